This is an optimization exercise on Yosys and OpenROAD, whose aim is small area, a short achievable clock period and few clock cycles per item, not a production implementation. RTL that was checked went through simulation tests only; none was proved equivalent to the original. The runs stand in the order in which they began. Some may have run side by side, so a run need not build on the results above it, and the first need not be the original design. The series may have gaps, and a smaller design here may also do less where the tests do not look. The RTL of runs 2 to 7 was laid out without a check of its function. Power figures rest on the tool's default switching activity, not on a simulated workload.

===== flow/run.sh =====
#!/bin/bash
# synth_recipe.tcl (not shown) runs the flow's synth.tcl, then flattens the netlist and writes it again
# the make line also repeats each setting of config.mk as NAME=value (left out here)
make -C /OpenROAD-flow-scripts/flow DESIGN_CONFIG=/design/flow/config.mk WORK_HOME=/design/flow/orfs CLKGATE_MAP_FILE= SYNTH_SCRIPT=/design/flow/synth_recipe.tcl finish

===== flow/config.mk =====
export PLATFORM = sky130hd
export DESIGN_NAME = median_filter
export DESIGN_NICKNAME = median_filter
export VERILOG_FILES = /design/flow/design.v
export SDC_FILE = /design/flow/constraint.sdc
export NUM_CORES = 4
export LEC_CHECK = 0
export CAP_MARGIN = 20
export CORE_MARGIN = 2
export CORE_UTILIZATION = 40
export SLEW_MARGIN = 20

===== flow/constraint.sdc =====
create_clock -name core_clock -period 8.5 [get_ports {clk}]
set_input_delay 1.7000 -clock core_clock [delete_from_list [all_inputs] [get_ports {clk}]]
set_output_delay 1.7000 -clock core_clock [all_outputs]
set_load 0.01 [all_outputs]

===== flow/design.v =====
module median_filter #(
  parameter WIDTH = 8,
  parameter P_WIN = 5
) (
  input  logic [WIDTH*P_WIN*P_WIN-1:0]  filter_win_in,
  input  logic                          filter_in_vld,
  output logic                          filter_in_rdy,
  output logic [WIDTH-1:0]              filter_data_out,
  output logic                          filter_out_vld,
  input  logic                          filter_out_rdy,
  input  logic [5:0]                    r_mf_threshold,
  input  logic clk,
  input  logic rst_n
);
genvar i,j;
wire  filter_act = filter_in_vld && filter_in_rdy;
logic   [WIDTH*P_WIN*P_WIN-1:0] filter_win_reg;
always@(posedge clk or negedge rst_n)
begin
    if(~rst_n)begin
      filter_win_reg   <= 'd0;
    end else if(filter_act) begin
      filter_win_reg   <= filter_win_in;
    end
end
logic   [WIDTH-1:0]  P00 ;
logic   [WIDTH-1:0]  P01 ;
logic   [WIDTH-1:0]  P02 ;
logic   [WIDTH-1:0]  P03 ;
logic   [WIDTH-1:0]  P04 ;
logic   [WIDTH-1:0]  P10 ;
logic   [WIDTH-1:0]  P11 ;
logic   [WIDTH-1:0]  P12 ;
logic   [WIDTH-1:0]  P13 ;
logic   [WIDTH-1:0]  P14 ;
logic   [WIDTH-1:0]  P20 ;
logic   [WIDTH-1:0]  P21 ;
logic   [WIDTH-1:0]  P22 ;
logic   [WIDTH-1:0]  P23 ;
logic   [WIDTH-1:0]  P24 ;
logic   [WIDTH-1:0]  P30 ;
logic   [WIDTH-1:0]  P31 ;
logic   [WIDTH-1:0]  P32 ;
logic   [WIDTH-1:0]  P33 ;
logic   [WIDTH-1:0]  P34 ;
logic   [WIDTH-1:0]  P40 ;
logic   [WIDTH-1:0]  P41 ;
logic   [WIDTH-1:0]  P42 ;
logic   [WIDTH-1:0]  P43 ;
logic   [WIDTH-1:0]  P44 ;
assign  P00 = filter_win_reg[0*P_WIN*WIDTH+0*WIDTH+:WIDTH];
assign  P01 = filter_win_reg[0*P_WIN*WIDTH+1*WIDTH+:WIDTH];
assign  P02 = filter_win_reg[0*P_WIN*WIDTH+2*WIDTH+:WIDTH];
assign  P03 = filter_win_reg[0*P_WIN*WIDTH+3*WIDTH+:WIDTH];
assign  P04 = filter_win_reg[0*P_WIN*WIDTH+4*WIDTH+:WIDTH];
assign  P10 = filter_win_reg[1*P_WIN*WIDTH+0*WIDTH+:WIDTH];
assign  P11 = filter_win_reg[1*P_WIN*WIDTH+1*WIDTH+:WIDTH];
assign  P12 = filter_win_reg[1*P_WIN*WIDTH+2*WIDTH+:WIDTH];
assign  P13 = filter_win_reg[1*P_WIN*WIDTH+3*WIDTH+:WIDTH];
assign  P14 = filter_win_reg[1*P_WIN*WIDTH+4*WIDTH+:WIDTH];
assign  P20 = filter_win_reg[2*P_WIN*WIDTH+0*WIDTH+:WIDTH];
assign  P21 = filter_win_reg[2*P_WIN*WIDTH+1*WIDTH+:WIDTH];
assign  P22 = filter_win_reg[2*P_WIN*WIDTH+2*WIDTH+:WIDTH];
assign  P23 = filter_win_reg[2*P_WIN*WIDTH+3*WIDTH+:WIDTH];
assign  P24 = filter_win_reg[2*P_WIN*WIDTH+4*WIDTH+:WIDTH];
assign  P30 = filter_win_reg[3*P_WIN*WIDTH+0*WIDTH+:WIDTH];
assign  P31 = filter_win_reg[3*P_WIN*WIDTH+1*WIDTH+:WIDTH];
assign  P32 = filter_win_reg[3*P_WIN*WIDTH+2*WIDTH+:WIDTH];
assign  P33 = filter_win_reg[3*P_WIN*WIDTH+3*WIDTH+:WIDTH];
assign  P34 = filter_win_reg[3*P_WIN*WIDTH+4*WIDTH+:WIDTH];
assign  P40 = filter_win_reg[4*P_WIN*WIDTH+0*WIDTH+:WIDTH];
assign  P41 = filter_win_reg[4*P_WIN*WIDTH+1*WIDTH+:WIDTH];
assign  P42 = filter_win_reg[4*P_WIN*WIDTH+2*WIDTH+:WIDTH];
assign  P43 = filter_win_reg[4*P_WIN*WIDTH+3*WIDTH+:WIDTH];
assign  P44 = filter_win_reg[4*P_WIN*WIDTH+4*WIDTH+:WIDTH];
logic   [24:0]  bit7, bit6, bit5, bit4, bit3, bit2, bit1, bit0;
always@*
begin
    for(int k=0; k<25; k++) begin
        bit7[k] = filter_win_reg[(k*WIDTH+7)+:1];
        bit6[k] = filter_win_reg[(k*WIDTH+6)+:1];
        bit5[k] = filter_win_reg[(k*WIDTH+5)+:1];
        bit4[k] = filter_win_reg[(k*WIDTH+4)+:1];
        bit3[k] = filter_win_reg[(k*WIDTH+3)+:1];
        bit2[k] = filter_win_reg[(k*WIDTH+2)+:1];
        bit1[k] = filter_win_reg[(k*WIDTH+1)+:1];
        bit0[k] = filter_win_reg[(k*WIDTH+0)+:1];
    end
end
enum logic [1:0] {IDLE=2'd0,ACT=2'd1} mf_cs, mf_ns;
logic   pe_clr, latch_last, latch_last_d1, bv_enable;
logic   [2:0] bit_cnt, bit_cnt_nxt, bit_cnt_d1;
always@(posedge clk or negedge rst_n)
begin
    if(~rst_n)begin
        mf_cs   <= IDLE;
        bit_cnt <= 3'd0;
    end else begin
        mf_cs   <= mf_ns;
        bit_cnt <= bit_cnt_nxt;
    end
end
always_comb
begin
    mf_ns = mf_cs;
    pe_clr = 1'b0;
    bit_cnt_nxt = 3'd0;
    latch_last = 1'b0;
    filter_in_rdy = 1'b0;
    bv_enable = 1'b0;
    case(mf_cs)
    IDLE: begin
    filter_in_rdy = filter_out_rdy;
       if(filter_in_vld && filter_out_rdy) begin
           pe_clr = 1'b1;
           mf_ns = ACT;
           bit_cnt_nxt = 3'd7;
       end
    end
    ACT: begin
    bv_enable = 1'b1;
        if(bit_cnt!=3'd0) begin
            bit_cnt_nxt = bit_cnt - 1'b1;
        end else begin
            mf_ns = IDLE;
            filter_in_rdy = 1'b0;
            latch_last = 1'b1;
        end
    end
    default: mf_ns = IDLE;
    endcase
end
logic [24:0] bit_select_array, bit_pe_out;
assign bit_select_array[ 0] = P00[bit_cnt];
assign bit_select_array[ 1] = P01[bit_cnt];
assign bit_select_array[ 2] = P02[bit_cnt];
assign bit_select_array[ 3] = P03[bit_cnt];
assign bit_select_array[ 4] = P04[bit_cnt];
assign bit_select_array[ 5] = P10[bit_cnt];
assign bit_select_array[ 6] = P11[bit_cnt];
assign bit_select_array[ 7] = P12[bit_cnt];
assign bit_select_array[ 8] = P13[bit_cnt];
assign bit_select_array[ 9] = P14[bit_cnt];
assign bit_select_array[10] = P20[bit_cnt];
assign bit_select_array[11] = P21[bit_cnt];
assign bit_select_array[12] = P22[bit_cnt];
assign bit_select_array[13] = P23[bit_cnt];
assign bit_select_array[14] = P24[bit_cnt];
assign bit_select_array[15] = P30[bit_cnt];
assign bit_select_array[16] = P31[bit_cnt];
assign bit_select_array[17] = P32[bit_cnt];
assign bit_select_array[18] = P33[bit_cnt];
assign bit_select_array[19] = P34[bit_cnt];
assign bit_select_array[20] = P40[bit_cnt];
assign bit_select_array[21] = P41[bit_cnt];
assign bit_select_array[22] = P42[bit_cnt];
assign bit_select_array[23] = P43[bit_cnt];
assign bit_select_array[24] = P44[bit_cnt];
logic   bit_fbbk;
generate
    for(i=0; i<25; i++) begin : gen_median_bv_pe
        median_bv_pe u_median_bv_pe_px(
          .bit_in(bit_select_array[i]),
          .bit_fbbk(bit_fbbk),
          .bit_out(bit_pe_out[i]),
          .bit_clr(pe_clr),
          .clk,
          .rst_n
        );
    end
endgenerate
wire   [5:0]   bit_threshold = r_mf_threshold;  
median_bv_acc u_median_bv_acc(
  .bits_in(bit_pe_out),
  .bit_out(bit_fbbk),
  .bit_clr(pe_clr),
  .bit_threshold(bit_threshold),
  .clk,
  .rst_n
);
logic [WIDTH-1:0] median_binary, median_binary_nxt;
always_comb
begin
    median_binary_nxt = median_binary;
    if(bv_enable) begin
        case(bit_cnt[2:0])
        3'd7: median_binary_nxt = {median_binary[6:0],bit_fbbk};
        3'd6: median_binary_nxt = {median_binary[6:0],bit_fbbk};
        3'd5: median_binary_nxt = {median_binary[6:0],bit_fbbk};
        3'd4: median_binary_nxt = {median_binary[6:0],bit_fbbk};
        3'd3: median_binary_nxt = {median_binary[6:0],bit_fbbk};
        3'd2: median_binary_nxt = {median_binary[6:0],bit_fbbk};
        3'd1: median_binary_nxt = {median_binary[6:0],bit_fbbk};
        3'd0: median_binary_nxt = {median_binary[6:0],bit_fbbk};
        default: median_binary_nxt = median_binary;
        endcase
    end else begin
        median_binary_nxt = median_binary;
    end
end
always@(posedge clk or negedge rst_n)
begin
    if(~rst_n)begin
        bit_cnt_d1 <= 3'd0;
        latch_last_d1 <= 1'b0;
    end else begin
        bit_cnt_d1 <= bit_cnt;
        latch_last_d1 <= latch_last;
    end
end
always@(posedge clk or negedge rst_n)
begin
    if(~rst_n)begin
        median_binary <= 'd0;
    end else if(pe_clr) begin
        median_binary <= 'd0;        
    end else if( bv_enable ) begin
        median_binary <= median_binary_nxt;
    end
end
always@(posedge clk or negedge rst_n)
begin
    if(~rst_n)begin
        filter_data_out <= 'd0;
    end else if(latch_last) begin
        filter_data_out <= median_binary_nxt;
    end
end
always@(posedge clk or negedge rst_n)
begin
    if(~rst_n)begin
        filter_out_vld <= 'd0;
    end else if(filter_out_vld & filter_out_rdy) begin
        filter_out_vld <= 1'b0;
    end else if(latch_last) begin
        filter_out_vld <= 1'b1;
    end
end
endmodule
module median_bv_pe(
  input  logic bit_in,
  input  logic bit_fbbk,
  output logic bit_out,
  input  logic bit_clr,
  input  logic clk,
  input  logic rst_n
);
logic   bit_hold, bit_elim;  
logic   st_elim;
always@(posedge clk or negedge rst_n)
    if(~rst_n) begin
        st_elim <= 1'b0;
    end else if(bit_clr) begin
        st_elim <= 1'b0;
    end else if( bit_fbbk!=bit_out && st_elim==0 ) begin
        st_elim <= 1'b1;
    end
always@(posedge clk or negedge rst_n)
    if(~rst_n) begin
        bit_elim <= 1'b0;
    end else if(bit_clr) begin
        bit_elim <= 1'b0;
    end else if( bit_fbbk!=bit_out && st_elim==0 ) begin
        bit_elim <= bit_in;
    end
assign  bit_out = (st_elim & ~bit_clr) ? bit_elim : bit_in ;
endmodule
module median_bv_acc#(
  parameter WIDTH = 8,
  parameter P_WIN = 5
) (
  input  logic  [P_WIN*P_WIN-1:0]   bits_in,
  output logic                      bit_out,
  input logic                       bit_clr,
  input logic   [5:0]               bit_threshold,
  input logic clk,
  input logic rst_n
);
logic [5:0] bit_acc;
assign  bit_acc = $countones(bits_in);
always_comb
begin
    if(bit_acc > bit_threshold)
        bit_out = 1'b1;
    else
        bit_out = 1'b0;
end
endmodule

==> results.py, run 1 <==
metrics = {
    "run_status": {
        "status": "finished clean",
    },
    "setup_path": {
        "worstPathArrival_ps": 8470,
        "reg2reg_slack_ps": 920,
        "endpoint_kind": "flop",
        "cp.required_ps": 8890,
        "cpMostUsedCell": "fa_1",
        "cp_max_fo": 16,
        "reg2reg_depth": 23,
        "start_kind": "input pin",
        "crit_type": "in -> reg",
        "rr_startpoint": "bit_cnt[0]",
        "crit_slowest_cell": "fa_1",
        "slowest_delay_ps": 560,
        "setup.worst_path.start": "filter_in_vld",
        "r2r-end": "gen_median_bv_pe[0].u_median_bv_pe_px.st_elim",
        "worstPathCellList": "clkdlybuf4s50_1 -> nand2_1 -> or2_4 -> nand2_1 -> mux2_4 -> fa_1 -> fa_1 -> fa_1 -> fa_1 -> inv_1 -> fa_1 -> fa_1 -> fa_1 -> nor2b_1 -> o21ai_0 -> nand2b_1 -> ha_1 -> and3_1 -> and3_1 -> a311oi_4 -> buf_4 -> buf_4 -> xnor2_1 -> a21oi_1",
    },
    "yosys": {
        "yosysTopAreaCell": "dfrtp_1",
        "mappedNetlistNets": 1562,
        "synth.avg_cell_area_um2": 9.89,
        "syn_inst": 1321,
        "ys_types": 33,
        "yosysTopAreaCellShare_pct": 51.7,
        "synth.top_cells.by_area": "dfrtp_1 (52%), nand2_1 (18%), mux4_2 (8.6%)",
        "synth_warnings": 3,
        "yosys_register_bits": 270,
        "synth_seq_area_share_pct": 51.7,
        "syn_area_mm2": 0.0131,
    },
    "sta": {
        "setup_viol": 0,
        "tightest_slew_ps": 1000,
        "clock-skew-final_ps": 17.6,
        "period_share_pct": 95.1,
        "min_period_ps": 8080,
        "max-slew-margin-rel_pct": 33.3,
        "rsz0062_at_grt": "no",
        "finalMaxSlewViolations": 0,
        "hold_viol": 0,
        "fmaxAchievable_ghz": 0.124,
        "whs_ps": 468,
    },
    "flow_run": {
        "maxCapViolCount": 0,
    },
    "finish": {
        "fin_area_mm2": 0.0167,
        "syn_to_final_growth_pct": 27.9,
        "final_core_util_pct": 51.6,
        "n_antenna_cell": 0,
        "drive_above_1_share_pct": 11.7,
        "nNetsFinal": 1762,
        "largest_reg_flops": 200,
        "final_cell_count_no_fill": 1983,
    },
    "floorplanning": {
        "die_area_mm2": 0.0341,
        "core_mm2": 0.0324,
        "initial_core_util_pct": 40.4,
        "pin_count": 220,
        "die_h_um": 185,
        "die_w_um": 185,
        "std_cell_rows": 66,
    },
    "global_route": {
        "overflow": 0,
        "grt_pass1_wl_um": 51000,
        "grt_max_degree": 167,
        "first_global_vias": 9818,
        "grt_antenna_before_repair": 0,
        "track_usage_pct": 18.8,
    },
    "hold_path": {
        "hp-class": "reg -> reg",
        "worst_hold_startpoint": "filter_win_reg[116]",
        "min_to": "filter_win_reg[116]",
        "holdPathStages": 2,
    },
    "drt": {
        "wl_per_cell_um": 15.7,
        "drt_first_pass_iters": 4,
        "ant_nets": 0,
        "viasPerCell": 4.81,
        "finalWirelength_um": 31100,
        "drc": 0,
        "num_vias": 9547,
        "initialDrtViolationCount": 500,
    },
    "placement": {
        "dp.final_hpwl_um": 20800,
        "post_dp_cell_area_mm2": 0.0157,
        "numPortBuffers": 219,
        "dp_cells": 1932,
        "globalplace.congestion": 0.732,
    },
    "clocking": {
        "cts_max_level": 1,
        "cts_hold_buf": 0,
        "cts_setup_buffers": 0,
        "cts-root-buf": "clkbuf_16",
        "clockBufferDepth": 3,
        "cts_resized": 0,
        "cts_tree": "built",
        "cts.sinks": 270,
        "clkSlewWorstSetupHoldPaths_ps": 60,
        "numCtsBuffers": 29,
        "clock_latency_ps": 560,
    },
}
## logic make-up after synthesis
kind of cell | Yosys count | share of synthesized area (%)
simple gates | 640 | 18.6
flops | 270 | 51.7
buf+inv | 125 | 4.21
compound gates | 120 | 5.19
mux | 108 | 14.5
fa+ha+maj | 31 | 4.00
xor+xnor | 27 | 1.81
## through the flow
| step | setup TNS (ps) | setup slack [ps] |
|---|---|---|
| 2_1_floorplan | 0 | 538 |
| 3_3_place_gp | -238 | -49.4 |
| 3_5_place_dp | -2460 | -136 |
| 4_1_cts | 0 | 403 |
| 5_1_grt | 0 | 149 |
| 6_report | 0 | 420 |
## cells in the final DEF (no fill, tap or decap), types with 2 or more instances in the layout
cell               n
a21oi_1           55
a22o_1             7
a31oi_1            2
and3_1             2
buf_12             4
buf_4             22
bufinv_16          4
clkbuf_1           5
clkbuf_16         29
clkbuf_8           4
clkdlybuf4s50_1  218
clkinv_2           6
clkinvlp_4         2
dfrtp_1          267
dfrtp_2            2
fa_1              18
ha_1              13
inv_1             49
mux2_2            16
mux2_4            34
mux2i_1            8
mux4_2            50
nand2_1          628
nand2b_1           2
nor2b_1            3
o21ai_0           23
o21ai_1            5
o22ai_1           24
xnor2_1           27
## synth_stat cells
cell      instances
a211oi_1          1
a21o_1            1
a21oi_1          55
a22o_1            7
a311oi_2          1
a31o_1            1
a31oi_1           2
and3_1            2
buf_1             1
buf_2            11
buf_4             1
buf_6             7
buf_8             1
clkbuf_1         55
dfrtp_1         270
fa_1             18
ha_1             13
inv_1            49
mux2_2           16
mux2_4           34
mux2i_1           8
mux4_2           50
nand2_1         628
nand2b_1          2
nand3_1           1
nor2_1            2
nor2b_1           3
o21ai_0          23
o21ai_1           5
o22ai_1          24
or2_1             1
or2_2             1
xnor2_1          27
## worst max-delay path by stage
stage                                                                  to  slack (ps)  depth (start not counted)
final                       gen_median_bv_pe[0].u_median_bv_pe_px.st_elim         420                         24
after global placement      gen_median_bv_pe[2].u_median_bv_pe_px.st_elim         -50                         24
after CTS                   gen_median_bv_pe[0].u_median_bv_pe_px.st_elim         400                         24
after global routing        gen_median_bv_pe[0].u_median_bv_pe_px.st_elim         150                         24
after detailed placement    gen_median_bv_pe[2].u_median_bv_pe_px.st_elim        -140                         24
after floorplan           gen_median_bv_pe[17].u_median_bv_pe_px.bit_elim         540                         26
## critical path: cells and delay by family
| family | cells | cell delay, ps |
|---|---|---|
| xor+xnor | 1 | 120 |
| mux | 1 | 320 |
| buf+inv | 4 | 950 |
| compound gates | 3 | 550 |
| fa+ha+maj | 8 | 3700 |
| simple gates | 7 | 1140 |
## final cells by class
class / count / area, um^2
Multi-Input combinational cell: 926 / 5780
Timing Repair Buffer: 245 / 2440
Clock inverter: 13 / 185
Sequential cell: 270 / 6760
Clock buffer: 38 / 800
Tap cell: 442 / 553
Inverter: 49 / 184
Fill cell: 2958 / 15700
## routing by layer
layer	vias to the layer above	GRT usage, %	wire, um
met5	-	0	0
met4	0	3.37	408
met3	30	2.23	1150
met2	168	31.4	15100
met1	4685	26.7	14400
li1	4664	-	-
Testbench counts, summed over its fixed seeds: cycles 28,808, items 3,200.
Power of run 1 is left out: the tool's default activity adds up to more than one toggle a clock period on the data nets, which glitch-free logic cannot reach.
==> inputs of run 2 (changes only) <==
==> flow/design.v (replaced) <==
module median_filter #(
  parameter WIDTH = 8,
  parameter P_WIN = 5
) (
  input  logic [WIDTH*P_WIN*P_WIN-1:0]  filter_win_in,
  input  logic                          filter_in_vld,
  output logic                          filter_in_rdy,
  output logic [WIDTH-1:0]              filter_data_out,
  output logic                          filter_out_vld,
  input  logic                          filter_out_rdy,
  input  logic [5:0]                    r_mf_threshold,
  input  logic clk,
  input  logic rst_n
);
localparam int LAT = 3;    
localparam int CAP = 5;    
localparam int CW  = $clog2(CAP+1);
wire acc = filter_in_vld & filter_in_rdy;
wire [5:0] rc0 = ~r_mf_threshold;
wire v0 = acc;
wire [7:0] e0_0 = filter_win_in[7:0];
wire [7:0] e0_1 = filter_win_in[15:8];
wire [7:0] e0_2 = filter_win_in[23:16];
wire [7:0] e0_3 = filter_win_in[31:24];
wire [7:0] e0_4 = filter_win_in[39:32];
wire [7:0] e0_5 = filter_win_in[47:40];
wire [7:0] e0_6 = filter_win_in[55:48];
wire [7:0] e0_7 = filter_win_in[63:56];
wire [7:0] e0_8 = filter_win_in[71:64];
wire [7:0] e0_9 = filter_win_in[79:72];
wire [7:0] e0_10 = filter_win_in[87:80];
wire [7:0] e0_11 = filter_win_in[95:88];
wire [7:0] e0_12 = filter_win_in[103:96];
wire [7:0] e0_13 = filter_win_in[111:104];
wire [7:0] e0_14 = filter_win_in[119:112];
wire [7:0] e0_15 = filter_win_in[127:120];
wire [7:0] e0_16 = filter_win_in[135:128];
wire [7:0] e0_17 = filter_win_in[143:136];
wire [7:0] e0_18 = filter_win_in[151:144];
wire [7:0] e0_19 = filter_win_in[159:152];
wire [7:0] e0_20 = filter_win_in[167:160];
wire [7:0] e0_21 = filter_win_in[175:168];
wire [7:0] e0_22 = filter_win_in[183:176];
wire [7:0] e0_23 = filter_win_in[191:184];
wire [7:0] e0_24 = filter_win_in[199:192];
wire s0a_f1s = (e0_0[7] & e0_0[6]) ^ (e0_10[7] & e0_10[6]) ^ (e0_11[7] & e0_11[6]);
wire s0a_f1c = ((e0_0[7] & e0_0[6]) & (e0_10[7] & e0_10[6])) | ((e0_0[7] & e0_0[6]) & (e0_11[7] & e0_11[6])) | ((e0_10[7] & e0_10[6]) & (e0_11[7] & e0_11[6]));
wire s0a_f2s = (e0_12[7] & e0_12[6]) ^ (e0_13[7] & e0_13[6]) ^ (e0_14[7] & e0_14[6]);
wire s0a_f2c = ((e0_12[7] & e0_12[6]) & (e0_13[7] & e0_13[6])) | ((e0_12[7] & e0_12[6]) & (e0_14[7] & e0_14[6])) | ((e0_13[7] & e0_13[6]) & (e0_14[7] & e0_14[6]));
wire s0a_f3s = (e0_15[7] & e0_15[6]) ^ (e0_16[7] & e0_16[6]) ^ (e0_17[7] & e0_17[6]);
wire s0a_f3c = ((e0_15[7] & e0_15[6]) & (e0_16[7] & e0_16[6])) | ((e0_15[7] & e0_15[6]) & (e0_17[7] & e0_17[6])) | ((e0_16[7] & e0_16[6]) & (e0_17[7] & e0_17[6]));
wire s0a_f4s = (e0_18[7] & e0_18[6]) ^ (e0_19[7] & e0_19[6]) ^ (e0_1[7] & e0_1[6]);
wire s0a_f4c = ((e0_18[7] & e0_18[6]) & (e0_19[7] & e0_19[6])) | ((e0_18[7] & e0_18[6]) & (e0_1[7] & e0_1[6])) | ((e0_19[7] & e0_19[6]) & (e0_1[7] & e0_1[6]));
wire s0a_f5s = (e0_20[7] & e0_20[6]) ^ (e0_21[7] & e0_21[6]) ^ (e0_22[7] & e0_22[6]);
wire s0a_f5c = ((e0_20[7] & e0_20[6]) & (e0_21[7] & e0_21[6])) | ((e0_20[7] & e0_20[6]) & (e0_22[7] & e0_22[6])) | ((e0_21[7] & e0_21[6]) & (e0_22[7] & e0_22[6]));
wire s0a_f6s = (e0_23[7] & e0_23[6]) ^ (e0_24[7] & e0_24[6]) ^ (e0_2[7] & e0_2[6]);
wire s0a_f6c = ((e0_23[7] & e0_23[6]) & (e0_24[7] & e0_24[6])) | ((e0_23[7] & e0_23[6]) & (e0_2[7] & e0_2[6])) | ((e0_24[7] & e0_24[6]) & (e0_2[7] & e0_2[6]));
wire s0a_f7s = (e0_3[7] & e0_3[6]) ^ (e0_4[7] & e0_4[6]) ^ (e0_5[7] & e0_5[6]);
wire s0a_f7c = ((e0_3[7] & e0_3[6]) & (e0_4[7] & e0_4[6])) | ((e0_3[7] & e0_3[6]) & (e0_5[7] & e0_5[6])) | ((e0_4[7] & e0_4[6]) & (e0_5[7] & e0_5[6]));
wire s0a_f8s = (e0_6[7] & e0_6[6]) ^ (e0_7[7] & e0_7[6]) ^ (e0_8[7] & e0_8[6]);
wire s0a_f8c = ((e0_6[7] & e0_6[6]) & (e0_7[7] & e0_7[6])) | ((e0_6[7] & e0_6[6]) & (e0_8[7] & e0_8[6])) | ((e0_7[7] & e0_7[6]) & (e0_8[7] & e0_8[6]));
wire s0a_f9s = (e0_9[7] & e0_9[6]) ^ rc0[0] ^ s0a_f1s;
wire s0a_f9c = ((e0_9[7] & e0_9[6]) & rc0[0]) | ((e0_9[7] & e0_9[6]) & s0a_f1s) | (rc0[0] & s0a_f1s);
wire s0a_f10s = s0a_f2s ^ s0a_f3s ^ s0a_f4s;
wire s0a_f10c = (s0a_f2s & s0a_f3s) | (s0a_f2s & s0a_f4s) | (s0a_f3s & s0a_f4s);
wire s0a_f11s = s0a_f5s ^ s0a_f6s ^ s0a_f7s;
wire s0a_f11c = (s0a_f5s & s0a_f6s) | (s0a_f5s & s0a_f7s) | (s0a_f6s & s0a_f7s);
wire s0a_f12s = s0a_f8s ^ s0a_f10s ^ s0a_f11s;
wire s0a_f12c = (s0a_f8s & s0a_f10s) | (s0a_f8s & s0a_f11s) | (s0a_f10s & s0a_f11s);
wire s0a_f13s = rc0[1] ^ s0a_f1c ^ s0a_f2c;
wire s0a_f13c = (rc0[1] & s0a_f1c) | (rc0[1] & s0a_f2c) | (s0a_f1c & s0a_f2c);
wire s0a_f14s = s0a_f3c ^ s0a_f4c ^ s0a_f5c;
wire s0a_f14c = (s0a_f3c & s0a_f4c) | (s0a_f3c & s0a_f5c) | (s0a_f4c & s0a_f5c);
wire s0a_f15s = s0a_f6c ^ s0a_f7c ^ s0a_f8c;
wire s0a_f15c = (s0a_f6c & s0a_f7c) | (s0a_f6c & s0a_f8c) | (s0a_f7c & s0a_f8c);
wire s0a_f16s = s0a_f10c ^ s0a_f11c ^ s0a_f13s;
wire s0a_f16c = (s0a_f10c & s0a_f11c) | (s0a_f10c & s0a_f13s) | (s0a_f11c & s0a_f13s);
wire s0a_f17s = s0a_f14s ^ s0a_f15s ^ s0a_f9c;
wire s0a_f17c = (s0a_f14s & s0a_f15s) | (s0a_f14s & s0a_f9c) | (s0a_f15s & s0a_f9c);
wire s0a_f18s = s0a_f12c ^ s0a_f16s ^ s0a_f17s;
wire s0a_f18c = (s0a_f12c & s0a_f16s) | (s0a_f12c & s0a_f17s) | (s0a_f16s & s0a_f17s);
wire s0a_f19s = rc0[2] ^ s0a_f13c ^ s0a_f14c;
wire s0a_f19c = (rc0[2] & s0a_f13c) | (rc0[2] & s0a_f14c) | (s0a_f13c & s0a_f14c);
wire s0a_f20s = s0a_f15c ^ s0a_f16c ^ s0a_f17c;
wire s0a_f20c = (s0a_f15c & s0a_f16c) | (s0a_f15c & s0a_f17c) | (s0a_f16c & s0a_f17c);
wire s0a_f21s = s0a_f19s ^ s0a_f18c ^ s0a_f20s;
wire s0a_f21c = (s0a_f19s & s0a_f18c) | (s0a_f19s & s0a_f20s) | (s0a_f18c & s0a_f20s);
wire s0a_f22s = rc0[3] ^ s0a_f19c ^ s0a_f20c;
wire s0a_f22c = (rc0[3] & s0a_f19c) | (rc0[3] & s0a_f20c) | (s0a_f19c & s0a_f20c);
wire [6:0] s0a = {1'b0, rc0[5], rc0[4], s0a_f21c, s0a_f21s, s0a_f18s, s0a_f9s} + {1'b0, 1'b0, s0a_f22c, s0a_f22s, 1'b0, 1'b0, s0a_f12s};
wire s0b_f1s = e0_0[7] ^ e0_10[7] ^ e0_11[7];
wire s0b_f1c = (e0_0[7] & e0_10[7]) | (e0_0[7] & e0_11[7]) | (e0_10[7] & e0_11[7]);
wire s0b_f2s = e0_12[7] ^ e0_13[7] ^ e0_14[7];
wire s0b_f2c = (e0_12[7] & e0_13[7]) | (e0_12[7] & e0_14[7]) | (e0_13[7] & e0_14[7]);
wire s0b_f3s = e0_15[7] ^ e0_16[7] ^ e0_17[7];
wire s0b_f3c = (e0_15[7] & e0_16[7]) | (e0_15[7] & e0_17[7]) | (e0_16[7] & e0_17[7]);
wire s0b_f4s = e0_18[7] ^ e0_19[7] ^ e0_1[7];
wire s0b_f4c = (e0_18[7] & e0_19[7]) | (e0_18[7] & e0_1[7]) | (e0_19[7] & e0_1[7]);
wire s0b_f5s = e0_20[7] ^ e0_21[7] ^ e0_22[7];
wire s0b_f5c = (e0_20[7] & e0_21[7]) | (e0_20[7] & e0_22[7]) | (e0_21[7] & e0_22[7]);
wire s0b_f6s = e0_23[7] ^ e0_24[7] ^ e0_2[7];
wire s0b_f6c = (e0_23[7] & e0_24[7]) | (e0_23[7] & e0_2[7]) | (e0_24[7] & e0_2[7]);
wire s0b_f7s = e0_3[7] ^ e0_4[7] ^ e0_5[7];
wire s0b_f7c = (e0_3[7] & e0_4[7]) | (e0_3[7] & e0_5[7]) | (e0_4[7] & e0_5[7]);
wire s0b_f8s = e0_6[7] ^ e0_7[7] ^ e0_8[7];
wire s0b_f8c = (e0_6[7] & e0_7[7]) | (e0_6[7] & e0_8[7]) | (e0_7[7] & e0_8[7]);
wire s0b_f9s = e0_9[7] ^ rc0[0] ^ s0b_f1s;
wire s0b_f9c = (e0_9[7] & rc0[0]) | (e0_9[7] & s0b_f1s) | (rc0[0] & s0b_f1s);
wire s0b_f10s = s0b_f2s ^ s0b_f3s ^ s0b_f4s;
wire s0b_f10c = (s0b_f2s & s0b_f3s) | (s0b_f2s & s0b_f4s) | (s0b_f3s & s0b_f4s);
wire s0b_f11s = s0b_f5s ^ s0b_f6s ^ s0b_f7s;
wire s0b_f11c = (s0b_f5s & s0b_f6s) | (s0b_f5s & s0b_f7s) | (s0b_f6s & s0b_f7s);
wire s0b_f12s = s0b_f8s ^ s0b_f10s ^ s0b_f11s;
wire s0b_f12c = (s0b_f8s & s0b_f10s) | (s0b_f8s & s0b_f11s) | (s0b_f10s & s0b_f11s);
wire s0b_f13s = rc0[1] ^ s0b_f1c ^ s0b_f2c;
wire s0b_f13c = (rc0[1] & s0b_f1c) | (rc0[1] & s0b_f2c) | (s0b_f1c & s0b_f2c);
wire s0b_f14s = s0b_f3c ^ s0b_f4c ^ s0b_f5c;
wire s0b_f14c = (s0b_f3c & s0b_f4c) | (s0b_f3c & s0b_f5c) | (s0b_f4c & s0b_f5c);
wire s0b_f15s = s0b_f6c ^ s0b_f7c ^ s0b_f8c;
wire s0b_f15c = (s0b_f6c & s0b_f7c) | (s0b_f6c & s0b_f8c) | (s0b_f7c & s0b_f8c);
wire s0b_f16s = s0b_f10c ^ s0b_f11c ^ s0b_f13s;
wire s0b_f16c = (s0b_f10c & s0b_f11c) | (s0b_f10c & s0b_f13s) | (s0b_f11c & s0b_f13s);
wire s0b_f17s = s0b_f14s ^ s0b_f15s ^ s0b_f9c;
wire s0b_f17c = (s0b_f14s & s0b_f15s) | (s0b_f14s & s0b_f9c) | (s0b_f15s & s0b_f9c);
wire s0b_f18s = s0b_f12c ^ s0b_f16s ^ s0b_f17s;
wire s0b_f18c = (s0b_f12c & s0b_f16s) | (s0b_f12c & s0b_f17s) | (s0b_f16s & s0b_f17s);
wire s0b_f19s = rc0[2] ^ s0b_f13c ^ s0b_f14c;
wire s0b_f19c = (rc0[2] & s0b_f13c) | (rc0[2] & s0b_f14c) | (s0b_f13c & s0b_f14c);
wire s0b_f20s = s0b_f15c ^ s0b_f16c ^ s0b_f17c;
wire s0b_f20c = (s0b_f15c & s0b_f16c) | (s0b_f15c & s0b_f17c) | (s0b_f16c & s0b_f17c);
wire s0b_f21s = s0b_f19s ^ s0b_f18c ^ s0b_f20s;
wire s0b_f21c = (s0b_f19s & s0b_f18c) | (s0b_f19s & s0b_f20s) | (s0b_f18c & s0b_f20s);
wire s0b_f22s = rc0[3] ^ s0b_f19c ^ s0b_f20c;
wire s0b_f22c = (rc0[3] & s0b_f19c) | (rc0[3] & s0b_f20c) | (s0b_f19c & s0b_f20c);
wire [6:0] s0b = {1'b0, rc0[5], rc0[4], s0b_f21c, s0b_f21s, s0b_f18s, s0b_f9s} + {1'b0, 1'b0, s0b_f22c, s0b_f22s, 1'b0, 1'b0, s0b_f12s};
wire s0c_f1s = ((e0_0[7] | e0_0[6])) ^ ((e0_10[7] | e0_10[6])) ^ ((e0_11[7] | e0_11[6]));
wire s0c_f1c = (((e0_0[7] | e0_0[6])) & ((e0_10[7] | e0_10[6]))) | (((e0_0[7] | e0_0[6])) & ((e0_11[7] | e0_11[6]))) | (((e0_10[7] | e0_10[6])) & ((e0_11[7] | e0_11[6])));
wire s0c_f2s = ((e0_12[7] | e0_12[6])) ^ ((e0_13[7] | e0_13[6])) ^ ((e0_14[7] | e0_14[6]));
wire s0c_f2c = (((e0_12[7] | e0_12[6])) & ((e0_13[7] | e0_13[6]))) | (((e0_12[7] | e0_12[6])) & ((e0_14[7] | e0_14[6]))) | (((e0_13[7] | e0_13[6])) & ((e0_14[7] | e0_14[6])));
wire s0c_f3s = ((e0_15[7] | e0_15[6])) ^ ((e0_16[7] | e0_16[6])) ^ ((e0_17[7] | e0_17[6]));
wire s0c_f3c = (((e0_15[7] | e0_15[6])) & ((e0_16[7] | e0_16[6]))) | (((e0_15[7] | e0_15[6])) & ((e0_17[7] | e0_17[6]))) | (((e0_16[7] | e0_16[6])) & ((e0_17[7] | e0_17[6])));
wire s0c_f4s = ((e0_18[7] | e0_18[6])) ^ ((e0_19[7] | e0_19[6])) ^ ((e0_1[7] | e0_1[6]));
wire s0c_f4c = (((e0_18[7] | e0_18[6])) & ((e0_19[7] | e0_19[6]))) | (((e0_18[7] | e0_18[6])) & ((e0_1[7] | e0_1[6]))) | (((e0_19[7] | e0_19[6])) & ((e0_1[7] | e0_1[6])));
wire s0c_f5s = ((e0_20[7] | e0_20[6])) ^ ((e0_21[7] | e0_21[6])) ^ ((e0_22[7] | e0_22[6]));
wire s0c_f5c = (((e0_20[7] | e0_20[6])) & ((e0_21[7] | e0_21[6]))) | (((e0_20[7] | e0_20[6])) & ((e0_22[7] | e0_22[6]))) | (((e0_21[7] | e0_21[6])) & ((e0_22[7] | e0_22[6])));
wire s0c_f6s = ((e0_23[7] | e0_23[6])) ^ ((e0_24[7] | e0_24[6])) ^ ((e0_2[7] | e0_2[6]));
wire s0c_f6c = (((e0_23[7] | e0_23[6])) & ((e0_24[7] | e0_24[6]))) | (((e0_23[7] | e0_23[6])) & ((e0_2[7] | e0_2[6]))) | (((e0_24[7] | e0_24[6])) & ((e0_2[7] | e0_2[6])));
wire s0c_f7s = ((e0_3[7] | e0_3[6])) ^ ((e0_4[7] | e0_4[6])) ^ ((e0_5[7] | e0_5[6]));
wire s0c_f7c = (((e0_3[7] | e0_3[6])) & ((e0_4[7] | e0_4[6]))) | (((e0_3[7] | e0_3[6])) & ((e0_5[7] | e0_5[6]))) | (((e0_4[7] | e0_4[6])) & ((e0_5[7] | e0_5[6])));
wire s0c_f8s = ((e0_6[7] | e0_6[6])) ^ ((e0_7[7] | e0_7[6])) ^ ((e0_8[7] | e0_8[6]));
wire s0c_f8c = (((e0_6[7] | e0_6[6])) & ((e0_7[7] | e0_7[6]))) | (((e0_6[7] | e0_6[6])) & ((e0_8[7] | e0_8[6]))) | (((e0_7[7] | e0_7[6])) & ((e0_8[7] | e0_8[6])));
wire s0c_f9s = ((e0_9[7] | e0_9[6])) ^ rc0[0] ^ s0c_f1s;
wire s0c_f9c = (((e0_9[7] | e0_9[6])) & rc0[0]) | (((e0_9[7] | e0_9[6])) & s0c_f1s) | (rc0[0] & s0c_f1s);
wire s0c_f10s = s0c_f2s ^ s0c_f3s ^ s0c_f4s;
wire s0c_f10c = (s0c_f2s & s0c_f3s) | (s0c_f2s & s0c_f4s) | (s0c_f3s & s0c_f4s);
wire s0c_f11s = s0c_f5s ^ s0c_f6s ^ s0c_f7s;
wire s0c_f11c = (s0c_f5s & s0c_f6s) | (s0c_f5s & s0c_f7s) | (s0c_f6s & s0c_f7s);
wire s0c_f12s = s0c_f8s ^ s0c_f10s ^ s0c_f11s;
wire s0c_f12c = (s0c_f8s & s0c_f10s) | (s0c_f8s & s0c_f11s) | (s0c_f10s & s0c_f11s);
wire s0c_f13s = rc0[1] ^ s0c_f1c ^ s0c_f2c;
wire s0c_f13c = (rc0[1] & s0c_f1c) | (rc0[1] & s0c_f2c) | (s0c_f1c & s0c_f2c);
wire s0c_f14s = s0c_f3c ^ s0c_f4c ^ s0c_f5c;
wire s0c_f14c = (s0c_f3c & s0c_f4c) | (s0c_f3c & s0c_f5c) | (s0c_f4c & s0c_f5c);
wire s0c_f15s = s0c_f6c ^ s0c_f7c ^ s0c_f8c;
wire s0c_f15c = (s0c_f6c & s0c_f7c) | (s0c_f6c & s0c_f8c) | (s0c_f7c & s0c_f8c);
wire s0c_f16s = s0c_f10c ^ s0c_f11c ^ s0c_f13s;
wire s0c_f16c = (s0c_f10c & s0c_f11c) | (s0c_f10c & s0c_f13s) | (s0c_f11c & s0c_f13s);
wire s0c_f17s = s0c_f14s ^ s0c_f15s ^ s0c_f9c;
wire s0c_f17c = (s0c_f14s & s0c_f15s) | (s0c_f14s & s0c_f9c) | (s0c_f15s & s0c_f9c);
wire s0c_f18s = s0c_f12c ^ s0c_f16s ^ s0c_f17s;
wire s0c_f18c = (s0c_f12c & s0c_f16s) | (s0c_f12c & s0c_f17s) | (s0c_f16s & s0c_f17s);
wire s0c_f19s = rc0[2] ^ s0c_f13c ^ s0c_f14c;
wire s0c_f19c = (rc0[2] & s0c_f13c) | (rc0[2] & s0c_f14c) | (s0c_f13c & s0c_f14c);
wire s0c_f20s = s0c_f15c ^ s0c_f16c ^ s0c_f17c;
wire s0c_f20c = (s0c_f15c & s0c_f16c) | (s0c_f15c & s0c_f17c) | (s0c_f16c & s0c_f17c);
wire s0c_f21s = s0c_f19s ^ s0c_f18c ^ s0c_f20s;
wire s0c_f21c = (s0c_f19s & s0c_f18c) | (s0c_f19s & s0c_f20s) | (s0c_f18c & s0c_f20s);
wire s0c_f22s = rc0[3] ^ s0c_f19c ^ s0c_f20c;
wire s0c_f22c = (rc0[3] & s0c_f19c) | (rc0[3] & s0c_f20c) | (s0c_f19c & s0c_f20c);
wire [6:0] s0c = {1'b0, rc0[5], rc0[4], s0c_f21c, s0c_f21s, s0c_f18s, s0c_f9s} + {1'b0, 1'b0, s0c_f22c, s0c_f22s, 1'b0, 1'b0, s0c_f12s};
wire [7:6] d0 = {s0b[6], s0a[6] | (s0c[6] & ~s0b[6])};
wire [5:0] rc1n = s0a[6] ? rc0 : s0b[6] ? s0a[5:0] : s0c[6] ? s0b[5:0] : s0c[5:0];
wire [7:6] r1n = d0;
wire q1n_0 = (e0_0[7:6] == d0);
wire q1n_1 = (e0_1[7:6] == d0);
wire q1n_2 = (e0_2[7:6] == d0);
wire q1n_3 = (e0_3[7:6] == d0);
wire q1n_4 = (e0_4[7:6] == d0);
wire q1n_5 = (e0_5[7:6] == d0);
wire q1n_6 = (e0_6[7:6] == d0);
wire q1n_7 = (e0_7[7:6] == d0);
wire q1n_8 = (e0_8[7:6] == d0);
wire q1n_9 = (e0_9[7:6] == d0);
wire q1n_10 = (e0_10[7:6] == d0);
wire q1n_11 = (e0_11[7:6] == d0);
wire q1n_12 = (e0_12[7:6] == d0);
wire q1n_13 = (e0_13[7:6] == d0);
wire q1n_14 = (e0_14[7:6] == d0);
wire q1n_15 = (e0_15[7:6] == d0);
wire q1n_16 = (e0_16[7:6] == d0);
wire q1n_17 = (e0_17[7:6] == d0);
wire q1n_18 = (e0_18[7:6] == d0);
wire q1n_19 = (e0_19[7:6] == d0);
wire q1n_20 = (e0_20[7:6] == d0);
wire q1n_21 = (e0_21[7:6] == d0);
wire q1n_22 = (e0_22[7:6] == d0);
wire q1n_23 = (e0_23[7:6] == d0);
wire q1n_24 = (e0_24[7:6] == d0);
logic [5:0] rc1;
logic [7:6] r1;
logic v1;
logic [5:0] e1_0;
logic q1_0;
logic [5:0] e1_1;
logic q1_1;
logic [5:0] e1_2;
logic q1_2;
logic [5:0] e1_3;
logic q1_3;
logic [5:0] e1_4;
logic q1_4;
logic [5:0] e1_5;
logic q1_5;
logic [5:0] e1_6;
logic q1_6;
logic [5:0] e1_7;
logic q1_7;
logic [5:0] e1_8;
logic q1_8;
logic [5:0] e1_9;
logic q1_9;
logic [5:0] e1_10;
logic q1_10;
logic [5:0] e1_11;
logic q1_11;
logic [5:0] e1_12;
logic q1_12;
logic [5:0] e1_13;
logic q1_13;
logic [5:0] e1_14;
logic q1_14;
logic [5:0] e1_15;
logic q1_15;
logic [5:0] e1_16;
logic q1_16;
logic [5:0] e1_17;
logic q1_17;
logic [5:0] e1_18;
logic q1_18;
logic [5:0] e1_19;
logic q1_19;
logic [5:0] e1_20;
logic q1_20;
logic [5:0] e1_21;
logic q1_21;
logic [5:0] e1_22;
logic q1_22;
logic [5:0] e1_23;
logic q1_23;
logic [5:0] e1_24;
logic q1_24;
always_ff @(posedge clk) begin
  e1_0 <= e0_0[5:0];
  q1_0 <= q1n_0;
  e1_1 <= e0_1[5:0];
  q1_1 <= q1n_1;
  e1_2 <= e0_2[5:0];
  q1_2 <= q1n_2;
  e1_3 <= e0_3[5:0];
  q1_3 <= q1n_3;
  e1_4 <= e0_4[5:0];
  q1_4 <= q1n_4;
  e1_5 <= e0_5[5:0];
  q1_5 <= q1n_5;
  e1_6 <= e0_6[5:0];
  q1_6 <= q1n_6;
  e1_7 <= e0_7[5:0];
  q1_7 <= q1n_7;
  e1_8 <= e0_8[5:0];
  q1_8 <= q1n_8;
  e1_9 <= e0_9[5:0];
  q1_9 <= q1n_9;
  e1_10 <= e0_10[5:0];
  q1_10 <= q1n_10;
  e1_11 <= e0_11[5:0];
  q1_11 <= q1n_11;
  e1_12 <= e0_12[5:0];
  q1_12 <= q1n_12;
  e1_13 <= e0_13[5:0];
  q1_13 <= q1n_13;
  e1_14 <= e0_14[5:0];
  q1_14 <= q1n_14;
  e1_15 <= e0_15[5:0];
  q1_15 <= q1n_15;
  e1_16 <= e0_16[5:0];
  q1_16 <= q1n_16;
  e1_17 <= e0_17[5:0];
  q1_17 <= q1n_17;
  e1_18 <= e0_18[5:0];
  q1_18 <= q1n_18;
  e1_19 <= e0_19[5:0];
  q1_19 <= q1n_19;
  e1_20 <= e0_20[5:0];
  q1_20 <= q1n_20;
  e1_21 <= e0_21[5:0];
  q1_21 <= q1n_21;
  e1_22 <= e0_22[5:0];
  q1_22 <= q1n_22;
  e1_23 <= e0_23[5:0];
  q1_23 <= q1n_23;
  e1_24 <= e0_24[5:0];
  q1_24 <= q1n_24;
  rc1 <= rc1n;
  r1 <= r1n;
end
always_ff @(posedge clk or negedge rst_n)
  if (~rst_n) v1 <= 1'b0; else v1 <= v0;
wire s1a_f1s = (q1_0 & e1_0[5] & e1_0[4]) ^ (q1_1 & e1_1[5] & e1_1[4]) ^ (q1_10 & e1_10[5] & e1_10[4]);
wire s1a_f1c = ((q1_0 & e1_0[5] & e1_0[4]) & (q1_1 & e1_1[5] & e1_1[4])) | ((q1_0 & e1_0[5] & e1_0[4]) & (q1_10 & e1_10[5] & e1_10[4])) | ((q1_1 & e1_1[5] & e1_1[4]) & (q1_10 & e1_10[5] & e1_10[4]));
wire s1a_f2s = (q1_11 & e1_11[5] & e1_11[4]) ^ (q1_12 & e1_12[5] & e1_12[4]) ^ (q1_13 & e1_13[5] & e1_13[4]);
wire s1a_f2c = ((q1_11 & e1_11[5] & e1_11[4]) & (q1_12 & e1_12[5] & e1_12[4])) | ((q1_11 & e1_11[5] & e1_11[4]) & (q1_13 & e1_13[5] & e1_13[4])) | ((q1_12 & e1_12[5] & e1_12[4]) & (q1_13 & e1_13[5] & e1_13[4]));
wire s1a_f3s = (q1_14 & e1_14[5] & e1_14[4]) ^ (q1_15 & e1_15[5] & e1_15[4]) ^ (q1_16 & e1_16[5] & e1_16[4]);
wire s1a_f3c = ((q1_14 & e1_14[5] & e1_14[4]) & (q1_15 & e1_15[5] & e1_15[4])) | ((q1_14 & e1_14[5] & e1_14[4]) & (q1_16 & e1_16[5] & e1_16[4])) | ((q1_15 & e1_15[5] & e1_15[4]) & (q1_16 & e1_16[5] & e1_16[4]));
wire s1a_f4s = (q1_17 & e1_17[5] & e1_17[4]) ^ (q1_18 & e1_18[5] & e1_18[4]) ^ (q1_19 & e1_19[5] & e1_19[4]);
wire s1a_f4c = ((q1_17 & e1_17[5] & e1_17[4]) & (q1_18 & e1_18[5] & e1_18[4])) | ((q1_17 & e1_17[5] & e1_17[4]) & (q1_19 & e1_19[5] & e1_19[4])) | ((q1_18 & e1_18[5] & e1_18[4]) & (q1_19 & e1_19[5] & e1_19[4]));
wire s1a_f5s = (q1_2 & e1_2[5] & e1_2[4]) ^ (q1_20 & e1_20[5] & e1_20[4]) ^ (q1_21 & e1_21[5] & e1_21[4]);
wire s1a_f5c = ((q1_2 & e1_2[5] & e1_2[4]) & (q1_20 & e1_20[5] & e1_20[4])) | ((q1_2 & e1_2[5] & e1_2[4]) & (q1_21 & e1_21[5] & e1_21[4])) | ((q1_20 & e1_20[5] & e1_20[4]) & (q1_21 & e1_21[5] & e1_21[4]));
wire s1a_f6s = (q1_22 & e1_22[5] & e1_22[4]) ^ (q1_23 & e1_23[5] & e1_23[4]) ^ (q1_24 & e1_24[5] & e1_24[4]);
wire s1a_f6c = ((q1_22 & e1_22[5] & e1_22[4]) & (q1_23 & e1_23[5] & e1_23[4])) | ((q1_22 & e1_22[5] & e1_22[4]) & (q1_24 & e1_24[5] & e1_24[4])) | ((q1_23 & e1_23[5] & e1_23[4]) & (q1_24 & e1_24[5] & e1_24[4]));
wire s1a_f7s = (q1_3 & e1_3[5] & e1_3[4]) ^ (q1_4 & e1_4[5] & e1_4[4]) ^ (q1_5 & e1_5[5] & e1_5[4]);
wire s1a_f7c = ((q1_3 & e1_3[5] & e1_3[4]) & (q1_4 & e1_4[5] & e1_4[4])) | ((q1_3 & e1_3[5] & e1_3[4]) & (q1_5 & e1_5[5] & e1_5[4])) | ((q1_4 & e1_4[5] & e1_4[4]) & (q1_5 & e1_5[5] & e1_5[4]));
wire s1a_f8s = (q1_6 & e1_6[5] & e1_6[4]) ^ (q1_7 & e1_7[5] & e1_7[4]) ^ (q1_8 & e1_8[5] & e1_8[4]);
wire s1a_f8c = ((q1_6 & e1_6[5] & e1_6[4]) & (q1_7 & e1_7[5] & e1_7[4])) | ((q1_6 & e1_6[5] & e1_6[4]) & (q1_8 & e1_8[5] & e1_8[4])) | ((q1_7 & e1_7[5] & e1_7[4]) & (q1_8 & e1_8[5] & e1_8[4]));
wire s1a_f9s = (q1_9 & e1_9[5] & e1_9[4]) ^ rc1[0] ^ s1a_f1s;
wire s1a_f9c = ((q1_9 & e1_9[5] & e1_9[4]) & rc1[0]) | ((q1_9 & e1_9[5] & e1_9[4]) & s1a_f1s) | (rc1[0] & s1a_f1s);
wire s1a_f10s = s1a_f2s ^ s1a_f3s ^ s1a_f4s;
wire s1a_f10c = (s1a_f2s & s1a_f3s) | (s1a_f2s & s1a_f4s) | (s1a_f3s & s1a_f4s);
wire s1a_f11s = s1a_f5s ^ s1a_f6s ^ s1a_f7s;
wire s1a_f11c = (s1a_f5s & s1a_f6s) | (s1a_f5s & s1a_f7s) | (s1a_f6s & s1a_f7s);
wire s1a_f12s = s1a_f8s ^ s1a_f10s ^ s1a_f11s;
wire s1a_f12c = (s1a_f8s & s1a_f10s) | (s1a_f8s & s1a_f11s) | (s1a_f10s & s1a_f11s);
wire s1a_f13s = rc1[1] ^ s1a_f1c ^ s1a_f2c;
wire s1a_f13c = (rc1[1] & s1a_f1c) | (rc1[1] & s1a_f2c) | (s1a_f1c & s1a_f2c);
wire s1a_f14s = s1a_f3c ^ s1a_f4c ^ s1a_f5c;
wire s1a_f14c = (s1a_f3c & s1a_f4c) | (s1a_f3c & s1a_f5c) | (s1a_f4c & s1a_f5c);
wire s1a_f15s = s1a_f6c ^ s1a_f7c ^ s1a_f8c;
wire s1a_f15c = (s1a_f6c & s1a_f7c) | (s1a_f6c & s1a_f8c) | (s1a_f7c & s1a_f8c);
wire s1a_f16s = s1a_f10c ^ s1a_f11c ^ s1a_f13s;
wire s1a_f16c = (s1a_f10c & s1a_f11c) | (s1a_f10c & s1a_f13s) | (s1a_f11c & s1a_f13s);
wire s1a_f17s = s1a_f14s ^ s1a_f15s ^ s1a_f9c;
wire s1a_f17c = (s1a_f14s & s1a_f15s) | (s1a_f14s & s1a_f9c) | (s1a_f15s & s1a_f9c);
wire s1a_f18s = s1a_f12c ^ s1a_f16s ^ s1a_f17s;
wire s1a_f18c = (s1a_f12c & s1a_f16s) | (s1a_f12c & s1a_f17s) | (s1a_f16s & s1a_f17s);
wire s1a_f19s = rc1[2] ^ s1a_f13c ^ s1a_f14c;
wire s1a_f19c = (rc1[2] & s1a_f13c) | (rc1[2] & s1a_f14c) | (s1a_f13c & s1a_f14c);
wire s1a_f20s = s1a_f15c ^ s1a_f16c ^ s1a_f17c;
wire s1a_f20c = (s1a_f15c & s1a_f16c) | (s1a_f15c & s1a_f17c) | (s1a_f16c & s1a_f17c);
wire s1a_f21s = s1a_f19s ^ s1a_f18c ^ s1a_f20s;
wire s1a_f21c = (s1a_f19s & s1a_f18c) | (s1a_f19s & s1a_f20s) | (s1a_f18c & s1a_f20s);
wire s1a_f22s = rc1[3] ^ s1a_f19c ^ s1a_f20c;
wire s1a_f22c = (rc1[3] & s1a_f19c) | (rc1[3] & s1a_f20c) | (s1a_f19c & s1a_f20c);
wire [6:0] s1a = {1'b0, rc1[5], rc1[4], s1a_f21c, s1a_f21s, s1a_f18s, s1a_f9s} + {1'b0, 1'b0, s1a_f22c, s1a_f22s, 1'b0, 1'b0, s1a_f12s};
wire s1b_f1s = (q1_0 & e1_0[5]) ^ (q1_1 & e1_1[5]) ^ (q1_10 & e1_10[5]);
wire s1b_f1c = ((q1_0 & e1_0[5]) & (q1_1 & e1_1[5])) | ((q1_0 & e1_0[5]) & (q1_10 & e1_10[5])) | ((q1_1 & e1_1[5]) & (q1_10 & e1_10[5]));
wire s1b_f2s = (q1_11 & e1_11[5]) ^ (q1_12 & e1_12[5]) ^ (q1_13 & e1_13[5]);
wire s1b_f2c = ((q1_11 & e1_11[5]) & (q1_12 & e1_12[5])) | ((q1_11 & e1_11[5]) & (q1_13 & e1_13[5])) | ((q1_12 & e1_12[5]) & (q1_13 & e1_13[5]));
wire s1b_f3s = (q1_14 & e1_14[5]) ^ (q1_15 & e1_15[5]) ^ (q1_16 & e1_16[5]);
wire s1b_f3c = ((q1_14 & e1_14[5]) & (q1_15 & e1_15[5])) | ((q1_14 & e1_14[5]) & (q1_16 & e1_16[5])) | ((q1_15 & e1_15[5]) & (q1_16 & e1_16[5]));
wire s1b_f4s = (q1_17 & e1_17[5]) ^ (q1_18 & e1_18[5]) ^ (q1_19 & e1_19[5]);
wire s1b_f4c = ((q1_17 & e1_17[5]) & (q1_18 & e1_18[5])) | ((q1_17 & e1_17[5]) & (q1_19 & e1_19[5])) | ((q1_18 & e1_18[5]) & (q1_19 & e1_19[5]));
wire s1b_f5s = (q1_2 & e1_2[5]) ^ (q1_20 & e1_20[5]) ^ (q1_21 & e1_21[5]);
wire s1b_f5c = ((q1_2 & e1_2[5]) & (q1_20 & e1_20[5])) | ((q1_2 & e1_2[5]) & (q1_21 & e1_21[5])) | ((q1_20 & e1_20[5]) & (q1_21 & e1_21[5]));
wire s1b_f6s = (q1_22 & e1_22[5]) ^ (q1_23 & e1_23[5]) ^ (q1_24 & e1_24[5]);
wire s1b_f6c = ((q1_22 & e1_22[5]) & (q1_23 & e1_23[5])) | ((q1_22 & e1_22[5]) & (q1_24 & e1_24[5])) | ((q1_23 & e1_23[5]) & (q1_24 & e1_24[5]));
wire s1b_f7s = (q1_3 & e1_3[5]) ^ (q1_4 & e1_4[5]) ^ (q1_5 & e1_5[5]);
wire s1b_f7c = ((q1_3 & e1_3[5]) & (q1_4 & e1_4[5])) | ((q1_3 & e1_3[5]) & (q1_5 & e1_5[5])) | ((q1_4 & e1_4[5]) & (q1_5 & e1_5[5]));
wire s1b_f8s = (q1_6 & e1_6[5]) ^ (q1_7 & e1_7[5]) ^ (q1_8 & e1_8[5]);
wire s1b_f8c = ((q1_6 & e1_6[5]) & (q1_7 & e1_7[5])) | ((q1_6 & e1_6[5]) & (q1_8 & e1_8[5])) | ((q1_7 & e1_7[5]) & (q1_8 & e1_8[5]));
wire s1b_f9s = (q1_9 & e1_9[5]) ^ rc1[0] ^ s1b_f1s;
wire s1b_f9c = ((q1_9 & e1_9[5]) & rc1[0]) | ((q1_9 & e1_9[5]) & s1b_f1s) | (rc1[0] & s1b_f1s);
wire s1b_f10s = s1b_f2s ^ s1b_f3s ^ s1b_f4s;
wire s1b_f10c = (s1b_f2s & s1b_f3s) | (s1b_f2s & s1b_f4s) | (s1b_f3s & s1b_f4s);
wire s1b_f11s = s1b_f5s ^ s1b_f6s ^ s1b_f7s;
wire s1b_f11c = (s1b_f5s & s1b_f6s) | (s1b_f5s & s1b_f7s) | (s1b_f6s & s1b_f7s);
wire s1b_f12s = s1b_f8s ^ s1b_f10s ^ s1b_f11s;
wire s1b_f12c = (s1b_f8s & s1b_f10s) | (s1b_f8s & s1b_f11s) | (s1b_f10s & s1b_f11s);
wire s1b_f13s = rc1[1] ^ s1b_f1c ^ s1b_f2c;
wire s1b_f13c = (rc1[1] & s1b_f1c) | (rc1[1] & s1b_f2c) | (s1b_f1c & s1b_f2c);
wire s1b_f14s = s1b_f3c ^ s1b_f4c ^ s1b_f5c;
wire s1b_f14c = (s1b_f3c & s1b_f4c) | (s1b_f3c & s1b_f5c) | (s1b_f4c & s1b_f5c);
wire s1b_f15s = s1b_f6c ^ s1b_f7c ^ s1b_f8c;
wire s1b_f15c = (s1b_f6c & s1b_f7c) | (s1b_f6c & s1b_f8c) | (s1b_f7c & s1b_f8c);
wire s1b_f16s = s1b_f10c ^ s1b_f11c ^ s1b_f13s;
wire s1b_f16c = (s1b_f10c & s1b_f11c) | (s1b_f10c & s1b_f13s) | (s1b_f11c & s1b_f13s);
wire s1b_f17s = s1b_f14s ^ s1b_f15s ^ s1b_f9c;
wire s1b_f17c = (s1b_f14s & s1b_f15s) | (s1b_f14s & s1b_f9c) | (s1b_f15s & s1b_f9c);
wire s1b_f18s = s1b_f12c ^ s1b_f16s ^ s1b_f17s;
wire s1b_f18c = (s1b_f12c & s1b_f16s) | (s1b_f12c & s1b_f17s) | (s1b_f16s & s1b_f17s);
wire s1b_f19s = rc1[2] ^ s1b_f13c ^ s1b_f14c;
wire s1b_f19c = (rc1[2] & s1b_f13c) | (rc1[2] & s1b_f14c) | (s1b_f13c & s1b_f14c);
wire s1b_f20s = s1b_f15c ^ s1b_f16c ^ s1b_f17c;
wire s1b_f20c = (s1b_f15c & s1b_f16c) | (s1b_f15c & s1b_f17c) | (s1b_f16c & s1b_f17c);
wire s1b_f21s = s1b_f19s ^ s1b_f18c ^ s1b_f20s;
wire s1b_f21c = (s1b_f19s & s1b_f18c) | (s1b_f19s & s1b_f20s) | (s1b_f18c & s1b_f20s);
wire s1b_f22s = rc1[3] ^ s1b_f19c ^ s1b_f20c;
wire s1b_f22c = (rc1[3] & s1b_f19c) | (rc1[3] & s1b_f20c) | (s1b_f19c & s1b_f20c);
wire [6:0] s1b = {1'b0, rc1[5], rc1[4], s1b_f21c, s1b_f21s, s1b_f18s, s1b_f9s} + {1'b0, 1'b0, s1b_f22c, s1b_f22s, 1'b0, 1'b0, s1b_f12s};
wire s1c_f1s = (q1_0 & (e1_0[5] | e1_0[4])) ^ (q1_1 & (e1_1[5] | e1_1[4])) ^ (q1_10 & (e1_10[5] | e1_10[4]));
wire s1c_f1c = ((q1_0 & (e1_0[5] | e1_0[4])) & (q1_1 & (e1_1[5] | e1_1[4]))) | ((q1_0 & (e1_0[5] | e1_0[4])) & (q1_10 & (e1_10[5] | e1_10[4]))) | ((q1_1 & (e1_1[5] | e1_1[4])) & (q1_10 & (e1_10[5] | e1_10[4])));
wire s1c_f2s = (q1_11 & (e1_11[5] | e1_11[4])) ^ (q1_12 & (e1_12[5] | e1_12[4])) ^ (q1_13 & (e1_13[5] | e1_13[4]));
wire s1c_f2c = ((q1_11 & (e1_11[5] | e1_11[4])) & (q1_12 & (e1_12[5] | e1_12[4]))) | ((q1_11 & (e1_11[5] | e1_11[4])) & (q1_13 & (e1_13[5] | e1_13[4]))) | ((q1_12 & (e1_12[5] | e1_12[4])) & (q1_13 & (e1_13[5] | e1_13[4])));
wire s1c_f3s = (q1_14 & (e1_14[5] | e1_14[4])) ^ (q1_15 & (e1_15[5] | e1_15[4])) ^ (q1_16 & (e1_16[5] | e1_16[4]));
wire s1c_f3c = ((q1_14 & (e1_14[5] | e1_14[4])) & (q1_15 & (e1_15[5] | e1_15[4]))) | ((q1_14 & (e1_14[5] | e1_14[4])) & (q1_16 & (e1_16[5] | e1_16[4]))) | ((q1_15 & (e1_15[5] | e1_15[4])) & (q1_16 & (e1_16[5] | e1_16[4])));
wire s1c_f4s = (q1_17 & (e1_17[5] | e1_17[4])) ^ (q1_18 & (e1_18[5] | e1_18[4])) ^ (q1_19 & (e1_19[5] | e1_19[4]));
wire s1c_f4c = ((q1_17 & (e1_17[5] | e1_17[4])) & (q1_18 & (e1_18[5] | e1_18[4]))) | ((q1_17 & (e1_17[5] | e1_17[4])) & (q1_19 & (e1_19[5] | e1_19[4]))) | ((q1_18 & (e1_18[5] | e1_18[4])) & (q1_19 & (e1_19[5] | e1_19[4])));
wire s1c_f5s = (q1_2 & (e1_2[5] | e1_2[4])) ^ (q1_20 & (e1_20[5] | e1_20[4])) ^ (q1_21 & (e1_21[5] | e1_21[4]));
wire s1c_f5c = ((q1_2 & (e1_2[5] | e1_2[4])) & (q1_20 & (e1_20[5] | e1_20[4]))) | ((q1_2 & (e1_2[5] | e1_2[4])) & (q1_21 & (e1_21[5] | e1_21[4]))) | ((q1_20 & (e1_20[5] | e1_20[4])) & (q1_21 & (e1_21[5] | e1_21[4])));
wire s1c_f6s = (q1_22 & (e1_22[5] | e1_22[4])) ^ (q1_23 & (e1_23[5] | e1_23[4])) ^ (q1_24 & (e1_24[5] | e1_24[4]));
wire s1c_f6c = ((q1_22 & (e1_22[5] | e1_22[4])) & (q1_23 & (e1_23[5] | e1_23[4]))) | ((q1_22 & (e1_22[5] | e1_22[4])) & (q1_24 & (e1_24[5] | e1_24[4]))) | ((q1_23 & (e1_23[5] | e1_23[4])) & (q1_24 & (e1_24[5] | e1_24[4])));
wire s1c_f7s = (q1_3 & (e1_3[5] | e1_3[4])) ^ (q1_4 & (e1_4[5] | e1_4[4])) ^ (q1_5 & (e1_5[5] | e1_5[4]));
wire s1c_f7c = ((q1_3 & (e1_3[5] | e1_3[4])) & (q1_4 & (e1_4[5] | e1_4[4]))) | ((q1_3 & (e1_3[5] | e1_3[4])) & (q1_5 & (e1_5[5] | e1_5[4]))) | ((q1_4 & (e1_4[5] | e1_4[4])) & (q1_5 & (e1_5[5] | e1_5[4])));
wire s1c_f8s = (q1_6 & (e1_6[5] | e1_6[4])) ^ (q1_7 & (e1_7[5] | e1_7[4])) ^ (q1_8 & (e1_8[5] | e1_8[4]));
wire s1c_f8c = ((q1_6 & (e1_6[5] | e1_6[4])) & (q1_7 & (e1_7[5] | e1_7[4]))) | ((q1_6 & (e1_6[5] | e1_6[4])) & (q1_8 & (e1_8[5] | e1_8[4]))) | ((q1_7 & (e1_7[5] | e1_7[4])) & (q1_8 & (e1_8[5] | e1_8[4])));
wire s1c_f9s = (q1_9 & (e1_9[5] | e1_9[4])) ^ rc1[0] ^ s1c_f1s;
wire s1c_f9c = ((q1_9 & (e1_9[5] | e1_9[4])) & rc1[0]) | ((q1_9 & (e1_9[5] | e1_9[4])) & s1c_f1s) | (rc1[0] & s1c_f1s);
wire s1c_f10s = s1c_f2s ^ s1c_f3s ^ s1c_f4s;
wire s1c_f10c = (s1c_f2s & s1c_f3s) | (s1c_f2s & s1c_f4s) | (s1c_f3s & s1c_f4s);
wire s1c_f11s = s1c_f5s ^ s1c_f6s ^ s1c_f7s;
wire s1c_f11c = (s1c_f5s & s1c_f6s) | (s1c_f5s & s1c_f7s) | (s1c_f6s & s1c_f7s);
wire s1c_f12s = s1c_f8s ^ s1c_f10s ^ s1c_f11s;
wire s1c_f12c = (s1c_f8s & s1c_f10s) | (s1c_f8s & s1c_f11s) | (s1c_f10s & s1c_f11s);
wire s1c_f13s = rc1[1] ^ s1c_f1c ^ s1c_f2c;
wire s1c_f13c = (rc1[1] & s1c_f1c) | (rc1[1] & s1c_f2c) | (s1c_f1c & s1c_f2c);
wire s1c_f14s = s1c_f3c ^ s1c_f4c ^ s1c_f5c;
wire s1c_f14c = (s1c_f3c & s1c_f4c) | (s1c_f3c & s1c_f5c) | (s1c_f4c & s1c_f5c);
wire s1c_f15s = s1c_f6c ^ s1c_f7c ^ s1c_f8c;
wire s1c_f15c = (s1c_f6c & s1c_f7c) | (s1c_f6c & s1c_f8c) | (s1c_f7c & s1c_f8c);
wire s1c_f16s = s1c_f10c ^ s1c_f11c ^ s1c_f13s;
wire s1c_f16c = (s1c_f10c & s1c_f11c) | (s1c_f10c & s1c_f13s) | (s1c_f11c & s1c_f13s);
wire s1c_f17s = s1c_f14s ^ s1c_f15s ^ s1c_f9c;
wire s1c_f17c = (s1c_f14s & s1c_f15s) | (s1c_f14s & s1c_f9c) | (s1c_f15s & s1c_f9c);
wire s1c_f18s = s1c_f12c ^ s1c_f16s ^ s1c_f17s;
wire s1c_f18c = (s1c_f12c & s1c_f16s) | (s1c_f12c & s1c_f17s) | (s1c_f16s & s1c_f17s);
wire s1c_f19s = rc1[2] ^ s1c_f13c ^ s1c_f14c;
wire s1c_f19c = (rc1[2] & s1c_f13c) | (rc1[2] & s1c_f14c) | (s1c_f13c & s1c_f14c);
wire s1c_f20s = s1c_f15c ^ s1c_f16c ^ s1c_f17c;
wire s1c_f20c = (s1c_f15c & s1c_f16c) | (s1c_f15c & s1c_f17c) | (s1c_f16c & s1c_f17c);
wire s1c_f21s = s1c_f19s ^ s1c_f18c ^ s1c_f20s;
wire s1c_f21c = (s1c_f19s & s1c_f18c) | (s1c_f19s & s1c_f20s) | (s1c_f18c & s1c_f20s);
wire s1c_f22s = rc1[3] ^ s1c_f19c ^ s1c_f20c;
wire s1c_f22c = (rc1[3] & s1c_f19c) | (rc1[3] & s1c_f20c) | (s1c_f19c & s1c_f20c);
wire [6:0] s1c = {1'b0, rc1[5], rc1[4], s1c_f21c, s1c_f21s, s1c_f18s, s1c_f9s} + {1'b0, 1'b0, s1c_f22c, s1c_f22s, 1'b0, 1'b0, s1c_f12s};
wire [5:4] d1 = {s1b[6], s1a[6] | (s1c[6] & ~s1b[6])};
wire [5:0] rc2n = s1a[6] ? rc1 : s1b[6] ? s1a[5:0] : s1c[6] ? s1b[5:0] : s1c[5:0];
wire [7:4] r2n = {r1, d1};
wire q2n_0 = q1_0 & (e1_0[5:4] == d1);
wire q2n_1 = q1_1 & (e1_1[5:4] == d1);
wire q2n_2 = q1_2 & (e1_2[5:4] == d1);
wire q2n_3 = q1_3 & (e1_3[5:4] == d1);
wire q2n_4 = q1_4 & (e1_4[5:4] == d1);
wire q2n_5 = q1_5 & (e1_5[5:4] == d1);
wire q2n_6 = q1_6 & (e1_6[5:4] == d1);
wire q2n_7 = q1_7 & (e1_7[5:4] == d1);
wire q2n_8 = q1_8 & (e1_8[5:4] == d1);
wire q2n_9 = q1_9 & (e1_9[5:4] == d1);
wire q2n_10 = q1_10 & (e1_10[5:4] == d1);
wire q2n_11 = q1_11 & (e1_11[5:4] == d1);
wire q2n_12 = q1_12 & (e1_12[5:4] == d1);
wire q2n_13 = q1_13 & (e1_13[5:4] == d1);
wire q2n_14 = q1_14 & (e1_14[5:4] == d1);
wire q2n_15 = q1_15 & (e1_15[5:4] == d1);
wire q2n_16 = q1_16 & (e1_16[5:4] == d1);
wire q2n_17 = q1_17 & (e1_17[5:4] == d1);
wire q2n_18 = q1_18 & (e1_18[5:4] == d1);
wire q2n_19 = q1_19 & (e1_19[5:4] == d1);
wire q2n_20 = q1_20 & (e1_20[5:4] == d1);
wire q2n_21 = q1_21 & (e1_21[5:4] == d1);
wire q2n_22 = q1_22 & (e1_22[5:4] == d1);
wire q2n_23 = q1_23 & (e1_23[5:4] == d1);
wire q2n_24 = q1_24 & (e1_24[5:4] == d1);
logic [5:0] rc2;
logic [7:4] r2;
logic v2;
logic [3:0] e2_0;
logic q2_0;
logic [3:0] e2_1;
logic q2_1;
logic [3:0] e2_2;
logic q2_2;
logic [3:0] e2_3;
logic q2_3;
logic [3:0] e2_4;
logic q2_4;
logic [3:0] e2_5;
logic q2_5;
logic [3:0] e2_6;
logic q2_6;
logic [3:0] e2_7;
logic q2_7;
logic [3:0] e2_8;
logic q2_8;
logic [3:0] e2_9;
logic q2_9;
logic [3:0] e2_10;
logic q2_10;
logic [3:0] e2_11;
logic q2_11;
logic [3:0] e2_12;
logic q2_12;
logic [3:0] e2_13;
logic q2_13;
logic [3:0] e2_14;
logic q2_14;
logic [3:0] e2_15;
logic q2_15;
logic [3:0] e2_16;
logic q2_16;
logic [3:0] e2_17;
logic q2_17;
logic [3:0] e2_18;
logic q2_18;
logic [3:0] e2_19;
logic q2_19;
logic [3:0] e2_20;
logic q2_20;
logic [3:0] e2_21;
logic q2_21;
logic [3:0] e2_22;
logic q2_22;
logic [3:0] e2_23;
logic q2_23;
logic [3:0] e2_24;
logic q2_24;
always_ff @(posedge clk) begin
  e2_0 <= e1_0[3:0];
  q2_0 <= q2n_0;
  e2_1 <= e1_1[3:0];
  q2_1 <= q2n_1;
  e2_2 <= e1_2[3:0];
  q2_2 <= q2n_2;
  e2_3 <= e1_3[3:0];
  q2_3 <= q2n_3;
  e2_4 <= e1_4[3:0];
  q2_4 <= q2n_4;
  e2_5 <= e1_5[3:0];
  q2_5 <= q2n_5;
  e2_6 <= e1_6[3:0];
  q2_6 <= q2n_6;
  e2_7 <= e1_7[3:0];
  q2_7 <= q2n_7;
  e2_8 <= e1_8[3:0];
  q2_8 <= q2n_8;
  e2_9 <= e1_9[3:0];
  q2_9 <= q2n_9;
  e2_10 <= e1_10[3:0];
  q2_10 <= q2n_10;
  e2_11 <= e1_11[3:0];
  q2_11 <= q2n_11;
  e2_12 <= e1_12[3:0];
  q2_12 <= q2n_12;
  e2_13 <= e1_13[3:0];
  q2_13 <= q2n_13;
  e2_14 <= e1_14[3:0];
  q2_14 <= q2n_14;
  e2_15 <= e1_15[3:0];
  q2_15 <= q2n_15;
  e2_16 <= e1_16[3:0];
  q2_16 <= q2n_16;
  e2_17 <= e1_17[3:0];
  q2_17 <= q2n_17;
  e2_18 <= e1_18[3:0];
  q2_18 <= q2n_18;
  e2_19 <= e1_19[3:0];
  q2_19 <= q2n_19;
  e2_20 <= e1_20[3:0];
  q2_20 <= q2n_20;
  e2_21 <= e1_21[3:0];
  q2_21 <= q2n_21;
  e2_22 <= e1_22[3:0];
  q2_22 <= q2n_22;
  e2_23 <= e1_23[3:0];
  q2_23 <= q2n_23;
  e2_24 <= e1_24[3:0];
  q2_24 <= q2n_24;
  rc2 <= rc2n;
  r2 <= r2n;
end
always_ff @(posedge clk or negedge rst_n)
  if (~rst_n) v2 <= 1'b0; else v2 <= v1;
wire s2a_f1s = (q2_0 & e2_0[3] & e2_0[2]) ^ (q2_1 & e2_1[3] & e2_1[2]) ^ (q2_10 & e2_10[3] & e2_10[2]);
wire s2a_f1c = ((q2_0 & e2_0[3] & e2_0[2]) & (q2_1 & e2_1[3] & e2_1[2])) | ((q2_0 & e2_0[3] & e2_0[2]) & (q2_10 & e2_10[3] & e2_10[2])) | ((q2_1 & e2_1[3] & e2_1[2]) & (q2_10 & e2_10[3] & e2_10[2]));
wire s2a_f2s = (q2_11 & e2_11[3] & e2_11[2]) ^ (q2_12 & e2_12[3] & e2_12[2]) ^ (q2_13 & e2_13[3] & e2_13[2]);
wire s2a_f2c = ((q2_11 & e2_11[3] & e2_11[2]) & (q2_12 & e2_12[3] & e2_12[2])) | ((q2_11 & e2_11[3] & e2_11[2]) & (q2_13 & e2_13[3] & e2_13[2])) | ((q2_12 & e2_12[3] & e2_12[2]) & (q2_13 & e2_13[3] & e2_13[2]));
wire s2a_f3s = (q2_14 & e2_14[3] & e2_14[2]) ^ (q2_15 & e2_15[3] & e2_15[2]) ^ (q2_16 & e2_16[3] & e2_16[2]);
wire s2a_f3c = ((q2_14 & e2_14[3] & e2_14[2]) & (q2_15 & e2_15[3] & e2_15[2])) | ((q2_14 & e2_14[3] & e2_14[2]) & (q2_16 & e2_16[3] & e2_16[2])) | ((q2_15 & e2_15[3] & e2_15[2]) & (q2_16 & e2_16[3] & e2_16[2]));
wire s2a_f4s = (q2_17 & e2_17[3] & e2_17[2]) ^ (q2_18 & e2_18[3] & e2_18[2]) ^ (q2_19 & e2_19[3] & e2_19[2]);
wire s2a_f4c = ((q2_17 & e2_17[3] & e2_17[2]) & (q2_18 & e2_18[3] & e2_18[2])) | ((q2_17 & e2_17[3] & e2_17[2]) & (q2_19 & e2_19[3] & e2_19[2])) | ((q2_18 & e2_18[3] & e2_18[2]) & (q2_19 & e2_19[3] & e2_19[2]));
wire s2a_f5s = (q2_2 & e2_2[3] & e2_2[2]) ^ (q2_20 & e2_20[3] & e2_20[2]) ^ (q2_21 & e2_21[3] & e2_21[2]);
wire s2a_f5c = ((q2_2 & e2_2[3] & e2_2[2]) & (q2_20 & e2_20[3] & e2_20[2])) | ((q2_2 & e2_2[3] & e2_2[2]) & (q2_21 & e2_21[3] & e2_21[2])) | ((q2_20 & e2_20[3] & e2_20[2]) & (q2_21 & e2_21[3] & e2_21[2]));
wire s2a_f6s = (q2_22 & e2_22[3] & e2_22[2]) ^ (q2_23 & e2_23[3] & e2_23[2]) ^ (q2_24 & e2_24[3] & e2_24[2]);
wire s2a_f6c = ((q2_22 & e2_22[3] & e2_22[2]) & (q2_23 & e2_23[3] & e2_23[2])) | ((q2_22 & e2_22[3] & e2_22[2]) & (q2_24 & e2_24[3] & e2_24[2])) | ((q2_23 & e2_23[3] & e2_23[2]) & (q2_24 & e2_24[3] & e2_24[2]));
wire s2a_f7s = (q2_3 & e2_3[3] & e2_3[2]) ^ (q2_4 & e2_4[3] & e2_4[2]) ^ (q2_5 & e2_5[3] & e2_5[2]);
wire s2a_f7c = ((q2_3 & e2_3[3] & e2_3[2]) & (q2_4 & e2_4[3] & e2_4[2])) | ((q2_3 & e2_3[3] & e2_3[2]) & (q2_5 & e2_5[3] & e2_5[2])) | ((q2_4 & e2_4[3] & e2_4[2]) & (q2_5 & e2_5[3] & e2_5[2]));
wire s2a_f8s = (q2_6 & e2_6[3] & e2_6[2]) ^ (q2_7 & e2_7[3] & e2_7[2]) ^ (q2_8 & e2_8[3] & e2_8[2]);
wire s2a_f8c = ((q2_6 & e2_6[3] & e2_6[2]) & (q2_7 & e2_7[3] & e2_7[2])) | ((q2_6 & e2_6[3] & e2_6[2]) & (q2_8 & e2_8[3] & e2_8[2])) | ((q2_7 & e2_7[3] & e2_7[2]) & (q2_8 & e2_8[3] & e2_8[2]));
wire s2a_f9s = (q2_9 & e2_9[3] & e2_9[2]) ^ rc2[0] ^ s2a_f1s;
wire s2a_f9c = ((q2_9 & e2_9[3] & e2_9[2]) & rc2[0]) | ((q2_9 & e2_9[3] & e2_9[2]) & s2a_f1s) | (rc2[0] & s2a_f1s);
wire s2a_f10s = s2a_f2s ^ s2a_f3s ^ s2a_f4s;
wire s2a_f10c = (s2a_f2s & s2a_f3s) | (s2a_f2s & s2a_f4s) | (s2a_f3s & s2a_f4s);
wire s2a_f11s = s2a_f5s ^ s2a_f6s ^ s2a_f7s;
wire s2a_f11c = (s2a_f5s & s2a_f6s) | (s2a_f5s & s2a_f7s) | (s2a_f6s & s2a_f7s);
wire s2a_f12s = s2a_f8s ^ s2a_f10s ^ s2a_f11s;
wire s2a_f12c = (s2a_f8s & s2a_f10s) | (s2a_f8s & s2a_f11s) | (s2a_f10s & s2a_f11s);
wire s2a_f13s = rc2[1] ^ s2a_f1c ^ s2a_f2c;
wire s2a_f13c = (rc2[1] & s2a_f1c) | (rc2[1] & s2a_f2c) | (s2a_f1c & s2a_f2c);
wire s2a_f14s = s2a_f3c ^ s2a_f4c ^ s2a_f5c;
wire s2a_f14c = (s2a_f3c & s2a_f4c) | (s2a_f3c & s2a_f5c) | (s2a_f4c & s2a_f5c);
wire s2a_f15s = s2a_f6c ^ s2a_f7c ^ s2a_f8c;
wire s2a_f15c = (s2a_f6c & s2a_f7c) | (s2a_f6c & s2a_f8c) | (s2a_f7c & s2a_f8c);
wire s2a_f16s = s2a_f10c ^ s2a_f11c ^ s2a_f13s;
wire s2a_f16c = (s2a_f10c & s2a_f11c) | (s2a_f10c & s2a_f13s) | (s2a_f11c & s2a_f13s);
wire s2a_f17s = s2a_f14s ^ s2a_f15s ^ s2a_f9c;
wire s2a_f17c = (s2a_f14s & s2a_f15s) | (s2a_f14s & s2a_f9c) | (s2a_f15s & s2a_f9c);
wire s2a_f18s = s2a_f12c ^ s2a_f16s ^ s2a_f17s;
wire s2a_f18c = (s2a_f12c & s2a_f16s) | (s2a_f12c & s2a_f17s) | (s2a_f16s & s2a_f17s);
wire s2a_f19s = rc2[2] ^ s2a_f13c ^ s2a_f14c;
wire s2a_f19c = (rc2[2] & s2a_f13c) | (rc2[2] & s2a_f14c) | (s2a_f13c & s2a_f14c);
wire s2a_f20s = s2a_f15c ^ s2a_f16c ^ s2a_f17c;
wire s2a_f20c = (s2a_f15c & s2a_f16c) | (s2a_f15c & s2a_f17c) | (s2a_f16c & s2a_f17c);
wire s2a_f21s = s2a_f19s ^ s2a_f18c ^ s2a_f20s;
wire s2a_f21c = (s2a_f19s & s2a_f18c) | (s2a_f19s & s2a_f20s) | (s2a_f18c & s2a_f20s);
wire s2a_f22s = rc2[3] ^ s2a_f19c ^ s2a_f20c;
wire s2a_f22c = (rc2[3] & s2a_f19c) | (rc2[3] & s2a_f20c) | (s2a_f19c & s2a_f20c);
wire [6:0] s2a = {1'b0, rc2[5], rc2[4], s2a_f21c, s2a_f21s, s2a_f18s, s2a_f9s} + {1'b0, 1'b0, s2a_f22c, s2a_f22s, 1'b0, 1'b0, s2a_f12s};
wire s2b_f1s = (q2_0 & e2_0[3]) ^ (q2_1 & e2_1[3]) ^ (q2_10 & e2_10[3]);
wire s2b_f1c = ((q2_0 & e2_0[3]) & (q2_1 & e2_1[3])) | ((q2_0 & e2_0[3]) & (q2_10 & e2_10[3])) | ((q2_1 & e2_1[3]) & (q2_10 & e2_10[3]));
wire s2b_f2s = (q2_11 & e2_11[3]) ^ (q2_12 & e2_12[3]) ^ (q2_13 & e2_13[3]);
wire s2b_f2c = ((q2_11 & e2_11[3]) & (q2_12 & e2_12[3])) | ((q2_11 & e2_11[3]) & (q2_13 & e2_13[3])) | ((q2_12 & e2_12[3]) & (q2_13 & e2_13[3]));
wire s2b_f3s = (q2_14 & e2_14[3]) ^ (q2_15 & e2_15[3]) ^ (q2_16 & e2_16[3]);
wire s2b_f3c = ((q2_14 & e2_14[3]) & (q2_15 & e2_15[3])) | ((q2_14 & e2_14[3]) & (q2_16 & e2_16[3])) | ((q2_15 & e2_15[3]) & (q2_16 & e2_16[3]));
wire s2b_f4s = (q2_17 & e2_17[3]) ^ (q2_18 & e2_18[3]) ^ (q2_19 & e2_19[3]);
wire s2b_f4c = ((q2_17 & e2_17[3]) & (q2_18 & e2_18[3])) | ((q2_17 & e2_17[3]) & (q2_19 & e2_19[3])) | ((q2_18 & e2_18[3]) & (q2_19 & e2_19[3]));
wire s2b_f5s = (q2_2 & e2_2[3]) ^ (q2_20 & e2_20[3]) ^ (q2_21 & e2_21[3]);
wire s2b_f5c = ((q2_2 & e2_2[3]) & (q2_20 & e2_20[3])) | ((q2_2 & e2_2[3]) & (q2_21 & e2_21[3])) | ((q2_20 & e2_20[3]) & (q2_21 & e2_21[3]));
wire s2b_f6s = (q2_22 & e2_22[3]) ^ (q2_23 & e2_23[3]) ^ (q2_24 & e2_24[3]);
wire s2b_f6c = ((q2_22 & e2_22[3]) & (q2_23 & e2_23[3])) | ((q2_22 & e2_22[3]) & (q2_24 & e2_24[3])) | ((q2_23 & e2_23[3]) & (q2_24 & e2_24[3]));
wire s2b_f7s = (q2_3 & e2_3[3]) ^ (q2_4 & e2_4[3]) ^ (q2_5 & e2_5[3]);
wire s2b_f7c = ((q2_3 & e2_3[3]) & (q2_4 & e2_4[3])) | ((q2_3 & e2_3[3]) & (q2_5 & e2_5[3])) | ((q2_4 & e2_4[3]) & (q2_5 & e2_5[3]));
wire s2b_f8s = (q2_6 & e2_6[3]) ^ (q2_7 & e2_7[3]) ^ (q2_8 & e2_8[3]);
wire s2b_f8c = ((q2_6 & e2_6[3]) & (q2_7 & e2_7[3])) | ((q2_6 & e2_6[3]) & (q2_8 & e2_8[3])) | ((q2_7 & e2_7[3]) & (q2_8 & e2_8[3]));
wire s2b_f9s = (q2_9 & e2_9[3]) ^ rc2[0] ^ s2b_f1s;
wire s2b_f9c = ((q2_9 & e2_9[3]) & rc2[0]) | ((q2_9 & e2_9[3]) & s2b_f1s) | (rc2[0] & s2b_f1s);
wire s2b_f10s = s2b_f2s ^ s2b_f3s ^ s2b_f4s;
wire s2b_f10c = (s2b_f2s & s2b_f3s) | (s2b_f2s & s2b_f4s) | (s2b_f3s & s2b_f4s);
wire s2b_f11s = s2b_f5s ^ s2b_f6s ^ s2b_f7s;
wire s2b_f11c = (s2b_f5s & s2b_f6s) | (s2b_f5s & s2b_f7s) | (s2b_f6s & s2b_f7s);
wire s2b_f12s = s2b_f8s ^ s2b_f10s ^ s2b_f11s;
wire s2b_f12c = (s2b_f8s & s2b_f10s) | (s2b_f8s & s2b_f11s) | (s2b_f10s & s2b_f11s);
wire s2b_f13s = rc2[1] ^ s2b_f1c ^ s2b_f2c;
wire s2b_f13c = (rc2[1] & s2b_f1c) | (rc2[1] & s2b_f2c) | (s2b_f1c & s2b_f2c);
wire s2b_f14s = s2b_f3c ^ s2b_f4c ^ s2b_f5c;
wire s2b_f14c = (s2b_f3c & s2b_f4c) | (s2b_f3c & s2b_f5c) | (s2b_f4c & s2b_f5c);
wire s2b_f15s = s2b_f6c ^ s2b_f7c ^ s2b_f8c;
wire s2b_f15c = (s2b_f6c & s2b_f7c) | (s2b_f6c & s2b_f8c) | (s2b_f7c & s2b_f8c);
wire s2b_f16s = s2b_f10c ^ s2b_f11c ^ s2b_f13s;
wire s2b_f16c = (s2b_f10c & s2b_f11c) | (s2b_f10c & s2b_f13s) | (s2b_f11c & s2b_f13s);
wire s2b_f17s = s2b_f14s ^ s2b_f15s ^ s2b_f9c;
wire s2b_f17c = (s2b_f14s & s2b_f15s) | (s2b_f14s & s2b_f9c) | (s2b_f15s & s2b_f9c);
wire s2b_f18s = s2b_f12c ^ s2b_f16s ^ s2b_f17s;
wire s2b_f18c = (s2b_f12c & s2b_f16s) | (s2b_f12c & s2b_f17s) | (s2b_f16s & s2b_f17s);
wire s2b_f19s = rc2[2] ^ s2b_f13c ^ s2b_f14c;
wire s2b_f19c = (rc2[2] & s2b_f13c) | (rc2[2] & s2b_f14c) | (s2b_f13c & s2b_f14c);
wire s2b_f20s = s2b_f15c ^ s2b_f16c ^ s2b_f17c;
wire s2b_f20c = (s2b_f15c & s2b_f16c) | (s2b_f15c & s2b_f17c) | (s2b_f16c & s2b_f17c);
wire s2b_f21s = s2b_f19s ^ s2b_f18c ^ s2b_f20s;
wire s2b_f21c = (s2b_f19s & s2b_f18c) | (s2b_f19s & s2b_f20s) | (s2b_f18c & s2b_f20s);
wire s2b_f22s = rc2[3] ^ s2b_f19c ^ s2b_f20c;
wire s2b_f22c = (rc2[3] & s2b_f19c) | (rc2[3] & s2b_f20c) | (s2b_f19c & s2b_f20c);
wire [6:0] s2b = {1'b0, rc2[5], rc2[4], s2b_f21c, s2b_f21s, s2b_f18s, s2b_f9s} + {1'b0, 1'b0, s2b_f22c, s2b_f22s, 1'b0, 1'b0, s2b_f12s};
wire s2c_f1s = (q2_0 & (e2_0[3] | e2_0[2])) ^ (q2_1 & (e2_1[3] | e2_1[2])) ^ (q2_10 & (e2_10[3] | e2_10[2]));
wire s2c_f1c = ((q2_0 & (e2_0[3] | e2_0[2])) & (q2_1 & (e2_1[3] | e2_1[2]))) | ((q2_0 & (e2_0[3] | e2_0[2])) & (q2_10 & (e2_10[3] | e2_10[2]))) | ((q2_1 & (e2_1[3] | e2_1[2])) & (q2_10 & (e2_10[3] | e2_10[2])));
wire s2c_f2s = (q2_11 & (e2_11[3] | e2_11[2])) ^ (q2_12 & (e2_12[3] | e2_12[2])) ^ (q2_13 & (e2_13[3] | e2_13[2]));
wire s2c_f2c = ((q2_11 & (e2_11[3] | e2_11[2])) & (q2_12 & (e2_12[3] | e2_12[2]))) | ((q2_11 & (e2_11[3] | e2_11[2])) & (q2_13 & (e2_13[3] | e2_13[2]))) | ((q2_12 & (e2_12[3] | e2_12[2])) & (q2_13 & (e2_13[3] | e2_13[2])));
wire s2c_f3s = (q2_14 & (e2_14[3] | e2_14[2])) ^ (q2_15 & (e2_15[3] | e2_15[2])) ^ (q2_16 & (e2_16[3] | e2_16[2]));
wire s2c_f3c = ((q2_14 & (e2_14[3] | e2_14[2])) & (q2_15 & (e2_15[3] | e2_15[2]))) | ((q2_14 & (e2_14[3] | e2_14[2])) & (q2_16 & (e2_16[3] | e2_16[2]))) | ((q2_15 & (e2_15[3] | e2_15[2])) & (q2_16 & (e2_16[3] | e2_16[2])));
wire s2c_f4s = (q2_17 & (e2_17[3] | e2_17[2])) ^ (q2_18 & (e2_18[3] | e2_18[2])) ^ (q2_19 & (e2_19[3] | e2_19[2]));
wire s2c_f4c = ((q2_17 & (e2_17[3] | e2_17[2])) & (q2_18 & (e2_18[3] | e2_18[2]))) | ((q2_17 & (e2_17[3] | e2_17[2])) & (q2_19 & (e2_19[3] | e2_19[2]))) | ((q2_18 & (e2_18[3] | e2_18[2])) & (q2_19 & (e2_19[3] | e2_19[2])));
wire s2c_f5s = (q2_2 & (e2_2[3] | e2_2[2])) ^ (q2_20 & (e2_20[3] | e2_20[2])) ^ (q2_21 & (e2_21[3] | e2_21[2]));
wire s2c_f5c = ((q2_2 & (e2_2[3] | e2_2[2])) & (q2_20 & (e2_20[3] | e2_20[2]))) | ((q2_2 & (e2_2[3] | e2_2[2])) & (q2_21 & (e2_21[3] | e2_21[2]))) | ((q2_20 & (e2_20[3] | e2_20[2])) & (q2_21 & (e2_21[3] | e2_21[2])));
wire s2c_f6s = (q2_22 & (e2_22[3] | e2_22[2])) ^ (q2_23 & (e2_23[3] | e2_23[2])) ^ (q2_24 & (e2_24[3] | e2_24[2]));
wire s2c_f6c = ((q2_22 & (e2_22[3] | e2_22[2])) & (q2_23 & (e2_23[3] | e2_23[2]))) | ((q2_22 & (e2_22[3] | e2_22[2])) & (q2_24 & (e2_24[3] | e2_24[2]))) | ((q2_23 & (e2_23[3] | e2_23[2])) & (q2_24 & (e2_24[3] | e2_24[2])));
wire s2c_f7s = (q2_3 & (e2_3[3] | e2_3[2])) ^ (q2_4 & (e2_4[3] | e2_4[2])) ^ (q2_5 & (e2_5[3] | e2_5[2]));
wire s2c_f7c = ((q2_3 & (e2_3[3] | e2_3[2])) & (q2_4 & (e2_4[3] | e2_4[2]))) | ((q2_3 & (e2_3[3] | e2_3[2])) & (q2_5 & (e2_5[3] | e2_5[2]))) | ((q2_4 & (e2_4[3] | e2_4[2])) & (q2_5 & (e2_5[3] | e2_5[2])));
wire s2c_f8s = (q2_6 & (e2_6[3] | e2_6[2])) ^ (q2_7 & (e2_7[3] | e2_7[2])) ^ (q2_8 & (e2_8[3] | e2_8[2]));
wire s2c_f8c = ((q2_6 & (e2_6[3] | e2_6[2])) & (q2_7 & (e2_7[3] | e2_7[2]))) | ((q2_6 & (e2_6[3] | e2_6[2])) & (q2_8 & (e2_8[3] | e2_8[2]))) | ((q2_7 & (e2_7[3] | e2_7[2])) & (q2_8 & (e2_8[3] | e2_8[2])));
wire s2c_f9s = (q2_9 & (e2_9[3] | e2_9[2])) ^ rc2[0] ^ s2c_f1s;
wire s2c_f9c = ((q2_9 & (e2_9[3] | e2_9[2])) & rc2[0]) | ((q2_9 & (e2_9[3] | e2_9[2])) & s2c_f1s) | (rc2[0] & s2c_f1s);
wire s2c_f10s = s2c_f2s ^ s2c_f3s ^ s2c_f4s;
wire s2c_f10c = (s2c_f2s & s2c_f3s) | (s2c_f2s & s2c_f4s) | (s2c_f3s & s2c_f4s);
wire s2c_f11s = s2c_f5s ^ s2c_f6s ^ s2c_f7s;
wire s2c_f11c = (s2c_f5s & s2c_f6s) | (s2c_f5s & s2c_f7s) | (s2c_f6s & s2c_f7s);
wire s2c_f12s = s2c_f8s ^ s2c_f10s ^ s2c_f11s;
wire s2c_f12c = (s2c_f8s & s2c_f10s) | (s2c_f8s & s2c_f11s) | (s2c_f10s & s2c_f11s);
wire s2c_f13s = rc2[1] ^ s2c_f1c ^ s2c_f2c;
wire s2c_f13c = (rc2[1] & s2c_f1c) | (rc2[1] & s2c_f2c) | (s2c_f1c & s2c_f2c);
wire s2c_f14s = s2c_f3c ^ s2c_f4c ^ s2c_f5c;
wire s2c_f14c = (s2c_f3c & s2c_f4c) | (s2c_f3c & s2c_f5c) | (s2c_f4c & s2c_f5c);
wire s2c_f15s = s2c_f6c ^ s2c_f7c ^ s2c_f8c;
wire s2c_f15c = (s2c_f6c & s2c_f7c) | (s2c_f6c & s2c_f8c) | (s2c_f7c & s2c_f8c);
wire s2c_f16s = s2c_f10c ^ s2c_f11c ^ s2c_f13s;
wire s2c_f16c = (s2c_f10c & s2c_f11c) | (s2c_f10c & s2c_f13s) | (s2c_f11c & s2c_f13s);
wire s2c_f17s = s2c_f14s ^ s2c_f15s ^ s2c_f9c;
wire s2c_f17c = (s2c_f14s & s2c_f15s) | (s2c_f14s & s2c_f9c) | (s2c_f15s & s2c_f9c);
wire s2c_f18s = s2c_f12c ^ s2c_f16s ^ s2c_f17s;
wire s2c_f18c = (s2c_f12c & s2c_f16s) | (s2c_f12c & s2c_f17s) | (s2c_f16s & s2c_f17s);
wire s2c_f19s = rc2[2] ^ s2c_f13c ^ s2c_f14c;
wire s2c_f19c = (rc2[2] & s2c_f13c) | (rc2[2] & s2c_f14c) | (s2c_f13c & s2c_f14c);
wire s2c_f20s = s2c_f15c ^ s2c_f16c ^ s2c_f17c;
wire s2c_f20c = (s2c_f15c & s2c_f16c) | (s2c_f15c & s2c_f17c) | (s2c_f16c & s2c_f17c);
wire s2c_f21s = s2c_f19s ^ s2c_f18c ^ s2c_f20s;
wire s2c_f21c = (s2c_f19s & s2c_f18c) | (s2c_f19s & s2c_f20s) | (s2c_f18c & s2c_f20s);
wire s2c_f22s = rc2[3] ^ s2c_f19c ^ s2c_f20c;
wire s2c_f22c = (rc2[3] & s2c_f19c) | (rc2[3] & s2c_f20c) | (s2c_f19c & s2c_f20c);
wire [6:0] s2c = {1'b0, rc2[5], rc2[4], s2c_f21c, s2c_f21s, s2c_f18s, s2c_f9s} + {1'b0, 1'b0, s2c_f22c, s2c_f22s, 1'b0, 1'b0, s2c_f12s};
wire [3:2] d2 = {s2b[6], s2a[6] | (s2c[6] & ~s2b[6])};
wire [5:0] rc3n = s2a[6] ? rc2 : s2b[6] ? s2a[5:0] : s2c[6] ? s2b[5:0] : s2c[5:0];
wire [7:2] r3n = {r2, d2};
wire q3n_0 = q2_0 & (e2_0[3:2] == d2);
wire q3n_1 = q2_1 & (e2_1[3:2] == d2);
wire q3n_2 = q2_2 & (e2_2[3:2] == d2);
wire q3n_3 = q2_3 & (e2_3[3:2] == d2);
wire q3n_4 = q2_4 & (e2_4[3:2] == d2);
wire q3n_5 = q2_5 & (e2_5[3:2] == d2);
wire q3n_6 = q2_6 & (e2_6[3:2] == d2);
wire q3n_7 = q2_7 & (e2_7[3:2] == d2);
wire q3n_8 = q2_8 & (e2_8[3:2] == d2);
wire q3n_9 = q2_9 & (e2_9[3:2] == d2);
wire q3n_10 = q2_10 & (e2_10[3:2] == d2);
wire q3n_11 = q2_11 & (e2_11[3:2] == d2);
wire q3n_12 = q2_12 & (e2_12[3:2] == d2);
wire q3n_13 = q2_13 & (e2_13[3:2] == d2);
wire q3n_14 = q2_14 & (e2_14[3:2] == d2);
wire q3n_15 = q2_15 & (e2_15[3:2] == d2);
wire q3n_16 = q2_16 & (e2_16[3:2] == d2);
wire q3n_17 = q2_17 & (e2_17[3:2] == d2);
wire q3n_18 = q2_18 & (e2_18[3:2] == d2);
wire q3n_19 = q2_19 & (e2_19[3:2] == d2);
wire q3n_20 = q2_20 & (e2_20[3:2] == d2);
wire q3n_21 = q2_21 & (e2_21[3:2] == d2);
wire q3n_22 = q2_22 & (e2_22[3:2] == d2);
wire q3n_23 = q2_23 & (e2_23[3:2] == d2);
wire q3n_24 = q2_24 & (e2_24[3:2] == d2);
logic [5:0] rc3;
logic [7:2] r3;
logic v3;
logic [1:0] e3_0;
logic q3_0;
logic [1:0] e3_1;
logic q3_1;
logic [1:0] e3_2;
logic q3_2;
logic [1:0] e3_3;
logic q3_3;
logic [1:0] e3_4;
logic q3_4;
logic [1:0] e3_5;
logic q3_5;
logic [1:0] e3_6;
logic q3_6;
logic [1:0] e3_7;
logic q3_7;
logic [1:0] e3_8;
logic q3_8;
logic [1:0] e3_9;
logic q3_9;
logic [1:0] e3_10;
logic q3_10;
logic [1:0] e3_11;
logic q3_11;
logic [1:0] e3_12;
logic q3_12;
logic [1:0] e3_13;
logic q3_13;
logic [1:0] e3_14;
logic q3_14;
logic [1:0] e3_15;
logic q3_15;
logic [1:0] e3_16;
logic q3_16;
logic [1:0] e3_17;
logic q3_17;
logic [1:0] e3_18;
logic q3_18;
logic [1:0] e3_19;
logic q3_19;
logic [1:0] e3_20;
logic q3_20;
logic [1:0] e3_21;
logic q3_21;
logic [1:0] e3_22;
logic q3_22;
logic [1:0] e3_23;
logic q3_23;
logic [1:0] e3_24;
logic q3_24;
always_ff @(posedge clk) begin
  e3_0 <= e2_0[1:0];
  q3_0 <= q3n_0;
  e3_1 <= e2_1[1:0];
  q3_1 <= q3n_1;
  e3_2 <= e2_2[1:0];
  q3_2 <= q3n_2;
  e3_3 <= e2_3[1:0];
  q3_3 <= q3n_3;
  e3_4 <= e2_4[1:0];
  q3_4 <= q3n_4;
  e3_5 <= e2_5[1:0];
  q3_5 <= q3n_5;
  e3_6 <= e2_6[1:0];
  q3_6 <= q3n_6;
  e3_7 <= e2_7[1:0];
  q3_7 <= q3n_7;
  e3_8 <= e2_8[1:0];
  q3_8 <= q3n_8;
  e3_9 <= e2_9[1:0];
  q3_9 <= q3n_9;
  e3_10 <= e2_10[1:0];
  q3_10 <= q3n_10;
  e3_11 <= e2_11[1:0];
  q3_11 <= q3n_11;
  e3_12 <= e2_12[1:0];
  q3_12 <= q3n_12;
  e3_13 <= e2_13[1:0];
  q3_13 <= q3n_13;
  e3_14 <= e2_14[1:0];
  q3_14 <= q3n_14;
  e3_15 <= e2_15[1:0];
  q3_15 <= q3n_15;
  e3_16 <= e2_16[1:0];
  q3_16 <= q3n_16;
  e3_17 <= e2_17[1:0];
  q3_17 <= q3n_17;
  e3_18 <= e2_18[1:0];
  q3_18 <= q3n_18;
  e3_19 <= e2_19[1:0];
  q3_19 <= q3n_19;
  e3_20 <= e2_20[1:0];
  q3_20 <= q3n_20;
  e3_21 <= e2_21[1:0];
  q3_21 <= q3n_21;
  e3_22 <= e2_22[1:0];
  q3_22 <= q3n_22;
  e3_23 <= e2_23[1:0];
  q3_23 <= q3n_23;
  e3_24 <= e2_24[1:0];
  q3_24 <= q3n_24;
  rc3 <= rc3n;
  r3 <= r3n;
end
always_ff @(posedge clk or negedge rst_n)
  if (~rst_n) v3 <= 1'b0; else v3 <= v2;
wire s3a_f1s = (q3_0 & e3_0[1] & e3_0[0]) ^ (q3_1 & e3_1[1] & e3_1[0]) ^ (q3_10 & e3_10[1] & e3_10[0]);
wire s3a_f1c = ((q3_0 & e3_0[1] & e3_0[0]) & (q3_1 & e3_1[1] & e3_1[0])) | ((q3_0 & e3_0[1] & e3_0[0]) & (q3_10 & e3_10[1] & e3_10[0])) | ((q3_1 & e3_1[1] & e3_1[0]) & (q3_10 & e3_10[1] & e3_10[0]));
wire s3a_f2s = (q3_11 & e3_11[1] & e3_11[0]) ^ (q3_12 & e3_12[1] & e3_12[0]) ^ (q3_13 & e3_13[1] & e3_13[0]);
wire s3a_f2c = ((q3_11 & e3_11[1] & e3_11[0]) & (q3_12 & e3_12[1] & e3_12[0])) | ((q3_11 & e3_11[1] & e3_11[0]) & (q3_13 & e3_13[1] & e3_13[0])) | ((q3_12 & e3_12[1] & e3_12[0]) & (q3_13 & e3_13[1] & e3_13[0]));
wire s3a_f3s = (q3_14 & e3_14[1] & e3_14[0]) ^ (q3_15 & e3_15[1] & e3_15[0]) ^ (q3_16 & e3_16[1] & e3_16[0]);
wire s3a_f3c = ((q3_14 & e3_14[1] & e3_14[0]) & (q3_15 & e3_15[1] & e3_15[0])) | ((q3_14 & e3_14[1] & e3_14[0]) & (q3_16 & e3_16[1] & e3_16[0])) | ((q3_15 & e3_15[1] & e3_15[0]) & (q3_16 & e3_16[1] & e3_16[0]));
wire s3a_f4s = (q3_17 & e3_17[1] & e3_17[0]) ^ (q3_18 & e3_18[1] & e3_18[0]) ^ (q3_19 & e3_19[1] & e3_19[0]);
wire s3a_f4c = ((q3_17 & e3_17[1] & e3_17[0]) & (q3_18 & e3_18[1] & e3_18[0])) | ((q3_17 & e3_17[1] & e3_17[0]) & (q3_19 & e3_19[1] & e3_19[0])) | ((q3_18 & e3_18[1] & e3_18[0]) & (q3_19 & e3_19[1] & e3_19[0]));
wire s3a_f5s = (q3_2 & e3_2[1] & e3_2[0]) ^ (q3_20 & e3_20[1] & e3_20[0]) ^ (q3_21 & e3_21[1] & e3_21[0]);
wire s3a_f5c = ((q3_2 & e3_2[1] & e3_2[0]) & (q3_20 & e3_20[1] & e3_20[0])) | ((q3_2 & e3_2[1] & e3_2[0]) & (q3_21 & e3_21[1] & e3_21[0])) | ((q3_20 & e3_20[1] & e3_20[0]) & (q3_21 & e3_21[1] & e3_21[0]));
wire s3a_f6s = (q3_22 & e3_22[1] & e3_22[0]) ^ (q3_23 & e3_23[1] & e3_23[0]) ^ (q3_24 & e3_24[1] & e3_24[0]);
wire s3a_f6c = ((q3_22 & e3_22[1] & e3_22[0]) & (q3_23 & e3_23[1] & e3_23[0])) | ((q3_22 & e3_22[1] & e3_22[0]) & (q3_24 & e3_24[1] & e3_24[0])) | ((q3_23 & e3_23[1] & e3_23[0]) & (q3_24 & e3_24[1] & e3_24[0]));
wire s3a_f7s = (q3_3 & e3_3[1] & e3_3[0]) ^ (q3_4 & e3_4[1] & e3_4[0]) ^ (q3_5 & e3_5[1] & e3_5[0]);
wire s3a_f7c = ((q3_3 & e3_3[1] & e3_3[0]) & (q3_4 & e3_4[1] & e3_4[0])) | ((q3_3 & e3_3[1] & e3_3[0]) & (q3_5 & e3_5[1] & e3_5[0])) | ((q3_4 & e3_4[1] & e3_4[0]) & (q3_5 & e3_5[1] & e3_5[0]));
wire s3a_f8s = (q3_6 & e3_6[1] & e3_6[0]) ^ (q3_7 & e3_7[1] & e3_7[0]) ^ (q3_8 & e3_8[1] & e3_8[0]);
wire s3a_f8c = ((q3_6 & e3_6[1] & e3_6[0]) & (q3_7 & e3_7[1] & e3_7[0])) | ((q3_6 & e3_6[1] & e3_6[0]) & (q3_8 & e3_8[1] & e3_8[0])) | ((q3_7 & e3_7[1] & e3_7[0]) & (q3_8 & e3_8[1] & e3_8[0]));
wire s3a_f9s = (q3_9 & e3_9[1] & e3_9[0]) ^ rc3[0] ^ s3a_f1s;
wire s3a_f9c = ((q3_9 & e3_9[1] & e3_9[0]) & rc3[0]) | ((q3_9 & e3_9[1] & e3_9[0]) & s3a_f1s) | (rc3[0] & s3a_f1s);
wire s3a_f10s = s3a_f2s ^ s3a_f3s ^ s3a_f4s;
wire s3a_f10c = (s3a_f2s & s3a_f3s) | (s3a_f2s & s3a_f4s) | (s3a_f3s & s3a_f4s);
wire s3a_f11s = s3a_f5s ^ s3a_f6s ^ s3a_f7s;
wire s3a_f11c = (s3a_f5s & s3a_f6s) | (s3a_f5s & s3a_f7s) | (s3a_f6s & s3a_f7s);
wire s3a_f12s = s3a_f8s ^ s3a_f10s ^ s3a_f11s;
wire s3a_f12c = (s3a_f8s & s3a_f10s) | (s3a_f8s & s3a_f11s) | (s3a_f10s & s3a_f11s);
wire s3a_f13s = rc3[1] ^ s3a_f1c ^ s3a_f2c;
wire s3a_f13c = (rc3[1] & s3a_f1c) | (rc3[1] & s3a_f2c) | (s3a_f1c & s3a_f2c);
wire s3a_f14s = s3a_f3c ^ s3a_f4c ^ s3a_f5c;
wire s3a_f14c = (s3a_f3c & s3a_f4c) | (s3a_f3c & s3a_f5c) | (s3a_f4c & s3a_f5c);
wire s3a_f15s = s3a_f6c ^ s3a_f7c ^ s3a_f8c;
wire s3a_f15c = (s3a_f6c & s3a_f7c) | (s3a_f6c & s3a_f8c) | (s3a_f7c & s3a_f8c);
wire s3a_f16s = s3a_f10c ^ s3a_f11c ^ s3a_f13s;
wire s3a_f16c = (s3a_f10c & s3a_f11c) | (s3a_f10c & s3a_f13s) | (s3a_f11c & s3a_f13s);
wire s3a_f17s = s3a_f14s ^ s3a_f15s ^ s3a_f9c;
wire s3a_f17c = (s3a_f14s & s3a_f15s) | (s3a_f14s & s3a_f9c) | (s3a_f15s & s3a_f9c);
wire s3a_f18s = s3a_f12c ^ s3a_f16s ^ s3a_f17s;
wire s3a_f18c = (s3a_f12c & s3a_f16s) | (s3a_f12c & s3a_f17s) | (s3a_f16s & s3a_f17s);
wire s3a_f19s = rc3[2] ^ s3a_f13c ^ s3a_f14c;
wire s3a_f19c = (rc3[2] & s3a_f13c) | (rc3[2] & s3a_f14c) | (s3a_f13c & s3a_f14c);
wire s3a_f20s = s3a_f15c ^ s3a_f16c ^ s3a_f17c;
wire s3a_f20c = (s3a_f15c & s3a_f16c) | (s3a_f15c & s3a_f17c) | (s3a_f16c & s3a_f17c);
wire s3a_f21s = s3a_f19s ^ s3a_f18c ^ s3a_f20s;
wire s3a_f21c = (s3a_f19s & s3a_f18c) | (s3a_f19s & s3a_f20s) | (s3a_f18c & s3a_f20s);
wire s3a_f22s = rc3[3] ^ s3a_f19c ^ s3a_f20c;
wire s3a_f22c = (rc3[3] & s3a_f19c) | (rc3[3] & s3a_f20c) | (s3a_f19c & s3a_f20c);
wire [6:0] s3a = {1'b0, rc3[5], rc3[4], s3a_f21c, s3a_f21s, s3a_f18s, s3a_f9s} + {1'b0, 1'b0, s3a_f22c, s3a_f22s, 1'b0, 1'b0, s3a_f12s};
wire s3b_f1s = (q3_0 & e3_0[1]) ^ (q3_1 & e3_1[1]) ^ (q3_10 & e3_10[1]);
wire s3b_f1c = ((q3_0 & e3_0[1]) & (q3_1 & e3_1[1])) | ((q3_0 & e3_0[1]) & (q3_10 & e3_10[1])) | ((q3_1 & e3_1[1]) & (q3_10 & e3_10[1]));
wire s3b_f2s = (q3_11 & e3_11[1]) ^ (q3_12 & e3_12[1]) ^ (q3_13 & e3_13[1]);
wire s3b_f2c = ((q3_11 & e3_11[1]) & (q3_12 & e3_12[1])) | ((q3_11 & e3_11[1]) & (q3_13 & e3_13[1])) | ((q3_12 & e3_12[1]) & (q3_13 & e3_13[1]));
wire s3b_f3s = (q3_14 & e3_14[1]) ^ (q3_15 & e3_15[1]) ^ (q3_16 & e3_16[1]);
wire s3b_f3c = ((q3_14 & e3_14[1]) & (q3_15 & e3_15[1])) | ((q3_14 & e3_14[1]) & (q3_16 & e3_16[1])) | ((q3_15 & e3_15[1]) & (q3_16 & e3_16[1]));
wire s3b_f4s = (q3_17 & e3_17[1]) ^ (q3_18 & e3_18[1]) ^ (q3_19 & e3_19[1]);
wire s3b_f4c = ((q3_17 & e3_17[1]) & (q3_18 & e3_18[1])) | ((q3_17 & e3_17[1]) & (q3_19 & e3_19[1])) | ((q3_18 & e3_18[1]) & (q3_19 & e3_19[1]));
wire s3b_f5s = (q3_2 & e3_2[1]) ^ (q3_20 & e3_20[1]) ^ (q3_21 & e3_21[1]);
wire s3b_f5c = ((q3_2 & e3_2[1]) & (q3_20 & e3_20[1])) | ((q3_2 & e3_2[1]) & (q3_21 & e3_21[1])) | ((q3_20 & e3_20[1]) & (q3_21 & e3_21[1]));
wire s3b_f6s = (q3_22 & e3_22[1]) ^ (q3_23 & e3_23[1]) ^ (q3_24 & e3_24[1]);
wire s3b_f6c = ((q3_22 & e3_22[1]) & (q3_23 & e3_23[1])) | ((q3_22 & e3_22[1]) & (q3_24 & e3_24[1])) | ((q3_23 & e3_23[1]) & (q3_24 & e3_24[1]));
wire s3b_f7s = (q3_3 & e3_3[1]) ^ (q3_4 & e3_4[1]) ^ (q3_5 & e3_5[1]);
wire s3b_f7c = ((q3_3 & e3_3[1]) & (q3_4 & e3_4[1])) | ((q3_3 & e3_3[1]) & (q3_5 & e3_5[1])) | ((q3_4 & e3_4[1]) & (q3_5 & e3_5[1]));
wire s3b_f8s = (q3_6 & e3_6[1]) ^ (q3_7 & e3_7[1]) ^ (q3_8 & e3_8[1]);
wire s3b_f8c = ((q3_6 & e3_6[1]) & (q3_7 & e3_7[1])) | ((q3_6 & e3_6[1]) & (q3_8 & e3_8[1])) | ((q3_7 & e3_7[1]) & (q3_8 & e3_8[1]));
wire s3b_f9s = (q3_9 & e3_9[1]) ^ rc3[0] ^ s3b_f1s;
wire s3b_f9c = ((q3_9 & e3_9[1]) & rc3[0]) | ((q3_9 & e3_9[1]) & s3b_f1s) | (rc3[0] & s3b_f1s);
wire s3b_f10s = s3b_f2s ^ s3b_f3s ^ s3b_f4s;
wire s3b_f10c = (s3b_f2s & s3b_f3s) | (s3b_f2s & s3b_f4s) | (s3b_f3s & s3b_f4s);
wire s3b_f11s = s3b_f5s ^ s3b_f6s ^ s3b_f7s;
wire s3b_f11c = (s3b_f5s & s3b_f6s) | (s3b_f5s & s3b_f7s) | (s3b_f6s & s3b_f7s);
wire s3b_f12s = s3b_f8s ^ s3b_f10s ^ s3b_f11s;
wire s3b_f12c = (s3b_f8s & s3b_f10s) | (s3b_f8s & s3b_f11s) | (s3b_f10s & s3b_f11s);
wire s3b_f13s = rc3[1] ^ s3b_f1c ^ s3b_f2c;
wire s3b_f13c = (rc3[1] & s3b_f1c) | (rc3[1] & s3b_f2c) | (s3b_f1c & s3b_f2c);
wire s3b_f14s = s3b_f3c ^ s3b_f4c ^ s3b_f5c;
wire s3b_f14c = (s3b_f3c & s3b_f4c) | (s3b_f3c & s3b_f5c) | (s3b_f4c & s3b_f5c);
wire s3b_f15s = s3b_f6c ^ s3b_f7c ^ s3b_f8c;
wire s3b_f15c = (s3b_f6c & s3b_f7c) | (s3b_f6c & s3b_f8c) | (s3b_f7c & s3b_f8c);
wire s3b_f16s = s3b_f10c ^ s3b_f11c ^ s3b_f13s;
wire s3b_f16c = (s3b_f10c & s3b_f11c) | (s3b_f10c & s3b_f13s) | (s3b_f11c & s3b_f13s);
wire s3b_f17s = s3b_f14s ^ s3b_f15s ^ s3b_f9c;
wire s3b_f17c = (s3b_f14s & s3b_f15s) | (s3b_f14s & s3b_f9c) | (s3b_f15s & s3b_f9c);
wire s3b_f18s = s3b_f12c ^ s3b_f16s ^ s3b_f17s;
wire s3b_f18c = (s3b_f12c & s3b_f16s) | (s3b_f12c & s3b_f17s) | (s3b_f16s & s3b_f17s);
wire s3b_f19s = rc3[2] ^ s3b_f13c ^ s3b_f14c;
wire s3b_f19c = (rc3[2] & s3b_f13c) | (rc3[2] & s3b_f14c) | (s3b_f13c & s3b_f14c);
wire s3b_f20s = s3b_f15c ^ s3b_f16c ^ s3b_f17c;
wire s3b_f20c = (s3b_f15c & s3b_f16c) | (s3b_f15c & s3b_f17c) | (s3b_f16c & s3b_f17c);
wire s3b_f21s = s3b_f19s ^ s3b_f18c ^ s3b_f20s;
wire s3b_f21c = (s3b_f19s & s3b_f18c) | (s3b_f19s & s3b_f20s) | (s3b_f18c & s3b_f20s);
wire s3b_f22s = rc3[3] ^ s3b_f19c ^ s3b_f20c;
wire s3b_f22c = (rc3[3] & s3b_f19c) | (rc3[3] & s3b_f20c) | (s3b_f19c & s3b_f20c);
wire [6:0] s3b = {1'b0, rc3[5], rc3[4], s3b_f21c, s3b_f21s, s3b_f18s, s3b_f9s} + {1'b0, 1'b0, s3b_f22c, s3b_f22s, 1'b0, 1'b0, s3b_f12s};
wire s3c_f1s = (q3_0 & (e3_0[1] | e3_0[0])) ^ (q3_1 & (e3_1[1] | e3_1[0])) ^ (q3_10 & (e3_10[1] | e3_10[0]));
wire s3c_f1c = ((q3_0 & (e3_0[1] | e3_0[0])) & (q3_1 & (e3_1[1] | e3_1[0]))) | ((q3_0 & (e3_0[1] | e3_0[0])) & (q3_10 & (e3_10[1] | e3_10[0]))) | ((q3_1 & (e3_1[1] | e3_1[0])) & (q3_10 & (e3_10[1] | e3_10[0])));
wire s3c_f2s = (q3_11 & (e3_11[1] | e3_11[0])) ^ (q3_12 & (e3_12[1] | e3_12[0])) ^ (q3_13 & (e3_13[1] | e3_13[0]));
wire s3c_f2c = ((q3_11 & (e3_11[1] | e3_11[0])) & (q3_12 & (e3_12[1] | e3_12[0]))) | ((q3_11 & (e3_11[1] | e3_11[0])) & (q3_13 & (e3_13[1] | e3_13[0]))) | ((q3_12 & (e3_12[1] | e3_12[0])) & (q3_13 & (e3_13[1] | e3_13[0])));
wire s3c_f3s = (q3_14 & (e3_14[1] | e3_14[0])) ^ (q3_15 & (e3_15[1] | e3_15[0])) ^ (q3_16 & (e3_16[1] | e3_16[0]));
wire s3c_f3c = ((q3_14 & (e3_14[1] | e3_14[0])) & (q3_15 & (e3_15[1] | e3_15[0]))) | ((q3_14 & (e3_14[1] | e3_14[0])) & (q3_16 & (e3_16[1] | e3_16[0]))) | ((q3_15 & (e3_15[1] | e3_15[0])) & (q3_16 & (e3_16[1] | e3_16[0])));
wire s3c_f4s = (q3_17 & (e3_17[1] | e3_17[0])) ^ (q3_18 & (e3_18[1] | e3_18[0])) ^ (q3_19 & (e3_19[1] | e3_19[0]));
wire s3c_f4c = ((q3_17 & (e3_17[1] | e3_17[0])) & (q3_18 & (e3_18[1] | e3_18[0]))) | ((q3_17 & (e3_17[1] | e3_17[0])) & (q3_19 & (e3_19[1] | e3_19[0]))) | ((q3_18 & (e3_18[1] | e3_18[0])) & (q3_19 & (e3_19[1] | e3_19[0])));
wire s3c_f5s = (q3_2 & (e3_2[1] | e3_2[0])) ^ (q3_20 & (e3_20[1] | e3_20[0])) ^ (q3_21 & (e3_21[1] | e3_21[0]));
wire s3c_f5c = ((q3_2 & (e3_2[1] | e3_2[0])) & (q3_20 & (e3_20[1] | e3_20[0]))) | ((q3_2 & (e3_2[1] | e3_2[0])) & (q3_21 & (e3_21[1] | e3_21[0]))) | ((q3_20 & (e3_20[1] | e3_20[0])) & (q3_21 & (e3_21[1] | e3_21[0])));
wire s3c_f6s = (q3_22 & (e3_22[1] | e3_22[0])) ^ (q3_23 & (e3_23[1] | e3_23[0])) ^ (q3_24 & (e3_24[1] | e3_24[0]));
wire s3c_f6c = ((q3_22 & (e3_22[1] | e3_22[0])) & (q3_23 & (e3_23[1] | e3_23[0]))) | ((q3_22 & (e3_22[1] | e3_22[0])) & (q3_24 & (e3_24[1] | e3_24[0]))) | ((q3_23 & (e3_23[1] | e3_23[0])) & (q3_24 & (e3_24[1] | e3_24[0])));
wire s3c_f7s = (q3_3 & (e3_3[1] | e3_3[0])) ^ (q3_4 & (e3_4[1] | e3_4[0])) ^ (q3_5 & (e3_5[1] | e3_5[0]));
wire s3c_f7c = ((q3_3 & (e3_3[1] | e3_3[0])) & (q3_4 & (e3_4[1] | e3_4[0]))) | ((q3_3 & (e3_3[1] | e3_3[0])) & (q3_5 & (e3_5[1] | e3_5[0]))) | ((q3_4 & (e3_4[1] | e3_4[0])) & (q3_5 & (e3_5[1] | e3_5[0])));
wire s3c_f8s = (q3_6 & (e3_6[1] | e3_6[0])) ^ (q3_7 & (e3_7[1] | e3_7[0])) ^ (q3_8 & (e3_8[1] | e3_8[0]));
wire s3c_f8c = ((q3_6 & (e3_6[1] | e3_6[0])) & (q3_7 & (e3_7[1] | e3_7[0]))) | ((q3_6 & (e3_6[1] | e3_6[0])) & (q3_8 & (e3_8[1] | e3_8[0]))) | ((q3_7 & (e3_7[1] | e3_7[0])) & (q3_8 & (e3_8[1] | e3_8[0])));
wire s3c_f9s = (q3_9 & (e3_9[1] | e3_9[0])) ^ rc3[0] ^ s3c_f1s;
wire s3c_f9c = ((q3_9 & (e3_9[1] | e3_9[0])) & rc3[0]) | ((q3_9 & (e3_9[1] | e3_9[0])) & s3c_f1s) | (rc3[0] & s3c_f1s);
wire s3c_f10s = s3c_f2s ^ s3c_f3s ^ s3c_f4s;
wire s3c_f10c = (s3c_f2s & s3c_f3s) | (s3c_f2s & s3c_f4s) | (s3c_f3s & s3c_f4s);
wire s3c_f11s = s3c_f5s ^ s3c_f6s ^ s3c_f7s;
wire s3c_f11c = (s3c_f5s & s3c_f6s) | (s3c_f5s & s3c_f7s) | (s3c_f6s & s3c_f7s);
wire s3c_f12s = s3c_f8s ^ s3c_f10s ^ s3c_f11s;
wire s3c_f12c = (s3c_f8s & s3c_f10s) | (s3c_f8s & s3c_f11s) | (s3c_f10s & s3c_f11s);
wire s3c_f13s = rc3[1] ^ s3c_f1c ^ s3c_f2c;
wire s3c_f13c = (rc3[1] & s3c_f1c) | (rc3[1] & s3c_f2c) | (s3c_f1c & s3c_f2c);
wire s3c_f14s = s3c_f3c ^ s3c_f4c ^ s3c_f5c;
wire s3c_f14c = (s3c_f3c & s3c_f4c) | (s3c_f3c & s3c_f5c) | (s3c_f4c & s3c_f5c);
wire s3c_f15s = s3c_f6c ^ s3c_f7c ^ s3c_f8c;
wire s3c_f15c = (s3c_f6c & s3c_f7c) | (s3c_f6c & s3c_f8c) | (s3c_f7c & s3c_f8c);
wire s3c_f16s = s3c_f10c ^ s3c_f11c ^ s3c_f13s;
wire s3c_f16c = (s3c_f10c & s3c_f11c) | (s3c_f10c & s3c_f13s) | (s3c_f11c & s3c_f13s);
wire s3c_f17s = s3c_f14s ^ s3c_f15s ^ s3c_f9c;
wire s3c_f17c = (s3c_f14s & s3c_f15s) | (s3c_f14s & s3c_f9c) | (s3c_f15s & s3c_f9c);
wire s3c_f18s = s3c_f12c ^ s3c_f16s ^ s3c_f17s;
wire s3c_f18c = (s3c_f12c & s3c_f16s) | (s3c_f12c & s3c_f17s) | (s3c_f16s & s3c_f17s);
wire s3c_f19s = rc3[2] ^ s3c_f13c ^ s3c_f14c;
wire s3c_f19c = (rc3[2] & s3c_f13c) | (rc3[2] & s3c_f14c) | (s3c_f13c & s3c_f14c);
wire s3c_f20s = s3c_f15c ^ s3c_f16c ^ s3c_f17c;
wire s3c_f20c = (s3c_f15c & s3c_f16c) | (s3c_f15c & s3c_f17c) | (s3c_f16c & s3c_f17c);
wire s3c_f21s = s3c_f19s ^ s3c_f18c ^ s3c_f20s;
wire s3c_f21c = (s3c_f19s & s3c_f18c) | (s3c_f19s & s3c_f20s) | (s3c_f18c & s3c_f20s);
wire s3c_f22s = rc3[3] ^ s3c_f19c ^ s3c_f20c;
wire s3c_f22c = (rc3[3] & s3c_f19c) | (rc3[3] & s3c_f20c) | (s3c_f19c & s3c_f20c);
wire [6:0] s3c = {1'b0, rc3[5], rc3[4], s3c_f21c, s3c_f21s, s3c_f18s, s3c_f9s} + {1'b0, 1'b0, s3c_f22c, s3c_f22s, 1'b0, 1'b0, s3c_f12s};
wire [1:0] d3 = {s3b[6], s3a[6] | (s3c[6] & ~s3b[6])};
wire [5:0] rc4n = s3a[6] ? rc3 : s3b[6] ? s3a[5:0] : s3c[6] ? s3b[5:0] : s3c[5:0];
wire [7:0] r4n = {r3, d3};
wire [5:0] rc4 = rc4n;
wire [7:0] r4 = r4n;
wire v4 = v3;
wire [7:0] res     = r4;
wire       res_vld = v4;
logic [7:0]     q  [CAP];
logic [CAP-1:0] qv;
logic [CW-1:0]  cnt;       
wire take = qv[0] & filter_out_rdy;
logic [CAP-1:0] ld;        
always_comb
  for (int k = 0; k < CAP; k++)
    ld[k] = res_vld & (take ? (((k+1 < CAP) ? ~qv[(k+1) % CAP] : 1'b1) & ((k == 0) ? 1'b1 : qv[k]))
                            : (~qv[k] & ((k == 0) ? 1'b1 : qv[(k+CAP-1) % CAP])));
always_ff @(posedge clk or negedge rst_n)
  if (~rst_n) qv <= '0;
  else
    for (int k = 0; k < CAP; k++) begin
      if (take) qv[k] <= (k+1 < CAP) ? qv[(k+1) % CAP] : 1'b0;
      if (ld[k]) qv[k] <= 1'b1;
    end
always_ff @(posedge clk)
  for (int k = 0; k < CAP; k++) begin
    if (take && k+1 < CAP) q[k] <= q[(k+1) % CAP];
    if (ld[k]) q[k] <= res;
  end
always_ff @(posedge clk or negedge rst_n)
  if (~rst_n) cnt <= '0;
  else cnt <= cnt + CW'(acc) - CW'(take);
assign filter_out_vld  = qv[0];
assign filter_data_out = q[0];
assign filter_in_rdy = (cnt < CW'(CAP));
endmodule
==> results.py, run 2 <==
metrics = {
    "finish": {
        "nNetsFinal": 2744,
        "largest_reg_flops": 40,
        "final_common_cell": "dfxtp_1",
        "drive_above_1_share_pct": 6.60,
        "nFillCells": 4938,
        "layout_common_cells": "dfxtp_1 (405), inv_1 (297), fa_1 (253)",
        "syn_to_final_growth_pct": 20.6,
    },
    "sta": {
        "clock-skew-final_ps": 22.0,
        "period_share_pct": 76.7,
        "hold_viol": 0,
        "fmaxAchievable_ghz": 0.153,
        "min_period_ps": 6520,
        "rsz0062_at_grt": "no",
        "setup_viol": 0,
        "finalMaxSlewViolations": 0,
        "max-slew-margin-rel_pct": 34.4,
        "tightest_slew_ps": 982,
        "finalSetupTns_ps": 0,
    },
    "yosys": {
        "yosys_register_bits": 456,
        "syn_area_mm2": 0.0225,
        "synth_flop_cell": "dfxtp_1",
        "synth_commonest_cells": "dfxtp_1 (405), inv_1 (297), fa_1 (253), nand2_1 (118), o21ai_0 (114)",
        "synth.most_common_cell": "dfxtp_1",
        "syn_inst": 2008,
        "ys_types": 68,
        "mappedNetlistNets": 2517,
        "synth-edff-count": 40,
        "synth.avg_cell_area_um2": 11.2,
        "synth_seq_area_share_pct": 42.5,
        "synth_warnings": 2,
        "yosysTopAreaCellShare_pct": 36.0,
        "synth.top_cells.by_area": "dfxtp_1 (36%), fa_1 (22%), edfxtp_1 (5.3%)",
        "yosysTopAreaCell": "dfxtp_1",
        "synthArstFlopShare_pct": 2.41,
    },
    "drt": {
        "wl_per_cell_um": 18.8,
        "drc": 0,
        "finalWirelength_um": 56700,
        "viasPerCell": 4.84,
        "drt_first_pass_iters": 5,
        "num_vias": 14600,
        "initialDrtViolationCount": 792,
        "ant_nets": 0,
    },
    "hold_path": {
        "hp-class": "reg -> reg",
        "holdPathStages": 0,
    },
    "setup_path": {
        "cpMostUsedCell": "fa_1",
        "crit_type": "in -> reg",
        "crit_end": "q1_3",
        "cp_max_fo": 34,
        "start_kind": "input pin",
        "rr_startpoint": "q2_11",
        "path_depth": 17,
        "worstPathCellList": "clkdlybuf4s50_1 -> inv_1 -> fa_1 -> fa_1 -> inv_1 -> fa_1 -> fa_1 -> inv_1 -> fa_1 -> inv_1 -> ha_1 -> nand4b_1 -> and2_1 -> a21oi_4 -> buf_4 -> nor3_1 -> nor3_1",
        "reg2reg_depth": 14,
        "worstPathArrival_ps": 7020,
        "cp.required_ps": 8990,
        "endpoint_kind": "flop",
        "reg2reg_slack_ps": 3190,
        "r2r-end": "q3_1",
        "crit_buf_inv": 6,
        "crit_slowest_cell": "a21oi_4",
        "slowest_delay_ps": 830,
        "cpLargestDelayFamily": "adder cells",
        "setup.worst_path.start": "filter_win_in[103]",
    },
    "clocking": {
        "cts-root-buf": "clkbuf_16",
        "clkSlewWorstSetupHoldPaths_ps": 70,
        "cts_max_level": 2,
        "clockBufferDepth": 3,
        "cts_resized": 0,
        "numCtsBuffers": 49,
        "cts_hold_buf": 0,
        "cts_tree": "built",
        "clock_latency_ps": 590,
        "cts_setup_buffers": 0,
        "cts.sinks": 456,
    },
    "floorplanning": {
        "pin_count": 220,
        "die_area_mm2": 0.0582,
        "initial_core_util_pct": 40.7,
        "die_w_um": 241,
        "core_mm2": 0.0554,
        "die_h_um": 241,
        "std_cell_rows": 86,
    },
    "flow_run": {
        "maxCapViolCount": 0,
    },
    "placement": {
        "numPortBuffers": 219,
        "dp.final_hpwl_um": 46400,
        "globalplace.congestion": 0.917,
    },
    "run_status": {
        "status": "finished clean",
    },
    "global_route": {
        "grt_pass1_wl_um": 87400,
        "first_global_vias": 15600,
        "grt_max_degree": 67,
        "track_usage_pct": 20.0,
        "overflow": 0,
        "grt_antenna_before_repair": 5,
    },
}
run 2: kinds of logic after synthesis:
logic type | synth area share, %
simple gates | 12.0
flops | 42.5
buf+inv | 6.36
fa+ha+maj | 25.4
compound gates | 7.70
xor+xnor | 4.70
mux | 1.30
run 2: cell type report:
cell class	count	area [um^2]	area share (%)
timing repair buffer	224	2260	8.33
clock buffer	69	1480	5.43
sequential	456	9580	35.3
tap	748	936	3.44
inverter	298	1120	4.12
antenna	2	5.00	0.0184
multi-input combinational	1206	11500	42.4
clock inverter	21	282	1.04
run 2: worst min-delay path by stage:
stage | from | to | slack, ps
6_report | e2_2[1] | e3_2[1] | 320
3_3_place_gp | e1_21[0] | e2_21[0] | 310
3_5_place_dp | e1_11[1] | e2_11[1] | 310
4_1_cts | r2[5] | r3[5] | 330
5_1_grt | e1_16[0] | e2_16[0] | 330
2_1_floorplan | e1_0[0] | e2_0[0] | 310
run 2: worst reg2reg max path: stages (launching register included):
cell and delay (ps):
dfxtp_1 430, o21ai_0 170, fa_1 570, inv_1 60, fa_1 470, fa_1 470
fa_1 430, fa_1 400, ha_1 350, a21oi_1 340, nand2_1 220, a21oi_4 560
buf_16 250, nor3_1 70, and4b_1 420
run 2: layer usage:
metal | vias to the layer above | global-route usage, % | wire (um)
met4 | 6 | 6.90 | 1770
met3 | 92 | 4.06 | 3210
met5 | - | 0 | 46
met2 | 415 | 33.6 | 27000
li1 | 7009 | - | -
met1 | 7120 | 25.8 | 24700
run 2: through the flow:
step,hold slack [ps],worst slack (ps),instances,area [um^2],utilization (%)
after CTS,326,2020,3022,27200,49.0
after global placement,312,1490,2930,25400,45.8
after detailed placement,312,1420,2932,25400,45.9
after global routing,330,1730,3022,27200,49.0
final,324,1980,3024,27200,49.1
after floorplan,310,2960,2008,22500,-
Power of run 2 is not shown: the default activity estimate is doubtful for this run.
==> inputs of run 3 (changes only) <==
--- a/flow/design.v
+++ b/flow/design.v
@@ -14,33 +14,63 @@
 );
-localparam int LAT = 3;    
-localparam int CAP = 5;    
+localparam int LAT = 4;    
+localparam int CAP = 6;    
 localparam int CW  = $clog2(CAP+1);
 wire acc = filter_in_vld & filter_in_rdy;
-wire [5:0] rc0 = ~r_mf_threshold;
-wire v0 = acc;
-wire [7:0] e0_0 = filter_win_in[7:0];
-wire [7:0] e0_1 = filter_win_in[15:8];
-wire [7:0] e0_2 = filter_win_in[23:16];
-wire [7:0] e0_3 = filter_win_in[31:24];
-wire [7:0] e0_4 = filter_win_in[39:32];
-wire [7:0] e0_5 = filter_win_in[47:40];
-wire [7:0] e0_6 = filter_win_in[55:48];
-wire [7:0] e0_7 = filter_win_in[63:56];
-wire [7:0] e0_8 = filter_win_in[71:64];
-wire [7:0] e0_9 = filter_win_in[79:72];
-wire [7:0] e0_10 = filter_win_in[87:80];
-wire [7:0] e0_11 = filter_win_in[95:88];
-wire [7:0] e0_12 = filter_win_in[103:96];
-wire [7:0] e0_13 = filter_win_in[111:104];
-wire [7:0] e0_14 = filter_win_in[119:112];
-wire [7:0] e0_15 = filter_win_in[127:120];
-wire [7:0] e0_16 = filter_win_in[135:128];
-wire [7:0] e0_17 = filter_win_in[143:136];
-wire [7:0] e0_18 = filter_win_in[151:144];
-wire [7:0] e0_19 = filter_win_in[159:152];
-wire [7:0] e0_20 = filter_win_in[167:160];
-wire [7:0] e0_21 = filter_win_in[175:168];
-wire [7:0] e0_22 = filter_win_in[183:176];
-wire [7:0] e0_23 = filter_win_in[191:184];
-wire [7:0] e0_24 = filter_win_in[199:192];
+logic [5:0] rc0;
+logic v0;
+logic [7:0] e0_0;
+logic [7:0] e0_1;
+logic [7:0] e0_2;
+logic [7:0] e0_3;
+logic [7:0] e0_4;
+logic [7:0] e0_5;
+logic [7:0] e0_6;
+logic [7:0] e0_7;
+logic [7:0] e0_8;
+logic [7:0] e0_9;
+logic [7:0] e0_10;
+logic [7:0] e0_11;
+logic [7:0] e0_12;
+logic [7:0] e0_13;
+logic [7:0] e0_14;
+logic [7:0] e0_15;
+logic [7:0] e0_16;
+logic [7:0] e0_17;
+logic [7:0] e0_18;
+logic [7:0] e0_19;
+logic [7:0] e0_20;
+logic [7:0] e0_21;
+logic [7:0] e0_22;
+logic [7:0] e0_23;
+logic [7:0] e0_24;
+always_ff @(posedge clk) begin
+  e0_0 <= filter_win_in[7:0];
+  e0_1 <= filter_win_in[15:8];
+  e0_2 <= filter_win_in[23:16];
+  e0_3 <= filter_win_in[31:24];
+  e0_4 <= filter_win_in[39:32];
+  e0_5 <= filter_win_in[47:40];
+  e0_6 <= filter_win_in[55:48];
+  e0_7 <= filter_win_in[63:56];
+  e0_8 <= filter_win_in[71:64];
+  e0_9 <= filter_win_in[79:72];
+  e0_10 <= filter_win_in[87:80];
+  e0_11 <= filter_win_in[95:88];
+  e0_12 <= filter_win_in[103:96];
+  e0_13 <= filter_win_in[111:104];
+  e0_14 <= filter_win_in[119:112];
+  e0_15 <= filter_win_in[127:120];
+  e0_16 <= filter_win_in[135:128];
+  e0_17 <= filter_win_in[143:136];
+  e0_18 <= filter_win_in[151:144];
+  e0_19 <= filter_win_in[159:152];
+  e0_20 <= filter_win_in[167:160];
+  e0_21 <= filter_win_in[175:168];
+  e0_22 <= filter_win_in[183:176];
+  e0_23 <= filter_win_in[191:184];
+  e0_24 <= filter_win_in[199:192];
+  rc0 <= ~r_mf_threshold;
+end
+always_ff @(posedge clk or negedge rst_n)
+  if (~rst_n) v0 <= 1'b0; else v0 <= acc;
 wire s0a_f1s = (e0_0[7] & e0_0[6]) ^ (e0_10[7] & e0_10[6]) ^ (e0_11[7] & e0_11[6]);
==> results.py, run 3 <==
metrics = {
    "run_status": {
        "status": "finished clean",
    },
    "floorplanning": {
        "std_cell_rows": 95,
        "die_area_mm2": 0.0697,
        "core_mm2": 0.0670,
        "die_h_um": 264,
        "pin_count": 220,
        "die_w_um": 264,
        "initial_core_util_pct": 40.3,
    },
    "finish": {
        "syn_to_final_growth_pct": 20.3,
        "final_common_cell": "dfxtp_1",
        "n_antenna_cell": 0,
        "drive_above_1_share_pct": 7.05,
        "nNetsFinal": 3037,
        "seq_area_mm2": 0.0140,
        "largest_reg_flops": 48,
        "final_cell_count_no_fill": 3456,
        "final_core_util_pct": 48.5,
        "nFillCells": 5919,
        "multiInputGateArea_mm2": 0.0116,
        "layout_common_cells": "dfxtp_1 (609), inv_1 (300), fa_1 (253)",
    },
    "global_route": {
        "track_usage_pct": 18.1,
        "grt_max_degree": 66,
        "grt_antenna_before_repair": 0,
        "overflow": 0,
        "first_global_vias": 17300,
        "grt_pass1_wl_um": 96500,
    },
    "clocking": {
        "clockBufferDepth": 3,
        "cts_max_level": 3,
        "cts_setup_buffers": 0,
        "cts_tree": "built",
        "cts-root-buf": "clkbuf_16",
        "clock_latency_ps": 620,
        "numCtsBuffers": 70,
        "cts.sinks": 672,
        "clkSlewWorstSetupHoldPaths_ps": 60,
        "cts_resized": 0,
        "cts_hold_buf": 0,
    },
    "flow_run": {
        "maxCapViolCount": 0,
    },
    "yosys": {
        "synth-edff-count": 48,
        "synth_flop_cell": "dfxtp_1",
        "synth.most_common_cell": "dfxtp_1",
        "yosysTopAreaCellShare_pct": 45.2,
        "mappedNetlistNets": 2791,
        "syn_area_mm2": 0.0270,
        "synth_commonest_cells": "dfxtp_1 (611), inv_1 (300), fa_1 (253), nand2_1 (161), o21ai_0 (94)",
        "synth.avg_cell_area_um2": 11.8,
        "synth_warnings": 2,
        "syn_inst": 2283,
        "synth.top_cells.by_area": "dfxtp_1 (45%), fa_1 (19%), edfxtp_1 (5.3%)",
        "yosysTopAreaCell": "dfxtp_1",
        "ys_types": 69,
        "synth_seq_area_share_pct": 51.8,
        "synthArstFlopShare_pct": 1.93,
        "yosys_register_bits": 672,
    },
    "setup_path": {
        "worstPathCellList": "o21ai_0 -> fa_1 -> inv_1 -> fa_1 -> inv_1 -> fa_1 -> fa_1 -> fa_1 -> inv_1 -> ha_1 -> and4b_4 -> a211o_4 -> a21oi_4 -> buf_16 -> o21ai_0 -> and4b_1",
        "start_kind": "flop",
        "endpoint_kind": "flop",
        "cp_max_fo": 28,
        "cpLargestDelayFamily": "adder cells",
        "crit_buf_inv": 4,
        "worstPathArrival_ps": 5860,
        "cp.required_ps": 9010,
        "crit_type": "reg -> reg",
        "slowest_delay_ps": 690,
        "crit_slowest_cell": "a21oi_4",
        "cpMostUsedCell": "fa_1",
    },
    "drt": {
        "drc": 0,
        "drt_first_pass_iters": 5,
        "ant_nets": 0,
        "initialDrtViolationCount": 830,
        "num_vias": 16300,
        "wl_per_cell_um": 17.9,
        "viasPerCell": 4.71,
        "finalWirelength_um": 62000,
    },
    "power_and_ir_drop": {
        "ir_worst_vdd_v": 0.000427,
        "p_leak_nw": 13.8,
        "p_per_area_mw_per_mm2": 399,
    },
    "placement": {
        "pre_cts_ws_ps": 3150,
        "dp_cells": 3330,
        "numPortBuffers": 219,
        "globalplace.congestion": 0.892,
        "dp.final_hpwl_um": 49200,
    },
    "sta": {
        "fmaxAchievable_ghz": 0.187,
        "hold_viol": 0,
        "rsz0062_at_grt": "no",
        "setup_viol": 0,
        "min_period_ps": 5350,
        "finalMaxSlewViolations": 0,
        "clock-skew-final_ps": 26.2,
        "fin_ws_ps": 3150,
        "tightest_slew_ps": 1070,
        "period_share_pct": 62.9,
        "whs_ps": 315,
        "max-slew-margin-rel_pct": 28.2,
        "finalSetupTns_ps": 0,
    },
    "hold_path": {
        "hp-class": "reg -> reg",
    },
}
-- run 3: changes by cell type after synthesis, sizes merged, moves of 16 or more --
cell / before / now
o21a: 62 / 37
nor3: 112 / 34
and4b: 50 / 26
nand3: 35 / 91
nand2: 120 / 162
o21ai: 116 / 95
dfxtp: 405 / 611
xnor2: 74 / 90
a21oi: 37 / 74
a21o: 4 / 56
-- run 3: cell families (layout without fill, tap and decap cells) --
logic type               after synthesis  after routing  share of synthesized area [%]
flip-flops                           672            672                           51.8
AND/OR/NAND/NOR                      469            469                           8.97
XOR/XNOR                             123            123                           3.98
AO/OA/AOI/OAI                        327            327                           7.71
multiplexers                          31             31                           1.29
buffers and inverters                355            655                           5.19
adder cells (fa/ha/maj)              306            306                           21.1
-- run 3: worst reg2reg max path: stages, from the launching register on --
cell and delay, ps:
dfxtp_1 380, o21ai_0 160, fa_1 560, inv_1 60, fa_1 540, inv_1 50
fa_1 420, fa_1 480, fa_1 420, inv_1 70, ha_1 270, and4b_4 240
a211o_4 350, a21oi_4 690, buf_16 230, o21ai_0 110, and4b_1 220
-- run 3: power by group --
group / internal [W] / total, W / switching, W / leakage [nW]
Sequential: 0.00370 / 0.00405 / 0.000357 / 5.75
Clock: 0.00184 / 0.00310 / 0.00126 / 1.16
Combinational: 0.00250 / 0.00581 / 0.00331 / 6.90
Total: 0.00804 / 0.0130 / 0.00492 / 13.8
-- run 3: cell type report --
cell class,instances,area share (%)
clock buffers,100,6.27
clock inverters,26,1.04
inverters,302,3.49
multi-input cells,1256,35.8
flip-flops and latches,672,43.0
well taps,873,3.36
repair buffers,227,6.99
-- run 3: worst paths after layout --
kind,startpoint,end,slack (ps),cells after the start
max,e2_11[3],q3_17,3150,16
min in group asynchronous,rst_n,qv[1],1460,1
min,e2_17[1],e3_17[1],320,0
min reg2reg,e2_17[1],e3_17[1],320,0
max reg2reg,e2_11[3],q3_17,3150,16
max in group asynchronous,rst_n,qv[2],6650,1
-- run 3: metrics by stage --
stage	total power [W]	cell area [um^2]
2_1_floorplan	0.00828	27000
3_5_place_dp	0.00991	30100
5_1_grt	0.0139	32500
6_report	0.0130	32500
3_3_place_gp	0.00982	30100
4_1_cts	0.0131	32500
-- run 3: routing by layer --
| metal | GRT usage [%] | vias to the layer above | routed length (um) |
|---|---|---|---|
| li1 | - | 7869 | - |
| met1 | 23.4 | 7913 | 27700 |
| met2 | 30.5 | 398 | 29900 |
| met3 | 2.89 | 102 | 2410 |
| met4 | 6.65 | 0 | 1960 |
| met5 | 0 | - | 0 |
==> inputs of run 4 (changes only) <==
==> flow/design.v: back to that of run 2 <==
--- a/flow/config.mk
+++ b/flow/config.mk
@@ -9,3 +9,4 @@
 export CORE_MARGIN = 2
-export CORE_UTILIZATION = 40
+export CORE_UTILIZATION = 60
+export SETUP_SLACK_MARGIN = 3.0
 export SLEW_MARGIN = 20
==> results.py, run 4 <==
metrics = {
    "sta": {
        "hold_viol": 0,
        "rsz0062_at_grt": "no",
        "finalMaxSlewViolations": 0,
        "tightest_slew_ps": 1120,
        "fmaxAchievable_ghz": 0.186,
        "clock-skew-final_ps": 25.9,
        "period_share_pct": 63.3,
        "min_period_ps": 5380,
        "finalSetupTns_ps": 0,
        "max-slew-margin-rel_pct": 25.5,
        "setup_viol": 0,
    },
    "floorplanning": {
        "std_cell_rows": 70,
        "initial_core_util_pct": 61.3,
        "die_area_mm2": 0.0391,
        "pin_count": 220,
        "die_w_um": 198,
        "die_h_um": 198,
        "core_mm2": 0.0368,
    },
    "setup_path": {
        "worstPathArrival_ps": 5870,
        "start_kind": "input pin",
        "crit_type": "in -> reg",
        "cp_max_fo": 12,
        "endpoint_kind": "flop",
        "cp.required_ps": 8990,
        "reg2reg_depth": 14,
    },
    "yosys": {
        "ys_types": 68,
        "yosys_register_bits": 456,
        "synth_flop_cell": "dfxtp_1",
        "syn_area_mm2": 0.0225,
        "synth_warnings": 2,
        "mappedNetlistNets": 2517,
        "yosysTopAreaCellShare_pct": 36.0,
        "synth.avg_cell_area_um2": 11.2,
        "synth-edff-count": 40,
        "synth.top_cells.by_area": "dfxtp_1 (36%), fa_1 (22%), edfxtp_1 (5.3%)",
        "yosysTopAreaCell": "dfxtp_1",
        "synth_seq_area_share_pct": 42.5,
        "synthArstFlopShare_pct": 2.41,
        "synth.most_common_cell": "dfxtp_1",
        "synth_commonest_cells": "dfxtp_1 (405), inv_1 (297), fa_1 (253), nand2_1 (118), o21ai_0 (114)",
        "syn_inst": 2008,
    },
    "drt": {
        "wl_per_cell_um": 20.0,
        "drc": 0,
        "viasPerCell": 5.44,
        "num_vias": 15100,
        "finalWirelength_um": 55400,
        "ant_nets": 0,
        "initialDrtViolationCount": 963,
        "drt_first_pass_iters": 6,
    },
    "global_route": {
        "grt_pass1_wl_um": 84400,
        "track_usage_pct": 28.9,
        "first_global_vias": 15500,
        "grt_max_degree": 68,
        "overflow": 0,
        "grt_antenna_before_repair": 3,
    },
    "finish": {
        "nNetsFinal": 2771,
        "final_common_cell": "dfxtp_1",
        "final_core_util_pct": 74.2,
        "multiInputGateArea_mm2": 0.0117,
        "drive_above_1_share_pct": 10.2,
        "syn_to_final_growth_pct": 21.1,
        "nFillCells": 2503,
        "largest_reg_flops": 40,
        "layout_common_cells": "dfxtp_1 (405), inv_1 (284), fa_1 (232)",
        "n_antenna_cell": 0,
        "seq_area_mm2": 0.00958,
    },
    "clocking": {
        "numCtsBuffers": 45,
        "cts-root-buf": "clkbuf_16",
        "clkSlewWorstSetupHoldPaths_ps": 70,
        "cts_max_level": 2,
        "cts.sinks": 456,
        "clock_latency_ps": 570,
        "clockBufferDepth": 3,
        "cts_tree": "built",
    },
    "hold_path": {
        "holdPathStages": 0,
        "hp-class": "reg -> reg",
    },
    "placement": {
        "globalplace.congestion": 0.918,
        "dp.final_hpwl_um": 42500,
        "numPortBuffers": 219,
    },
    "run_status": {
        "status": "finished clean",
    },
    "flow_run": {
        "maxCapViolCount": 0,
    },
}
[run 4: cell types whose count changed in the layout (fill, tap and decap cells not counted), sizes merged, moves of 26 or more]
| cell | change |
|---|---|
| nor3 | +78 |
| dfxtp | -206 |
| clkdlybuf4s50 | -49 |
| a21oi | -36 |
| clkbuf | -36 |
| nand3 | -56 |
| buf | +26 |
| nand2 | -42 |
| a21o | -52 |
[run 4: path summary, 6_finish.rpt]
check                                        start  endpoint  slack [ps]
worst max-delay path            filter_win_in[102]     q1_21        3120
worst max register to register            e2_14[3]     q3_20        3280
worst min register to register             e1_4[3]   e2_4[3]         310
worst min-delay path                       e1_4[3]   e2_4[3]         310
max in group asynchronous                    rst_n        v3        6690
min in group asynchronous                    rst_n        v2        1470
[run 4: through the flow]
step	worst slack (ps)	cell area, um^2	hold WS (ps)	instances
after CTS	3000	27000	305	2755
after floorplan	3010	22500	310	2008
after global routing	2960	27300	319	2767
after global placement	1630	25000	310	2650
after detailed placement	1520	25000	312	2650
final	3120	27300	311	2767
[run 4: cells by family (layout without fill, tap and decap cells)]
| logic type | Yosys count | count (layout) | synth area share, % |
|---|---|---|---|
| AOI/OAI and AO/OA | 275 | 276 | 7.70 |
| adders and majority gates | 307 | 307 | 25.4 |
| DFF | 456 | 456 | 42.5 |
| xor gates and xnor gates | 121 | 121 | 4.70 |
| and+or+nand+nor | 477 | 478 | 12.0 |
| buffers and inverters | 346 | 635 | 6.36 |
| muxes | 26 | 26 | 1.30 |
[run 4: what timing repair did]
| action | 4_1_cts | 5_1_grt |
|---|---|---|
| endpoints found under the setup margin | 33 | 33 |
| hold buffers | 0 | 0 |
| pin swaps | 18 | 19 |
| setup buffers | 19 | 9 |
| resized for setup | 66 | 57 |
| gates cloned | 2 | 1 |
[run 4: layout make-up]
cell class / count / share of cell area, %
clock buffer: 62 / 5.00
multi-input combinational: 1208 / 43.0
clock inverter: 22 / 1.06
tap: 468 / 2.15
sequential: 456 / 35.1
inverter: 298 / 4.10
timing repair buffer: 253 / 9.61
[run 4: worst max-delay path: stages]
cell           delay, ps
dlygate4sd2_1        280
or2_2                310
fa_2                 560
inv_1                 50
fa_2                 330
inv_2                 90
fa_2                 430
fa_2                 350
inv_2                 60
fa_2                 440
nand4b_1             290
nand2_2              200
a21oi_4               80
buf_12               150
clkbuf_16            170
o21a_1               180
nor3_2               190
[run 4: per-layer routing]
layer  up-vias  global-route usage (%)  part of all wire [%]
met5         -                       0                 0.029
met4         2                    9.77                   3.1
met3       113                    7.66                   9.0
met2       592                    45.5                    45
met1      7281                    39.2                    43
li1       7066                       -                     -
Power of run 4 is not shown: the default activity estimate is doubtful for this run.
==> inputs of run 5 (changes only) <==
--- a/flow/config.mk
+++ b/flow/config.mk
@@ -10,3 +10,3 @@
 export CORE_UTILIZATION = 60
-export SETUP_SLACK_MARGIN = 3.0
+export SETUP_SLACK_MARGIN = 4.0
 export SLEW_MARGIN = 20
==> results.py, run 5 <==
metrics = {
    "global_route": {
        "grt_pass1_wl_um": 88300,
        "grt_max_degree": 68,
        "first_global_vias": 16000,
        "track_usage_pct": 30.2,
        "grt_antenna_before_repair": 1,
        "overflow": 0,
    },
    "floorplanning": {
        "die_w_um": 198,
        "initial_core_util_pct": 61.3,
        "die_h_um": 198,
        "die_area_mm2": 0.0391,
        "pin_count": 220,
        "std_cell_rows": 70,
        "core_mm2": 0.0368,
    },
    "drt": {
        "initialDrtViolationCount": 928,
        "drc": 0,
        "ant_nets": 0,
        "drt_first_pass_iters": 7,
        "finalWirelength_um": 59000,
        "num_vias": 15600,
        "viasPerCell": 5.53,
        "wl_per_cell_um": 20.9,
    },
    "finish": {
        "layout_common_cells": "dfxtp_1 (288), inv_1 (251), clkdlybuf4s50_1 (169)",
        "n_antenna_cell": 0,
        "syn_to_final_growth_pct": 27.6,
        "largest_reg_flops": 40,
        "drive_above_1_share_pct": 28.5,
        "nNetsFinal": 2830,
        "final_common_cell": "dfxtp_1",
    },
    "sta": {
        "hold_viol": 0,
        "max-slew-margin-rel_pct": 39.6,
        "tightest_slew_ps": 900,
        "setup_viol": 0,
        "rsz0062_at_grt": "yes",
        "fmaxAchievable_ghz": 0.194,
        "period_share_pct": 60.8,
        "finalSetupTns_ps": 0,
        "whs_ps": 319,
        "clock-skew-final_ps": 14.6,
        "min_period_ps": 5170,
        "finalMaxSlewViolations": 0,
    },
    "clocking": {
        "clockBufferDepth": 3,
        "clkSlewWorstSetupHoldPaths_ps": 60,
        "cts_hold_buf": 0,
        "numCtsBuffers": 44,
        "cts_tree": "built",
        "cts.sinks": 456,
        "cts-root-buf": "clkbuf_16",
        "clock_latency_ps": 560,
        "cts_max_level": 2,
    },
    "yosys": {
        "synth.top_cells.by_area": "dfxtp_1 (36%), fa_1 (22%), edfxtp_1 (5.3%)",
        "synth_flop_cell": "dfxtp_1",
        "yosysTopAreaCellShare_pct": 36.0,
        "yosysTopAreaCell": "dfxtp_1",
        "synthArstFlopShare_pct": 2.41,
        "synth-edff-count": 40,
        "synth_warnings": 2,
        "syn_area_mm2": 0.0225,
        "ys_types": 68,
        "mappedNetlistNets": 2517,
        "synth.most_common_cell": "dfxtp_1",
        "synth_commonest_cells": "dfxtp_1 (405), inv_1 (297), fa_1 (253), nand2_1 (118), o21ai_0 (114)",
        "synth_seq_area_share_pct": 42.5,
        "syn_inst": 2008,
        "synth.avg_cell_area_um2": 11.2,
        "yosys_register_bits": 456,
    },
    "setup_path": {
        "cpMostUsedCell": "fa_2",
        "cp.required_ps": 8970,
        "cpLargestDelayFamily": "adder cells",
        "start_kind": "input pin",
        "rr_startpoint": "q1_19",
        "crit_slowest_cell": "fa_2",
        "cp_max_fo": 7,
        "r2r-end": "q2_2",
        "worstPathArrival_ps": 5640,
        "reg2reg_slack_ps": 4060,
        "crit_type": "in -> reg",
        "worstPathCellList": "buf_4 -> or2_4 -> fa_2 -> inv_2 -> fa_2 -> inv_2 -> fa_2 -> fa_2 -> inv_2 -> fa_2 -> nand4b_1 -> nand2_2 -> a21oi_4 -> buf_12 -> buf_12 -> clkbuf_16 -> o21a_1 -> nor3_2",
        "slowest_delay_ps": 580,
        "endpoint_kind": "flop",
        "crit_buf_inv": 7,
        "reg2reg_depth": 17,
    },
    "hold_path": {
        "min_to": "r3[6]",
        "hp-class": "reg -> reg",
        "holdPathStages": 0,
        "worst_hold_startpoint": "r2[6]",
    },
    "placement": {
        "globalplace.congestion": 0.923,
        "dp.final_hpwl_um": 42700,
        "numPortBuffers": 219,
    },
    "flow_run": {
        "maxCapViolCount": 0,
    },
    "run_status": {
        "status": "finished clean",
    },
}
-- run 5: per-stage QoR --
stage                     area [um^2]  worst slack, ps  instances  util, %
after CTS                       28000             3330       2791     76.0
after floorplan                 22800             3210       2008        -
after global placement          25300             1720       2650     68.7
after global routing            28700             3250       2819     78.1
after detailed placement        25300             1670       2651     68.8
final                           28700             3330       2819     78.1
-- run 5: final cells by class --
type	instances	area [um^2]
fillers	2319	8040
multi-input cells	1212	12600
well taps	468	586
clock inverters	19	198
flip-flops and latches	456	9780
repair buffers	309	3160
clock buffers	57	1290
inverters	298	1130
-- run 5: kinds of logic (layout without fill, tap and decap cells) --
| kind of cell | Yosys count | count (layout) | synth area share, % |
|---|---|---|---|
| buffers and inverters | 346 | 683 | 6.36 |
| AOI/OAI and AO/OA | 275 | 278 | 7.70 |
| muxes | 26 | 26 | 1.30 |
| and+or+nand+nor | 477 | 480 | 12.0 |
| DFF | 456 | 456 | 42.5 |
| xor gates and xnor gates | 121 | 121 | 4.70 |
| adders and majority gates | 307 | 307 | 25.4 |
-- run 5: worst register-to-register path, delay by kind of cell, from the launching register on --
kind,cells,cell delay [ps]
adder cells (fa/ha/maj),6,2430
AND/OR/NAND/NOR,4,670
buffers and inverters,5,520
AO/OA/AOI/OAI,2,390
flip-flops,1,370
-- run 5: worst max-delay path by stage --
stage	startpoint	to	depth (start not counted)
after global routing	filter_win_in[166]	q1_18	19
after detailed placement	filter_win_in[119]	q1_20	17
after floorplan	filter_win_in[191]	rc1[3]	14
after CTS	filter_win_in[118]	rc1[3]	16
final	filter_win_in[182]	q1_18	18
after global placement	filter_win_in[119]	q1_10	17
-- run 5: per-layer routing --
metal | track usage, % | wire length [um] | vias up
met2 | 47.4 | 26700 | 592
met3 | 5.52 | 4170 | 106
met5 | 0 | 9 | -
li1 | - | - | 7187
met4 | 9.75 | 1760 | 2
met1 | 42.8 | 26300 | 7704
-- run 5: timing repair --
| item | CTS | global route |
|---|---|---|
| pin swaps | 88 | 83 |
| buffers inserted | 54 | 22 |
| gates resized for setup | 398 | 257 |
| cloned | 10 | 6 |
| endpoints found under the setup margin | 101 | 101 |
Power of run 5 is not shown: the default activity estimate is doubtful for this run.
==> inputs of run 6 (changes only) <==
--- a/flow/design.v
+++ b/flow/design.v
@@ -15,3 +15,3 @@
 localparam int LAT = 3;    
-localparam int CAP = 5;    
+localparam int CAP = 4;    
 localparam int CW  = $clog2(CAP+1);
@@ -756,102 +756,52 @@
 logic [1:0] e3_0;
-logic q3_0;
 logic [1:0] e3_1;
-logic q3_1;
 logic [1:0] e3_2;
-logic q3_2;
 logic [1:0] e3_3;
-logic q3_3;
 logic [1:0] e3_4;
-logic q3_4;
 logic [1:0] e3_5;
-logic q3_5;
 logic [1:0] e3_6;
-logic q3_6;
 logic [1:0] e3_7;
-logic q3_7;
 logic [1:0] e3_8;
-logic q3_8;
 logic [1:0] e3_9;
-logic q3_9;
 logic [1:0] e3_10;
-logic q3_10;
 logic [1:0] e3_11;
-logic q3_11;
 logic [1:0] e3_12;
-logic q3_12;
 logic [1:0] e3_13;
-logic q3_13;
 logic [1:0] e3_14;
-logic q3_14;
 logic [1:0] e3_15;
-logic q3_15;
 logic [1:0] e3_16;
-logic q3_16;
 logic [1:0] e3_17;
-logic q3_17;
 logic [1:0] e3_18;
-logic q3_18;
 logic [1:0] e3_19;
-logic q3_19;
 logic [1:0] e3_20;
-logic q3_20;
 logic [1:0] e3_21;
-logic q3_21;
 logic [1:0] e3_22;
-logic q3_22;
 logic [1:0] e3_23;
-logic q3_23;
 logic [1:0] e3_24;
-logic q3_24;
 always_ff @(posedge clk) begin
-  e3_0 <= e2_0[1:0];
-  q3_0 <= q3n_0;
-  e3_1 <= e2_1[1:0];
-  q3_1 <= q3n_1;
-  e3_2 <= e2_2[1:0];
-  q3_2 <= q3n_2;
-  e3_3 <= e2_3[1:0];
-  q3_3 <= q3n_3;
-  e3_4 <= e2_4[1:0];
-  q3_4 <= q3n_4;
-  e3_5 <= e2_5[1:0];
-  q3_5 <= q3n_5;
-  e3_6 <= e2_6[1:0];
-  q3_6 <= q3n_6;
-  e3_7 <= e2_7[1:0];
-  q3_7 <= q3n_7;
-  e3_8 <= e2_8[1:0];
-  q3_8 <= q3n_8;
-  e3_9 <= e2_9[1:0];
-  q3_9 <= q3n_9;
-  e3_10 <= e2_10[1:0];
-  q3_10 <= q3n_10;
-  e3_11 <= e2_11[1:0];
-  q3_11 <= q3n_11;
-  e3_12 <= e2_12[1:0];
-  q3_12 <= q3n_12;
-  e3_13 <= e2_13[1:0];
-  q3_13 <= q3n_13;
-  e3_14 <= e2_14[1:0];
-  q3_14 <= q3n_14;
-  e3_15 <= e2_15[1:0];
-  q3_15 <= q3n_15;
-  e3_16 <= e2_16[1:0];
-  q3_16 <= q3n_16;
-  e3_17 <= e2_17[1:0];
-  q3_17 <= q3n_17;
-  e3_18 <= e2_18[1:0];
-  q3_18 <= q3n_18;
-  e3_19 <= e2_19[1:0];
-  q3_19 <= q3n_19;
-  e3_20 <= e2_20[1:0];
-  q3_20 <= q3n_20;
-  e3_21 <= e2_21[1:0];
-  q3_21 <= q3n_21;
-  e3_22 <= e2_22[1:0];
-  q3_22 <= q3n_22;
-  e3_23 <= e2_23[1:0];
-  q3_23 <= q3n_23;
-  e3_24 <= e2_24[1:0];
-  q3_24 <= q3n_24;
+  e3_0 <= e2_0[1:0] & {2{q3n_0}};
+  e3_1 <= e2_1[1:0] & {2{q3n_1}};
+  e3_2 <= e2_2[1:0] & {2{q3n_2}};
+  e3_3 <= e2_3[1:0] & {2{q3n_3}};
+  e3_4 <= e2_4[1:0] & {2{q3n_4}};
+  e3_5 <= e2_5[1:0] & {2{q3n_5}};
+  e3_6 <= e2_6[1:0] & {2{q3n_6}};
+  e3_7 <= e2_7[1:0] & {2{q3n_7}};
+  e3_8 <= e2_8[1:0] & {2{q3n_8}};
+  e3_9 <= e2_9[1:0] & {2{q3n_9}};
+  e3_10 <= e2_10[1:0] & {2{q3n_10}};
+  e3_11 <= e2_11[1:0] & {2{q3n_11}};
+  e3_12 <= e2_12[1:0] & {2{q3n_12}};
+  e3_13 <= e2_13[1:0] & {2{q3n_13}};
+  e3_14 <= e2_14[1:0] & {2{q3n_14}};
+  e3_15 <= e2_15[1:0] & {2{q3n_15}};
+  e3_16 <= e2_16[1:0] & {2{q3n_16}};
+  e3_17 <= e2_17[1:0] & {2{q3n_17}};
+  e3_18 <= e2_18[1:0] & {2{q3n_18}};
+  e3_19 <= e2_19[1:0] & {2{q3n_19}};
+  e3_20 <= e2_20[1:0] & {2{q3n_20}};
+  e3_21 <= e2_21[1:0] & {2{q3n_21}};
+  e3_22 <= e2_22[1:0] & {2{q3n_22}};
+  e3_23 <= e2_23[1:0] & {2{q3n_23}};
+  e3_24 <= e2_24[1:0] & {2{q3n_24}};
   rc3 <= rc3n;
@@ -861,20 +811,20 @@
   if (~rst_n) v3 <= 1'b0; else v3 <= v2;
-wire s3a_f1s = (q3_0 & e3_0[1] & e3_0[0]) ^ (q3_1 & e3_1[1] & e3_1[0]) ^ (q3_10 & e3_10[1] & e3_10[0]);
-wire s3a_f1c = ((q3_0 & e3_0[1] & e3_0[0]) & (q3_1 & e3_1[1] & e3_1[0])) | ((q3_0 & e3_0[1] & e3_0[0]) & (q3_10 & e3_10[1] & e3_10[0])) | ((q3_1 & e3_1[1] & e3_1[0]) & (q3_10 & e3_10[1] & e3_10[0]));
-wire s3a_f2s = (q3_11 & e3_11[1] & e3_11[0]) ^ (q3_12 & e3_12[1] & e3_12[0]) ^ (q3_13 & e3_13[1] & e3_13[0]);
-wire s3a_f2c = ((q3_11 & e3_11[1] & e3_11[0]) & (q3_12 & e3_12[1] & e3_12[0])) | ((q3_11 & e3_11[1] & e3_11[0]) & (q3_13 & e3_13[1] & e3_13[0])) | ((q3_12 & e3_12[1] & e3_12[0]) & (q3_13 & e3_13[1] & e3_13[0]));
-wire s3a_f3s = (q3_14 & e3_14[1] & e3_14[0]) ^ (q3_15 & e3_15[1] & e3_15[0]) ^ (q3_16 & e3_16[1] & e3_16[0]);
-wire s3a_f3c = ((q3_14 & e3_14[1] & e3_14[0]) & (q3_15 & e3_15[1] & e3_15[0])) | ((q3_14 & e3_14[1] & e3_14[0]) & (q3_16 & e3_16[1] & e3_16[0])) | ((q3_15 & e3_15[1] & e3_15[0]) & (q3_16 & e3_16[1] & e3_16[0]));
-wire s3a_f4s = (q3_17 & e3_17[1] & e3_17[0]) ^ (q3_18 & e3_18[1] & e3_18[0]) ^ (q3_19 & e3_19[1] & e3_19[0]);
-wire s3a_f4c = ((q3_17 & e3_17[1] & e3_17[0]) & (q3_18 & e3_18[1] & e3_18[0])) | ((q3_17 & e3_17[1] & e3_17[0]) & (q3_19 & e3_19[1] & e3_19[0])) | ((q3_18 & e3_18[1] & e3_18[0]) & (q3_19 & e3_19[1] & e3_19[0]));
-wire s3a_f5s = (q3_2 & e3_2[1] & e3_2[0]) ^ (q3_20 & e3_20[1] & e3_20[0]) ^ (q3_21 & e3_21[1] & e3_21[0]);
-wire s3a_f5c = ((q3_2 & e3_2[1] & e3_2[0]) & (q3_20 & e3_20[1] & e3_20[0])) | ((q3_2 & e3_2[1] & e3_2[0]) & (q3_21 & e3_21[1] & e3_21[0])) | ((q3_20 & e3_20[1] & e3_20[0]) & (q3_21 & e3_21[1] & e3_21[0]));
-wire s3a_f6s = (q3_22 & e3_22[1] & e3_22[0]) ^ (q3_23 & e3_23[1] & e3_23[0]) ^ (q3_24 & e3_24[1] & e3_24[0]);
-wire s3a_f6c = ((q3_22 & e3_22[1] & e3_22[0]) & (q3_23 & e3_23[1] & e3_23[0])) | ((q3_22 & e3_22[1] & e3_22[0]) & (q3_24 & e3_24[1] & e3_24[0])) | ((q3_23 & e3_23[1] & e3_23[0]) & (q3_24 & e3_24[1] & e3_24[0]));
-wire s3a_f7s = (q3_3 & e3_3[1] & e3_3[0]) ^ (q3_4 & e3_4[1] & e3_4[0]) ^ (q3_5 & e3_5[1] & e3_5[0]);
-wire s3a_f7c = ((q3_3 & e3_3[1] & e3_3[0]) & (q3_4 & e3_4[1] & e3_4[0])) | ((q3_3 & e3_3[1] & e3_3[0]) & (q3_5 & e3_5[1] & e3_5[0])) | ((q3_4 & e3_4[1] & e3_4[0]) & (q3_5 & e3_5[1] & e3_5[0]));
-wire s3a_f8s = (q3_6 & e3_6[1] & e3_6[0]) ^ (q3_7 & e3_7[1] & e3_7[0]) ^ (q3_8 & e3_8[1] & e3_8[0]);
-wire s3a_f8c = ((q3_6 & e3_6[1] & e3_6[0]) & (q3_7 & e3_7[1] & e3_7[0])) | ((q3_6 & e3_6[1] & e3_6[0]) & (q3_8 & e3_8[1] & e3_8[0])) | ((q3_7 & e3_7[1] & e3_7[0]) & (q3_8 & e3_8[1] & e3_8[0]));
-wire s3a_f9s = (q3_9 & e3_9[1] & e3_9[0]) ^ rc3[0] ^ s3a_f1s;
-wire s3a_f9c = ((q3_9 & e3_9[1] & e3_9[0]) & rc3[0]) | ((q3_9 & e3_9[1] & e3_9[0]) & s3a_f1s) | (rc3[0] & s3a_f1s);
+wire s3a_f1s = (e3_0[1] & e3_0[0]) ^ (e3_10[1] & e3_10[0]) ^ (e3_11[1] & e3_11[0]);
+wire s3a_f1c = ((e3_0[1] & e3_0[0]) & (e3_10[1] & e3_10[0])) | ((e3_0[1] & e3_0[0]) & (e3_11[1] & e3_11[0])) | ((e3_10[1] & e3_10[0]) & (e3_11[1] & e3_11[0]));
+wire s3a_f2s = (e3_12[1] & e3_12[0]) ^ (e3_13[1] & e3_13[0]) ^ (e3_14[1] & e3_14[0]);
+wire s3a_f2c = ((e3_12[1] & e3_12[0]) & (e3_13[1] & e3_13[0])) | ((e3_12[1] & e3_12[0]) & (e3_14[1] & e3_14[0])) | ((e3_13[1] & e3_13[0]) & (e3_14[1] & e3_14[0]));
+wire s3a_f3s = (e3_15[1] & e3_15[0]) ^ (e3_16[1] & e3_16[0]) ^ (e3_17[1] & e3_17[0]);
+wire s3a_f3c = ((e3_15[1] & e3_15[0]) & (e3_16[1] & e3_16[0])) | ((e3_15[1] & e3_15[0]) & (e3_17[1] & e3_17[0])) | ((e3_16[1] & e3_16[0]) & (e3_17[1] & e3_17[0]));
+wire s3a_f4s = (e3_18[1] & e3_18[0]) ^ (e3_19[1] & e3_19[0]) ^ (e3_1[1] & e3_1[0]);
+wire s3a_f4c = ((e3_18[1] & e3_18[0]) & (e3_19[1] & e3_19[0])) | ((e3_18[1] & e3_18[0]) & (e3_1[1] & e3_1[0])) | ((e3_19[1] & e3_19[0]) & (e3_1[1] & e3_1[0]));
+wire s3a_f5s = (e3_20[1] & e3_20[0]) ^ (e3_21[1] & e3_21[0]) ^ (e3_22[1] & e3_22[0]);
+wire s3a_f5c = ((e3_20[1] & e3_20[0]) & (e3_21[1] & e3_21[0])) | ((e3_20[1] & e3_20[0]) & (e3_22[1] & e3_22[0])) | ((e3_21[1] & e3_21[0]) & (e3_22[1] & e3_22[0]));
+wire s3a_f6s = (e3_23[1] & e3_23[0]) ^ (e3_24[1] & e3_24[0]) ^ (e3_2[1] & e3_2[0]);
+wire s3a_f6c = ((e3_23[1] & e3_23[0]) & (e3_24[1] & e3_24[0])) | ((e3_23[1] & e3_23[0]) & (e3_2[1] & e3_2[0])) | ((e3_24[1] & e3_24[0]) & (e3_2[1] & e3_2[0]));
+wire s3a_f7s = (e3_3[1] & e3_3[0]) ^ (e3_4[1] & e3_4[0]) ^ (e3_5[1] & e3_5[0]);
+wire s3a_f7c = ((e3_3[1] & e3_3[0]) & (e3_4[1] & e3_4[0])) | ((e3_3[1] & e3_3[0]) & (e3_5[1] & e3_5[0])) | ((e3_4[1] & e3_4[0]) & (e3_5[1] & e3_5[0]));
+wire s3a_f8s = (e3_6[1] & e3_6[0]) ^ (e3_7[1] & e3_7[0]) ^ (e3_8[1] & e3_8[0]);
+wire s3a_f8c = ((e3_6[1] & e3_6[0]) & (e3_7[1] & e3_7[0])) | ((e3_6[1] & e3_6[0]) & (e3_8[1] & e3_8[0])) | ((e3_7[1] & e3_7[0]) & (e3_8[1] & e3_8[0]));
+wire s3a_f9s = (e3_9[1] & e3_9[0]) ^ rc3[0] ^ s3a_f1s;
+wire s3a_f9c = ((e3_9[1] & e3_9[0]) & rc3[0]) | ((e3_9[1] & e3_9[0]) & s3a_f1s) | (rc3[0] & s3a_f1s);
 wire s3a_f10s = s3a_f2s ^ s3a_f3s ^ s3a_f4s;
@@ -906,20 +856,20 @@
 wire [6:0] s3a = {1'b0, rc3[5], rc3[4], s3a_f21c, s3a_f21s, s3a_f18s, s3a_f9s} + {1'b0, 1'b0, s3a_f22c, s3a_f22s, 1'b0, 1'b0, s3a_f12s};
-wire s3b_f1s = (q3_0 & e3_0[1]) ^ (q3_1 & e3_1[1]) ^ (q3_10 & e3_10[1]);
-wire s3b_f1c = ((q3_0 & e3_0[1]) & (q3_1 & e3_1[1])) | ((q3_0 & e3_0[1]) & (q3_10 & e3_10[1])) | ((q3_1 & e3_1[1]) & (q3_10 & e3_10[1]));
-wire s3b_f2s = (q3_11 & e3_11[1]) ^ (q3_12 & e3_12[1]) ^ (q3_13 & e3_13[1]);
-wire s3b_f2c = ((q3_11 & e3_11[1]) & (q3_12 & e3_12[1])) | ((q3_11 & e3_11[1]) & (q3_13 & e3_13[1])) | ((q3_12 & e3_12[1]) & (q3_13 & e3_13[1]));
-wire s3b_f3s = (q3_14 & e3_14[1]) ^ (q3_15 & e3_15[1]) ^ (q3_16 & e3_16[1]);
-wire s3b_f3c = ((q3_14 & e3_14[1]) & (q3_15 & e3_15[1])) | ((q3_14 & e3_14[1]) & (q3_16 & e3_16[1])) | ((q3_15 & e3_15[1]) & (q3_16 & e3_16[1]));
-wire s3b_f4s = (q3_17 & e3_17[1]) ^ (q3_18 & e3_18[1]) ^ (q3_19 & e3_19[1]);
-wire s3b_f4c = ((q3_17 & e3_17[1]) & (q3_18 & e3_18[1])) | ((q3_17 & e3_17[1]) & (q3_19 & e3_19[1])) | ((q3_18 & e3_18[1]) & (q3_19 & e3_19[1]));
-wire s3b_f5s = (q3_2 & e3_2[1]) ^ (q3_20 & e3_20[1]) ^ (q3_21 & e3_21[1]);
-wire s3b_f5c = ((q3_2 & e3_2[1]) & (q3_20 & e3_20[1])) | ((q3_2 & e3_2[1]) & (q3_21 & e3_21[1])) | ((q3_20 & e3_20[1]) & (q3_21 & e3_21[1]));
-wire s3b_f6s = (q3_22 & e3_22[1]) ^ (q3_23 & e3_23[1]) ^ (q3_24 & e3_24[1]);
-wire s3b_f6c = ((q3_22 & e3_22[1]) & (q3_23 & e3_23[1])) | ((q3_22 & e3_22[1]) & (q3_24 & e3_24[1])) | ((q3_23 & e3_23[1]) & (q3_24 & e3_24[1]));
-wire s3b_f7s = (q3_3 & e3_3[1]) ^ (q3_4 & e3_4[1]) ^ (q3_5 & e3_5[1]);
-wire s3b_f7c = ((q3_3 & e3_3[1]) & (q3_4 & e3_4[1])) | ((q3_3 & e3_3[1]) & (q3_5 & e3_5[1])) | ((q3_4 & e3_4[1]) & (q3_5 & e3_5[1]));
-wire s3b_f8s = (q3_6 & e3_6[1]) ^ (q3_7 & e3_7[1]) ^ (q3_8 & e3_8[1]);
-wire s3b_f8c = ((q3_6 & e3_6[1]) & (q3_7 & e3_7[1])) | ((q3_6 & e3_6[1]) & (q3_8 & e3_8[1])) | ((q3_7 & e3_7[1]) & (q3_8 & e3_8[1]));
-wire s3b_f9s = (q3_9 & e3_9[1]) ^ rc3[0] ^ s3b_f1s;
-wire s3b_f9c = ((q3_9 & e3_9[1]) & rc3[0]) | ((q3_9 & e3_9[1]) & s3b_f1s) | (rc3[0] & s3b_f1s);
+wire s3b_f1s = e3_0[1] ^ e3_10[1] ^ e3_11[1];
+wire s3b_f1c = (e3_0[1] & e3_10[1]) | (e3_0[1] & e3_11[1]) | (e3_10[1] & e3_11[1]);
+wire s3b_f2s = e3_12[1] ^ e3_13[1] ^ e3_14[1];
+wire s3b_f2c = (e3_12[1] & e3_13[1]) | (e3_12[1] & e3_14[1]) | (e3_13[1] & e3_14[1]);
+wire s3b_f3s = e3_15[1] ^ e3_16[1] ^ e3_17[1];
+wire s3b_f3c = (e3_15[1] & e3_16[1]) | (e3_15[1] & e3_17[1]) | (e3_16[1] & e3_17[1]);
+wire s3b_f4s = e3_18[1] ^ e3_19[1] ^ e3_1[1];
+wire s3b_f4c = (e3_18[1] & e3_19[1]) | (e3_18[1] & e3_1[1]) | (e3_19[1] & e3_1[1]);
+wire s3b_f5s = e3_20[1] ^ e3_21[1] ^ e3_22[1];
+wire s3b_f5c = (e3_20[1] & e3_21[1]) | (e3_20[1] & e3_22[1]) | (e3_21[1] & e3_22[1]);
+wire s3b_f6s = e3_23[1] ^ e3_24[1] ^ e3_2[1];
+wire s3b_f6c = (e3_23[1] & e3_24[1]) | (e3_23[1] & e3_2[1]) | (e3_24[1] & e3_2[1]);
+wire s3b_f7s = e3_3[1] ^ e3_4[1] ^ e3_5[1];
+wire s3b_f7c = (e3_3[1] & e3_4[1]) | (e3_3[1] & e3_5[1]) | (e3_4[1] & e3_5[1]);
+wire s3b_f8s = e3_6[1] ^ e3_7[1] ^ e3_8[1];
+wire s3b_f8c = (e3_6[1] & e3_7[1]) | (e3_6[1] & e3_8[1]) | (e3_7[1] & e3_8[1]);
+wire s3b_f9s = e3_9[1] ^ rc3[0] ^ s3b_f1s;
+wire s3b_f9c = (e3_9[1] & rc3[0]) | (e3_9[1] & s3b_f1s) | (rc3[0] & s3b_f1s);
 wire s3b_f10s = s3b_f2s ^ s3b_f3s ^ s3b_f4s;
@@ -951,20 +901,20 @@
 wire [6:0] s3b = {1'b0, rc3[5], rc3[4], s3b_f21c, s3b_f21s, s3b_f18s, s3b_f9s} + {1'b0, 1'b0, s3b_f22c, s3b_f22s, 1'b0, 1'b0, s3b_f12s};
-wire s3c_f1s = (q3_0 & (e3_0[1] | e3_0[0])) ^ (q3_1 & (e3_1[1] | e3_1[0])) ^ (q3_10 & (e3_10[1] | e3_10[0]));
-wire s3c_f1c = ((q3_0 & (e3_0[1] | e3_0[0])) & (q3_1 & (e3_1[1] | e3_1[0]))) | ((q3_0 & (e3_0[1] | e3_0[0])) & (q3_10 & (e3_10[1] | e3_10[0]))) | ((q3_1 & (e3_1[1] | e3_1[0])) & (q3_10 & (e3_10[1] | e3_10[0])));
-wire s3c_f2s = (q3_11 & (e3_11[1] | e3_11[0])) ^ (q3_12 & (e3_12[1] | e3_12[0])) ^ (q3_13 & (e3_13[1] | e3_13[0]));
-wire s3c_f2c = ((q3_11 & (e3_11[1] | e3_11[0])) & (q3_12 & (e3_12[1] | e3_12[0]))) | ((q3_11 & (e3_11[1] | e3_11[0])) & (q3_13 & (e3_13[1] | e3_13[0]))) | ((q3_12 & (e3_12[1] | e3_12[0])) & (q3_13 & (e3_13[1] | e3_13[0])));
-wire s3c_f3s = (q3_14 & (e3_14[1] | e3_14[0])) ^ (q3_15 & (e3_15[1] | e3_15[0])) ^ (q3_16 & (e3_16[1] | e3_16[0]));
-wire s3c_f3c = ((q3_14 & (e3_14[1] | e3_14[0])) & (q3_15 & (e3_15[1] | e3_15[0]))) | ((q3_14 & (e3_14[1] | e3_14[0])) & (q3_16 & (e3_16[1] | e3_16[0]))) | ((q3_15 & (e3_15[1] | e3_15[0])) & (q3_16 & (e3_16[1] | e3_16[0])));
-wire s3c_f4s = (q3_17 & (e3_17[1] | e3_17[0])) ^ (q3_18 & (e3_18[1] | e3_18[0])) ^ (q3_19 & (e3_19[1] | e3_19[0]));
-wire s3c_f4c = ((q3_17 & (e3_17[1] | e3_17[0])) & (q3_18 & (e3_18[1] | e3_18[0]))) | ((q3_17 & (e3_17[1] | e3_17[0])) & (q3_19 & (e3_19[1] | e3_19[0]))) | ((q3_18 & (e3_18[1] | e3_18[0])) & (q3_19 & (e3_19[1] | e3_19[0])));
-wire s3c_f5s = (q3_2 & (e3_2[1] | e3_2[0])) ^ (q3_20 & (e3_20[1] | e3_20[0])) ^ (q3_21 & (e3_21[1] | e3_21[0]));
-wire s3c_f5c = ((q3_2 & (e3_2[1] | e3_2[0])) & (q3_20 & (e3_20[1] | e3_20[0]))) | ((q3_2 & (e3_2[1] | e3_2[0])) & (q3_21 & (e3_21[1] | e3_21[0]))) | ((q3_20 & (e3_20[1] | e3_20[0])) & (q3_21 & (e3_21[1] | e3_21[0])));
-wire s3c_f6s = (q3_22 & (e3_22[1] | e3_22[0])) ^ (q3_23 & (e3_23[1] | e3_23[0])) ^ (q3_24 & (e3_24[1] | e3_24[0]));
-wire s3c_f6c = ((q3_22 & (e3_22[1] | e3_22[0])) & (q3_23 & (e3_23[1] | e3_23[0]))) | ((q3_22 & (e3_22[1] | e3_22[0])) & (q3_24 & (e3_24[1] | e3_24[0]))) | ((q3_23 & (e3_23[1] | e3_23[0])) & (q3_24 & (e3_24[1] | e3_24[0])));
-wire s3c_f7s = (q3_3 & (e3_3[1] | e3_3[0])) ^ (q3_4 & (e3_4[1] | e3_4[0])) ^ (q3_5 & (e3_5[1] | e3_5[0]));
-wire s3c_f7c = ((q3_3 & (e3_3[1] | e3_3[0])) & (q3_4 & (e3_4[1] | e3_4[0]))) | ((q3_3 & (e3_3[1] | e3_3[0])) & (q3_5 & (e3_5[1] | e3_5[0]))) | ((q3_4 & (e3_4[1] | e3_4[0])) & (q3_5 & (e3_5[1] | e3_5[0])));
-wire s3c_f8s = (q3_6 & (e3_6[1] | e3_6[0])) ^ (q3_7 & (e3_7[1] | e3_7[0])) ^ (q3_8 & (e3_8[1] | e3_8[0]));
-wire s3c_f8c = ((q3_6 & (e3_6[1] | e3_6[0])) & (q3_7 & (e3_7[1] | e3_7[0]))) | ((q3_6 & (e3_6[1] | e3_6[0])) & (q3_8 & (e3_8[1] | e3_8[0]))) | ((q3_7 & (e3_7[1] | e3_7[0])) & (q3_8 & (e3_8[1] | e3_8[0])));
-wire s3c_f9s = (q3_9 & (e3_9[1] | e3_9[0])) ^ rc3[0] ^ s3c_f1s;
-wire s3c_f9c = ((q3_9 & (e3_9[1] | e3_9[0])) & rc3[0]) | ((q3_9 & (e3_9[1] | e3_9[0])) & s3c_f1s) | (rc3[0] & s3c_f1s);
+wire s3c_f1s = ((e3_0[1] | e3_0[0])) ^ ((e3_10[1] | e3_10[0])) ^ ((e3_11[1] | e3_11[0]));
+wire s3c_f1c = (((e3_0[1] | e3_0[0])) & ((e3_10[1] | e3_10[0]))) | (((e3_0[1] | e3_0[0])) & ((e3_11[1] | e3_11[0]))) | (((e3_10[1] | e3_10[0])) & ((e3_11[1] | e3_11[0])));
+wire s3c_f2s = ((e3_12[1] | e3_12[0])) ^ ((e3_13[1] | e3_13[0])) ^ ((e3_14[1] | e3_14[0]));
+wire s3c_f2c = (((e3_12[1] | e3_12[0])) & ((e3_13[1] | e3_13[0]))) | (((e3_12[1] | e3_12[0])) & ((e3_14[1] | e3_14[0]))) | (((e3_13[1] | e3_13[0])) & ((e3_14[1] | e3_14[0])));
+wire s3c_f3s = ((e3_15[1] | e3_15[0])) ^ ((e3_16[1] | e3_16[0])) ^ ((e3_17[1] | e3_17[0]));
+wire s3c_f3c = (((e3_15[1] | e3_15[0])) & ((e3_16[1] | e3_16[0]))) | (((e3_15[1] | e3_15[0])) & ((e3_17[1] | e3_17[0]))) | (((e3_16[1] | e3_16[0])) & ((e3_17[1] | e3_17[0])));
+wire s3c_f4s = ((e3_18[1] | e3_18[0])) ^ ((e3_19[1] | e3_19[0])) ^ ((e3_1[1] | e3_1[0]));
+wire s3c_f4c = (((e3_18[1] | e3_18[0])) & ((e3_19[1] | e3_19[0]))) | (((e3_18[1] | e3_18[0])) & ((e3_1[1] | e3_1[0]))) | (((e3_19[1] | e3_19[0])) & ((e3_1[1] | e3_1[0])));
+wire s3c_f5s = ((e3_20[1] | e3_20[0])) ^ ((e3_21[1] | e3_21[0])) ^ ((e3_22[1] | e3_22[0]));
+wire s3c_f5c = (((e3_20[1] | e3_20[0])) & ((e3_21[1] | e3_21[0]))) | (((e3_20[1] | e3_20[0])) & ((e3_22[1] | e3_22[0]))) | (((e3_21[1] | e3_21[0])) & ((e3_22[1] | e3_22[0])));
+wire s3c_f6s = ((e3_23[1] | e3_23[0])) ^ ((e3_24[1] | e3_24[0])) ^ ((e3_2[1] | e3_2[0]));
+wire s3c_f6c = (((e3_23[1] | e3_23[0])) & ((e3_24[1] | e3_24[0]))) | (((e3_23[1] | e3_23[0])) & ((e3_2[1] | e3_2[0]))) | (((e3_24[1] | e3_24[0])) & ((e3_2[1] | e3_2[0])));
+wire s3c_f7s = ((e3_3[1] | e3_3[0])) ^ ((e3_4[1] | e3_4[0])) ^ ((e3_5[1] | e3_5[0]));
+wire s3c_f7c = (((e3_3[1] | e3_3[0])) & ((e3_4[1] | e3_4[0]))) | (((e3_3[1] | e3_3[0])) & ((e3_5[1] | e3_5[0]))) | (((e3_4[1] | e3_4[0])) & ((e3_5[1] | e3_5[0])));
+wire s3c_f8s = ((e3_6[1] | e3_6[0])) ^ ((e3_7[1] | e3_7[0])) ^ ((e3_8[1] | e3_8[0]));
+wire s3c_f8c = (((e3_6[1] | e3_6[0])) & ((e3_7[1] | e3_7[0]))) | (((e3_6[1] | e3_6[0])) & ((e3_8[1] | e3_8[0]))) | (((e3_7[1] | e3_7[0])) & ((e3_8[1] | e3_8[0])));
+wire s3c_f9s = ((e3_9[1] | e3_9[0])) ^ rc3[0] ^ s3c_f1s;
+wire s3c_f9c = (((e3_9[1] | e3_9[0])) & rc3[0]) | (((e3_9[1] | e3_9[0])) & s3c_f1s) | (rc3[0] & s3c_f1s);
 wire s3c_f10s = s3c_f2s ^ s3c_f3s ^ s3c_f4s;
@@ -1030,3 +980,3 @@
 assign filter_data_out = q[0];
-assign filter_in_rdy = (cnt < CW'(CAP));
+assign filter_in_rdy = (cnt < CW'(CAP)) | take;
 endmodule
--- a/flow/config.mk
+++ b/flow/config.mk
@@ -10,3 +10,3 @@
 export CORE_UTILIZATION = 60
-export SETUP_SLACK_MARGIN = 4.0
+export SETUP_SLACK_MARGIN = 3.0
 export SLEW_MARGIN = 20
==> results.py, run 6 <==
metrics = {
    "run_status": {
        "status": "finished clean",
    },
    "yosys": {
        "synth_flop_cell": "dfxtp_1",
        "synth.top_cells.by_area": "dfxtp_1 (34%), fa_1 (23%), inv_1 (5.3%)",
        "mappedNetlistNets": 2590,
        "synth.most_common_cell": "dfxtp_1",
        "syn_area_mm2": 0.0222,
        "ys_types": 71,
        "yosysTopAreaCellShare_pct": 34.3,
        "synth_commonest_cells": "dfxtp_1 (380), inv_1 (315), fa_1 (259), nand2_1 (102), xnor2_1 (101)",
        "synth_seq_area_share_pct": 39.8,
        "synth_warnings": 2,
        "yosysTopAreaCell": "dfxtp_1",
        "synthArstFlopShare_pct": 2.37,
        "synth-edff-count": 32,
        "synth.avg_cell_area_um2": 10.7,
        "yosys_register_bits": 422,
        "syn_inst": 2077,
    },
    "hold_path": {
        "min_to": "e2_18[2]",
        "holdPathStages": 0,
        "worst_hold_startpoint": "e1_18[2]",
        "hp-class": "reg -> reg",
    },
    "setup_path": {
        "r2r-end": "q2_8",
        "cp.required_ps": 8970,
        "cp_max_fo": 12,
        "rr_startpoint": "q1_2",
        "reg2reg_slack_ps": 3100,
        "worstPathArrival_ps": 5920,
        "reg2reg_depth": 14,
        "start_kind": "input pin",
        "endpoint_kind": "flop",
        "crit_type": "in -> reg",
    },
    "sta": {
        "clock-skew-final_ps": 21.6,
        "fmaxAchievable_ghz": 0.184,
        "hold_viol": 0,
        "tightest_slew_ps": 975,
        "max-slew-margin-rel_pct": 35.0,
        "finalMaxSlewViolations": 0,
        "finalSetupTns_ps": 0,
        "rsz0062_at_grt": "no",
        "period_share_pct": 64.1,
        "min_period_ps": 5450,
        "setup_viol": 0,
    },
    "floorplanning": {
        "pin_count": 220,
        "std_cell_rows": 70,
        "core_mm2": 0.0365,
        "die_area_mm2": 0.0385,
        "initial_core_util_pct": 60.7,
        "die_w_um": 196,
        "die_h_um": 196,
    },
    "finish": {
        "drive_above_1_share_pct": 11.6,
        "final_common_cell": "dfxtp_1",
        "nNetsFinal": 2842,
        "syn_to_final_growth_pct": 21.1,
        "layout_common_cells": "dfxtp_1 (378), inv_1 (301), fa_1 (240)",
        "final_core_util_pct": 73.5,
        "largest_reg_flops": 32,
        "fin_area_mm2": 0.0268,
    },
    "global_route": {
        "first_global_vias": 16500,
        "grt_antenna_before_repair": 5,
        "track_usage_pct": 30.9,
        "grt_max_degree": 63,
        "grt_pass1_wl_um": 89900,
        "overflow": 0,
    },
    "drt": {
        "viasPerCell": 5.63,
        "drc": 0,
        "ant_nets": 0,
        "drt_first_pass_iters": 5,
        "finalWirelength_um": 58600,
        "initialDrtViolationCount": 1112,
        "num_vias": 15900,
        "wl_per_cell_um": 20.7,
    },
    "placement": {
        "dp.final_hpwl_um": 44100,
        "globalplace.congestion": 0.916,
        "numPortBuffers": 219,
        "post_dp_cell_area_mm2": 0.0248,
    },
    "clocking": {
        "cts.sinks": 422,
        "cts_tree": "built",
        "numCtsBuffers": 43,
        "clock_latency_ps": 580,
        "clkSlewWorstSetupHoldPaths_ps": 70,
        "clockBufferDepth": 3,
        "cts_hold_buf": 0,
        "cts-root-buf": "clkbuf_16",
        "cts_max_level": 2,
    },
    "power_and_ir_drop": {
        "p_leak_nw": 11.3,
        "total_power_w": 0.0113,
        "p_per_area_mw_per_mm2": 419,
        "ir_worst_vdd_v": 0.000378,
    },
    "flow_run": {
        "maxCapViolCount": 0,
    },
}
[run 6: changes by cell type after synthesis, sizes merged, moves of 19 or more]
cell / delta
nand3: +65
o21a: -40
nor3: -58
and4b: -49
a32oi: +25
nor2: +43
dfxtp: -25
a21o: +29
xnor2: +27
o32ai: +25
clkbuf: +19
a21oi: +59
o21ai: -68
xor2: -38
[run 6: cell type report]
cell class	instances	area [um^2]
diodes	1	2.50
clock buffers	56	1250
clock inverters	22	275
fillers	2599	9690
inverters	315	1180
multi-input cells	1282	12200
flip-flops and latches	422	8820
well taps	468	586
repair buffers	265	2510
[run 6: timing repair]
action | CTS | global route
gates resized for setup | 103 | 103
buffers inserted | 23 | 10
cloned | 5 | 2
pin swaps | 19 | 12
endpoints found under the setup margin | 58 | 77
[run 6: how the worst max path moves through the flow]
stage,startpoint,to,slack (ps),cells after the start
final,filter_win_in[6],q1_11,3050,16
after global routing,filter_win_in[86],q1_11,2940,16
after CTS,filter_win_in[151],rc1[3],3000,18
after detailed placement,filter_win_in[126],q1_19,1580,17
after global placement,filter_win_in[126],q1_19,1720,17
after floorplan,filter_win_in[166],q1_0,3000,13
[run 6: kinds of logic after synthesis]
family	after synthesis	share of synthesized area [%]
compound gates	337	10.4
fa+ha+maj	308	26.1
mux	20	1.01
simple gates	503	11.6
flops	422	39.8
buf+inv	377	6.73
xor+xnor	110	4.35
[run 6: metrics by stage]
stage	std cells	worst slack (ps)	hold WS, ps
finish	2831	3050	307
global route	2830	2940	314
CTS	2818	3000	299
detailed placement	2712	1580	312
global placement	2712	1720	312
floorplan	2077	3000	310
[run 6: power by group]
group / leakage [nW] / internal (W) / total (W) / switching, W
combinational: 6.99 / 0.00280 / 0.00658 / 0.00377
sequential: 3.60 / 0.00238 / 0.00269 / 0.000315
clock: 0.737 / 0.00117 / 0.00198 / 0.000813
[run 6: metal layers]
metal | share of wire [%] | track usage [%]
met5 | 0 | 0
met4 | 5.4 | 16.3
met3 | 6.8 | 4.62
met2 | 47 | 50.3
met1 | 41 | 40.3
[run 6: critical path, stage by stage]
cell and delay, ps:
dlygate4sd2_1 280, and2_1 190, fa_1 450, inv_1 100, fa_1 410, inv_1 80, fa_2 440, fa_1 410
inv_1 100, fa_1 500, nand4b_1 250, and2_4 210, a21oi_4 290, clkbuf_16 240, a32oi_1 80, o32ai_2 180
==> inputs of run 7 (changes only) <==
==> flow/flow/run.sh (new file) <==
#!/bin/bash
# The standard layout (standard.sh: standard synthesis, ORFS place, CTS and route),
# with one change: the port buffers that global placement inserts on every input and output
# are sky130_fd_sc_hd__buf_1 instead of the cell buffer_ports picks by default. The resizer
# may still upsize them later. make's full output goes to flow.log here.
set -euo pipefail
export BUFFER_PORTS_ARGS="-buffer_cell sky130_fd_sc_hd__buf_1"
bash standard.sh BUFFER_PORTS_ARGS="$BUFFER_PORTS_ARGS" finish > flow.log 2>&1
==> flow/standard.sh (new file) <==
#!/bin/bash
# synth_recipe.tcl (not shown) runs the flow's synth.tcl, then flattens the netlist and writes it again
# the make line also repeats each setting of config.mk as NAME=value (left out here)
make -C /OpenROAD-flow-scripts/flow DESIGN_CONFIG=/design/flow/config.mk WORK_HOME=/design/flow/orfs CLKGATE_MAP_FILE= SYNTH_SCRIPT=/design/flow/synth_recipe.tcl "${@:-finish}"
removed: flow/run.sh
==> results.py, run 7 <==
metrics = {
    "run_status": {
        "status": "finished clean",
    },
    "yosys": {
        "yosysTopAreaCellShare_pct": 34.3,
        "synthMuxAreaShare_pct": 1.01,
        "synth_commonest_cells": "dfxtp_1 (380), inv_1 (315), fa_1 (259), nand2_1 (102), xnor2_1 (101)",
        "synth-edff-count": 32,
        "synth_top_family_by_area": "adder cells",
        "ys_types": 71,
        "synth_warnings": 2,
        "synth.most_common_cell": "dfxtp_1",
        "mappedNetlistNets": 2590,
        "yosys_register_bits": 422,
        "synthXorXnorAreaFrac_pct": 4.35,
        "synth_compound_area_share_pct": 10.4,
        "synth_flop_cell": "dfxtp_1",
        "synth-simple-area-share_pct": 11.6,
        "syn_area_mm2": 0.0222,
        "synth_seq_area_share_pct": 39.8,
        "synthAdderAreaFrac_pct": 26.1,
        "synthArstFlopShare_pct": 2.37,
        "yosysTopAreaCell": "dfxtp_1",
        "synth.top_cells.by_area": "dfxtp_1 (34%), fa_1 (23%), inv_1 (5.3%)",
        "syn_inst": 2077,
        "synth.avg_cell_area_um2": 10.7,
    },
    "setup_path": {
        "cpLargestDelayFamily": "adder cells",
        "crit_slowest_cell": "a31oi_4",
        "crit_buf_inv": 2,
        "endpoint_kind": "flop",
        "slowest_delay_ps": 570,
        "start_kind": "input pin",
        "worstPathCellList": "buf_1 -> and2_1 -> fa_1 -> fa_1 -> fa_1 -> fa_1 -> inv_1 -> fa_1 -> nand4b_1 -> and2_4 -> a31oi_4 -> o32ai_1",
        "crit_type": "in -> reg",
        "reg2reg_slack_ps": 3140,
        "cp_max_fo": 14,
        "worstPathArrival_ps": 5800,
        "cpMostUsedCell": "fa_1",
        "cp.required_ps": 8910,
    },
    "finish": {
        "drive_above_1_share_pct": 9.70,
        "nNetsFinal": 2819,
        "syn_to_final_growth_pct": 14.1,
        "largest_reg_flops": 32,
        "final_common_cell": "dfxtp_1",
        "layout_common_cells": "dfxtp_1 (379), inv_1 (309), fa_1 (243)",
    },
    "clocking": {
        "clkSlewWorstSetupHoldPaths_ps": 60,
        "cts_hold_buf": 0,
        "cts-root-buf": "clkbuf_16",
        "clockBufferDepth": 3,
        "cts_tree": "built",
        "numCtsBuffers": 44,
        "cts_max_level": 2,
        "clock_latency_ps": 590,
        "cts.sinks": 422,
    },
    "drt": {
        "viasPerCell": 5.57,
        "finalWirelength_um": 56800,
        "drc": 0,
        "initialDrtViolationCount": 1105,
        "ant_nets": 0,
        "drt_first_pass_iters": 5,
        "num_vias": 15700,
        "wl_per_cell_um": 20.2,
    },
    "hold_path": {
        "hp-class": "reg -> reg",
    },
    "placement": {
        "globalplace.congestion": 0.965,
        "dp.final_hpwl_um": 44500,
        "numPortBuffers": 219,
    },
    "sta": {
        "finalMaxSlewViolations": 0,
        "rsz0062_at_grt": "yes",
        "fmaxAchievable_ghz": 0.185,
        "hold_viol": 0,
        "min_period_ps": 5400,
        "setup_viol": 0,
        "clock-skew-final_ps": 20.8,
        "tightest_slew_ps": 1070,
        "period_share_pct": 63.5,
        "max-slew-margin-rel_pct": 28.9,
        "finalSetupTns_ps": 0,
    },
    "floorplanning": {
        "die_h_um": 196,
        "initial_core_util_pct": 60.7,
        "die_area_mm2": 0.0385,
        "die_w_um": 196,
        "core_mm2": 0.0365,
        "pin_count": 220,
        "std_cell_rows": 70,
    },
    "global_route": {
        "grt_antenna_before_repair": 9,
        "overflow": 0,
        "grt_max_degree": 63,
        "grt_pass1_wl_um": 87400,
        "track_usage_pct": 30.4,
        "first_global_vias": 16000,
    },
    "flow_run": {
        "maxCapViolCount": 0,
    },
}
## run 7: cell count changes in the layout (fill, tap and decap cells not counted), sizes merged
cell           change
inv                -2
clkinv             +7
dlygate4sd2        -8
clkdlybuf4s15      -3
buf              +160
o21ai              -1
clkdlybuf4s50    -171
clkinvlp           -3
bufinv             -1
## run 7: worst paths after layout
path                                          from       to  depth (start not counted)
worst min register to register             e1_2[2]  e2_2[2]                          0
max in group asynchronous                    rst_n    qv[2]                          1
worst max register to register               q1_15     q2_6                         13
worst max-delay path            filter_win_in[166]    q1_16                         12
min in group asynchronous                    rst_n    qv[0]                          1
worst min-delay path                       e1_2[2]  e2_2[2]                          0
## run 7: worst reg2reg max path, cell delays in order, from the launching register on
cell	delay, ps
dfxtp_1	510
o21ai_0	200
fa_1	470
fa_1	560
inv_1	60
fa_1	430
fa_1	440
fa_1	440
ha_1	400
a21o_1	250
a31oi_4	420
a31o_2	500
nand2_1	110
a31oi_1	400
## run 7: through the flow
| stage | instances | util, % | setup slack (ps) | area (um^2) | hold WS, ps |
|---|---|---|---|---|---|
| global route | 2808 | 69.2 | 2940 | 25300 | 316 |
| finish | 2809 | 69.2 | 3100 | 25300 | 314 |
| floorplan | 2077 | - | 3000 | 22300 | 310 |
| CTS | 2799 | 68.6 | 2960 | 25100 | 310 |
| global placement | 2712 | 64.1 | 1880 | 23400 | 310 |
| detailed placement | 2712 | 64.1 | 1720 | 23400 | 312 |
## run 7: repair_timing
| item | in CTS | in global routing |
|---|---|---|
| gates resized for setup | 18 | 68 |
| buffers inserted | 3 | 9 |
| cloned | 4 | 0 |
| setup endpoints to repair | 56 | 81 |
| pin swaps | 3 | 8 |
| hold endpoints to repair | 0 | 0 |
## run 7: routing by layer
layer	wire, um	track usage [%]
met1	23200	38.6
met2	26600	50.3
met3	3770	4.83
met4	3300	16.4
met5	14	0
## run 7: final cells by class
class | instances | area (um^2)
clock inverter | 23 | 272
inverter | 315 | 1180
sequential | 422 | 8820
antenna | 1 | 2.50
fill | 2800 | 11200
timing repair buffer | 242 | 1130
multi-input combinational | 1281 | 12100
tap | 468 | 586
clock buffer | 57 | 1210
## run 7: logic make-up (layout without fill, tap and decap cells)
group | Yosys count | after routing
fa+ha+maj | 308 | 308
simple gates | 503 | 503
xor+xnor | 110 | 110
compound gates | 337 | 340
other cells | 0 | 1
buf+inv | 377 | 637
mux | 20 | 20
flops | 422 | 422
Power of run 7 is not shown: the default activity estimate is doubtful for this run.
==> inputs of run 8 (changes only) <==
--- a/flow/design.v
+++ b/flow/design.v
@@ -16,3 +16,3 @@
 localparam int CAP = 4;    
-localparam int CW  = $clog2(CAP+1);
+localparam int CW  = 3;
 wire acc = filter_in_vld & filter_in_rdy;
==> results.py, run 8 <==
metrics = {
    "run_status": {
        "status": "finished clean",
    },
    "yosys": {
        "synth_commonest_cells": "dfxtp_1 (380), inv_1 (315), fa_1 (259), nand2_1 (102), xnor2_1 (101)",
        "mappedNetlistNets": 2590,
        "yosys_register_bits": 422,
        "synth_flop_cell": "dfxtp_1",
        "syn_area_mm2": 0.0222,
        "synth_seq_area_share_pct": 39.8,
        "syn_inst": 2077,
        "synthArstFlopShare_pct": 2.37,
        "synth.most_common_cell": "dfxtp_1",
        "yosysTopAreaCell": "dfxtp_1",
        "synth-edff-count": 32,
        "yosysTopAreaCellShare_pct": 34.3,
        "ys_types": 71,
        "synth.top_cells.by_area": "dfxtp_1 (34%), fa_1 (23%), inv_1 (5.3%)",
        "synth_warnings": 2,
        "synth.avg_cell_area_um2": 10.7,
    },
    "placement": {
        "globalplace.congestion": 0.965,
        "dp.final_hpwl_um": 44500,
        "numPortBuffers": 219,
    },
    "floorplanning": {
        "die_w_um": 196,
        "initial_core_util_pct": 60.7,
        "pin_count": 220,
        "std_cell_rows": 70,
        "die_h_um": 196,
        "die_area_mm2": 0.0385,
        "core_mm2": 0.0365,
    },
    "global_route": {
        "overflow": 0,
        "grt_pass1_wl_um": 87400,
        "grt_max_degree": 63,
        "grt_antenna_before_repair": 9,
        "globalRouteMet1Util_pct": 38.6,
        "track_usage_pct": 30.4,
        "grt_util_met2_pct": 50.3,
        "grt_busiest_layer": "met2",
        "grtUsageMet3_pct": 4.83,
        "first_global_vias": 16000,
    },
    "sta": {
        "finalSetupTns_ps": 0,
        "hold_viol": 0,
        "min_period_ps": 5400,
        "fmaxAchievable_ghz": 0.185,
        "tightest_slew_ps": 1070,
        "rsz0062_at_grt": "yes",
        "max-slew-margin-rel_pct": 28.9,
        "finalMaxSlewViolations": 0,
        "clock-skew-final_ps": 20.8,
        "period_share_pct": 63.5,
        "setup_viol": 0,
    },
    "finish": {
        "syn_to_final_growth_pct": 14.1,
        "drive_above_1_share_pct": 9.70,
        "nNetsFinal": 2819,
        "largest_reg_flops": 32,
        "seq_area_mm2": 0.00882,
        "multiInputGateArea_mm2": 0.0121,
        "nFillCells": 2800,
        "final_common_cell": "dfxtp_1",
        "layout_common_cells": "dfxtp_1 (379), inv_1 (309), fa_1 (243)",
    },
    "drt": {
        "ant_nets": 0,
        "drt_first_pass_iters": 5,
        "num_vias": 15700,
        "initialDrtViolationCount": 1105,
        "viasPerCell": 5.57,
        "wl_per_cell_um": 20.2,
        "drc": 0,
        "finalWirelength_um": 56800,
    },
    "clocking": {
        "clockBufferDepth": 3,
        "cts-root-buf": "clkbuf_16",
        "cts.sinks": 422,
        "clock_latency_ps": 590,
        "cts_hold_buf": 0,
        "cts_tree": "built",
        "cts_max_level": 2,
        "numCtsBuffers": 44,
        "clkSlewWorstSetupHoldPaths_ps": 60,
    },
    "flow_run": {
        "maxCapViolCount": 0,
    },
    "setup_path": {
        "endpoint_kind": "flop",
        "worstPathArrival_ps": 5800,
        "crit_type": "in -> reg",
        "cp.required_ps": 8910,
        "cp_max_fo": 14,
        "start_kind": "input pin",
    },
    "hold_path": {
        "hp-class": "reg -> reg",
    },
}
-- run 8: per-layer routing --
metal,part of all wire (%),routed length (um)
met5,0.025,14
met4,5.8,3300
met3,6.6,3770
met2,47,26600
met1,41,23200
-- run 8: metrics by stage --
| step | utilization (%) | setup WS, ps | std cells | instance area, um^2 | hold slack, ps |
|---|---|---|---|---|---|
| CTS | 68.6 | 2960 | 2799 | 25100 | 310 |
| detailed placement | 64.1 | 1720 | 2712 | 23400 | 312 |
| global placement | 64.1 | 1880 | 2712 | 23400 | 310 |
| global route | 69.2 | 2940 | 2808 | 25300 | 316 |
| floorplan | - | 3000 | 2077 | 22300 | 310 |
| finish | 69.2 | 3100 | 2809 | 25300 | 314 |
-- run 8: final timing paths --
kind                                         start       to  slack, ps  depth (start not counted)
worst max-delay path            filter_win_in[166]    q1_16       3100                         12
worst min-delay path                       e1_2[2]  e2_2[2]        310                          0
worst max register to register               q1_15     q2_6       3140                         13
worst min register to register             e1_2[2]  e2_2[2]        310                          0
max in group asynchronous                    rst_n    qv[2]       7080                          1
min in group asynchronous                    rst_n    qv[0]       1060                          1
-- run 8: critical path, stage by stage --
cell and delay, ps:
buf_1 120, and2_1 190, fa_1 530, fa_1 500, fa_1 440, fa_1 520
inv_1 50, fa_1 500, nand4b_1 250, and2_4 230, a31oi_4 570, o32ai_1 180
-- run 8: logic make-up after synthesis --
kind of cell | Yosys count | share of synthesized area, %
mux | 20 | 1.01
compound gates | 337 | 10.4
simple gates | 503 | 11.6
fa+ha+maj | 308 | 26.1
buf+inv | 377 | 6.73
flops | 422 | 39.8
xor+xnor | 110 | 4.35
-- run 8: cell type report --
type | count | area share, %
diodes | 1 | 0.00989
inverters | 315 | 4.67
clock buffers | 57 | 4.80
flip-flops and latches | 422 | 34.9
multi-input cells | 1281 | 47.8
well taps | 468 | 2.32
repair buffers | 242 | 4.45
clock inverters | 23 | 1.07
-- run 8: repair_timing --
item | 4_1_cts | 5_1_grt
gates cloned | 4 | 0
endpoints found under the setup margin | 56 | 81
resized for setup | 18 | 68
setup buffers | 3 | 9
pin swaps | 3 | 8
Testbench counts for the RTL of run 8, summed over its fixed seeds: cycles 3,232, items 3,200.
Power of run 8 is not shown: the default activity estimate is doubtful for this run.
==> inputs of run 9 (changes only) <==
--- a/flow/config.mk
+++ b/flow/config.mk
@@ -10,2 +10,4 @@
 export CORE_UTILIZATION = 60
+export CTS_BUF_LIST = sky130_fd_sc_hd__clkbuf_4 sky130_fd_sc_hd__clkbuf_8
+export CTS_CLUSTER_SIZE = 20
 export SETUP_SLACK_MARGIN = 3.0
==> results.py, run 9 <==
metrics = {
    "placement": {
        "globalplace.congestion": 0.965,
        "numPortBuffers": 219,
        "post_dp_cell_area_mm2": 0.0234,
        "pre_cts_ws_ps": 1720,
        "dp.final_hpwl_um": 44500,
    },
    "finish": {
        "final_common_cell": "dfxtp_1",
        "layout_common_cells": "dfxtp_1 (379), inv_1 (310), fa_1 (249)",
        "nNetsFinal": 2843,
        "nFillCells": 2809,
        "syn_to_final_growth_pct": 14.1,
        "drive_above_1_share_pct": 10.6,
        "final_core_util_pct": 69.3,
        "largest_reg_flops": 32,
        "fin_area_mm2": 0.0253,
    },
    "sta": {
        "whs_ps": 316,
        "min_period_ps": 5410,
        "finalMaxSlewViolations": 0,
        "fin_ws_ps": 3090,
        "rsz0062_at_grt": "yes",
        "period_share_pct": 63.6,
        "fmaxAchievable_ghz": 0.185,
        "tightest_slew_ps": 1070,
        "max-slew-margin-rel_pct": 28.6,
        "hold_viol": 0,
        "setup_viol": 0,
        "clock-skew-final_ps": 43.2,
        "finalSetupTns_ps": 0,
    },
    "drt": {
        "wl_per_cell_um": 20.1,
        "viasPerCell": 5.55,
        "initialDrtViolationCount": 1016,
        "num_vias": 15800,
        "drc": 0,
        "drt_first_pass_iters": 6,
        "finalWirelength_um": 57200,
        "ant_nets": 0,
    },
    "yosys": {
        "synth-edff-count": 32,
        "ys_types": 71,
        "synth_commonest_cells": "dfxtp_1 (380), inv_1 (315), fa_1 (259), nand2_1 (102), xnor2_1 (101)",
        "synth.avg_cell_area_um2": 10.7,
        "mappedNetlistNets": 2590,
        "synthArstFlopShare_pct": 2.37,
        "synth.most_common_cell": "dfxtp_1",
        "yosysTopAreaCell": "dfxtp_1",
        "syn_inst": 2077,
        "synth.top_cells.by_area": "dfxtp_1 (34%), fa_1 (23%), inv_1 (5.3%)",
        "syn_area_mm2": 0.0222,
        "synth_flop_cell": "dfxtp_1",
        "synth_seq_area_share_pct": 39.8,
        "yosysTopAreaCellShare_pct": 34.3,
        "yosys_register_bits": 422,
        "synth_warnings": 2,
    },
    "floorplanning": {
        "core_mm2": 0.0365,
        "initial_core_util_pct": 60.7,
        "die_area_mm2": 0.0385,
        "die_w_um": 196,
        "pin_count": 220,
        "die_h_um": 196,
        "std_cell_rows": 70,
    },
    "run_status": {
        "status": "finished clean",
    },
    "power_and_ir_drop": {
        "p_leak_nw": 10.7,
        "p_per_area_mw_per_mm2": 423,
        "ir_worst_vdd_v": 0.000401,
    },
    "hold_path": {
        "holdPathStages": 0,
        "hp-class": "reg -> reg",
        "worst_hold_startpoint": "e1_22[0]",
        "min_to": "e2_22[0]",
    },
    "global_route": {
        "grt_max_degree": 63,
        "first_global_vias": 16200,
        "grt_antenna_before_repair": 11,
        "track_usage_pct": 30.5,
        "grt_pass1_wl_um": 87600,
        "overflow": 0,
    },
    "setup_path": {
        "r2r-end": "q2_6",
        "endpoint_kind": "flop",
        "cp.required_ps": 8980,
        "reg2reg_depth": 15,
        "setup.worst_path.start": "filter_win_in[38]",
        "crit_type": "in -> reg",
        "reg2reg_slack_ps": 3100,
        "worstPathArrival_ps": 5880,
        "rr_startpoint": "q1_15",
        "start_kind": "input pin",
        "cp_max_fo": 7,
    },
    "flow_run": {
        "maxCapViolCount": 0,
    },
    "clocking": {
        "clkSlewWorstSetupHoldPaths_ps": 70,
        "cts_tree": "built",
        "cts_max_level": 3,
        "clockBufferDepth": 3,
        "clock_latency_ps": 650,
        "cts-root-buf": "clkbuf_8",
        "numCtsBuffers": 68,
        "cts.sinks": 422,
        "cts_hold_buf": 0,
    },
}
run 9: cell count changes in the layout (fill, tap and decap cells not counted), moves of 11 or more:
cell	delta
clkbuf_4	+19
clkbuf_2	-11
clkbuf_8	+69
buf_1	+13
clkbuf_16	-43
run 9: final cells by class:
class | instances | area (um^2) | share of cell area, %
timing repair buffer | 242 | 1090 | 4.32
inverter | 315 | 1180 | 4.67
multi-input combinational | 1281 | 12100 | 47.7
sequential | 422 | 8820 | 34.9
clock inverter | 25 | 352 | 1.39
clock buffer | 96 | 1190 | 4.70
antenna | 2 | 5.00 | 0.0198
tap | 468 | 586 | 2.32
run 9: logic make-up (layout without fill, tap and decap cells):
kind of cell,after synthesis,in the layout,share of synthesized area (%)
adder cells (fa/ha/maj),308,308,26.1
multiplexers,20,20,1.01
AO/OA/AOI/OAI,337,340,10.4
flip-flops,422,422,39.8
buffers and inverters,377,678,6.73
XOR/XNOR,110,110,4.35
AND/OR/NAND/NOR,503,503,11.6
other,0,2,0
run 9: how the worst max path moves through the flow:
stage / to / slack [ps] / depth (start not counted)
final: rc1[5] / 3090 / 17
after detailed placement: q1_16 / 1720 / 17
after global routing: rc1[5] / 2980 / 14
after floorplan: q1_0 / 3000 / 13
after CTS: q2_8 / 2950 / 13
after global placement: q1_13 / 1880 / 17
run 9: stage by stage:
step / std cells / power [W]
4_1_cts: 2837 / 0.0106
3_3_place_gp: 2712 / 0.00834
3_5_place_dp: 2712 / 0.00845
5_1_grt: 2849 / 0.0116
6_report: 2851 / 0.0107
2_1_floorplan: 2077 / 0.00700
run 9: metal layers:
| layer | track usage (%) | wire, um | up-vias |
|---|---|---|---|
| li1 | - | - | 7391 |
| met1 | 38.5 | 23200 | 7662 |
| met2 | 49.7 | 26800 | 609 |
| met3 | 6.14 | 3910 | 146 |
| met4 | 16.8 | 3260 | 6 |
| met5 | 0 | 38 | - |
run 9: critical path, stage by stage:
cell	delay, ps
buf_1	210
nor2_1	100
fa_1	440
fa_1	540
inv_1	60
fa_1	410
fa_1	490
inv_1	60
fa_2	350
inv_1	100
ha_4	150
nor2b_4	180
a31oi_4	170
buf_4	190
or4_1	400
o22ai_1	230
a211oi_1	90
run 9: what timing repair did:
action | in CTS | in global routing
pin swaps | 2 | 6
setup endpoints to repair | 55 | 76
gates resized for setup | 14 | 48
hold endpoints to repair | 0 | 0
setup buffers | 1 | 11
cloned | 3 | 1
run 9: power by group:
| group | internal, W | switching (W) |
|---|---|---|
| logic | 0.00248 | 0.00358 |
| clock network | 0.00111 | 0.000826 |
| registers | 0.00238 | 0.000327 |
| total | 0.00597 | 0.00473 |
==> inputs of run 10 (changes only) <==
--- a/flow/config.mk
+++ b/flow/config.mk
@@ -9,5 +9,3 @@
 export CORE_MARGIN = 2
-export CORE_UTILIZATION = 60
-export CTS_BUF_LIST = sky130_fd_sc_hd__clkbuf_4 sky130_fd_sc_hd__clkbuf_8
-export CTS_CLUSTER_SIZE = 20
+export CORE_UTILIZATION = 75
 export SETUP_SLACK_MARGIN = 3.0
==> results.py, run 10 <==
metrics = {
    "yosys": {
        "yosys_register_bits": 422,
        "synthArstFlopShare_pct": 2.37,
        "synth_commonest_cells": "dfxtp_1 (380), inv_1 (315), fa_1 (259), nand2_1 (102), xnor2_1 (101)",
        "synth_seq_area_share_pct": 39.8,
        "syn_inst": 2077,
        "ys_types": 71,
        "mappedNetlistNets": 2590,
        "synth.top_cells.by_area": "dfxtp_1 (34%), fa_1 (23%), inv_1 (5.3%)",
        "yosysTopAreaCell": "dfxtp_1",
        "synth-edff-count": 32,
        "synth_warnings": 2,
        "synth.most_common_cell": "dfxtp_1",
        "synth_flop_cell": "dfxtp_1",
        "synth.avg_cell_area_um2": 10.7,
        "yosysTopAreaCellShare_pct": 34.3,
        "syn_area_mm2": 0.0222,
    },
    "setup_path": {
        "crit_buf_inv": 7,
        "cp_max_fo": 7,
        "crit_type": "in -> reg",
        "worstPathArrival_ps": 5910,
        "slowest_delay_ps": 550,
        "cpLargestDelayFamily": "adder cells",
        "endpoint_kind": "flop",
        "cp.required_ps": 8950,
        "start_kind": "input pin",
        "cpMostUsedCell": "fa_2",
        "crit_slowest_cell": "fa_1",
        "worstPathCellList": "buf_2 -> nor2_1 -> fa_2 -> fa_1 -> inv_1 -> fa_2 -> fa_1 -> inv_1 -> fa_2 -> inv_2 -> ha_4 -> nor2b_4 -> a31oi_4 -> buf_4 -> buf_12 -> a31oi_4 -> buf_4 -> o32ai_1",
    },
    "clocking": {
        "clock_latency_ps": 570,
        "cts.sinks": 422,
        "clockBufferDepth": 3,
        "cts_tree": "built",
        "clkSlewWorstSetupHoldPaths_ps": 60,
        "cts_max_level": 2,
        "numCtsBuffers": 42,
        "cts-root-buf": "clkbuf_16",
    },
    "finish": {
        "layout_common_cells": "dfxtp_1 (379), inv_1 (305), fa_1 (239)",
        "final_common_cell": "dfxtp_1",
        "largest_reg_flops": 32,
        "drive_above_1_share_pct": 10.9,
        "syn_to_final_growth_pct": 14.5,
        "nNetsFinal": 2829,
    },
    "floorplanning": {
        "die_h_um": 176,
        "die_w_um": 176,
        "die_area_mm2": 0.0309,
        "core_mm2": 0.0289,
        "initial_core_util_pct": 76.6,
        "std_cell_rows": 62,
        "pin_count": 220,
    },
    "global_route": {
        "grt_antenna_before_repair": 5,
        "grt_max_degree": 63,
        "track_usage_pct": 41.1,
        "first_global_vias": 17900,
        "overflow": 0,
        "grt_pass1_wl_um": 96000,
    },
    "hold_path": {
        "hp-class": "reg -> reg",
    },
    "drt": {
        "drc": 0,
        "viasPerCell": 6.29,
        "highest_layer": "met5",
        "met3_length_um": 6060,
        "ant_nets": 0,
        "wl_met1_um": 21900,
        "drt_first_pass_iters": 6,
        "wl_per_cell_um": 23.0,
        "initialDrtViolationCount": 1844,
        "finalWirelength_um": 62900,
        "wl_met2_um": 30400,
        "num_vias": 17200,
    },
    "sta": {
        "tightest_slew_ps": 1070,
        "rsz0062_at_grt": "yes",
        "min_period_ps": 5460,
        "finalMaxSlewViolations": 0,
        "fmaxAchievable_ghz": 0.183,
        "finalSetupTns_ps": 0,
        "period_share_pct": 64.2,
        "hold_viol": 0,
        "setup_viol": 0,
        "max-slew-margin-rel_pct": 28.9,
        "clock-skew-final_ps": 22.6,
    },
    "run_status": {
        "status": "finished clean",
    },
    "placement": {
        "numPortBuffers": 219,
        "globalplace.congestion": 0.976,
        "dp.final_hpwl_um": 44300,
    },
    "flow_run": {
        "maxCapViolCount": 0,
    },
}
[run 10: cell counts after synthesis]
No cell type changed its count.
[run 10: per-stage QoR]
stage / area [um^2] / hold WS (ps) / util [%] / setup slack, ps / std cells
3_3_place_gp: 23300 / 311 / 80.5 / 1840 / 2625
5_1_grt: 25400 / 327 / 87.7 / 2920 / 2733
3_5_place_dp: 23300 / 312 / 80.5 / 1600 / 2625
2_1_floorplan: 22300 / 310 / - / 3000 / 2077
6_report: 25400 / 315 / 87.7 / 3040 / 2735
4_1_cts: 25100 / 319 / 86.8 / 2980 / 2721
[run 10: worst paths after layout]
kind                                    start       to  slack (ps)  depth (start not counted)
max in group asynchronous               rst_n   cnt[1]        7060                          1
hold / removal                        e1_5[1]  e2_5[1]         310                          0
setup reg to reg                        q1_14     q2_6        3090                         15
min in group asynchronous               rst_n    qv[3]        1080                          1
hold reg to reg                       e1_5[1]  e2_5[1]         310                          0
setup / recovery           filter_win_in[142]    q1_11        3040                         18
[run 10: timing repair]
| action | in CTS | in global routing |
|---|---|---|
| gates cloned | 5 | 0 |
| pin swaps | 5 | 11 |
| hold buffers | 0 | 0 |
| gates resized for setup | 39 | 66 |
| setup endpoints to repair | 62 | 80 |
| setup buffers | 14 | 12 |
[run 10: per-layer routing]
metal	global-route usage [%]	vias to the layer above
met5	0	-
met2	68.5	1115
met4	26.5	2
met1	48.1	8430
met3	9.37	287
li1	-	7360
[run 10: final cells by class]
cell class	instances	area, um^2
inverters	315	1180
well taps	384	480
multi-input cells	1282	12200
fillers	1376	3550
flip-flops and latches	422	8820
clock buffers	51	1130
repair buffers	253	1220
clock inverters	26	374
diodes	2	5.00
[run 10: cell families after synthesis]
group,count (synthesis),synth area share [%]
flip-flops,422,39.8
adder cells (fa/ha/maj),308,26.1
XOR/XNOR,110,4.35
AO/OA/AOI/OAI,337,10.4
buffers and inverters,377,6.73
multiplexers,20,1.01
AND/OR/NAND/NOR,503,11.6
Power of run 10 is not shown: the default activity estimate is doubtful for this run.
==> inputs of run 11 (changes only) <==
--- a/flow/config.mk
+++ b/flow/config.mk
@@ -9,4 +9,4 @@
 export CORE_MARGIN = 2
-export CORE_UTILIZATION = 75
-export SETUP_SLACK_MARGIN = 3.0
+export CORE_UTILIZATION = 60
+export SETUP_SLACK_MARGIN = 3.5
 export SLEW_MARGIN = 20
==> results.py, run 11 <==
metrics = {
    "run_status": {
        "status": "finished clean",
    },
    "finish": {
        "final_common_cell": "dfxtp_1",
        "nNetsFinal": 2887,
        "final_core_util_pct": 73.7,
        "largest_reg_flops": 32,
        "syn_to_final_growth_pct": 21.5,
        "layout_common_cells": "dfxtp_1 (346), inv_1 (283), fa_1 (217)",
        "drive_above_1_share_pct": 19.4,
    },
    "drt": {
        "num_vias": 16300,
        "ant_nets": 0,
        "wl_per_cell_um": 21.2,
        "finalWirelength_um": 61000,
        "drc": 0,
        "viasPerCell": 5.65,
        "drt_first_pass_iters": 5,
        "initialDrtViolationCount": 1122,
    },
    "sta": {
        "hold_viol": 0,
        "tightest_slew_ps": 1230,
        "fmaxAchievable_ghz": 0.194,
        "period_share_pct": 60.7,
        "finalMaxSlewViolations": 0,
        "max-slew-margin-rel_pct": 18.2,
        "clock-skew-final_ps": 30.3,
        "min_period_ps": 5160,
        "rsz0062_at_grt": "yes",
        "finalSetupTns_ps": 0,
        "setup_viol": 0,
    },
    "yosys": {
        "synth_seq_area_share_pct": 39.8,
        "synth_warnings": 2,
        "synthXorXnorAreaFrac_pct": 4.35,
        "synth_commonest_cells": "dfxtp_1 (380), inv_1 (315), fa_1 (259), nand2_1 (102), xnor2_1 (101)",
        "synth.top_cells.by_area": "dfxtp_1 (34%), fa_1 (23%), inv_1 (5.3%)",
        "ys_types": 71,
        "syn_inst": 2077,
        "yosysTopAreaCellShare_pct": 34.3,
        "synthMuxAreaShare_pct": 1.01,
        "syn_area_mm2": 0.0222,
        "synth_top_family_by_area": "adder cells",
        "mappedNetlistNets": 2590,
        "synth_flop_cell": "dfxtp_1",
        "synth.most_common_cell": "dfxtp_1",
        "synth.avg_cell_area_um2": 10.7,
        "synthAdderAreaFrac_pct": 26.1,
        "synth-simple-area-share_pct": 11.6,
        "synthArstFlopShare_pct": 2.37,
        "synth_compound_area_share_pct": 10.4,
        "synth-edff-count": 32,
        "yosys_register_bits": 422,
        "yosysTopAreaCell": "dfxtp_1",
    },
    "hold_path": {
        "hp-class": "reg -> reg",
        "min_to": "e2_24[2]",
        "holdPathStages": 0,
        "worst_hold_startpoint": "e1_24[2]",
    },
    "clocking": {
        "cts_hold_buf": 0,
        "cts_tree": "built",
        "clock_latency_ps": 590,
        "clockBufferDepth": 3,
        "numCtsBuffers": 43,
        "cts-root-buf": "clkbuf_16",
        "cts.sinks": 422,
        "cts_max_level": 2,
        "clkSlewWorstSetupHoldPaths_ps": 60,
    },
    "setup_path": {
        "cp.required_ps": 8910,
        "worstPathArrival_ps": 5570,
        "slowest_delay_ps": 590,
        "crit_type": "in -> reg",
        "start_kind": "input pin",
        "crit_buf_inv": 6,
        "worstPathCellList": "buf_4 -> nor2_2 -> fa_2 -> fa_2 -> inv_2 -> fa_2 -> fa_1 -> inv_2 -> fa_2 -> inv_2 -> ha_4 -> nor2b_4 -> a31oi_4 -> buf_12 -> a21oi_4 -> buf_12 -> a32oi_2 -> o32ai_2",
        "cp_max_fo": 8,
        "endpoint_kind": "flop",
        "rr_startpoint": "q1_17",
        "cpLargestDelayFamily": "adder cells",
        "cpMostUsedCell": "fa_2",
        "crit_slowest_cell": "fa_2",
        "reg2reg_depth": 16,
        "reg2reg_slack_ps": 3590,
        "r2r-end": "q2_17",
    },
    "placement": {
        "numPortBuffers": 219,
        "dp.final_hpwl_um": 43800,
        "globalplace.congestion": 0.917,
    },
    "floorplanning": {
        "die_h_um": 196,
        "std_cell_rows": 70,
        "initial_core_util_pct": 60.7,
        "die_area_mm2": 0.0385,
        "die_w_um": 196,
        "pin_count": 220,
        "core_mm2": 0.0365,
    },
    "global_route": {
        "track_usage_pct": 31.4,
        "first_global_vias": 16400,
        "globalRouteMet1Util_pct": 40.3,
        "grtUsageMet3_pct": 4.56,
        "grt_pass1_wl_um": 90800,
        "grt_util_met2_pct": 52.7,
        "grt_max_degree": 63,
        "grt_antenna_before_repair": 3,
        "overflow": 0,
        "grt_busiest_layer": "met2",
    },
    "flow_run": {
        "maxCapViolCount": 0,
    },
}
[run 11: cell counts after synthesis]
Identical to the previous run, type by type.
[run 11: logic make-up after synthesis]
logic type,after synthesis
AO/OA/AOI/OAI,337
XOR/XNOR,110
adder cells (fa/ha/maj),308
buffers and inverters,377
flip-flops,422
multiplexers,20
AND/OR/NAND/NOR,503
[run 11: area by class of cell]
type	instances	area, um^2
Antenna cell	2	5.00
Multi-Input combinational cell	1289	12800
Clock buffer	54	1200
Timing Repair Buffer	303	1980
Clock inverter	25	295
Fill cell	2591	9600
Inverter	315	1190
Sequential cell	422	8880
Tap cell	468	586
[run 11: what timing repair did]
item                                    CTS  global route
endpoints found under the setup margin   92            94
buffers inserted                         46            26
endpoints found under the hold margin     0             0
pin swaps                                33            36
cloned                                   10             4
gates resized for setup                 161           144
[run 11: how the worst max path moves through the flow]
stage               slack, ps      to               start  cells after the start
floorplan                3210  rc1[0]  filter_win_in[190]                     16
global placement         1860   q1_12  filter_win_in[183]                     15
detailed placement       1720   q1_22  filter_win_in[183]                     13
CTS                      3360  rc1[1]  filter_win_in[191]                     18
global route             3260  rc1[5]  filter_win_in[191]                     18
finish                   3340   q1_21  filter_win_in[167]                     18
[run 11: per-layer routing]
metal  up-vias  wire length, um
met2       619            29500
met4         2             3100
met3       154             3720
met5         -               12
met1      7986            24700
li1       7497                -
[run 11: through the flow]
step / setup slack (ps) / instances / cell area, um^2 / hold WS [ps]
finish: 3340 / 2878 / 26900 / 321
global route: 3260 / 2877 / 26900 / 329
CTS: 3360 / 2846 / 26100 / 324
detailed placement: 1720 / 2711 / 23600 / 312
global placement: 1860 / 2710 / 23600 / 309
floorplan: 3210 / 2077 / 22500 / 310
Power of run 11 is not shown: the default activity estimate is doubtful for this run.
==> inputs of run 12 (changes only) <==
--- a/flow/config.mk
+++ b/flow/config.mk
@@ -7,2 +7,3 @@
 export LEC_CHECK = 0
+export ABC_AREA = 1
 export CAP_MARGIN = 20
@@ -10,3 +11,3 @@
 export CORE_UTILIZATION = 60
-export SETUP_SLACK_MARGIN = 3.5
+export SETUP_SLACK_MARGIN = 3.0
 export SLEW_MARGIN = 20
==> results.py, run 12 <==
metrics = {
    "yosys": {
        "synthArstFlopShare_pct": 2.37,
        "synth_flop_cell": "dfxtp_1",
        "synth_warnings": 2,
        "syn_area_mm2": 0.0225,
        "synth-edff-count": 32,
        "mappedNetlistNets": 3043,
        "synth_commonest_cells": "inv_1 (517), nand2_1 (483), dfxtp_1 (380), nor2_1 (280), fa_1 (259)",
        "synth.avg_cell_area_um2": 8.87,
        "yosysTopAreaCellShare_pct": 33.9,
        "yosys_register_bits": 422,
        "ys_types": 39,
        "synth.top_cells.by_area": "dfxtp_1 (34%), fa_1 (23%), inv_1 (8.6%)",
        "syn_inst": 2530,
        "synth_seq_area_share_pct": 39.3,
        "synth.most_common_cell": "inv_1",
        "yosysTopAreaCell": "dfxtp_1",
    },
    "sta": {
        "tightest_slew_ps": 685,
        "hold_viol": 0,
        "period_share_pct": 63.3,
        "clock-skew-final_ps": 26.1,
        "setup_viol": 0,
        "rsz0062_at_grt": "yes",
        "min_period_ps": 5380,
        "max-slew-margin-rel_pct": 54.1,
        "finalMaxSlewViolations": 0,
        "whs_ps": 313,
        "finalSetupTns_ps": 0,
        "fmaxAchievable_ghz": 0.186,
    },
    "drt": {
        "num_vias": 16600,
        "wl_met2_um": 24200,
        "highest_layer": "met4",
        "wl_met1_um": 25300,
        "viasPerCell": 5.09,
        "finalWirelength_um": 55600,
        "wl_per_cell_um": 17.1,
        "met3_length_um": 4700,
        "ant_nets": 0,
        "drc": 0,
        "drt_first_pass_iters": 5,
        "initialDrtViolationCount": 1237,
    },
    "run_status": {
        "status": "finished clean",
    },
    "setup_path": {
        "worstPathArrival_ps": 5890,
        "cp.required_ps": 9000,
        "crit_type": "in -> reg",
        "endpoint_kind": "flop",
        "cp_max_fo": 15,
        "cpLargestDelayFamily": "adder cells",
        "crit_buf_inv": 5,
        "cpMostUsedCell": "fa_1",
        "start_kind": "input pin",
        "crit_slowest_cell": "fa_1",
        "worstPathCellList": "buf_1 -> inv_1 -> fa_1 -> fa_1 -> inv_1 -> fa_1 -> fa_1 -> inv_1 -> fa_1 -> inv_1 -> ha_1 -> nand2_1 -> nor2_2 -> nand2_4 -> nand2_8 -> xor2_1 -> nand2_1 -> nor2_1",
        "slowest_delay_ps": 560,
    },
    "floorplanning": {
        "die_w_um": 197,
        "die_h_um": 197,
        "initial_core_util_pct": 61.2,
        "die_area_mm2": 0.0390,
        "std_cell_rows": 70,
        "core_mm2": 0.0367,
        "pin_count": 220,
    },
    "hold_path": {
        "hp-class": "reg -> reg",
    },
    "finish": {
        "syn_to_final_growth_pct": 12.5,
        "drive_above_1_share_pct": 5.05,
        "largest_reg_flops": 32,
        "multiInputGateArea_mm2": 0.0115,
        "final_common_cell": "inv_1",
        "nNetsFinal": 3272,
        "final_core_util_pct": 68.8,
        "layout_common_cells": "inv_1 (516), nand2_1 (480), dfxtp_1 (380)",
        "seq_area_mm2": 0.00882,
        "nFillCells": 2991,
        "fin_area_mm2": 0.0252,
    },
    "clocking": {
        "cts_max_level": 2,
        "cts.sinks": 422,
        "cts_tree": "built",
        "cts-root-buf": "clkbuf_16",
        "clock_latency_ps": 570,
        "numCtsBuffers": 42,
        "clkSlewWorstSetupHoldPaths_ps": 70,
        "clockBufferDepth": 3,
    },
    "placement": {
        "post_dp_cell_area_mm2": 0.0236,
        "numPortBuffers": 219,
        "dp.final_hpwl_um": 43500,
        "globalplace.congestion": 0.937,
    },
    "flow_run": {
        "maxCapViolCount": 0,
    },
    "global_route": {
        "grt_max_degree": 52,
        "grt_pass1_wl_um": 84800,
        "first_global_vias": 16200,
        "grt_antenna_before_repair": 1,
        "track_usage_pct": 28.7,
        "overflow": 0,
    },
}
==> run 12: cell types whose count changed after synthesis, moves of 33 or more <==
cell,delta
nor3_1,-51
nand2_1,+381
a21o_1,-33
nand3_1,+98
inv_1,+202
nor2_1,+197
and2_1,-46
xnor2_1,-84
clkbuf_1,-34
==> run 12: worst paths after layout <==
kind / startpoint / to / slack, ps / cells after the start
max: filter_win_in[167] / q1_7 / 3120 / 18
max in group asynchronous: rst_n / cnt[1] / 7060 / 1
min reg2reg: e1_7[2] / e2_7[2] / 310 / 0
min in group asynchronous: rst_n / qv[1] / 1090 / 1
max reg2reg: q1_18 / q2_21 / 3220 / 19
min: e1_7[2] / e2_7[2] / 310 / 0
==> run 12: worst register-to-register path: stages (launching register included) <==
cell and delay, ps:
dfxtp_1 410, nand2_1 150, fa_1 430, fa_1 620, inv_1 90, fa_1 440, fa_1 500, inv_1 50
fa_1 380, inv_1 70, ha_1 230, inv_1 110, nor2_1 50, nand3_1 70, nand2_1 80, inv_2 410
nand2_4 300, nand2_8 290, nor2_1 90, nor2_1 350
==> run 12: logic make-up after synthesis <==
kind of cell	Yosys count	synth area share, %
and+or+nand+nor	1018	19.1
buffers and inverters	571	10.3
DFF	422	39.3
adders and majority gates	303	25.5
AOI/OAI and AO/OA	166	3.87
xor gates and xnor gates	50	1.95
==> run 12: layer usage <==
layer | up-vias | global-route usage, %
met2 | 598 | 43.9
met1 | 7880 | 42.2
met3 | 88 | 5.45
li1 | 8034 | -
met4 | 0 | 7.85
met5 | - | 0
==> run 12: repair_timing <==
action,CTS,global route
setup endpoints to repair,37,99
buffers inserted,0,4
resized for setup,2,24
cloned,1,5
pin swaps,1,5
hold buffers,0,0
==> run 12: stage by stage <==
| stage | std cells | setup WS (ps) |
|---|---|---|
| final | 3261 | 3120 |
| after global routing | 3260 | 2990 |
| after CTS | 3251 | 3000 |
| after detailed placement | 3173 | 2190 |
| after global placement | 3172 | 2370 |
| after floorplan | 2530 | 3080 |
==> run 12: layout make-up <==
type,count,area share (%)
timing repair buffer,227,3.56
clock buffer,54,4.66
multi-input combinational,1543,45.6
sequential,422,34.9
tap,468,2.32
clock inverter,23,1.12
antenna,1,0.00991
inverter,523,7.81
Power of run 12 is not shown: the default activity estimate is doubtful for this run.
==> inputs of run 13 (changes only) <==
==> flow/design.v (replaced) <==
module median_filter #(
  parameter WIDTH = 8,
  parameter P_WIN = 5
) (
  input  logic [WIDTH*P_WIN*P_WIN-1:0]  filter_win_in,
  input  logic                          filter_in_vld,
  output logic                          filter_in_rdy,
  output logic [WIDTH-1:0]              filter_data_out,
  output logic                          filter_out_vld,
  input  logic                          filter_out_rdy,
  input  logic [5:0]                    r_mf_threshold,
  input  logic clk,
  input  logic rst_n
);
localparam int LAT = 3;    
localparam int CAP = 4;    
localparam int CW  = 3;
wire acc = filter_in_vld & filter_in_rdy;
wire [5:0] rc0 = ~r_mf_threshold;
wire v0 = acc;
wire [7:0] e0_0 = filter_win_in[7:0];
wire [7:0] e0_1 = filter_win_in[15:8];
wire [7:0] e0_2 = filter_win_in[23:16];
wire [7:0] e0_3 = filter_win_in[31:24];
wire [7:0] e0_4 = filter_win_in[39:32];
wire [7:0] e0_5 = filter_win_in[47:40];
wire [7:0] e0_6 = filter_win_in[55:48];
wire [7:0] e0_7 = filter_win_in[63:56];
wire [7:0] e0_8 = filter_win_in[71:64];
wire [7:0] e0_9 = filter_win_in[79:72];
wire [7:0] e0_10 = filter_win_in[87:80];
wire [7:0] e0_11 = filter_win_in[95:88];
wire [7:0] e0_12 = filter_win_in[103:96];
wire [7:0] e0_13 = filter_win_in[111:104];
wire [7:0] e0_14 = filter_win_in[119:112];
wire [7:0] e0_15 = filter_win_in[127:120];
wire [7:0] e0_16 = filter_win_in[135:128];
wire [7:0] e0_17 = filter_win_in[143:136];
wire [7:0] e0_18 = filter_win_in[151:144];
wire [7:0] e0_19 = filter_win_in[159:152];
wire [7:0] e0_20 = filter_win_in[167:160];
wire [7:0] e0_21 = filter_win_in[175:168];
wire [7:0] e0_22 = filter_win_in[183:176];
wire [7:0] e0_23 = filter_win_in[191:184];
wire [7:0] e0_24 = filter_win_in[199:192];
wire [1:0] s0a_f1v = {1'b0, (e0_0[7] & e0_0[6])} + {1'b0, (e0_10[7] & e0_10[6])} + {1'b0, (e0_11[7] & e0_11[6])};
wire s0a_f1s = s0a_f1v[0];
wire s0a_f1c = s0a_f1v[1];
wire [1:0] s0a_f2v = {1'b0, (e0_12[7] & e0_12[6])} + {1'b0, (e0_13[7] & e0_13[6])} + {1'b0, (e0_14[7] & e0_14[6])};
wire s0a_f2s = s0a_f2v[0];
wire s0a_f2c = s0a_f2v[1];
wire [1:0] s0a_f3v = {1'b0, (e0_15[7] & e0_15[6])} + {1'b0, (e0_16[7] & e0_16[6])} + {1'b0, (e0_17[7] & e0_17[6])};
wire s0a_f3s = s0a_f3v[0];
wire s0a_f3c = s0a_f3v[1];
wire [1:0] s0a_f4v = {1'b0, (e0_18[7] & e0_18[6])} + {1'b0, (e0_19[7] & e0_19[6])} + {1'b0, (e0_1[7] & e0_1[6])};
wire s0a_f4s = s0a_f4v[0];
wire s0a_f4c = s0a_f4v[1];
wire [1:0] s0a_f5v = {1'b0, (e0_20[7] & e0_20[6])} + {1'b0, (e0_21[7] & e0_21[6])} + {1'b0, (e0_22[7] & e0_22[6])};
wire s0a_f5s = s0a_f5v[0];
wire s0a_f5c = s0a_f5v[1];
wire [1:0] s0a_f6v = {1'b0, (e0_23[7] & e0_23[6])} + {1'b0, (e0_24[7] & e0_24[6])} + {1'b0, (e0_2[7] & e0_2[6])};
wire s0a_f6s = s0a_f6v[0];
wire s0a_f6c = s0a_f6v[1];
wire [1:0] s0a_f7v = {1'b0, (e0_3[7] & e0_3[6])} + {1'b0, (e0_4[7] & e0_4[6])} + {1'b0, (e0_5[7] & e0_5[6])};
wire s0a_f7s = s0a_f7v[0];
wire s0a_f7c = s0a_f7v[1];
wire [1:0] s0a_f8v = {1'b0, (e0_6[7] & e0_6[6])} + {1'b0, (e0_7[7] & e0_7[6])} + {1'b0, (e0_8[7] & e0_8[6])};
wire s0a_f8s = s0a_f8v[0];
wire s0a_f8c = s0a_f8v[1];
wire [1:0] s0a_f9v = {1'b0, (e0_9[7] & e0_9[6])} + {1'b0, rc0[0]} + {1'b0, s0a_f1s};
wire s0a_f9s = s0a_f9v[0];
wire s0a_f9c = s0a_f9v[1];
wire [1:0] s0a_f10v = {1'b0, s0a_f2s} + {1'b0, s0a_f3s} + {1'b0, s0a_f4s};
wire s0a_f10s = s0a_f10v[0];
wire s0a_f10c = s0a_f10v[1];
wire [1:0] s0a_f11v = {1'b0, s0a_f5s} + {1'b0, s0a_f6s} + {1'b0, s0a_f7s};
wire s0a_f11s = s0a_f11v[0];
wire s0a_f11c = s0a_f11v[1];
wire [1:0] s0a_f12v = {1'b0, s0a_f8s} + {1'b0, s0a_f10s} + {1'b0, s0a_f11s};
wire s0a_f12s = s0a_f12v[0];
wire s0a_f12c = s0a_f12v[1];
wire [1:0] s0a_f13v = {1'b0, rc0[1]} + {1'b0, s0a_f1c} + {1'b0, s0a_f2c};
wire s0a_f13s = s0a_f13v[0];
wire s0a_f13c = s0a_f13v[1];
wire [1:0] s0a_f14v = {1'b0, s0a_f3c} + {1'b0, s0a_f4c} + {1'b0, s0a_f5c};
wire s0a_f14s = s0a_f14v[0];
wire s0a_f14c = s0a_f14v[1];
wire [1:0] s0a_f15v = {1'b0, s0a_f6c} + {1'b0, s0a_f7c} + {1'b0, s0a_f8c};
wire s0a_f15s = s0a_f15v[0];
wire s0a_f15c = s0a_f15v[1];
wire [1:0] s0a_f16v = {1'b0, s0a_f10c} + {1'b0, s0a_f11c} + {1'b0, s0a_f13s};
wire s0a_f16s = s0a_f16v[0];
wire s0a_f16c = s0a_f16v[1];
wire [1:0] s0a_f17v = {1'b0, s0a_f14s} + {1'b0, s0a_f15s} + {1'b0, s0a_f9c};
wire s0a_f17s = s0a_f17v[0];
wire s0a_f17c = s0a_f17v[1];
wire [1:0] s0a_f18v = {1'b0, s0a_f12c} + {1'b0, s0a_f16s} + {1'b0, s0a_f17s};
wire s0a_f18s = s0a_f18v[0];
wire s0a_f18c = s0a_f18v[1];
wire [1:0] s0a_f19v = {1'b0, rc0[2]} + {1'b0, s0a_f13c} + {1'b0, s0a_f14c};
wire s0a_f19s = s0a_f19v[0];
wire s0a_f19c = s0a_f19v[1];
wire [1:0] s0a_f20v = {1'b0, s0a_f15c} + {1'b0, s0a_f16c} + {1'b0, s0a_f17c};
wire s0a_f20s = s0a_f20v[0];
wire s0a_f20c = s0a_f20v[1];
wire [1:0] s0a_f21v = {1'b0, s0a_f19s} + {1'b0, s0a_f18c} + {1'b0, s0a_f20s};
wire s0a_f21s = s0a_f21v[0];
wire s0a_f21c = s0a_f21v[1];
wire [1:0] s0a_f22v = {1'b0, rc0[3]} + {1'b0, s0a_f19c} + {1'b0, s0a_f20c};
wire s0a_f22s = s0a_f22v[0];
wire s0a_f22c = s0a_f22v[1];
wire [6:0] s0a = {1'b0, rc0[5], rc0[4], s0a_f21c, s0a_f21s, s0a_f18s, s0a_f9s} + {1'b0, 1'b0, s0a_f22c, s0a_f22s, 1'b0, 1'b0, s0a_f12s};
wire [1:0] s0b_f1v = {1'b0, e0_0[7]} + {1'b0, e0_10[7]} + {1'b0, e0_11[7]};
wire s0b_f1s = s0b_f1v[0];
wire s0b_f1c = s0b_f1v[1];
wire [1:0] s0b_f2v = {1'b0, e0_12[7]} + {1'b0, e0_13[7]} + {1'b0, e0_14[7]};
wire s0b_f2s = s0b_f2v[0];
wire s0b_f2c = s0b_f2v[1];
wire [1:0] s0b_f3v = {1'b0, e0_15[7]} + {1'b0, e0_16[7]} + {1'b0, e0_17[7]};
wire s0b_f3s = s0b_f3v[0];
wire s0b_f3c = s0b_f3v[1];
wire [1:0] s0b_f4v = {1'b0, e0_18[7]} + {1'b0, e0_19[7]} + {1'b0, e0_1[7]};
wire s0b_f4s = s0b_f4v[0];
wire s0b_f4c = s0b_f4v[1];
wire [1:0] s0b_f5v = {1'b0, e0_20[7]} + {1'b0, e0_21[7]} + {1'b0, e0_22[7]};
wire s0b_f5s = s0b_f5v[0];
wire s0b_f5c = s0b_f5v[1];
wire [1:0] s0b_f6v = {1'b0, e0_23[7]} + {1'b0, e0_24[7]} + {1'b0, e0_2[7]};
wire s0b_f6s = s0b_f6v[0];
wire s0b_f6c = s0b_f6v[1];
wire [1:0] s0b_f7v = {1'b0, e0_3[7]} + {1'b0, e0_4[7]} + {1'b0, e0_5[7]};
wire s0b_f7s = s0b_f7v[0];
wire s0b_f7c = s0b_f7v[1];
wire [1:0] s0b_f8v = {1'b0, e0_6[7]} + {1'b0, e0_7[7]} + {1'b0, e0_8[7]};
wire s0b_f8s = s0b_f8v[0];
wire s0b_f8c = s0b_f8v[1];
wire [1:0] s0b_f9v = {1'b0, e0_9[7]} + {1'b0, rc0[0]} + {1'b0, s0b_f1s};
wire s0b_f9s = s0b_f9v[0];
wire s0b_f9c = s0b_f9v[1];
wire [1:0] s0b_f10v = {1'b0, s0b_f2s} + {1'b0, s0b_f3s} + {1'b0, s0b_f4s};
wire s0b_f10s = s0b_f10v[0];
wire s0b_f10c = s0b_f10v[1];
wire [1:0] s0b_f11v = {1'b0, s0b_f5s} + {1'b0, s0b_f6s} + {1'b0, s0b_f7s};
wire s0b_f11s = s0b_f11v[0];
wire s0b_f11c = s0b_f11v[1];
wire [1:0] s0b_f12v = {1'b0, s0b_f8s} + {1'b0, s0b_f10s} + {1'b0, s0b_f11s};
wire s0b_f12s = s0b_f12v[0];
wire s0b_f12c = s0b_f12v[1];
wire [1:0] s0b_f13v = {1'b0, rc0[1]} + {1'b0, s0b_f1c} + {1'b0, s0b_f2c};
wire s0b_f13s = s0b_f13v[0];
wire s0b_f13c = s0b_f13v[1];
wire [1:0] s0b_f14v = {1'b0, s0b_f3c} + {1'b0, s0b_f4c} + {1'b0, s0b_f5c};
wire s0b_f14s = s0b_f14v[0];
wire s0b_f14c = s0b_f14v[1];
wire [1:0] s0b_f15v = {1'b0, s0b_f6c} + {1'b0, s0b_f7c} + {1'b0, s0b_f8c};
wire s0b_f15s = s0b_f15v[0];
wire s0b_f15c = s0b_f15v[1];
wire [1:0] s0b_f16v = {1'b0, s0b_f10c} + {1'b0, s0b_f11c} + {1'b0, s0b_f13s};
wire s0b_f16s = s0b_f16v[0];
wire s0b_f16c = s0b_f16v[1];
wire [1:0] s0b_f17v = {1'b0, s0b_f14s} + {1'b0, s0b_f15s} + {1'b0, s0b_f9c};
wire s0b_f17s = s0b_f17v[0];
wire s0b_f17c = s0b_f17v[1];
wire [1:0] s0b_f18v = {1'b0, s0b_f12c} + {1'b0, s0b_f16s} + {1'b0, s0b_f17s};
wire s0b_f18s = s0b_f18v[0];
wire s0b_f18c = s0b_f18v[1];
wire [1:0] s0b_f19v = {1'b0, rc0[2]} + {1'b0, s0b_f13c} + {1'b0, s0b_f14c};
wire s0b_f19s = s0b_f19v[0];
wire s0b_f19c = s0b_f19v[1];
wire [1:0] s0b_f20v = {1'b0, s0b_f15c} + {1'b0, s0b_f16c} + {1'b0, s0b_f17c};
wire s0b_f20s = s0b_f20v[0];
wire s0b_f20c = s0b_f20v[1];
wire [1:0] s0b_f21v = {1'b0, s0b_f19s} + {1'b0, s0b_f18c} + {1'b0, s0b_f20s};
wire s0b_f21s = s0b_f21v[0];
wire s0b_f21c = s0b_f21v[1];
wire [1:0] s0b_f22v = {1'b0, rc0[3]} + {1'b0, s0b_f19c} + {1'b0, s0b_f20c};
wire s0b_f22s = s0b_f22v[0];
wire s0b_f22c = s0b_f22v[1];
wire [6:0] s0b = {1'b0, rc0[5], rc0[4], s0b_f21c, s0b_f21s, s0b_f18s, s0b_f9s} + {1'b0, 1'b0, s0b_f22c, s0b_f22s, 1'b0, 1'b0, s0b_f12s};
wire [1:0] s0c_f1v = {1'b0, ((e0_0[7] | e0_0[6]))} + {1'b0, ((e0_10[7] | e0_10[6]))} + {1'b0, ((e0_11[7] | e0_11[6]))};
wire s0c_f1s = s0c_f1v[0];
wire s0c_f1c = s0c_f1v[1];
wire [1:0] s0c_f2v = {1'b0, ((e0_12[7] | e0_12[6]))} + {1'b0, ((e0_13[7] | e0_13[6]))} + {1'b0, ((e0_14[7] | e0_14[6]))};
wire s0c_f2s = s0c_f2v[0];
wire s0c_f2c = s0c_f2v[1];
wire [1:0] s0c_f3v = {1'b0, ((e0_15[7] | e0_15[6]))} + {1'b0, ((e0_16[7] | e0_16[6]))} + {1'b0, ((e0_17[7] | e0_17[6]))};
wire s0c_f3s = s0c_f3v[0];
wire s0c_f3c = s0c_f3v[1];
wire [1:0] s0c_f4v = {1'b0, ((e0_18[7] | e0_18[6]))} + {1'b0, ((e0_19[7] | e0_19[6]))} + {1'b0, ((e0_1[7] | e0_1[6]))};
wire s0c_f4s = s0c_f4v[0];
wire s0c_f4c = s0c_f4v[1];
wire [1:0] s0c_f5v = {1'b0, ((e0_20[7] | e0_20[6]))} + {1'b0, ((e0_21[7] | e0_21[6]))} + {1'b0, ((e0_22[7] | e0_22[6]))};
wire s0c_f5s = s0c_f5v[0];
wire s0c_f5c = s0c_f5v[1];
wire [1:0] s0c_f6v = {1'b0, ((e0_23[7] | e0_23[6]))} + {1'b0, ((e0_24[7] | e0_24[6]))} + {1'b0, ((e0_2[7] | e0_2[6]))};
wire s0c_f6s = s0c_f6v[0];
wire s0c_f6c = s0c_f6v[1];
wire [1:0] s0c_f7v = {1'b0, ((e0_3[7] | e0_3[6]))} + {1'b0, ((e0_4[7] | e0_4[6]))} + {1'b0, ((e0_5[7] | e0_5[6]))};
wire s0c_f7s = s0c_f7v[0];
wire s0c_f7c = s0c_f7v[1];
wire [1:0] s0c_f8v = {1'b0, ((e0_6[7] | e0_6[6]))} + {1'b0, ((e0_7[7] | e0_7[6]))} + {1'b0, ((e0_8[7] | e0_8[6]))};
wire s0c_f8s = s0c_f8v[0];
wire s0c_f8c = s0c_f8v[1];
wire [1:0] s0c_f9v = {1'b0, ((e0_9[7] | e0_9[6]))} + {1'b0, rc0[0]} + {1'b0, s0c_f1s};
wire s0c_f9s = s0c_f9v[0];
wire s0c_f9c = s0c_f9v[1];
wire [1:0] s0c_f10v = {1'b0, s0c_f2s} + {1'b0, s0c_f3s} + {1'b0, s0c_f4s};
wire s0c_f10s = s0c_f10v[0];
wire s0c_f10c = s0c_f10v[1];
wire [1:0] s0c_f11v = {1'b0, s0c_f5s} + {1'b0, s0c_f6s} + {1'b0, s0c_f7s};
wire s0c_f11s = s0c_f11v[0];
wire s0c_f11c = s0c_f11v[1];
wire [1:0] s0c_f12v = {1'b0, s0c_f8s} + {1'b0, s0c_f10s} + {1'b0, s0c_f11s};
wire s0c_f12s = s0c_f12v[0];
wire s0c_f12c = s0c_f12v[1];
wire [1:0] s0c_f13v = {1'b0, rc0[1]} + {1'b0, s0c_f1c} + {1'b0, s0c_f2c};
wire s0c_f13s = s0c_f13v[0];
wire s0c_f13c = s0c_f13v[1];
wire [1:0] s0c_f14v = {1'b0, s0c_f3c} + {1'b0, s0c_f4c} + {1'b0, s0c_f5c};
wire s0c_f14s = s0c_f14v[0];
wire s0c_f14c = s0c_f14v[1];
wire [1:0] s0c_f15v = {1'b0, s0c_f6c} + {1'b0, s0c_f7c} + {1'b0, s0c_f8c};
wire s0c_f15s = s0c_f15v[0];
wire s0c_f15c = s0c_f15v[1];
wire [1:0] s0c_f16v = {1'b0, s0c_f10c} + {1'b0, s0c_f11c} + {1'b0, s0c_f13s};
wire s0c_f16s = s0c_f16v[0];
wire s0c_f16c = s0c_f16v[1];
wire [1:0] s0c_f17v = {1'b0, s0c_f14s} + {1'b0, s0c_f15s} + {1'b0, s0c_f9c};
wire s0c_f17s = s0c_f17v[0];
wire s0c_f17c = s0c_f17v[1];
wire [1:0] s0c_f18v = {1'b0, s0c_f12c} + {1'b0, s0c_f16s} + {1'b0, s0c_f17s};
wire s0c_f18s = s0c_f18v[0];
wire s0c_f18c = s0c_f18v[1];
wire [1:0] s0c_f19v = {1'b0, rc0[2]} + {1'b0, s0c_f13c} + {1'b0, s0c_f14c};
wire s0c_f19s = s0c_f19v[0];
wire s0c_f19c = s0c_f19v[1];
wire [1:0] s0c_f20v = {1'b0, s0c_f15c} + {1'b0, s0c_f16c} + {1'b0, s0c_f17c};
wire s0c_f20s = s0c_f20v[0];
wire s0c_f20c = s0c_f20v[1];
wire [1:0] s0c_f21v = {1'b0, s0c_f19s} + {1'b0, s0c_f18c} + {1'b0, s0c_f20s};
wire s0c_f21s = s0c_f21v[0];
wire s0c_f21c = s0c_f21v[1];
wire [1:0] s0c_f22v = {1'b0, rc0[3]} + {1'b0, s0c_f19c} + {1'b0, s0c_f20c};
wire s0c_f22s = s0c_f22v[0];
wire s0c_f22c = s0c_f22v[1];
wire [6:0] s0c = {1'b0, rc0[5], rc0[4], s0c_f21c, s0c_f21s, s0c_f18s, s0c_f9s} + {1'b0, 1'b0, s0c_f22c, s0c_f22s, 1'b0, 1'b0, s0c_f12s};
wire [7:6] d0 = {s0b[6], s0a[6] | (s0c[6] & ~s0b[6])};
wire [5:0] rc1n = s0a[6] ? rc0 : s0b[6] ? s0a[5:0] : s0c[6] ? s0b[5:0] : s0c[5:0];
wire [7:6] r1n = d0;
wire q1n_0 = (e0_0[7:6] == d0);
wire q1n_1 = (e0_1[7:6] == d0);
wire q1n_2 = (e0_2[7:6] == d0);
wire q1n_3 = (e0_3[7:6] == d0);
wire q1n_4 = (e0_4[7:6] == d0);
wire q1n_5 = (e0_5[7:6] == d0);
wire q1n_6 = (e0_6[7:6] == d0);
wire q1n_7 = (e0_7[7:6] == d0);
wire q1n_8 = (e0_8[7:6] == d0);
wire q1n_9 = (e0_9[7:6] == d0);
wire q1n_10 = (e0_10[7:6] == d0);
wire q1n_11 = (e0_11[7:6] == d0);
wire q1n_12 = (e0_12[7:6] == d0);
wire q1n_13 = (e0_13[7:6] == d0);
wire q1n_14 = (e0_14[7:6] == d0);
wire q1n_15 = (e0_15[7:6] == d0);
wire q1n_16 = (e0_16[7:6] == d0);
wire q1n_17 = (e0_17[7:6] == d0);
wire q1n_18 = (e0_18[7:6] == d0);
wire q1n_19 = (e0_19[7:6] == d0);
wire q1n_20 = (e0_20[7:6] == d0);
wire q1n_21 = (e0_21[7:6] == d0);
wire q1n_22 = (e0_22[7:6] == d0);
wire q1n_23 = (e0_23[7:6] == d0);
wire q1n_24 = (e0_24[7:6] == d0);
logic [5:0] rc1;
logic [7:6] r1;
logic v1;
logic [5:0] e1_0;
logic q1_0;
logic [5:0] e1_1;
logic q1_1;
logic [5:0] e1_2;
logic q1_2;
logic [5:0] e1_3;
logic q1_3;
logic [5:0] e1_4;
logic q1_4;
logic [5:0] e1_5;
logic q1_5;
logic [5:0] e1_6;
logic q1_6;
logic [5:0] e1_7;
logic q1_7;
logic [5:0] e1_8;
logic q1_8;
logic [5:0] e1_9;
logic q1_9;
logic [5:0] e1_10;
logic q1_10;
logic [5:0] e1_11;
logic q1_11;
logic [5:0] e1_12;
logic q1_12;
logic [5:0] e1_13;
logic q1_13;
logic [5:0] e1_14;
logic q1_14;
logic [5:0] e1_15;
logic q1_15;
logic [5:0] e1_16;
logic q1_16;
logic [5:0] e1_17;
logic q1_17;
logic [5:0] e1_18;
logic q1_18;
logic [5:0] e1_19;
logic q1_19;
logic [5:0] e1_20;
logic q1_20;
logic [5:0] e1_21;
logic q1_21;
logic [5:0] e1_22;
logic q1_22;
logic [5:0] e1_23;
logic q1_23;
logic [5:0] e1_24;
logic q1_24;
always_ff @(posedge clk) begin
  e1_0 <= e0_0[5:0];
  q1_0 <= q1n_0;
  e1_1 <= e0_1[5:0];
  q1_1 <= q1n_1;
  e1_2 <= e0_2[5:0];
  q1_2 <= q1n_2;
  e1_3 <= e0_3[5:0];
  q1_3 <= q1n_3;
  e1_4 <= e0_4[5:0];
  q1_4 <= q1n_4;
  e1_5 <= e0_5[5:0];
  q1_5 <= q1n_5;
  e1_6 <= e0_6[5:0];
  q1_6 <= q1n_6;
  e1_7 <= e0_7[5:0];
  q1_7 <= q1n_7;
  e1_8 <= e0_8[5:0];
  q1_8 <= q1n_8;
  e1_9 <= e0_9[5:0];
  q1_9 <= q1n_9;
  e1_10 <= e0_10[5:0];
  q1_10 <= q1n_10;
  e1_11 <= e0_11[5:0];
  q1_11 <= q1n_11;
  e1_12 <= e0_12[5:0];
  q1_12 <= q1n_12;
  e1_13 <= e0_13[5:0];
  q1_13 <= q1n_13;
  e1_14 <= e0_14[5:0];
  q1_14 <= q1n_14;
  e1_15 <= e0_15[5:0];
  q1_15 <= q1n_15;
  e1_16 <= e0_16[5:0];
  q1_16 <= q1n_16;
  e1_17 <= e0_17[5:0];
  q1_17 <= q1n_17;
  e1_18 <= e0_18[5:0];
  q1_18 <= q1n_18;
  e1_19 <= e0_19[5:0];
  q1_19 <= q1n_19;
  e1_20 <= e0_20[5:0];
  q1_20 <= q1n_20;
  e1_21 <= e0_21[5:0];
  q1_21 <= q1n_21;
  e1_22 <= e0_22[5:0];
  q1_22 <= q1n_22;
  e1_23 <= e0_23[5:0];
  q1_23 <= q1n_23;
  e1_24 <= e0_24[5:0];
  q1_24 <= q1n_24;
  rc1 <= rc1n;
  r1 <= r1n;
end
always_ff @(posedge clk or negedge rst_n)
  if (~rst_n) v1 <= 1'b0; else v1 <= v0;
wire [1:0] s1a_f1v = {1'b0, (q1_0 & e1_0[5] & e1_0[4])} + {1'b0, (q1_1 & e1_1[5] & e1_1[4])} + {1'b0, (q1_10 & e1_10[5] & e1_10[4])};
wire s1a_f1s = s1a_f1v[0];
wire s1a_f1c = s1a_f1v[1];
wire [1:0] s1a_f2v = {1'b0, (q1_11 & e1_11[5] & e1_11[4])} + {1'b0, (q1_12 & e1_12[5] & e1_12[4])} + {1'b0, (q1_13 & e1_13[5] & e1_13[4])};
wire s1a_f2s = s1a_f2v[0];
wire s1a_f2c = s1a_f2v[1];
wire [1:0] s1a_f3v = {1'b0, (q1_14 & e1_14[5] & e1_14[4])} + {1'b0, (q1_15 & e1_15[5] & e1_15[4])} + {1'b0, (q1_16 & e1_16[5] & e1_16[4])};
wire s1a_f3s = s1a_f3v[0];
wire s1a_f3c = s1a_f3v[1];
wire [1:0] s1a_f4v = {1'b0, (q1_17 & e1_17[5] & e1_17[4])} + {1'b0, (q1_18 & e1_18[5] & e1_18[4])} + {1'b0, (q1_19 & e1_19[5] & e1_19[4])};
wire s1a_f4s = s1a_f4v[0];
wire s1a_f4c = s1a_f4v[1];
wire [1:0] s1a_f5v = {1'b0, (q1_2 & e1_2[5] & e1_2[4])} + {1'b0, (q1_20 & e1_20[5] & e1_20[4])} + {1'b0, (q1_21 & e1_21[5] & e1_21[4])};
wire s1a_f5s = s1a_f5v[0];
wire s1a_f5c = s1a_f5v[1];
wire [1:0] s1a_f6v = {1'b0, (q1_22 & e1_22[5] & e1_22[4])} + {1'b0, (q1_23 & e1_23[5] & e1_23[4])} + {1'b0, (q1_24 & e1_24[5] & e1_24[4])};
wire s1a_f6s = s1a_f6v[0];
wire s1a_f6c = s1a_f6v[1];
wire [1:0] s1a_f7v = {1'b0, (q1_3 & e1_3[5] & e1_3[4])} + {1'b0, (q1_4 & e1_4[5] & e1_4[4])} + {1'b0, (q1_5 & e1_5[5] & e1_5[4])};
wire s1a_f7s = s1a_f7v[0];
wire s1a_f7c = s1a_f7v[1];
wire [1:0] s1a_f8v = {1'b0, (q1_6 & e1_6[5] & e1_6[4])} + {1'b0, (q1_7 & e1_7[5] & e1_7[4])} + {1'b0, (q1_8 & e1_8[5] & e1_8[4])};
wire s1a_f8s = s1a_f8v[0];
wire s1a_f8c = s1a_f8v[1];
wire [1:0] s1a_f9v = {1'b0, (q1_9 & e1_9[5] & e1_9[4])} + {1'b0, rc1[0]} + {1'b0, s1a_f1s};
wire s1a_f9s = s1a_f9v[0];
wire s1a_f9c = s1a_f9v[1];
wire [1:0] s1a_f10v = {1'b0, s1a_f2s} + {1'b0, s1a_f3s} + {1'b0, s1a_f4s};
wire s1a_f10s = s1a_f10v[0];
wire s1a_f10c = s1a_f10v[1];
wire [1:0] s1a_f11v = {1'b0, s1a_f5s} + {1'b0, s1a_f6s} + {1'b0, s1a_f7s};
wire s1a_f11s = s1a_f11v[0];
wire s1a_f11c = s1a_f11v[1];
wire [1:0] s1a_f12v = {1'b0, s1a_f8s} + {1'b0, s1a_f10s} + {1'b0, s1a_f11s};
wire s1a_f12s = s1a_f12v[0];
wire s1a_f12c = s1a_f12v[1];
wire [1:0] s1a_f13v = {1'b0, rc1[1]} + {1'b0, s1a_f1c} + {1'b0, s1a_f2c};
wire s1a_f13s = s1a_f13v[0];
wire s1a_f13c = s1a_f13v[1];
wire [1:0] s1a_f14v = {1'b0, s1a_f3c} + {1'b0, s1a_f4c} + {1'b0, s1a_f5c};
wire s1a_f14s = s1a_f14v[0];
wire s1a_f14c = s1a_f14v[1];
wire [1:0] s1a_f15v = {1'b0, s1a_f6c} + {1'b0, s1a_f7c} + {1'b0, s1a_f8c};
wire s1a_f15s = s1a_f15v[0];
wire s1a_f15c = s1a_f15v[1];
wire [1:0] s1a_f16v = {1'b0, s1a_f10c} + {1'b0, s1a_f11c} + {1'b0, s1a_f13s};
wire s1a_f16s = s1a_f16v[0];
wire s1a_f16c = s1a_f16v[1];
wire [1:0] s1a_f17v = {1'b0, s1a_f14s} + {1'b0, s1a_f15s} + {1'b0, s1a_f9c};
wire s1a_f17s = s1a_f17v[0];
wire s1a_f17c = s1a_f17v[1];
wire [1:0] s1a_f18v = {1'b0, s1a_f12c} + {1'b0, s1a_f16s} + {1'b0, s1a_f17s};
wire s1a_f18s = s1a_f18v[0];
wire s1a_f18c = s1a_f18v[1];
wire [1:0] s1a_f19v = {1'b0, rc1[2]} + {1'b0, s1a_f13c} + {1'b0, s1a_f14c};
wire s1a_f19s = s1a_f19v[0];
wire s1a_f19c = s1a_f19v[1];
wire [1:0] s1a_f20v = {1'b0, s1a_f15c} + {1'b0, s1a_f16c} + {1'b0, s1a_f17c};
wire s1a_f20s = s1a_f20v[0];
wire s1a_f20c = s1a_f20v[1];
wire [1:0] s1a_f21v = {1'b0, s1a_f19s} + {1'b0, s1a_f18c} + {1'b0, s1a_f20s};
wire s1a_f21s = s1a_f21v[0];
wire s1a_f21c = s1a_f21v[1];
wire [1:0] s1a_f22v = {1'b0, rc1[3]} + {1'b0, s1a_f19c} + {1'b0, s1a_f20c};
wire s1a_f22s = s1a_f22v[0];
wire s1a_f22c = s1a_f22v[1];
wire [6:0] s1a = {1'b0, rc1[5], rc1[4], s1a_f21c, s1a_f21s, s1a_f18s, s1a_f9s} + {1'b0, 1'b0, s1a_f22c, s1a_f22s, 1'b0, 1'b0, s1a_f12s};
wire [1:0] s1b_f1v = {1'b0, (q1_0 & e1_0[5])} + {1'b0, (q1_1 & e1_1[5])} + {1'b0, (q1_10 & e1_10[5])};
wire s1b_f1s = s1b_f1v[0];
wire s1b_f1c = s1b_f1v[1];
wire [1:0] s1b_f2v = {1'b0, (q1_11 & e1_11[5])} + {1'b0, (q1_12 & e1_12[5])} + {1'b0, (q1_13 & e1_13[5])};
wire s1b_f2s = s1b_f2v[0];
wire s1b_f2c = s1b_f2v[1];
wire [1:0] s1b_f3v = {1'b0, (q1_14 & e1_14[5])} + {1'b0, (q1_15 & e1_15[5])} + {1'b0, (q1_16 & e1_16[5])};
wire s1b_f3s = s1b_f3v[0];
wire s1b_f3c = s1b_f3v[1];
wire [1:0] s1b_f4v = {1'b0, (q1_17 & e1_17[5])} + {1'b0, (q1_18 & e1_18[5])} + {1'b0, (q1_19 & e1_19[5])};
wire s1b_f4s = s1b_f4v[0];
wire s1b_f4c = s1b_f4v[1];
wire [1:0] s1b_f5v = {1'b0, (q1_2 & e1_2[5])} + {1'b0, (q1_20 & e1_20[5])} + {1'b0, (q1_21 & e1_21[5])};
wire s1b_f5s = s1b_f5v[0];
wire s1b_f5c = s1b_f5v[1];
wire [1:0] s1b_f6v = {1'b0, (q1_22 & e1_22[5])} + {1'b0, (q1_23 & e1_23[5])} + {1'b0, (q1_24 & e1_24[5])};
wire s1b_f6s = s1b_f6v[0];
wire s1b_f6c = s1b_f6v[1];
wire [1:0] s1b_f7v = {1'b0, (q1_3 & e1_3[5])} + {1'b0, (q1_4 & e1_4[5])} + {1'b0, (q1_5 & e1_5[5])};
wire s1b_f7s = s1b_f7v[0];
wire s1b_f7c = s1b_f7v[1];
wire [1:0] s1b_f8v = {1'b0, (q1_6 & e1_6[5])} + {1'b0, (q1_7 & e1_7[5])} + {1'b0, (q1_8 & e1_8[5])};
wire s1b_f8s = s1b_f8v[0];
wire s1b_f8c = s1b_f8v[1];
wire [1:0] s1b_f9v = {1'b0, (q1_9 & e1_9[5])} + {1'b0, rc1[0]} + {1'b0, s1b_f1s};
wire s1b_f9s = s1b_f9v[0];
wire s1b_f9c = s1b_f9v[1];
wire [1:0] s1b_f10v = {1'b0, s1b_f2s} + {1'b0, s1b_f3s} + {1'b0, s1b_f4s};
wire s1b_f10s = s1b_f10v[0];
wire s1b_f10c = s1b_f10v[1];
wire [1:0] s1b_f11v = {1'b0, s1b_f5s} + {1'b0, s1b_f6s} + {1'b0, s1b_f7s};
wire s1b_f11s = s1b_f11v[0];
wire s1b_f11c = s1b_f11v[1];
wire [1:0] s1b_f12v = {1'b0, s1b_f8s} + {1'b0, s1b_f10s} + {1'b0, s1b_f11s};
wire s1b_f12s = s1b_f12v[0];
wire s1b_f12c = s1b_f12v[1];
wire [1:0] s1b_f13v = {1'b0, rc1[1]} + {1'b0, s1b_f1c} + {1'b0, s1b_f2c};
wire s1b_f13s = s1b_f13v[0];
wire s1b_f13c = s1b_f13v[1];
wire [1:0] s1b_f14v = {1'b0, s1b_f3c} + {1'b0, s1b_f4c} + {1'b0, s1b_f5c};
wire s1b_f14s = s1b_f14v[0];
wire s1b_f14c = s1b_f14v[1];
wire [1:0] s1b_f15v = {1'b0, s1b_f6c} + {1'b0, s1b_f7c} + {1'b0, s1b_f8c};
wire s1b_f15s = s1b_f15v[0];
wire s1b_f15c = s1b_f15v[1];
wire [1:0] s1b_f16v = {1'b0, s1b_f10c} + {1'b0, s1b_f11c} + {1'b0, s1b_f13s};
wire s1b_f16s = s1b_f16v[0];
wire s1b_f16c = s1b_f16v[1];
wire [1:0] s1b_f17v = {1'b0, s1b_f14s} + {1'b0, s1b_f15s} + {1'b0, s1b_f9c};
wire s1b_f17s = s1b_f17v[0];
wire s1b_f17c = s1b_f17v[1];
wire [1:0] s1b_f18v = {1'b0, s1b_f12c} + {1'b0, s1b_f16s} + {1'b0, s1b_f17s};
wire s1b_f18s = s1b_f18v[0];
wire s1b_f18c = s1b_f18v[1];
wire [1:0] s1b_f19v = {1'b0, rc1[2]} + {1'b0, s1b_f13c} + {1'b0, s1b_f14c};
wire s1b_f19s = s1b_f19v[0];
wire s1b_f19c = s1b_f19v[1];
wire [1:0] s1b_f20v = {1'b0, s1b_f15c} + {1'b0, s1b_f16c} + {1'b0, s1b_f17c};
wire s1b_f20s = s1b_f20v[0];
wire s1b_f20c = s1b_f20v[1];
wire [1:0] s1b_f21v = {1'b0, s1b_f19s} + {1'b0, s1b_f18c} + {1'b0, s1b_f20s};
wire s1b_f21s = s1b_f21v[0];
wire s1b_f21c = s1b_f21v[1];
wire [1:0] s1b_f22v = {1'b0, rc1[3]} + {1'b0, s1b_f19c} + {1'b0, s1b_f20c};
wire s1b_f22s = s1b_f22v[0];
wire s1b_f22c = s1b_f22v[1];
wire [6:0] s1b = {1'b0, rc1[5], rc1[4], s1b_f21c, s1b_f21s, s1b_f18s, s1b_f9s} + {1'b0, 1'b0, s1b_f22c, s1b_f22s, 1'b0, 1'b0, s1b_f12s};
wire [1:0] s1c_f1v = {1'b0, (q1_0 & (e1_0[5] | e1_0[4]))} + {1'b0, (q1_1 & (e1_1[5] | e1_1[4]))} + {1'b0, (q1_10 & (e1_10[5] | e1_10[4]))};
wire s1c_f1s = s1c_f1v[0];
wire s1c_f1c = s1c_f1v[1];
wire [1:0] s1c_f2v = {1'b0, (q1_11 & (e1_11[5] | e1_11[4]))} + {1'b0, (q1_12 & (e1_12[5] | e1_12[4]))} + {1'b0, (q1_13 & (e1_13[5] | e1_13[4]))};
wire s1c_f2s = s1c_f2v[0];
wire s1c_f2c = s1c_f2v[1];
wire [1:0] s1c_f3v = {1'b0, (q1_14 & (e1_14[5] | e1_14[4]))} + {1'b0, (q1_15 & (e1_15[5] | e1_15[4]))} + {1'b0, (q1_16 & (e1_16[5] | e1_16[4]))};
wire s1c_f3s = s1c_f3v[0];
wire s1c_f3c = s1c_f3v[1];
wire [1:0] s1c_f4v = {1'b0, (q1_17 & (e1_17[5] | e1_17[4]))} + {1'b0, (q1_18 & (e1_18[5] | e1_18[4]))} + {1'b0, (q1_19 & (e1_19[5] | e1_19[4]))};
wire s1c_f4s = s1c_f4v[0];
wire s1c_f4c = s1c_f4v[1];
wire [1:0] s1c_f5v = {1'b0, (q1_2 & (e1_2[5] | e1_2[4]))} + {1'b0, (q1_20 & (e1_20[5] | e1_20[4]))} + {1'b0, (q1_21 & (e1_21[5] | e1_21[4]))};
wire s1c_f5s = s1c_f5v[0];
wire s1c_f5c = s1c_f5v[1];
wire [1:0] s1c_f6v = {1'b0, (q1_22 & (e1_22[5] | e1_22[4]))} + {1'b0, (q1_23 & (e1_23[5] | e1_23[4]))} + {1'b0, (q1_24 & (e1_24[5] | e1_24[4]))};
wire s1c_f6s = s1c_f6v[0];
wire s1c_f6c = s1c_f6v[1];
wire [1:0] s1c_f7v = {1'b0, (q1_3 & (e1_3[5] | e1_3[4]))} + {1'b0, (q1_4 & (e1_4[5] | e1_4[4]))} + {1'b0, (q1_5 & (e1_5[5] | e1_5[4]))};
wire s1c_f7s = s1c_f7v[0];
wire s1c_f7c = s1c_f7v[1];
wire [1:0] s1c_f8v = {1'b0, (q1_6 & (e1_6[5] | e1_6[4]))} + {1'b0, (q1_7 & (e1_7[5] | e1_7[4]))} + {1'b0, (q1_8 & (e1_8[5] | e1_8[4]))};
wire s1c_f8s = s1c_f8v[0];
wire s1c_f8c = s1c_f8v[1];
wire [1:0] s1c_f9v = {1'b0, (q1_9 & (e1_9[5] | e1_9[4]))} + {1'b0, rc1[0]} + {1'b0, s1c_f1s};
wire s1c_f9s = s1c_f9v[0];
wire s1c_f9c = s1c_f9v[1];
wire [1:0] s1c_f10v = {1'b0, s1c_f2s} + {1'b0, s1c_f3s} + {1'b0, s1c_f4s};
wire s1c_f10s = s1c_f10v[0];
wire s1c_f10c = s1c_f10v[1];
wire [1:0] s1c_f11v = {1'b0, s1c_f5s} + {1'b0, s1c_f6s} + {1'b0, s1c_f7s};
wire s1c_f11s = s1c_f11v[0];
wire s1c_f11c = s1c_f11v[1];
wire [1:0] s1c_f12v = {1'b0, s1c_f8s} + {1'b0, s1c_f10s} + {1'b0, s1c_f11s};
wire s1c_f12s = s1c_f12v[0];
wire s1c_f12c = s1c_f12v[1];
wire [1:0] s1c_f13v = {1'b0, rc1[1]} + {1'b0, s1c_f1c} + {1'b0, s1c_f2c};
wire s1c_f13s = s1c_f13v[0];
wire s1c_f13c = s1c_f13v[1];
wire [1:0] s1c_f14v = {1'b0, s1c_f3c} + {1'b0, s1c_f4c} + {1'b0, s1c_f5c};
wire s1c_f14s = s1c_f14v[0];
wire s1c_f14c = s1c_f14v[1];
wire [1:0] s1c_f15v = {1'b0, s1c_f6c} + {1'b0, s1c_f7c} + {1'b0, s1c_f8c};
wire s1c_f15s = s1c_f15v[0];
wire s1c_f15c = s1c_f15v[1];
wire [1:0] s1c_f16v = {1'b0, s1c_f10c} + {1'b0, s1c_f11c} + {1'b0, s1c_f13s};
wire s1c_f16s = s1c_f16v[0];
wire s1c_f16c = s1c_f16v[1];
wire [1:0] s1c_f17v = {1'b0, s1c_f14s} + {1'b0, s1c_f15s} + {1'b0, s1c_f9c};
wire s1c_f17s = s1c_f17v[0];
wire s1c_f17c = s1c_f17v[1];
wire [1:0] s1c_f18v = {1'b0, s1c_f12c} + {1'b0, s1c_f16s} + {1'b0, s1c_f17s};
wire s1c_f18s = s1c_f18v[0];
wire s1c_f18c = s1c_f18v[1];
wire [1:0] s1c_f19v = {1'b0, rc1[2]} + {1'b0, s1c_f13c} + {1'b0, s1c_f14c};
wire s1c_f19s = s1c_f19v[0];
wire s1c_f19c = s1c_f19v[1];
wire [1:0] s1c_f20v = {1'b0, s1c_f15c} + {1'b0, s1c_f16c} + {1'b0, s1c_f17c};
wire s1c_f20s = s1c_f20v[0];
wire s1c_f20c = s1c_f20v[1];
wire [1:0] s1c_f21v = {1'b0, s1c_f19s} + {1'b0, s1c_f18c} + {1'b0, s1c_f20s};
wire s1c_f21s = s1c_f21v[0];
wire s1c_f21c = s1c_f21v[1];
wire [1:0] s1c_f22v = {1'b0, rc1[3]} + {1'b0, s1c_f19c} + {1'b0, s1c_f20c};
wire s1c_f22s = s1c_f22v[0];
wire s1c_f22c = s1c_f22v[1];
wire [6:0] s1c = {1'b0, rc1[5], rc1[4], s1c_f21c, s1c_f21s, s1c_f18s, s1c_f9s} + {1'b0, 1'b0, s1c_f22c, s1c_f22s, 1'b0, 1'b0, s1c_f12s};
wire [5:4] d1 = {s1b[6], s1a[6] | (s1c[6] & ~s1b[6])};
wire [5:0] rc2n = s1a[6] ? rc1 : s1b[6] ? s1a[5:0] : s1c[6] ? s1b[5:0] : s1c[5:0];
wire [7:4] r2n = {r1, d1};
wire q2n_0 = q1_0 & (e1_0[5:4] == d1);
wire q2n_1 = q1_1 & (e1_1[5:4] == d1);
wire q2n_2 = q1_2 & (e1_2[5:4] == d1);
wire q2n_3 = q1_3 & (e1_3[5:4] == d1);
wire q2n_4 = q1_4 & (e1_4[5:4] == d1);
wire q2n_5 = q1_5 & (e1_5[5:4] == d1);
wire q2n_6 = q1_6 & (e1_6[5:4] == d1);
wire q2n_7 = q1_7 & (e1_7[5:4] == d1);
wire q2n_8 = q1_8 & (e1_8[5:4] == d1);
wire q2n_9 = q1_9 & (e1_9[5:4] == d1);
wire q2n_10 = q1_10 & (e1_10[5:4] == d1);
wire q2n_11 = q1_11 & (e1_11[5:4] == d1);
wire q2n_12 = q1_12 & (e1_12[5:4] == d1);
wire q2n_13 = q1_13 & (e1_13[5:4] == d1);
wire q2n_14 = q1_14 & (e1_14[5:4] == d1);
wire q2n_15 = q1_15 & (e1_15[5:4] == d1);
wire q2n_16 = q1_16 & (e1_16[5:4] == d1);
wire q2n_17 = q1_17 & (e1_17[5:4] == d1);
wire q2n_18 = q1_18 & (e1_18[5:4] == d1);
wire q2n_19 = q1_19 & (e1_19[5:4] == d1);
wire q2n_20 = q1_20 & (e1_20[5:4] == d1);
wire q2n_21 = q1_21 & (e1_21[5:4] == d1);
wire q2n_22 = q1_22 & (e1_22[5:4] == d1);
wire q2n_23 = q1_23 & (e1_23[5:4] == d1);
wire q2n_24 = q1_24 & (e1_24[5:4] == d1);
logic [5:0] rc2;
logic [7:4] r2;
logic v2;
logic [3:0] e2_0;
logic q2_0;
logic [3:0] e2_1;
logic q2_1;
logic [3:0] e2_2;
logic q2_2;
logic [3:0] e2_3;
logic q2_3;
logic [3:0] e2_4;
logic q2_4;
logic [3:0] e2_5;
logic q2_5;
logic [3:0] e2_6;
logic q2_6;
logic [3:0] e2_7;
logic q2_7;
logic [3:0] e2_8;
logic q2_8;
logic [3:0] e2_9;
logic q2_9;
logic [3:0] e2_10;
logic q2_10;
logic [3:0] e2_11;
logic q2_11;
logic [3:0] e2_12;
logic q2_12;
logic [3:0] e2_13;
logic q2_13;
logic [3:0] e2_14;
logic q2_14;
logic [3:0] e2_15;
logic q2_15;
logic [3:0] e2_16;
logic q2_16;
logic [3:0] e2_17;
logic q2_17;
logic [3:0] e2_18;
logic q2_18;
logic [3:0] e2_19;
logic q2_19;
logic [3:0] e2_20;
logic q2_20;
logic [3:0] e2_21;
logic q2_21;
logic [3:0] e2_22;
logic q2_22;
logic [3:0] e2_23;
logic q2_23;
logic [3:0] e2_24;
logic q2_24;
always_ff @(posedge clk) begin
  e2_0 <= e1_0[3:0];
  q2_0 <= q2n_0;
  e2_1 <= e1_1[3:0];
  q2_1 <= q2n_1;
  e2_2 <= e1_2[3:0];
  q2_2 <= q2n_2;
  e2_3 <= e1_3[3:0];
  q2_3 <= q2n_3;
  e2_4 <= e1_4[3:0];
  q2_4 <= q2n_4;
  e2_5 <= e1_5[3:0];
  q2_5 <= q2n_5;
  e2_6 <= e1_6[3:0];
  q2_6 <= q2n_6;
  e2_7 <= e1_7[3:0];
  q2_7 <= q2n_7;
  e2_8 <= e1_8[3:0];
  q2_8 <= q2n_8;
  e2_9 <= e1_9[3:0];
  q2_9 <= q2n_9;
  e2_10 <= e1_10[3:0];
  q2_10 <= q2n_10;
  e2_11 <= e1_11[3:0];
  q2_11 <= q2n_11;
  e2_12 <= e1_12[3:0];
  q2_12 <= q2n_12;
  e2_13 <= e1_13[3:0];
  q2_13 <= q2n_13;
  e2_14 <= e1_14[3:0];
  q2_14 <= q2n_14;
  e2_15 <= e1_15[3:0];
  q2_15 <= q2n_15;
  e2_16 <= e1_16[3:0];
  q2_16 <= q2n_16;
  e2_17 <= e1_17[3:0];
  q2_17 <= q2n_17;
  e2_18 <= e1_18[3:0];
  q2_18 <= q2n_18;
  e2_19 <= e1_19[3:0];
  q2_19 <= q2n_19;
  e2_20 <= e1_20[3:0];
  q2_20 <= q2n_20;
  e2_21 <= e1_21[3:0];
  q2_21 <= q2n_21;
  e2_22 <= e1_22[3:0];
  q2_22 <= q2n_22;
  e2_23 <= e1_23[3:0];
  q2_23 <= q2n_23;
  e2_24 <= e1_24[3:0];
  q2_24 <= q2n_24;
  rc2 <= rc2n;
  r2 <= r2n;
end
always_ff @(posedge clk or negedge rst_n)
  if (~rst_n) v2 <= 1'b0; else v2 <= v1;
wire [1:0] s2a_f1v = {1'b0, (q2_0 & e2_0[3] & e2_0[2])} + {1'b0, (q2_1 & e2_1[3] & e2_1[2])} + {1'b0, (q2_10 & e2_10[3] & e2_10[2])};
wire s2a_f1s = s2a_f1v[0];
wire s2a_f1c = s2a_f1v[1];
wire [1:0] s2a_f2v = {1'b0, (q2_11 & e2_11[3] & e2_11[2])} + {1'b0, (q2_12 & e2_12[3] & e2_12[2])} + {1'b0, (q2_13 & e2_13[3] & e2_13[2])};
wire s2a_f2s = s2a_f2v[0];
wire s2a_f2c = s2a_f2v[1];
wire [1:0] s2a_f3v = {1'b0, (q2_14 & e2_14[3] & e2_14[2])} + {1'b0, (q2_15 & e2_15[3] & e2_15[2])} + {1'b0, (q2_16 & e2_16[3] & e2_16[2])};
wire s2a_f3s = s2a_f3v[0];
wire s2a_f3c = s2a_f3v[1];
wire [1:0] s2a_f4v = {1'b0, (q2_17 & e2_17[3] & e2_17[2])} + {1'b0, (q2_18 & e2_18[3] & e2_18[2])} + {1'b0, (q2_19 & e2_19[3] & e2_19[2])};
wire s2a_f4s = s2a_f4v[0];
wire s2a_f4c = s2a_f4v[1];
wire [1:0] s2a_f5v = {1'b0, (q2_2 & e2_2[3] & e2_2[2])} + {1'b0, (q2_20 & e2_20[3] & e2_20[2])} + {1'b0, (q2_21 & e2_21[3] & e2_21[2])};
wire s2a_f5s = s2a_f5v[0];
wire s2a_f5c = s2a_f5v[1];
wire [1:0] s2a_f6v = {1'b0, (q2_22 & e2_22[3] & e2_22[2])} + {1'b0, (q2_23 & e2_23[3] & e2_23[2])} + {1'b0, (q2_24 & e2_24[3] & e2_24[2])};
wire s2a_f6s = s2a_f6v[0];
wire s2a_f6c = s2a_f6v[1];
wire [1:0] s2a_f7v = {1'b0, (q2_3 & e2_3[3] & e2_3[2])} + {1'b0, (q2_4 & e2_4[3] & e2_4[2])} + {1'b0, (q2_5 & e2_5[3] & e2_5[2])};
wire s2a_f7s = s2a_f7v[0];
wire s2a_f7c = s2a_f7v[1];
wire [1:0] s2a_f8v = {1'b0, (q2_6 & e2_6[3] & e2_6[2])} + {1'b0, (q2_7 & e2_7[3] & e2_7[2])} + {1'b0, (q2_8 & e2_8[3] & e2_8[2])};
wire s2a_f8s = s2a_f8v[0];
wire s2a_f8c = s2a_f8v[1];
wire [1:0] s2a_f9v = {1'b0, (q2_9 & e2_9[3] & e2_9[2])} + {1'b0, rc2[0]} + {1'b0, s2a_f1s};
wire s2a_f9s = s2a_f9v[0];
wire s2a_f9c = s2a_f9v[1];
wire [1:0] s2a_f10v = {1'b0, s2a_f2s} + {1'b0, s2a_f3s} + {1'b0, s2a_f4s};
wire s2a_f10s = s2a_f10v[0];
wire s2a_f10c = s2a_f10v[1];
wire [1:0] s2a_f11v = {1'b0, s2a_f5s} + {1'b0, s2a_f6s} + {1'b0, s2a_f7s};
wire s2a_f11s = s2a_f11v[0];
wire s2a_f11c = s2a_f11v[1];
wire [1:0] s2a_f12v = {1'b0, s2a_f8s} + {1'b0, s2a_f10s} + {1'b0, s2a_f11s};
wire s2a_f12s = s2a_f12v[0];
wire s2a_f12c = s2a_f12v[1];
wire [1:0] s2a_f13v = {1'b0, rc2[1]} + {1'b0, s2a_f1c} + {1'b0, s2a_f2c};
wire s2a_f13s = s2a_f13v[0];
wire s2a_f13c = s2a_f13v[1];
wire [1:0] s2a_f14v = {1'b0, s2a_f3c} + {1'b0, s2a_f4c} + {1'b0, s2a_f5c};
wire s2a_f14s = s2a_f14v[0];
wire s2a_f14c = s2a_f14v[1];
wire [1:0] s2a_f15v = {1'b0, s2a_f6c} + {1'b0, s2a_f7c} + {1'b0, s2a_f8c};
wire s2a_f15s = s2a_f15v[0];
wire s2a_f15c = s2a_f15v[1];
wire [1:0] s2a_f16v = {1'b0, s2a_f10c} + {1'b0, s2a_f11c} + {1'b0, s2a_f13s};
wire s2a_f16s = s2a_f16v[0];
wire s2a_f16c = s2a_f16v[1];
wire [1:0] s2a_f17v = {1'b0, s2a_f14s} + {1'b0, s2a_f15s} + {1'b0, s2a_f9c};
wire s2a_f17s = s2a_f17v[0];
wire s2a_f17c = s2a_f17v[1];
wire [1:0] s2a_f18v = {1'b0, s2a_f12c} + {1'b0, s2a_f16s} + {1'b0, s2a_f17s};
wire s2a_f18s = s2a_f18v[0];
wire s2a_f18c = s2a_f18v[1];
wire [1:0] s2a_f19v = {1'b0, rc2[2]} + {1'b0, s2a_f13c} + {1'b0, s2a_f14c};
wire s2a_f19s = s2a_f19v[0];
wire s2a_f19c = s2a_f19v[1];
wire [1:0] s2a_f20v = {1'b0, s2a_f15c} + {1'b0, s2a_f16c} + {1'b0, s2a_f17c};
wire s2a_f20s = s2a_f20v[0];
wire s2a_f20c = s2a_f20v[1];
wire [1:0] s2a_f21v = {1'b0, s2a_f19s} + {1'b0, s2a_f18c} + {1'b0, s2a_f20s};
wire s2a_f21s = s2a_f21v[0];
wire s2a_f21c = s2a_f21v[1];
wire [1:0] s2a_f22v = {1'b0, rc2[3]} + {1'b0, s2a_f19c} + {1'b0, s2a_f20c};
wire s2a_f22s = s2a_f22v[0];
wire s2a_f22c = s2a_f22v[1];
wire [6:0] s2a = {1'b0, rc2[5], rc2[4], s2a_f21c, s2a_f21s, s2a_f18s, s2a_f9s} + {1'b0, 1'b0, s2a_f22c, s2a_f22s, 1'b0, 1'b0, s2a_f12s};
wire [1:0] s2b_f1v = {1'b0, (q2_0 & e2_0[3])} + {1'b0, (q2_1 & e2_1[3])} + {1'b0, (q2_10 & e2_10[3])};
wire s2b_f1s = s2b_f1v[0];
wire s2b_f1c = s2b_f1v[1];
wire [1:0] s2b_f2v = {1'b0, (q2_11 & e2_11[3])} + {1'b0, (q2_12 & e2_12[3])} + {1'b0, (q2_13 & e2_13[3])};
wire s2b_f2s = s2b_f2v[0];
wire s2b_f2c = s2b_f2v[1];
wire [1:0] s2b_f3v = {1'b0, (q2_14 & e2_14[3])} + {1'b0, (q2_15 & e2_15[3])} + {1'b0, (q2_16 & e2_16[3])};
wire s2b_f3s = s2b_f3v[0];
wire s2b_f3c = s2b_f3v[1];
wire [1:0] s2b_f4v = {1'b0, (q2_17 & e2_17[3])} + {1'b0, (q2_18 & e2_18[3])} + {1'b0, (q2_19 & e2_19[3])};
wire s2b_f4s = s2b_f4v[0];
wire s2b_f4c = s2b_f4v[1];
wire [1:0] s2b_f5v = {1'b0, (q2_2 & e2_2[3])} + {1'b0, (q2_20 & e2_20[3])} + {1'b0, (q2_21 & e2_21[3])};
wire s2b_f5s = s2b_f5v[0];
wire s2b_f5c = s2b_f5v[1];
wire [1:0] s2b_f6v = {1'b0, (q2_22 & e2_22[3])} + {1'b0, (q2_23 & e2_23[3])} + {1'b0, (q2_24 & e2_24[3])};
wire s2b_f6s = s2b_f6v[0];
wire s2b_f6c = s2b_f6v[1];
wire [1:0] s2b_f7v = {1'b0, (q2_3 & e2_3[3])} + {1'b0, (q2_4 & e2_4[3])} + {1'b0, (q2_5 & e2_5[3])};
wire s2b_f7s = s2b_f7v[0];
wire s2b_f7c = s2b_f7v[1];
wire [1:0] s2b_f8v = {1'b0, (q2_6 & e2_6[3])} + {1'b0, (q2_7 & e2_7[3])} + {1'b0, (q2_8 & e2_8[3])};
wire s2b_f8s = s2b_f8v[0];
wire s2b_f8c = s2b_f8v[1];
wire [1:0] s2b_f9v = {1'b0, (q2_9 & e2_9[3])} + {1'b0, rc2[0]} + {1'b0, s2b_f1s};
wire s2b_f9s = s2b_f9v[0];
wire s2b_f9c = s2b_f9v[1];
wire [1:0] s2b_f10v = {1'b0, s2b_f2s} + {1'b0, s2b_f3s} + {1'b0, s2b_f4s};
wire s2b_f10s = s2b_f10v[0];
wire s2b_f10c = s2b_f10v[1];
wire [1:0] s2b_f11v = {1'b0, s2b_f5s} + {1'b0, s2b_f6s} + {1'b0, s2b_f7s};
wire s2b_f11s = s2b_f11v[0];
wire s2b_f11c = s2b_f11v[1];
wire [1:0] s2b_f12v = {1'b0, s2b_f8s} + {1'b0, s2b_f10s} + {1'b0, s2b_f11s};
wire s2b_f12s = s2b_f12v[0];
wire s2b_f12c = s2b_f12v[1];
wire [1:0] s2b_f13v = {1'b0, rc2[1]} + {1'b0, s2b_f1c} + {1'b0, s2b_f2c};
wire s2b_f13s = s2b_f13v[0];
wire s2b_f13c = s2b_f13v[1];
wire [1:0] s2b_f14v = {1'b0, s2b_f3c} + {1'b0, s2b_f4c} + {1'b0, s2b_f5c};
wire s2b_f14s = s2b_f14v[0];
wire s2b_f14c = s2b_f14v[1];
wire [1:0] s2b_f15v = {1'b0, s2b_f6c} + {1'b0, s2b_f7c} + {1'b0, s2b_f8c};
wire s2b_f15s = s2b_f15v[0];
wire s2b_f15c = s2b_f15v[1];
wire [1:0] s2b_f16v = {1'b0, s2b_f10c} + {1'b0, s2b_f11c} + {1'b0, s2b_f13s};
wire s2b_f16s = s2b_f16v[0];
wire s2b_f16c = s2b_f16v[1];
wire [1:0] s2b_f17v = {1'b0, s2b_f14s} + {1'b0, s2b_f15s} + {1'b0, s2b_f9c};
wire s2b_f17s = s2b_f17v[0];
wire s2b_f17c = s2b_f17v[1];
wire [1:0] s2b_f18v = {1'b0, s2b_f12c} + {1'b0, s2b_f16s} + {1'b0, s2b_f17s};
wire s2b_f18s = s2b_f18v[0];
wire s2b_f18c = s2b_f18v[1];
wire [1:0] s2b_f19v = {1'b0, rc2[2]} + {1'b0, s2b_f13c} + {1'b0, s2b_f14c};
wire s2b_f19s = s2b_f19v[0];
wire s2b_f19c = s2b_f19v[1];
wire [1:0] s2b_f20v = {1'b0, s2b_f15c} + {1'b0, s2b_f16c} + {1'b0, s2b_f17c};
wire s2b_f20s = s2b_f20v[0];
wire s2b_f20c = s2b_f20v[1];
wire [1:0] s2b_f21v = {1'b0, s2b_f19s} + {1'b0, s2b_f18c} + {1'b0, s2b_f20s};
wire s2b_f21s = s2b_f21v[0];
wire s2b_f21c = s2b_f21v[1];
wire [1:0] s2b_f22v = {1'b0, rc2[3]} + {1'b0, s2b_f19c} + {1'b0, s2b_f20c};
wire s2b_f22s = s2b_f22v[0];
wire s2b_f22c = s2b_f22v[1];
wire [6:0] s2b = {1'b0, rc2[5], rc2[4], s2b_f21c, s2b_f21s, s2b_f18s, s2b_f9s} + {1'b0, 1'b0, s2b_f22c, s2b_f22s, 1'b0, 1'b0, s2b_f12s};
wire [1:0] s2c_f1v = {1'b0, (q2_0 & (e2_0[3] | e2_0[2]))} + {1'b0, (q2_1 & (e2_1[3] | e2_1[2]))} + {1'b0, (q2_10 & (e2_10[3] | e2_10[2]))};
wire s2c_f1s = s2c_f1v[0];
wire s2c_f1c = s2c_f1v[1];
wire [1:0] s2c_f2v = {1'b0, (q2_11 & (e2_11[3] | e2_11[2]))} + {1'b0, (q2_12 & (e2_12[3] | e2_12[2]))} + {1'b0, (q2_13 & (e2_13[3] | e2_13[2]))};
wire s2c_f2s = s2c_f2v[0];
wire s2c_f2c = s2c_f2v[1];
wire [1:0] s2c_f3v = {1'b0, (q2_14 & (e2_14[3] | e2_14[2]))} + {1'b0, (q2_15 & (e2_15[3] | e2_15[2]))} + {1'b0, (q2_16 & (e2_16[3] | e2_16[2]))};
wire s2c_f3s = s2c_f3v[0];
wire s2c_f3c = s2c_f3v[1];
wire [1:0] s2c_f4v = {1'b0, (q2_17 & (e2_17[3] | e2_17[2]))} + {1'b0, (q2_18 & (e2_18[3] | e2_18[2]))} + {1'b0, (q2_19 & (e2_19[3] | e2_19[2]))};
wire s2c_f4s = s2c_f4v[0];
wire s2c_f4c = s2c_f4v[1];
wire [1:0] s2c_f5v = {1'b0, (q2_2 & (e2_2[3] | e2_2[2]))} + {1'b0, (q2_20 & (e2_20[3] | e2_20[2]))} + {1'b0, (q2_21 & (e2_21[3] | e2_21[2]))};
wire s2c_f5s = s2c_f5v[0];
wire s2c_f5c = s2c_f5v[1];
wire [1:0] s2c_f6v = {1'b0, (q2_22 & (e2_22[3] | e2_22[2]))} + {1'b0, (q2_23 & (e2_23[3] | e2_23[2]))} + {1'b0, (q2_24 & (e2_24[3] | e2_24[2]))};
wire s2c_f6s = s2c_f6v[0];
wire s2c_f6c = s2c_f6v[1];
wire [1:0] s2c_f7v = {1'b0, (q2_3 & (e2_3[3] | e2_3[2]))} + {1'b0, (q2_4 & (e2_4[3] | e2_4[2]))} + {1'b0, (q2_5 & (e2_5[3] | e2_5[2]))};
wire s2c_f7s = s2c_f7v[0];
wire s2c_f7c = s2c_f7v[1];
wire [1:0] s2c_f8v = {1'b0, (q2_6 & (e2_6[3] | e2_6[2]))} + {1'b0, (q2_7 & (e2_7[3] | e2_7[2]))} + {1'b0, (q2_8 & (e2_8[3] | e2_8[2]))};
wire s2c_f8s = s2c_f8v[0];
wire s2c_f8c = s2c_f8v[1];
wire [1:0] s2c_f9v = {1'b0, (q2_9 & (e2_9[3] | e2_9[2]))} + {1'b0, rc2[0]} + {1'b0, s2c_f1s};
wire s2c_f9s = s2c_f9v[0];
wire s2c_f9c = s2c_f9v[1];
wire [1:0] s2c_f10v = {1'b0, s2c_f2s} + {1'b0, s2c_f3s} + {1'b0, s2c_f4s};
wire s2c_f10s = s2c_f10v[0];
wire s2c_f10c = s2c_f10v[1];
wire [1:0] s2c_f11v = {1'b0, s2c_f5s} + {1'b0, s2c_f6s} + {1'b0, s2c_f7s};
wire s2c_f11s = s2c_f11v[0];
wire s2c_f11c = s2c_f11v[1];
wire [1:0] s2c_f12v = {1'b0, s2c_f8s} + {1'b0, s2c_f10s} + {1'b0, s2c_f11s};
wire s2c_f12s = s2c_f12v[0];
wire s2c_f12c = s2c_f12v[1];
wire [1:0] s2c_f13v = {1'b0, rc2[1]} + {1'b0, s2c_f1c} + {1'b0, s2c_f2c};
wire s2c_f13s = s2c_f13v[0];
wire s2c_f13c = s2c_f13v[1];
wire [1:0] s2c_f14v = {1'b0, s2c_f3c} + {1'b0, s2c_f4c} + {1'b0, s2c_f5c};
wire s2c_f14s = s2c_f14v[0];
wire s2c_f14c = s2c_f14v[1];
wire [1:0] s2c_f15v = {1'b0, s2c_f6c} + {1'b0, s2c_f7c} + {1'b0, s2c_f8c};
wire s2c_f15s = s2c_f15v[0];
wire s2c_f15c = s2c_f15v[1];
wire [1:0] s2c_f16v = {1'b0, s2c_f10c} + {1'b0, s2c_f11c} + {1'b0, s2c_f13s};
wire s2c_f16s = s2c_f16v[0];
wire s2c_f16c = s2c_f16v[1];
wire [1:0] s2c_f17v = {1'b0, s2c_f14s} + {1'b0, s2c_f15s} + {1'b0, s2c_f9c};
wire s2c_f17s = s2c_f17v[0];
wire s2c_f17c = s2c_f17v[1];
wire [1:0] s2c_f18v = {1'b0, s2c_f12c} + {1'b0, s2c_f16s} + {1'b0, s2c_f17s};
wire s2c_f18s = s2c_f18v[0];
wire s2c_f18c = s2c_f18v[1];
wire [1:0] s2c_f19v = {1'b0, rc2[2]} + {1'b0, s2c_f13c} + {1'b0, s2c_f14c};
wire s2c_f19s = s2c_f19v[0];
wire s2c_f19c = s2c_f19v[1];
wire [1:0] s2c_f20v = {1'b0, s2c_f15c} + {1'b0, s2c_f16c} + {1'b0, s2c_f17c};
wire s2c_f20s = s2c_f20v[0];
wire s2c_f20c = s2c_f20v[1];
wire [1:0] s2c_f21v = {1'b0, s2c_f19s} + {1'b0, s2c_f18c} + {1'b0, s2c_f20s};
wire s2c_f21s = s2c_f21v[0];
wire s2c_f21c = s2c_f21v[1];
wire [1:0] s2c_f22v = {1'b0, rc2[3]} + {1'b0, s2c_f19c} + {1'b0, s2c_f20c};
wire s2c_f22s = s2c_f22v[0];
wire s2c_f22c = s2c_f22v[1];
wire [6:0] s2c = {1'b0, rc2[5], rc2[4], s2c_f21c, s2c_f21s, s2c_f18s, s2c_f9s} + {1'b0, 1'b0, s2c_f22c, s2c_f22s, 1'b0, 1'b0, s2c_f12s};
wire [3:2] d2 = {s2b[6], s2a[6] | (s2c[6] & ~s2b[6])};
wire [5:0] rc3n = s2a[6] ? rc2 : s2b[6] ? s2a[5:0] : s2c[6] ? s2b[5:0] : s2c[5:0];
wire [7:2] r3n = {r2, d2};
wire q3n_0 = q2_0 & (e2_0[3:2] == d2);
wire q3n_1 = q2_1 & (e2_1[3:2] == d2);
wire q3n_2 = q2_2 & (e2_2[3:2] == d2);
wire q3n_3 = q2_3 & (e2_3[3:2] == d2);
wire q3n_4 = q2_4 & (e2_4[3:2] == d2);
wire q3n_5 = q2_5 & (e2_5[3:2] == d2);
wire q3n_6 = q2_6 & (e2_6[3:2] == d2);
wire q3n_7 = q2_7 & (e2_7[3:2] == d2);
wire q3n_8 = q2_8 & (e2_8[3:2] == d2);
wire q3n_9 = q2_9 & (e2_9[3:2] == d2);
wire q3n_10 = q2_10 & (e2_10[3:2] == d2);
wire q3n_11 = q2_11 & (e2_11[3:2] == d2);
wire q3n_12 = q2_12 & (e2_12[3:2] == d2);
wire q3n_13 = q2_13 & (e2_13[3:2] == d2);
wire q3n_14 = q2_14 & (e2_14[3:2] == d2);
wire q3n_15 = q2_15 & (e2_15[3:2] == d2);
wire q3n_16 = q2_16 & (e2_16[3:2] == d2);
wire q3n_17 = q2_17 & (e2_17[3:2] == d2);
wire q3n_18 = q2_18 & (e2_18[3:2] == d2);
wire q3n_19 = q2_19 & (e2_19[3:2] == d2);
wire q3n_20 = q2_20 & (e2_20[3:2] == d2);
wire q3n_21 = q2_21 & (e2_21[3:2] == d2);
wire q3n_22 = q2_22 & (e2_22[3:2] == d2);
wire q3n_23 = q2_23 & (e2_23[3:2] == d2);
wire q3n_24 = q2_24 & (e2_24[3:2] == d2);
logic [5:0] rc3;
logic [7:2] r3;
logic v3;
logic [1:0] e3_0;
logic [1:0] e3_1;
logic [1:0] e3_2;
logic [1:0] e3_3;
logic [1:0] e3_4;
logic [1:0] e3_5;
logic [1:0] e3_6;
logic [1:0] e3_7;
logic [1:0] e3_8;
logic [1:0] e3_9;
logic [1:0] e3_10;
logic [1:0] e3_11;
logic [1:0] e3_12;
logic [1:0] e3_13;
logic [1:0] e3_14;
logic [1:0] e3_15;
logic [1:0] e3_16;
logic [1:0] e3_17;
logic [1:0] e3_18;
logic [1:0] e3_19;
logic [1:0] e3_20;
logic [1:0] e3_21;
logic [1:0] e3_22;
logic [1:0] e3_23;
logic [1:0] e3_24;
always_ff @(posedge clk) begin
  e3_0 <= e2_0[1:0] & {2{q3n_0}};
  e3_1 <= e2_1[1:0] & {2{q3n_1}};
  e3_2 <= e2_2[1:0] & {2{q3n_2}};
  e3_3 <= e2_3[1:0] & {2{q3n_3}};
  e3_4 <= e2_4[1:0] & {2{q3n_4}};
  e3_5 <= e2_5[1:0] & {2{q3n_5}};
  e3_6 <= e2_6[1:0] & {2{q3n_6}};
  e3_7 <= e2_7[1:0] & {2{q3n_7}};
  e3_8 <= e2_8[1:0] & {2{q3n_8}};
  e3_9 <= e2_9[1:0] & {2{q3n_9}};
  e3_10 <= e2_10[1:0] & {2{q3n_10}};
  e3_11 <= e2_11[1:0] & {2{q3n_11}};
  e3_12 <= e2_12[1:0] & {2{q3n_12}};
  e3_13 <= e2_13[1:0] & {2{q3n_13}};
  e3_14 <= e2_14[1:0] & {2{q3n_14}};
  e3_15 <= e2_15[1:0] & {2{q3n_15}};
  e3_16 <= e2_16[1:0] & {2{q3n_16}};
  e3_17 <= e2_17[1:0] & {2{q3n_17}};
  e3_18 <= e2_18[1:0] & {2{q3n_18}};
  e3_19 <= e2_19[1:0] & {2{q3n_19}};
  e3_20 <= e2_20[1:0] & {2{q3n_20}};
  e3_21 <= e2_21[1:0] & {2{q3n_21}};
  e3_22 <= e2_22[1:0] & {2{q3n_22}};
  e3_23 <= e2_23[1:0] & {2{q3n_23}};
  e3_24 <= e2_24[1:0] & {2{q3n_24}};
  rc3 <= rc3n;
  r3 <= r3n;
end
always_ff @(posedge clk or negedge rst_n)
  if (~rst_n) v3 <= 1'b0; else v3 <= v2;
wire [1:0] s3a_f1v = {1'b0, (e3_0[1] & e3_0[0])} + {1'b0, (e3_10[1] & e3_10[0])} + {1'b0, (e3_11[1] & e3_11[0])};
wire s3a_f1s = s3a_f1v[0];
wire s3a_f1c = s3a_f1v[1];
wire [1:0] s3a_f2v = {1'b0, (e3_12[1] & e3_12[0])} + {1'b0, (e3_13[1] & e3_13[0])} + {1'b0, (e3_14[1] & e3_14[0])};
wire s3a_f2s = s3a_f2v[0];
wire s3a_f2c = s3a_f2v[1];
wire [1:0] s3a_f3v = {1'b0, (e3_15[1] & e3_15[0])} + {1'b0, (e3_16[1] & e3_16[0])} + {1'b0, (e3_17[1] & e3_17[0])};
wire s3a_f3s = s3a_f3v[0];
wire s3a_f3c = s3a_f3v[1];
wire [1:0] s3a_f4v = {1'b0, (e3_18[1] & e3_18[0])} + {1'b0, (e3_19[1] & e3_19[0])} + {1'b0, (e3_1[1] & e3_1[0])};
wire s3a_f4s = s3a_f4v[0];
wire s3a_f4c = s3a_f4v[1];
wire [1:0] s3a_f5v = {1'b0, (e3_20[1] & e3_20[0])} + {1'b0, (e3_21[1] & e3_21[0])} + {1'b0, (e3_22[1] & e3_22[0])};
wire s3a_f5s = s3a_f5v[0];
wire s3a_f5c = s3a_f5v[1];
wire [1:0] s3a_f6v = {1'b0, (e3_23[1] & e3_23[0])} + {1'b0, (e3_24[1] & e3_24[0])} + {1'b0, (e3_2[1] & e3_2[0])};
wire s3a_f6s = s3a_f6v[0];
wire s3a_f6c = s3a_f6v[1];
wire [1:0] s3a_f7v = {1'b0, (e3_3[1] & e3_3[0])} + {1'b0, (e3_4[1] & e3_4[0])} + {1'b0, (e3_5[1] & e3_5[0])};
wire s3a_f7s = s3a_f7v[0];
wire s3a_f7c = s3a_f7v[1];
wire [1:0] s3a_f8v = {1'b0, (e3_6[1] & e3_6[0])} + {1'b0, (e3_7[1] & e3_7[0])} + {1'b0, (e3_8[1] & e3_8[0])};
wire s3a_f8s = s3a_f8v[0];
wire s3a_f8c = s3a_f8v[1];
wire [1:0] s3a_f9v = {1'b0, (e3_9[1] & e3_9[0])} + {1'b0, rc3[0]} + {1'b0, s3a_f1s};
wire s3a_f9s = s3a_f9v[0];
wire s3a_f9c = s3a_f9v[1];
wire [1:0] s3a_f10v = {1'b0, s3a_f2s} + {1'b0, s3a_f3s} + {1'b0, s3a_f4s};
wire s3a_f10s = s3a_f10v[0];
wire s3a_f10c = s3a_f10v[1];
wire [1:0] s3a_f11v = {1'b0, s3a_f5s} + {1'b0, s3a_f6s} + {1'b0, s3a_f7s};
wire s3a_f11s = s3a_f11v[0];
wire s3a_f11c = s3a_f11v[1];
wire [1:0] s3a_f12v = {1'b0, s3a_f8s} + {1'b0, s3a_f10s} + {1'b0, s3a_f11s};
wire s3a_f12s = s3a_f12v[0];
wire s3a_f12c = s3a_f12v[1];
wire [1:0] s3a_f13v = {1'b0, rc3[1]} + {1'b0, s3a_f1c} + {1'b0, s3a_f2c};
wire s3a_f13s = s3a_f13v[0];
wire s3a_f13c = s3a_f13v[1];
wire [1:0] s3a_f14v = {1'b0, s3a_f3c} + {1'b0, s3a_f4c} + {1'b0, s3a_f5c};
wire s3a_f14s = s3a_f14v[0];
wire s3a_f14c = s3a_f14v[1];
wire [1:0] s3a_f15v = {1'b0, s3a_f6c} + {1'b0, s3a_f7c} + {1'b0, s3a_f8c};
wire s3a_f15s = s3a_f15v[0];
wire s3a_f15c = s3a_f15v[1];
wire [1:0] s3a_f16v = {1'b0, s3a_f10c} + {1'b0, s3a_f11c} + {1'b0, s3a_f13s};
wire s3a_f16s = s3a_f16v[0];
wire s3a_f16c = s3a_f16v[1];
wire [1:0] s3a_f17v = {1'b0, s3a_f14s} + {1'b0, s3a_f15s} + {1'b0, s3a_f9c};
wire s3a_f17s = s3a_f17v[0];
wire s3a_f17c = s3a_f17v[1];
wire [1:0] s3a_f18v = {1'b0, s3a_f12c} + {1'b0, s3a_f16s} + {1'b0, s3a_f17s};
wire s3a_f18s = s3a_f18v[0];
wire s3a_f18c = s3a_f18v[1];
wire [1:0] s3a_f19v = {1'b0, rc3[2]} + {1'b0, s3a_f13c} + {1'b0, s3a_f14c};
wire s3a_f19s = s3a_f19v[0];
wire s3a_f19c = s3a_f19v[1];
wire [1:0] s3a_f20v = {1'b0, s3a_f15c} + {1'b0, s3a_f16c} + {1'b0, s3a_f17c};
wire s3a_f20s = s3a_f20v[0];
wire s3a_f20c = s3a_f20v[1];
wire [1:0] s3a_f21v = {1'b0, s3a_f19s} + {1'b0, s3a_f18c} + {1'b0, s3a_f20s};
wire s3a_f21s = s3a_f21v[0];
wire s3a_f21c = s3a_f21v[1];
wire [1:0] s3a_f22v = {1'b0, rc3[3]} + {1'b0, s3a_f19c} + {1'b0, s3a_f20c};
wire s3a_f22s = s3a_f22v[0];
wire s3a_f22c = s3a_f22v[1];
wire [6:0] s3a = {1'b0, rc3[5], rc3[4], s3a_f21c, s3a_f21s, s3a_f18s, s3a_f9s} + {1'b0, 1'b0, s3a_f22c, s3a_f22s, 1'b0, 1'b0, s3a_f12s};
wire [1:0] s3b_f1v = {1'b0, e3_0[1]} + {1'b0, e3_10[1]} + {1'b0, e3_11[1]};
wire s3b_f1s = s3b_f1v[0];
wire s3b_f1c = s3b_f1v[1];
wire [1:0] s3b_f2v = {1'b0, e3_12[1]} + {1'b0, e3_13[1]} + {1'b0, e3_14[1]};
wire s3b_f2s = s3b_f2v[0];
wire s3b_f2c = s3b_f2v[1];
wire [1:0] s3b_f3v = {1'b0, e3_15[1]} + {1'b0, e3_16[1]} + {1'b0, e3_17[1]};
wire s3b_f3s = s3b_f3v[0];
wire s3b_f3c = s3b_f3v[1];
wire [1:0] s3b_f4v = {1'b0, e3_18[1]} + {1'b0, e3_19[1]} + {1'b0, e3_1[1]};
wire s3b_f4s = s3b_f4v[0];
wire s3b_f4c = s3b_f4v[1];
wire [1:0] s3b_f5v = {1'b0, e3_20[1]} + {1'b0, e3_21[1]} + {1'b0, e3_22[1]};
wire s3b_f5s = s3b_f5v[0];
wire s3b_f5c = s3b_f5v[1];
wire [1:0] s3b_f6v = {1'b0, e3_23[1]} + {1'b0, e3_24[1]} + {1'b0, e3_2[1]};
wire s3b_f6s = s3b_f6v[0];
wire s3b_f6c = s3b_f6v[1];
wire [1:0] s3b_f7v = {1'b0, e3_3[1]} + {1'b0, e3_4[1]} + {1'b0, e3_5[1]};
wire s3b_f7s = s3b_f7v[0];
wire s3b_f7c = s3b_f7v[1];
wire [1:0] s3b_f8v = {1'b0, e3_6[1]} + {1'b0, e3_7[1]} + {1'b0, e3_8[1]};
wire s3b_f8s = s3b_f8v[0];
wire s3b_f8c = s3b_f8v[1];
wire [1:0] s3b_f9v = {1'b0, e3_9[1]} + {1'b0, rc3[0]} + {1'b0, s3b_f1s};
wire s3b_f9s = s3b_f9v[0];
wire s3b_f9c = s3b_f9v[1];
wire [1:0] s3b_f10v = {1'b0, s3b_f2s} + {1'b0, s3b_f3s} + {1'b0, s3b_f4s};
wire s3b_f10s = s3b_f10v[0];
wire s3b_f10c = s3b_f10v[1];
wire [1:0] s3b_f11v = {1'b0, s3b_f5s} + {1'b0, s3b_f6s} + {1'b0, s3b_f7s};
wire s3b_f11s = s3b_f11v[0];
wire s3b_f11c = s3b_f11v[1];
wire [1:0] s3b_f12v = {1'b0, s3b_f8s} + {1'b0, s3b_f10s} + {1'b0, s3b_f11s};
wire s3b_f12s = s3b_f12v[0];
wire s3b_f12c = s3b_f12v[1];
wire [1:0] s3b_f13v = {1'b0, rc3[1]} + {1'b0, s3b_f1c} + {1'b0, s3b_f2c};
wire s3b_f13s = s3b_f13v[0];
wire s3b_f13c = s3b_f13v[1];
wire [1:0] s3b_f14v = {1'b0, s3b_f3c} + {1'b0, s3b_f4c} + {1'b0, s3b_f5c};
wire s3b_f14s = s3b_f14v[0];
wire s3b_f14c = s3b_f14v[1];
wire [1:0] s3b_f15v = {1'b0, s3b_f6c} + {1'b0, s3b_f7c} + {1'b0, s3b_f8c};
wire s3b_f15s = s3b_f15v[0];
wire s3b_f15c = s3b_f15v[1];
wire [1:0] s3b_f16v = {1'b0, s3b_f10c} + {1'b0, s3b_f11c} + {1'b0, s3b_f13s};
wire s3b_f16s = s3b_f16v[0];
wire s3b_f16c = s3b_f16v[1];
wire [1:0] s3b_f17v = {1'b0, s3b_f14s} + {1'b0, s3b_f15s} + {1'b0, s3b_f9c};
wire s3b_f17s = s3b_f17v[0];
wire s3b_f17c = s3b_f17v[1];
wire [1:0] s3b_f18v = {1'b0, s3b_f12c} + {1'b0, s3b_f16s} + {1'b0, s3b_f17s};
wire s3b_f18s = s3b_f18v[0];
wire s3b_f18c = s3b_f18v[1];
wire [1:0] s3b_f19v = {1'b0, rc3[2]} + {1'b0, s3b_f13c} + {1'b0, s3b_f14c};
wire s3b_f19s = s3b_f19v[0];
wire s3b_f19c = s3b_f19v[1];
wire [1:0] s3b_f20v = {1'b0, s3b_f15c} + {1'b0, s3b_f16c} + {1'b0, s3b_f17c};
wire s3b_f20s = s3b_f20v[0];
wire s3b_f20c = s3b_f20v[1];
wire [1:0] s3b_f21v = {1'b0, s3b_f19s} + {1'b0, s3b_f18c} + {1'b0, s3b_f20s};
wire s3b_f21s = s3b_f21v[0];
wire s3b_f21c = s3b_f21v[1];
wire [1:0] s3b_f22v = {1'b0, rc3[3]} + {1'b0, s3b_f19c} + {1'b0, s3b_f20c};
wire s3b_f22s = s3b_f22v[0];
wire s3b_f22c = s3b_f22v[1];
wire [6:0] s3b = {1'b0, rc3[5], rc3[4], s3b_f21c, s3b_f21s, s3b_f18s, s3b_f9s} + {1'b0, 1'b0, s3b_f22c, s3b_f22s, 1'b0, 1'b0, s3b_f12s};
wire [1:0] s3c_f1v = {1'b0, ((e3_0[1] | e3_0[0]))} + {1'b0, ((e3_10[1] | e3_10[0]))} + {1'b0, ((e3_11[1] | e3_11[0]))};
wire s3c_f1s = s3c_f1v[0];
wire s3c_f1c = s3c_f1v[1];
wire [1:0] s3c_f2v = {1'b0, ((e3_12[1] | e3_12[0]))} + {1'b0, ((e3_13[1] | e3_13[0]))} + {1'b0, ((e3_14[1] | e3_14[0]))};
wire s3c_f2s = s3c_f2v[0];
wire s3c_f2c = s3c_f2v[1];
wire [1:0] s3c_f3v = {1'b0, ((e3_15[1] | e3_15[0]))} + {1'b0, ((e3_16[1] | e3_16[0]))} + {1'b0, ((e3_17[1] | e3_17[0]))};
wire s3c_f3s = s3c_f3v[0];
wire s3c_f3c = s3c_f3v[1];
wire [1:0] s3c_f4v = {1'b0, ((e3_18[1] | e3_18[0]))} + {1'b0, ((e3_19[1] | e3_19[0]))} + {1'b0, ((e3_1[1] | e3_1[0]))};
wire s3c_f4s = s3c_f4v[0];
wire s3c_f4c = s3c_f4v[1];
wire [1:0] s3c_f5v = {1'b0, ((e3_20[1] | e3_20[0]))} + {1'b0, ((e3_21[1] | e3_21[0]))} + {1'b0, ((e3_22[1] | e3_22[0]))};
wire s3c_f5s = s3c_f5v[0];
wire s3c_f5c = s3c_f5v[1];
wire [1:0] s3c_f6v = {1'b0, ((e3_23[1] | e3_23[0]))} + {1'b0, ((e3_24[1] | e3_24[0]))} + {1'b0, ((e3_2[1] | e3_2[0]))};
wire s3c_f6s = s3c_f6v[0];
wire s3c_f6c = s3c_f6v[1];
wire [1:0] s3c_f7v = {1'b0, ((e3_3[1] | e3_3[0]))} + {1'b0, ((e3_4[1] | e3_4[0]))} + {1'b0, ((e3_5[1] | e3_5[0]))};
wire s3c_f7s = s3c_f7v[0];
wire s3c_f7c = s3c_f7v[1];
wire [1:0] s3c_f8v = {1'b0, ((e3_6[1] | e3_6[0]))} + {1'b0, ((e3_7[1] | e3_7[0]))} + {1'b0, ((e3_8[1] | e3_8[0]))};
wire s3c_f8s = s3c_f8v[0];
wire s3c_f8c = s3c_f8v[1];
wire [1:0] s3c_f9v = {1'b0, ((e3_9[1] | e3_9[0]))} + {1'b0, rc3[0]} + {1'b0, s3c_f1s};
wire s3c_f9s = s3c_f9v[0];
wire s3c_f9c = s3c_f9v[1];
wire [1:0] s3c_f10v = {1'b0, s3c_f2s} + {1'b0, s3c_f3s} + {1'b0, s3c_f4s};
wire s3c_f10s = s3c_f10v[0];
wire s3c_f10c = s3c_f10v[1];
wire [1:0] s3c_f11v = {1'b0, s3c_f5s} + {1'b0, s3c_f6s} + {1'b0, s3c_f7s};
wire s3c_f11s = s3c_f11v[0];
wire s3c_f11c = s3c_f11v[1];
wire [1:0] s3c_f12v = {1'b0, s3c_f8s} + {1'b0, s3c_f10s} + {1'b0, s3c_f11s};
wire s3c_f12s = s3c_f12v[0];
wire s3c_f12c = s3c_f12v[1];
wire [1:0] s3c_f13v = {1'b0, rc3[1]} + {1'b0, s3c_f1c} + {1'b0, s3c_f2c};
wire s3c_f13s = s3c_f13v[0];
wire s3c_f13c = s3c_f13v[1];
wire [1:0] s3c_f14v = {1'b0, s3c_f3c} + {1'b0, s3c_f4c} + {1'b0, s3c_f5c};
wire s3c_f14s = s3c_f14v[0];
wire s3c_f14c = s3c_f14v[1];
wire [1:0] s3c_f15v = {1'b0, s3c_f6c} + {1'b0, s3c_f7c} + {1'b0, s3c_f8c};
wire s3c_f15s = s3c_f15v[0];
wire s3c_f15c = s3c_f15v[1];
wire [1:0] s3c_f16v = {1'b0, s3c_f10c} + {1'b0, s3c_f11c} + {1'b0, s3c_f13s};
wire s3c_f16s = s3c_f16v[0];
wire s3c_f16c = s3c_f16v[1];
wire [1:0] s3c_f17v = {1'b0, s3c_f14s} + {1'b0, s3c_f15s} + {1'b0, s3c_f9c};
wire s3c_f17s = s3c_f17v[0];
wire s3c_f17c = s3c_f17v[1];
wire [1:0] s3c_f18v = {1'b0, s3c_f12c} + {1'b0, s3c_f16s} + {1'b0, s3c_f17s};
wire s3c_f18s = s3c_f18v[0];
wire s3c_f18c = s3c_f18v[1];
wire [1:0] s3c_f19v = {1'b0, rc3[2]} + {1'b0, s3c_f13c} + {1'b0, s3c_f14c};
wire s3c_f19s = s3c_f19v[0];
wire s3c_f19c = s3c_f19v[1];
wire [1:0] s3c_f20v = {1'b0, s3c_f15c} + {1'b0, s3c_f16c} + {1'b0, s3c_f17c};
wire s3c_f20s = s3c_f20v[0];
wire s3c_f20c = s3c_f20v[1];
wire [1:0] s3c_f21v = {1'b0, s3c_f19s} + {1'b0, s3c_f18c} + {1'b0, s3c_f20s};
wire s3c_f21s = s3c_f21v[0];
wire s3c_f21c = s3c_f21v[1];
wire [1:0] s3c_f22v = {1'b0, rc3[3]} + {1'b0, s3c_f19c} + {1'b0, s3c_f20c};
wire s3c_f22s = s3c_f22v[0];
wire s3c_f22c = s3c_f22v[1];
wire [6:0] s3c = {1'b0, rc3[5], rc3[4], s3c_f21c, s3c_f21s, s3c_f18s, s3c_f9s} + {1'b0, 1'b0, s3c_f22c, s3c_f22s, 1'b0, 1'b0, s3c_f12s};
wire [1:0] d3 = {s3b[6], s3a[6] | (s3c[6] & ~s3b[6])};
wire [5:0] rc4n = s3a[6] ? rc3 : s3b[6] ? s3a[5:0] : s3c[6] ? s3b[5:0] : s3c[5:0];
wire [7:0] r4n = {r3, d3};
wire [5:0] rc4 = rc4n;
wire [7:0] r4 = r4n;
wire v4 = v3;
wire [7:0] res     = r4;
wire       res_vld = v4;
logic [7:0]     q  [CAP];
logic [CAP-1:0] qv;
logic [CW-1:0]  cnt;       
wire take = qv[0] & filter_out_rdy;
logic [CAP-1:0] ld;        
always_comb
  for (int k = 0; k < CAP; k++)
    ld[k] = res_vld & (take ? (((k+1 < CAP) ? ~qv[(k+1) % CAP] : 1'b1) & ((k == 0) ? 1'b1 : qv[k]))
                            : (~qv[k] & ((k == 0) ? 1'b1 : qv[(k+CAP-1) % CAP])));
always_ff @(posedge clk or negedge rst_n)
  if (~rst_n) qv <= '0;
  else
    for (int k = 0; k < CAP; k++) begin
      if (take) qv[k] <= (k+1 < CAP) ? qv[(k+1) % CAP] : 1'b0;
      if (ld[k]) qv[k] <= 1'b1;
    end
always_ff @(posedge clk)
  for (int k = 0; k < CAP; k++) begin
    if (take && k+1 < CAP) q[k] <= q[(k+1) % CAP];
    if (ld[k]) q[k] <= res;
  end
always_ff @(posedge clk or negedge rst_n)
  if (~rst_n) cnt <= '0;
  else cnt <= cnt + CW'(acc) - CW'(take);
assign filter_out_vld  = qv[0];
assign filter_data_out = q[0];
assign filter_in_rdy = (cnt < CW'(CAP)) | take;
endmodule
--- a/flow/config.mk
+++ b/flow/config.mk
@@ -7,3 +7,2 @@
 export LEC_CHECK = 0
-export ABC_AREA = 1
 export CAP_MARGIN = 20
==> results.py, run 13 <==
metrics = {
    "run_status": {
        "status": "finished clean",
    },
    "yosys": {
        "synth_flop_cell": "dfxtp_1",
        "synth.top_cells.by_area": "dfxtp_1 (34%), fa_1 (24%), edfxtp_1 (4.3%)",
        "syn_area_mm2": 0.0221,
        "yosysTopAreaCell": "dfxtp_1",
        "synth.most_common_cell": "dfxtp_1",
        "yosys_register_bits": 422,
        "syn_inst": 2005,
        "synth_commonest_cells": "dfxtp_1 (380), fa_1 (265), inv_1 (225), nand2_1 (129), and2_1 (102)",
        "synth-edff-count": 32,
        "ys_types": 71,
        "synth_warnings": 2,
        "mappedNetlistNets": 2524,
        "synthArstFlopShare_pct": 2.37,
        "yosysTopAreaCellShare_pct": 34.4,
        "synth.avg_cell_area_um2": 11.0,
        "synth_seq_area_share_pct": 39.9,
    },
    "placement": {
        "numPortBuffers": 219,
        "pre_cts_ws_ps": 1750,
        "globalplace.congestion": 0.952,
        "dp.final_hpwl_um": 43300,
    },
    "setup_path": {
        "start_kind": "input pin",
        "cp_max_fo": 7,
        "crit_type": "in -> reg",
        "worstPathArrival_ps": 5930,
        "cp.required_ps": 8930,
        "endpoint_kind": "flop",
    },
    "finish": {
        "largest_reg_flops": 32,
        "multiInputGateArea_mm2": 0.0125,
        "final_common_cell": "dfxtp_1",
        "nFillCells": 2734,
        "layout_common_cells": "dfxtp_1 (379), fa_1 (243), inv_1 (218)",
        "seq_area_mm2": 0.00882,
        "drive_above_1_share_pct": 11.1,
        "syn_to_final_growth_pct": 15.3,
        "nNetsFinal": 2767,
    },
    "sta": {
        "fmaxAchievable_ghz": 0.182,
        "min_period_ps": 5500,
        "fin_ws_ps": 3000,
        "finalSetupTns_ps": 0,
        "period_share_pct": 64.7,
        "max-slew-margin-rel_pct": 33.7,
        "tightest_slew_ps": 993,
        "setup_viol": 0,
        "finalMaxSlewViolations": 0,
        "rsz0062_at_grt": "yes",
        "clock-skew-final_ps": 15.7,
        "hold_viol": 0,
    },
    "drt": {
        "finalWirelength_um": 56500,
        "ant_nets": 0,
        "wl_met2_um": 27700,
        "viasPerCell": 5.61,
        "met3_length_um": 3270,
        "num_vias": 15500,
        "wl_met1_um": 23100,
        "wl_per_cell_um": 20.5,
        "drc": 0,
        "initialDrtViolationCount": 972,
        "drt_first_pass_iters": 6,
        "highest_layer": "met5",
    },
    "clocking": {
        "cts-root-buf": "clkbuf_16",
        "clock_latency_ps": 580,
        "clkSlewWorstSetupHoldPaths_ps": 70,
        "cts_hold_buf": 0,
        "cts.sinks": 422,
        "cts_max_level": 2,
        "clockBufferDepth": 3,
        "numCtsBuffers": 42,
        "cts_tree": "built",
    },
    "power_and_ir_drop": {
        "p_leak_nw": 10.2,
        "ir_worst_vdd_v": 0.000299,
        "p_per_area_mw_per_mm2": 410,
    },
    "global_route": {
        "grt_antenna_before_repair": 9,
        "grt_pass1_wl_um": 84800,
        "grt_max_degree": 92,
        "track_usage_pct": 29.3,
        "overflow": 0,
        "first_global_vias": 15600,
    },
    "hold_path": {
        "hp-class": "reg -> reg",
    },
    "floorplanning": {
        "die_area_mm2": 0.0384,
        "initial_core_util_pct": 60.7,
        "die_w_um": 196,
        "die_h_um": 196,
        "core_mm2": 0.0364,
        "pin_count": 220,
        "std_cell_rows": 70,
    },
    "flow_run": {
        "maxCapViolCount": 0,
    },
}
[run 13: changes by cell type in the layout (fill, tap and decap cells not counted), moves of 54 or more]
cell,previous run,this run
xnor2_1,17,71
nand3_1,198,92
and2_1,0,92
nand2_1,480,124
inv_1,516,218
nor2_1,279,86
[run 13: routing by layer]
layer  global-route usage [%]  up-vias
li1                         -     7248
met2                     49.8      512
met4                     13.3        2
met1                     36.8     7585
met3                     5.05      111
met5                        0        -
[run 13: path summary, 6_finish.rpt]
check | startpoint | to | slack [ps] | depth (start not counted)
worst max-delay path | filter_win_in[7] | q1_23 | 3000 | 15
worst min-delay path | e1_21[1] | e2_21[1] | 320 | 0
worst max register to register | q1_14 | q2_6 | 3170 | 13
worst min register to register | e1_21[1] | e2_21[1] | 320 | 0
max in group asynchronous | rst_n | cnt[0] | 7040 | 1
min in group asynchronous | rst_n | qv[3] | 1090 | 1
[run 13: area by class of cell]
| cell class | instances | share of cell area, % |
|---|---|---|
| Sequential cell | 422 | 34.6 |
| Timing Repair Buffer | 247 | 4.42 |
| Antenna cell | 6 | 0.0589 |
| Multi-Input combinational cell | 1309 | 49.2 |
| Clock buffer | 49 | 4.51 |
| Tap cell | 468 | 2.30 |
| Clock inverter | 29 | 1.56 |
| Inverter | 226 | 3.33 |
[run 13: cells by family (layout without fill, tap and decap cells)]
logic type	count (synthesis)	after routing	synth area share (%)
mux	23	23	1.14
buf+inv	282	551	5.16
flops	422	422	39.9
xor+xnor	75	75	2.97
simple gates	588	592	14.8
compound gates	306	310	9.59
other cells	0	6	0
fa+ha+maj	309	309	26.5
[run 13: per-stage QoR]
step | hold WS, ps | power, W | util, % | cells | area (um^2)
detailed placement | 312 | 0.00805 | 64.2 | 2646 | 23400
global placement | 313 | 0.00802 | 64.2 | 2646 | 23400
CTS | 323 | 0.0102 | 68.8 | 2732 | 25100
global route | 325 | 0.0111 | 69.9 | 2750 | 25500
finish | 321 | 0.0104 | 70.0 | 2756 | 25500
floorplan | 310 | 0.00658 | - | 2005 | 22200
[run 13: worst max-delay path, stage by stage]
cell and delay (ps):
buf_2 140, fa_1 550, inv_1 70, fa_1 420, fa_2 420, fa_2 370
fa_1 510, inv_1 70, ha_4 290, nand4b_1 220, and2_4 300, o21ai_4 130
buf_12 180, nor4b_1 60, a2111o_1 490
[run 13: power breakdown]
| group | switching (W) | internal, W |
|---|---|---|
| sequential | 0.000305 | 0.00237 |
| clock | 0.000814 | 0.00120 |
| combinational | 0.00334 | 0.00242 |
| total | 0.00446 | 0.00598 |
[run 13: repair_timing]
item | 4_1_cts | 5_1_grt
endpoints found under the setup margin | 28 | 84
setup buffers | 5 | 12
gates cloned | 3 | 6
gates resized for setup | 13 | 90
pin swaps | 5 | 31
Testbench counts for the RTL of run 13, summed over its fixed seeds: cycles 3,232, items 3,200.
==> inputs of run 14 (changes only) <==
==> flow/design.v: back to that of run 8 <==
==> flow/flow/run.sh (replaced) <==
#!/bin/bash
# The standard layout (standard.sh: standard synthesis, ORFS place, CTS and route),
# with two changes: the port buffers that global placement inserts on every input and output
# are sky130_fd_sc_hd__buf_1 instead of the cell buffer_ports picks by default (the resizer
# may still upsize them), and clock tree synthesis uses larger sink clusters and no dummy
# loads. make's full output goes to flow.log here.
set -euo pipefail
bash standard.sh \
  BUFFER_PORTS_ARGS="-buffer_cell sky130_fd_sc_hd__buf_1" \
  CTS_ARGS="-sink_clustering_enable -repair_clock_nets -sink_clustering_size 24 -sink_clustering_max_diameter 100 -dont_use_dummy_load" \
  finish > flow.log 2>&1
==> results.py, run 14 <==
metrics = {
    "floorplanning": {
        "core_mm2": 0.0365,
        "pin_count": 220,
        "die_w_um": 196,
        "std_cell_rows": 70,
        "die_area_mm2": 0.0385,
        "die_h_um": 196,
        "initial_core_util_pct": 60.7,
    },
    "setup_path": {
        "r2r-end": "q2_0",
        "reg2reg_slack_ps": 3160,
        "crit_type": "in -> reg",
        "cpMostUsedCell": "fa_1",
        "cp.required_ps": 8840,
        "slowest_delay_ps": 510,
        "endpoint_kind": "flop",
        "worstPathCellList": "buf_1 -> nor2_1 -> fa_1 -> fa_1 -> inv_1 -> fa_1 -> fa_1 -> inv_1 -> fa_2 -> inv_1 -> ha_4 -> nor2b_4 -> a31oi_4 -> a21oi_4 -> buf_6 -> a32oi_1 -> o32ai_1",
        "crit_slowest_cell": "fa_1",
        "cp_max_fo": 12,
        "start_kind": "input pin",
        "reg2reg_depth": 16,
        "setup.worst_path.start": "filter_win_in[118]",
        "rr_startpoint": "q1_15",
        "worstPathArrival_ps": 5810,
        "crit_end": "q1_16",
    },
    "global_route": {
        "grt_max_degree": 63,
        "grt_pass1_wl_um": 85400,
        "first_global_vias": 15600,
        "grt_antenna_before_repair": 10,
        "overflow": 0,
        "track_usage_pct": 29.5,
    },
    "finish": {
        "fin_area_mm2": 0.0244,
        "layout_common_cells": "dfxtp_1 (379), inv_1 (309), fa_1 (244)",
        "nNetsFinal": 2798,
        "drive_above_1_share_pct": 7.75,
        "largest_reg_flops": 32,
        "final_cell_count_no_fill": 2753,
        "syn_to_final_growth_pct": 10.1,
        "final_common_cell": "dfxtp_1",
    },
    "yosys": {
        "synthMuxAreaShare_pct": 1.01,
        "ys_types": 71,
        "mappedNetlistNets": 2590,
        "synth_seq_area_share_pct": 39.8,
        "synth-simple-area-share_pct": 11.6,
        "synth_compound_area_share_pct": 10.4,
        "yosysTopAreaCellShare_pct": 34.3,
        "synthArstFlopShare_pct": 2.37,
        "synthXorXnorAreaFrac_pct": 4.35,
        "syn_inst": 2077,
        "synth_flop_cell": "dfxtp_1",
        "synth_commonest_cells": "dfxtp_1 (380), inv_1 (315), fa_1 (259), nand2_1 (102), xnor2_1 (101)",
        "synth.most_common_cell": "dfxtp_1",
        "synth.avg_cell_area_um2": 10.7,
        "yosys_register_bits": 422,
        "yosysTopAreaCell": "dfxtp_1",
        "syn_area_mm2": 0.0222,
        "synth_warnings": 2,
        "synth_top_family_by_area": "adder cells",
        "synthAdderAreaFrac_pct": 26.1,
        "synth-edff-count": 32,
        "synth.top_cells.by_area": "dfxtp_1 (34%), fa_1 (23%), inv_1 (5.3%)",
    },
    "drt": {
        "drt_first_pass_iters": 5,
        "initialDrtViolationCount": 1080,
        "viasPerCell": 5.63,
        "drc": 0,
        "wl_per_cell_um": 20.4,
        "num_vias": 15500,
        "finalWirelength_um": 56100,
        "ant_nets": 0,
    },
    "placement": {
        "dp_cells": 2712,
        "post_dp_cell_area_mm2": 0.0234,
        "globalplace.congestion": 0.965,
        "dp.final_hpwl_um": 44500,
        "numPortBuffers": 219,
    },
    "clocking": {
        "clock_latency_ps": 560,
        "cts.sinks": 422,
        "clkSlewWorstSetupHoldPaths_ps": 80,
        "cts-root-buf": "clkbuf_16",
        "numCtsBuffers": 22,
        "cts_hold_buf": 0,
        "cts_max_level": 1,
        "clockBufferDepth": 3,
        "cts_tree": "built",
    },
    "sta": {
        "rsz0062_at_grt": "yes",
        "max-slew-margin-rel_pct": 27.7,
        "tightest_slew_ps": 1080,
        "clock-skew-final_ps": 51.6,
        "finalSetupTns_ps": 0,
        "hold_viol": 0,
        "whs_ps": 315,
        "setup_viol": 0,
        "fmaxAchievable_ghz": 0.183,
        "finalMaxSlewViolations": 0,
        "period_share_pct": 64.3,
        "min_period_ps": 5470,
    },
    "hold_path": {
        "holdPathStages": 0,
        "hp-class": "reg -> reg",
    },
    "run_status": {
        "status": "finished clean",
    },
    "flow_run": {
        "maxCapViolCount": 0,
    },
}
run 14: changes by cell type after synthesis, moves of 14 or more:
cell / previous run / this run
nor2b_1: 30 / 16
and4_1: 2 / 16
and2_1: 102 / 46
o32ai_1: 7 / 25
nor2_1: 100 / 83
nor3_1: 3 / 53
nand2_1: 129 / 102
inv_1: 225 / 315
and4b_1: 22 / 1
a2111o_1: 22 / 0
nor4b_1: 44 / 1
o22ai_1: 22 / 8
xnor2_1: 71 / 101
run 14: final cells by class:
cell class	count	area (um^2)
Antenna cell	2	5.00
Clock buffer	22	551
Fill cell	2917	12100
Inverter	315	1180
Multi-Input combinational cell	1281	12100
Sequential cell	422	8820
Tap cell	468	586
Timing Repair Buffer	243	1150
run 14: logic make-up after synthesis:
| logic type | count (synthesis) |
|---|---|
| simple gates | 503 |
| flops | 422 |
| buf+inv | 377 |
| compound gates | 337 |
| fa+ha+maj | 308 |
| xor+xnor | 110 |
| mux | 20 |
run 14: timing repair:
| item | in CTS | in global routing |
|---|---|---|
| gates cloned | 3 | 1 |
| gates resized for setup | 18 | 70 |
| pin swaps | 3 | 8 |
| setup buffers | 4 | 9 |
| setup endpoints to repair | 56 | 77 |
run 14: worst max-delay path: cells and delay by family:
family                     cells  cell delay, ps
adders and majority gates      6            2370
buffers and inverters          5             620
AOI/OAI and AO/OA              4             840
and+or+nand+nor                2             260
run 14: per-layer routing:
layer  wire (um)  vias to the layer above  track usage (%)  share of wire [%]
li1            -                     7254                -                  -
met1       23100                     7523             39.0                 41
met2       26500                      577             49.5                 47
met5          24                        -                0              0.043
met3        3450                      136             3.52                6.1
met4        3040                        4             12.7                5.4
run 14: worst min-delay path by stage:
stage,from,to
floorplan,e1_0[0],e2_0[0]
global placement,e1_13[2],e2_13[2]
detailed placement,e1_10[3],e2_10[3]
CTS,e1_2[2],e2_2[2]
global route,e1_23[1],e2_23[1]
finish,e1_2[2],e2_2[2]
run 14: stage by stage:
stage               utilization (%)  setup slack [ps]
floorplan                         -              3000
global placement               64.1              1880
detailed placement             64.1              1720
CTS                            66.1              2930
global route                   66.8              2890
finish                         66.8              3030
Testbench counts for the RTL of run 14, summed over its fixed seeds: cycles 3,232, items 3,200.
Power of run 14 is not shown: the default activity estimate is doubtful for this run.
==> inputs of run 15 (changes only) <==
--- a/flow/flow/run.sh
+++ b/flow/flow/run.sh
@@ -9,3 +9,3 @@
   BUFFER_PORTS_ARGS="-buffer_cell sky130_fd_sc_hd__buf_1" \
-  CTS_ARGS="-sink_clustering_enable -repair_clock_nets -sink_clustering_size 24 -sink_clustering_max_diameter 100 -dont_use_dummy_load" \
+  CTS_ARGS="-sink_clustering_enable -repair_clock_nets -sink_clustering_size 32 -sink_clustering_max_diameter 140 -dont_use_dummy_load" \
   finish > flow.log 2>&1
==> results.py, run 15 <==
metrics = {
    "yosys": {
        "synthMuxAreaShare_pct": 1.01,
        "synth.avg_cell_area_um2": 10.7,
        "synth.most_common_cell": "dfxtp_1",
        "synth-edff-count": 32,
        "yosysTopAreaCellShare_pct": 34.3,
        "synthArstFlopShare_pct": 2.37,
        "ys_types": 71,
        "mappedNetlistNets": 2590,
        "synth_flop_cell": "dfxtp_1",
        "synthXorXnorAreaFrac_pct": 4.35,
        "syn_inst": 2077,
        "synth_top_family_by_area": "adder cells",
        "synth_warnings": 2,
        "yosysTopAreaCell": "dfxtp_1",
        "synth_commonest_cells": "dfxtp_1 (380), inv_1 (315), fa_1 (259), nand2_1 (102), xnor2_1 (101)",
        "synthAdderAreaFrac_pct": 26.1,
        "synth-simple-area-share_pct": 11.6,
        "synth_compound_area_share_pct": 10.4,
        "syn_area_mm2": 0.0222,
        "yosys_register_bits": 422,
        "synth_seq_area_share_pct": 39.8,
        "synth.top_cells.by_area": "dfxtp_1 (34%), fa_1 (23%), inv_1 (5.3%)",
    },
    "sta": {
        "period_share_pct": 63.7,
        "rsz0062_at_grt": "yes",
        "max-slew-margin-rel_pct": 30.6,
        "clock-skew-final_ps": 60.9,
        "setup_viol": 0,
        "min_period_ps": 5420,
        "fmaxAchievable_ghz": 0.185,
        "hold_viol": 0,
        "tightest_slew_ps": 1040,
        "finalSetupTns_ps": 0,
        "finalMaxSlewViolations": 0,
    },
    "setup_path": {
        "slowest_delay_ps": 530,
        "start_kind": "input pin",
        "worstPathArrival_ps": 5810,
        "cp_max_fo": 14,
        "crit_slowest_cell": "fa_1",
        "cp.required_ps": 8890,
        "cpMostUsedCell": "fa_1",
        "worstPathCellList": "buf_1 -> nor2_1 -> fa_1 -> fa_1 -> inv_1 -> fa_1 -> fa_1 -> inv_1 -> fa_2 -> inv_1 -> ha_4 -> nor2b_4 -> a31oi_4 -> buf_4 -> a31oi_4 -> buf_12 -> o32ai_1",
        "crit_type": "in -> reg",
        "endpoint_kind": "flop",
    },
    "global_route": {
        "grt_pass1_wl_um": 85500,
        "grt_antenna_before_repair": 10,
        "first_global_vias": 15600,
        "track_usage_pct": 29.6,
        "overflow": 0,
        "grt_max_degree": 63,
    },
    "drt": {
        "wl_per_cell_um": 20.4,
        "finalWirelength_um": 56100,
        "num_vias": 15400,
        "ant_nets": 0,
        "drc": 0,
        "initialDrtViolationCount": 1149,
        "drt_first_pass_iters": 7,
        "viasPerCell": 5.59,
    },
    "finish": {
        "drive_above_1_share_pct": 8.10,
        "layout_common_cells": "dfxtp_1 (379), inv_1 (305), fa_1 (243)",
        "final_common_cell": "dfxtp_1",
        "nFillCells": 2931,
        "syn_to_final_growth_pct": 9.64,
        "nNetsFinal": 2798,
        "largest_reg_flops": 32,
    },
    "placement": {
        "globalplace.congestion": 0.965,
        "numPortBuffers": 219,
        "dp.final_hpwl_um": 44500,
    },
    "floorplanning": {
        "pin_count": 220,
        "core_mm2": 0.0365,
        "die_h_um": 196,
        "std_cell_rows": 70,
        "die_area_mm2": 0.0385,
        "initial_core_util_pct": 60.7,
        "die_w_um": 196,
    },
    "run_status": {
        "status": "finished clean",
    },
    "clocking": {
        "cts_tree": "built",
        "cts-root-buf": "clkbuf_16",
        "cts.sinks": 422,
        "clockBufferDepth": 3,
        "clock_latency_ps": 560,
        "cts_max_level": 1,
        "numCtsBuffers": 17,
        "clkSlewWorstSetupHoldPaths_ps": 110,
    },
    "hold_path": {
        "hp-class": "reg -> reg",
    },
    "flow_run": {
        "maxCapViolCount": 0,
    },
}
-- run 15: cell counts after synthesis --
No cell type changed its count.
-- run 15: critical path, delay by kind of cell --
kind	cells	cell delay, ps
compound gates	3	630
simple gates	2	230
fa+ha+maj	6	2410
buf+inv	6	820
-- run 15: what timing repair did --
item,4_1_cts,5_1_grt
hold buffers,0,0
cloned,3,1
setup endpoints to repair,56,77
endpoints found under the hold margin,0,0
buffers inserted,12,6
pin swaps,6,9
resized for setup,23,72
-- run 15: logic make-up (layout without fill, tap and decap cells) --
group | Yosys count | in the layout
compound gates | 337 | 340
buf+inv | 377 | 580
flops | 422 | 422
xor+xnor | 110 | 110
mux | 20 | 20
other cells | 0 | 2
simple gates | 503 | 503
fa+ha+maj | 308 | 308
-- run 15: area by class of cell --
cell class                 instances  area (um^2)  area share, %
inverter                         315         1180           4.87
timing repair buffer             248         1170           4.84
sequential                       422         8820           36.3
clock buffer                      17          425           1.75
multi-input combinational       1281        12100           49.8
antenna                            2         5.00         0.0206
tap                              468          586           2.41
-- run 15: metal layers --
layer,global-route usage [%],vias to the layer above,wire (um)
met2,50.0,511,26600
met3,4.11,115,3320
li1,-,7253,-
met4,12.3,0,2760
met5,0,-,0
met1,38.5,7497,23400
-- run 15: stage by stage --
step	utilization, %	instance area (um^2)	cells	setup WS (ps)	hold slack [ps]
floorplan	-	22300	2077	3000	310
global placement	64.1	23400	2712	1880	310
detailed placement	64.1	23400	2712	1720	312
CTS	65.9	24100	2744	2930	298
global route	66.5	24300	2751	2990	303
finish	66.5	24300	2753	3080	305
-- run 15: final timing paths --
kind	startpoint	end	slack, ps	cells past startpoint
setup / recovery	filter_win_in[70]	q1_16	3080	17
hold / removal	e1_23[2]	e2_23[2]	300	0
setup reg to reg	q1_14	q2_0	3160	16
min in group asynchronous	rst_n	qv[1]	1080	1
max in group asynchronous	rst_n	qv[3]	7060	1
hold reg to reg	e1_23[2]	e2_23[2]	300	0
Power of run 15 is not shown: the default activity estimate is doubtful for this run.
==> inputs of run 16 (changes only) <==
--- a/flow/flow/run.sh
+++ b/flow/flow/run.sh
@@ -9,3 +9,3 @@
   BUFFER_PORTS_ARGS="-buffer_cell sky130_fd_sc_hd__buf_1" \
-  CTS_ARGS="-sink_clustering_enable -repair_clock_nets -sink_clustering_size 32 -sink_clustering_max_diameter 140 -dont_use_dummy_load" \
+  CTS_ARGS="-sink_clustering_enable -repair_clock_nets -sink_clustering_size 24 -sink_clustering_max_diameter 100 -dont_use_dummy_load" \
   finish > flow.log 2>&1
--- a/flow/config.mk
+++ b/flow/config.mk
@@ -7,2 +7,3 @@
 export LEC_CHECK = 0
+export ABC_AREA = 1
 export CAP_MARGIN = 20
==> results.py, run 16 <==
metrics = {
    "setup_path": {
        "cp_max_fo": 15,
        "worstPathArrival_ps": 5760,
        "start_kind": "input pin",
        "endpoint_kind": "flop",
        "cp.required_ps": 8880,
        "crit_type": "in -> reg",
        "reg2reg_depth": 16,
    },
    "yosys": {
        "synth.avg_cell_area_um2": 8.87,
        "yosysTopAreaCell": "dfxtp_1",
        "synth.most_common_cell": "inv_1",
        "mappedNetlistNets": 3043,
        "yosys_register_bits": 422,
        "synth.top_cells.by_area": "dfxtp_1 (34%), fa_1 (23%), inv_1 (8.6%)",
        "synth_commonest_cells": "inv_1 (517), nand2_1 (483), dfxtp_1 (380), nor2_1 (280), fa_1 (259)",
        "synth-edff-count": 32,
        "synthArstFlopShare_pct": 2.37,
        "synth_warnings": 2,
        "yosysTopAreaCellShare_pct": 33.9,
        "ys_types": 39,
        "synth_seq_area_share_pct": 39.3,
        "syn_area_mm2": 0.0225,
        "syn_inst": 2530,
        "synth_flop_cell": "dfxtp_1",
    },
    "drt": {
        "drc": 0,
        "finalWirelength_um": 54300,
        "drt_first_pass_iters": 6,
        "num_vias": 16400,
        "ant_nets": 0,
        "initialDrtViolationCount": 1124,
        "viasPerCell": 5.11,
        "wl_per_cell_um": 16.9,
    },
    "finish": {
        "nFillCells": 3095,
        "layout_common_cells": "inv_1 (516), nand2_1 (481), dfxtp_1 (380)",
        "final_common_cell": "inv_1",
        "largest_reg_flops": 32,
        "syn_to_final_growth_pct": 8.43,
        "nNetsFinal": 3252,
        "multiInputGateArea_mm2": 0.0115,
        "n_antenna_cell": 0,
        "seq_area_mm2": 0.00882,
        "drive_above_1_share_pct": 3.29,
    },
    "clocking": {
        "clkSlewWorstSetupHoldPaths_ps": 90,
        "clockBufferDepth": 3,
        "clock_latency_ps": 560,
        "cts_hold_buf": 0,
        "cts.sinks": 422,
        "cts-root-buf": "clkbuf_16",
        "numCtsBuffers": 22,
        "cts_tree": "built",
        "cts_max_level": 1,
    },
    "placement": {
        "dp.final_hpwl_um": 43500,
        "numPortBuffers": 219,
        "globalplace.congestion": 0.937,
    },
    "floorplanning": {
        "die_w_um": 197,
        "std_cell_rows": 70,
        "die_area_mm2": 0.0390,
        "pin_count": 220,
        "core_mm2": 0.0367,
        "initial_core_util_pct": 61.2,
        "die_h_um": 197,
    },
    "sta": {
        "fmaxAchievable_ghz": 0.186,
        "clock-skew-final_ps": 71.9,
        "hold_viol": 0,
        "tightest_slew_ps": 645,
        "setup_viol": 0,
        "max-slew-margin-rel_pct": 56.8,
        "finalMaxSlewViolations": 0,
        "finalSetupTns_ps": 0,
        "period_share_pct": 63.3,
        "min_period_ps": 5380,
        "whs_ps": 303,
        "rsz0062_at_grt": "yes",
    },
    "global_route": {
        "overflow": 0,
        "grt_max_degree": 52,
        "track_usage_pct": 27.9,
        "grt_pass1_wl_um": 82800,
        "grt_antenna_before_repair": 0,
        "first_global_vias": 15800,
    },
    "hold_path": {
        "hp-class": "reg -> reg",
        "holdPathStages": 0,
    },
    "run_status": {
        "status": "finished clean",
    },
    "flow_run": {
        "maxCapViolCount": 0,
    },
}
## run 16: cells by family after synthesis
| family | after synthesis | synth area share (%) |
|---|---|---|
| DFF | 422 | 39.3 |
| AOI/OAI and AO/OA | 166 | 3.87 |
| adders and majority gates | 303 | 25.5 |
| buffers and inverters | 571 | 10.3 |
| and+or+nand+nor | 1018 | 19.1 |
| xor gates and xnor gates | 50 | 1.95 |
## run 16: layout make-up
type	instances	share of cell area (%)
timing repair buffer	228	3.78
inverter	523	8.10
tap	468	2.41
clock buffer	22	2.26
sequential	422	36.2
multi-input combinational	1542	47.2
## run 16: metal layers
metal	part of all wire (%)	up-vias	global-route usage, %	wire [um]
met5	0	-	0	0
met3	8.3	66	5.02	4520
met4	1.9	0	5.26	1050
li1	-	7956	-	-
met1	46	7778	41.7	25000
met2	44	564	43.0	23700
## run 16: final timing paths
kind	start	to	slack [ps]
worst max-delay path	filter_win_in[167]	rc1[5]	3120
worst min-delay path	r2[7]	r3[7]	300
worst max register to register	e2_8[3]	e3_22[1]	3300
worst min register to register	r2[7]	r3[7]	300
max in group asynchronous	rst_n	qv[3]	7020
min in group asynchronous	rst_n	cnt[2]	1120
## run 16: timing repair
| action | CTS | global route |
|---|---|---|
| pin swaps | 1 | 4 |
| gates resized for setup | 4 | 20 |
| setup buffers | 0 | 5 |
| endpoints found under the setup margin | 36 | 96 |
| gates cloned | 1 | 4 |
## run 16: worst max-delay path: stages
cell and delay [ps]:
buf_1 120, inv_1 100, fa_1 460, fa_1 550, inv_1 100, fa_1 420
fa_1 560, inv_1 60, fa_1 420, inv_1 80, ha_1 220, nand3_1 110
o21ai_1 200, inv_2 230, nand2_8 220, a21oi_1 60, o21ai_0 80, nand2_1 70
## run 16: through the flow
stage	cells	setup slack [ps]	cell area (um^2)	utilization, %
3_3_place_gp	3172	2370	23600	64.2
4_1_cts	3196	3020	24100	65.8
5_1_grt	3205	2990	24300	66.3
2_1_floorplan	2530	3080	22500	-
6_report	3205	3120	24300	66.3
3_5_place_dp	3173	2190	23600	64.2
Power of run 16 is not shown: the default activity estimate is doubtful for this run.
==> inputs of run 17 (changes only) <==
--- a/flow/config.mk
+++ b/flow/config.mk
@@ -10,3 +10,3 @@
 export CORE_MARGIN = 2
-export CORE_UTILIZATION = 60
+export CORE_UTILIZATION = 50
 export SETUP_SLACK_MARGIN = 3.0
==> results.py, run 17 <==
metrics = {
    "yosys": {
        "synth_flop_cell": "dfxtp_1",
        "synthArstFlopShare_pct": 2.37,
        "synth_seq_area_share_pct": 39.3,
        "mappedNetlistNets": 3043,
        "synth.top_cells.by_area": "dfxtp_1 (34%), fa_1 (23%), inv_1 (8.6%)",
        "synth_commonest_cells": "inv_1 (517), nand2_1 (483), dfxtp_1 (380), nor2_1 (280), fa_1 (259)",
        "synth-edff-count": 32,
        "yosysTopAreaCellShare_pct": 33.9,
        "yosysTopAreaCell": "dfxtp_1",
        "ys_types": 39,
        "syn_area_mm2": 0.0225,
        "synth.most_common_cell": "inv_1",
        "yosys_register_bits": 422,
        "synth_warnings": 2,
        "syn_inst": 2530,
        "synth.avg_cell_area_um2": 8.87,
    },
    "floorplanning": {
        "core_mm2": 0.0443,
        "initial_core_util_pct": 50.7,
        "die_w_um": 216,
        "die_h_um": 216,
        "die_area_mm2": 0.0466,
        "std_cell_rows": 77,
        "pin_count": 220,
    },
    "drt": {
        "wl_per_cell_um": 16.6,
        "drt_first_pass_iters": 7,
        "finalWirelength_um": 55400,
        "ant_nets": 0,
        "num_vias": 16100,
        "viasPerCell": 4.83,
        "drc": 0,
        "initialDrtViolationCount": 1066,
    },
    "finish": {
        "nNetsFinal": 3250,
        "final_cell_count_no_fill": 3329,
        "nFillCells": 4094,
        "syn_to_final_growth_pct": 9.33,
        "drive_above_1_share_pct": 3.29,
        "final_common_cell": "inv_1",
        "layout_common_cells": "inv_1 (516), nand2_1 (480), dfxtp_1 (380)",
        "largest_reg_flops": 32,
    },
    "sta": {
        "max-slew-margin-rel_pct": 52.3,
        "min_period_ps": 5420,
        "hold_viol": 0,
        "finalMaxSlewViolations": 0,
        "clock-skew-final_ps": 32.8,
        "rsz0062_at_grt": "yes",
        "tightest_slew_ps": 711,
        "fmaxAchievable_ghz": 0.185,
        "period_share_pct": 63.7,
        "finalSetupTns_ps": 0,
        "setup_viol": 0,
    },
    "clocking": {
        "clkSlewWorstSetupHoldPaths_ps": 90,
        "cts_tree": "built",
        "cts-root-buf": "clkbuf_16",
        "numCtsBuffers": 22,
        "clock_latency_ps": 550,
        "cts.sinks": 422,
        "clockBufferDepth": 3,
        "cts_max_level": 1,
    },
    "global_route": {
        "grt_antenna_before_repair": 1,
        "overflow": 0,
        "track_usage_pct": 23.5,
        "grt_pass1_wl_um": 84900,
        "grt_max_degree": 52,
        "first_global_vias": 16000,
    },
    "hold_path": {
        "hp-class": "reg -> reg",
    },
    "placement": {
        "dp.final_hpwl_um": 44400,
        "numPortBuffers": 219,
        "globalplace.congestion": 0.918,
        "dp_cells": 3296,
    },
    "setup_path": {
        "cp.required_ps": 8920,
        "worstPathArrival_ps": 5840,
        "start_kind": "input pin",
        "cp_max_fo": 13,
        "crit_type": "in -> reg",
        "endpoint_kind": "flop",
    },
    "run_status": {
        "status": "finished clean",
    },
    "flow_run": {
        "maxCapViolCount": 0,
    },
}
[run 17: cell type report]
type / count / area, um^2 / area share [%]
antenna: 2 / 5.00 / 0.0204
clock buffer: 22 / 551 / 2.24
inverter: 523 / 1970 / 8.04
multi-input combinational: 1543 / 11500 / 47.0
sequential: 422 / 8820 / 35.9
tap: 592 / 741 / 3.02
timing repair buffer: 225 / 910 / 3.71
[run 17: path summary, 6_finish.rpt]
path / start / to / slack, ps / cells after the start
worst max-delay path: filter_win_in[103] / q1_18 / 3080 / 19
worst min-delay path: r2[7] / r3[7] / 300 / 0
worst max register to register: e2_8[3] / e3_15[0] / 3320 / 19
worst min register to register: r2[7] / r3[7] / 300 / 0
max in group asynchronous: rst_n / qv[3] / 7030 / 1
min in group asynchronous: rst_n / qv[0] / 1090 / 1
[run 17: routing by layer]
| metal | global-route usage [%] | wire [um] |
|---|---|---|
| met2 | 37.4 | 24500 |
| met5 | 0 | 0 |
| met4 | 4.63 | 1050 |
| met3 | 3.37 | 3850 |
| met1 | 34.6 | 26000 |
[run 17: cells by family (layout without fill, tap and decap cells)]
logic type / count (synthesis) / in the layout / share of synthesized area (%)
flip-flops: 422 / 422 / 39.3
AO/OA/AOI/OAI: 166 / 167 / 3.87
AND/OR/NAND/NOR: 1018 / 1023 / 19.1
XOR/XNOR: 50 / 50 / 1.95
buffers and inverters: 571 / 770 / 10.3
other: 0 / 2 / 0
adder cells (fa/ha/maj): 303 / 303 / 25.5
[run 17: worst max-delay path, stage by stage]
cell	delay, ps
buf_1	120
inv_1	100
fa_1	480
fa_1	510
inv_1	50
fa_1	450
fa_1	600
inv_1	80
fa_1	420
inv_1	70
ha_1	200
nand2_1	120
nor2_4	230
a21oi_4	90
buf_12	170
nand2_4	190
nand3_1	110
nand2_1	80
nor2_1	40
[run 17: metrics by stage]
stage / instance area [um^2] / setup slack, ps / hold WS [ps] / utilization [%]
after detailed placement: 23700 / 2180 / 312 / 53.5
after floorplan: 22500 / 3080 / 310 / -
final: 24500 / 3080 / 298 / 55.4
after global placement: 23700 / 2280 / 310 / 53.5
after CTS: 24300 / 3010 / 302 / 54.8
after global routing: 24500 / 2930 / 313 / 55.4
[run 17: repair_timing]
action / in CTS / in global routing
endpoints found under the setup margin: 45 / 102
gates resized for setup: 4 / 26
pin swaps: 0 / 6
setup buffers: 0 / 3
cloned: 0 / 6
hold buffers: 0 / 0
Power of run 17 is not shown: the default activity estimate is doubtful for this run.
==> inputs of run 18 (changes only) <==
--- a/flow/config.mk
+++ b/flow/config.mk
@@ -10,4 +10,4 @@
 export CORE_MARGIN = 2
-export CORE_UTILIZATION = 50
-export SETUP_SLACK_MARGIN = 3.0
+export CORE_UTILIZATION = 60
+export SETUP_SLACK_MARGIN = 2.5
 export SLEW_MARGIN = 20
==> results.py, run 18 <==
metrics = {
    "yosys": {
        "synth_commonest_cells": "inv_1 (517), nand2_1 (483), dfxtp_1 (380), nor2_1 (280), fa_1 (259)",
        "synth.most_common_cell": "inv_1",
        "yosysTopAreaCell": "dfxtp_1",
        "mappedNetlistNets": 3043,
        "synth-edff-count": 32,
        "yosys_register_bits": 422,
        "syn_area_mm2": 0.0225,
        "synth.top_cells.by_area": "dfxtp_1 (34%), fa_1 (23%), inv_1 (8.6%)",
        "synthArstFlopShare_pct": 2.37,
        "yosysTopAreaCellShare_pct": 33.9,
        "synth_warnings": 2,
        "synth.avg_cell_area_um2": 8.87,
        "syn_inst": 2530,
        "synth_seq_area_share_pct": 39.3,
        "synth_flop_cell": "dfxtp_1",
        "ys_types": 39,
    },
    "flow_run": {
        "maxCapViolCount": 0,
    },
    "finish": {
        "layout_common_cells": "inv_1 (517), nand2_1 (483), dfxtp_1 (380)",
        "drive_above_1_share_pct": 2.75,
        "nNetsFinal": 3242,
        "largest_reg_flops": 32,
        "n_antenna_cell": 0,
        "final_common_cell": "inv_1",
        "syn_to_final_growth_pct": 7.40,
    },
    "drt": {
        "initialDrtViolationCount": 1016,
        "drt_first_pass_iters": 5,
        "ant_nets": 0,
        "drc": 0,
        "num_vias": 16200,
        "wl_per_cell_um": 16.5,
        "viasPerCell": 5.06,
        "finalWirelength_um": 52700,
    },
    "clocking": {
        "cts_tree": "built",
        "clock_latency_ps": 570,
        "clkSlewWorstSetupHoldPaths_ps": 90,
        "cts_max_level": 1,
        "cts-root-buf": "clkbuf_16",
        "cts_setup_buffers": 0,
        "numCtsBuffers": 22,
        "cts.sinks": 422,
        "clockBufferDepth": 3,
    },
    "setup_path": {
        "cp_max_fo": 33,
        "worstPathArrival_ps": 6120,
        "cp.required_ps": 8940,
        "crit_type": "in -> reg",
        "reg2reg_slack_ps": 2870,
        "start_kind": "input pin",
        "endpoint_kind": "flop",
    },
    "floorplanning": {
        "die_w_um": 197,
        "pin_count": 220,
        "initial_core_util_pct": 61.2,
        "die_h_um": 197,
        "core_mm2": 0.0367,
        "std_cell_rows": 70,
        "die_area_mm2": 0.0390,
    },
    "sta": {
        "clock-skew-final_ps": 74.5,
        "hold_viol": 0,
        "setup_viol": 0,
        "fin_ws_ps": 2810,
        "finalMaxSlewViolations": 0,
        "max-slew-margin-rel_pct": 38.9,
        "fmaxAchievable_ghz": 0.176,
        "rsz0062_at_grt": "no",
        "min_period_ps": 5690,
        "period_share_pct": 66.9,
        "tightest_slew_ps": 916,
        "finalSetupTns_ps": 0,
    },
    "placement": {
        "globalplace.congestion": 0.937,
        "pre_cts_ws_ps": 2190,
        "numPortBuffers": 219,
        "dp.final_hpwl_um": 43500,
    },
    "run_status": {
        "status": "finished clean",
    },
    "global_route": {
        "overflow": 0,
        "grt_antenna_before_repair": 0,
        "grt_pass1_wl_um": 82500,
        "first_global_vias": 15700,
        "grt_max_degree": 52,
        "track_usage_pct": 27.8,
    },
    "hold_path": {
        "hp-class": "reg -> reg",
    },
}
[run 18: final timing paths]
path,startpoint,depth (start not counted),to
worst min-delay path,r2[7],0,r3[7]
max in group asynchronous,rst_n,1,qv[3]
worst max register to register,q1_17,19,q2_2
worst min register to register,r2[7],0,r3[7]
worst max-delay path,filter_win_in[126],18,q1_13
min in group asynchronous,rst_n,1,cnt[2]
[run 18: logic make-up (layout without fill, tap and decap cells)]
logic type	count (synthesis)	count (layout)	synth area share, %
AOI/OAI and AO/OA	166	166	3.87
buffers and inverters	571	768	10.3
adders and majority gates	303	303	25.5
DFF	422	422	39.3
and+or+nand+nor	1018	1018	19.1
xor gates and xnor gates	50	50	1.95
[run 18: layout make-up]
class	instances	area, um^2
fill	3125	12600
clock buffer	22	551
inverter	523	1970
tap	468	586
multi-input combinational	1537	11300
sequential	422	8820
timing repair buffer	223	850
[run 18: per-stage QoR]
stage                     cells  instance area, um^2  hold slack (ps)  util (%)
final                      3195                24100              298      65.7
after global routing       3195                24100              315      65.7
after CTS                  3195                24100              302      65.7
after detailed placement   3173                23600              312      64.2
after global placement     3172                23600              310      64.2
after floorplan            2530                22500              310         -
[run 18: worst max-delay path: stages]
cell and delay [ps]:
buf_1 150, nand2_1 110, fa_1 480, fa_1 550
inv_1 100, fa_1 450, fa_1 490, inv_1 50
fa_1 360, inv_1 70, ha_1 240, inv_1 120
nor3_2 80, a21oi_4 460, buf_4 420, nand3_1 120
nand2_1 100, nor2_1 40
[run 18: what timing repair did]
action	4_1_cts	5_1_grt
endpoints found under the hold margin	0	0
resized for setup	0	1
setup endpoints to repair	0	1
hold buffers	0	0
[run 18: layer usage]
metal | part of all wire, % | vias up | global-route usage [%]
met5 | 0 | - | 0
met2 | 44 | 507 | 42.9
met1 | 47 | 7682 | 41.4
li1 | - | 7929 | -
met4 | 2.0 | 0 | 5.26
met3 | 6.8 | 63 | 5.02
Power of run 18 is not shown: the default activity estimate is doubtful for this run.
==> inputs of run 19 (changes only) <==
==> flow/design.v: back to that of run 13 <==
--- a/flow/config.mk
+++ b/flow/config.mk
@@ -11,3 +11,3 @@
 export CORE_UTILIZATION = 60
-export SETUP_SLACK_MARGIN = 2.5
+export SETUP_SLACK_MARGIN = 3.0
 export SLEW_MARGIN = 20
==> results.py, run 19 <==
metrics = {
    "drt": {
        "drt_first_pass_iters": 7,
        "finalWirelength_um": 52200,
        "num_vias": 15800,
        "initialDrtViolationCount": 1027,
        "wl_per_cell_um": 16.5,
        "ant_nets": 0,
        "viasPerCell": 5.02,
        "drc": 0,
    },
    "floorplanning": {
        "initial_core_util_pct": 60.7,
        "die_area_mm2": 0.0384,
        "die_w_um": 196,
        "core_mm2": 0.0364,
        "pin_count": 220,
        "die_h_um": 196,
        "std_cell_rows": 70,
    },
    "yosys": {
        "synth.avg_cell_area_um2": 8.95,
        "synth-edff-count": 32,
        "yosysTopAreaCell": "dfxtp_1",
        "syn_inst": 2473,
        "synth_seq_area_share_pct": 39.9,
        "yosys_register_bits": 422,
        "yosysTopAreaCellShare_pct": 34.4,
        "synth_flop_cell": "dfxtp_1",
        "ys_types": 33,
        "syn_area_mm2": 0.0221,
        "synth.top_cells.by_area": "dfxtp_1 (34%), fa_1 (24%), nand2_1 (8.6%)",
        "mappedNetlistNets": 2992,
        "synth.most_common_cell": "nand2_1",
        "synthArstFlopShare_pct": 2.37,
        "synth_commonest_cells": "nand2_1 (504), inv_1 (484), dfxtp_1 (380), nor2_1 (283), fa_1 (265)",
        "synth_warnings": 2,
    },
    "setup_path": {
        "endpoint_kind": "flop",
        "reg2reg_depth": 19,
        "cp_max_fo": 12,
        "start_kind": "input pin",
        "worstPathArrival_ps": 5740,
        "cp.required_ps": 8920,
        "reg2reg_slack_ps": 3440,
        "crit_type": "in -> reg",
    },
    "sta": {
        "clock-skew-final_ps": 50.7,
        "finalMaxSlewViolations": 0,
        "max-slew-margin-rel_pct": 41.6,
        "rsz0062_at_grt": "no",
        "setup_viol": 0,
        "hold_viol": 0,
        "tightest_slew_ps": 876,
        "min_period_ps": 5320,
        "fmaxAchievable_ghz": 0.188,
        "period_share_pct": 62.6,
        "finalSetupTns_ps": 0,
    },
    "global_route": {
        "grt_pass1_wl_um": 81200,
        "globalRouteMet1Util_pct": 40.3,
        "first_global_vias": 15700,
        "overflow": 0,
        "grt_max_degree": 52,
        "track_usage_pct": 27.6,
        "grt_util_met2_pct": 41.9,
        "grt_antenna_before_repair": 2,
        "grt_busiest_layer": "met2",
        "grtUsageMet3_pct": 6.89,
    },
    "clocking": {
        "cts_tree": "built",
        "cts_max_level": 1,
        "cts-root-buf": "clkbuf_16",
        "cts_hold_buf": 0,
        "clock_latency_ps": 570,
        "clkSlewWorstSetupHoldPaths_ps": 100,
        "numCtsBuffers": 21,
        "cts.sinks": 422,
        "clockBufferDepth": 3,
    },
    "placement": {
        "dp.final_hpwl_um": 42200,
        "globalplace.congestion": 0.950,
        "numPortBuffers": 219,
    },
    "finish": {
        "syn_to_final_growth_pct": 8.92,
        "drive_above_1_share_pct": 3.02,
        "nNetsFinal": 3205,
        "final_common_cell": "nand2_1",
        "layout_common_cells": "nand2_1 (502), inv_1 (484), dfxtp_1 (380)",
        "largest_reg_flops": 32,
    },
    "flow_run": {
        "maxCapViolCount": 0,
    },
    "hold_path": {
        "holdPathStages": 0,
        "hp-class": "reg -> reg",
    },
    "run_status": {
        "status": "finished clean",
    },
}
[run 19: cell types whose count changed in the layout (fill, tap and decap cells not counted), sizes merged, moves of 12 or more]
cell / before / now
nand3: 198 / 178
xnor2: 17 / 29
xor2: 33 / 15
nand2: 493 / 514
or2: 25 / 13
inv: 523 / 489
[run 19: per-layer routing]
metal,vias up,part of all wire (%)
met3,68,8.4
met1,7486,46
met2,487,43
li1,7789,-
met5,-,0
met4,0,2.3
[run 19: cell families after synthesis]
kind of cell | after synthesis | synth area share (%)
xor+xnor | 44 | 1.74
flops | 422 | 39.9
simple gates | 1010 | 18.7
fa+ha+maj | 309 | 26.5
buf+inv | 536 | 9.60
compound gates | 152 | 3.61
[run 19: layout make-up]
class                   count  area (um^2)
flip-flops and latches    422         8820
multi-input cells        1518        11300
fillers                  3058        12300
repair buffers            234         1000
clock buffers              21          526
diodes                      2         5.00
well taps                 468          586
inverters                 489         1840
[run 19: critical path, stage by stage]
cell and delay (ps):
buf_1 140, nand2_1 80, inv_1 60, fa_1 420
inv_1 90, fa_1 480, fa_1 450, fa_1 440
fa_1 510, inv_1 40, ha_1 310, inv_1 100
nor3_4 280, a21oi_4 170, buf_6 190, a21oi_1 180
nor2_2 80
[run 19: metrics by stage]
stage | worst slack (ps) | instance area, um^2 | util (%) | hold slack [ps] | instances
after floorplan | 3030 | 22100 | - | 310 | 2473
after global routing | 3000 | 24100 | 66.1 | 314 | 3153
final | 3180 | 24100 | 66.1 | 298 | 3154
after global placement | 2140 | 23300 | 63.9 | 310 | 3119
after CTS | 3000 | 23900 | 65.6 | 313 | 3145
after detailed placement | 1980 | 23300 | 63.9 | 312 | 3120
[run 19: final timing paths]
| path | startpoint | to |
|---|---|---|
| worst max-delay path | filter_win_in[127] | q1_18 |
| worst min-delay path | e1_3[2] | e2_3[2] |
| worst min register to register | e1_3[2] | e2_3[2] |
| worst max register to register | e2_0[2] | e3_12[0] |
| min in group asynchronous | rst_n | v1 |
| max in group asynchronous | rst_n | qv[3] |
[run 19: repair_timing]
| action | 4_1_cts | 5_1_grt |
|---|---|---|
| gates resized for setup | 7 | 21 |
| gates cloned | 2 | 2 |
| setup buffers | 2 | 5 |
| endpoints found under the setup margin | 28 | 41 |
| pin swaps | 2 | 7 |
Testbench counts for the RTL of run 19, summed over its fixed seeds: cycles 3,232, items 3,200.
Power of run 19 is not shown: the default activity estimate is doubtful for this run.
==> inputs of run 20 (changes only) <==
--- a/flow/config.mk
+++ b/flow/config.mk
@@ -11,3 +11,3 @@
 export CORE_UTILIZATION = 60
-export SETUP_SLACK_MARGIN = 3.0
+export SETUP_SLACK_MARGIN = 3.5
 export SLEW_MARGIN = 20
==> results.py, run 20 <==
metrics = {
    "setup_path": {
        "reg2reg_depth": 19,
        "endpoint_kind": "flop",
        "cp_max_fo": 8,
        "crit_end": "q1_8",
        "cp.required_ps": 8990,
        "worstPathCellList": "buf_8 -> or2_4 -> fa_1 -> inv_1 -> fa_1 -> fa_2 -> fa_2 -> inv_2 -> fa_1 -> ha_4 -> nand4_1 -> nand2_4 -> buf_12 -> nand2_8 -> nand3_2 -> nand2_1 -> nor2_1",
        "r2r-end": "e3_11[0]",
        "rr_startpoint": "q2_11",
        "cpMostUsedCell": "fa_1",
        "setup.worst_path.start": "filter_win_in[86]",
        "crit_type": "in -> reg",
        "worstPathArrival_ps": 5520,
        "slowest_delay_ps": 450,
        "reg2reg_slack_ps": 3630,
        "crit_slowest_cell": "fa_1",
        "start_kind": "input pin",
    },
    "clocking": {
        "cts_hold_buf": 0,
        "cts_tree": "built",
        "cts-root-buf": "clkbuf_16",
        "clock_latency_ps": 560,
        "cts.sinks": 422,
        "numCtsBuffers": 21,
        "cts_max_level": 1,
        "clockBufferDepth": 3,
        "clkSlewWorstSetupHoldPaths_ps": 100,
    },
    "floorplanning": {
        "initial_core_util_pct": 60.7,
        "die_area_mm2": 0.0384,
        "die_h_um": 196,
        "std_cell_rows": 70,
        "die_w_um": 196,
        "pin_count": 220,
        "core_mm2": 0.0364,
    },
    "yosys": {
        "synth-simple-area-share_pct": 18.7,
        "synth_compound_area_share_pct": 3.61,
        "synth_flop_cell": "dfxtp_1",
        "synth.most_common_cell": "nand2_1",
        "synth-edff-count": 32,
        "synthMuxAreaShare_pct": 0,
        "yosys_register_bits": 422,
        "mappedNetlistNets": 2992,
        "synth_commonest_cells": "nand2_1 (504), inv_1 (484), dfxtp_1 (380), nor2_1 (283), fa_1 (265)",
        "yosysTopAreaCellShare_pct": 34.4,
        "syn_area_mm2": 0.0221,
        "syn_inst": 2473,
        "synth.avg_cell_area_um2": 8.95,
        "synth_seq_area_share_pct": 39.9,
        "synth.top_cells.by_area": "dfxtp_1 (34%), fa_1 (24%), nand2_1 (8.6%)",
        "synth_warnings": 2,
        "synthXorXnorAreaFrac_pct": 1.74,
        "synth_top_family_by_area": "adder cells",
        "synthArstFlopShare_pct": 2.37,
        "yosysTopAreaCell": "dfxtp_1",
        "ys_types": 33,
        "synthAdderAreaFrac_pct": 26.5,
    },
    "global_route": {
        "grt_antenna_before_repair": 2,
        "grtUsageMet3_pct": 7.00,
        "grt_util_met2_pct": 43.1,
        "grt_busiest_layer": "met2",
        "first_global_vias": 15800,
        "overflow": 0,
        "track_usage_pct": 28.6,
        "grt_pass1_wl_um": 83300,
        "grt_max_degree": 52,
        "globalRouteMet1Util_pct": 42.1,
    },
    "finish": {
        "n_antenna_cell": 0,
        "syn_to_final_growth_pct": 15.2,
        "layout_common_cells": "nand2_1 (481), inv_1 (455), dfxtp_1 (380)",
        "nNetsFinal": 3245,
        "largest_reg_flops": 32,
        "final_common_cell": "nand2_1",
        "nFillCells": 2902,
        "drive_above_1_share_pct": 11.9,
        "final_core_util_pct": 70.0,
    },
    "flow_run": {
        "maxCapViolCount": 0,
    },
    "sta": {
        "tightest_slew_ps": 694,
        "fmaxAchievable_ghz": 0.199,
        "period_share_pct": 59.2,
        "setup_viol": 0,
        "finalSetupTns_ps": 0,
        "max-slew-margin-rel_pct": 53.4,
        "min_period_ps": 5030,
        "clock-skew-final_ps": 37.5,
        "hold_viol": 0,
        "finalMaxSlewViolations": 0,
        "rsz0062_at_grt": "yes",
    },
    "drt": {
        "num_vias": 16400,
        "finalWirelength_um": 56400,
        "drc": 0,
        "drt_first_pass_iters": 6,
        "ant_nets": 0,
        "wl_per_cell_um": 17.7,
        "initialDrtViolationCount": 1158,
        "viasPerCell": 5.15,
    },
    "run_status": {
        "status": "finished clean",
    },
    "placement": {
        "numPortBuffers": 219,
        "dp.final_hpwl_um": 42600,
        "globalplace.congestion": 0.978,
    },
    "hold_path": {
        "hp-class": "reg -> reg",
    },
}
==> run 20: cell counts after synthesis <==
Identical to the previous run, type by type.
==> run 20: repair_timing <==
item	4_1_cts	5_1_grt
cloned	6	12
pin swaps	11	81
endpoints found under the setup margin	108	109
resized for setup	39	247
setup buffers	14	21
==> run 20: worst min path at each step <==
stage	from	endpoint	cells past startpoint
after floorplan	e1_0[0]	e2_0[0]	0
after global placement	r2[7]	r3[7]	0
after detailed placement	e1_11[0]	e2_11[0]	0
after CTS	e1_12[3]	e2_12[3]	0
after global routing	e1_12[3]	e2_12[3]	0
final	e1_12[3]	e2_12[3]	0
==> run 20: logic make-up after synthesis <==
| family | Yosys count |
|---|---|
| compound gates | 152 |
| buf+inv | 536 |
| flops | 422 |
| simple gates | 1010 |
| fa+ha+maj | 309 |
| xor+xnor | 44 |
==> run 20: routing by layer <==
layer  wire length (um)  vias to the layer above
met3               4860                       94
met1              25800                     7816
met4               1560                        2
li1                   -                     7896
met2              24100                      617
met5                 64                        -
==> run 20: final cells by class <==
cell class              instances  area, um^2  area share, %
clock buffers                  21         526           2.06
inverters                     489        1850           7.27
multi-input cells            1528       12200           47.7
flip-flops and latches        422        8820           34.6
well taps                     468         586           2.30
repair buffers                264        1550           6.07
==> run 20: critical path, delay by kind of cell <==
kind | cells | cell delay, ps
and+or+nand+nor | 7 | 960
buffers and inverters | 4 | 450
adders and majority gates | 6 | 2370
==> run 20: stage by stage <==
stage	area, um^2	worst slack (ps)	instances	hold slack, ps
floorplan	22400	3360	2473	310
global placement	23500	2210	3118	311
detailed placement	23500	2060	3118	312
CTS	24400	3500	3159	319
global route	25500	3410	3192	329
finish	25500	3470	3192	321
Power of run 20 is not shown: the default activity estimate is doubtful for this run.
==> inputs of run 21 (changes only) <==
--- a/flow/config.mk
+++ b/flow/config.mk
@@ -7,3 +7,3 @@
 export LEC_CHECK = 0
-export ABC_AREA = 1
+export ABC_CLOCK_PERIOD_IN_PS = 5000
 export CAP_MARGIN = 20
@@ -11,3 +11,3 @@
 export CORE_UTILIZATION = 60
-export SETUP_SLACK_MARGIN = 3.5
+export SETUP_SLACK_MARGIN = 3.0
 export SLEW_MARGIN = 20
==> results.py, run 21 <==
metrics = {
    "finish": {
        "syn_to_final_growth_pct": 12.2,
        "multiInputGateArea_mm2": 0.0127,
        "largest_reg_flops": 32,
        "nNetsFinal": 2761,
        "drive_above_1_share_pct": 10.8,
        "nFillCells": 2832,
        "layout_common_cells": "dfxtp_1 (379), fa_1 (236), inv_1 (213)",
        "fin_area_mm2": 0.0248,
        "final_core_util_pct": 68.1,
        "final_common_cell": "dfxtp_1",
        "seq_area_mm2": 0.00882,
    },
    "setup_path": {
        "reg2reg_slack_ps": 3190,
        "crit_slowest_cell": "fa_1",
        "cpMostUsedCell": "fa_2",
        "setup.worst_path.start": "filter_win_in[47]",
        "cp_max_fo": 7,
        "rr_startpoint": "q1_11",
        "crit_type": "in -> reg",
        "cp.required_ps": 8890,
        "reg2reg_depth": 15,
        "slowest_delay_ps": 520,
        "worstPathCellList": "clkbuf_2 -> and2_4 -> fa_1 -> inv_1 -> fa_2 -> fa_2 -> fa_2 -> fa_1 -> inv_2 -> ha_4 -> nand4b_1 -> buf_4 -> nand2_8 -> o21ai_4 -> buf_12 -> nor4b_4 -> a2111o_1",
        "worstPathArrival_ps": 5950,
        "start_kind": "input pin",
        "endpoint_kind": "flop",
    },
    "power_and_ir_drop": {
        "p_leak_nw": 9.80,
        "switchingPower_w": 0.00427,
        "total_power_w": 0.00959,
        "comb_power_share_pct": 61.2,
        "internal_power_w": 0.00532,
        "seq_power_share_pct": 27.8,
        "ir_worst_vdd_v": 0.000326,
        "p_sw_share_pct": 44.5,
        "p_per_area_mw_per_mm2": 387,
        "p_clk_share_pct": 11.0,
    },
    "clocking": {
        "cts-root-buf": "clkbuf_16",
        "cts_max_level": 1,
        "cts.sinks": 422,
        "clockBufferDepth": 3,
        "cts_tree": "built",
        "clock_latency_ps": 560,
        "numCtsBuffers": 22,
        "clkSlewWorstSetupHoldPaths_ps": 90,
    },
    "global_route": {
        "grt_antenna_before_repair": 6,
        "globalRouteMet1Util_pct": 37.4,
        "overflow": 0,
        "grt_pass1_wl_um": 83600,
        "grt_max_degree": 93,
        "first_global_vias": 15200,
        "grtUsageMet3_pct": 4.11,
        "grt_busiest_layer": "met2",
        "grt_util_met2_pct": 49.3,
        "track_usage_pct": 28.8,
    },
    "floorplanning": {
        "core_mm2": 0.0364,
        "initial_core_util_pct": 60.7,
        "die_w_um": 196,
        "std_cell_rows": 70,
        "die_h_um": 196,
        "die_area_mm2": 0.0384,
        "pin_count": 220,
    },
    "yosys": {
        "yosysTopAreaCell": "dfxtp_1",
        "synth_commonest_cells": "dfxtp_1 (380), fa_1 (265), inv_1 (225), nand2_1 (129), and2_1 (102)",
        "syn_inst": 2005,
        "synth-edff-count": 32,
        "synth_warnings": 2,
        "synthArstFlopShare_pct": 2.37,
        "synth.most_common_cell": "dfxtp_1",
        "ys_types": 71,
        "synth_flop_cell": "dfxtp_1",
        "synth_seq_area_share_pct": 39.9,
        "syn_area_mm2": 0.0221,
        "mappedNetlistNets": 2524,
        "yosysTopAreaCellShare_pct": 34.4,
        "synth.top_cells.by_area": "dfxtp_1 (34%), fa_1 (24%), edfxtp_1 (4.3%)",
        "yosys_register_bits": 422,
        "synth.avg_cell_area_um2": 11.0,
    },
    "sta": {
        "period_share_pct": 65.4,
        "tightest_slew_ps": 969,
        "hold_viol": 0,
        "setup_viol": 0,
        "finalSetupTns_ps": 0,
        "fmaxAchievable_ghz": 0.180,
        "max-slew-margin-rel_pct": 35.3,
        "finalMaxSlewViolations": 0,
        "clock-skew-final_ps": 57.7,
        "whs_ps": 306,
        "rsz0062_at_grt": "yes",
        "min_period_ps": 5560,
    },
    "drt": {
        "drt_first_pass_iters": 5,
        "drc": 0,
        "viasPerCell": 5.65,
        "num_vias": 15300,
        "ant_nets": 0,
        "initialDrtViolationCount": 970,
        "finalWirelength_um": 55800,
        "wl_per_cell_um": 20.6,
    },
    "hold_path": {
        "hp-class": "reg -> reg",
        "worst_hold_startpoint": "e1_22[2]",
        "holdPathStages": 0,
    },
    "placement": {
        "globalplace.congestion": 0.952,
        "post_dp_cell_area_mm2": 0.0234,
        "numPortBuffers": 219,
        "dp.final_hpwl_um": 43300,
    },
    "flow_run": {
        "maxCapViolCount": 0,
    },
    "run_status": {
        "status": "finished clean",
    },
}
-- run 21: changes by cell type after synthesis, sizes merged, moves of 44 or more --
cell / before / now
nand2: 512 / 129
inv: 489 / 225
nand3: 178 / 92
nor4b: 0 / 44
and2: 0 / 103
nor2: 284 / 102
-- run 21: final cells by class --
class | instances | area share [%]
clock buffer | 22 | 2.22
sequential | 422 | 35.6
antenna | 1 | 0.0101
tap | 468 | 2.36
multi-input combinational | 1311 | 51.3
inverter | 226 | 3.42
timing repair buffer | 259 | 5.17
-- run 21: per-layer routing --
layer | vias up | part of all wire (%)
li1 | 7190 | -
met1 | 7481 | 41
met2 | 532 | 49
met3 | 113 | 6.3
met4 | 2 | 4.3
met5 | - | 0.027
-- run 21: stage by stage --
| step | worst slack [ps] | cells |
|---|---|---|
| after global placement | 1840 | 2646 |
| after global routing | 2890 | 2708 |
| after CTS | 2970 | 2691 |
| after floorplan | 2880 | 2005 |
| after detailed placement | 1750 | 2646 |
| final | 2940 | 2709 |
-- run 21: power by group through the flow --
stage	registers [W]	logic [W]	clock network [W]
2_1_floorplan	0.00258	0.00400	0
3_3_place_gp	0.00270	0.00532	0
3_5_place_dp	0.00271	0.00534	0
4_1_cts	0.00266	0.00555	0.00108
5_1_grt	0.00270	0.00641	0.00114
6_report	0.00267	0.00587	0.00105
-- run 21: worst paths after layout --
path,endpoint
setup / recovery,q1_1
hold / removal,e2_22[2]
setup reg to reg,q2_13
hold reg to reg,e2_22[2]
max in group asynchronous,qv[2]
min in group asynchronous,qv[1]
-- run 21: timing repair --
action                     CTS  global route
setup buffers               16            13
setup endpoints to repair   28            86
resized for setup           21           140
cloned                       7             4
pin swaps                   16            52
hold buffers                 0             0
-- run 21: kinds of logic (layout without fill, tap and decap cells) --
kind of cell             after synthesis  after routing  share of synthesized area [%]
AO/OA/AOI/OAI                        306            310                           9.59
buffers and inverters                282            507                           5.16
multiplexers                          23             23                           1.14
adder cells (fa/ha/maj)              309            309                           26.5
XOR/XNOR                              75             75                           2.97
flip-flops                           422            422                           39.9
AND/OR/NAND/NOR                      588            594                           14.8
other                                  0              1                              0
-- run 21: critical path, delay by kind of cell --
kind,cells,cell delay (ps)
AO/OA/AOI/OAI,2,750
AND/OR/NAND/NOR,4,450
adder cells (fa/ha/maj),6,2400
buffers and inverters,5,640
==> inputs of run 22 (changes only) <==
--- a/flow/config.mk
+++ b/flow/config.mk
@@ -7,3 +7,3 @@
 export LEC_CHECK = 0
-export ABC_CLOCK_PERIOD_IN_PS = 5000
+export ABC_AREA = 1
 export CAP_MARGIN = 20
@@ -11,3 +11,3 @@
 export CORE_UTILIZATION = 60
-export SETUP_SLACK_MARGIN = 3.0
+export SETUP_SLACK_MARGIN = 3.25
 export SLEW_MARGIN = 20
==> results.py, run 22 <==
metrics = {
    "clocking": {
        "clock_latency_ps": 560,
        "cts_hold_buf": 0,
        "cts_tree": "built",
        "clockBufferDepth": 3,
        "cts_max_level": 1,
        "cts-root-buf": "clkbuf_16",
        "clkSlewWorstSetupHoldPaths_ps": 90,
        "cts.sinks": 422,
        "numCtsBuffers": 21,
    },
    "floorplanning": {
        "pin_count": 220,
        "die_area_mm2": 0.0384,
        "die_w_um": 196,
        "die_h_um": 196,
        "core_mm2": 0.0364,
        "std_cell_rows": 70,
        "initial_core_util_pct": 60.7,
    },
    "placement": {
        "dp.final_hpwl_um": 41800,
        "globalplace.congestion": 0.960,
        "numPortBuffers": 219,
    },
    "yosys": {
        "synth_commonest_cells": "nand2_1 (504), inv_1 (484), dfxtp_1 (380), nor2_1 (283), fa_1 (265)",
        "synth.most_common_cell": "nand2_1",
        "synth_warnings": 2,
        "synth-edff-count": 32,
        "syn_area_mm2": 0.0221,
        "synth_seq_area_share_pct": 39.9,
        "yosysTopAreaCellShare_pct": 34.4,
        "syn_inst": 2473,
        "yosys_register_bits": 422,
        "ys_types": 33,
        "yosysTopAreaCell": "dfxtp_1",
        "synth.top_cells.by_area": "dfxtp_1 (34%), fa_1 (24%), nand2_1 (8.6%)",
        "synth_flop_cell": "dfxtp_1",
        "synthArstFlopShare_pct": 2.37,
        "mappedNetlistNets": 2992,
        "synth.avg_cell_area_um2": 8.95,
    },
    "setup_path": {
        "start_kind": "input pin",
        "crit_slowest_cell": "fa_1",
        "cp.required_ps": 8950,
        "cp_max_fo": 10,
        "cpMostUsedCell": "fa_1",
        "reg2reg_slack_ps": 3500,
        "crit_buf_inv": 6,
        "worstPathCellList": "clkbuf_2 -> nand2_1 -> inv_1 -> fa_1 -> inv_1 -> fa_2 -> fa_1 -> fa_1 -> fa_1 -> inv_1 -> ha_4 -> inv_2 -> nor3_4 -> buf_4 -> a21oi_2 -> nand3_1 -> nand2_1 -> nor2_1",
        "crit_type": "in -> reg",
        "endpoint_kind": "flop",
        "worstPathArrival_ps": 5620,
        "slowest_delay_ps": 530,
        "cpLargestDelayFamily": "adder cells",
    },
    "global_route": {
        "grt_pass1_wl_um": 81200,
        "track_usage_pct": 27.7,
        "globalRouteMet1Util_pct": 41.6,
        "first_global_vias": 15400,
        "grtUsageMet3_pct": 6.22,
        "grt_util_met2_pct": 41.8,
        "overflow": 0,
        "grt_max_degree": 52,
        "grt_busiest_layer": "met2",
        "grt_antenna_before_repair": 0,
    },
    "drt": {
        "num_vias": 16000,
        "finalWirelength_um": 52500,
        "drt_first_pass_iters": 6,
        "wl_per_cell_um": 16.6,
        "initialDrtViolationCount": 1294,
        "viasPerCell": 5.04,
        "ant_nets": 0,
        "drc": 0,
    },
    "flow_run": {
        "maxCapViolCount": 0,
    },
    "finish": {
        "largest_reg_flops": 32,
        "syn_to_final_growth_pct": 10.0,
        "layout_common_cells": "nand2_1 (501), inv_1 (482), dfxtp_1 (380)",
        "final_common_cell": "nand2_1",
        "drive_above_1_share_pct": 4.56,
        "nNetsFinal": 3216,
        "n_antenna_cell": 0,
    },
    "sta": {
        "setup_viol": 0,
        "finalMaxSlewViolations": 0,
        "tightest_slew_ps": 1110,
        "clock-skew-final_ps": 49.2,
        "period_share_pct": 60.8,
        "hold_viol": 0,
        "rsz0062_at_grt": "yes",
        "min_period_ps": 5170,
        "max-slew-margin-rel_pct": 25.4,
        "finalSetupTns_ps": 0,
        "fmaxAchievable_ghz": 0.193,
    },
    "run_status": {
        "status": "finished clean",
    },
    "hold_path": {
        "hp-class": "reg -> reg",
    },
}
-- run 22: cell count changes after synthesis, moves of 30 or more --
cell | previous run | this run
a21o_1 | 32 | 0
and2_1 | 102 | 0
inv_1 | 225 | 484
nand2_1 | 129 | 504
nand3_1 | 92 | 178
nor2_1 | 100 | 283
nor2b_1 | 30 | 0
nor4b_1 | 44 | 0
xnor2_1 | 71 | 29
-- run 22: what timing repair did --
item,4_1_cts,5_1_grt
gates resized for setup,12,40
endpoints found under the setup margin,27,103
pin swaps,1,11
setup buffers,3,9
cloned,3,7
-- run 22: layout make-up --
class | count | area [um^2]
flip-flops and latches | 422 | 8820
well taps | 468 | 586
multi-input cells | 1521 | 11400
repair buffers | 242 | 1140
fillers | 3062 | 12100
inverters | 489 | 1840
clock buffers | 21 | 526
-- run 22: routing by layer --
layer	wire (um)	share of wire (%)
met3	4230	8.1
met4	919	1.7
met1	24800	47
met5	0	0
met2	22600	43
-- run 22: stage by stage --
stage | worst slack (ps) | util (%) | hold WS, ps | cells | cell area [um^2]
global route | 3190 | 66.8 | 301 | 3163 | 24300
finish | 3330 | 66.8 | 303 | 3163 | 24300
global placement | 2410 | 64.1 | 310 | 3120 | 23300
CTS | 3270 | 65.9 | 291 | 3147 | 24000
floorplan | 3270 | - | 310 | 2473 | 22200
detailed placement | 2250 | 64.1 | 312 | 3120 | 23300
-- run 22: cells by family after synthesis --
logic type      Yosys count  share of synthesized area [%]
compound gates          152                           3.61
simple gates           1010                           18.7
buf+inv                 536                           9.60
flops                   422                           39.9
fa+ha+maj               309                           26.5
xor+xnor                 44                           1.74
-- run 22: final timing paths --
path | start | end | cells after the start
worst min register to register | e1_8[2] | e2_8[2] | 0
min in group asynchronous | rst_n | v1 | 1
max in group asynchronous | rst_n | qv[3] | 1
worst max register to register | q1_19 | q2_24 | 15
worst max-delay path | filter_win_in[167] | q1_9 | 18
worst min-delay path | e1_8[2] | e2_8[2] | 0
Power of run 22 is not shown: the default activity estimate is doubtful for this run.
==> inputs of run 23 (changes only) <==
--- a/flow/design.v
+++ b/flow/design.v
@@ -18,3 +18,3 @@
 wire acc = filter_in_vld & filter_in_rdy;
-wire [5:0] rc0 = ~r_mf_threshold;
+wire [4:0] rc0 = r_mf_threshold[5] ? 5'd0 : ~r_mf_threshold[4:0];
 wire v0 = acc;
@@ -111,3 +111,3 @@
 wire s0a_f22c = s0a_f22v[1];
-wire [6:0] s0a = {1'b0, rc0[5], rc0[4], s0a_f21c, s0a_f21s, s0a_f18s, s0a_f9s} + {1'b0, 1'b0, s0a_f22c, s0a_f22s, 1'b0, 1'b0, s0a_f12s};
+wire [5:0] s0a = {1'b0, rc0[4], s0a_f21c, s0a_f21s, s0a_f18s, s0a_f9s} + {1'b0, s0a_f22c, s0a_f22s, 1'b0, 1'b0, s0a_f12s};
 wire [1:0] s0b_f1v = {1'b0, e0_0[7]} + {1'b0, e0_10[7]} + {1'b0, e0_11[7]};
@@ -178,3 +178,3 @@
 wire s0b_f22c = s0b_f22v[1];
-wire [6:0] s0b = {1'b0, rc0[5], rc0[4], s0b_f21c, s0b_f21s, s0b_f18s, s0b_f9s} + {1'b0, 1'b0, s0b_f22c, s0b_f22s, 1'b0, 1'b0, s0b_f12s};
+wire [5:0] s0b = {1'b0, rc0[4], s0b_f21c, s0b_f21s, s0b_f18s, s0b_f9s} + {1'b0, s0b_f22c, s0b_f22s, 1'b0, 1'b0, s0b_f12s};
 wire [1:0] s0c_f1v = {1'b0, ((e0_0[7] | e0_0[6]))} + {1'b0, ((e0_10[7] | e0_10[6]))} + {1'b0, ((e0_11[7] | e0_11[6]))};
@@ -245,5 +245,5 @@
 wire s0c_f22c = s0c_f22v[1];
-wire [6:0] s0c = {1'b0, rc0[5], rc0[4], s0c_f21c, s0c_f21s, s0c_f18s, s0c_f9s} + {1'b0, 1'b0, s0c_f22c, s0c_f22s, 1'b0, 1'b0, s0c_f12s};
-wire [7:6] d0 = {s0b[6], s0a[6] | (s0c[6] & ~s0b[6])};
-wire [5:0] rc1n = s0a[6] ? rc0 : s0b[6] ? s0a[5:0] : s0c[6] ? s0b[5:0] : s0c[5:0];
+wire [5:0] s0c = {1'b0, rc0[4], s0c_f21c, s0c_f21s, s0c_f18s, s0c_f9s} + {1'b0, s0c_f22c, s0c_f22s, 1'b0, 1'b0, s0c_f12s};
+wire [7:6] d0 = {s0b[5], s0a[5] | (s0c[5] & ~s0b[5])};
+wire [4:0] rc1n = s0a[5] ? rc0 : s0b[5] ? s0a[4:0] : s0c[5] ? s0b[4:0] : s0c[4:0];
 wire [7:6] r1n = d0;
@@ -274,3 +274,3 @@
 wire q1n_24 = (e0_24[7:6] == d0);
-logic [5:0] rc1;
+logic [4:0] rc1;
 logic [7:6] r1;
@@ -449,3 +449,3 @@
 wire s1a_f22c = s1a_f22v[1];
-wire [6:0] s1a = {1'b0, rc1[5], rc1[4], s1a_f21c, s1a_f21s, s1a_f18s, s1a_f9s} + {1'b0, 1'b0, s1a_f22c, s1a_f22s, 1'b0, 1'b0, s1a_f12s};
+wire [5:0] s1a = {1'b0, rc1[4], s1a_f21c, s1a_f21s, s1a_f18s, s1a_f9s} + {1'b0, s1a_f22c, s1a_f22s, 1'b0, 1'b0, s1a_f12s};
 wire [1:0] s1b_f1v = {1'b0, (q1_0 & e1_0[5])} + {1'b0, (q1_1 & e1_1[5])} + {1'b0, (q1_10 & e1_10[5])};
@@ -516,3 +516,3 @@
 wire s1b_f22c = s1b_f22v[1];
-wire [6:0] s1b = {1'b0, rc1[5], rc1[4], s1b_f21c, s1b_f21s, s1b_f18s, s1b_f9s} + {1'b0, 1'b0, s1b_f22c, s1b_f22s, 1'b0, 1'b0, s1b_f12s};
+wire [5:0] s1b = {1'b0, rc1[4], s1b_f21c, s1b_f21s, s1b_f18s, s1b_f9s} + {1'b0, s1b_f22c, s1b_f22s, 1'b0, 1'b0, s1b_f12s};
 wire [1:0] s1c_f1v = {1'b0, (q1_0 & (e1_0[5] | e1_0[4]))} + {1'b0, (q1_1 & (e1_1[5] | e1_1[4]))} + {1'b0, (q1_10 & (e1_10[5] | e1_10[4]))};
@@ -583,5 +583,5 @@
 wire s1c_f22c = s1c_f22v[1];
-wire [6:0] s1c = {1'b0, rc1[5], rc1[4], s1c_f21c, s1c_f21s, s1c_f18s, s1c_f9s} + {1'b0, 1'b0, s1c_f22c, s1c_f22s, 1'b0, 1'b0, s1c_f12s};
-wire [5:4] d1 = {s1b[6], s1a[6] | (s1c[6] & ~s1b[6])};
-wire [5:0] rc2n = s1a[6] ? rc1 : s1b[6] ? s1a[5:0] : s1c[6] ? s1b[5:0] : s1c[5:0];
+wire [5:0] s1c = {1'b0, rc1[4], s1c_f21c, s1c_f21s, s1c_f18s, s1c_f9s} + {1'b0, s1c_f22c, s1c_f22s, 1'b0, 1'b0, s1c_f12s};
+wire [5:4] d1 = {s1b[5], s1a[5] | (s1c[5] & ~s1b[5])};
+wire [4:0] rc2n = s1a[5] ? rc1 : s1b[5] ? s1a[4:0] : s1c[5] ? s1b[4:0] : s1c[4:0];
 wire [7:4] r2n = {r1, d1};
@@ -612,3 +612,3 @@
 wire q2n_24 = q1_24 & (e1_24[5:4] == d1);
-logic [5:0] rc2;
+logic [4:0] rc2;
 logic [7:4] r2;
@@ -787,3 +787,3 @@
 wire s2a_f22c = s2a_f22v[1];
-wire [6:0] s2a = {1'b0, rc2[5], rc2[4], s2a_f21c, s2a_f21s, s2a_f18s, s2a_f9s} + {1'b0, 1'b0, s2a_f22c, s2a_f22s, 1'b0, 1'b0, s2a_f12s};
+wire [5:0] s2a = {1'b0, rc2[4], s2a_f21c, s2a_f21s, s2a_f18s, s2a_f9s} + {1'b0, s2a_f22c, s2a_f22s, 1'b0, 1'b0, s2a_f12s};
 wire [1:0] s2b_f1v = {1'b0, (q2_0 & e2_0[3])} + {1'b0, (q2_1 & e2_1[3])} + {1'b0, (q2_10 & e2_10[3])};
@@ -854,3 +854,3 @@
 wire s2b_f22c = s2b_f22v[1];
-wire [6:0] s2b = {1'b0, rc2[5], rc2[4], s2b_f21c, s2b_f21s, s2b_f18s, s2b_f9s} + {1'b0, 1'b0, s2b_f22c, s2b_f22s, 1'b0, 1'b0, s2b_f12s};
+wire [5:0] s2b = {1'b0, rc2[4], s2b_f21c, s2b_f21s, s2b_f18s, s2b_f9s} + {1'b0, s2b_f22c, s2b_f22s, 1'b0, 1'b0, s2b_f12s};
 wire [1:0] s2c_f1v = {1'b0, (q2_0 & (e2_0[3] | e2_0[2]))} + {1'b0, (q2_1 & (e2_1[3] | e2_1[2]))} + {1'b0, (q2_10 & (e2_10[3] | e2_10[2]))};
@@ -921,5 +921,5 @@
 wire s2c_f22c = s2c_f22v[1];
-wire [6:0] s2c = {1'b0, rc2[5], rc2[4], s2c_f21c, s2c_f21s, s2c_f18s, s2c_f9s} + {1'b0, 1'b0, s2c_f22c, s2c_f22s, 1'b0, 1'b0, s2c_f12s};
-wire [3:2] d2 = {s2b[6], s2a[6] | (s2c[6] & ~s2b[6])};
-wire [5:0] rc3n = s2a[6] ? rc2 : s2b[6] ? s2a[5:0] : s2c[6] ? s2b[5:0] : s2c[5:0];
+wire [5:0] s2c = {1'b0, rc2[4], s2c_f21c, s2c_f21s, s2c_f18s, s2c_f9s} + {1'b0, s2c_f22c, s2c_f22s, 1'b0, 1'b0, s2c_f12s};
+wire [3:2] d2 = {s2b[5], s2a[5] | (s2c[5] & ~s2b[5])};
+wire [4:0] rc3n = s2a[5] ? rc2 : s2b[5] ? s2a[4:0] : s2c[5] ? s2b[4:0] : s2c[4:0];
 wire [7:2] r3n = {r2, d2};
@@ -950,3 +950,3 @@
 wire q3n_24 = q2_24 & (e2_24[3:2] == d2);
-logic [5:0] rc3;
+logic [4:0] rc3;
 logic [7:2] r3;
@@ -1075,3 +1075,3 @@
 wire s3a_f22c = s3a_f22v[1];
-wire [6:0] s3a = {1'b0, rc3[5], rc3[4], s3a_f21c, s3a_f21s, s3a_f18s, s3a_f9s} + {1'b0, 1'b0, s3a_f22c, s3a_f22s, 1'b0, 1'b0, s3a_f12s};
+wire [5:0] s3a = {1'b0, rc3[4], s3a_f21c, s3a_f21s, s3a_f18s, s3a_f9s} + {1'b0, s3a_f22c, s3a_f22s, 1'b0, 1'b0, s3a_f12s};
 wire [1:0] s3b_f1v = {1'b0, e3_0[1]} + {1'b0, e3_10[1]} + {1'b0, e3_11[1]};
@@ -1142,3 +1142,3 @@
 wire s3b_f22c = s3b_f22v[1];
-wire [6:0] s3b = {1'b0, rc3[5], rc3[4], s3b_f21c, s3b_f21s, s3b_f18s, s3b_f9s} + {1'b0, 1'b0, s3b_f22c, s3b_f22s, 1'b0, 1'b0, s3b_f12s};
+wire [5:0] s3b = {1'b0, rc3[4], s3b_f21c, s3b_f21s, s3b_f18s, s3b_f9s} + {1'b0, s3b_f22c, s3b_f22s, 1'b0, 1'b0, s3b_f12s};
 wire [1:0] s3c_f1v = {1'b0, ((e3_0[1] | e3_0[0]))} + {1'b0, ((e3_10[1] | e3_10[0]))} + {1'b0, ((e3_11[1] | e3_11[0]))};
@@ -1209,7 +1209,7 @@
 wire s3c_f22c = s3c_f22v[1];
-wire [6:0] s3c = {1'b0, rc3[5], rc3[4], s3c_f21c, s3c_f21s, s3c_f18s, s3c_f9s} + {1'b0, 1'b0, s3c_f22c, s3c_f22s, 1'b0, 1'b0, s3c_f12s};
-wire [1:0] d3 = {s3b[6], s3a[6] | (s3c[6] & ~s3b[6])};
-wire [5:0] rc4n = s3a[6] ? rc3 : s3b[6] ? s3a[5:0] : s3c[6] ? s3b[5:0] : s3c[5:0];
+wire [5:0] s3c = {1'b0, rc3[4], s3c_f21c, s3c_f21s, s3c_f18s, s3c_f9s} + {1'b0, s3c_f22c, s3c_f22s, 1'b0, 1'b0, s3c_f12s};
+wire [1:0] d3 = {s3b[5], s3a[5] | (s3c[5] & ~s3b[5])};
+wire [4:0] rc4n = s3a[5] ? rc3 : s3b[5] ? s3a[4:0] : s3c[5] ? s3b[4:0] : s3c[4:0];
 wire [7:0] r4n = {r3, d3};
-wire [5:0] rc4 = rc4n;
+wire [4:0] rc4 = rc4n;
 wire [7:0] r4 = r4n;
==> results.py, run 23 <==
metrics = {
    "sta": {
        "period_share_pct": 60.7,
        "hold_viol": 0,
        "tightest_slew_ps": 771,
        "setup_viol": 0,
        "finalSetupTns_ps": 0,
        "clock-skew-final_ps": 66.3,
        "min_period_ps": 5160,
        "rsz0062_at_grt": "yes",
        "fmaxAchievable_ghz": 0.194,
        "max-slew-margin-rel_pct": 48.4,
        "finalMaxSlewViolations": 0,
    },
    "finish": {
        "nNetsFinal": 3110,
        "drive_above_1_share_pct": 3.59,
        "syn_to_final_growth_pct": 9.87,
        "largest_reg_flops": 32,
        "layout_common_cells": "inv_1 (471), nand2_1 (452), dfxtp_1 (377)",
        "final_common_cell": "inv_1",
    },
    "yosys": {
        "synth_warnings": 2,
        "synthArstFlopShare_pct": 2.39,
        "mappedNetlistNets": 2889,
        "synth.most_common_cell": "inv_1",
        "syn_area_mm2": 0.0216,
        "yosysTopAreaCellShare_pct": 35.0,
        "syn_inst": 2370,
        "synth_commonest_cells": "inv_1 (472), nand2_1 (456), dfxtp_1 (377), nor2_1 (335), fa_1 (265)",
        "synth.top_cells.by_area": "dfxtp_1 (35%), fa_1 (25%), inv_1 (8.2%)",
        "synth_flop_cell": "dfxtp_1",
        "synth.avg_cell_area_um2": 9.11,
        "synth-edff-count": 32,
        "ys_types": 36,
        "yosys_register_bits": 419,
        "synth_seq_area_share_pct": 40.6,
        "yosysTopAreaCell": "dfxtp_1",
    },
    "setup_path": {
        "rr_startpoint": "q2_6",
        "reg2reg_depth": 16,
        "crit_type": "in -> reg",
        "r2r-end": "e3_12[1]",
        "cp.required_ps": 8930,
        "endpoint_kind": "flop",
        "reg2reg_slack_ps": 3470,
        "cp_max_fo": 12,
        "start_kind": "input pin",
        "worstPathArrival_ps": 5590,
    },
    "global_route": {
        "first_global_vias": 15600,
        "grt_antenna_before_repair": 1,
        "grt_pass1_wl_um": 80600,
        "grt_max_degree": 52,
        "track_usage_pct": 27.8,
        "overflow": 0,
    },
    "hold_path": {
        "worst_hold_startpoint": "e1_19[1]",
        "holdPathStages": 0,
        "hp-class": "reg -> reg",
        "min_to": "e2_19[1]",
    },
    "floorplanning": {
        "std_cell_rows": 69,
        "pin_count": 220,
        "die_h_um": 194,
        "die_area_mm2": 0.0375,
        "initial_core_util_pct": 60.8,
        "die_w_um": 194,
        "core_mm2": 0.0355,
    },
    "drt": {
        "drc": 0,
        "wl_per_cell_um": 16.9,
        "ant_nets": 0,
        "viasPerCell": 5.01,
        "initialDrtViolationCount": 892,
        "num_vias": 15300,
        "drt_first_pass_iters": 5,
        "finalWirelength_um": 51600,
    },
    "clocking": {
        "cts.sinks": 419,
        "cts_tree": "built",
        "clock_latency_ps": 570,
        "clockBufferDepth": 3,
        "numCtsBuffers": 22,
        "cts-root-buf": "clkbuf_16",
        "clkSlewWorstSetupHoldPaths_ps": 100,
        "cts_hold_buf": 0,
        "cts_max_level": 1,
    },
    "placement": {
        "globalplace.congestion": 0.916,
        "numPortBuffers": 219,
        "dp.final_hpwl_um": 41500,
    },
    "flow_run": {
        "maxCapViolCount": 0,
    },
    "run_status": {
        "status": "finished clean",
    },
}
==> run 23: layout make-up <==
cell class,count,area (um^2)
timing repair buffer,230,955
tap,461,577
fill,2984,11800
sequential,419,8760
clock buffer,22,551
multi-input combinational,1440,11100
inverter,478,1810
antenna,2,5.00
==> run 23: worst max-delay path by stage <==
| stage | endpoint | start | cells past startpoint | slack [ps] |
|---|---|---|---|---|
| floorplan | q1_0 | filter_win_in[6] | 18 | 3230 |
| global route | q1_1 | filter_win_in[95] | 19 | 3210 |
| detailed placement | q1_15 | filter_win_in[7] | 18 | 2350 |
| CTS | q1_20 | filter_win_in[7] | 18 | 3260 |
| finish | q1_14 | filter_win_in[127] | 15 | 3340 |
| global placement | q1_1 | filter_win_in[7] | 18 | 2440 |
==> run 23: layer usage <==
metal	GRT usage (%)	up-vias	share of wire, %
met2	44.7	499	45
met3	5.44	81	7.9
met1	39.1	7272	44
met4	7.46	0	3.0
li1	-	7435	-
met5	0	-	0
==> run 23: logic make-up after synthesis <==
family	Yosys count	synth area share [%]
compound gates	106	2.53
xor+xnor	44	1.79
fa+ha+maj	309	27.1
buf+inv	518	9.34
flops	419	40.6
simple gates	974	18.6
==> run 23: repair_timing <==
| action | in CTS | in global routing |
|---|---|---|
| pin swaps | 1 | 6 |
| setup buffers | 0 | 5 |
| resized for setup | 7 | 34 |
| gates cloned | 2 | 6 |
| endpoints found under the setup margin | 99 | 96 |
==> run 23: metrics by stage <==
step | setup WS [ps] | cell area, um^2 | utilization, % | hold slack, ps | cells
6_report | 3340 | 23700 | 66.8 | 326 | 3052
5_1_grt | 3210 | 23700 | 66.8 | 336 | 3051
4_1_cts | 3260 | 23400 | 66.0 | 330 | 3039
3_5_place_dp | 2350 | 22800 | 64.3 | 312 | 3015
3_3_place_gp | 2440 | 22800 | 64.3 | 311 | 3015
2_1_floorplan | 3230 | 21600 | - | 310 | 2370
==> run 23: worst max-delay path, cell delays in order <==
cell	delay [ps]
buf_1	200
nor2_1	100
fa_1	470
fa_1	580
fa_1	460
fa_1	400
inv_1	80
fa_1	460
ha_4	180
a21oi_1	260
nand2_4	140
nand2_8	180
nand2_4	160
nor2_1	150
nor2_1	60
Testbench counts for the RTL of run 23, summed over its fixed seeds: cycles 3,232, items 3,200.
Power of run 23 is not shown: the default activity estimate is doubtful for this run.
==> inputs of run 24 (changes only) <==
--- a/flow/config.mk
+++ b/flow/config.mk
@@ -10,3 +10,3 @@
 export CORE_MARGIN = 2
-export CORE_UTILIZATION = 60
+export CORE_UTILIZATION = 70
 export SETUP_SLACK_MARGIN = 3.25
==> results.py, run 24 <==
metrics = {
    "yosys": {
        "synthMuxAreaShare_pct": 0,
        "synthAdderAreaFrac_pct": 27.1,
        "ys_types": 36,
        "synth_seq_area_share_pct": 40.6,
        "synth_compound_area_share_pct": 2.53,
        "yosys_register_bits": 419,
        "synth_top_family_by_area": "adder cells",
        "mappedNetlistNets": 2889,
        "synth_commonest_cells": "inv_1 (472), nand2_1 (456), dfxtp_1 (377), nor2_1 (335), fa_1 (265)",
        "synth-edff-count": 32,
        "synthArstFlopShare_pct": 2.39,
        "synth-simple-area-share_pct": 18.6,
        "syn_area_mm2": 0.0216,
        "synth.top_cells.by_area": "dfxtp_1 (35%), fa_1 (25%), inv_1 (8.2%)",
        "synthXorXnorAreaFrac_pct": 1.79,
        "synth.avg_cell_area_um2": 9.11,
        "synth_flop_cell": "dfxtp_1",
        "syn_inst": 2370,
        "yosysTopAreaCell": "dfxtp_1",
        "yosysTopAreaCellShare_pct": 35.0,
        "synth_warnings": 2,
        "synth.most_common_cell": "inv_1",
    },
    "sta": {
        "min_period_ps": 5140,
        "rsz0062_at_grt": "no",
        "clock-skew-final_ps": 29.6,
        "finalSetupTns_ps": 0,
        "finalMaxSlewViolations": 0,
        "tightest_slew_ps": 765,
        "max-slew-margin-rel_pct": 48.9,
        "fmaxAchievable_ghz": 0.195,
        "setup_viol": 0,
        "period_share_pct": 60.4,
        "hold_viol": 0,
    },
    "global_route": {
        "grt_pass1_wl_um": 83000,
        "grt_antenna_before_repair": 0,
        "overflow": 0,
        "track_usage_pct": 33.0,
        "grt_max_degree": 32,
        "first_global_vias": 16100,
    },
    "clocking": {
        "numCtsBuffers": 21,
        "clkSlewWorstSetupHoldPaths_ps": 90,
        "cts.sinks": 419,
        "cts-root-buf": "clkbuf_16",
        "clock_latency_ps": 540,
        "clockBufferDepth": 3,
        "cts_tree": "built",
        "cts_max_level": 1,
    },
    "setup_path": {
        "worstPathArrival_ps": 5570,
        "setup.worst_path.start": "filter_win_in[127]",
        "reg2reg_slack_ps": 3490,
        "reg2reg_depth": 19,
        "crit_end": "q1_16",
        "rr_startpoint": "q1_11",
        "r2r-end": "q2_21",
        "cp.required_ps": 8930,
        "endpoint_kind": "flop",
        "start_kind": "input pin",
        "cp_max_fo": 6,
        "crit_type": "in -> reg",
    },
    "finish": {
        "fin_area_mm2": 0.0237,
        "nNetsFinal": 3112,
        "syn_to_final_growth_pct": 9.60,
        "largest_reg_flops": 32,
        "final_common_cell": "inv_1",
        "layout_common_cells": "inv_1 (470), nand2_1 (451), dfxtp_1 (377)",
        "drive_above_1_share_pct": 3.59,
    },
    "placement": {
        "numPortBuffers": 219,
        "dp.final_hpwl_um": 41400,
        "globalplace.congestion": 0.962,
        "post_dp_cell_area_mm2": 0.0227,
    },
    "floorplanning": {
        "die_w_um": 180,
        "core_mm2": 0.0305,
        "std_cell_rows": 64,
        "die_area_mm2": 0.0323,
        "pin_count": 220,
        "die_h_um": 180,
        "initial_core_util_pct": 70.8,
    },
    "run_status": {
        "status": "finished clean",
    },
    "drt": {
        "finalWirelength_um": 52900,
        "wl_per_cell_um": 17.7,
        "drc": 0,
        "initialDrtViolationCount": 1275,
        "ant_nets": 0,
        "viasPerCell": 5.29,
        "num_vias": 15800,
        "drt_first_pass_iters": 7,
    },
    "flow_run": {
        "maxCapViolCount": 0,
    },
    "hold_path": {
        "holdPathStages": 0,
        "hp-class": "reg -> reg",
    },
}
## run 24: cell count changes in the layout (fill, tap and decap cells not counted), sizes merged
cell,before,now
clkinv,1,2
buf,226,231
inv,476,475
diode,2,1
clkbuf,26,22
bufbuf,0,1
## run 24: metal layers
layer | GRT usage [%] | vias to the layer above | wire, um
met1 | 47.5 | 7535 | 22200
met2 | 53.1 | 752 | 24400
li1 | - | 7424 | -
met4 | 8.62 | 0 | 1480
met5 | 0 | - | 0
met3 | 5.23 | 95 | 4820
## run 24: final cells by class
| type | count | area [um^2] |
|---|---|---|
| Fill cell | 2158 | 6850 |
| Inverter | 478 | 1820 |
| Clock buffer | 21 | 526 |
| Multi-Input combinational cell | 1440 | 11100 |
| Tap cell | 396 | 495 |
| Antenna cell | 1 | 2.50 |
| Timing Repair Buffer | 233 | 991 |
| Sequential cell | 419 | 8760 |
## run 24: logic make-up (layout without fill, tap and decap cells)
logic type	after synthesis	after routing
flip-flops	419	419
adder cells (fa/ha/maj)	309	309
other	0	1
buffers and inverters	518	732
AND/OR/NAND/NOR	974	981
AO/OA/AOI/OAI	106	106
XOR/XNOR	44	44
## run 24: timing repair
action | CTS | global route
gates cloned | 4 | 4
resized for setup | 20 | 22
buffers inserted | 3 | 4
pin swaps | 4 | 4
hold buffers | 0 | 0
setup endpoints to repair | 104 | 99
## run 24: worst min path at each step
| stage | from | to |
|---|---|---|
| 6_report | e1_3[2] | e2_3[2] |
| 5_1_grt | e1_3[2] | e2_3[2] |
| 4_1_cts | e1_3[2] | e2_3[2] |
| 3_5_place_dp | e1_11[2] | e2_11[2] |
| 3_3_place_gp | e1_16[0] | e2_16[0] |
| 2_1_floorplan | e1_0[0] | e2_0[0] |
## run 24: stage by stage
step           cells  utilization (%)  setup WS, ps  hold slack [ps]
2_1_floorplan   2370                -          3230              310
3_3_place_gp    2951             74.5          2160              310
3_5_place_dp    2951             74.5          1990              312
4_1_cts         2979             76.9          3260              308
5_1_grt         2987             77.5          3220              312
6_report        2988             77.5          3360              307
## run 24: critical path, stage by stage
cell and delay [ps]:
buf_1 200, nor2_1 110, fa_1 460, fa_1 580
fa_1 450, fa_1 410, inv_1 90, fa_1 460
ha_4 310, nand4_1 150, nand2_4 160, nand2_8 140
nand2_4 180, nand2_1 70, nand2_1 60, nor2_1 40
Power of run 24 is not shown: the default activity estimate is doubtful for this run.
==> inputs of run 25 (changes only) <==
--- a/flow/config.mk
+++ b/flow/config.mk
@@ -10,4 +10,4 @@
 export CORE_MARGIN = 2
-export CORE_UTILIZATION = 70
-export SETUP_SLACK_MARGIN = 3.25
+export CORE_UTILIZATION = 60
+export SETUP_SLACK_MARGIN = 4.0
 export SLEW_MARGIN = 20
==> results.py, run 25 <==
metrics = {
    "yosys": {
        "mappedNetlistNets": 2889,
        "synth-edff-count": 32,
        "ys_types": 36,
        "synth_warnings": 2,
        "syn_inst": 2370,
        "yosysTopAreaCellShare_pct": 35.0,
        "syn_area_mm2": 0.0216,
        "synthArstFlopShare_pct": 2.39,
        "synth.top_cells.by_area": "dfxtp_1 (35%), fa_1 (25%), inv_1 (8.2%)",
        "synth.most_common_cell": "inv_1",
        "yosys_register_bits": 419,
        "yosysTopAreaCell": "dfxtp_1",
        "synth.avg_cell_area_um2": 9.11,
        "synth_seq_area_share_pct": 40.6,
        "synth_flop_cell": "dfxtp_1",
        "synth_commonest_cells": "inv_1 (472), nand2_1 (456), dfxtp_1 (377), nor2_1 (335), fa_1 (265)",
    },
    "finish": {
        "largest_reg_flops": 32,
        "final_common_cell": "nand2_1",
        "nFillCells": 2758,
        "fin_area_mm2": 0.0252,
        "layout_common_cells": "nand2_1 (425), inv_1 (421), dfxtp_1 (366)",
        "drive_above_1_share_pct": 15.4,
        "syn_to_final_growth_pct": 17.0,
        "nNetsFinal": 3164,
    },
    "clocking": {
        "cts.sinks": 419,
        "clock_latency_ps": 550,
        "cts_hold_buf": 0,
        "clkSlewWorstSetupHoldPaths_ps": 90,
        "cts_max_level": 1,
        "cts_tree": "built",
        "numCtsBuffers": 21,
        "cts-root-buf": "clkbuf_16",
        "clockBufferDepth": 3,
    },
    "setup_path": {
        "rr_startpoint": "q2_0",
        "cp.required_ps": 8930,
        "start_kind": "input pin",
        "r2r-end": "e3_14[1]",
        "setup.worst_path.start": "filter_win_in[86]",
        "reg2reg_depth": 20,
        "worstPathArrival_ps": 5270,
        "endpoint_kind": "flop",
        "reg2reg_slack_ps": 4100,
        "crit_type": "in -> reg",
        "cp_max_fo": 7,
    },
    "sta": {
        "max-slew-margin-rel_pct": 48.8,
        "min_period_ps": 4840,
        "period_share_pct": 56.9,
        "fin_ws_ps": 3660,
        "tightest_slew_ps": 762,
        "finalMaxSlewViolations": 0,
        "finalSetupTns_ps": 0,
        "clock-skew-final_ps": 27.6,
        "hold_viol": 0,
        "fmaxAchievable_ghz": 0.207,
        "rsz0062_at_grt": "yes",
        "setup_viol": 0,
    },
    "floorplanning": {
        "core_mm2": 0.0355,
        "initial_core_util_pct": 60.8,
        "std_cell_rows": 69,
        "die_h_um": 194,
        "die_area_mm2": 0.0375,
        "die_w_um": 194,
        "pin_count": 220,
    },
    "placement": {
        "numPortBuffers": 219,
        "pre_cts_ws_ps": 2180,
        "globalplace.congestion": 0.952,
        "post_dp_cell_area_mm2": 0.0230,
        "dp.final_hpwl_um": 41900,
    },
    "drt": {
        "finalWirelength_um": 56100,
        "drc": 0,
        "viasPerCell": 5.10,
        "num_vias": 15800,
        "initialDrtViolationCount": 1179,
        "ant_nets": 0,
        "wl_per_cell_um": 18.1,
        "drt_first_pass_iters": 5,
    },
    "global_route": {
        "overflow": 0,
        "grt_antenna_before_repair": 2,
        "track_usage_pct": 29.8,
        "first_global_vias": 16000,
        "grt_max_degree": 34,
        "grt_pass1_wl_um": 85300,
    },
    "run_status": {
        "status": "finished clean",
    },
    "hold_path": {
        "min_to": "e2_4[2]",
        "hp-class": "reg -> reg",
        "worst_hold_startpoint": "e1_4[2]",
        "holdPathStages": 0,
    },
    "flow_run": {
        "maxCapViolCount": 0,
    },
}
==> run 25: layout make-up <==
type	count	area, um^2	share of cell area (%)
clock buffer	21	526	2.08
tap	461	577	2.28
timing repair inverter	4	35.0	0.139
sequential	419	8770	34.8
multi-input combinational	1449	11900	47.2
inverter	478	1870	7.39
antenna	1	2.50	0.00991
timing repair buffer	272	1560	6.18
==> run 25: metal layers <==
layer	share of wire (%)	global-route usage, %	vias up
li1	-	-	7555
met1	43	42.7	7571
met2	45	46.3	618
met3	8.8	6.33	99
met4	2.7	8.31	0
met5	0	0	-
==> run 25: what timing repair did <==
item	CTS	global route
buffers inserted	29	18
gates cloned	19	3
resized for setup	197	163
pin swaps	62	70
endpoints found under the setup margin	119	118
==> run 25: per-stage QoR <==
step | utilization [%] | hold WS (ps) | cells
floorplan | - | 310 | 2370
global placement | 64.8 | 310 | 3014
detailed placement | 64.8 | 312 | 3014
CTS | 69.2 | 322 | 3083
global route | 71.2 | 319 | 3104
finish | 71.2 | 320 | 3105
==> run 25: logic make-up after synthesis <==
family | after synthesis | synth area share [%]
buf+inv | 518 | 9.34
compound gates | 106 | 2.53
flops | 419 | 40.6
simple gates | 974 | 18.6
xor+xnor | 44 | 1.79
fa+ha+maj | 309 | 27.1
==> run 25: worst max-delay path, cell delays in order <==
cell     delay, ps
buf_2          120
inv_4           60
nand2_4         50
fa_2           560
inv_2           40
fa_2           360
fa_2           380
fa_2           560
fa_2           450
nor2_2         140
nand4_1        190
nand2_4        180
nand2_8        150
nand2_8        160
nand2_2         60
nand2_1         50
nor2_1          50
==> run 25: how the worst max path moves through the flow <==
stage / endpoint / depth (start not counted)
2_1_floorplan: q1_12 / 15
3_3_place_gp: q1_1 / 17
3_5_place_dp: q1_13 / 17
4_1_cts: q1_3 / 17
5_1_grt: q1_14 / 16
6_report: q1_22 / 17
Power of run 25 is not shown: the default activity estimate is doubtful for this run.
==> inputs of run 26 (changes only) <==
--- a/flow/config.mk
+++ b/flow/config.mk
@@ -11,3 +11,3 @@
 export CORE_UTILIZATION = 60
-export SETUP_SLACK_MARGIN = 4.0
+export SETUP_SLACK_MARGIN = 3.6
 export SLEW_MARGIN = 20
==> results.py, run 26 <==
metrics = {
    "run_status": {
        "status": "finished clean",
    },
    "clocking": {
        "clkSlewWorstSetupHoldPaths_ps": 80,
        "cts_tree": "built",
        "clockBufferDepth": 3,
        "cts_max_level": 1,
        "cts_hold_buf": 0,
        "cts.sinks": 419,
        "cts-root-buf": "clkbuf_16",
        "clock_latency_ps": 550,
        "numCtsBuffers": 21,
    },
    "yosys": {
        "ys_types": 36,
        "synth_warnings": 2,
        "synthAdderAreaFrac_pct": 27.1,
        "synth-simple-area-share_pct": 18.6,
        "yosys_register_bits": 419,
        "synth_flop_cell": "dfxtp_1",
        "synth_seq_area_share_pct": 40.6,
        "synth.most_common_cell": "inv_1",
        "synthXorXnorAreaFrac_pct": 1.79,
        "synth.top_cells.by_area": "dfxtp_1 (35%), fa_1 (25%), inv_1 (8.2%)",
        "yosysTopAreaCell": "dfxtp_1",
        "synth_top_family_by_area": "adder cells",
        "synth_commonest_cells": "inv_1 (472), nand2_1 (456), dfxtp_1 (377), nor2_1 (335), fa_1 (265)",
        "synthMuxAreaShare_pct": 0,
        "yosysTopAreaCellShare_pct": 35.0,
        "syn_inst": 2370,
        "synth_compound_area_share_pct": 2.53,
        "syn_area_mm2": 0.0216,
        "mappedNetlistNets": 2889,
        "synth-edff-count": 32,
        "synth.avg_cell_area_um2": 9.11,
        "synthArstFlopShare_pct": 2.39,
    },
    "setup_path": {
        "reg2reg_depth": 18,
        "cp.required_ps": 8920,
        "rr_startpoint": "q1_11",
        "cp_max_fo": 7,
        "r2r-end": "q2_14",
        "worstPathArrival_ps": 5320,
        "reg2reg_slack_ps": 3780,
        "crit_type": "in -> reg",
        "endpoint_kind": "flop",
        "start_kind": "input pin",
    },
    "finish": {
        "largest_reg_flops": 32,
        "final_common_cell": "inv_1",
        "layout_common_cells": "inv_1 (443), nand2_1 (437), dfxtp_1 (376)",
        "nNetsFinal": 3134,
        "final_core_util_pct": 68.5,
        "syn_to_final_growth_pct": 12.6,
        "nFillCells": 2890,
        "drive_above_1_share_pct": 9.91,
    },
    "sta": {
        "clock-skew-final_ps": 37.0,
        "finalMaxSlewViolations": 0,
        "hold_viol": 0,
        "min_period_ps": 4900,
        "tightest_slew_ps": 720,
        "finalSetupTns_ps": 0,
        "max-slew-margin-rel_pct": 51.7,
        "rsz0062_at_grt": "yes",
        "setup_viol": 0,
        "fmaxAchievable_ghz": 0.204,
        "period_share_pct": 57.7,
    },
    "hold_path": {
        "hp-class": "reg -> reg",
        "min_to": "e2_24[0]",
        "holdPathStages": 0,
        "worst_hold_startpoint": "e1_24[0]",
    },
    "global_route": {
        "overflow": 0,
        "grt_max_degree": 32,
        "track_usage_pct": 27.9,
        "first_global_vias": 15300,
        "grt_pass1_wl_um": 80400,
        "grt_antenna_before_repair": 1,
    },
    "drt": {
        "num_vias": 15400,
        "finalWirelength_um": 52700,
        "initialDrtViolationCount": 1129,
        "drt_first_pass_iters": 6,
        "drc": 0,
        "wl_per_cell_um": 17.1,
        "viasPerCell": 5.02,
        "ant_nets": 0,
    },
    "floorplanning": {
        "std_cell_rows": 69,
        "die_area_mm2": 0.0375,
        "core_mm2": 0.0355,
        "die_h_um": 194,
        "initial_core_util_pct": 60.8,
        "die_w_um": 194,
        "pin_count": 220,
    },
    "placement": {
        "numPortBuffers": 219,
        "dp.final_hpwl_um": 41700,
        "globalplace.congestion": 0.942,
    },
    "flow_run": {
        "maxCapViolCount": 0,
    },
}
==> run 26: cell type report <==
| cell class | count | area (um^2) | area share (%) |
|---|---|---|---|
| inverters | 478 | 1850 | 7.61 |
| flip-flops and latches | 419 | 8760 | 36.1 |
| multi-input cells | 1445 | 11400 | 46.9 |
| diodes | 3 | 7.51 | 0.0309 |
| clock buffers | 21 | 526 | 2.16 |
| repair buffers | 248 | 1170 | 4.81 |
| repair inverters | 2 | 17.5 | 0.0721 |
| well taps | 461 | 577 | 2.37 |
==> run 26: cells by family (layout without fill, tap and decap cells) <==
| family | count (synthesis) | after routing |
|---|---|---|
| other cells | 0 | 3 |
| xor+xnor | 44 | 44 |
| fa+ha+maj | 309 | 309 |
| compound gates | 106 | 106 |
| flops | 419 | 419 |
| simple gates | 974 | 986 |
| buf+inv | 518 | 749 |
==> run 26: per-stage QoR <==
step	std cells	area, um^2	hold slack [ps]	setup slack, ps
3_3_place_gp	3016	22900	311	2360
3_5_place_dp	3016	22900	312	2190
6_report	3077	24300	332	3600
2_1_floorplan	2370	21800	310	3490
5_1_grt	3076	24300	337	3530
4_1_cts	3046	23700	332	3580
==> run 26: how the worst max path moves through the flow <==
stage / from / to / depth (start not counted)
after global placement: filter_win_in[103] / q1_1 / 17
after floorplan: filter_win_in[23] / q1_12 / 15
after CTS: q1_11 / q2_17 / 19
after detailed placement: filter_win_in[103] / q1_18 / 17
after global routing: filter_win_in[151] / q1_21 / 16
final: filter_win_in[119] / q1_15 / 16
==> run 26: timing repair <==
action	CTS	global route
buffers inserted	3	20
gates resized for setup	37	166
setup endpoints to repair	109	99
cloned	6	8
pin swaps	9	38
==> run 26: layer usage <==
layer	vias to the layer above	wire, um	share of wire, %	global-route usage, %
met3	81	3520	6.7	4.09
met1	7389	24000	46	40.9
met5	-	0	0	0
met4	0	1450	2.7	6.47
li1	7490	-	-	-
met2	489	23700	45	44.2
==> run 26: worst max-delay path, cell delays in order <==
cell	delay, ps
buf_8	110
fa_2	440
fa_1	560
inv_2	60
fa_2	370
fa_2	540
fa_2	450
nor2_2	150
nand4_1	130
buf_6	160
nand2_8	80
clkinv_8	70
nand2_8	180
nand2_4	130
nor2_1	120
nor2_1	50
Power of run 26 is not shown: the default activity estimate is doubtful for this run.
==> inputs of run 27 (changes only) <==
--- a/flow/config.mk
+++ b/flow/config.mk
@@ -10,3 +10,3 @@
 export CORE_MARGIN = 2
-export CORE_UTILIZATION = 60
+export CORE_UTILIZATION = 70
 export SETUP_SLACK_MARGIN = 3.6
==> results.py, run 27 <==
metrics = {
    "finish": {
        "final_core_util_pct": 79.6,
        "largest_reg_flops": 32,
        "layout_common_cells": "inv_1 (434), nand2_1 (427), dfxtp_1 (377)",
        "syn_to_final_growth_pct": 12.5,
        "drive_above_1_share_pct": 11.1,
        "nNetsFinal": 3135,
        "seq_area_mm2": 0.00876,
        "final_common_cell": "inv_1",
        "multiInputGateArea_mm2": 0.0115,
        "nFillCells": 2003,
    },
    "sta": {
        "period_share_pct": 57.8,
        "setup_viol": 0,
        "hold_viol": 0,
        "fin_ws_ps": 3590,
        "clock-skew-final_ps": 33.9,
        "rsz0062_at_grt": "yes",
        "finalMaxSlewViolations": 0,
        "fmaxAchievable_ghz": 0.204,
        "max-slew-margin-rel_pct": 25.5,
        "whs_ps": 322,
        "tightest_slew_ps": 1110,
        "finalSetupTns_ps": 0,
        "min_period_ps": 4910,
    },
    "floorplanning": {
        "pin_count": 220,
        "die_area_mm2": 0.0323,
        "die_w_um": 180,
        "initial_core_util_pct": 70.8,
        "std_cell_rows": 64,
        "core_mm2": 0.0305,
        "die_h_um": 180,
    },
    "setup_path": {
        "cpMostUsedCell": "fa_2",
        "start_kind": "input pin",
        "worstPathCellList": "buf_2 -> nand2_2 -> inv_2 -> fa_2 -> inv_2 -> fa_2 -> fa_2 -> fa_2 -> fa_2 -> nor2_2 -> nand4_1 -> nand2_4 -> clkinv_8 -> nand2_4 -> nand2_1 -> nand2_1 -> nor2_1",
        "cp_max_fo": 7,
        "cp.required_ps": 8930,
        "endpoint_kind": "flop",
        "crit_slowest_cell": "fa_2",
        "worstPathArrival_ps": 5340,
        "crit_type": "in -> reg",
        "slowest_delay_ps": 590,
    },
    "yosys": {
        "mappedNetlistNets": 2889,
        "synth.avg_cell_area_um2": 9.11,
        "synthArstFlopShare_pct": 2.39,
        "synth_warnings": 2,
        "synth_commonest_cells": "inv_1 (472), nand2_1 (456), dfxtp_1 (377), nor2_1 (335), fa_1 (265)",
        "synth_seq_area_share_pct": 40.6,
        "yosysTopAreaCell": "dfxtp_1",
        "synth-edff-count": 32,
        "synth.top_cells.by_area": "dfxtp_1 (35%), fa_1 (25%), inv_1 (8.2%)",
        "yosys_register_bits": 419,
        "syn_inst": 2370,
        "yosysTopAreaCellShare_pct": 35.0,
        "ys_types": 36,
        "syn_area_mm2": 0.0216,
        "synth.most_common_cell": "inv_1",
        "synth_flop_cell": "dfxtp_1",
    },
    "drt": {
        "ant_nets": 0,
        "drc": 0,
        "viasPerCell": 5.44,
        "finalWirelength_um": 57000,
        "initialDrtViolationCount": 1596,
        "num_vias": 16400,
        "wl_per_cell_um": 18.9,
        "drt_first_pass_iters": 7,
    },
    "clocking": {
        "numCtsBuffers": 21,
        "cts.sinks": 419,
        "clkSlewWorstSetupHoldPaths_ps": 90,
        "cts_max_level": 1,
        "clock_latency_ps": 550,
        "cts-root-buf": "clkbuf_16",
        "cts_tree": "built",
        "clockBufferDepth": 3,
    },
    "global_route": {
        "overflow": 0,
        "track_usage_pct": 35.1,
        "first_global_vias": 17000,
        "grt_antenna_before_repair": 2,
        "grt_pass1_wl_um": 87600,
        "grt_max_degree": 32,
    },
    "placement": {
        "dp.final_hpwl_um": 43500,
        "globalplace.congestion": 0.942,
        "pre_cts_ws_ps": 2240,
        "numPortBuffers": 219,
    },
    "run_status": {
        "status": "finished clean",
    },
    "hold_path": {
        "hp-class": "reg -> reg",
    },
    "flow_run": {
        "maxCapViolCount": 0,
    },
}
==> run 27: cell types whose count changed in the layout (fill, tap and decap cells not counted), moves of 4 or more <==
cell	delta
inv_2	+9
buf_4	+5
nor2_1	-5
inv_1	-9
nand2_1	-10
clkbuf_2	-14
nand2_2	+12
nand3_1	-4
nor2_2	+7
buf_2	+11
nand3_2	+4
==> run 27: area by class of cell <==
cell class / instances / share of cell area [%]
antenna: 1 / 0.0103
inverter: 478 / 7.58
tap: 396 / 2.04
timing repair buffer: 248 / 4.88
multi-input combinational: 1446 / 47.2
clock buffer: 21 / 2.16
timing repair inverter: 2 / 0.0721
sequential: 419 / 36.1
==> run 27: kinds of logic after synthesis <==
| group | after synthesis | share of synthesized area, % |
|---|---|---|
| adders and majority gates | 309 | 27.1 |
| xor gates and xnor gates | 44 | 1.79 |
| and+or+nand+nor | 974 | 18.6 |
| DFF | 419 | 40.6 |
| buffers and inverters | 518 | 9.34 |
| AOI/OAI and AO/OA | 106 | 2.53 |
==> run 27: repair_timing <==
item / in CTS / in global routing
hold buffers: 0 / 0
setup endpoints to repair: 115 / 103
setup buffers: 6 / 18
pin swaps: 9 / 44
gates cloned: 6 / 9
gates resized for setup: 56 / 177
==> run 27: path summary, 6_finish.rpt <==
| path | start | endpoint | depth (start not counted) | slack [ps] |
|---|---|---|---|---|
| max in group asynchronous | rst_n | qv[1] | 1 | 7050 |
| max | filter_win_in[102] | q1_13 | 17 | 3590 |
| max reg2reg | q1_11 | q2_14 | 17 | 3740 |
| min reg2reg | e1_3[3] | e2_3[3] | 0 | 320 |
| min | e1_3[3] | e2_3[3] | 0 | 320 |
| min in group asynchronous | rst_n | v1 | 1 | 1100 |
==> run 27: critical path, delay by kind of cell <==
kind,cells,cell delay (ps)
adders and majority gates,5,2350
and+or+nand+nor,8,930
buffers and inverters,4,340
==> run 27: per-layer routing <==
layer  wire length (um)  share of wire (%)  global-route usage [%]
met4               2640                4.6                    12.6
met5                 18              0.032                       0
met3               5390                9.5                    6.58
met1              22200                 39                    46.5
met2              26800                 47                    58.3
==> run 27: metrics by stage <==
stage | instance area (um^2) | instances
2_1_floorplan | 21800 | 2370
3_3_place_gp | 22900 | 2950
3_5_place_dp | 22900 | 2950
4_1_cts | 23700 | 2983
5_1_grt | 24300 | 3011
6_report | 24300 | 3011
Power of run 27 is not shown: the default activity estimate is doubtful for this run.
==> inputs of run 28 (changes only) <==
--- a/flow/config.mk
+++ b/flow/config.mk
@@ -10,3 +10,3 @@
 export CORE_MARGIN = 2
-export CORE_UTILIZATION = 70
+export CORE_UTILIZATION = 55
 export SETUP_SLACK_MARGIN = 3.6
==> results.py, run 28 <==
metrics = {
    "finish": {
        "drive_above_1_share_pct": 9.82,
        "final_common_cell": "inv_1",
        "syn_to_final_growth_pct": 13.2,
        "nNetsFinal": 3127,
        "final_core_util_pct": 63.1,
        "largest_reg_flops": 32,
        "nFillCells": 3390,
        "n_antenna_cell": 0,
        "layout_common_cells": "inv_1 (439), nand2_1 (431), dfxtp_1 (376)",
    },
    "flow_run": {
        "maxCapViolCount": 0,
    },
    "sta": {
        "min_period_ps": 4880,
        "finalMaxSlewViolations": 0,
        "hold_viol": 0,
        "clock-skew-final_ps": 36.5,
        "tightest_slew_ps": 832,
        "setup_viol": 0,
        "max-slew-margin-rel_pct": 44.4,
        "period_share_pct": 57.4,
        "fmaxAchievable_ghz": 0.205,
        "rsz0062_at_grt": "yes",
        "finalSetupTns_ps": 0,
    },
    "yosys": {
        "synth-simple-area-share_pct": 18.6,
        "yosys_register_bits": 419,
        "synth.avg_cell_area_um2": 9.11,
        "synth-edff-count": 32,
        "synthMuxAreaShare_pct": 0,
        "synthXorXnorAreaFrac_pct": 1.79,
        "synth.most_common_cell": "inv_1",
        "synth_seq_area_share_pct": 40.6,
        "synth_warnings": 2,
        "synth_flop_cell": "dfxtp_1",
        "synth_commonest_cells": "inv_1 (472), nand2_1 (456), dfxtp_1 (377), nor2_1 (335), fa_1 (265)",
        "synthAdderAreaFrac_pct": 27.1,
        "synthArstFlopShare_pct": 2.39,
        "yosysTopAreaCellShare_pct": 35.0,
        "yosysTopAreaCell": "dfxtp_1",
        "synth_compound_area_share_pct": 2.53,
        "syn_inst": 2370,
        "mappedNetlistNets": 2889,
        "syn_area_mm2": 0.0216,
        "synth_top_family_by_area": "adder cells",
        "synth.top_cells.by_area": "dfxtp_1 (35%), fa_1 (25%), inv_1 (8.2%)",
        "ys_types": 36,
    },
    "setup_path": {
        "rr_startpoint": "q1_1",
        "slowest_delay_ps": 510,
        "crit_slowest_cell": "fa_1",
        "reg2reg_depth": 17,
        "cp.required_ps": 8920,
        "start_kind": "input pin",
        "endpoint_kind": "flop",
        "reg2reg_slack_ps": 3810,
        "cpLargestDelayFamily": "adder cells",
        "worstPathCellList": "clkbuf_4 -> fa_2 -> fa_1 -> inv_1 -> fa_2 -> fa_2 -> inv_2 -> fa_1 -> ha_4 -> nand4_1 -> buf_6 -> nand2_8 -> inv_8 -> nand2_8 -> nand2_4 -> nor2_1 -> nor2_1",
        "r2r-end": "q2_12",
        "cpMostUsedCell": "fa_2",
        "crit_type": "in -> reg",
        "cp_max_fo": 12,
        "worstPathArrival_ps": 5300,
        "crit_buf_inv": 5,
        "setup.worst_path.start": "filter_win_in[103]",
    },
    "floorplanning": {
        "core_mm2": 0.0387,
        "die_area_mm2": 0.0408,
        "die_h_um": 202,
        "initial_core_util_pct": 55.7,
        "die_w_um": 202,
        "std_cell_rows": 72,
        "pin_count": 220,
    },
    "clocking": {
        "cts.sinks": 419,
        "cts_max_level": 1,
        "cts-root-buf": "clkbuf_16",
        "cts_tree": "built",
        "clkSlewWorstSetupHoldPaths_ps": 100,
        "clockBufferDepth": 3,
        "clock_latency_ps": 550,
        "cts_hold_buf": 0,
        "numCtsBuffers": 21,
    },
    "drt": {
        "ant_nets": 0,
        "finalWirelength_um": 55100,
        "wl_per_cell_um": 17.6,
        "viasPerCell": 4.97,
        "drt_first_pass_iters": 5,
        "num_vias": 15500,
        "drc": 0,
        "initialDrtViolationCount": 915,
    },
    "hold_path": {
        "hp-class": "reg -> reg",
        "holdPathStages": 0,
        "worst_hold_startpoint": "e1_8[3]",
        "min_to": "e2_8[3]",
    },
    "placement": {
        "numPortBuffers": 219,
        "globalplace.congestion": 0.983,
        "dp.final_hpwl_um": 43800,
    },
    "global_route": {
        "first_global_vias": 15500,
        "grt_pass1_wl_um": 84100,
        "track_usage_pct": 27.0,
        "overflow": 0,
        "grt_antenna_before_repair": 1,
        "grt_max_degree": 32,
    },
    "run_status": {
        "status": "finished clean",
    },
}
## run 28: cell type report
cell class                 count  area (um^2)  area share [%]
sequential                   419         8760            35.9
clock buffer                  21          526            2.15
tap                          518          648            2.65
timing repair buffer         242         1190            4.87
multi-input combinational   1444        11400            46.9
inverter                     478         1840            7.53
timing repair inverter         2         17.5          0.0717
## run 28: routing by layer
| layer | wire length, um | share of wire, % | vias to the layer above | track usage [%] |
|---|---|---|---|---|
| met1 | 24900 | 45 | 7450 | 38.4 |
| li1 | - | - | 7471 | - |
| met3 | 4100 | 7.4 | 84 | 5.56 |
| met2 | 24700 | 45 | 508 | 42.8 |
| met5 | 13 | 0.024 | - | 0 |
| met4 | 1480 | 2.7 | 2 | 6.65 |
## run 28: worst max path at each step
stage,endpoint,slack [ps],cells past startpoint
after floorplan,q1_12,3490,15
after global placement,q1_15,2380,17
after detailed placement,q1_8,2290,17
after CTS,q1_14,3570,17
after global routing,q1_8,3500,18
final,q1_6,3620,17
## run 28: per-stage QoR
step	hold WS (ps)	worst slack [ps]	instance area [um^2]	cells
2_1_floorplan	310	3490	21800	2370
3_3_place_gp	311	2380	23000	3072
3_5_place_dp	312	2290	23000	3072
4_1_cts	317	3570	23800	3103
5_1_grt	325	3500	24400	3124
6_report	318	3620	24400	3124
## run 28: logic make-up (layout without fill, tap and decap cells)
logic type	Yosys count	in the layout
and+or+nand+nor	974	985
buffers and inverters	518	743
DFF	419	419
adders and majority gates	309	309
AOI/OAI and AO/OA	106	106
xor gates and xnor gates	44	44
## run 28: repair_timing
action / 4_1_cts / 5_1_grt
pin swaps: 4 / 45
cloned: 5 / 9
buffers inserted: 5 / 12
setup endpoints to repair: 114 / 99
resized for setup: 51 / 163
Power of run 28 is not shown: the default activity estimate is doubtful for this run.
==> inputs of run 29 (changes only) <==
--- a/flow/config.mk
+++ b/flow/config.mk
@@ -10,4 +10,4 @@
 export CORE_MARGIN = 2
-export CORE_UTILIZATION = 55
-export SETUP_SLACK_MARGIN = 3.6
+export CORE_UTILIZATION = 60
+export SETUP_SLACK_MARGIN = 3.8
 export SLEW_MARGIN = 20
==> results.py, run 29 <==
metrics = {
    "run_status": {
        "status": "finished clean",
    },
    "global_route": {
        "first_global_vias": 15800,
        "grt_antenna_before_repair": 2,
        "track_usage_pct": 29.1,
        "grt_pass1_wl_um": 83500,
        "overflow": 0,
        "grt_max_degree": 33,
    },
    "floorplanning": {
        "std_cell_rows": 69,
        "core_mm2": 0.0355,
        "die_w_um": 194,
        "initial_core_util_pct": 60.8,
        "die_area_mm2": 0.0375,
        "die_h_um": 194,
        "pin_count": 220,
    },
    "drt": {
        "wl_per_cell_um": 17.6,
        "viasPerCell": 5.04,
        "drt_first_pass_iters": 5,
        "drc": 0,
        "num_vias": 15600,
        "initialDrtViolationCount": 1073,
        "finalWirelength_um": 54600,
        "ant_nets": 0,
    },
    "yosys": {
        "yosysTopAreaCellShare_pct": 35.0,
        "synth-edff-count": 32,
        "synthArstFlopShare_pct": 2.39,
        "synth.most_common_cell": "inv_1",
        "synth_compound_area_share_pct": 2.53,
        "synthAdderAreaFrac_pct": 27.1,
        "synth_warnings": 2,
        "ys_types": 36,
        "yosys_register_bits": 419,
        "yosysTopAreaCell": "dfxtp_1",
        "synthMuxAreaShare_pct": 0,
        "synth_commonest_cells": "inv_1 (472), nand2_1 (456), dfxtp_1 (377), nor2_1 (335), fa_1 (265)",
        "mappedNetlistNets": 2889,
        "synth-simple-area-share_pct": 18.6,
        "synth_top_family_by_area": "adder cells",
        "synth.top_cells.by_area": "dfxtp_1 (35%), fa_1 (25%), inv_1 (8.2%)",
        "synth_seq_area_share_pct": 40.6,
        "synth_flop_cell": "dfxtp_1",
        "synth.avg_cell_area_um2": 9.11,
        "syn_area_mm2": 0.0216,
        "syn_inst": 2370,
        "synthXorXnorAreaFrac_pct": 1.79,
    },
    "setup_path": {
        "rr_startpoint": "e2_2[3]",
        "crit_type": "in -> reg",
        "crit_end": "q1_14",
        "cp.required_ps": 8970,
        "start_kind": "input pin",
        "r2r-end": "e3_9[0]",
        "setup.worst_path.start": "filter_win_in[47]",
        "cp_max_fo": 7,
        "reg2reg_slack_ps": 3970,
        "worstPathArrival_ps": 5300,
        "reg2reg_depth": 21,
        "endpoint_kind": "flop",
    },
    "sta": {
        "fmaxAchievable_ghz": 0.207,
        "finalMaxSlewViolations": 0,
        "setup_viol": 0,
        "finalSetupTns_ps": 0,
        "min_period_ps": 4830,
        "period_share_pct": 56.8,
        "rsz0062_at_grt": "yes",
        "hold_viol": 0,
        "clock-skew-final_ps": 26.2,
        "max-slew-margin-rel_pct": 45.4,
        "tightest_slew_ps": 817,
        "whs_ps": 321,
    },
    "placement": {
        "globalplace.congestion": 0.952,
        "post_dp_cell_area_mm2": 0.0230,
        "numPortBuffers": 219,
        "dp.final_hpwl_um": 41900,
    },
    "clocking": {
        "cts-root-buf": "clkbuf_16",
        "cts_max_level": 1,
        "clkSlewWorstSetupHoldPaths_ps": 90,
        "clockBufferDepth": 3,
        "numCtsBuffers": 21,
        "cts.sinks": 419,
        "clock_latency_ps": 550,
        "cts_tree": "built",
        "cts_hold_buf": 0,
    },
    "finish": {
        "multiInputGateArea_mm2": 0.0117,
        "largest_reg_flops": 32,
        "layout_common_cells": "inv_1 (429), nand2_1 (418), dfxtp_1 (374)",
        "fin_area_mm2": 0.0249,
        "syn_to_final_growth_pct": 15.6,
        "drive_above_1_share_pct": 13.6,
        "seq_area_mm2": 0.00876,
        "final_common_cell": "inv_1",
        "nFillCells": 2812,
        "nNetsFinal": 3152,
    },
    "flow_run": {
        "maxCapViolCount": 0,
    },
    "hold_path": {
        "hp-class": "reg -> reg",
    },
}
## run 29: area by class of cell
class                   count  share of cell area, %
diodes                      1                 0.0100
flip-flops and latches    419                   35.1
clock buffers              21                   2.11
repair buffers            266                   6.02
inverters                 478                   7.56
repair inverters            1                 0.0351
well taps                 461                   2.31
multi-input cells        1446                   46.8
## run 29: logic make-up after synthesis
group / after synthesis
simple gates: 974
buf+inv: 518
flops: 419
fa+ha+maj: 309
compound gates: 106
xor+xnor: 44
## run 29: timing repair
item,CTS,global route
cloned,12,3
setup endpoints to repair,119,112
pin swaps,41,79
buffers inserted,16,26
gates resized for setup,110,223
## run 29: worst min-delay path by stage
stage                   from  endpoint  slack, ps  depth (start not counted)
global placement    e1_17[1]  e2_17[1]        310                          0
global route         e1_4[2]   e2_4[2]        320                          0
floorplan            e1_0[0]   e2_0[0]        310                          0
CTS                  e1_4[2]   e2_4[2]        320                          0
finish               e1_4[2]   e2_4[2]        320                          0
detailed placement  e1_14[0]  e2_14[0]        310                          0
## run 29: stage by stage
step / worst slack, ps / utilization (%) / instances
3_3_place_gp: 2350 / 64.8 / 3014
5_1_grt: 3550 / 70.3 / 3092
3_5_place_dp: 2180 / 64.8 / 3014
2_1_floorplan: 3490 / - / 2370
6_report: 3670 / 70.3 / 3093
4_1_cts: 3680 / 68.0 / 3063
## run 29: per-layer routing
metal / GRT usage (%) / wire [um]
met1: 41.0 / 23800
met2: 45.7 / 25000
met3: 6.52 / 4420
met4: 7.77 / 1310
met5: 0 / 0
## run 29: critical path, cell delays in order
cell     delay, ps
buf_8          100
fa_1           550
inv_2           50
fa_2           400
fa_2           400
fa_2           340
inv_2           60
fa_1           440
ha_4           290
nand4_1        170
nand2_4        190
inv_6           50
nand2_8        180
nand2_8        120
nand2_2         80
nand2_1         50
nor2_1         110
Power of run 29 is not shown: the default activity estimate is doubtful for this run.

==> what the ideal ports hide <==
The results above use ideal ports. As a check the final layouts listed here were re-extracted and re-timed, cells and wires unchanged. Step 1: set_driving_cell puts a clkbuf_16 on clk and a buf_2 on each other input, an assumption about the parent block. Step 2, shift: input delay + t, output delay - t, t = (earliest + latest rising clock arrival at the registers) / 2. This alone moves slack from input paths to output paths. Three values: ideal, step 1, step 2; two values: the first two.
run | t, ns | slack for setup (ns) | latest minus earliest clock arrival (ns) | cell pins on the clock port's net
run 1 | 0.597 | 0.420 / 0.443 / -0.154 | 0.018 / 0.018 | 1
run 2 | 0.641 | 1.977 / 2.011 / 1.370 | 0.023 / 0.023 | 1
run 3 | 0.659 | 3.150 / 3.150 / 3.150 | 0.027 / 0.027 | 1
run 4 | 0.614 | 3.121 / 3.155 / 2.541 | 0.026 / 0.026 | 1
run 5 | 0.611 | 3.334 / 3.339 / 2.728 | 0.015 / 0.015 | 1
run 6 | 0.627 | 3.053 / 3.091 / 2.463 | 0.025 / 0.025 | 1
run 7 | 0.634 | 3.101 / 3.135 / 2.501 | 0.021 / 0.022 | 1
run 8 | 0.634 | 3.101 / 3.135 / 2.501 | 0.021 / 0.022 | 1
run 9 | 0.677 | 3.095 / 3.103 / 2.432 | 0.043 / 0.043 | 1
run 10 | 0.611 | 3.042 / 3.044 / 2.433 | 0.023 / 0.023 | 1
run 11 | 0.629 | 3.338 / 3.335 / 2.706 | 0.031 / 0.031 | 1
run 12 | 0.613 | 3.116 / 3.148 / 2.536 | 0.027 / 0.027 | 1
run 13 | 0.623 | 3.000 / 3.032 / 2.409 | 0.016 / 0.016 | 1
run 14 | 0.581 | 3.032 / 3.049 / 2.469 | 0.052 / 0.051 | 1
run 15 | 0.579 | 3.085 / 3.063 / 2.485 | 0.061 / 0.061 | 1
run 16 | 0.588 | 3.119 / 3.149 / 2.561 | 0.080 / 0.080 | 1
run 17 | 0.591 | 3.082 / 3.117 / 2.526 | 0.033 / 0.034 | 1
run 18 | 0.587 | 2.815 / 2.850 / 2.263 | 0.080 / 0.080 | 1
run 19 | 0.593 | 3.179 / 3.213 / 2.620 | 0.052 / 0.052 | 1
run 20 | 0.597 | 3.470 / 3.474 / 2.877 | 0.040 / 0.039 | 1
run 21 | 0.593 | 2.939 / 2.957 / 2.365 | 0.060 / 0.059 | 1
run 22 | 0.591 | 3.329 / 3.362 / 2.771 | 0.050 / 0.049 | 1
run 23 | 0.591 | 3.340 / 3.372 / 2.781 | 0.067 / 0.067 | 1
run 24 | 0.581 | 3.364 / 3.396 / 2.815 | 0.031 / 0.031 | 1
run 25 | 0.597 | 3.665 / 3.674 / 3.077 | 0.028 / 0.028 | 1
run 26 | 0.587 | 3.600 / 3.611 / 3.023 | 0.037 / 0.037 | 1
run 27 | 0.591 | 3.589 / 3.612 / 3.022 | 0.037 / 0.037 | 1
run 28 | 0.589 | 3.619 / 3.632 / 3.043 | 0.037 / 0.037 | 1
run 29 | 0.595 | 3.670 / 3.672 / 3.076 | 0.026 / 0.027 | 1
With both steps, setup timing fails in run 1, where it was met with ideal ports. The setup slack of run 9, which loses most, moves by +0.008 ns with the drivers and by -0.663 ns with both steps.
